Source: an optimization exercise on an open RTL-to-GDS flow (aim: small area, a short achievable clock period and few clock cycles per item). Production flows keep margins and buffers that such runs may drop. Where RTL was checked, it was by simulation tests only, not by an equivalence proof against the original. Runs are listed by start time; runs that overlapped did not see each other's results, and the first one shown may already differ from the original design. The series may have gaps, and a smaller design here may also do less where the tests do not look. Only the layout flow was run in runs 3, 4, 9, 12, 13 and 15 to 18; the RTL was not checked for function there. Power is estimated from default activity; no workload was simulated.

===== constraint.sdc =====
create_clock -name core_clock -period 7.5 [get_ports {clk}]
set_input_delay 1.5000 -clock core_clock [delete_from_list [all_inputs] [get_ports {clk}]]
set_output_delay 1.5000 -clock core_clock [all_outputs]
set_load 0.01 [all_outputs]

===== design.v =====
`timescale 1 ns / 1 ps
`default_nettype none
`timescale 1ns/1ns
module ShiftReg
  #(parameter SHIFT = 8, DATA=32)
   (input         clk,reset,
    input [DATA-1:0]  data_in,
    output [DATA-1:0] data_out);
   reg [DATA-1:0]     shift_array [SHIFT-1:0];
   always @(posedge clk or posedge reset) begin
      if(reset)
        shift_array[0] <= 0;
      else
        shift_array[0] <= data_in;
   end
   genvar shft;
   generate
      for(shft=0; shft < SHIFT-1; shft=shft+1) begin: DELAY_BLOCK
         always @(posedge clk or posedge reset) begin
            if(reset)
              shift_array[shft+1] <= 0;
            else
              shift_array[shft+1] <= shift_array[shft];
         end
      end
   endgenerate
   assign data_out = shift_array[SHIFT-1];
endmodule
`default_nettype wire
`timescale 1ns / 1ps
module BRAM #(parameter DLEN = 32, HLEN=9)
           (input                 clk,
            input                 wen,
            input      [HLEN-1:0] waddr,
            input      [DLEN-1:0] din,
            input      [HLEN-1:0] raddr,
            output reg [DLEN-1:0] dout);
(* ram_style="block" *) reg [DLEN-1:0] blockram [(1<<HLEN)-1:0];
always @(posedge clk) begin
    if(wen)
        blockram[waddr] <= din;
end
always @(posedge clk) begin
    dout <= blockram[raddr];
end
endmodule
`timescale 1 ns / 1 ps
module FA(input  x,y,z,
          output c,s);
assign {c,s} = x+y+z;
endmodule
`timescale 1 ns / 1 ps
module CSA(input      [(2*(1 << ($clog2(14))))-1:0] x,y,z,
           output reg [(2*(1 << ($clog2(14))))-1:0] c,s);
wire [(2*(1 << ($clog2(14))))-1:0] c_t,s_t;
generate
	genvar csa_idx;
	for(csa_idx=0; csa_idx<(2*(1 << ($clog2(14)))); csa_idx=csa_idx+1) begin: FA_LOOP
		FA fau(x[csa_idx],y[csa_idx],z[csa_idx],c_t[csa_idx],s_t[csa_idx]);
	end
endgenerate
always @(*) begin: SHIFT_LOOP
	integer i;
	for(i=0; i<((2*(1 << ($clog2(14))))-1); i=i+1) begin
		c[i+1] = c_t[i];
		s[i]   = s_t[i];
	end
	c[0]                = 1'b0;
	s[(2*(1 << ($clog2(14))))-1] = s_t[(2*(1 << ($clog2(14))))-1];
end
endmodule
`timescale 1 ns / 1 ps
module intMult(input clk,reset,
			   input [14-1:0] A,B,
			   output reg[(2*14)-1:0] C);
(* use_dsp = "yes" *) reg [(2*(1 << ($clog2(14))))-1:0] output_dsp [(1 << (($clog2((1 << ($clog2(14))))) - 4))*(1 << (($clog2((1 << ($clog2(14))))) - 4))-1:0];
wire[(2*(1 << ($clog2(14))))-1:0] op_reg     [((((1 << ($clog2(14))) > 16) ? ((1 << (($clog2((1 << ($clog2(14))))) - 4))*(1 << (($clog2((1 << ($clog2(14))))) - 4))-2) : 0)*3+2)-1:0];
reg [15:0] first_index_dsp  [(1 << (($clog2((1 << ($clog2(14))))) - 4))-1:0];
reg [15:0] second_index_dsp [(1 << (($clog2((1 << ($clog2(14))))) - 4))-1:0];
wire[(2*(1 << ($clog2(14))))-1:0] csa_out_c;
wire[(2*(1 << ($clog2(14))))-1:0] csa_out_s;
reg [(2*(1 << ($clog2(14))))-1:0] C_out;
reg [(2*(1 << ($clog2(14))))-1:0] S_out;
genvar i_gen_loop,m_gen_loop;
generate
  for(i_gen_loop=0; i_gen_loop < (1 << (($clog2((1 << ($clog2(14))))) - 4)); i_gen_loop=i_gen_loop+1)
  begin
	always @(*) begin
	   first_index_dsp [i_gen_loop] = (A >> (i_gen_loop*16));
	   second_index_dsp[i_gen_loop] = (B >> (i_gen_loop*16));
	end
  end
endgenerate
integer i_loop;
integer m_loop;
always @(posedge clk or posedge reset)
begin
  if(reset) begin
    for(i_loop=0; i_loop < (1 << (($clog2((1 << ($clog2(14))))) - 4)); i_loop=i_loop+1)
      for(m_loop=0; m_loop < (1 << (($clog2((1 << ($clog2(14))))) - 4)); m_loop=m_loop+1)
        output_dsp[(i_loop*(1 << (($clog2((1 << ($clog2(14))))) - 4)))+m_loop][(2*(1 << ($clog2(14))))-1:0] <= 0;
  end
  else begin
    for(i_loop=0; i_loop < (1 << (($clog2((1 << ($clog2(14))))) - 4)); i_loop=i_loop+1)
      for(m_loop=0; m_loop < (1 << (($clog2((1 << ($clog2(14))))) - 4)); m_loop=m_loop+1)
        output_dsp[(i_loop*(1 << (($clog2((1 << ($clog2(14))))) - 4)))+m_loop][(2*(1 << ($clog2(14))))-1:0] <= (first_index_dsp[i_loop][15:0] * second_index_dsp[m_loop][15:0])<<((i_loop+m_loop)*16);
  end
end
generate
	genvar m;
	for(m=0; m<((1 << (($clog2((1 << ($clog2(14))))) - 4))*(1 << (($clog2((1 << ($clog2(14))))) - 4))); m=m+1) begin: DUMMY
        assign op_reg[m] = output_dsp[m];
    end
endgenerate
generate
	genvar k;
	for(k=0; k<((((1 << ($clog2(14))) > 16) ? ((1 << (($clog2((1 << ($clog2(14))))) - 4))*(1 << (($clog2((1 << ($clog2(14))))) - 4))-2) : 0)); k=k+1) begin: CSA_LOOP
		CSA csau(op_reg[3*k+0],op_reg[3*k+1],op_reg[3*k+2],op_reg[((1 << (($clog2((1 << ($clog2(14))))) - 4))*(1 << (($clog2((1 << ($clog2(14))))) - 4)))+2*k+0],op_reg[((1 << (($clog2((1 << ($clog2(14))))) - 4))*(1 << (($clog2((1 << ($clog2(14))))) - 4)))+2*k+1]);
	end
endgenerate
always @(posedge clk or posedge reset) begin
	if(reset) begin
		C_out <= 0;
		S_out <= 0;
	end
	else begin
		C_out <= ((1 << ($clog2(14))) > 16) ? op_reg[((((1 << ($clog2(14))) > 16) ? ((1 << (($clog2((1 << ($clog2(14))))) - 4))*(1 << (($clog2((1 << ($clog2(14))))) - 4))-2) : 0)*3+2)-1] : op_reg[0];
		S_out <= ((1 << ($clog2(14))) > 16) ? op_reg[((((1 << ($clog2(14))) > 16) ? ((1 << (($clog2((1 << ($clog2(14))))) - 4))*(1 << (($clog2((1 << ($clog2(14))))) - 4))-2) : 0)*3+2)-2] : op_reg[0];
	end
end
always @(posedge clk or posedge reset) begin
	if(reset)
		C <= 0;
	else
		C <= ((1 << ($clog2(14))) > 16) ? (C_out + S_out) : S_out;
end
endmodule
`timescale 1 ns / 1 ps
module ModRed_sub #(parameter CURR_DATA = 0, NEXT_DATA = 0)
                  (input                                     clk,reset,
				   input     [(14-((($clog2(32)))+1))-1:0]  qH,
				   input     [CURR_DATA-1:0]                 T1,
				   output reg[NEXT_DATA-1:0]                 C);
reg [(((($clog2(32)))+1))-1:0]             T2L;
reg [(((($clog2(32)))+1))-1:0]             T2;
reg [(CURR_DATA - ((($clog2(32)))+1))-1:0] T2H;
reg                             CARRY;
(* use_dsp = "yes" *) reg [14 - 1:0]      MULT;
always @(*) begin
	T2L = T1[(((($clog2(32)))+1))-1:0];
    T2  = (-T2L);
end
always @(posedge clk or posedge reset) begin
    if(reset) begin
        T2H   <= 0;
        CARRY <= 0;
        MULT  <= 0;
    end
    else begin
        T2H   <= (T1 >> (((($clog2(32)))+1)));
        CARRY <= (T2L[((($clog2(32)))+1)-1] | T2[((($clog2(32)))+1)-1]);
        MULT  <= qH * T2;
    end
end
always @(posedge clk or posedge reset) begin
    if(reset) begin
        C <= 0;
    end
    else begin
        C <= (MULT+T2H)+CARRY;
    end
end
endmodule
`timescale 1 ns / 1 ps
module ModRed (input                               clk,reset,
			   input      [14-1:0]     q,
			   input      [(2*14)-1:0] P,
			   output reg [14-1:0]     C);
wire [(2*14)-1:0] C_reg [((14 > ((($clog2(32)))+1)) ? ((14 > (((($clog2(32)))+1) * 2)) ? ((14 > (((($clog2(32)))+1) * 3)) ? ((14 > (((($clog2(32)))+1) * 4)) ? ((14 > (((($clog2(32)))+1) * 5)) ? ((14 > (((($clog2(32)))+1) * 6)) ? ((14 > (((($clog2(32)))+1) * 7)) ? 8 : 7) : 6) : 5) : 4) : 3) : 2) : 1):0];
assign C_reg[0][(2*14)-1:0] = P[(2*14)-1:0];
genvar i_gen_loop;
generate
  for(i_gen_loop=0; i_gen_loop < (((14 > ((($clog2(32)))+1)) ? ((14 > (((($clog2(32)))+1) * 2)) ? ((14 > (((($clog2(32)))+1) * 3)) ? ((14 > (((($clog2(32)))+1) * 4)) ? ((14 > (((($clog2(32)))+1) * 5)) ? ((14 > (((($clog2(32)))+1) * 6)) ? ((14 > (((($clog2(32)))+1) * 7)) ? 8 : 7) : 6) : 5) : 4) : 3) : 2) : 1)-1); i_gen_loop=i_gen_loop+1)
  begin
		ModRed_sub     #(.CURR_DATA((2*14)-(i_gen_loop  )*(((($clog2(32)))+1)-1)),
						 .NEXT_DATA((2*14)-(i_gen_loop+1)*(((($clog2(32)))+1)-1)))
		           mrs  (.clk(clk),
						 .reset(reset),
						 .qH(q[14-1:((($clog2(32)))+1)]),
						 .T1(C_reg[i_gen_loop]  [((2*14)-(i_gen_loop)  *(((($clog2(32)))+1)-1))-1:0]),
						 .C (C_reg[i_gen_loop+1][((2*14)-(i_gen_loop+1)*(((($clog2(32)))+1)-1))-1:0]));
  end
endgenerate
ModRed_sub     #(.CURR_DATA((2*14)-(((14 > ((($clog2(32)))+1)) ? ((14 > (((($clog2(32)))+1) * 2)) ? ((14 > (((($clog2(32)))+1) * 3)) ? ((14 > (((($clog2(32)))+1) * 4)) ? ((14 > (((($clog2(32)))+1) * 5)) ? ((14 > (((($clog2(32)))+1) * 6)) ? ((14 > (((($clog2(32)))+1) * 7)) ? 8 : 7) : 6) : 5) : 4) : 3) : 2) : 1)-1)*(((($clog2(32)))+1)-1)),
				 .NEXT_DATA(14+2))
		   mrsl (.clk(clk),
				 .reset(reset),
				 .qH(q[14-1:((($clog2(32)))+1)]),
				 .T1(C_reg[((14 > ((($clog2(32)))+1)) ? ((14 > (((($clog2(32)))+1) * 2)) ? ((14 > (((($clog2(32)))+1) * 3)) ? ((14 > (((($clog2(32)))+1) * 4)) ? ((14 > (((($clog2(32)))+1) * 5)) ? ((14 > (((($clog2(32)))+1) * 6)) ? ((14 > (((($clog2(32)))+1) * 7)) ? 8 : 7) : 6) : 5) : 4) : 3) : 2) : 1)-1][((2*14)-(((14 > ((($clog2(32)))+1)) ? ((14 > (((($clog2(32)))+1) * 2)) ? ((14 > (((($clog2(32)))+1) * 3)) ? ((14 > (((($clog2(32)))+1) * 4)) ? ((14 > (((($clog2(32)))+1) * 5)) ? ((14 > (((($clog2(32)))+1) * 6)) ? ((14 > (((($clog2(32)))+1) * 7)) ? 8 : 7) : 6) : 5) : 4) : 3) : 2) : 1)-1)*(((($clog2(32)))+1)-1))-1:0]),
				 .C (C_reg[((14 > ((($clog2(32)))+1)) ? ((14 > (((($clog2(32)))+1) * 2)) ? ((14 > (((($clog2(32)))+1) * 3)) ? ((14 > (((($clog2(32)))+1) * 4)) ? ((14 > (((($clog2(32)))+1) * 5)) ? ((14 > (((($clog2(32)))+1) * 6)) ? ((14 > (((($clog2(32)))+1) * 7)) ? 8 : 7) : 6) : 5) : 4) : 3) : 2) : 1)  ][(14+2)-1:0]));
wire [14+1:0] C_ext;
wire [14+1:0] C_temp;
assign C_ext  = C_reg[((14 > ((($clog2(32)))+1)) ? ((14 > (((($clog2(32)))+1) * 2)) ? ((14 > (((($clog2(32)))+1) * 3)) ? ((14 > (((($clog2(32)))+1) * 4)) ? ((14 > (((($clog2(32)))+1) * 5)) ? ((14 > (((($clog2(32)))+1) * 6)) ? ((14 > (((($clog2(32)))+1) * 7)) ? 8 : 7) : 6) : 5) : 4) : 3) : 2) : 1)][(14+2)-1:0];
assign C_temp = C_ext - q;
always @(posedge clk or posedge reset)
begin
	if(reset) begin
		C <= 0;
	end
	else begin
		if (C_temp[14+1])
			C <= C_ext;
		else
			C <= C_temp[14-1:0];
	end
end
endmodule
`timescale 1 ns / 1 ps
module ModMult(input clk,reset,
               input [14-1:0] A,B,
               input [14-1:0] q,
               output[14-1:0] C);
wire [(2*14)-1:0] P;
intMult im(clk,reset,A,B,P);
ModRed  mr(clk,reset,q,P,C);
endmodule
`timescale 1 ns / 1 ps
module NTT2(input 					        clk,reset,
			input      [14-1:0] q,
            input      [14-1:0] NTTin0,NTTin1,
			input      [14-1:0] MULin,
			output reg [14-1:0] ADDout,SUBout,
			output reg [14-1:0] NTToutEVEN,NTToutODD);
wire        [14  :0] madd;
wire signed [14+1:0] madd_q;
wire        [14-1:0] madd_res;
assign madd     = NTTin0 + NTTin1;
assign madd_q   = madd - q;
assign madd_res = (madd_q[14+1] == 1'b0) ? madd_q[14-1:0] : madd[14-1:0];
wire        [14  :0] msub;
wire signed [14+1:0] msub_q;
wire        [14-1:0] msub_res;
assign msub     = NTTin0 - NTTin1;
assign msub_q   = msub + q;
assign msub_res = (msub[14] == 1'b0) ? msub[14-1:0] : msub_q[14-1:0];
reg [14-1:0] MULin0,MULin1;
reg [14-1:0] ADDreg;
always @(posedge clk) begin
	if(reset) begin
		MULin0 <= 0;
		MULin1 <= 0;
		ADDreg <= 0;
	end
	else begin
		MULin0 <= MULin;
		MULin1 <= msub_res;
		ADDreg <= madd_res;
	end
end
wire [14-1:0] MODout;
ModMult mm(clk,reset,MULin0,MULin1,q,MODout);
wire [14-1:0] ADDreg_next;
ShiftReg #(.SHIFT(3 + ((((14 > ((($clog2(32)))+1)) ? ((14 > (((($clog2(32)))+1) * 2)) ? ((14 > (((($clog2(32)))+1) * 3)) ? ((14 > (((($clog2(32)))+1) * 4)) ? ((14 > (((($clog2(32)))+1) * 5)) ? ((14 > (((($clog2(32)))+1) * 6)) ? ((14 > (((($clog2(32)))+1) * 7)) ? 8 : 7) : 6) : 5) : 4) : 3) : 2) : 1))*2 + 1)),.DATA(14)) unit00(clk,reset,ADDreg,ADDreg_next);
always @(*) begin
    ADDout = ADDreg_next;
    SUBout = MODout;
    NTToutEVEN = ADDreg_next;
end
always @(posedge clk) begin
	if(reset) begin
		NTToutODD <= 0;
	end
	else begin
		NTToutODD <= SUBout;
	end
end
endmodule
`timescale 1 ns / 1 ps
module AddressGenerator (input                                       clk,reset,
                         input                                       start,
                         output reg [($clog2(32))-($clog2(2))+1:0]      raddr0,
                         output reg [($clog2(32))-($clog2(2))+1:0]      waddr0,waddr1,
                         output reg                                  wen0  ,wen1  ,
                         output reg                                  brsel0,brsel1,
                         output reg                                  brselen0,brselen1,
                         output reg [2*2*(($clog2(2))+1)-1:0] brscramble0,
                         output reg [($clog2(32))-($clog2(2))+2:0]      raddr_tw,
                         output reg [4:0]                            stage_count,
                         output reg                                  ntt_finished);
reg [4:0] c_stage_limit;
reg [($clog2(32))-($clog2(2)):0]   c_loop_limit;
reg [($clog2(32))-($clog2(2))+2:0] c_tw_limit;
reg [4:0] c_stage;
reg [($clog2(32))-($clog2(2)):0]   c_loop;
reg [($clog2(32))-($clog2(2))+2:0] c_tw;
reg [8:0] c_wait_limit;
reg [8:0] c_wait;
reg [($clog2(32))-($clog2(2))-1:0]     raddr;
reg [1:0]                           raddr_m;
reg [($clog2(32))-($clog2(2))-1:0]      waddre,waddro;
reg [1:0]                            waddr_m;
reg                                  wen;
reg                                  brsel;
reg                                  brselen;
reg                                  finished;
reg [2*2*(($clog2(2))+1)-1:0] brscramble;
reg [1:0] state;
always @(posedge clk or posedge reset) begin
    if(reset)
        state <= 0;
    else begin
        case(state)
        2'd0: begin
            state <= (start) ? 1 : 0;
        end
        2'd1: begin
            state <= (c_loop == c_loop_limit) ? 2 : 1;
        end
        2'd2: begin
            if((c_stage == c_stage_limit) && (c_wait == c_wait_limit))  
                state <= 0;
            else if(c_wait == c_wait_limit)                             
                state <= 1;
            else                                                        
                state <= 2;
        end
        default: state <= 0;
        endcase
    end
end
always @(posedge clk or posedge reset) begin
    if(reset) begin
        c_wait_limit <= 0;
        c_wait       <= 0;
    end
    else begin
        c_wait_limit <= (start) ? 8'd15 : c_wait_limit;
        if(state == 2'd2)
            c_wait <= (c_wait < c_wait_limit) ? (c_wait + 1) : 0;
        else
            c_wait <= 0;
    end
end
always @(posedge clk or posedge reset) begin
    if(reset) begin
        c_stage_limit <= 0;
        c_loop_limit  <= 0;
    end
    else begin
        if(start) begin
            c_stage_limit <= (($clog2(32))-1);
            c_loop_limit  <= ((32 >> (($clog2(2))+1))-1);
        end
        else begin
            c_stage_limit <= c_stage_limit;
            c_loop_limit  <= c_loop_limit;
        end
    end
end
always @(posedge clk or posedge reset) begin
    if(reset) begin
        c_stage       <= 0;
        c_loop        <= 0;
    end
    else begin
        if(start) begin
            c_stage <= 0;
            c_loop  <= 0;
        end
        else begin
            if((state == 2'd2) && (c_wait == c_wait_limit) && (c_stage == c_stage_limit))
                c_stage <= 0;
            else if((state == 2'd2) && (c_wait == c_wait_limit))
                c_stage <= c_stage + 1;
            else
                c_stage <= c_stage;
            if((state == 2'd2) && (c_wait == c_wait_limit))
                c_loop <= 0;
            else if((state == 2'd1) && (c_loop < c_loop_limit))
                c_loop <= c_loop + 1;
            else
                c_loop <= c_loop;
        end
    end
end
wire [($clog2(32))-($clog2(2))+2:0] c_tw_temp;
assign c_tw_temp = (c_loop_limit>>c_stage);
always @(posedge clk or posedge reset) begin
    if(reset) begin
        c_tw <= 0;
    end
    else begin
        if(start) begin
            c_tw <= 0;
        end
        else begin
            if((state == 2'd1) && (c_loop != c_loop_limit)) begin
                if(c_stage == 0) begin
                    if(c_loop[0] == 0)
                        c_tw <= (((c_tw + ((1 << (($clog2(32))-($clog2(2))-2))>>c_stage))) & c_loop_limit);
                    else
                        c_tw <= (((c_tw + 1 - ((1 << (($clog2(32))-($clog2(2))-2))>>c_stage))) & c_loop_limit);
                end
                else if(c_stage >= (($clog2(32))-($clog2(2))-1)) begin
                    c_tw <= c_tw;
                end
                else begin
                    if(c_loop[0] == 0) begin
                        c_tw <= c_tw + ((1 << (($clog2(32))-($clog2(2))-2))>>c_stage)
                              - (((c_loop & c_tw_temp) == c_tw_temp) ? (((c_loop & c_tw_temp)>>1)+1) : 0);
                    end
                    else begin
                        c_tw <= (c_tw + 1) - ((1 << (($clog2(32))-($clog2(2))-2))>>c_stage)
                              - (((c_loop & c_tw_temp) == c_tw_temp) ? (((c_loop & c_tw_temp)>>1)+1) : 0);
                    end
                end
            end
            else if((state == 2'd2) && (c_wait == c_wait_limit) && (c_stage == c_stage_limit))
                c_tw <= 0;
            else if((state == 2'd2) && (c_wait == c_wait_limit)) begin
                c_tw <= c_tw+1;
            end
            else begin
                c_tw <= c_tw;
            end
        end
    end
end
wire [($clog2(32))-($clog2(2))-1:0] raddr_temp;
assign raddr_temp = ((($clog2(32))-($clog2(2))-1) - (c_stage+1));
always @ (posedge clk or posedge reset) begin
    if(reset) begin
        raddr   <= 0;
        raddr_m <= 0;
    end
    else begin
        if(start) begin
            raddr   <= 0;
            raddr_m <= 0;
        end
        else begin
            if((state == 2'd2) && (c_wait == c_wait_limit))
                raddr <= 0;
            else if((state == 2'd1) && (c_loop <= c_loop_limit)) begin
                if(c_stage < (($clog2(32))-($clog2(2))-1)) begin
                    if(~c_loop[0])
                        raddr <= (c_loop >> 1) + ((c_loop >> (raddr_temp+1)) << raddr_temp);
                    else
                        raddr <= (1 << raddr_temp) + (c_loop >> 1) + ((c_loop >> (raddr_temp+1)) << raddr_temp);
                end
                else
                    raddr <= c_loop;
            end
            else
                raddr <= raddr;
            if((state == 2'd2) && (c_wait == c_wait_limit))
                raddr_m <= {raddr_m[1],~raddr_m[0]};
            else
                raddr_m <= raddr_m;
        end
    end
end
wire [($clog2(32))-($clog2(2))-1:0] waddr_temp;
assign waddr_temp = ((($clog2(32))-($clog2(2))-1) - (c_stage+1));
always @ (posedge clk or posedge reset) begin
    if(reset) begin
        waddre  <= 0;
        waddro  <= 0;
        waddr_m <= 0;
    end
    else begin
        if(start) begin
            waddre  <= 0;
            waddro  <= (1 << (($clog2(32))-($clog2(2))-1));
            waddr_m <= 1;
        end
        else begin
            if((state == 2'd2) && (c_wait == c_wait_limit)) begin
                waddre <= 0;
                waddro <= 0;
            end
            else if((state == 2'd1) && (c_loop <= c_loop_limit)) begin
                if(c_stage < (($clog2(32))-($clog2(2))-1)) begin
                    waddre <= (c_loop >> 1) + ((c_loop >> (waddr_temp+1)) << waddr_temp);
                    waddro <= (c_loop >> 1) + ((c_loop >> (waddr_temp+1)) << waddr_temp) + (1 << waddr_temp);
                end
                else begin
                    waddre <= c_loop;
                    waddro <= c_loop;
                end
            end
            else begin
                waddre <= waddre;
                waddro <= waddro;
            end
            if((state == 2'd2) && (c_wait == c_wait_limit) && (c_stage == (c_stage_limit-1)))
                waddr_m <= 2'b10;
            else if((state == 2'd2) && (c_wait == c_wait_limit))
                waddr_m <= {waddr_m[1],~waddr_m[0]};
            else
                waddr_m <= waddr_m;
        end
    end
end
always @(posedge clk or posedge reset) begin
    if(reset) begin
        wen     <= 0;
        brsel   <= 0;
        brselen <= 0;
    end
    else begin
        if(state == 2'd1) begin
            wen     <= 1;
            brsel   <= c_loop[0];
            brselen <= 1;
        end
        else begin
            wen     <= 0;
            brsel   <= 0;
            brselen <= 0;
        end
    end
end
wire [($clog2(2)):0] brscrambled_temp;
wire [($clog2(2)):0] brscrambled_temp2;
wire [($clog2(2)):0] brscrambled_temp3;
assign brscrambled_temp  = (2 >> (c_stage-(($clog2(32))-($clog2(2))-1)));
assign brscrambled_temp2 = (($clog2(2)) - (c_stage-(($clog2(32))-($clog2(2))-1)));
assign brscrambled_temp3 = ((($clog2(2))+1) - (c_stage-(($clog2(32))-($clog2(2))-1)));
always @(posedge clk or posedge reset) begin: B_BLOCK
    integer n;
    if(reset) begin
        for(n=0; n < (2*2); n=n+1) begin  
            brscramble[(($clog2(2))+1)*n+:(($clog2(2))+1)] <= 0;
        end
    end
    else begin
        for(n=0; n < (2*2); n=n+1) begin  
            if(c_stage >= (($clog2(32))-($clog2(2))-1)) begin
                brscramble[(($clog2(2))+1)*n+:(($clog2(2))+1)] <= (brscrambled_temp*n[0]) +
                                                              (((n>>1)<<1) & (brscrambled_temp-1)) +
                                                              ((n>>(brscrambled_temp2+1))<<(brscrambled_temp3)) +
                                                              ((n>>brscrambled_temp2) & 1);
            end
            else begin
                brscramble[(($clog2(2))+1)*n+:(($clog2(2))+1)] <= 0;
            end
        end
    end
end
always @(posedge clk or posedge reset) begin
    if(reset) begin
        finished <= 0;
    end
    else begin
        if((state == 2'd2) && (c_wait == c_wait_limit) && (c_stage == c_stage_limit))
            finished <= 1;
        else
            finished <= 0;
    end
end
wire [($clog2(32))-($clog2(2))+2:0] c_tw_w;
ShiftReg #(.SHIFT(1),.DATA(($clog2(32))-($clog2(2))+3)) sr00(clk,reset,c_tw,c_tw_w);
always @(posedge clk or posedge reset) begin
    if(reset) begin
        raddr0   <= 0;
        raddr_tw <= 0;
    end
    else begin
        raddr0   <= {raddr_m,raddr};
        raddr_tw <= c_tw_w;
    end
end
wire [($clog2(32))-($clog2(2))+1:0] waddre_w,waddro_w;
ShiftReg #(.SHIFT(3+((((14 > ((($clog2(32)))+1)) ? ((14 > (((($clog2(32)))+1) * 2)) ? ((14 > (((($clog2(32)))+1) * 3)) ? ((14 > (((($clog2(32)))+1) * 4)) ? ((14 > (((($clog2(32)))+1) * 5)) ? ((14 > (((($clog2(32)))+1) * 6)) ? ((14 > (((($clog2(32)))+1) * 7)) ? 8 : 7) : 6) : 5) : 4) : 3) : 2) : 1))*2 + 1)+5  ),.DATA(($clog2(32))-($clog2(2))+2)) sr01(clk,reset,{waddr_m,waddre},waddre_w);
ShiftReg #(.SHIFT(3+((((14 > ((($clog2(32)))+1)) ? ((14 > (((($clog2(32)))+1) * 2)) ? ((14 > (((($clog2(32)))+1) * 3)) ? ((14 > (((($clog2(32)))+1) * 4)) ? ((14 > (((($clog2(32)))+1) * 5)) ? ((14 > (((($clog2(32)))+1) * 6)) ? ((14 > (((($clog2(32)))+1) * 7)) ? 8 : 7) : 6) : 5) : 4) : 3) : 2) : 1))*2 + 1)+5+1),.DATA(($clog2(32))-($clog2(2))+2)) sr02(clk,reset,{waddr_m,waddro},waddro_w);
always @(*) begin
    waddr0 = waddre_w;
    waddr1 = waddro_w;
end
wire [0:0] wen0_w,wen1_w;
ShiftReg #(.SHIFT(3+((((14 > ((($clog2(32)))+1)) ? ((14 > (((($clog2(32)))+1) * 2)) ? ((14 > (((($clog2(32)))+1) * 3)) ? ((14 > (((($clog2(32)))+1) * 4)) ? ((14 > (((($clog2(32)))+1) * 5)) ? ((14 > (((($clog2(32)))+1) * 6)) ? ((14 > (((($clog2(32)))+1) * 7)) ? 8 : 7) : 6) : 5) : 4) : 3) : 2) : 1))*2 + 1)+5  ),.DATA(1)) sr03(clk,reset,wen,wen0_w);
ShiftReg #(.SHIFT(3+((((14 > ((($clog2(32)))+1)) ? ((14 > (((($clog2(32)))+1) * 2)) ? ((14 > (((($clog2(32)))+1) * 3)) ? ((14 > (((($clog2(32)))+1) * 4)) ? ((14 > (((($clog2(32)))+1) * 5)) ? ((14 > (((($clog2(32)))+1) * 6)) ? ((14 > (((($clog2(32)))+1) * 7)) ? 8 : 7) : 6) : 5) : 4) : 3) : 2) : 1))*2 + 1)+5+1),.DATA(1)) sr04(clk,reset,wen,wen1_w);
always @(*) begin
    wen0 = wen0_w;
    wen1 = wen1_w;
end
wire [0:0] brsel0_w,brsel1_w;
ShiftReg #(.SHIFT(3+((((14 > ((($clog2(32)))+1)) ? ((14 > (((($clog2(32)))+1) * 2)) ? ((14 > (((($clog2(32)))+1) * 3)) ? ((14 > (((($clog2(32)))+1) * 4)) ? ((14 > (((($clog2(32)))+1) * 5)) ? ((14 > (((($clog2(32)))+1) * 6)) ? ((14 > (((($clog2(32)))+1) * 7)) ? 8 : 7) : 6) : 5) : 4) : 3) : 2) : 1))*2 + 1)+5  ),.DATA(1)) sr05(clk,reset,brsel,brsel0_w);
ShiftReg #(.SHIFT(3+((((14 > ((($clog2(32)))+1)) ? ((14 > (((($clog2(32)))+1) * 2)) ? ((14 > (((($clog2(32)))+1) * 3)) ? ((14 > (((($clog2(32)))+1) * 4)) ? ((14 > (((($clog2(32)))+1) * 5)) ? ((14 > (((($clog2(32)))+1) * 6)) ? ((14 > (((($clog2(32)))+1) * 7)) ? 8 : 7) : 6) : 5) : 4) : 3) : 2) : 1))*2 + 1)+5+1),.DATA(1)) sr06(clk,reset,brsel,brsel1_w);
always @(*) begin
    brsel0 = brsel0_w;
    brsel1 = brsel1_w;
end
wire [0:0] brselen0_w,brselen1_w;
ShiftReg #(.SHIFT(3+((((14 > ((($clog2(32)))+1)) ? ((14 > (((($clog2(32)))+1) * 2)) ? ((14 > (((($clog2(32)))+1) * 3)) ? ((14 > (((($clog2(32)))+1) * 4)) ? ((14 > (((($clog2(32)))+1) * 5)) ? ((14 > (((($clog2(32)))+1) * 6)) ? ((14 > (((($clog2(32)))+1) * 7)) ? 8 : 7) : 6) : 5) : 4) : 3) : 2) : 1))*2 + 1)+5  ),.DATA(1)) sr07(clk,reset,brselen,brselen0_w);
ShiftReg #(.SHIFT(3+((((14 > ((($clog2(32)))+1)) ? ((14 > (((($clog2(32)))+1) * 2)) ? ((14 > (((($clog2(32)))+1) * 3)) ? ((14 > (((($clog2(32)))+1) * 4)) ? ((14 > (((($clog2(32)))+1) * 5)) ? ((14 > (((($clog2(32)))+1) * 6)) ? ((14 > (((($clog2(32)))+1) * 7)) ? 8 : 7) : 6) : 5) : 4) : 3) : 2) : 1))*2 + 1)+5+1),.DATA(1)) sr08(clk,reset,brselen,brselen1_w);
always @(*) begin
    brselen0 = brselen0_w;
    brselen1 = brselen1_w;
end
wire [4:0] c_stage_w;
ShiftReg #(.SHIFT(3+((((14 > ((($clog2(32)))+1)) ? ((14 > (((($clog2(32)))+1) * 2)) ? ((14 > (((($clog2(32)))+1) * 3)) ? ((14 > (((($clog2(32)))+1) * 4)) ? ((14 > (((($clog2(32)))+1) * 5)) ? ((14 > (((($clog2(32)))+1) * 6)) ? ((14 > (((($clog2(32)))+1) * 7)) ? 8 : 7) : 6) : 5) : 4) : 3) : 2) : 1))*2 + 1)+5+1),.DATA(5)) sr09(clk,reset,c_stage,c_stage_w);
always @(*) begin
    stage_count = c_stage_w;
end
wire [2*2*(($clog2(2))+1)-1:0] brscramble_w;
ShiftReg #(.SHIFT(3+((((14 > ((($clog2(32)))+1)) ? ((14 > (((($clog2(32)))+1) * 2)) ? ((14 > (((($clog2(32)))+1) * 3)) ? ((14 > (((($clog2(32)))+1) * 4)) ? ((14 > (((($clog2(32)))+1) * 5)) ? ((14 > (((($clog2(32)))+1) * 6)) ? ((14 > (((($clog2(32)))+1) * 7)) ? 8 : 7) : 6) : 5) : 4) : 3) : 2) : 1))*2 + 1)+5),.DATA(2*2*(($clog2(2))+1))) sr10(clk,reset,brscramble,brscramble_w);
always @(*) begin
    brscramble0 = brscramble_w;
end
wire finished_w;
ShiftReg #(.SHIFT(4),.DATA(1)) sr11(clk,reset,finished,finished_w);
always @(*) begin
    ntt_finished = finished_w;
end
endmodule
`timescale 1 ns / 1 ps
module NTTN   (input                           clk,reset,
               input                           load_w,
               input                           load_data,
               input                           start,
               input                           start_intt,
               input [14-1:0]      din,
               output reg                      done,
               output reg [14-1:0] dout
               );
reg [2:0] state;
reg [($clog2(32))+3:0] sys_cntr;
reg [14-1:0]q;
reg [14-1:0]n_inv;
reg [14-1:0]        pi [(2*2)-1:0];
wire[14-1:0]        po [(2*2)-1:0];
reg [($clog2(32))-($clog2(2))+1:0] pw [(2*2)-1:0];
reg [($clog2(32))-($clog2(2))+1:0] pr [(2*2)-1:0];
reg [0:0]                       pe [(2*2)-1:0];
reg [14-1:0]        ti [2-1:0];
wire[14-1:0]        to [2-1:0];
reg [($clog2(32))-($clog2(2))+3:0] tw [2-1:0];
reg [($clog2(32))-($clog2(2))+3:0] tr [2-1:0];
reg [0:0]                       te [2-1:0];
wire [($clog2(32))-($clog2(2))+1:0]      raddr;
wire [($clog2(32))-($clog2(2))+1:0]      waddr0,waddr1;
wire                                  wen0  ,wen1  ;
wire                                  brsel0,brsel1;
wire                                  brselen0,brselen1;
wire [2*2*(($clog2(2))+1)-1:0] brscramble;
wire [($clog2(32))-($clog2(2))+2:0]      raddr_tw;
wire [4:0]                       stage_count;
wire                             ntt_finished;
reg                              ntt_intt;  
reg [14-1:0] NTTin [(2*2)-1:0];
reg [14-1:0] MULin [2-1:0];
wire[14-1:0] ASout [(2*2)-1:0];  
wire[14-1:0] EOout [(2*2)-1:0];  
generate
	genvar k;
    for(k=0; k<2 ;k=k+1) begin: BRAM_GEN_BLOCK
        BRAM #(.DLEN(14),.HLEN(($clog2(32))-($clog2(2))+1)) bd00(clk,pe[2*k+0],{pw[2*k+0][($clog2(32))-($clog2(2))+1:($clog2(32))-($clog2(2))],pw[2*k+0][($clog2(32))-($clog2(2))-2:0]},pi[2*k+0],{pr[2*k+0][($clog2(32))-($clog2(2))+1:($clog2(32))-($clog2(2))],pr[2*k+0][($clog2(32))-($clog2(2))-2:0]},po[2*k+0]);
        BRAM #(.DLEN(14),.HLEN(($clog2(32))-($clog2(2))+1)) bd01(clk,pe[2*k+1],{pw[2*k+1][($clog2(32))-($clog2(2))+1:($clog2(32))-($clog2(2))],pw[2*k+1][($clog2(32))-($clog2(2))-2:0]},pi[2*k+1],{pr[2*k+1][($clog2(32))-($clog2(2))+1:($clog2(32))-($clog2(2))],pr[2*k+1][($clog2(32))-($clog2(2))-2:0]},po[2*k+1]);
        BRAM #(.DLEN(14),.HLEN(($clog2(32))-($clog2(2))+1)) bt00(clk,te[k],{tw[k][($clog2(32))-($clog2(2))+3],tw[k][($clog2(32))-($clog2(2))-1:0]},ti[k],{tr[k][($clog2(32))-($clog2(2))+3],tr[k][($clog2(32))-($clog2(2))-1:0]},to[k]);
    end
endgenerate
generate
	genvar m;
    for(m=0; m<2 ;m=m+1) begin: NTT2_GEN_BLOCK
        NTT2 nttu(clk,reset,
                  q,
			      NTTin[2*m+0],NTTin[2*m+1],
				  MULin[m],
				  ASout[2*m+0],ASout[2*m+1],
				  EOout[2*m+0],EOout[2*m+1]);
    end
endgenerate
AddressGenerator ag(clk,reset,
                    (start | start_intt),
                    raddr,
                    waddr0,waddr1,
                    wen0  ,wen1  ,
                    brsel0,brsel1,
                    brselen0,brselen1,
                    brscramble,
                    raddr_tw,
                    stage_count,
                    ntt_finished
                    );
always @(posedge clk or posedge reset) begin
    if(reset) begin
        ntt_intt <= 0;
    end
    else begin
        if(start)
            ntt_intt <= 0;
        else if(start_intt)
            ntt_intt <= 1;
        else
            ntt_intt <= ntt_intt;
    end
end
always @(posedge clk or posedge reset) begin
    if(reset) begin
        state <= 3'd0;
        sys_cntr <= 0;
    end
    else begin
        case(state)
        3'd0: begin
            if(load_w)
                state <= 3'd1;
            else if(load_data)
                state <= 3'd2;
            else if(start | start_intt)
                state <= 3'd3;
            else
                state <= 3'd0;
            sys_cntr <= 0;
        end
        3'd1: begin
            if(sys_cntr == ((((((1<<(($clog2(32))-($clog2(2))))-1)+($clog2(2)))<<($clog2(2)))<<1)+2-1)) begin
                state <= 3'd0;
                sys_cntr <= 0;
            end
            else begin
                state <= 3'd1;
                sys_cntr <= sys_cntr + 1;
            end
        end
        3'd2: begin
            if(sys_cntr == (32-1)) begin
                state <= 3'd0;
                sys_cntr <= 0;
            end
            else begin
                state <= 3'd2;
                sys_cntr <= sys_cntr + 1;
            end
        end
        3'd3: begin
            if(ntt_finished && (ntt_intt == 0))
                state <= 3'd4;
            else if(ntt_finished && (ntt_intt == 1))
                state <= 3'd5;
            else
                state <= 3'd3;
            sys_cntr <= 0;
        end
        3'd4: begin
            if(sys_cntr == (32+1)) begin
                state <= 3'd0;
                sys_cntr <= 0;
            end
            else begin
                state <= 3'd4;
                sys_cntr <= sys_cntr + 1;
            end
        end
        3'd5: begin
            if(sys_cntr == (((32 >> (($clog2(2))+1))<<1) + 3+((((14 > ((($clog2(32)))+1)) ? ((14 > (((($clog2(32)))+1) * 2)) ? ((14 > (((($clog2(32)))+1) * 3)) ? ((14 > (((($clog2(32)))+1) * 4)) ? ((14 > (((($clog2(32)))+1) * 5)) ? ((14 > (((($clog2(32)))+1) * 6)) ? ((14 > (((($clog2(32)))+1) * 7)) ? 8 : 7) : 6) : 5) : 4) : 3) : 2) : 1))*2 + 1)+5)) begin
                state <= 3'd4;
                sys_cntr <= 0;
            end
            else begin
                state <= 3'd5;
                sys_cntr <= sys_cntr + 1;
            end
        end
        default: begin
            state <= 3'd0;
            sys_cntr <= 0;
        end
        endcase
    end
end
always @(posedge clk or posedge reset) begin: TW_BLOCK
    integer n;
    if(reset) begin
        for(n=0; n < (2); n=n+1) begin  
            te[n] <= 0;
            tw[n] <= 0;
            ti[n] <= 0;
            tr[n] <= 0;
        end
    end
    else begin
        for(n=0; n < (2); n=n+1) begin  
            if((state == 3'd1) && (sys_cntr < ((((1<<(($clog2(32))-($clog2(2))))-1)+($clog2(2)))<<($clog2(2))))) begin
                te[n] <= (n == (sys_cntr & ((1 << ($clog2(2)))-1)));
                tw[n][($clog2(32))-($clog2(2))+3]   <= 0;
                tw[n][($clog2(32))-($clog2(2))+2:0] <= (sys_cntr >> ($clog2(2)));
                ti[n] <= din;
                tr[n] <= 0;
            end
            else if((state == 3'd1) && (sys_cntr < (((((1<<(($clog2(32))-($clog2(2))))-1)+($clog2(2)))<<($clog2(2)))<<1))) begin
                te[n] <= (n == ((sys_cntr-((((1<<(($clog2(32))-($clog2(2))))-1)+($clog2(2)))<<($clog2(2)))) & ((1 << ($clog2(2)))-1)));
                tw[n][($clog2(32))-($clog2(2))+3]   <= 1;
                tw[n][($clog2(32))-($clog2(2))+2:0] <= ((sys_cntr-((((1<<(($clog2(32))-($clog2(2))))-1)+($clog2(2)))<<($clog2(2)))) >> ($clog2(2)));
                ti[n] <= din;
                tr[n] <= 0;
            end
            else if(state == 3'd3) begin  
                te[n] <= 0;
                tw[n] <= 0;
                ti[n] <= 0;
                tr[n] <= {ntt_intt,raddr_tw};
            end
            else begin
                te[n] <= 0;
                tw[n] <= 0;
                ti[n] <= 0;
                tr[n] <= 0;
            end
        end
    end
end
always @(posedge clk or posedge reset) begin
    if(reset) begin
        q     <= 0;
        n_inv <= 0;
    end
    else begin
        q     <= ((state == 3'd1) && (sys_cntr == ((((((1<<(($clog2(32))-($clog2(2))))-1)+($clog2(2)))<<($clog2(2)))<<1)+2-2))) ? din : q;
        n_inv <= ((state == 3'd1) && (sys_cntr == ((((((1<<(($clog2(32))-($clog2(2))))-1)+($clog2(2)))<<($clog2(2)))<<1)+2-1))) ? din : n_inv;
    end
end
wire [($clog2(32))-($clog2(2))-1:0] addrout;
assign addrout = (sys_cntr >> (($clog2(2))+1));
wire [($clog2(32))-($clog2(2))-1:0] inttlast;
assign inttlast = (sys_cntr & ((32 >> (($clog2(2))+1))-1));
wire [($clog2(32))+3:0]           sys_cntr_d;
wire [($clog2(32))-($clog2(2))-1:0] inttlast_d;
always @(posedge clk or posedge reset) begin: DT_BLOCK
    integer n;
    if(reset) begin
        for(n=0; n < (2*2); n=n+1) begin  
            pe[n] <= 0;
            pw[n] <= 0;
            pi[n] <= 0;
            pr[n] <= 0;
        end
    end
    else begin
        for(n=0; n < (2*2); n=n+1) begin  
            if((state == 3'd2)) begin  
                if(sys_cntr < (32 >> 1)) begin
                    pe[n] <= (n == ((sys_cntr & ((1 << ($clog2(2)))-1)) << 1));
                    pw[n] <= (sys_cntr >> ($clog2(2)));
                    pi[n] <= din;
                    pr[n] <= 0;
                end
                else begin
                    pe[n] <= (n == (((sys_cntr & ((1 << ($clog2(2)))-1)) << 1)+1));
                    pw[n] <= ((sys_cntr-(32 >> 1)) >> ($clog2(2)));
                    pi[n] <= din;
                    pr[n] <= 0;
                end
            end
            else if(state == 3'd3) begin  
                if(stage_count < (($clog2(32)) - ($clog2(2)) - 1)) begin
                    if(brselen0) begin
                        if(brsel0 == 0) begin
                            if(n[0] == 0) begin
                                pe[n] <= wen0;
                                pw[n] <= waddr0;
                                pi[n] <= EOout[n];
                            end
                        end
                        else begin  
                            if(n[0] == 0) begin
                                pe[n] <= wen1;
                                pw[n] <= waddr1;
                                pi[n] <= EOout[n+1];
                            end
                        end
                    end
                    else begin
                        if(n[0] == 0) begin
                            pe[n] <= 0;
                            pw[n] <= pw[n];
                            pi[n] <= pi[n];
                        end
                    end
                    if(brselen1) begin
                        if(brsel1 == 0) begin
                            if(n[0] == 1) begin
                                pe[n] <= wen0;
                                pw[n] <= waddr0;
                                pi[n] <= EOout[n-1];
                            end
                        end
                        else begin  
                            if(n[0] == 1) begin
                                pe[n] <= wen1;
                                pw[n] <= waddr1;
                                pi[n] <= EOout[n];
                            end
                        end
                    end
                    else begin
                        if(n[0] == 1) begin
                            pe[n] <= 0;
                            pw[n] <= pw[n];
                            pi[n] <= pi[n];
                        end
                    end
                end
                else if(stage_count < (($clog2(32)) - 1)) begin
                    pe[n] <= wen0;
                    pw[n] <= waddr0;
                    pi[n] <= ASout[brscramble[(($clog2(2))+1)*n+:(($clog2(2))+1)]];
                end
                else begin
                    pe[n] <= wen0;
                    pw[n] <= waddr0;
                    pi[n] <= ASout[n];
                end
                pr[n] <= raddr;
            end
            else if(state == 3'd4) begin  
                pe[n] <= 0;
                pw[n] <= 0;
                pi[n] <= 0;
                pr[n] <= {2'b10,addrout};
            end
            else if(state == 3'd5) begin  
                if(sys_cntr_d < (32 >> (($clog2(2))+1))) begin
                    if(n[0] == 0) begin
                        pe[n] <= 1;
                        pw[n] <= {2'b10,inttlast_d};
                        pi[n] <= ASout[n+1];
                    end
                    else begin
                        pe[n] <= 0;
                        pw[n] <= 0;
                        pi[n] <= 0;
                    end
                end
                else if(sys_cntr_d < (32 >> (($clog2(2))))) begin
                    if(n[0] == 1) begin
                        pe[n] <= 1;
                        pw[n] <= {2'b10,inttlast_d};
                        pi[n] <= ASout[n];
                    end
                    else begin
                        pe[n] <= 0;
                        pw[n] <= 0;
                        pi[n] <= 0;
                    end
                end
                else begin
                    pe[n] <= 0;
                    pw[n] <= 0;
                    pi[n] <= 0;
                end
                pr[n] <= {2'b10,inttlast};
            end
            else begin
                pe[n] <= 0;
                pw[n] <= 0;
                pi[n] <= 0;
                pr[n] <= 0;
            end
        end
    end
end
wire [($clog2(2)):0] coefout;
assign coefout = (sys_cntr-2);
always @(posedge clk or posedge reset) begin
    if(reset) begin
        done <= 0;
        dout <= 0;
    end
    else begin
        if(state == 3'd4) begin
            done <= (sys_cntr == 1) ? 1 : 0;
            dout <= po[coefout];
        end
        else begin
            done <= 0;
            dout <= 0;
        end
    end
end
always @(posedge clk or posedge reset) begin: NT_BLOCK
    integer n;
    if(reset) begin
        for(n=0; n < (2); n=n+1) begin  
            NTTin[2*n+0] <= 0;
            NTTin[2*n+1] <= 0;
            MULin[n] <= 0;
        end
    end
    else begin
        for(n=0; n < (2); n=n+1) begin  
            if(state == 3'd5) begin
                if(sys_cntr < (2+(32 >> (($clog2(2))+1)))) begin
                    NTTin[2*n+0] <= po[2*n+0];
                    NTTin[2*n+1] <= 0;
                end
                else if(sys_cntr < (2+(32 >> (($clog2(2)))))) begin
                    NTTin[2*n+0] <= po[2*n+1];
                    NTTin[2*n+1] <= 0;
                end
                else begin
                    NTTin[2*n+0] <= po[2*n+0];
                    NTTin[2*n+1] <= po[2*n+1];
                end
                MULin[n] <= n_inv;
            end
            else begin
                NTTin[2*n+0] <= po[2*n+0];
                NTTin[2*n+1] <= po[2*n+1];
                MULin[n] <= to[n];
            end
        end
    end
end
ShiftReg #(.SHIFT(3+((((14 > ((($clog2(32)))+1)) ? ((14 > (((($clog2(32)))+1) * 2)) ? ((14 > (((($clog2(32)))+1) * 3)) ? ((14 > (((($clog2(32)))+1) * 4)) ? ((14 > (((($clog2(32)))+1) * 5)) ? ((14 > (((($clog2(32)))+1) * 6)) ? ((14 > (((($clog2(32)))+1) * 7)) ? 8 : 7) : 6) : 5) : 4) : 3) : 2) : 1))*2 + 1)+5-1),.DATA(($clog2(32))+4        )) sr00(clk,reset,sys_cntr,sys_cntr_d);
ShiftReg #(.SHIFT(3+((((14 > ((($clog2(32)))+1)) ? ((14 > (((($clog2(32)))+1) * 2)) ? ((14 > (((($clog2(32)))+1) * 3)) ? ((14 > (((($clog2(32)))+1) * 4)) ? ((14 > (((($clog2(32)))+1) * 5)) ? ((14 > (((($clog2(32)))+1) * 6)) ? ((14 > (((($clog2(32)))+1) * 7)) ? 8 : 7) : 6) : 5) : 4) : 3) : 2) : 1))*2 + 1)+5-1),.DATA(($clog2(32))-($clog2(2)))) sr01(clk,reset,inttlast,inttlast_d);
endmodule

===== run.sh =====
#!/bin/bash
# synth_recipe.tcl (not shown) runs the flow's synth.tcl, then flattens the netlist and writes it again
# the make line also repeats each setting of config.mk as NAME=value (left out here)
make -C /OpenROAD-flow-scripts/flow DESIGN_CONFIG=/design/flow/config.mk WORK_HOME=/design/flow/orfs CLKGATE_MAP_FILE= SYNTH_SCRIPT=/design/flow/synth_recipe.tcl finish

===== config.mk =====
export PLATFORM = sky130hd
export DESIGN_NAME = NTTN
export DESIGN_NICKNAME = NTTN
export VERILOG_FILES = /design/flow/design.v
export SDC_FILE = /design/flow/constraint.sdc
export NUM_CORES = 4
export LEC_CHECK = 0
export CAP_MARGIN = 20
export CORE_MARGIN = 2
export CORE_UTILIZATION = 40
export SLEW_MARGIN = 20

==> impl_metrics.toml, run 1 <==
[yosys]
synth_top_area_cell = "edfxtp_1"
synth_edf_count = 2688
netlist_area_mm2 = 0.186
synthCells = 11163
synth-seq-cells = 4421
synth_cell_types = 89
async_flop_share = 0.348
yosys_warnings = 56
synth_top_area_frac = 0.434
ys_seq_area_frac = 0.662
ys.flop_type = "edfxtp_1"
ys_top_cells_by_area = "edfxtp_1 (43%), dfrtp_1 (21%), mux4_2 (11%), fa_1 (5.0%), ha_1 (3.9%)"
synth.avg_cell_area_um2 = 16.7

[timing]
slew_viol_final = 0
final-setup-viol-count = 0
min_period_ns = 6.70
fin_crit_sh = 0.893
finalClockSkew_ns = 0.0754
holdWs_ns = 0.325
relSlewSlack = 0.186
tightest_slew_ns = 1.22
max_freq_ghz = 0.149
hold_violations = 0
rsz0062_at_grt = "no"
fin_tns_setup_ns = 0

[drt]
drtIter0Drc = 8355
wirelength_um = 439000
avgRoutedWirePerCell_um = 24.4
drt_pass1_iterations = 7
route.detailed.drc = 0
vias = 95751
viasPerCell = 5.33
antenna_left = 0

[cts]
clk_pin_slew_worst_paths_ns = 0.06
cts_made_buffers = 429
clockBufferDepth = 4
cts_hold_buf = 0
cts_sinks = 4421
cts_resized = 0
clockRootBuffer = "clkbuf_16"
cts_setup_buffers = 0
htreeDepth = 5
tritoncts = "yes"
clkLatencyLatePin_ns = 1.02

[grt]
grt_pass1_wl_um = 658000
grt_max_degree = 191
track_usage = 0.186
grt_antenna_before_repair = 31
gr-total-overflow = 0
grt_pass1_vias = 100337

[setup_path]
arrival_ns = 7.57
critPathLaunchType = "register"
crit_path_end_kind = "register"
r2r-start = "NTT2_GEN_BLOCK[1].nttu.MULin0[7]"
criticalPathCategory = "register to register"
worstPathRequired_ns = 8.37
cp_max_fo = 14
critPathLaunch = "NTT2_GEN_BLOCK[1].nttu.MULin0[7]"

[cells_and_area]
syn2layout_area_growth_pct = 12.7
final_common_cell = "edfxtp_1"
num-nets-final = 12463
final_layout_size_suffix_gt1_frac = 0.182
final_cell_mix = "edfxtp_1 (2,688), dfrtp_1 (1,482), mux4_2 (882)"
fin_area_mm2 = 0.210
utilization = 0.452

[die]
fp.dieH_um = 686
ios = 35
start_util = 0.402
die-area_mm2 = 0.470
coreArea_mm2 = 0.463
die_x_um = 686
rows = 250

[power_and_ir_drop]
p_sw_mw = 23.2
clockPowerShare = 0.303
p_comb_frac = 0.286
netSwitchingFraction = 0.314
peakVddDrop_uv = 328
leakagePower_nw = 76.9
power-per-cell-area_mw_per_mm2 = 352
internal_power_mw = 50.7
sequentialPowerShare = 0.411

[placed_design]
dpl-instance-area_mm2 = 0.195
gp_routability_congestion = 0.876
io_buffers = 34
dp_hpwl_um = 285000

[job]
max_cap_viol_count = 0

[hold_path]
min_path_type = "register to register"
min_from = "NTT2_GEN_BLOCK[0].nttu.mm.im.S_out[21]"

[run_status]
status = "no timing/DRC/antenna violations"
==> metal layers <==
| layer | global-route usage | share of wire | wire, um | vias up |
|---|---|---|---|---|
| met2 | 0.299 | 0.48 | 209000 | 2646 |
| met1 | 0.262 | 0.44 | 191000 | 50768 |
| met3 | 0.0289 | 0.056 | 24700 | 698 |
| met4 | 0.0549 | 0.031 | 13700 | 8 |
| li1 | - | - | - | 41631 |
| met5 | 0 | 0.00012 | 53 | - |
==> power by group through the flow <==
stage	combinational, mW	sequential [mW]	clock (mW)
floorplan	16.1	29.9	0
global placement	20.7	30.8	0
detailed placement	20.9	30.9	0
CTS	21.3	30.4	22.9
global route	24.0	30.6	23.8
finish	21.1	30.4	22.4
==> final timing paths <==
check / slack [ns] / cells after the start / endpoint
worst max-delay path: 0.80 / 20 / NTT2_GEN_BLOCK[1].nttu.mm.im.output_dsp[0][27]
worst min-delay path: 0.32 / 0 / NTT2_GEN_BLOCK[0].nttu.mm.im.C[21]
worst max register to register: 0.80 / 20 / NTT2_GEN_BLOCK[1].nttu.mm.im.output_dsp[0][27]
worst min register to register: 0.32 / 0 / NTT2_GEN_BLOCK[0].nttu.mm.im.C[21]
max in group asynchronous: 4.82 / 4 / pr[0][4]
min in group asynchronous: 0.92 / 2 / sr00.shift_array[13][6]
==> cells by family after synthesis <==
| group | share of synthesized area |
|---|---|
| other cells | 0.0000202 |
| fa+ha+maj | 0.0882 |
| simple gates | 0.0556 |
| xor+xnor | 0.0148 |
| buf+inv | 0.0233 |
| compound gates | 0.0332 |
| mux | 0.123 |
| flops | 0.662 |
==> stage by stage <==
step                cells  total power, mW  setup slack [ns]
CTS                 17955             74.6             0.910
detailed placement  17150             51.7             0.910
finish              17968             73.9             0.800
floorplan           11166             46.1            -19.49
global placement    17141             51.4             0.869
global route        17959             78.4             0.568
==> synthesized netlist by cell type (all sizes together), types with 102 or more instances <==
cell / count
mux2: 184
edfxtp: 2688
dfxtp: 196
ha: 575
dfrtp: 1537
fa: 460
nor2: 615
a21oi: 254
inv: 697
o21ai: 180
nor3: 102
nor2b: 108
xnor2: 232
mux4: 882
and2: 329
nand2: 649
clkbuf: 355
==> layout make-up <==
type,instances,area [um^2]
fillers,39357,254000
flip-flops and latches,4421,123000
multi-input cells,5602,58900
clock buffers,564,11900
well taps,6174,7720
clock inverters,241,2920
inverters,697,2620
repair buffers,257,2290
diodes,12,30.0
==> worst max-delay path: stages, from the launching register on <==
cell and delay, ns:
dfxtp_1 0.51, and2_1 0.26, fa_1 0.53, inv_1 0.05, fa_1 0.50, inv_1 0.07, fa_1 0.50, inv_1 0.06
fa_1 0.53, inv_1 0.05, fa_1 0.38, fa_1 0.46, ha_1 0.39, a21oi_1 0.22, a21oi_1 0.11, a211oi_1 0.48
a31oi_1 0.28, o41ai_1 0.66, o2111ai_1 0.21, a21oi_1 0.22, xnor2_1 0.15
Testbench counts, summed over its fixed seeds: cycles 13,312, transforms 64.
==> run 2: changes to the inputs <==
==> design.v (replaced) <==
module ModMult(input clk,
               input  [13:0] A, B,
               input  [13:0] q,
               output reg [13:0] C);
wire [7:0] qH = q[13:6];
reg [27:0] p0;
always @(posedge clk) p0 <= A * B;
function [22:0] rnd23;
    input [27:0] t;
    input [7:0]  qh;
    reg [5:0] m;
    begin
        m = -t[5:0];
        rnd23 = t[27:6] + (|t[5:0]) + m * qh;
    end
endfunction
reg [22:0] p1;
always @(posedge clk) p1 <= rnd23(p0, qH);
reg [16:0] p2;
always @(posedge clk) p2 <= rnd23({5'd0, p1}, qH);
wire [14:0] p3 = rnd23({11'd0, p2}, qH);
wire [15:0] p3q = {1'b0, p3} - {2'b0, q};
always @(posedge clk) C <= p3q[15] ? p3[13:0] : p3q[13:0];
endmodule
module NTT_ROM(input [6:0] cnt, output reg v, output reg pa, output reg [3:0] aa,
               output reg [3:0] ab, output reg [3:0] tw, output reg [1:0] sa,
               output reg [1:0] sb, output reg sw);
always @(*) begin
    v = 1'b0; pa = 1'b0; aa = 4'd0; ab = 4'd0; tw = 4'd0; sa = 2'd0; sb = 2'd0; sw = 1'b0;
    case (cnt)
    7'd18: begin v = 1'b1; pa = 1'b0; aa = 4'd0; ab = 4'd8; tw = 4'd0; sa = 2'd0; sb = 2'd3; sw = 1'b0; end
    7'd19: begin v = 1'b1; pa = 1'b1; aa = 4'd0; ab = 4'd8; tw = 4'd1; sa = 2'd0; sb = 2'd3; sw = 1'b0; end
    7'd20: begin v = 1'b1; pa = 1'b1; aa = 4'd1; ab = 4'd9; tw = 4'd2; sa = 2'd0; sb = 2'd3; sw = 1'b0; end
    7'd21: begin v = 1'b1; pa = 1'b0; aa = 4'd1; ab = 4'd9; tw = 4'd3; sa = 2'd0; sb = 2'd3; sw = 1'b0; end
    7'd22: begin v = 1'b1; pa = 1'b1; aa = 4'd2; ab = 4'd10; tw = 4'd4; sa = 2'd0; sb = 2'd3; sw = 1'b0; end
    7'd23: begin v = 1'b1; pa = 1'b0; aa = 4'd2; ab = 4'd10; tw = 4'd5; sa = 2'd0; sb = 2'd3; sw = 1'b0; end
    7'd24: begin v = 1'b1; pa = 1'b0; aa = 4'd3; ab = 4'd11; tw = 4'd6; sa = 2'd0; sb = 2'd3; sw = 1'b0; end
    7'd25: begin v = 1'b1; pa = 1'b1; aa = 4'd3; ab = 4'd11; tw = 4'd7; sa = 2'd0; sb = 2'd3; sw = 1'b0; end
    7'd26: begin v = 1'b1; pa = 1'b1; aa = 4'd4; ab = 4'd12; tw = 4'd8; sa = 2'd0; sb = 2'd3; sw = 1'b0; end
    7'd27: begin v = 1'b1; pa = 1'b0; aa = 4'd4; ab = 4'd12; tw = 4'd9; sa = 2'd0; sb = 2'd3; sw = 1'b0; end
    7'd28: begin v = 1'b1; pa = 1'b0; aa = 4'd5; ab = 4'd13; tw = 4'd10; sa = 2'd0; sb = 2'd3; sw = 1'b0; end
    7'd29: begin v = 1'b1; pa = 1'b1; aa = 4'd5; ab = 4'd13; tw = 4'd11; sa = 2'd0; sb = 2'd3; sw = 1'b0; end
    7'd30: begin v = 1'b1; pa = 1'b0; aa = 4'd6; ab = 4'd14; tw = 4'd12; sa = 2'd0; sb = 2'd3; sw = 1'b0; end
    7'd31: begin v = 1'b1; pa = 1'b1; aa = 4'd6; ab = 4'd14; tw = 4'd13; sa = 2'd0; sb = 2'd3; sw = 1'b0; end
    7'd32: begin v = 1'b1; pa = 1'b1; aa = 4'd7; ab = 4'd15; tw = 4'd14; sa = 2'd0; sb = 2'd3; sw = 1'b0; end
    7'd33: begin v = 1'b1; pa = 1'b0; aa = 4'd7; ab = 4'd15; tw = 4'd15; sa = 2'd0; sb = 2'd3; sw = 1'b0; end
    7'd34: begin v = 1'b1; pa = 1'b1; aa = 4'd0; ab = 4'd4; tw = 4'd2; sa = 2'd0; sb = 2'd0; sw = 1'b0; end
    7'd35: begin v = 1'b1; pa = 1'b0; aa = 4'd0; ab = 4'd4; tw = 4'd0; sa = 2'd0; sb = 2'd0; sw = 1'b0; end
    7'd36: begin v = 1'b1; pa = 1'b0; aa = 4'd1; ab = 4'd5; tw = 4'd6; sa = 2'd0; sb = 2'd0; sw = 1'b0; end
    7'd37: begin v = 1'b1; pa = 1'b1; aa = 4'd2; ab = 4'd6; tw = 4'd8; sa = 2'd0; sb = 2'd0; sw = 1'b0; end
    7'd38: begin v = 1'b1; pa = 1'b0; aa = 4'd2; ab = 4'd6; tw = 4'd10; sa = 2'd0; sb = 2'd0; sw = 1'b0; end
    7'd39: begin v = 1'b1; pa = 1'b1; aa = 4'd1; ab = 4'd5; tw = 4'd4; sa = 2'd0; sb = 2'd0; sw = 1'b0; end
    7'd40: begin v = 1'b1; pa = 1'b1; aa = 4'd3; ab = 4'd7; tw = 4'd14; sa = 2'd0; sb = 2'd0; sw = 1'b0; end
    7'd41: begin v = 1'b1; pa = 1'b0; aa = 4'd3; ab = 4'd7; tw = 4'd12; sa = 2'd0; sb = 2'd0; sw = 1'b0; end
    7'd42: begin v = 1'b1; pa = 1'b0; aa = 4'd1; ab = 4'd3; tw = 4'd12; sa = 2'd1; sb = 2'd2; sw = 1'b0; end
    7'd43: begin v = 1'b1; pa = 1'b0; aa = 4'd0; ab = 4'd2; tw = 4'd0; sa = 2'd0; sb = 2'd1; sw = 1'b0; end
    7'd44: begin v = 1'b1; pa = 1'b1; aa = 4'd0; ab = 4'd2; tw = 4'd4; sa = 2'd0; sb = 2'd1; sw = 1'b0; end
    7'd45: begin v = 1'b1; pa = 1'b0; aa = 4'd8; ab = 4'd12; tw = 4'd2; sa = 2'd0; sb = 2'd0; sw = 1'b1; end
    7'd46: begin v = 1'b1; pa = 1'b0; aa = 4'd4; ab = 4'd6; tw = 4'd4; sa = 2'd0; sb = 2'd0; sw = 1'b1; end
    7'd47: begin v = 1'b1; pa = 1'b1; aa = 4'd1; ab = 4'd3; tw = 4'd8; sa = 2'd0; sb = 2'd1; sw = 1'b0; end
    7'd48: begin v = 1'b1; pa = 1'b1; aa = 4'd10; ab = 4'd14; tw = 4'd10; sa = 2'd0; sb = 2'd0; sw = 1'b1; end
    7'd49: begin v = 1'b1; pa = 1'b0; aa = 4'd11; ab = 4'd15; tw = 4'd14; sa = 2'd0; sb = 2'd0; sw = 1'b1; end
    7'd50: begin v = 1'b1; pa = 1'b1; aa = 4'd9; ab = 4'd13; tw = 4'd6; sa = 2'd0; sb = 2'd0; sw = 1'b1; end
    7'd51: begin v = 1'b1; pa = 1'b1; aa = 4'd5; ab = 4'd7; tw = 4'd12; sa = 2'd0; sb = 2'd0; sw = 1'b1; end
    7'd52: begin v = 1'b1; pa = 1'b1; aa = 4'd0; ab = 4'd1; tw = 4'd8; sa = 2'd0; sb = 2'd0; sw = 1'b0; end
    7'd53: begin v = 1'b1; pa = 1'b0; aa = 4'd2; ab = 4'd3; tw = 4'd8; sa = 2'd0; sb = 2'd0; sw = 1'b1; end
    7'd54: begin v = 1'b1; pa = 1'b1; aa = 4'd8; ab = 4'd12; tw = 4'd0; sa = 2'd0; sb = 2'd0; sw = 1'b1; end
    7'd55: begin v = 1'b1; pa = 1'b0; aa = 4'd5; ab = 4'd7; tw = 4'd8; sa = 2'd0; sb = 2'd0; sw = 1'b1; end
    7'd56: begin v = 1'b1; pa = 1'b1; aa = 4'd4; ab = 4'd6; tw = 4'd0; sa = 2'd0; sb = 2'd0; sw = 1'b1; end
    7'd57: begin v = 1'b1; pa = 1'b0; aa = 4'd9; ab = 4'd13; tw = 4'd4; sa = 2'd0; sb = 2'd0; sw = 1'b1; end
    7'd58: begin v = 1'b1; pa = 1'b0; aa = 4'd10; ab = 4'd14; tw = 4'd8; sa = 2'd0; sb = 2'd0; sw = 1'b1; end
    7'd59: begin v = 1'b1; pa = 1'b1; aa = 4'd11; ab = 4'd15; tw = 4'd12; sa = 2'd0; sb = 2'd0; sw = 1'b1; end
    7'd60: begin v = 1'b1; pa = 1'b0; aa = 4'd4; ab = 4'd5; tw = 4'd8; sa = 2'd0; sb = 2'd0; sw = 1'b1; end
    7'd61: begin v = 1'b1; pa = 1'b0; aa = 4'd8; ab = 4'd10; tw = 4'd4; sa = 2'd0; sb = 2'd0; sw = 1'b1; end
    7'd62: begin v = 1'b1; pa = 1'b1; aa = 4'd9; ab = 4'd11; tw = 4'd12; sa = 2'd0; sb = 2'd0; sw = 1'b1; end
    7'd63: begin v = 1'b1; pa = 1'b1; aa = 4'd6; ab = 4'd7; tw = 4'd8; sa = 2'd0; sb = 2'd0; sw = 1'b1; end
    7'd64: begin v = 1'b1; pa = 1'b1; aa = 4'd8; ab = 4'd10; tw = 4'd0; sa = 2'd0; sb = 2'd1; sw = 1'b1; end
    7'd65: begin v = 1'b1; pa = 1'b1; aa = 4'd12; ab = 4'd14; tw = 4'd4; sa = 2'd0; sb = 2'd0; sw = 1'b1; end
    7'd66: begin v = 1'b1; pa = 1'b0; aa = 4'd9; ab = 4'd11; tw = 4'd8; sa = 2'd0; sb = 2'd0; sw = 1'b1; end
    7'd67: begin v = 1'b1; pa = 1'b0; aa = 4'd13; ab = 4'd15; tw = 4'd12; sa = 2'd0; sb = 2'd0; sw = 1'b1; end
    7'd68: begin v = 1'b1; pa = 1'b0; aa = 4'd8; ab = 4'd9; tw = 4'd8; sa = 2'd0; sb = 2'd1; sw = 1'b1; end
    7'd69: begin v = 1'b1; pa = 1'b1; aa = 4'd10; ab = 4'd11; tw = 4'd8; sa = 2'd0; sb = 2'd0; sw = 1'b1; end
    7'd70: begin v = 1'b1; pa = 1'b1; aa = 4'd13; ab = 4'd15; tw = 4'd8; sa = 2'd0; sb = 2'd0; sw = 1'b1; end
    7'd71: begin v = 1'b1; pa = 1'b0; aa = 4'd12; ab = 4'd14; tw = 4'd0; sa = 2'd0; sb = 2'd0; sw = 1'b1; end
    7'd73: begin v = 1'b1; pa = 1'b1; aa = 4'd12; ab = 4'd13; tw = 4'd8; sa = 2'd0; sb = 2'd1; sw = 1'b1; end
    7'd74: begin v = 1'b1; pa = 1'b0; aa = 4'd14; ab = 4'd15; tw = 4'd8; sa = 2'd0; sb = 2'd0; sw = 1'b1; end
    default: ;
    endcase
end
endmodule
module NTTN (input             clk, reset,
             input             load_w,
             input             load_data,
             input             start,
             input             start_intt,
             input      [13:0] din,
             output reg        done,
             output reg [13:0] dout);
localparam NM = 4;             
localparam LS = 2 + NM;        
localparam T0 = 62;            
localparam RUN0 = 34;          
reg        lw_r, ld_r, st_r, sti_r;
reg [13:0] din_r;
always @(posedge clk or posedge reset) begin
    if (reset) begin
        lw_r <= 1'b0; ld_r <= 1'b0; st_r <= 1'b0; sti_r <= 1'b0;
    end else begin
        lw_r <= load_w; ld_r <= load_data; st_r <= start; sti_r <= start_intt;
    end
end
always @(posedge clk) din_r <= din;
reg        wact;
reg [6:0]  wcnt;
reg        act;
reg [6:0]  cnt;
reg        dirv, intt;
wire       hold = (cnt == RUN0) && !dirv && !st_r && !sti_r;
wire       intt_now = dirv ? intt : sti_r;
always @(posedge clk or posedge reset) begin
    if (reset) begin
        wact <= 1'b0; wcnt <= 7'd0;
    end else if (lw_r) begin
        wact <= 1'b1; wcnt <= 7'd0;
    end else if (wact) begin
        wcnt <= wcnt + 7'd1;
        if (wcnt == 7'd65) wact <= 1'b0;
    end
end
always @(posedge clk or posedge reset) begin
    if (reset) begin
        act <= 1'b0; cnt <= 7'd0; dirv <= 1'b0; intt <= 1'b0;
    end else if (ld_r) begin
        act <= 1'b1; cnt <= 7'd2; dirv <= 1'b0;
    end else if (act) begin
        if ((st_r || sti_r) && !dirv) begin
            dirv <= 1'b1; intt <= sti_r;
        end
        if (!hold) cnt <= cnt + 7'd1;
        if (cnt == T0 + 31) act <= 1'b0;
    end
end
reg [13:0] T [0:15];
reg [13:0] q;
integer i;
always @(posedge clk) begin
    if (wact && wcnt < 7'd16) begin
        for (i = 0; i < 15; i = i + 1) T[i] <= T[i + 1];
        T[15] <= din_r;
    end
    if (wact && wcnt == 7'd64) q <= din_r;
end
wire       r_v, r_pa, r_sw;
wire [3:0] r_aa, r_ab, r_tw;
wire [1:0] r_sa, r_sb;
NTT_ROM rom(.cnt(cnt), .v(r_v), .pa(r_pa), .aa(r_aa), .ab(r_ab), .tw(r_tw),
            .sa(r_sa), .sb(r_sb), .sw(r_sw));
wire issue = act && r_v && !hold;
reg  [13:0] B0 [0:15];
reg  [13:0] B1 [0:15];
wire [3:0]  ra0 = r_pa ? r_ab : r_aa;
wire [3:0]  ra1 = r_pa ? r_aa : r_ab;
wire [13:0] rd0 = B0[ra0];
wire [13:0] rd1 = B1[ra1];
wire [13:0] W0, W1;
wire [3:0]  wa0, wa1;
wire        we0, we1;
reg  [13:0] S1;                   
wire [13:0] va_rf = r_pa ? rd1 : rd0;
wire [13:0] vb_rf = r_pa ? rd0 : rd1;
wire [13:0] va_w  = r_pa ? W1 : W0;
wire [13:0] vb_w  = r_pa ? W0 : W1;
wire [13:0] xsel  = (r_sa == 2'd0) ? va_rf : (r_sa == 2'd1) ? va_w : S1;
wire [13:0] ysel  = (r_sb == 2'd0) ? vb_rf : (r_sb == 2'd1) ? vb_w :
                    (r_sb == 2'd2) ? S1 : din_r;
reg [13:0] X, Y, TW, TW1, D1;
always @(posedge clk) begin
    X  <= xsel;
    Y  <= ysel;
    TW <= T[r_tw];
end
wire [14:0] s_raw = X + Y;
wire [15:0] s_q   = {1'b0, s_raw} - {2'b0, q};
wire [14:0] d_raw = {1'b0, X} - {1'b0, Y};
wire [13:0] d_q   = d_raw[13:0] + q;
always @(posedge clk) begin
    S1  <= s_q[15] ? s_raw[13:0] : s_q[13:0];
    D1  <= d_raw[14] ? d_q : d_raw[13:0];
    TW1 <= TW;
end
wire [13:0] DM;
ModMult mm(.clk(clk), .A(D1), .B(TW1), .q(q), .C(DM));
reg [13:0] SD [1:NM];
always @(posedge clk) begin
    SD[1] <= S1;
    for (i = 2; i <= NM; i = i + 1) SD[i] <= SD[i - 1];
end
reg        tv [1:LS];
reg        tpa [1:LS];
reg        tsw [1:LS];
reg [3:0]  taa [1:LS];
reg [3:0]  tab [1:LS];
always @(posedge clk or posedge reset) begin
    if (reset) begin
        for (i = 1; i <= LS; i = i + 1) tv[i] <= 1'b0;
    end else begin
        tv[1] <= issue;
        for (i = 2; i <= LS; i = i + 1) tv[i] <= tv[i - 1];
    end
end
always @(posedge clk) begin
    tpa[1] <= r_pa; tsw[1] <= r_sw & intt_now; taa[1] <= r_aa; tab[1] <= r_ab;
    for (i = 2; i <= LS; i = i + 1) begin
        tpa[i] <= tpa[i - 1]; tsw[i] <= tsw[i - 1]; taa[i] <= taa[i - 1]; tab[i] <= tab[i - 1];
    end
end
wire [13:0] val_a = tsw[LS] ? DM : SD[NM];
wire [13:0] val_b = tsw[LS] ? SD[NM] : DM;
wire [13:0] Wop0  = tpa[LS] ? val_b : val_a;
wire [13:0] Wop1  = tpa[LS] ? val_a : val_b;
assign W0 = Wop0;
assign W1 = Wop1;
wire [4:0]  lj   = cnt[4:0] - 5'd2;
wire        dinw = act && (cnt >= 7'd2) && (cnt <= 7'd17);
wire        ljp  = ^lj;
wire [13:0] B0in = dinw ? din_r : W0;
wire [13:0] B1in = dinw ? din_r : W1;
assign wa0 = dinw ? lj[4:1] : (tpa[LS] ? tab[LS] : taa[LS]);
assign wa1 = dinw ? lj[4:1] : (tpa[LS] ? taa[LS] : tab[LS]);
assign we0 = dinw ? !ljp : tv[LS];
assign we1 = dinw ?  ljp : tv[LS];
always @(posedge clk) begin
    if (we0) B0[wa0] <= B0in;
    if (we1) B1[wa1] <= B1in;
end
function [13:0] madd;
    input [13:0] a, b, qq;
    reg [14:0] s; reg [15:0] t;
    begin
        s = a + b; t = {1'b0, s} - {2'b0, qq};
        madd = t[15] ? s[13:0] : t[13:0];
    end
endfunction
function [13:0] msub;
    input [13:0] a, b, qq;
    reg [14:0] d;
    begin
        d = {1'b0, a} - {1'b0, b};
        msub = d[14] ? d[13:0] + qq : d[13:0];
    end
endfunction
function [13:0] div32;
    input [13:0] x;
    input [7:0]  qh;
    reg [4:0] m;
    reg [12:0] mq;
    begin
        m = -x[4:0];
        mq = m * qh;
        div32 = x[13:5] + (|x[4:0]) + {mq, 1'b0};
    end
endfunction
wire [6:0]  oc   = cnt - (T0 - 4);
wire        oact = act && (cnt >= T0 - 4);
wire [2:0]  oblk = oc[4:2];
wire        opar = ^oblk;
wire [3:0]  oa0  = {oblk, oc[0] ^ opar};
wire [3:0]  oa1  = {oblk, ~(oc[0] ^ opar)};
wire [13:0] o0   = B0[oa0];
wire [13:0] o1   = B1[oa1];
reg  [13:0] Ey0, Ey2, F1, F3, Z0, Z2, R1;
wire [6:0]  oc2  = oc - 7'd2;
wire [1:0]  orr  = oc2[1:0];
wire        osw4 = intt && (oblk != 3'd0);
wire        osub = orr[0] ^ (intt && !(oc2[4:2] == 3'd0 && !orr[1]));
wire [13:0] opa  = orr[1] ? Z2 : Z0;
wire [13:0] opb  = orr[1] ? F3 : F1;
wire [13:0] ysum = madd(Ey0, Ey2, q);
wire [13:0] ydif = msub(Ey0, Ey2, q);
always @(posedge clk) begin
    if (oc[1:0] == 2'd0) begin
        Ey0 <= opar ? o1 : o0;
        Ey2 <= opar ? o0 : o1;
    end
    if (oc[1:0] == 2'd1) begin
        F1 <= opar ? o0 : o1;
        F3 <= opar ? o1 : o0;
        Z0 <= osw4 ? ydif : ysum;
        Z2 <= osw4 ? ysum : ydif;
    end
    R1   <= osub ? msub(opa, opb, q) : madd(opa, opb, q);
    dout <= intt ? div32(R1, q[13:6]) : R1;
end
always @(posedge clk or posedge reset) begin
    if (reset) done <= 1'b0;
    else       done <= act && (cnt == T0 - 2);
end
endmodule
==> run 2 against run 1 <==
- still clean on timing, DRC and antenna
- clock skew down 0.036 ns
- final cell count down 55%
- clock-buffer cell count down 418
- core utilization down 0.56 points
- routed wire length down 58%
- first-iteration DRC count down 47%
- flip-flop and latch count down 3298
- worst hold slack worse by 0.014 ns
- global-route usage up 3.2 points
==> impl_metrics.toml, run 2 <==
[run_status]
status = "no timing/DRC/antenna violations"

[drt]
vias = 44933
drt_pass1_iterations = 6
antenna_left = 0
route.detailed.drc = 0
avgRoutedWirePerCell_um = 23.2
drtIter0Drc = 4391
wirelength_um = 186000
viasPerCell = 5.62

[cts]
clockBufferDepth = 3
clk_pin_slew_worst_paths_ns = 0.06
cts_made_buffers = 121
clockRootBuffer = "clkbuf_16"
cts_sinks = 1123
htreeDepth = 3
tritoncts = "yes"
cts_setup_buffers = 0
cts_hold_buf = 0
clkLatencyLatePin_ns = 0.77

[yosys]
netlist_area_mm2 = 0.0668
ys_seq_area_frac = 0.454
yosys_warnings = 10
synth-seq-cells = 1123
synth.avg_cell_area_um2 = 11.9
synth.area.mux_share = 0.120
synth_top_area_cell = "edfxtp_1"
synth_top_area_frac = 0.346
synth_edf_count = 770
ys.flop_type = "edfxtp_1"
synth_simple_gate_area_frac = 0.0879
synth_most_common_cell = "edfxtp_1"
async_flop_share = 0.0258
ys_top_cells_by_area = "edfxtp_1 (35%), dfxtp_1 (9.7%), ha_1 (8.0%), fa_1 (7.6%), mux2i_1 (5.5%)"
synth_top_family_by_area = "adder cells"
synth_compound_area_frac = 0.101
synth_xor_area_frac = 0.0386
synth_cell_types = 92
synth_common_cells = "edfxtp_1 (770), inv_1 (469), ha_1 (430)"
synthAdderAreaFrac = 0.156
synthCells = 5632

[timing]
fin_crit_sh = 0.928
tightest_slew_ns = 1.14
slew_viol_final = 0
max_freq_ghz = 0.144
rsz0062_at_grt = "no"
finalClockSkew_ns = 0.0393
min_period_ns = 6.96
hold_violations = 0
fin_tns_setup_ns = 0
final-setup-viol-count = 0
relSlewSlack = 0.241

[cells_and_area]
register_area_mm2 = 0.0303
final_common_cell = "edfxtp_1"
syn2layout_area_growth_pct = 11.3
fill_cells = 15170
multiInputGateArea_mm2 = 0.0339
num-nets-final = 6394
final_layout_size_suffix_gt1_frac = 0.113
final_cell_mix = "edfxtp_1 (770), inv_1 (469), ha_1 (427)"

[grt]
grt_pass1_vias = 45222
grt_max_degree = 113
grt_pass1_wl_um = 280000
track_usage = 0.217
gr-total-overflow = 0
grt_antenna_before_repair = 12

[die]
fp.dieH_um = 413
coreArea_mm2 = 0.166
ios = 35
die_x_um = 413
die-area_mm2 = 0.170
rows = 150
start_util = 0.401

[setup_path]
slowest_stage = "fa_1"
criticalPathCategory = "register to register"
crit_top_cell = "inv_1"
critPathLaunchType = "register"
crit_path_end_kind = "register"
crit_buf_inv = 5
crit_path_max_incr_delay_ns = 0.50
arrival_ns = 7.58
path_delay_family = "adder cells"
cp_max_fo = 14
worstPathRequired_ns = 8.12

[hold_path]
min_path_type = "register to register"

[placed_design]
io_buffers = 34
dp_hpwl_um = 130000
gp_routability_congestion = 0.932

[job]
max_cap_viol_count = 0
-- run 2: cell count changes in the layout (fill, tap and decap cells not counted), sizes merged, moves of 242 or more --
cell / change
clkbuf: -418
mux2i: +274
edfxtp: -1918
dfrtp: -1508
nor2: -297
inv: -242
nand2: -242
mux4: -742
-- run 2: final cells by class --
| type | instances | share of cell area |
|---|---|---|
| Sequential cell | 1123 | 0.408 |
| Timing Repair Buffer | 167 | 0.0191 |
| Antenna cell | 4 | 0.000135 |
| Inverter | 475 | 0.0240 |
| Clock buffer | 146 | 0.0456 |
| Multi-Input combinational cell | 3803 | 0.456 |
| Tap cell | 2204 | 0.0371 |
| Clock inverter | 79 | 0.00999 |
-- run 2: logic make-up after synthesis --
kind of cell               after synthesis
xor gates and xnor gates               294
DFF                                   1123
AOI/OAI and AO/OA                      964
muxes                                  613
buffers and inverters                  706
adders and majority gates              683
and+or+nand+nor                       1249
-- run 2: path summary, 6_finish.rpt --
check                         start  endpoint  slack, ns  depth (start not counted)
max                        mm.p2[3]   mm.C[2]       0.54                         29
min                           TW[6]    TW1[6]       0.31                          0
max reg2reg                mm.p2[3]   mm.C[2]       0.54                         29
min reg2reg                   TW[6]    TW1[6]       0.31                          0
max in group asynchronous     reset   wcnt[4]       6.08                          3
min in group asynchronous     reset     tv[5]       1.11                          3
-- run 2: worst register-to-register path: cells and delay by family (launching register included) --
kind / cells / cell delay, ns
adder cells (fa/ha/maj): 6 / 2.39
buffers and inverters: 5 / 0.52
flip-flops: 1 / 0.33
AND/OR/NAND/NOR: 6 / 0.98
AO/OA/AOI/OAI: 8 / 1.44
XOR/XNOR: 3 / 0.79
multiplexers: 1 / 0.37
-- run 2: metal layers --
layer	vias to the layer above	track usage	part of all wire
met2	1599	0.353	0.46
met4	6	0.0824	0.040
met3	337	0.0397	0.072
met1	22488	0.289	0.43
met5	-	0	0.00022
li1	20503	-	-
-- run 2: what timing repair did --
| item | CTS | global route |
|---|---|---|
| setup endpoints to repair | 0 | 13 |
| gates resized for setup | 0 | 3 |
| endpoints found under the hold margin | 0 | 0 |
-- run 2: metrics by stage --
| stage | utilization | cells | hold WS (ns) | setup WS (ns) | area, um^2 |
|---|---|---|---|---|---|
| 2_1_floorplan | - | 5632 | 0.310 | 0.526 | 66800 |
| 3_3_place_gp | 0.421 | 7770 | 0.310 | 0.425 | 70100 |
| 3_5_place_dp | 0.421 | 7771 | 0.312 | 0.349 | 70100 |
| 4_1_cts | 0.446 | 7996 | 0.312 | 0.295 | 74300 |
| 5_1_grt | 0.447 | 7997 | 0.312 | 0.117 | 74400 |
| 6_report | 0.447 | 8001 | 0.310 | 0.540 | 74400 |
Testbench counts for the RTL of run 2, summed over its fixed seeds: cycles 6,016, transforms 64.
Power of run 2 is left out: the tool's default activity adds up to more than one toggle a clock period on the data nets, which glitch-free logic cannot reach.
==> run 3: changes to the inputs <==
--- a/design.v
+++ b/design.v
@@ -1,25 +1,40 @@
-module ModMult(input clk,
+localparam NM = 4;    
+localparam T0 = 62;   
+module ModMult #(parameter NM = 4)
+              (input clk,
                input  [13:0] A, B,
                input  [13:0] q,
-               output reg [13:0] C);
+               output [13:0] C);
 wire [7:0] qH = q[13:6];
-reg [27:0] p0;
-always @(posedge clk) p0 <= A * B;
 function [22:0] rnd23;
     input [27:0] t;
     input [7:0]  qh;
     reg [5:0] m;
+    reg [13:0] mq;
     begin
         m = -t[5:0];
-        rnd23 = t[27:6] + (|t[5:0]) + m * qh;
+        mq = m * qh;
+        rnd23 = t[27:6] + (|t[5:0]) + mq;
     end
 endfunction
+reg [27:0] p0;
 reg [22:0] p1;
-always @(posedge clk) p1 <= rnd23(p0, qH);
 reg [16:0] p2;
-always @(posedge clk) p2 <= rnd23({5'd0, p1}, qH);
-wire [14:0] p3 = rnd23({11'd0, p2}, qH);
+always @(posedge clk) begin
+    p0 <= A * B;
+    p1 <= rnd23(p0, qH);
+    p2 <= rnd23({5'd0, p1}, qH);
+end
+wire [14:0] p3w = rnd23({11'd0, p2}, qH);
+reg  [14:0] p3;
+generate if (NM == 5) begin : g5
+    always @(posedge clk) p3 <= p3w;
+end else begin : g4
+    always @(*) p3 = p3w;
+end endgenerate
 wire [15:0] p3q = {1'b0, p3} - {2'b0, q};
-always @(posedge clk) C <= p3q[15] ? p3[13:0] : p3q[13:0];
+reg  [13:0] Cr;
+always @(posedge clk) Cr <= p3q[15] ? p3[13:0] : p3q[13:0];
+assign C = Cr;
 endmodule
 module NTT_ROM(input [6:0] cnt, output reg v, output reg pa, output reg [3:0] aa,
@@ -46,43 +61,43 @@
     7'd33: begin v = 1'b1; pa = 1'b0; aa = 4'd7; ab = 4'd15; tw = 4'd15; sa = 2'd0; sb = 2'd3; sw = 1'b0; end
     7'd34: begin v = 1'b1; pa = 1'b1; aa = 4'd0; ab = 4'd4; tw = 4'd2; sa = 2'd0; sb = 2'd0; sw = 1'b0; end
-    7'd35: begin v = 1'b1; pa = 1'b0; aa = 4'd0; ab = 4'd4; tw = 4'd0; sa = 2'd0; sb = 2'd0; sw = 1'b0; end
+    7'd35: begin v = 1'b1; pa = 1'b1; aa = 4'd1; ab = 4'd5; tw = 4'd4; sa = 2'd0; sb = 2'd0; sw = 1'b0; end
     7'd36: begin v = 1'b1; pa = 1'b0; aa = 4'd1; ab = 4'd5; tw = 4'd6; sa = 2'd0; sb = 2'd0; sw = 1'b0; end
-    7'd37: begin v = 1'b1; pa = 1'b1; aa = 4'd2; ab = 4'd6; tw = 4'd8; sa = 2'd0; sb = 2'd0; sw = 1'b0; end
+    7'd37: begin v = 1'b1; pa = 1'b0; aa = 4'd0; ab = 4'd4; tw = 4'd0; sa = 2'd0; sb = 2'd0; sw = 1'b0; end
     7'd38: begin v = 1'b1; pa = 1'b0; aa = 4'd2; ab = 4'd6; tw = 4'd10; sa = 2'd0; sb = 2'd0; sw = 1'b0; end
-    7'd39: begin v = 1'b1; pa = 1'b1; aa = 4'd1; ab = 4'd5; tw = 4'd4; sa = 2'd0; sb = 2'd0; sw = 1'b0; end
+    7'd39: begin v = 1'b1; pa = 1'b1; aa = 4'd2; ab = 4'd6; tw = 4'd8; sa = 2'd0; sb = 2'd0; sw = 1'b0; end
     7'd40: begin v = 1'b1; pa = 1'b1; aa = 4'd3; ab = 4'd7; tw = 4'd14; sa = 2'd0; sb = 2'd0; sw = 1'b0; end
     7'd41: begin v = 1'b1; pa = 1'b0; aa = 4'd3; ab = 4'd7; tw = 4'd12; sa = 2'd0; sb = 2'd0; sw = 1'b0; end
-    7'd42: begin v = 1'b1; pa = 1'b0; aa = 4'd1; ab = 4'd3; tw = 4'd12; sa = 2'd1; sb = 2'd2; sw = 1'b0; end
-    7'd43: begin v = 1'b1; pa = 1'b0; aa = 4'd0; ab = 4'd2; tw = 4'd0; sa = 2'd0; sb = 2'd1; sw = 1'b0; end
+    7'd42: begin v = 1'b1; pa = 1'b0; aa = 4'd11; ab = 4'd15; tw = 4'd14; sa = 2'd0; sb = 2'd0; sw = 1'b1; end
+    7'd43: begin v = 1'b1; pa = 1'b1; aa = 4'd10; ab = 4'd14; tw = 4'd10; sa = 2'd0; sb = 2'd0; sw = 1'b1; end
     7'd44: begin v = 1'b1; pa = 1'b1; aa = 4'd0; ab = 4'd2; tw = 4'd4; sa = 2'd0; sb = 2'd1; sw = 1'b0; end
-    7'd45: begin v = 1'b1; pa = 1'b0; aa = 4'd8; ab = 4'd12; tw = 4'd2; sa = 2'd0; sb = 2'd0; sw = 1'b1; end
-    7'd46: begin v = 1'b1; pa = 1'b0; aa = 4'd4; ab = 4'd6; tw = 4'd4; sa = 2'd0; sb = 2'd0; sw = 1'b1; end
+    7'd45: begin v = 1'b1; pa = 1'b0; aa = 4'd0; ab = 4'd2; tw = 4'd0; sa = 2'd0; sb = 2'd1; sw = 1'b0; end
+    7'd46: begin v = 1'b1; pa = 1'b0; aa = 4'd1; ab = 4'd3; tw = 4'd12; sa = 2'd0; sb = 2'd1; sw = 1'b0; end
     7'd47: begin v = 1'b1; pa = 1'b1; aa = 4'd1; ab = 4'd3; tw = 4'd8; sa = 2'd0; sb = 2'd1; sw = 1'b0; end
-    7'd48: begin v = 1'b1; pa = 1'b1; aa = 4'd10; ab = 4'd14; tw = 4'd10; sa = 2'd0; sb = 2'd0; sw = 1'b1; end
-    7'd49: begin v = 1'b1; pa = 1'b0; aa = 4'd11; ab = 4'd15; tw = 4'd14; sa = 2'd0; sb = 2'd0; sw = 1'b1; end
-    7'd50: begin v = 1'b1; pa = 1'b1; aa = 4'd9; ab = 4'd13; tw = 4'd6; sa = 2'd0; sb = 2'd0; sw = 1'b1; end
+    7'd48: begin v = 1'b1; pa = 1'b1; aa = 4'd9; ab = 4'd13; tw = 4'd6; sa = 2'd0; sb = 2'd0; sw = 1'b1; end
+    7'd49: begin v = 1'b1; pa = 1'b0; aa = 4'd4; ab = 4'd6; tw = 4'd4; sa = 2'd0; sb = 2'd0; sw = 1'b1; end
+    7'd50: begin v = 1'b1; pa = 1'b0; aa = 4'd8; ab = 4'd12; tw = 4'd2; sa = 2'd0; sb = 2'd0; sw = 1'b1; end
     7'd51: begin v = 1'b1; pa = 1'b1; aa = 4'd5; ab = 4'd7; tw = 4'd12; sa = 2'd0; sb = 2'd0; sw = 1'b1; end
-    7'd52: begin v = 1'b1; pa = 1'b1; aa = 4'd0; ab = 4'd1; tw = 4'd8; sa = 2'd0; sb = 2'd0; sw = 1'b0; end
+    7'd52: begin v = 1'b1; pa = 1'b1; aa = 4'd0; ab = 4'd1; tw = 4'd8; sa = 2'd0; sb = 2'd1; sw = 1'b0; end
     7'd53: begin v = 1'b1; pa = 1'b0; aa = 4'd2; ab = 4'd3; tw = 4'd8; sa = 2'd0; sb = 2'd0; sw = 1'b1; end
-    7'd54: begin v = 1'b1; pa = 1'b1; aa = 4'd8; ab = 4'd12; tw = 4'd0; sa = 2'd0; sb = 2'd0; sw = 1'b1; end
-    7'd55: begin v = 1'b1; pa = 1'b0; aa = 4'd5; ab = 4'd7; tw = 4'd8; sa = 2'd0; sb = 2'd0; sw = 1'b1; end
+    7'd54: begin v = 1'b1; pa = 1'b1; aa = 4'd11; ab = 4'd15; tw = 4'd12; sa = 2'd0; sb = 2'd0; sw = 1'b1; end
+    7'd55: begin v = 1'b1; pa = 1'b1; aa = 4'd8; ab = 4'd12; tw = 4'd0; sa = 2'd0; sb = 2'd0; sw = 1'b1; end
     7'd56: begin v = 1'b1; pa = 1'b1; aa = 4'd4; ab = 4'd6; tw = 4'd0; sa = 2'd0; sb = 2'd0; sw = 1'b1; end
-    7'd57: begin v = 1'b1; pa = 1'b0; aa = 4'd9; ab = 4'd13; tw = 4'd4; sa = 2'd0; sb = 2'd0; sw = 1'b1; end
-    7'd58: begin v = 1'b1; pa = 1'b0; aa = 4'd10; ab = 4'd14; tw = 4'd8; sa = 2'd0; sb = 2'd0; sw = 1'b1; end
-    7'd59: begin v = 1'b1; pa = 1'b1; aa = 4'd11; ab = 4'd15; tw = 4'd12; sa = 2'd0; sb = 2'd0; sw = 1'b1; end
-    7'd60: begin v = 1'b1; pa = 1'b0; aa = 4'd4; ab = 4'd5; tw = 4'd8; sa = 2'd0; sb = 2'd0; sw = 1'b1; end
-    7'd61: begin v = 1'b1; pa = 1'b0; aa = 4'd8; ab = 4'd10; tw = 4'd4; sa = 2'd0; sb = 2'd0; sw = 1'b1; end
-    7'd62: begin v = 1'b1; pa = 1'b1; aa = 4'd9; ab = 4'd11; tw = 4'd12; sa = 2'd0; sb = 2'd0; sw = 1'b1; end
+    7'd57: begin v = 1'b1; pa = 1'b0; aa = 4'd10; ab = 4'd14; tw = 4'd8; sa = 2'd0; sb = 2'd0; sw = 1'b1; end
+    7'd58: begin v = 1'b1; pa = 1'b0; aa = 4'd4; ab = 4'd5; tw = 4'd8; sa = 2'd0; sb = 2'd0; sw = 1'b1; end
+    7'd59: begin v = 1'b1; pa = 1'b0; aa = 4'd5; ab = 4'd7; tw = 4'd8; sa = 2'd0; sb = 2'd0; sw = 1'b1; end
+    7'd60: begin v = 1'b1; pa = 1'b1; aa = 4'd9; ab = 4'd11; tw = 4'd12; sa = 2'd0; sb = 2'd0; sw = 1'b1; end
+    7'd61: begin v = 1'b1; pa = 1'b0; aa = 4'd9; ab = 4'd13; tw = 4'd4; sa = 2'd0; sb = 2'd0; sw = 1'b1; end
+    7'd62: begin v = 1'b1; pa = 1'b0; aa = 4'd8; ab = 4'd10; tw = 4'd4; sa = 2'd0; sb = 2'd0; sw = 1'b1; end
     7'd63: begin v = 1'b1; pa = 1'b1; aa = 4'd6; ab = 4'd7; tw = 4'd8; sa = 2'd0; sb = 2'd0; sw = 1'b1; end
-    7'd64: begin v = 1'b1; pa = 1'b1; aa = 4'd8; ab = 4'd10; tw = 4'd0; sa = 2'd0; sb = 2'd1; sw = 1'b1; end
-    7'd65: begin v = 1'b1; pa = 1'b1; aa = 4'd12; ab = 4'd14; tw = 4'd4; sa = 2'd0; sb = 2'd0; sw = 1'b1; end
-    7'd66: begin v = 1'b1; pa = 1'b0; aa = 4'd9; ab = 4'd11; tw = 4'd8; sa = 2'd0; sb = 2'd0; sw = 1'b1; end
-    7'd67: begin v = 1'b1; pa = 1'b0; aa = 4'd13; ab = 4'd15; tw = 4'd12; sa = 2'd0; sb = 2'd0; sw = 1'b1; end
-    7'd68: begin v = 1'b1; pa = 1'b0; aa = 4'd8; ab = 4'd9; tw = 4'd8; sa = 2'd0; sb = 2'd1; sw = 1'b1; end
+    7'd64: begin v = 1'b1; pa = 1'b1; aa = 4'd8; ab = 4'd10; tw = 4'd0; sa = 2'd0; sb = 2'd0; sw = 1'b1; end
+    7'd65: begin v = 1'b1; pa = 1'b0; aa = 4'd13; ab = 4'd15; tw = 4'd12; sa = 2'd0; sb = 2'd0; sw = 1'b1; end
+    7'd66: begin v = 1'b1; pa = 1'b1; aa = 4'd12; ab = 4'd14; tw = 4'd4; sa = 2'd0; sb = 2'd0; sw = 1'b1; end
+    7'd67: begin v = 1'b1; pa = 1'b0; aa = 4'd9; ab = 4'd11; tw = 4'd8; sa = 2'd1; sb = 2'd0; sw = 1'b1; end
+    7'd68: begin v = 1'b1; pa = 1'b0; aa = 4'd8; ab = 4'd9; tw = 4'd8; sa = 2'd1; sb = 2'd0; sw = 1'b1; end
     7'd69: begin v = 1'b1; pa = 1'b1; aa = 4'd10; ab = 4'd11; tw = 4'd8; sa = 2'd0; sb = 2'd0; sw = 1'b1; end
     7'd70: begin v = 1'b1; pa = 1'b1; aa = 4'd13; ab = 4'd15; tw = 4'd8; sa = 2'd0; sb = 2'd0; sw = 1'b1; end
     7'd71: begin v = 1'b1; pa = 1'b0; aa = 4'd12; ab = 4'd14; tw = 4'd0; sa = 2'd0; sb = 2'd0; sw = 1'b1; end
-    7'd73: begin v = 1'b1; pa = 1'b1; aa = 4'd12; ab = 4'd13; tw = 4'd8; sa = 2'd0; sb = 2'd1; sw = 1'b1; end
-    7'd74: begin v = 1'b1; pa = 1'b0; aa = 4'd14; ab = 4'd15; tw = 4'd8; sa = 2'd0; sb = 2'd0; sw = 1'b1; end
+    7'd72: begin v = 1'b1; pa = 1'b1; aa = 4'd12; ab = 4'd13; tw = 4'd8; sa = 2'd1; sb = 2'd0; sw = 1'b1; end
+    7'd73: begin v = 1'b1; pa = 1'b0; aa = 4'd14; ab = 4'd15; tw = 4'd8; sa = 2'd0; sb = 2'd0; sw = 1'b1; end
     default: ;
     endcase
@@ -97,7 +112,7 @@
              output reg        done,
              output reg [13:0] dout);
-localparam NM = 4;             
+localparam NM = 4;    
+localparam T0 = 62;   
 localparam LS = 2 + NM;        
-localparam T0 = 62;            
 localparam RUN0 = 34;          
 reg        lw_r, ld_r, st_r, sti_r;
@@ -141,12 +156,12 @@
     end
 end
-reg [13:0] T [0:15];
+reg [13:0] Tr [0:15];
+reg [3:0]  tph;
 reg [13:0] q;
 integer i;
 always @(posedge clk) begin
-    if (wact && wcnt < 7'd16) begin
-        for (i = 0; i < 15; i = i + 1) T[i] <= T[i + 1];
-        T[15] <= din_r;
-    end
+    for (i = 0; i < 15; i = i + 1) Tr[i] <= Tr[i + 1];
+    Tr[15] <= (wact && wcnt < 7'd16) ? din_r : Tr[0];
+    tph <= (wact && wcnt == 7'd15) ? 4'd0 : tph + 4'd1;
     if (wact && wcnt == 7'd64) q <= din_r;
 end
@@ -166,17 +181,15 @@
 wire [3:0]  wa0, wa1;
 wire        we0, we1;
-reg  [13:0] S1;                   
 wire [13:0] va_rf = r_pa ? rd1 : rd0;
 wire [13:0] vb_rf = r_pa ? rd0 : rd1;
 wire [13:0] va_w  = r_pa ? W1 : W0;
 wire [13:0] vb_w  = r_pa ? W0 : W1;
-wire [13:0] xsel  = (r_sa == 2'd0) ? va_rf : (r_sa == 2'd1) ? va_w : S1;
-wire [13:0] ysel  = (r_sb == 2'd0) ? vb_rf : (r_sb == 2'd1) ? vb_w :
-                    (r_sb == 2'd2) ? S1 : din_r;
-reg [13:0] X, Y, TW, TW1, D1;
+wire [13:0] xsel  = r_sa[0] ? va_w : va_rf;
+wire [13:0] ysel  = r_sb[1] ? din_r : r_sb[0] ? vb_w : vb_rf;
+reg [13:0] X, Y, TW, TW1, D1, S1;
 always @(posedge clk) begin
     X  <= xsel;
     Y  <= ysel;
-    TW <= T[r_tw];
+    TW <= Tr[r_tw - tph];
 end
 wire [14:0] s_raw = X + Y;
@@ -190,5 +203,5 @@
 end
 wire [13:0] DM;
-ModMult mm(.clk(clk), .A(D1), .B(TW1), .q(q), .C(DM));
+ModMult #(.NM(NM)) mm(.clk(clk), .A(D1), .B(TW1), .q(q), .C(DM));
 reg [13:0] SD [1:NM];
 always @(posedge clk) begin
@@ -279,8 +292,6 @@
 wire [13:0] ydif = msub(Ey0, Ey2, q);
 always @(posedge clk) begin
-    if (oc[1:0] == 2'd0) begin
-        Ey0 <= opar ? o1 : o0;
-        Ey2 <= opar ? o0 : o1;
-    end
+    Ey0 <= opar ? o1 : o0;
+    Ey2 <= opar ? o0 : o1;
     if (oc[1:0] == 2'd1) begin
         F1 <= opar ? o0 : o1;
--- a/config.mk
+++ b/config.mk
@@ -6,4 +6,5 @@
 export NUM_CORES = 4
 export LEC_CHECK = 0
+export ABC_CLOCK_PERIOD_IN_PS = 3500
 export CAP_MARGIN = 20
 export CORE_MARGIN = 2
==> run 3 against run 2 <==
- register-to-register slack lost 0.02 ns
- die area shrank 2.2%
- still clean
- fmax shrank 0.34%
- routed wire length shrank 2.4%
- sequential share of layout area shrank 2.4 points
- clock-buffer cell count shrank 4
- critical path depth shrank 4
==> impl_metrics.toml, run 3 <==
[run_status]
status = "no timing/DRC/antenna violations"

[drt]
antenna_left = 0
drt_pass1_iterations = 6
viasPerCell = 5.45
drtIter0Drc = 3704
wirelength_um = 181000
avgRoutedWirePerCell_um = 22.5
vias = 43876
route.detailed.drc = 0

[cells_and_area]
multiInputGateArea_mm2 = 0.0347
num-nets-final = 6490
syn2layout_area_growth_pct = 11.1
final_cell_mix = "dfxtp_1 (580), edfxtp_1 (518), nand2_1 (500)"
final_layout_size_suffix_gt1_frac = 0.127
final_common_cell = "dfxtp_1"
register_area_mm2 = 0.0279
fill_cells = 14922

[setup_path]
r2r-start = "mm.p2[0]"
arrival_ns = 7.62
worstPathRequired_ns = 8.14
reg2regPathDepth = 25
criticalPathCategory = "register to register"
cp_max_fo = 13
reg2reg_slack_ns = 0.52
critPathLaunchType = "register"
reg2reg_to = "mm.Cr[1]"
crit_path_end_kind = "register"

[cts]
cts_sinks = 1127
clockBufferDepth = 3
clkLatencyLatePin_ns = 0.77
clk_pin_slew_worst_paths_ns = 0.06
htreeDepth = 3
clockRootBuffer = "clkbuf_16"
tritoncts = "yes"
cts_made_buffers = 117

[yosys]
synth_common_cells = "dfxtp_1 (580), edfxtp_1 (518), nand2_1 (500)"
synth_edf_count = 518
netlist_area_mm2 = 0.0654
synth.avg_cell_area_um2 = 11.4
ys_top_cells_by_area = "edfxtp_1 (24%), dfxtp_1 (18%), fa_1 (8.6%), ha_1 (8.2%), mux4_2 (7.5%)"
async_flop_share = 0.0257
ys_seq_area_frac = 0.427
yosys_warnings = 10
synth_top_area_frac = 0.238
ys.flop_type = "dfxtp_1"
synth_cell_types = 87
synth_top_area_cell = "edfxtp_1"
synth-seq-cells = 1127
synthCells = 5725
synth_most_common_cell = "dfxtp_1"

[die]
fp.dieH_um = 408
die_x_um = 408
coreArea_mm2 = 0.163
die-area_mm2 = 0.167
rows = 148
start_util = 0.402
ios = 35

[placed_design]
dp_hpwl_um = 132000
gp_routability_congestion = 0.952
io_buffers = 34

[hold_path]
min_path_type = "register to register"
holdPathStages = 0
hold_path_end = "Tr[4][12]"
min_from = "Tr[5][12]"

[job]
max_cap_viol_count = 0

[grt]
grt_pass1_wl_um = 272000
grt_antenna_before_repair = 12
grt.met1_usage = 0.294
gr-total-overflow = 0
use_met2 = 0.341
met3_usage = 0.0381
track_usage = 0.215
grt_pass1_vias = 43179
grt_max_degree = 65
top_usage_layer = "met2"

[timing]
finalClockSkew_ns = 0.0489
slew_viol_final = 0
relSlewSlack = 0.214
fin_crit_sh = 0.931
final-setup-viol-count = 0
rsz0062_at_grt = "no"
fin_tns_setup_ns = 0
max_freq_ghz = 0.143
min_period_ns = 6.98
hold_violations = 0
tightest_slew_ns = 1.18
run 3: area by class of cell:
type                       count  share of cell area
multi-input combinational   3842               0.478
sequential                  1127               0.384
clock buffer                 142              0.0430
tap                         2175              0.0375
inverter                     506              0.0262
timing repair buffer         167              0.0188
clock inverter                80              0.0119
antenna                        6            0.000207
run 3: logic make-up after synthesis:
| kind of cell | synth area share |
|---|---|
| compound gates | 0.0937 |
| xor+xnor | 0.0381 |
| fa+ha+maj | 0.168 |
| simple gates | 0.0955 |
| buf+inv | 0.0458 |
| flops | 0.427 |
| mux | 0.132 |
run 3: critical path, cell delays in order, from the launching register on:
cell       delay, ns
dfxtp_1         0.40
clkinv_1        0.26
ha_1            0.33
xnor2_1         0.14
buf_4           0.17
and2_1          0.17
fa_1            0.48
inv_1           0.05
fa_1            0.54
inv_1           0.05
fa_1            0.52
fa_1            0.43
ha_1            0.33
a21boi_0        0.16
o21a_1          0.22
or3_1           0.31
a31oi_1         0.20
xnor2_1         0.13
ha_1            0.25
or3_1           0.38
a2111oi_2       0.26
nor2_1          0.13
a41o_1          0.27
nor2b_1         0.12
buf_4           0.23
mux2_2          0.36
run 3: metal layers:
layer  part of all wire  vias up
met2               0.46     1365
li1                   -    20369
met1               0.44    21798
met5            0.00050        -
met3              0.066      332
met4              0.041       12
run 3: repair_timing:
action                     CTS  global route
setup buffers                0             0
resized for setup            0             2
hold buffers                 0             0
hold endpoints to repair     0             0
setup endpoints to repair    0            11
run 3: worst max path at each step:
stage	from	endpoint	cells after the start
after floorplan	mm.p2[0]	mm.Cr[10]	24
after global placement	mm.p2[0]	mm.Cr[6]	25
after detailed placement	mm.p2[0]	mm.Cr[1]	25
after CTS	mm.p2[0]	mm.Cr[1]	25
after global routing	mm.p2[0]	mm.Cr[8]	25
final	mm.p2[0]	mm.Cr[1]	25
run 3: stage by stage:
| stage | hold WS (ns) | util | cells | area (um^2) | setup slack (ns) |
|---|---|---|---|---|---|
| floorplan | 0.310 | - | 5725 | 65400 | 0.820 |
| global placement | 0.310 | 0.421 | 7817 | 68500 | 0.356 |
| detailed placement | 0.312 | 0.422 | 7817 | 68500 | 0.314 |
| CTS | 0.315 | 0.446 | 8039 | 72500 | 0.262 |
| global route | 0.315 | 0.447 | 8042 | 72600 | 0.0728 |
| finish | 0.308 | 0.447 | 8045 | 72600 | 0.516 |
Power of run 3 is left out for the same reason.
==> run 4: changes to the inputs <==
--- a/config.mk
+++ b/config.mk
@@ -10,3 +10,4 @@
 export CORE_MARGIN = 2
 export CORE_UTILIZATION = 40
+export SETUP_SLACK_MARGIN = 3.5
 export SLEW_MARGIN = 20
==> run 4 against run 3 <==
- clock skew up 0.023 ns
- highest routed layer unchanged
- core utilization rose by 6.3 points
- cell area grew 14%
- first-iteration DRC count rose by 25%
- synthesized area is the same
- sequential share of layout area shrank 4.6 points
- clock-buffer cell count increased by 8
- fmax rose by 12%
- final cell count is 5.7% higher
- register-to-register slack better by 0.74 ns
- flip-flop and latch count is the same
- die area did not move
==> impl_metrics.toml, run 4 <==
[run_status]
status = "no timing/DRC/antenna violations"

[grt]
grt_antenna_before_repair = 15
grt_pass1_wl_um = 293000
grt_pass1_vias = 45905
track_usage = 0.231
grt_max_degree = 60
gr-total-overflow = 0

[drt]
viasPerCell = 5.58
drt_pass1_iterations = 6
avgRoutedWirePerCell_um = 23.6
route.detailed.drc = 0
vias = 47438
wirelength_um = 200000
drtIter0Drc = 4614
antenna_left = 0

[yosys]
ys.flop_type = "dfxtp_1"
ys_seq_area_frac = 0.427
async_flop_share = 0.0257
synth_edf_count = 518
synth_top_area_frac = 0.238
synth_top_area_cell = "edfxtp_1"
synth_common_cells = "dfxtp_1 (580), edfxtp_1 (518), nand2_1 (500)"
synthCells = 5725
synth.avg_cell_area_um2 = 11.4
synth_most_common_cell = "dfxtp_1"
netlist_area_mm2 = 0.0654
ys_top_cells_by_area = "edfxtp_1 (24%), dfxtp_1 (18%), fa_1 (8.6%), ha_1 (8.2%), mux4_2 (7.5%)"
yosys_warnings = 10
synth-seq-cells = 1127
synth_cell_types = 87

[setup_path]
crit_path_max_incr_delay_ns = 0.58
crit_path_end_kind = "register"
slowest_stage = "fa_1"
criticalPathCategory = "register to register"
crit_top_cell = "fa_1"
r2r-start = "mm.p2[0]"
cp_max_fo = 5
critPathLaunch = "mm.p2[0]"
critPathLaunchType = "register"
worstPathRequired_ns = 8.14
arrival_ns = 6.88

[die]
rows = 148
ios = 35
start_util = 0.402
fp.dieH_um = 408
coreArea_mm2 = 0.163
die-area_mm2 = 0.167
die_x_um = 408

[job]
max_cap_viol_count = 0

[timing]
slew_viol_final = 0
fin_crit_sh = 0.832
tightest_slew_ns = 1.14
relSlewSlack = 0.240
fin_tns_setup_ns = 0
max_freq_ghz = 0.160
rsz0062_at_grt = "yes"
hold_violations = 0
finalClockSkew_ns = 0.0717
final-setup-viol-count = 0
min_period_ns = 6.24

[cells_and_area]
num-nets-final = 6950
final_layout_size_suffix_gt1_frac = 0.306
final_cell_mix = "dfxtp_1 (535), edfxtp_1 (518), nand2_1 (454)"
fill_cells = 13980
final_common_cell = "dfxtp_1"
syn2layout_area_growth_pct = 26.6

[placed_design]
gp_routability_congestion = 0.936
dp_hpwl_um = 131000
io_buffers = 34

[cts]
clockRootBuffer = "clkbuf_16"
clk_pin_slew_worst_paths_ns = 0.06
htreeDepth = 3
tritoncts = "yes"
cts_hold_buf = 0
clkLatencyLatePin_ns = 0.78
clockBufferDepth = 3
cts_sinks = 1127
cts_made_buffers = 117

[hold_path]
min_path_type = "register to register"
min_from = "taa[3][0]"
==> run 4: metrics by stage <==
stage / hold WS (ns) / cell area, um^2 / setup slack [ns] / util / cells
final: 0.294 / 82800 / 1.26 / 0.509 / 8500
after CTS: 0.308 / 78000 / 1.28 / 0.480 / 8286
after floorplan: 0.310 / 66600 / 1.44 / - / 5725
after global placement: 0.310 / 69100 / 0.804 / 0.425 / 7779
after global routing: 0.313 / 82800 / 1.05 / 0.509 / 8497
after detailed placement: 0.312 / 69100 / 0.743 / 0.425 / 7781
==> run 4: logic make-up (layout without fill, tap and decap cells) <==
kind of cell    after synthesis  count (layout)  synth area share
simple gates               1338            1340            0.0955
buf+inv                     756            1342            0.0458
mux                         577             585             0.132
fa+ha+maj                   709             709             0.168
compound gates              936             936            0.0937
flops                      1127            1127             0.427
xor+xnor                    282             282            0.0381
other cells                   0               4                 0
==> run 4: per-layer routing <==
layer / track usage / part of all wire
met5: 0 / 0.00034
met4: 0.0959 / 0.045
met3: 0.0450 / 0.084
met2: 0.358 / 0.45
met1: 0.317 / 0.42
==> run 4: layout make-up <==
cell class | instances | area (um^2) | area share
antenna | 4 | 10.0 | 0.000121
clock buffer | 150 | 3270 | 0.0395
clock inverter | 69 | 716 | 0.00865
inverter | 506 | 2000 | 0.0242
multi-input combinational | 3852 | 39700 | 0.480
sequential | 1127 | 28000 | 0.339
tap | 2175 | 2720 | 0.0329
timing repair buffer | 617 | 6300 | 0.0761
==> run 4: path summary, 6_finish.rpt <==
path	to	slack (ns)	depth (start not counted)
setup / recovery	mm.Cr[10]	1.26	25
hold / removal	taa[4][0]	0.29	0
setup reg to reg	mm.Cr[10]	1.26	25
hold reg to reg	taa[4][0]	0.29	0
max in group asynchronous	cnt[2]	5.89	3
min in group asynchronous	tv[4]	1.18	3
==> run 4: what timing repair did <==
| action | 4_1_cts | 5_1_grt |
|---|---|---|
| pin swaps | 181 | 316 |
| gates cloned | 28 | 8 |
| resized for setup | 506 | 666 |
| setup endpoints to repair | 981 | 410 |
| setup buffers | 258 | 202 |
==> run 4: critical path, delay by kind of cell, from the launching register on <==
family                     cells  cell delay (ns)
AOI/OAI and AO/OA              5             1.04
muxes                          1             0.33
xor gates and xnor gates       2             0.23
DFF                            1             0.38
adders and majority gates      7             2.67
buffers and inverters          5             0.38
and+or+nand+nor                5             1.10
Power of run 4 is left out for the same reason.
==> run 5: too many edits to list; what changed since run 4 <==
design.v: 309 -> 1204 lines; modules unchanged: 0
  MADD: new, 63 lines
  MSUB: new, 63 lines
  DIV32: new, 60 lines, not shown
  ModMult: edited, 37 -> 762 lines, shown in part
  NTT_ROM: edited, 66 -> 66 lines, not shown
  NTTN: edited, 204 -> 188 lines, not shown
  code outside the modules changed too, not shown
==> module MADD as of run 5 <==
module MADD (input [13:0] a, b, q, output [13:0] y);
wire ma_0 = a[0] ^ b[0];
wire ma_1 = a[0] & b[0];
wire ma_2 = a[1] ^ b[1];
wire ma_3 = a[1] & b[1];
wire ma_4 = a[2] ^ b[2];
wire ma_5 = a[2] & b[2];
wire ma_6 = a[3] ^ b[3];
wire ma_7 = a[3] & b[3];
wire ma_8 = a[4] ^ b[4];
wire ma_9 = a[4] & b[4];
wire ma_10 = a[5] ^ b[5];
wire ma_11 = a[5] & b[5];
wire ma_12 = a[6] ^ b[6];
wire ma_13 = a[6] & b[6];
wire ma_14 = a[7] ^ b[7];
wire ma_15 = a[7] & b[7];
wire ma_16 = a[8] ^ b[8];
wire ma_17 = a[8] & b[8];
wire ma_18 = a[9] ^ b[9];
wire ma_19 = a[9] & b[9];
wire ma_20 = a[10] ^ b[10];
wire ma_21 = a[10] & b[10];
wire ma_22 = a[11] ^ b[11];
wire ma_23 = a[11] & b[11];
wire ma_24 = a[12] ^ b[12];
wire ma_25 = a[12] & b[12];
wire ma_26 = a[13] ^ b[13];
wire ma_27 = a[13] & b[13];
wire ma_28 = ~q[0] ^ 1'b1;
wire ma_29 = ~q[0] & 1'b1;
wire ma_30 = ~q[1] ^ ma_1 ^ ma_2;
wire ma_31 = (~q[1] & ma_1) | (~q[1] & ma_2) | (ma_1 & ma_2);
wire ma_32 = ~q[2] ^ ma_3 ^ ma_4;
wire ma_33 = (~q[2] & ma_3) | (~q[2] & ma_4) | (ma_3 & ma_4);
wire ma_34 = ~q[3] ^ ma_5 ^ ma_6;
wire ma_35 = (~q[3] & ma_5) | (~q[3] & ma_6) | (ma_5 & ma_6);
wire ma_36 = ~q[4] ^ ma_7 ^ ma_8;
wire ma_37 = (~q[4] & ma_7) | (~q[4] & ma_8) | (ma_7 & ma_8);
wire ma_38 = ~q[5] ^ ma_9 ^ ma_10;
wire ma_39 = (~q[5] & ma_9) | (~q[5] & ma_10) | (ma_9 & ma_10);
wire ma_40 = ~q[6] ^ ma_11 ^ ma_12;
wire ma_41 = (~q[6] & ma_11) | (~q[6] & ma_12) | (ma_11 & ma_12);
wire ma_42 = ~q[7] ^ ma_13 ^ ma_14;
wire ma_43 = (~q[7] & ma_13) | (~q[7] & ma_14) | (ma_13 & ma_14);
wire ma_44 = ~q[8] ^ ma_15 ^ ma_16;
wire ma_45 = (~q[8] & ma_15) | (~q[8] & ma_16) | (ma_15 & ma_16);
wire ma_46 = ~q[9] ^ ma_17 ^ ma_18;
wire ma_47 = (~q[9] & ma_17) | (~q[9] & ma_18) | (ma_17 & ma_18);
wire ma_48 = ~q[10] ^ ma_19 ^ ma_20;
wire ma_49 = (~q[10] & ma_19) | (~q[10] & ma_20) | (ma_19 & ma_20);
wire ma_50 = ~q[11] ^ ma_21 ^ ma_22;
wire ma_51 = (~q[11] & ma_21) | (~q[11] & ma_22) | (ma_21 & ma_22);
wire ma_52 = ~q[12] ^ ma_23 ^ ma_24;
wire ma_53 = (~q[12] & ma_23) | (~q[12] & ma_24) | (ma_23 & ma_24);
wire ma_54 = ~q[13] ^ ma_25 ^ ma_26;
wire ma_55 = (~q[13] & ma_25) | (~q[13] & ma_26) | (ma_25 & ma_26);
wire ma_56 = 1'b1 ^ ma_27;
wire ma_57 = 1'b1 & ma_27;
wire [14:0] s = a + b;
wire [15:0] t = {1'b1, ma_55, ma_53, ma_51, ma_49, ma_47, ma_45, ma_43, ma_41, ma_39, ma_37, ma_35, ma_33, ma_31, ma_29, ma_0} + {ma_57, ma_56, ma_54, ma_52, ma_50, ma_48, ma_46, ma_44, ma_42, ma_40, ma_38, ma_36, ma_34, ma_32, ma_30, ma_28};
assign y = t[15] ? s[13:0] : t[13:0];
endmodule
==> module MSUB as of run 5 <==
module MSUB (input [13:0] a, b, q, output [13:0] y);
wire [14:0] d = {1'b0, a} - {1'b0, b};
wire ms_0 = a[0] ^ ~b[0];
wire ms_1 = a[0] & ~b[0];
wire ms_2 = a[1] ^ ~b[1];
wire ms_3 = a[1] & ~b[1];
wire ms_4 = a[2] ^ ~b[2];
wire ms_5 = a[2] & ~b[2];
wire ms_6 = a[3] ^ ~b[3];
wire ms_7 = a[3] & ~b[3];
wire ms_8 = a[4] ^ ~b[4];
wire ms_9 = a[4] & ~b[4];
wire ms_10 = a[5] ^ ~b[5];
wire ms_11 = a[5] & ~b[5];
wire ms_12 = a[6] ^ ~b[6];
wire ms_13 = a[6] & ~b[6];
wire ms_14 = a[7] ^ ~b[7];
wire ms_15 = a[7] & ~b[7];
wire ms_16 = a[8] ^ ~b[8];
wire ms_17 = a[8] & ~b[8];
wire ms_18 = a[9] ^ ~b[9];
wire ms_19 = a[9] & ~b[9];
wire ms_20 = a[10] ^ ~b[10];
wire ms_21 = a[10] & ~b[10];
wire ms_22 = a[11] ^ ~b[11];
wire ms_23 = a[11] & ~b[11];
wire ms_24 = a[12] ^ ~b[12];
wire ms_25 = a[12] & ~b[12];
wire ms_26 = a[13] ^ ~b[13];
wire ms_27 = a[13] & ~b[13];
wire ms_28 = q[0] ^ 1'b1;
wire ms_29 = q[0] & 1'b1;
wire ms_30 = q[1] ^ ms_1 ^ ms_2;
wire ms_31 = (q[1] & ms_1) | (q[1] & ms_2) | (ms_1 & ms_2);
wire ms_32 = q[2] ^ ms_3 ^ ms_4;
wire ms_33 = (q[2] & ms_3) | (q[2] & ms_4) | (ms_3 & ms_4);
wire ms_34 = q[3] ^ ms_5 ^ ms_6;
wire ms_35 = (q[3] & ms_5) | (q[3] & ms_6) | (ms_5 & ms_6);
wire ms_36 = q[4] ^ ms_7 ^ ms_8;
wire ms_37 = (q[4] & ms_7) | (q[4] & ms_8) | (ms_7 & ms_8);
wire ms_38 = q[5] ^ ms_9 ^ ms_10;
wire ms_39 = (q[5] & ms_9) | (q[5] & ms_10) | (ms_9 & ms_10);
wire ms_40 = q[6] ^ ms_11 ^ ms_12;
wire ms_41 = (q[6] & ms_11) | (q[6] & ms_12) | (ms_11 & ms_12);
wire ms_42 = q[7] ^ ms_13 ^ ms_14;
wire ms_43 = (q[7] & ms_13) | (q[7] & ms_14) | (ms_13 & ms_14);
wire ms_44 = q[8] ^ ms_15 ^ ms_16;
wire ms_45 = (q[8] & ms_15) | (q[8] & ms_16) | (ms_15 & ms_16);
wire ms_46 = q[9] ^ ms_17 ^ ms_18;
wire ms_47 = (q[9] & ms_17) | (q[9] & ms_18) | (ms_17 & ms_18);
wire ms_48 = q[10] ^ ms_19 ^ ms_20;
wire ms_49 = (q[10] & ms_19) | (q[10] & ms_20) | (ms_19 & ms_20);
wire ms_50 = q[11] ^ ms_21 ^ ms_22;
wire ms_51 = (q[11] & ms_21) | (q[11] & ms_22) | (ms_21 & ms_22);
wire ms_52 = q[12] ^ ms_23 ^ ms_24;
wire ms_53 = (q[12] & ms_23) | (q[12] & ms_24) | (ms_23 & ms_24);
wire ms_54 = q[13] ^ ms_25 ^ ms_26;
wire ms_55 = (q[13] & ms_25) | (q[13] & ms_26) | (ms_25 & ms_26);
wire ms_56 = 1'b1 ^ ms_27;
wire ms_57 = 1'b1 & ms_27;
wire [14:0] e = {ms_55, ms_53, ms_51, ms_49, ms_47, ms_45, ms_43, ms_41, ms_39, ms_37, ms_35, ms_33, ms_31, ms_29, ms_0} + {ms_56, ms_54, ms_52, ms_50, ms_48, ms_46, ms_44, ms_42, ms_40, ms_38, ms_36, ms_34, ms_32, ms_30, ms_28};
assign y = d[14] ? e[13:0] : d[13:0];
endmodule
==> module ModMult, changes in run 5, first 52 of 797 lines <==
@@ -1,37 +1,762 @@
-module ModMult #(parameter NM = 4)
-              (input clk,
-               input  [13:0] A, B,
-               input  [13:0] q,
-               output [13:0] C);
+module ModMult (input clk,
+                input  [13:0] A, B,
+                input  [13:0] q,
+                output [13:0] C);
 wire [7:0] qH = q[13:6];
-function [22:0] rnd23;
-    input [27:0] t;
-    input [7:0]  qh;
-    reg [5:0] m;
-    reg [13:0] mq;
-    begin
-        m = -t[5:0];
-        mq = m * qh;
-        rnd23 = t[27:6] + (|t[5:0]) + mq;
-    end
-endfunction
-reg [27:0] p0;
-reg [22:0] p1;
-reg [16:0] p2;
-always @(posedge clk) begin
-    p0 <= A * B;
-    p1 <= rnd23(p0, qH);
-    p2 <= rnd23({5'd0, p1}, qH);
-end
-wire [14:0] p3w = rnd23({11'd0, p2}, qH);
-reg  [14:0] p3;
-generate if (NM == 5) begin : g5
-    always @(posedge clk) p3 <= p3w;
-end else begin : g4
-    always @(*) p3 = p3w;
-end endgenerate
-wire [15:0] p3q = {1'b0, p3} - {2'b0, q};
-reg  [13:0] Cr;
-always @(posedge clk) Cr <= p3q[15] ? p3[13:0] : p3q[13:0];
+wire tp_0 = (A[13] & B[0]) ^ (A[12] & B[1]);
+wire tp_1 = (A[13] & B[0]) & (A[12] & B[1]);
+wire tp_2 = (A[13] & B[1]) ^ (A[12] & B[2]);
+wire tp_3 = (A[13] & B[1]) & (A[12] & B[2]);
+wire tp_4 = (A[9] & B[0]) ^ (A[8] & B[1]);
+wire tp_5 = (A[9] & B[0]) & (A[8] & B[1]);
+wire tp_6 = (A[10] & B[0]) ^ (A[9] & B[1]) ^ (A[8] & B[2]);
+wire tp_7 = ((A[10] & B[0]) & (A[9] & B[1])) | ((A[10] & B[0]) & (A[8] & B[2])) | ((A[9] & B[1]) & (A[8] & B[2]));
+wire tp_8 = (A[7] & B[3]) ^ (A[6] & B[4]);
+wire tp_9 = (A[7] & B[3]) & (A[6] & B[4]);
+wire tp_10 = (A[11] & B[0]) ^ (A[10] & B[1]) ^ (A[9] & B[2]);
+wire tp_11 = ((A[11] & B[0]) & (A[10] & B[1])) | ((A[11] & B[0]) & (A[9] & B[2])) | ((A[10] & B[1]) & (A[9] & B[2]));
--- a/config.mk
+++ b/config.mk
@@ -6,8 +6,6 @@
 export NUM_CORES = 4
 export LEC_CHECK = 0
-export ABC_CLOCK_PERIOD_IN_PS = 3500
 export CAP_MARGIN = 20
 export CORE_MARGIN = 2
 export CORE_UTILIZATION = 40
-export SETUP_SLACK_MARGIN = 3.5
 export SLEW_MARGIN = 20
==> run 5 against run 4 <==
- still clean on timing, DRC and antenna
- synthesized cell count down 5.6%
- clock-buffer cell count up 36
- first-iteration DRC count is 29% lower
- die area increased by 2.2%
- final cell count down 8.3%
- global-route usage down 3.2 points
- critical path depth shrank 13
- fmax up 18%
- sequential share of layout area is 7.7 points higher
- clock skew is 0.0072 ns lower
- core utilization shrank 5.9 points
- critical endpoint is now OPA[6]
==> impl_metrics.toml, run 5 <==
[cts]
cts_setup_buffers = 0
cts_made_buffers = 135
clockBufferDepth = 3
tritoncts = "yes"
clk_pin_slew_worst_paths_ns = 0.06
cts_resized = 0
cts_sinks = 1286
clockRootBuffer = "clkbuf_16"
cts_hold_buf = 0
clkLatencyLatePin_ns = 0.78
htreeDepth = 4

[drt]
drtIter0Drc = 3268
viasPerCell = 5.33
route.detailed.drc = 0
antenna_left = 0
avgRoutedWirePerCell_um = 21.7
drt_pass1_iterations = 8
vias = 41526
wirelength_um = 169000

[grt]
grt_max_degree = 62
track_usage = 0.200
grt_antenna_before_repair = 8
grt_pass1_vias = 42959
grt_pass1_wl_um = 256000
gr-total-overflow = 0

[setup_path]
r2r-start = "q[6]"
crit_path_end_kind = "register"
arrival_ns = 5.82
reg2regPathDepth = 12
reg2reg_slack_ns = 2.20
reg2reg_to = "OPA[6]"
cp_max_fo = 20
worstPathRequired_ns = 8.02
critPathLaunchType = "register"
criticalPathCategory = "register to register"

[die]
fp.dieH_um = 413
die_x_um = 413
coreArea_mm2 = 0.166
start_util = 0.401
ios = 35
die-area_mm2 = 0.170
rows = 150

[hold_path]
hold_path_end = "tr1[7][1]"
min_path_type = "register to register"
holdPathStages = 0
min_from = "tr1[6][1]"

[yosys]
synth_most_common_cell = "dfxtp_1"
synth_edf_count = 518
synthCells = 5405
ys_top_cells_by_area = "edfxtp_1 (23%), dfxtp_1 (22%), fa_1 (12%), mux4_2 (9.4%), ha_1 (5.8%)"
synth_top_area_frac = 0.233
ys_seq_area_frac = 0.465
synth_top_area_cell = "edfxtp_1"
synth-seq-cells = 1286
yosys_warnings = 10
netlist_area_mm2 = 0.0668
synth_common_cells = "dfxtp_1 (738), inv_1 (596), edfxtp_1 (518)"
async_flop_share = 0.0233
ys.flop_type = "dfxtp_1"
synth_cell_types = 90
synth.avg_cell_area_um2 = 12.4

[timing]
fin_crit_sh = 0.706
relSlewSlack = 0.302
hold_violations = 0
rsz0062_at_grt = "no"
tightest_slew_ns = 1.05
min_period_ns = 5.30
fin_tns_setup_ns = 0
slew_viol_final = 0
final-setup-viol-count = 0
max_freq_ghz = 0.189
finalClockSkew_ns = 0.0645

[placed_design]
gp_routability_congestion = 0.885
dp_hpwl_um = 118000
io_buffers = 34

[cells_and_area]
final_cell_mix = "dfxtp_1 (726), inv_1 (596), edfxtp_1 (518)"
num-nets-final = 6222
syn2layout_area_growth_pct = 12.1
diodes = 0
final_common_cell = "dfxtp_1"
final_layout_size_suffix_gt1_frac = 0.138

[job]
max_cap_viol_count = 0

[run_status]
status = "no timing/DRC/antenna violations"
==> run 5: cell count changes after synthesis, sizes merged, moves of 36 or more <==
| cell | delta |
|---|---|
| mux2i | -179 |
| nand2 | -168 |
| dfxtp | +158 |
| fa | +133 |
| ha | -119 |
| a21oi | -100 |
| inv | +93 |
| and2 | +77 |
| mux4 | +63 |
| a31oi | +48 |
| o21ai | -47 |
| xnor2 | -38 |
| mux2 | -36 |
==> run 5: cell families after synthesis <==
logic type / after synthesis / share of synthesized area
flops: 1286 / 0.465
simple gates: 1193 / 0.0862
buf+inv: 814 / 0.0467
compound gates: 749 / 0.0741
fa+ha+maj: 723 / 0.182
mux: 425 / 0.118
xor+xnor: 215 / 0.0283
==> run 5: cell type report <==
cell class	count	area, um^2
tap	2204	2760
clock inverter	63	797
multi-input combinational	3305	32800
inverter	608	2290
timing repair buffer	143	1160
fill	14978	91600
sequential	1286	31100
clock buffer	186	4010
==> run 5: critical path: stages (launching register included) <==
cell and delay [ns]:
edfxtp_1 0.78, inv_1 0.61, fa_1 0.63, ha_1 0.32
o21ai_0 0.10, a21boi_0 0.35, nand3_1 0.17, o211ai_1 0.23
nor3b_1 0.42, nor4_2 0.13, nor2_1 0.79, nor3_1 0.13
o32a_1 0.38
==> run 5: stage by stage <==
step	utilization	setup slack, ns	cell area (um^2)	hold slack (ns)	instances
after detailed placement	0.421	2.22	70100	0.312	7545
after floorplan	-	3.25	66800	0.310	5405
after global routing	0.450	1.71	74900	0.327	7795
final	0.450	2.20	74900	0.323	7795
after CTS	0.450	2.22	74900	0.323	7794
after global placement	0.421	2.32	70000	0.310	7544
==> run 5: worst max-delay path by stage <==
stage,start,to,slack (ns)
global placement,q[6],OPA[5],2.32
detailed placement,q[6],OPA[5],2.22
floorplan,R1[0],R2[11],3.25
CTS,q[6],OPA[11],2.22
finish,q[6],OPA[6],2.20
global route,q[6],OPA[6],1.71
==> run 5: metal layers <==
layer	global-route usage	vias to the layer above	wire length [um]	share of wire
met5	0	-	41	0.00024
met4	0.0725	6	5800	0.034
met3	0.0435	285	12400	0.074
met2	0.321	1304	78600	0.47
met1	0.266	20937	71900	0.43
li1	-	18994	-	-
Testbench counts for the RTL of run 5, summed over its fixed seeds: cycles 6,336, transforms 64.
Power of run 5 is not shown: the default activity estimate is doubtful for this run.
==> run 6: changes to the inputs <==
--- a/design.v
+++ b/design.v
@@ -1,190 +1,4 @@
 localparam NM = 5;    
-localparam T0 = 67;   
-module MADD (input [13:0] a, b, q, output [13:0] y);
-wire ma_0 = a[0] ^ b[0];
-wire ma_1 = a[0] & b[0];
-wire ma_2 = a[1] ^ b[1];
-wire ma_3 = a[1] & b[1];
-wire ma_4 = a[2] ^ b[2];
-wire ma_5 = a[2] & b[2];
-wire ma_6 = a[3] ^ b[3];
-wire ma_7 = a[3] & b[3];
-wire ma_8 = a[4] ^ b[4];
-wire ma_9 = a[4] & b[4];
-wire ma_10 = a[5] ^ b[5];
-wire ma_11 = a[5] & b[5];
-wire ma_12 = a[6] ^ b[6];
-wire ma_13 = a[6] & b[6];
-wire ma_14 = a[7] ^ b[7];
-wire ma_15 = a[7] & b[7];
-wire ma_16 = a[8] ^ b[8];
-wire ma_17 = a[8] & b[8];
-wire ma_18 = a[9] ^ b[9];
-wire ma_19 = a[9] & b[9];
-wire ma_20 = a[10] ^ b[10];
-wire ma_21 = a[10] & b[10];
-wire ma_22 = a[11] ^ b[11];
-wire ma_23 = a[11] & b[11];
-wire ma_24 = a[12] ^ b[12];
-wire ma_25 = a[12] & b[12];
-wire ma_26 = a[13] ^ b[13];
-wire ma_27 = a[13] & b[13];
-wire ma_28 = ~q[0] ^ 1'b1;
-wire ma_29 = ~q[0] & 1'b1;
-wire ma_30 = ~q[1] ^ ma_1 ^ ma_2;
-wire ma_31 = (~q[1] & ma_1) | (~q[1] & ma_2) | (ma_1 & ma_2);
-wire ma_32 = ~q[2] ^ ma_3 ^ ma_4;
-wire ma_33 = (~q[2] & ma_3) | (~q[2] & ma_4) | (ma_3 & ma_4);
-wire ma_34 = ~q[3] ^ ma_5 ^ ma_6;
-wire ma_35 = (~q[3] & ma_5) | (~q[3] & ma_6) | (ma_5 & ma_6);
-wire ma_36 = ~q[4] ^ ma_7 ^ ma_8;
-wire ma_37 = (~q[4] & ma_7) | (~q[4] & ma_8) | (ma_7 & ma_8);
-wire ma_38 = ~q[5] ^ ma_9 ^ ma_10;
-wire ma_39 = (~q[5] & ma_9) | (~q[5] & ma_10) | (ma_9 & ma_10);
-wire ma_40 = ~q[6] ^ ma_11 ^ ma_12;
-wire ma_41 = (~q[6] & ma_11) | (~q[6] & ma_12) | (ma_11 & ma_12);
-wire ma_42 = ~q[7] ^ ma_13 ^ ma_14;
-wire ma_43 = (~q[7] & ma_13) | (~q[7] & ma_14) | (ma_13 & ma_14);
-wire ma_44 = ~q[8] ^ ma_15 ^ ma_16;
-wire ma_45 = (~q[8] & ma_15) | (~q[8] & ma_16) | (ma_15 & ma_16);
-wire ma_46 = ~q[9] ^ ma_17 ^ ma_18;
-wire ma_47 = (~q[9] & ma_17) | (~q[9] & ma_18) | (ma_17 & ma_18);
-wire ma_48 = ~q[10] ^ ma_19 ^ ma_20;
-wire ma_49 = (~q[10] & ma_19) | (~q[10] & ma_20) | (ma_19 & ma_20);
-wire ma_50 = ~q[11] ^ ma_21 ^ ma_22;
-wire ma_51 = (~q[11] & ma_21) | (~q[11] & ma_22) | (ma_21 & ma_22);
-wire ma_52 = ~q[12] ^ ma_23 ^ ma_24;
-wire ma_53 = (~q[12] & ma_23) | (~q[12] & ma_24) | (ma_23 & ma_24);
-wire ma_54 = ~q[13] ^ ma_25 ^ ma_26;
-wire ma_55 = (~q[13] & ma_25) | (~q[13] & ma_26) | (ma_25 & ma_26);
-wire ma_56 = 1'b1 ^ ma_27;
-wire ma_57 = 1'b1 & ma_27;
-wire [14:0] s = a + b;
-wire [15:0] t = {1'b1, ma_55, ma_53, ma_51, ma_49, ma_47, ma_45, ma_43, ma_41, ma_39, ma_37, ma_35, ma_33, ma_31, ma_29, ma_0} + {ma_57, ma_56, ma_54, ma_52, ma_50, ma_48, ma_46, ma_44, ma_42, ma_40, ma_38, ma_36, ma_34, ma_32, ma_30, ma_28};
-assign y = t[15] ? s[13:0] : t[13:0];
-endmodule
-module MSUB (input [13:0] a, b, q, output [13:0] y);
-wire [14:0] d = {1'b0, a} - {1'b0, b};
-wire ms_0 = a[0] ^ ~b[0];
-wire ms_1 = a[0] & ~b[0];
-wire ms_2 = a[1] ^ ~b[1];
-wire ms_3 = a[1] & ~b[1];
-wire ms_4 = a[2] ^ ~b[2];
-wire ms_5 = a[2] & ~b[2];
-wire ms_6 = a[3] ^ ~b[3];
-wire ms_7 = a[3] & ~b[3];
-wire ms_8 = a[4] ^ ~b[4];
-wire ms_9 = a[4] & ~b[4];
-wire ms_10 = a[5] ^ ~b[5];
-wire ms_11 = a[5] & ~b[5];
-wire ms_12 = a[6] ^ ~b[6];
-wire ms_13 = a[6] & ~b[6];
-wire ms_14 = a[7] ^ ~b[7];
-wire ms_15 = a[7] & ~b[7];
-wire ms_16 = a[8] ^ ~b[8];
-wire ms_17 = a[8] & ~b[8];
-wire ms_18 = a[9] ^ ~b[9];
-wire ms_19 = a[9] & ~b[9];
-wire ms_20 = a[10] ^ ~b[10];
-wire ms_21 = a[10] & ~b[10];
-wire ms_22 = a[11] ^ ~b[11];
-wire ms_23 = a[11] & ~b[11];
-wire ms_24 = a[12] ^ ~b[12];
-wire ms_25 = a[12] & ~b[12];
-wire ms_26 = a[13] ^ ~b[13];
-wire ms_27 = a[13] & ~b[13];
-wire ms_28 = q[0] ^ 1'b1;
-wire ms_29 = q[0] & 1'b1;
-wire ms_30 = q[1] ^ ms_1 ^ ms_2;
-wire ms_31 = (q[1] & ms_1) | (q[1] & ms_2) | (ms_1 & ms_2);
-wire ms_32 = q[2] ^ ms_3 ^ ms_4;
-wire ms_33 = (q[2] & ms_3) | (q[2] & ms_4) | (ms_3 & ms_4);
-wire ms_34 = q[3] ^ ms_5 ^ ms_6;
-wire ms_35 = (q[3] & ms_5) | (q[3] & ms_6) | (ms_5 & ms_6);
-wire ms_36 = q[4] ^ ms_7 ^ ms_8;
-wire ms_37 = (q[4] & ms_7) | (q[4] & ms_8) | (ms_7 & ms_8);
-wire ms_38 = q[5] ^ ms_9 ^ ms_10;
-wire ms_39 = (q[5] & ms_9) | (q[5] & ms_10) | (ms_9 & ms_10);
-wire ms_40 = q[6] ^ ms_11 ^ ms_12;
-wire ms_41 = (q[6] & ms_11) | (q[6] & ms_12) | (ms_11 & ms_12);
-wire ms_42 = q[7] ^ ms_13 ^ ms_14;
-wire ms_43 = (q[7] & ms_13) | (q[7] & ms_14) | (ms_13 & ms_14);
-wire ms_44 = q[8] ^ ms_15 ^ ms_16;
-wire ms_45 = (q[8] & ms_15) | (q[8] & ms_16) | (ms_15 & ms_16);
-wire ms_46 = q[9] ^ ms_17 ^ ms_18;
-wire ms_47 = (q[9] & ms_17) | (q[9] & ms_18) | (ms_17 & ms_18);
-wire ms_48 = q[10] ^ ms_19 ^ ms_20;
-wire ms_49 = (q[10] & ms_19) | (q[10] & ms_20) | (ms_19 & ms_20);
-wire ms_50 = q[11] ^ ms_21 ^ ms_22;
-wire ms_51 = (q[11] & ms_21) | (q[11] & ms_22) | (ms_21 & ms_22);
-wire ms_52 = q[12] ^ ms_23 ^ ms_24;
-wire ms_53 = (q[12] & ms_23) | (q[12] & ms_24) | (ms_23 & ms_24);
-wire ms_54 = q[13] ^ ms_25 ^ ms_26;
-wire ms_55 = (q[13] & ms_25) | (q[13] & ms_26) | (ms_25 & ms_26);
-wire ms_56 = 1'b1 ^ ms_27;
-wire ms_57 = 1'b1 & ms_27;
-wire [14:0] e = {ms_55, ms_53, ms_51, ms_49, ms_47, ms_45, ms_43, ms_41, ms_39, ms_37, ms_35, ms_33, ms_31, ms_29, ms_0} + {ms_56, ms_54, ms_52, ms_50, ms_48, ms_46, ms_44, ms_42, ms_40, ms_38, ms_36, ms_34, ms_32, ms_30, ms_28};
-assign y = d[14] ? e[13:0] : d[13:0];
-endmodule
-module DIV32 (input [13:0] x, input [13:0] q, output [13:0] y);
-wire [4:0] m = -x[4:0];
-wire dv_0 = x[9] ^ (m[0] & q[9]);
-wire dv_1 = x[9] & (m[0] & q[9]);
-wire dv_2 = x[10] ^ (m[0] & q[10]) ^ (m[1] & q[9]);
-wire dv_3 = (x[10] & (m[0] & q[10])) | (x[10] & (m[1] & q[9])) | ((m[0] & q[10]) & (m[1] & q[9]));
-wire dv_4 = (m[2] & q[8]) ^ (m[3] & q[7]);
-wire dv_5 = (m[2] & q[8]) & (m[3] & q[7]);
-wire dv_6 = x[11] ^ (m[0] & q[11]) ^ (m[1] & q[10]);
-wire dv_7 = (x[11] & (m[0] & q[11])) | (x[11] & (m[1] & q[10])) | ((m[0] & q[11]) & (m[1] & q[10]));
-wire dv_8 = (m[2] & q[9]) ^ (m[3] & q[8]) ^ (m[4] & q[7]);
-wire dv_9 = ((m[2] & q[9]) & (m[3] & q[8])) | ((m[2] & q[9]) & (m[4] & q[7])) | ((m[3] & q[8]) & (m[4] & q[7]));
-wire dv_10 = x[12] ^ (m[0] & q[12]) ^ (m[1] & q[11]);
-wire dv_11 = (x[12] & (m[0] & q[12])) | (x[12] & (m[1] & q[11])) | ((m[0] & q[12]) & (m[1] & q[11]));
-wire dv_12 = (m[2] & q[10]) ^ (m[3] & q[9]) ^ (m[4] & q[8]);
-wire dv_13 = ((m[2] & q[10]) & (m[3] & q[9])) | ((m[2] & q[10]) & (m[4] & q[8])) | ((m[3] & q[9]) & (m[4] & q[8]));
-wire dv_14 = x[13] ^ (m[0] & q[13]) ^ (m[1] & q[12]);
-wire dv_15 = (x[13] & (m[0] & q[13])) | (x[13] & (m[1] & q[12])) | ((m[0] & q[13]) & (m[1] & q[12]));
-wire dv_16 = (m[2] & q[11]) ^ (m[3] & q[10]) ^ (m[4] & q[9]);
-wire dv_17 = ((m[2] & q[11]) & (m[3] & q[10])) | ((m[2] & q[11]) & (m[4] & q[9])) | ((m[3] & q[10]) & (m[4] & q[9]));
-wire dv_18 = (m[1] & q[13]) ^ (m[2] & q[12]) ^ (m[3] & q[11]);
-wire dv_19 = ((m[1] & q[13]) & (m[2] & q[12])) | ((m[1] & q[13]) & (m[3] & q[11])) | ((m[2] & q[12]) & (m[3] & q[11]));
-wire dv_20 = x[8] ^ (m[0] & q[8]);
-wire dv_21 = x[8] & (m[0] & q[8]);
-wire dv_22 = (m[1] & q[8]) ^ (m[2] & q[7]) ^ (m[3] & q[6]);
-wire dv_23 = ((m[1] & q[8]) & (m[2] & q[7])) | ((m[1] & q[8]) & (m[3] & q[6])) | ((m[2] & q[7]) & (m[3] & q[6]));
-wire dv_24 = (m[4] & q[6]) ^ dv_1 ^ dv_2;
-wire dv_25 = ((m[4] & q[6]) & dv_1) | ((m[4] & q[6]) & dv_2) | (dv_1 & dv_2);
-wire dv_26 = dv_3 ^ dv_5 ^ dv_6;
-wire dv_27 = (dv_3 & dv_5) | (dv_3 & dv_6) | (dv_5 & dv_6);
-wire dv_28 = dv_7 ^ dv_9 ^ dv_10;
-wire dv_29 = (dv_7 & dv_9) | (dv_7 & dv_10) | (dv_9 & dv_10);
-wire dv_30 = dv_11 ^ dv_13 ^ dv_14;
-wire dv_31 = (dv_11 & dv_13) | (dv_11 & dv_14) | (dv_13 & dv_14);
-wire dv_32 = (m[4] & q[10]) ^ dv_15 ^ dv_17;
-wire dv_33 = ((m[4] & q[10]) & dv_15) | ((m[4] & q[10]) & dv_17) | (dv_15 & dv_17);
-wire dv_34 = (m[2] & q[13]) ^ (m[3] & q[12]) ^ (m[4] & q[11]);
-wire dv_35 = ((m[2] & q[13]) & (m[3] & q[12])) | ((m[2] & q[13]) & (m[4] & q[11])) | ((m[3] & q[12]) & (m[4] & q[11]));
-wire dv_36 = x[7] ^ (m[0] & q[7]);
-wire dv_37 = x[7] & (m[0] & q[7]);
-wire dv_38 = (m[1] & q[7]) ^ (m[2] & q[6]) ^ dv_20;
-wire dv_39 = ((m[1] & q[7]) & (m[2] & q[6])) | ((m[1] & q[7]) & dv_20) | ((m[2] & q[6]) & dv_20);
-wire dv_40 = dv_0 ^ dv_21 ^ dv_22;
-wire dv_41 = (dv_0 & dv_21) | (dv_0 & dv_22) | (dv_21 & dv_22);
-wire dv_42 = dv_4 ^ dv_23 ^ dv_24;
-wire dv_43 = (dv_4 & dv_23) | (dv_4 & dv_24) | (dv_23 & dv_24);
-wire dv_44 = dv_8 ^ dv_25 ^ dv_26;
-wire dv_45 = (dv_8 & dv_25) | (dv_8 & dv_26) | (dv_25 & dv_26);
-wire dv_46 = dv_12 ^ dv_27 ^ dv_28;
-wire dv_47 = (dv_12 & dv_27) | (dv_12 & dv_28) | (dv_27 & dv_28);
-wire dv_48 = dv_16 ^ dv_29 ^ dv_30;
-wire dv_49 = (dv_16 & dv_29) | (dv_16 & dv_30) | (dv_29 & dv_30);
-wire dv_50 = dv_18 ^ dv_31 ^ dv_32;
-wire dv_51 = (dv_18 & dv_31) | (dv_18 & dv_32) | (dv_31 & dv_32);
-wire dv_52 = dv_19 ^ dv_33 ^ dv_34;
-wire dv_53 = (dv_19 & dv_33) | (dv_19 & dv_34) | (dv_33 & dv_34);
-wire dv_54 = (m[3] & q[13]) ^ (m[4] & q[12]) ^ dv_35;
-wire dv_55 = ((m[3] & q[13]) & (m[4] & q[12])) | ((m[3] & q[13]) & dv_35) | ((m[4] & q[12]) & dv_35);
-assign y = {1'b0, (m[4] & q[13]), dv_53, dv_51, dv_49, dv_47, dv_45, dv_43, dv_41, dv_39, dv_37, (m[1] & q[6]), x[6], x[5]} + {1'b0, dv_55, dv_54, dv_52, dv_50, dv_48, dv_46, dv_44, dv_42, dv_40, dv_38, dv_36, (m[0] & q[6]), (|x[4:0])};
-endmodule
+localparam T0 = 66;   
 module ModMult (input clk,
                 input  [13:0] A, B,
@@ -1024,5 +838,5 @@
              output reg [13:0] dout);
 localparam NM = 5;    
-localparam T0 = 67;   
+localparam T0 = 66;   
 localparam LS = 2 + NM;        
 localparam RUN0 = 34;          
@@ -1088,9 +902,9 @@
             .sa(n_sa), .sb(n_sb), .sw(n_sw));
 reg        r_v, r_pa, r_sw, r_sa;
-reg [3:0]  r_ra0, r_ra1, r_tw;
+reg [3:0]  r_ra0, r_ra1, r_ti;
 reg [1:0]  r_sb;
 always @(posedge clk) begin
     r_v <= n_v; r_pa <= n_pa; r_sw <= n_sw; r_sa <= n_sa; r_sb <= n_sb;
-    r_ra0 <= n_ra0; r_ra1 <= n_ra1; r_tw <= n_tw;
+    r_ra0 <= n_ra0; r_ra1 <= n_ra1; r_ti <= n_tw - tph_n;
 end
 wire issue = act && r_v && !hold;
@@ -1114,12 +928,13 @@
     X  <= r_sa ? va_w : va_rf;
     Y  <= r_sb[1] ? din_r : r_sb[0] ? vb_w : vb_rf;
-    TW <= Tr[r_tw - tph];
+    TW <= Tr[r_ti];
 end
-wire [13:0] xy_s, xy_d;
-MADD bma(.a(X), .b(Y), .q(q), .y(xy_s));
-MSUB bms(.a(X), .b(Y), .q(q), .y(xy_d));
+wire [14:0] s_raw = X + Y;
+wire [15:0] s_q   = {2'b0, X} + {2'b0, Y} - {2'b0, q};
+wire [14:0] d_raw = {1'b0, X} - {1'b0, Y};
+wire [14:0] d_q   = {1'b0, X} - {1'b0, Y} + {1'b0, q};
 always @(posedge clk) begin
-    S1  <= xy_s;
-    D1  <= xy_d;
+    S1  <= s_q[15] ? s_raw[13:0] : s_q[13:0];
+    D1  <= d_raw[14] ? d_q[13:0] : d_raw[13:0];
     TW1 <= TW;
 end
@@ -1159,9 +974,36 @@
     if (dinw ?  ljp : tv[LS]) B1[dinw ? lj[4:1] : tr1[LS]] <= dinw ? din_r : W1;
 end
-wire [6:0] oc_n  = cnt_n - (T0 - 5);
-wire [6:0] oc2_n = cnt_n - (T0 - 3);
+function [13:0] madd;
+    input [13:0] a, b, qq;
+    reg [14:0] s; reg [15:0] t;
+    begin
+        s = a + b; t = {2'b0, a} + {2'b0, b} - {2'b0, qq};
+        madd = t[15] ? s[13:0] : t[13:0];
+    end
+endfunction
+function [13:0] msub;
+    input [13:0] a, b, qq;
+    reg [14:0] d, e;
+    begin
+        d = {1'b0, a} - {1'b0, b}; e = {1'b0, a} - {1'b0, b} + {1'b0, qq};
+        msub = d[14] ? e[13:0] : d[13:0];
+    end
+endfunction
+function [13:0] div32;
+    input [13:0] x;
+    input [7:0]  qh;
+    reg [4:0] m;
+    reg [12:0] mq;
+    begin
+        m = -x[4:0];
+        mq = m * qh;
+        div32 = x[13:5] + (|x[4:0]) + {mq, 1'b0};
+    end
+endfunction
+wire [6:0] oc_n  = cnt_n - (T0 - 4);
+wire [6:0] oc2_n = cnt_n - (T0 - 2);
 wire       opar_n = ^oc_n[4:2];
 reg  [3:0] oa0, oa1;
-reg        opar, oldf, oswp, osw4, osub;
+reg        opar, oldf, onz, orr1, osub;
 always @(posedge clk) begin
     oa0    <= {oc_n[4:2], oc_n[0] ^ opar_n};
@@ -1169,32 +1011,27 @@
     opar   <= opar_n;
     oldf   <= (oc_n[1:0] == 2'd1);
-    oswp   <= (oc_n[1:0] == 2'd3);
-    osw4   <= intt_n && (oc_n[4:2] != 3'd0);
+    onz    <= (oc_n[4:2] != 3'd0);
+    orr1   <= oc2_n[1];
     osub   <= oc2_n[0] ^ (intt_n && !((oc2_n[4:2] == 3'd0) && !oc2_n[1]));
 end
 wire [13:0] o0 = B0[oa0];
 wire [13:0] o1 = B1[oa1];
-reg  [13:0] Ey0, Ey2, OPA, OPB, ZH, FH, R1, R2;
-wire [13:0] ysum, ydif, oadd, osb, odiv;
-MADD oma1(.a(Ey0), .b(Ey2), .q(q), .y(ysum));
-MSUB oms1(.a(Ey0), .b(Ey2), .q(q), .y(ydif));
-MADD oma2(.a(OPA), .b(OPB), .q(q), .y(oadd));
-MSUB oms2(.a(OPA), .b(OPB), .q(q), .y(osb));
-DIV32 odv(.x(R1), .q(q), .y(odiv));
+reg  [13:0] Ey0, Ey2, F1, F3, Z0, Z2, R1;
+wire        osw4 = intt && onz;
+wire [13:0] opa  = orr1 ? Z2 : Z0;
+wire [13:0] opb  = orr1 ? F3 : F1;
+wire [13:0] ysum = madd(Ey0, Ey2, q);
+wire [13:0] ydif = msub(Ey0, Ey2, q);
 always @(posedge clk) begin
     Ey0 <= opar ? o1 : o0;
     Ey2 <= opar ? o0 : o1;
     if (oldf) begin
-        OPB <= opar ? o0 : o1;
-        FH  <= opar ? o1 : o0;
-        OPA <= osw4 ? ydif : ysum;
-        ZH  <= osw4 ? ysum : ydif;
-    end else if (oswp) begin
-        OPA <= ZH;
-        OPB <= FH;
+        F1 <= opar ? o0 : o1;
+        F3 <= opar ? o1 : o0;
+        Z0 <= osw4 ? ydif : ysum;
+        Z2 <= osw4 ? ysum : ydif;
     end
-    R1   <= osub ? osb : oadd;
-    R2   <= intt ? odiv : R1;
-    dout <= R2;
+    R1   <= osub ? msub(opa, opb, q) : madd(opa, opb, q);
+    dout <= intt ? div32(R1, q[13:6]) : R1;
 end
 always @(posedge clk or posedge reset) begin
==> run 6 against run 5 <==
- worst setup slack worse by 0.091 ns
- via count is 1.6% lower
- clock skew is 0.013 ns lower
- non-clock buffer count is 21 lower
- cell area is 1.9% lower
- synthesized area is 1.5% lower
- critical endpoint is now R1[2]
- sequential share of layout area is 0.43 points higher
- first-iteration DRC count is 5.9% higher
- critical path depth is 1 higher
==> impl_metrics.toml, run 6 <==
[run_status]
status = "no timing/DRC/antenna violations"

[timing]
fin_crit_sh = 0.718
rsz0062_at_grt = "no"
fin_tns_setup_ns = 0
slew_viol_final = 0
relSlewSlack = 0.273
tightest_slew_ns = 1.09
hold_violations = 0
min_period_ns = 5.39
final-setup-viol-count = 0
max_freq_ghz = 0.186
finalClockSkew_ns = 0.0513

[cells_and_area]
final_layout_size_suffix_gt1_frac = 0.138
fill_cells = 14560
final_common_cell = "dfxtp_1"
num-nets-final = 6044
syn2layout_area_growth_pct = 11.6
final_cell_mix = "dfxtp_1 (712), inv_1 (594), edfxtp_1 (518)"

[placed_design]
dp_hpwl_um = 114000
io_buffers = 34
gp_routability_congestion = 0.871

[die]
rows = 148
die-area_mm2 = 0.168
coreArea_mm2 = 0.163
die_x_um = 410
fp.dieH_um = 410
ios = 35
start_util = 0.404

[cts]
cts_made_buffers = 134
clockRootBuffer = "clkbuf_16"
cts_hold_buf = 0
clk_pin_slew_worst_paths_ns = 0.07
cts_sinks = 1272
clockBufferDepth = 3
cts_resized = 0
tritoncts = "yes"
htreeDepth = 4
cts_setup_buffers = 0
clkLatencyLatePin_ns = 0.77

[grt]
track_usage = 0.197
grt_pass1_vias = 41794
grt_antenna_before_repair = 7
grt_pass1_wl_um = 252000
gr-total-overflow = 0
grt_max_degree = 60

[job]
max_cap_viol_count = 0

[yosys]
synth_top_area_frac = 0.236
netlist_area_mm2 = 0.0658
synth_most_common_cell = "dfxtp_1"
yosys_warnings = 10
synth_cell_types = 89
synth_edf_count = 518
ys.flop_type = "dfxtp_1"
synth-seq-cells = 1272
synth_common_cells = "dfxtp_1 (724), inv_1 (594), edfxtp_1 (518)"
ys_seq_area_frac = 0.468
synth.avg_cell_area_um2 = 12.5
async_flop_share = 0.0236
synthCells = 5287
synth_top_area_cell = "edfxtp_1"
ys_top_cells_by_area = "edfxtp_1 (24%), dfxtp_1 (22%), fa_1 (11%), mux4_2 (9.6%), ha_1 (6.0%)"

[drt]
wirelength_um = 165000
viasPerCell = 5.36
drtIter0Drc = 3462
antenna_left = 0
route.detailed.drc = 0
vias = 40846
avgRoutedWirePerCell_um = 21.6
drt_pass1_iterations = 6

[setup_path]
worstPathRequired_ns = 8.12
arrival_ns = 6.01
cp_max_fo = 28
critPathLaunchType = "register"
criticalPathCategory = "register to register"
crit_path_end_kind = "register"

[hold_path]
min_path_type = "register to register"
run 6: changes by cell type after synthesis, moves of 28 or more:
cell and change:
nand2_1 -37, fa_1 -42, nor2_1 -65, and2_1 +28, o21ai_0 -29, mux2i_1 +44
run 6: cells by family (layout without fill, tap and decap cells):
logic type      Yosys count  after routing  synth area share
flops                  1272           1272             0.468
simple gates           1084           1084            0.0812
buf+inv                 812            969            0.0471
compound gates          744            744            0.0752
fa+ha+maj               689            689             0.173
mux                     473            473             0.127
xor+xnor                213            213            0.0286
other cells               0              1                 0
run 6: worst max-delay path, stage by stage, from the launching register on:
cell and delay [ns]:
dfxtp_2 0.88, mux2i_1 0.67, fa_1 0.57, inv_1 0.08, ha_1 0.24, a211o_1 0.35, a2111oi_0 0.45, nor3_1 0.19
o2111a_1 0.30, o21a_1 0.22, nor3_4 0.79, nor3_1 0.14, a211oi_1 0.28, a21oi_1 0.06
run 6: final cells by class:
class                   instances  area (um^2)  area share
diodes                          1         2.50   0.0000341
clock buffers                 186         3840      0.0523
clock inverters                59          707     0.00962
inverters                     602         2260      0.0308
multi-input cells            3203        32100       0.437
flip-flops and latches       1272        30800       0.420
well taps                    2175         2720      0.0370
repair buffers                122         1010      0.0137
run 6: worst paths after layout:
| path | startpoint | endpoint | slack [ns] | cells past startpoint |
|---|---|---|---|---|
| min in group asynchronous | reset | cnt[3] | 1.12 | 3 |
| max in group asynchronous | reset | wact | 6.09 | 3 |
| worst max-delay path | orr1 | R1[2] | 2.11 | 13 |
| worst min-delay path | SD[4][1] | SD[5][1] | 0.32 | 0 |
| worst max register to register | orr1 | R1[2] | 2.11 | 13 |
| worst min register to register | SD[4][1] | SD[5][1] | 0.32 | 0 |
run 6: metal layers:
| metal | part of all wire | track usage | vias to the layer above | wire length (um) |
|---|---|---|---|---|
| met5 | 0 | 0 | - | 0 |
| met4 | 0.024 | 0.0506 | 0 | 3920 |
| met3 | 0.066 | 0.0314 | 205 | 10900 |
| met2 | 0.47 | 0.316 | 1266 | 76900 |
| met1 | 0.44 | 0.279 | 20802 | 73100 |
| li1 | - | - | 18573 | - |
run 6: through the flow:
stage / hold slack [ns] / util / setup WS (ns) / instance area, um^2 / std cells
2_1_floorplan: 0.310 / - / 2.62 / 65800 / 5287
3_3_place_gp: 0.310 / 0.422 / 2.28 / 68800 / 7373
3_5_place_dp: 0.312 / 0.422 / 2.13 / 68900 / 7373
4_1_cts: 0.313 / 0.450 / 2.14 / 73400 / 7618
5_1_grt: 0.321 / 0.450 / 1.56 / 73500 / 7619
6_report: 0.315 / 0.450 / 2.11 / 73500 / 7620
Testbench counts for the RTL of run 6, summed over its fixed seeds: cycles 6,272, transforms 64.
Power of run 6 is left out: the tool's default activity adds up to more than one toggle a clock period on the data nets, which glitch-free logic cannot reach.
==> run 7: changes to the inputs <==
==> design.v: back to that of run 5 <==
--- a/config.mk
+++ b/config.mk
@@ -9,3 +9,4 @@
 export CORE_MARGIN = 2
 export CORE_UTILIZATION = 40
+export SETUP_SLACK_MARGIN = 3.4
 export SLEW_MARGIN = 20
==> run 7 against run 6 <==
- still clean
- first-iteration DRC count shrank 7.6%
- clock-buffer cell count fell by 1
- final cell count grew 3.3%
- critical path type unchanged
- critical endpoint is now R2[11]
- largest cell class unchanged
==> impl_metrics.toml, run 7 <==
[placed_design]
io_buffers = 34
dp_hpwl_um = 117000
place_ws_ns = 2.26
gp_routability_congestion = 0.881

[drt]
drt_pass1_iterations = 5
drtIter0Drc = 3199
vias = 42124
routed.top_layer = "met5"
antenna_left = 0
wl_met3_um = 11000
avgRoutedWirePerCell_um = 21.7
route.detailed.drc = 0
wirelength_um = 170000
viasPerCell = 5.35
wl_met2_um = 80400
drt-met1-wl_um = 73900

[setup_path]
cp_max_fo = 6
slowest_stage = "fa_1"
path_delay_family = "adder cells"
crit_path_max_incr_delay_ns = 0.58
criticalPathCategory = "register to register"
worstPathRequired_ns = 8.13
critPathLaunchType = "register"
crit_buf_inv = 2
arrival_ns = 4.71
crit_chain = "inv_1 -> ha_4 -> nor3b_4 -> ha_4 -> nand2_2 -> fa_2 -> inv_2 -> fa_1 -> fa_1 -> ha_4 -> and2_4 -> a22o_1 -> o21bai_4 -> o31ai_4 -> xnor2_1 -> mux2_4"
crit_top_cell = "ha_4"
crit_path_end_kind = "register"

[grt]
grt_pass1_vias = 43232
gr-total-overflow = 0
grt_antenna_before_repair = 8
grt_max_degree = 58
grt_pass1_wl_um = 259000
track_usage = 0.201

[cts]
clockRootBuffer = "clkbuf_16"
clk_pin_slew_worst_paths_ns = 0.06
tritoncts = "yes"
clockBufferDepth = 3
clkLatencyLatePin_ns = 0.78
cts_made_buffers = 133
cts_sinks = 1286
htreeDepth = 4

[timing]
fin_crit_sh = 0.545
min_period_ns = 4.09
slew_viol_final = 0
finalClockSkew_ns = 0.0374
setup_ws_ns = 3.41
final-setup-viol-count = 0
tightest_slew_ns = 1.02
max_freq_ghz = 0.245
hold_violations = 0
rsz0062_at_grt = "yes"
relSlewSlack = 0.317
fin_tns_setup_ns = 0

[cells_and_area]
final_common_cell = "dfxtp_1"
num-nets-final = 6298
syn2layout_area_growth_pct = 13.4
final_cell_mix = "dfxtp_1 (722), inv_1 (581), edfxtp_1 (518)"
final_layout_size_suffix_gt1_frac = 0.162

[yosys]
ys.flop_type = "dfxtp_1"
async_flop_share = 0.0233
yosys_warnings = 10
synth_common_cells = "dfxtp_1 (738), inv_1 (596), edfxtp_1 (518)"
ys_seq_area_frac = 0.465
synth-seq-cells = 1286
ys_top_cells_by_area = "edfxtp_1 (23%), dfxtp_1 (22%), fa_1 (12%), mux4_2 (9.4%), ha_1 (5.8%)"
synth_edf_count = 518
synth_cell_types = 90
synth_most_common_cell = "dfxtp_1"
synth_top_area_frac = 0.233
synth_top_area_cell = "edfxtp_1"
synth.avg_cell_area_um2 = 12.4
netlist_area_mm2 = 0.0668
synthCells = 5405

[die]
rows = 150
die-area_mm2 = 0.170
die_x_um = 413
ios = 35
start_util = 0.401
coreArea_mm2 = 0.166
fp.dieH_um = 413

[job]
max_cap_viol_count = 0

[run_status]
status = "no timing/DRC/antenna violations"

[hold_path]
min_path_type = "register to register"
==> run 7: changes by cell type after synthesis, sizes merged, moves of 21 or more <==
cell / change
a21oi: -24
and2: -28
mux2i: -44
nor2: +64
nor3: +21
nand2: +37
fa: +42
o21ai: +30
a22oi: -22
==> run 7: metrics by stage <==
stage / util / std cells / cell area (um^2) / hold slack [ns]
final: 0.455 / 7871 / 75800 / 0.321
after global routing: 0.455 / 7870 / 75800 / 0.329
after CTS: 0.451 / 7829 / 75100 / 0.321
after detailed placement: 0.421 / 7549 / 70100 / 0.312
after global placement: 0.421 / 7549 / 70100 / 0.310
after floorplan: - / 5405 / 66900 / 0.310
==> run 7: final cells by class <==
class | count | area [um^2]
Timing Repair Buffer | 219 | 1780
Clock buffer | 185 | 3680
Fill cell | 14916 | 90700
Multi-Input combinational cell | 3307 | 33400
Inverter | 608 | 2350
Antenna cell | 1 | 2.50
Clock inverter | 61 | 719
Tap cell | 2204 | 2760
Sequential cell | 1286 | 31100
==> run 7: routing by layer <==
layer  track usage  vias to the layer above
li1              -                    19170
met1         0.277                    21368
met2         0.327                     1313
met3        0.0321                      271
met4        0.0630                        2
met5             0                        -
==> run 7: path summary, 6_finish.rpt <==
check                           from         to  slack (ns)  cells past startpoint
min in group asynchronous      reset     cnt[6]        1.11                      3
min reg2reg                SD[1][12]  SD[2][12]        0.32                      0
max in group asynchronous      reset       intt        6.08                      3
min                        SD[1][12]  SD[2][12]        0.32                      0
max                            R1[1]     R2[11]        3.41                     16
max reg2reg                    R1[1]     R2[11]        3.41                     16
==> run 7: cells by family after synthesis <==
| logic type | count (synthesis) | synth area share |
|---|---|---|
| XOR/XNOR | 215 | 0.0283 |
| flip-flops | 1286 | 0.465 |
| adder cells (fa/ha/maj) | 723 | 0.182 |
| AND/OR/NAND/NOR | 1193 | 0.0862 |
| AO/OA/AOI/OAI | 749 | 0.0741 |
| multiplexers | 425 | 0.118 |
| buffers and inverters | 814 | 0.0467 |
==> run 7: worst reg2reg max path: stages, from the launching register on <==
cell,delay (ns)
dfxtp_4,0.38
inv_1,0.08
ha_4,0.19
nor3b_4,0.16
ha_4,0.32
nand2_2,0.07
fa_2,0.35
inv_2,0.06
fa_1,0.42
fa_1,0.58
ha_4,0.23
and2_4,0.15
a22o_1,0.20
o21bai_4,0.19
o31ai_4,0.25
xnor2_1,0.09
mux2_4,0.25
==> run 7: repair_timing <==
action | in CTS | in global routing
cloned | 1 | 1
endpoints found under the setup margin | 104 | 115
pin swaps | 16 | 22
hold buffers | 0 | 0
setup buffers | 33 | 40
resized for setup | 56 | 70
Testbench counts for the RTL of run 7, summed over its fixed seeds: cycles 6,336, transforms 64.
Power of run 7 is left out for the same reason.
==> run 8: changes to the inputs <==
--- a/config.mk
+++ b/config.mk
@@ -9,4 +9,4 @@
 export CORE_MARGIN = 2
 export CORE_UTILIZATION = 40
-export SETUP_SLACK_MARGIN = 3.4
+export SETUP_SLACK_MARGIN = 2.7
 export SLEW_MARGIN = 20
==> run 8 against run 7 <==
- still clean
- global-route usage shrank 0.16 points
- final cell count decreased by 0.80%
- clock-buffer cell count rose by 1
- core utilization down 0.45 points
- synthesized cell count is the same
- fmax down 9.6%
- clock skew rose by 0.028 ns
- synthesized area unchanged
- die area stayed put
- critical path depth down 2
==> impl_metrics.toml, run 8 <==
[die]
start_util = 0.401
fp.dieH_um = 413
ios = 35
coreArea_mm2 = 0.166
rows = 150
die-area_mm2 = 0.170
die_x_um = 413

[drt]
route.detailed.drc = 0
viasPerCell = 5.32
antenna_left = 0
vias = 41572
avgRoutedWirePerCell_um = 21.7
drtIter0Drc = 3227
wirelength_um = 169000
drt_pass1_iterations = 5

[grt]
grt_pass1_vias = 42979
grt_pass1_wl_um = 256000
grt_max_degree = 62
track_usage = 0.200
met3_usage = 0.0429
gr-total-overflow = 0
top_usage_layer = "met2"
grt_antenna_before_repair = 9
use_met2 = 0.321
grt.met1_usage = 0.266

[yosys]
synth_compound_area_frac = 0.0741
yosys_warnings = 10
ys.flop_type = "dfxtp_1"
synth.area.mux_share = 0.118
synth_simple_gate_area_frac = 0.0862
synth-seq-cells = 1286
synth_most_common_cell = "dfxtp_1"
synth_cell_types = 90
ys_top_cells_by_area = "edfxtp_1 (23%), dfxtp_1 (22%), fa_1 (12%), mux4_2 (9.4%), ha_1 (5.8%)"
synth_xor_area_frac = 0.0283
async_flop_share = 0.0233
synthCells = 5405
synth.avg_cell_area_um2 = 12.4
synth_common_cells = "dfxtp_1 (738), inv_1 (596), edfxtp_1 (518)"
ys_seq_area_frac = 0.465
synth_top_family_by_area = "adder cells"
synth_top_area_cell = "edfxtp_1"
synth_top_area_frac = 0.233
netlist_area_mm2 = 0.0668
synth_edf_count = 518
synthAdderAreaFrac = 0.182

[cells_and_area]
final_common_cell = "dfxtp_1"
final_cell_mix = "dfxtp_1 (725), inv_1 (594), edfxtp_1 (518)"
multiInputGateArea_mm2 = 0.0328
register_area_mm2 = 0.0311
num-nets-final = 6234
fill_cells = 14968
syn2layout_area_growth_pct = 12.3
final_layout_size_suffix_gt1_frac = 0.141

[placed_design]
gp_routability_congestion = 0.885
io_buffers = 34
dp_hpwl_um = 118000

[cts]
clkLatencyLatePin_ns = 0.78
clockBufferDepth = 3
cts_made_buffers = 135
cts_hold_buf = 0
htreeDepth = 4
cts_sinks = 1286
clockRootBuffer = "clkbuf_16"
tritoncts = "yes"
clk_pin_slew_worst_paths_ns = 0.06

[timing]
tightest_slew_ns = 1.04
max_freq_ghz = 0.221
fin_crit_sh = 0.603
final-setup-viol-count = 0
hold_violations = 0
min_period_ns = 4.52
finalClockSkew_ns = 0.0649
rsz0062_at_grt = "yes"
relSlewSlack = 0.301
slew_viol_final = 0
fin_tns_setup_ns = 0

[setup_path]
criticalPathCategory = "register to register"
crit_path_end_kind = "register"
critPathLaunchType = "register"
cp_max_fo = 8
worstPathRequired_ns = 8.15
arrival_ns = 5.17

[run_status]
status = "no timing/DRC/antenna violations"

[hold_path]
min_path_type = "register to register"

[job]
max_cap_viol_count = 0
==> run 8: final timing paths <==
path	from	end	slack (ns)	depth (start not counted)
worst max-delay path	R1[2]	R2[11]	2.98	14
worst min-delay path	R2[6]	dout[6]	0.32	0
worst max register to register	R1[2]	R2[11]	2.98	14
worst min register to register	R2[6]	dout[6]	0.32	0
max in group asynchronous	reset	intt	6.07	3
min in group asynchronous	reset	wcnt[4]	1.11	3
==> run 8: kinds of logic after synthesis <==
kind of cell | Yosys count
AO/OA/AOI/OAI | 749
XOR/XNOR | 215
adder cells (fa/ha/maj) | 723
buffers and inverters | 814
flip-flops | 1286
multiplexers | 425
AND/OR/NAND/NOR | 1193
==> run 8: what timing repair did <==
action | CTS | global route
resized for setup | 5 | 4
cloned | 0 | 0
setup endpoints to repair | 26 | 37
setup buffers | 3 | 9
==> run 8: layout make-up <==
class                   count  area share
clock inverters            63      0.0106
inverters                 608      0.0307
diodes                      1   0.0000334
flip-flops and latches   1286       0.415
repair buffers            155      0.0167
clock buffers             186      0.0535
well taps                2204      0.0368
multi-input cells        3305       0.437
==> run 8: per-layer routing <==
layer	vias to the layer above	wire length, um
met5	-	41
met4	6	5940
met3	290	11800
met2	1207	79000
met1	21054	72300
li1	19015	-
==> run 8: through the flow <==
stage	utilization	instances	cell area, um^2	setup WS [ns]	hold WS (ns)
after floorplan	-	5405	66800	3.25	0.310
after global placement	0.421	7544	70000	2.32	0.310
after detailed placement	0.421	7545	70100	2.22	0.312
after CTS	0.450	7797	74900	2.69	0.323
after global routing	0.451	7807	75000	2.69	0.327
final	0.451	7808	75000	2.98	0.324
==> run 8: critical path, cell delays in order (launching register included) <==
cell and delay (ns):
dfxtp_1 0.46, nor3_1 0.11, xnor2_1 0.68, nand2_1 0.17, fa_1 0.42, inv_1 0.08, fa_1 0.43, fa_1 0.46
ha_1 0.33, and2_1 0.21, a22o_1 0.23, o21bai_1 0.19, o31ai_2 0.26, xnor2_1 0.09, mux2_2 0.26
Power of run 8 is not shown: the default activity estimate is doubtful for this run.
==> run 9: changes to the inputs <==
--- a/design.v
+++ b/design.v
@@ -1,4 +1,4 @@
 localparam NM = 5;    
-localparam T0 = 67;   
+localparam T0 = 65;   
 module MADD (input [13:0] a, b, q, output [13:0] y);
 wire ma_0 = a[0] ^ b[0];
@@ -950,65 +950,65 @@
 endmodule
 module NTT_ROM(input [6:0] cnt, output reg v, output reg pa, output reg [3:0] ra0,
-               output reg [3:0] ra1, output reg [3:0] tw, output reg sa,
+               output reg [3:0] ra1, output reg [3:0] tw, output reg [1:0] sa,
                output reg [1:0] sb, output reg sw);
 always @(*) begin
-    v = 1'b0; pa = 1'b0; ra0 = 4'd0; ra1 = 4'd0; tw = 4'd0; sa = 1'b0; sb = 2'd0; sw = 1'b0;
+    v = 1'b0; pa = 1'b0; ra0 = 4'd0; ra1 = 4'd0; tw = 4'd0; sa = 2'd0; sb = 2'd0; sw = 1'b0;
     case (cnt)
-    7'd18: begin v = 1'b1; pa = 1'b0; ra0 = 4'd0; ra1 = 4'd8; tw = 4'd0; sa = 1'b0; sb = 2'd3; sw = 1'b0; end
-    7'd19: begin v = 1'b1; pa = 1'b1; ra0 = 4'd8; ra1 = 4'd0; tw = 4'd1; sa = 1'b0; sb = 2'd3; sw = 1'b0; end
-    7'd20: begin v = 1'b1; pa = 1'b1; ra0 = 4'd9; ra1 = 4'd1; tw = 4'd2; sa = 1'b0; sb = 2'd3; sw = 1'b0; end
-    7'd21: begin v = 1'b1; pa = 1'b0; ra0 = 4'd1; ra1 = 4'd9; tw = 4'd3; sa = 1'b0; sb = 2'd3; sw = 1'b0; end
-    7'd22: begin v = 1'b1; pa = 1'b1; ra0 = 4'd10; ra1 = 4'd2; tw = 4'd4; sa = 1'b0; sb = 2'd3; sw = 1'b0; end
-    7'd23: begin v = 1'b1; pa = 1'b0; ra0 = 4'd2; ra1 = 4'd10; tw = 4'd5; sa = 1'b0; sb = 2'd3; sw = 1'b0; end
-    7'd24: begin v = 1'b1; pa = 1'b0; ra0 = 4'd3; ra1 = 4'd11; tw = 4'd6; sa = 1'b0; sb = 2'd3; sw = 1'b0; end
-    7'd25: begin v = 1'b1; pa = 1'b1; ra0 = 4'd11; ra1 = 4'd3; tw = 4'd7; sa = 1'b0; sb = 2'd3; sw = 1'b0; end
-    7'd26: begin v = 1'b1; pa = 1'b1; ra0 = 4'd12; ra1 = 4'd4; tw = 4'd8; sa = 1'b0; sb = 2'd3; sw = 1'b0; end
-    7'd27: begin v = 1'b1; pa = 1'b0; ra0 = 4'd4; ra1 = 4'd12; tw = 4'd9; sa = 1'b0; sb = 2'd3; sw = 1'b0; end
-    7'd28: begin v = 1'b1; pa = 1'b0; ra0 = 4'd5; ra1 = 4'd13; tw = 4'd10; sa = 1'b0; sb = 2'd3; sw = 1'b0; end
-    7'd29: begin v = 1'b1; pa = 1'b1; ra0 = 4'd13; ra1 = 4'd5; tw = 4'd11; sa = 1'b0; sb = 2'd3; sw = 1'b0; end
-    7'd30: begin v = 1'b1; pa = 1'b0; ra0 = 4'd6; ra1 = 4'd14; tw = 4'd12; sa = 1'b0; sb = 2'd3; sw = 1'b0; end
-    7'd31: begin v = 1'b1; pa = 1'b1; ra0 = 4'd14; ra1 = 4'd6; tw = 4'd13; sa = 1'b0; sb = 2'd3; sw = 1'b0; end
-    7'd32: begin v = 1'b1; pa = 1'b1; ra0 = 4'd15; ra1 = 4'd7; tw = 4'd14; sa = 1'b0; sb = 2'd3; sw = 1'b0; end
-    7'd33: begin v = 1'b1; pa = 1'b0; ra0 = 4'd7; ra1 = 4'd15; tw = 4'd15; sa = 1'b0; sb = 2'd3; sw = 1'b0; end
-    7'd34: begin v = 1'b1; pa = 1'b0; ra0 = 4'd0; ra1 = 4'd4; tw = 4'd0; sa = 1'b0; sb = 2'd0; sw = 1'b0; end
-    7'd35: begin v = 1'b1; pa = 1'b1; ra0 = 4'd4; ra1 = 4'd0; tw = 4'd2; sa = 1'b0; sb = 2'd0; sw = 1'b0; end
-    7'd36: begin v = 1'b1; pa = 1'b1; ra0 = 4'd5; ra1 = 4'd1; tw = 4'd4; sa = 1'b0; sb = 2'd0; sw = 1'b0; end
-    7'd37: begin v = 1'b1; pa = 1'b0; ra0 = 4'd1; ra1 = 4'd5; tw = 4'd6; sa = 1'b0; sb = 2'd0; sw = 1'b0; end
-    7'd38: begin v = 1'b1; pa = 1'b1; ra0 = 4'd6; ra1 = 4'd2; tw = 4'd8; sa = 1'b0; sb = 2'd0; sw = 1'b0; end
-    7'd39: begin v = 1'b1; pa = 1'b0; ra0 = 4'd2; ra1 = 4'd6; tw = 4'd10; sa = 1'b0; sb = 2'd0; sw = 1'b0; end
-    7'd40: begin v = 1'b1; pa = 1'b0; ra0 = 4'd3; ra1 = 4'd7; tw = 4'd12; sa = 1'b0; sb = 2'd0; sw = 1'b0; end
-    7'd41: begin v = 1'b1; pa = 1'b1; ra0 = 4'd7; ra1 = 4'd3; tw = 4'd14; sa = 1'b0; sb = 2'd0; sw = 1'b0; end
-    7'd42: begin v = 1'b1; pa = 1'b0; ra0 = 4'd8; ra1 = 4'd12; tw = 4'd2; sa = 1'b0; sb = 2'd0; sw = 1'b1; end
-    7'd43: begin v = 1'b1; pa = 1'b1; ra0 = 4'd13; ra1 = 4'd9; tw = 4'd6; sa = 1'b0; sb = 2'd0; sw = 1'b1; end
-    7'd44: begin v = 1'b1; pa = 1'b1; ra0 = 4'd14; ra1 = 4'd10; tw = 4'd10; sa = 1'b0; sb = 2'd0; sw = 1'b1; end
-    7'd45: begin v = 1'b1; pa = 1'b0; ra0 = 4'd11; ra1 = 4'd15; tw = 4'd14; sa = 1'b0; sb = 2'd0; sw = 1'b1; end
-    7'd46: begin v = 1'b1; pa = 1'b1; ra0 = 4'd2; ra1 = 4'd0; tw = 4'd4; sa = 1'b0; sb = 2'd1; sw = 1'b0; end
-    7'd47: begin v = 1'b1; pa = 1'b0; ra0 = 4'd0; ra1 = 4'd2; tw = 4'd0; sa = 1'b0; sb = 2'd0; sw = 1'b0; end
-    7'd48: begin v = 1'b1; pa = 1'b0; ra0 = 4'd1; ra1 = 4'd3; tw = 4'd12; sa = 1'b0; sb = 2'd1; sw = 1'b0; end
-    7'd49: begin v = 1'b1; pa = 1'b1; ra0 = 4'd3; ra1 = 4'd1; tw = 4'd8; sa = 1'b0; sb = 2'd0; sw = 1'b0; end
-    7'd50: begin v = 1'b1; pa = 1'b0; ra0 = 4'd4; ra1 = 4'd6; tw = 4'd4; sa = 1'b0; sb = 2'd0; sw = 1'b1; end
-    7'd51: begin v = 1'b1; pa = 1'b1; ra0 = 4'd7; ra1 = 4'd5; tw = 4'd12; sa = 1'b0; sb = 2'd0; sw = 1'b1; end
-    7'd52: begin v = 1'b1; pa = 1'b1; ra0 = 4'd12; ra1 = 4'd8; tw = 4'd0; sa = 1'b0; sb = 2'd0; sw = 1'b1; end
-    7'd53: begin v = 1'b1; pa = 1'b0; ra0 = 4'd9; ra1 = 4'd13; tw = 4'd4; sa = 1'b0; sb = 2'd0; sw = 1'b1; end
-    7'd54: begin v = 1'b1; pa = 1'b0; ra0 = 4'd10; ra1 = 4'd14; tw = 4'd8; sa = 1'b0; sb = 2'd0; sw = 1'b1; end
-    7'd55: begin v = 1'b1; pa = 1'b1; ra0 = 4'd1; ra1 = 4'd0; tw = 4'd8; sa = 1'b0; sb = 2'd1; sw = 1'b0; end
-    7'd56: begin v = 1'b1; pa = 1'b0; ra0 = 4'd2; ra1 = 4'd3; tw = 4'd8; sa = 1'b0; sb = 2'd0; sw = 1'b1; end
-    7'd57: begin v = 1'b1; pa = 1'b1; ra0 = 4'd15; ra1 = 4'd11; tw = 4'd12; sa = 1'b0; sb = 2'd0; sw = 1'b1; end
-    7'd58: begin v = 1'b1; pa = 1'b1; ra0 = 4'd6; ra1 = 4'd4; tw = 4'd0; sa = 1'b0; sb = 2'd0; sw = 1'b1; end
-    7'd59: begin v = 1'b1; pa = 1'b0; ra0 = 4'd5; ra1 = 4'd7; tw = 4'd8; sa = 1'b0; sb = 2'd0; sw = 1'b1; end
-    7'd60: begin v = 1'b1; pa = 1'b0; ra0 = 4'd8; ra1 = 4'd10; tw = 4'd4; sa = 1'b0; sb = 2'd0; sw = 1'b1; end
-    7'd61: begin v = 1'b1; pa = 1'b1; ra0 = 4'd11; ra1 = 4'd9; tw = 4'd12; sa = 1'b0; sb = 2'd0; sw = 1'b1; end
-    7'd62: begin v = 1'b1; pa = 1'b0; ra0 = 4'd4; ra1 = 4'd5; tw = 4'd8; sa = 1'b0; sb = 2'd0; sw = 1'b1; end
-    7'd63: begin v = 1'b1; pa = 1'b1; ra0 = 4'd7; ra1 = 4'd6; tw = 4'd8; sa = 1'b0; sb = 2'd0; sw = 1'b1; end
-    7'd64: begin v = 1'b1; pa = 1'b1; ra0 = 4'd10; ra1 = 4'd8; tw = 4'd0; sa = 1'b0; sb = 2'd0; sw = 1'b1; end
-    7'd65: begin v = 1'b1; pa = 1'b0; ra0 = 4'd9; ra1 = 4'd11; tw = 4'd8; sa = 1'b0; sb = 2'd0; sw = 1'b1; end
-    7'd66: begin v = 1'b1; pa = 1'b1; ra0 = 4'd14; ra1 = 4'd12; tw = 4'd4; sa = 1'b0; sb = 2'd0; sw = 1'b1; end
-    7'd67: begin v = 1'b1; pa = 1'b0; ra0 = 4'd13; ra1 = 4'd15; tw = 4'd12; sa = 1'b0; sb = 2'd0; sw = 1'b1; end
-    7'd68: begin v = 1'b1; pa = 1'b0; ra0 = 4'd8; ra1 = 4'd9; tw = 4'd8; sa = 1'b0; sb = 2'd1; sw = 1'b1; end
-    7'd69: begin v = 1'b1; pa = 1'b1; ra0 = 4'd11; ra1 = 4'd10; tw = 4'd8; sa = 1'b0; sb = 2'd0; sw = 1'b1; end
-    7'd70: begin v = 1'b1; pa = 1'b0; ra0 = 4'd12; ra1 = 4'd14; tw = 4'd0; sa = 1'b0; sb = 2'd0; sw = 1'b1; end
-    7'd71: begin v = 1'b1; pa = 1'b1; ra0 = 4'd15; ra1 = 4'd13; tw = 4'd8; sa = 1'b0; sb = 2'd0; sw = 1'b1; end
-    7'd74: begin v = 1'b1; pa = 1'b1; ra0 = 4'd13; ra1 = 4'd12; tw = 4'd8; sa = 1'b0; sb = 2'd1; sw = 1'b1; end
-    7'd75: begin v = 1'b1; pa = 1'b0; ra0 = 4'd14; ra1 = 4'd15; tw = 4'd8; sa = 1'b0; sb = 2'd0; sw = 1'b1; end
+    7'd18: begin v = 1'b1; pa = 1'b0; ra0 = 4'd0; ra1 = 4'd8; tw = 4'd0; sa = 2'd0; sb = 2'd3; sw = 1'b0; end
+    7'd19: begin v = 1'b1; pa = 1'b1; ra0 = 4'd8; ra1 = 4'd0; tw = 4'd1; sa = 2'd0; sb = 2'd3; sw = 1'b0; end
+    7'd20: begin v = 1'b1; pa = 1'b1; ra0 = 4'd9; ra1 = 4'd1; tw = 4'd2; sa = 2'd0; sb = 2'd3; sw = 1'b0; end
+    7'd21: begin v = 1'b1; pa = 1'b0; ra0 = 4'd1; ra1 = 4'd9; tw = 4'd3; sa = 2'd0; sb = 2'd3; sw = 1'b0; end
+    7'd22: begin v = 1'b1; pa = 1'b1; ra0 = 4'd10; ra1 = 4'd2; tw = 4'd4; sa = 2'd0; sb = 2'd3; sw = 1'b0; end
+    7'd23: begin v = 1'b1; pa = 1'b0; ra0 = 4'd2; ra1 = 4'd10; tw = 4'd5; sa = 2'd0; sb = 2'd3; sw = 1'b0; end
+    7'd24: begin v = 1'b1; pa = 1'b0; ra0 = 4'd3; ra1 = 4'd11; tw = 4'd6; sa = 2'd0; sb = 2'd3; sw = 1'b0; end
+    7'd25: begin v = 1'b1; pa = 1'b1; ra0 = 4'd11; ra1 = 4'd3; tw = 4'd7; sa = 2'd0; sb = 2'd3; sw = 1'b0; end
+    7'd26: begin v = 1'b1; pa = 1'b1; ra0 = 4'd12; ra1 = 4'd4; tw = 4'd8; sa = 2'd0; sb = 2'd3; sw = 1'b0; end
+    7'd27: begin v = 1'b1; pa = 1'b0; ra0 = 4'd4; ra1 = 4'd12; tw = 4'd9; sa = 2'd0; sb = 2'd3; sw = 1'b0; end
+    7'd28: begin v = 1'b1; pa = 1'b0; ra0 = 4'd5; ra1 = 4'd13; tw = 4'd10; sa = 2'd0; sb = 2'd3; sw = 1'b0; end
+    7'd29: begin v = 1'b1; pa = 1'b1; ra0 = 4'd13; ra1 = 4'd5; tw = 4'd11; sa = 2'd0; sb = 2'd3; sw = 1'b0; end
+    7'd30: begin v = 1'b1; pa = 1'b0; ra0 = 4'd6; ra1 = 4'd14; tw = 4'd12; sa = 2'd0; sb = 2'd3; sw = 1'b0; end
+    7'd31: begin v = 1'b1; pa = 1'b1; ra0 = 4'd14; ra1 = 4'd6; tw = 4'd13; sa = 2'd0; sb = 2'd3; sw = 1'b0; end
+    7'd32: begin v = 1'b1; pa = 1'b1; ra0 = 4'd15; ra1 = 4'd7; tw = 4'd14; sa = 2'd0; sb = 2'd3; sw = 1'b0; end
+    7'd33: begin v = 1'b1; pa = 1'b0; ra0 = 4'd7; ra1 = 4'd15; tw = 4'd15; sa = 2'd0; sb = 2'd3; sw = 1'b0; end
+    7'd34: begin v = 1'b1; pa = 1'b1; ra0 = 4'd12; ra1 = 4'd8; tw = 4'd0; sa = 2'd0; sb = 2'd0; sw = 1'b1; end
+    7'd35: begin v = 1'b1; pa = 1'b1; ra0 = 4'd4; ra1 = 4'd0; tw = 4'd2; sa = 2'd0; sb = 2'd0; sw = 1'b0; end
+    7'd36: begin v = 1'b1; pa = 1'b1; ra0 = 4'd5; ra1 = 4'd1; tw = 4'd4; sa = 2'd0; sb = 2'd0; sw = 1'b0; end
+    7'd37: begin v = 1'b1; pa = 1'b0; ra0 = 4'd1; ra1 = 4'd5; tw = 4'd6; sa = 2'd0; sb = 2'd0; sw = 1'b0; end
+    7'd38: begin v = 1'b1; pa = 1'b1; ra0 = 4'd6; ra1 = 4'd2; tw = 4'd8; sa = 2'd0; sb = 2'd0; sw = 1'b0; end
+    7'd39: begin v = 1'b1; pa = 1'b0; ra0 = 4'd2; ra1 = 4'd6; tw = 4'd10; sa = 2'd0; sb = 2'd0; sw = 1'b0; end
+    7'd40: begin v = 1'b1; pa = 1'b0; ra0 = 4'd3; ra1 = 4'd7; tw = 4'd12; sa = 2'd0; sb = 2'd0; sw = 1'b0; end
+    7'd41: begin v = 1'b1; pa = 1'b1; ra0 = 4'd15; ra1 = 4'd11; tw = 4'd12; sa = 2'd0; sb = 2'd0; sw = 1'b1; end
+    7'd42: begin v = 1'b1; pa = 1'b1; ra0 = 4'd7; ra1 = 4'd3; tw = 4'd14; sa = 2'd0; sb = 2'd0; sw = 1'b0; end
+    7'd43: begin v = 1'b1; pa = 1'b1; ra0 = 4'd14; ra1 = 4'd10; tw = 4'd10; sa = 2'd0; sb = 2'd0; sw = 1'b1; end
+    7'd44: begin v = 1'b1; pa = 1'b0; ra0 = 4'd1; ra1 = 4'd3; tw = 4'd12; sa = 2'd1; sb = 2'd2; sw = 1'b0; end
+    7'd45: begin v = 1'b1; pa = 1'b0; ra0 = 4'd0; ra1 = 4'd4; tw = 4'd0; sa = 2'd0; sb = 2'd0; sw = 1'b0; end
+    7'd46: begin v = 1'b1; pa = 1'b1; ra0 = 4'd2; ra1 = 4'd0; tw = 4'd4; sa = 2'd0; sb = 2'd1; sw = 1'b0; end
+    7'd47: begin v = 1'b1; pa = 1'b1; ra0 = 4'd13; ra1 = 4'd9; tw = 4'd6; sa = 2'd0; sb = 2'd0; sw = 1'b1; end
+    7'd48: begin v = 1'b1; pa = 1'b0; ra0 = 4'd4; ra1 = 4'd6; tw = 4'd4; sa = 2'd0; sb = 2'd0; sw = 1'b1; end
+    7'd49: begin v = 1'b1; pa = 1'b1; ra0 = 4'd3; ra1 = 4'd1; tw = 4'd8; sa = 2'd0; sb = 2'd0; sw = 1'b0; end
+    7'd50: begin v = 1'b1; pa = 1'b0; ra0 = 4'd5; ra1 = 4'd7; tw = 4'd8; sa = 2'd0; sb = 2'd0; sw = 1'b1; end
+    7'd51: begin v = 1'b1; pa = 1'b0; ra0 = 4'd11; ra1 = 4'd15; tw = 4'd14; sa = 2'd0; sb = 2'd0; sw = 1'b1; end
+    7'd52: begin v = 1'b1; pa = 1'b0; ra0 = 4'd0; ra1 = 4'd2; tw = 4'd0; sa = 2'd1; sb = 2'd0; sw = 1'b0; end
+    7'd53: begin v = 1'b1; pa = 1'b1; ra0 = 4'd1; ra1 = 4'd0; tw = 4'd8; sa = 2'd1; sb = 2'd0; sw = 1'b0; end
+    7'd54: begin v = 1'b1; pa = 1'b1; ra0 = 4'd7; ra1 = 4'd5; tw = 4'd12; sa = 2'd0; sb = 2'd0; sw = 1'b1; end
+    7'd55: begin v = 1'b1; pa = 1'b0; ra0 = 4'd8; ra1 = 4'd12; tw = 4'd2; sa = 2'd0; sb = 2'd0; sw = 1'b1; end
+    7'd56: begin v = 1'b1; pa = 1'b0; ra0 = 4'd2; ra1 = 4'd3; tw = 4'd8; sa = 2'd0; sb = 2'd0; sw = 1'b1; end
+    7'd57: begin v = 1'b1; pa = 1'b1; ra0 = 4'd6; ra1 = 4'd4; tw = 4'd0; sa = 2'd0; sb = 2'd0; sw = 1'b1; end
+    7'd58: begin v = 1'b1; pa = 1'b1; ra0 = 4'd11; ra1 = 4'd9; tw = 4'd12; sa = 2'd0; sb = 2'd1; sw = 1'b1; end
+    7'd59: begin v = 1'b1; pa = 1'b0; ra0 = 4'd10; ra1 = 4'd14; tw = 4'd8; sa = 2'd0; sb = 2'd0; sw = 1'b1; end
+    7'd60: begin v = 1'b1; pa = 1'b0; ra0 = 4'd9; ra1 = 4'd13; tw = 4'd4; sa = 2'd0; sb = 2'd0; sw = 1'b1; end
+    7'd61: begin v = 1'b1; pa = 1'b0; ra0 = 4'd4; ra1 = 4'd5; tw = 4'd8; sa = 2'd0; sb = 2'd1; sw = 1'b1; end
+    7'd62: begin v = 1'b1; pa = 1'b0; ra0 = 4'd8; ra1 = 4'd10; tw = 4'd4; sa = 2'd1; sb = 2'd0; sw = 1'b1; end
+    7'd63: begin v = 1'b1; pa = 1'b1; ra0 = 4'd14; ra1 = 4'd12; tw = 4'd4; sa = 2'd0; sb = 2'd0; sw = 1'b1; end
+    7'd64: begin v = 1'b1; pa = 1'b1; ra0 = 4'd7; ra1 = 4'd6; tw = 4'd8; sa = 2'd0; sb = 2'd0; sw = 1'b1; end
+    7'd65: begin v = 1'b1; pa = 1'b0; ra0 = 4'd13; ra1 = 4'd15; tw = 4'd12; sa = 2'd0; sb = 2'd0; sw = 1'b1; end
+    7'd66: begin v = 1'b1; pa = 1'b1; ra0 = 4'd10; ra1 = 4'd8; tw = 4'd0; sa = 2'd0; sb = 2'd1; sw = 1'b1; end
+    7'd67: begin v = 1'b1; pa = 1'b0; ra0 = 4'd9; ra1 = 4'd11; tw = 4'd8; sa = 2'd1; sb = 2'd0; sw = 1'b1; end
+    7'd68: begin v = 1'b1; pa = 1'b1; ra0 = 4'd15; ra1 = 4'd13; tw = 4'd8; sa = 2'd0; sb = 2'd0; sw = 1'b1; end
+    7'd69: begin v = 1'b1; pa = 1'b0; ra0 = 4'd8; ra1 = 4'd9; tw = 4'd8; sa = 2'd1; sb = 2'd0; sw = 1'b1; end
+    7'd70: begin v = 1'b1; pa = 1'b1; ra0 = 4'd11; ra1 = 4'd10; tw = 4'd8; sa = 2'd0; sb = 2'd0; sw = 1'b1; end
+    7'd71: begin v = 1'b1; pa = 1'b0; ra0 = 4'd12; ra1 = 4'd14; tw = 4'd0; sa = 2'd0; sb = 2'd0; sw = 1'b1; end
+    7'd72: begin v = 1'b1; pa = 1'b1; ra0 = 4'd13; ra1 = 4'd12; tw = 4'd8; sa = 2'd0; sb = 2'd1; sw = 1'b1; end
+    7'd73: begin v = 1'b1; pa = 1'b0; ra0 = 4'd14; ra1 = 4'd15; tw = 4'd8; sa = 2'd0; sb = 2'd0; sw = 1'b1; end
     default: ;
     endcase
@@ -1024,5 +1024,5 @@
              output reg [13:0] dout);
 localparam NM = 5;    
-localparam T0 = 67;   
+localparam T0 = 65;   
 localparam LS = 2 + NM;        
 localparam RUN0 = 34;          
@@ -1082,10 +1082,12 @@
     end
 end
-wire       n_v, n_pa, n_sw, n_sa;
+wire       n_v, n_pa, n_sw;
+wire [1:0] n_sa;
 wire [3:0] n_ra0, n_ra1, n_tw;
 wire [1:0] n_sb;
 NTT_ROM rom(.cnt(cnt_n), .v(n_v), .pa(n_pa), .ra0(n_ra0), .ra1(n_ra1), .tw(n_tw),
             .sa(n_sa), .sb(n_sb), .sw(n_sw));
-reg        r_v, r_pa, r_sw, r_sa;
+reg        r_v, r_pa, r_sw;
+reg  [1:0] r_sa;
 reg [3:0]  r_ra0, r_ra1, r_tw;
 reg [1:0]  r_sb;
@@ -1112,6 +1114,6 @@
 reg  [13:0] X, Y, TW, TW1, S1, D1;
 always @(posedge clk) begin
-    X  <= r_sa ? va_w : va_rf;
-    Y  <= r_sb[1] ? din_r : r_sb[0] ? vb_w : vb_rf;
+    X  <= r_sa[1] ? S1 : r_sa[0] ? va_w : va_rf;
+    Y  <= (r_sb == 2'd3) ? din_r : (r_sb == 2'd2) ? S1 : r_sb[0] ? vb_w : vb_rf;
     TW <= Tr[r_tw - tph];
 end
--- a/config.mk
+++ b/config.mk
@@ -8,5 +8,5 @@
 export CAP_MARGIN = 20
 export CORE_MARGIN = 2
-export CORE_UTILIZATION = 40
-export SETUP_SLACK_MARGIN = 2.7
+export CORE_UTILIZATION = 60
+export SETUP_SLACK_MARGIN = 3.2
 export SLEW_MARGIN = 20
==> run 9 against run 8 <==
- via count grew 1.1%
- routed wire length increased by 3.5%
- still clean on timing, DRC and antenna
- core utilization up 22 points
- synthesized cell count fell by 1.4%
- fmax grew 8.5%
- register-to-register slack improved by 0.36 ns
- first-iteration DRC count increased by 8.8%
- non-clock buffer count up 4
- cell area shrank 0.44%
==> impl_metrics.toml, run 9 <==
[placed_design]
gp_routability_congestion = 0.908
dp_hpwl_um = 124000
dp_cells = 6762
place_ws_ns = 2.34
io_buffers = 34

[setup_path]
cp_max_fo = 20
criticalPathCategory = "register to register"
critPathLaunch = "q[6]"
arrival_ns = 4.79
worstPathRequired_ns = 8.12
r2r-start = "q[6]"
critPathLaunchType = "register"
crit_path_end_kind = "register"

[yosys]
ys.flop_type = "dfxtp_1"
synth_common_cells = "dfxtp_1 (739), inv_1 (604), edfxtp_1 (518)"
synthCells = 5330
synth_cell_types = 88
yosys_warnings = 10
netlist_area_mm2 = 0.0673
synth_edf_count = 518
async_flop_share = 0.0233
ys_top_cells_by_area = "edfxtp_1 (23%), dfxtp_1 (22%), fa_1 (12%), mux4_2 (10%), ha_1 (5.8%)"
synth_most_common_cell = "dfxtp_1"
synth-seq-cells = 1287
synth.avg_cell_area_um2 = 12.6
synth_top_area_cell = "edfxtp_1"
ys_seq_area_frac = 0.462
synth_top_area_frac = 0.231

[timing]
fin_crit_sh = 0.555
relSlewSlack = 0.235
tightest_slew_ns = 1.14
final-setup-viol-count = 0
max_freq_ghz = 0.240
fin_tns_setup_ns = 0
finalClockSkew_ns = 0.0393
rsz0062_at_grt = "no"
slew_viol_final = 0
min_period_ns = 4.17
hold_violations = 0
setup_ws_ns = 3.33

[hold_path]
min_from = "SD[4][10]"
min_path_type = "register to register"

[cts]
clkLatencyLatePin_ns = 0.76
tritoncts = "yes"
cts_sinks = 1287
cts_hold_buf = 0
cts_made_buffers = 134
clockRootBuffer = "clkbuf_16"
htreeDepth = 4
clockBufferDepth = 3
clk_pin_slew_worst_paths_ns = 0.07

[cells_and_area]
num-nets-final = 6176
syn2layout_area_growth_pct = 10.9
final_common_cell = "dfxtp_1"
fin_cells = 7047
final_cell_mix = "dfxtp_1 (725), inv_1 (600), edfxtp_1 (518)"
final_layout_size_suffix_gt1_frac = 0.155
fill_cells = 8249

[drt]
routed.top_layer = "met5"
vias = 42033
drt_pass1_iterations = 6
wl_met3_um = 11000
drtIter0Drc = 3510
wl_met2_um = 84700
avgRoutedWirePerCell_um = 24.8
viasPerCell = 5.96
antenna_left = 0
wirelength_um = 175000
route.detailed.drc = 0
drt-met1-wl_um = 72200

[job]
max_cap_viol_count = 0

[die]
ios = 35
die_x_um = 339
rows = 122
coreArea_mm2 = 0.111
start_util = 0.607
fp.dieH_um = 339
die-area_mm2 = 0.115

[grt]
grt_pass1_wl_um = 265000
grt_antenna_before_repair = 15
grt_max_degree = 63
track_usage = 0.309
grt_pass1_vias = 43015
gr-total-overflow = 0

[run_status]
status = "no timing/DRC/antenna violations"
-- run 9: changes by cell type in the layout (fill, tap and decap cells not counted), sizes merged, moves of 23 or more --
cell	before	now
mux4	280	309
nand2	332	245
a21oi	176	206
nor2	322	291
mux2i	59	82
o21ai	153	106
a31oi	72	33
-- run 9: path summary, 6_finish.rpt --
| path | endpoint | slack (ns) | depth (start not counted) |
|---|---|---|---|
| worst max-delay path | S1[0] | 3.33 | 13 |
| worst min-delay path | SD[5][10] | 0.32 | 0 |
| worst max register to register | S1[0] | 3.33 | 13 |
| worst min register to register | SD[5][10] | 0.32 | 0 |
| max in group asynchronous | intt | 5.98 | 3 |
| min in group asynchronous | ld_r | 1.13 | 3 |
-- run 9: kinds of logic (layout without fill, tap and decap cells) --
group	after synthesis	after routing	synth area share
AO/OA/AOI/OAI	686	687	0.0675
other	0	20	0
XOR/XNOR	223	224	0.0291
buffers and inverters	818	1025	0.0474
adder cells (fa/ha/maj)	725	725	0.181
AND/OR/NAND/NOR	1098	1098	0.0804
multiplexers	493	493	0.133
flip-flops	1287	1287	0.462
-- run 9: metrics by stage --
| step | instance area, um^2 | utilization | hold slack [ns] |
|---|---|---|---|
| floorplan | 67300 | - | 0.310 |
| global placement | 69600 | 0.627 | 0.310 |
| detailed placement | 69600 | 0.627 | 0.312 |
| CTS | 74300 | 0.670 | 0.310 |
| global route | 74700 | 0.673 | 0.321 |
| finish | 74700 | 0.673 | 0.319 |
-- run 9: worst max-delay path, cell delays in order (launching register included) --
cell,delay (ns)
edfxtp_1,0.32
buf_4,0.27
clkinvlp_4,0.30
fa_1,0.54
ha_1,0.37
a211o_1,0.31
or3_1,0.37
nand2_1,0.12
o2111ai_1,0.19
a31o_1,0.26
a21oi_1,0.22
xnor2_2,0.14
buf_6,0.22
mux2_2,0.39
-- run 9: what timing repair did --
| item | CTS | global route |
|---|---|---|
| gates resized for setup | 13 | 31 |
| pin swaps | 1 | 8 |
| setup buffers | 8 | 8 |
| setup endpoints to repair | 73 | 97 |
| cloned | 1 | 1 |
-- run 9: area by class of cell --
| class | count | area [um^2] | share of cell area |
|---|---|---|---|
| diodes | 20 | 50.0 | 0.000670 |
| clock buffers | 186 | 3840 | 0.0514 |
| clock inverters | 58 | 701 | 0.00938 |
| inverters | 622 | 2350 | 0.0315 |
| multi-input cells | 3227 | 33500 | 0.448 |
| flip-flops and latches | 1287 | 31100 | 0.417 |
| well taps | 1488 | 1860 | 0.0249 |
| repair buffers | 159 | 1310 | 0.0175 |
-- run 9: routing by layer --
metal / GRT usage / vias up
met5: 0 / -
met4: 0.129 / 2
met3: 0.0490 / 278
met2: 0.504 / 1358
met1: 0.416 / 21486
li1: - / 18909
Power of run 9 is not shown: the default activity estimate is doubtful for this run.
==> run 10: changes to the inputs <==
--- a/design.v
+++ b/design.v
@@ -60,10 +60,13 @@
 wire ma_56 = 1'b1 ^ ma_27;
 wire ma_57 = 1'b1 & ma_27;
-wire [14:0] s = a + b;
-wire [15:0] t = {1'b1, ma_55, ma_53, ma_51, ma_49, ma_47, ma_45, ma_43, ma_41, ma_39, ma_37, ma_35, ma_33, ma_31, ma_29, ma_0} + {ma_57, ma_56, ma_54, ma_52, ma_50, ma_48, ma_46, ma_44, ma_42, ma_40, ma_38, ma_36, ma_34, ma_32, ma_30, ma_28};
+wire [14:0] maa_s = {1'b0, a[13], a[12], a[11], a[10], a[9], a[8], a[7], a[6], a[5], a[4], a[3], a[2], a[1], a[0]} + {1'b0, b[13], b[12], b[11], b[10], b[9], b[8], b[7], b[6], b[5], b[4], b[3], b[2], b[1], b[0]};
+wire [16:0] mab_s = {1'b0, 1'b1, ma_55, ma_53, ma_51, ma_49, ma_47, ma_45, ma_43, ma_41, ma_39, ma_37, ma_35, ma_33, ma_31, ma_29, ma_0} + {1'b0, ma_57, ma_56, ma_54, ma_52, ma_50, ma_48, ma_46, ma_44, ma_42, ma_40, ma_38, ma_36, ma_34, ma_32, ma_30, ma_28};
+wire [14:0] s = {maa_s[14], maa_s[13], maa_s[12], maa_s[11], maa_s[10], maa_s[9], maa_s[8], maa_s[7], maa_s[6], maa_s[5], maa_s[4], maa_s[3], maa_s[2], maa_s[1], maa_s[0]};
+wire [15:0] t = {mab_s[15], mab_s[14], mab_s[13], mab_s[12], mab_s[11], mab_s[10], mab_s[9], mab_s[8], mab_s[7], mab_s[6], mab_s[5], mab_s[4], mab_s[3], mab_s[2], mab_s[1], mab_s[0]};
 assign y = t[15] ? s[13:0] : t[13:0];
 endmodule
 module MSUB (input [13:0] a, b, q, output [13:0] y);
-wire [14:0] d = {1'b0, a} - {1'b0, b};
+wire [15:0] msa_s = {1'b0, 1'b0, a[13], a[12], a[11], a[10], a[9], a[8], a[7], a[6], a[5], a[4], a[3], a[2], a[1], a[0]} + {1'b0, 1'b1, ~b[13], ~b[12], ~b[11], ~b[10], ~b[9], ~b[8], ~b[7], ~b[6], ~b[5], ~b[4], ~b[3], ~b[2], ~b[1], ~b[0]} + 1'b1;
+wire [14:0] d = {msa_s[14], msa_s[13], msa_s[12], msa_s[11], msa_s[10], msa_s[9], msa_s[8], msa_s[7], msa_s[6], msa_s[5], msa_s[4], msa_s[3], msa_s[2], msa_s[1], msa_s[0]};
 wire ms_0 = a[0] ^ ~b[0];
 wire ms_1 = a[0] & ~b[0];
@@ -124,8 +127,9 @@
 wire ms_56 = 1'b1 ^ ms_27;
 wire ms_57 = 1'b1 & ms_27;
-wire [14:0] e = {ms_55, ms_53, ms_51, ms_49, ms_47, ms_45, ms_43, ms_41, ms_39, ms_37, ms_35, ms_33, ms_31, ms_29, ms_0} + {ms_56, ms_54, ms_52, ms_50, ms_48, ms_46, ms_44, ms_42, ms_40, ms_38, ms_36, ms_34, ms_32, ms_30, ms_28};
+wire [15:0] msb_s = {1'b0, ms_55, ms_53, ms_51, ms_49, ms_47, ms_45, ms_43, ms_41, ms_39, ms_37, ms_35, ms_33, ms_31, ms_29, ms_0} + {1'b0, ms_56, ms_54, ms_52, ms_50, ms_48, ms_46, ms_44, ms_42, ms_40, ms_38, ms_36, ms_34, ms_32, ms_30, ms_28};
+wire [14:0] e = {msb_s[14], msb_s[13], msb_s[12], msb_s[11], msb_s[10], msb_s[9], msb_s[8], msb_s[7], msb_s[6], msb_s[5], msb_s[4], msb_s[3], msb_s[2], msb_s[1], msb_s[0]};
 assign y = d[14] ? e[13:0] : d[13:0];
 endmodule
-module DIV32 (input [13:0] x, input [13:0] q, output [13:0] y);
+module DIV32 (input [13:0] x, input [13:0] q, output [13:0] ya, yb);
 wire [4:0] m = -x[4:0];
 wire dv_0 = x[9] ^ (m[0] & q[9]);
@@ -185,5 +189,6 @@
 wire dv_54 = (m[3] & q[13]) ^ (m[4] & q[12]) ^ dv_35;
 wire dv_55 = ((m[3] & q[13]) & (m[4] & q[12])) | ((m[3] & q[13]) & dv_35) | ((m[4] & q[12]) & dv_35);
-assign y = {1'b0, (m[4] & q[13]), dv_53, dv_51, dv_49, dv_47, dv_45, dv_43, dv_41, dv_39, dv_37, (m[1] & q[6]), x[6], x[5]} + {1'b0, dv_55, dv_54, dv_52, dv_50, dv_48, dv_46, dv_44, dv_42, dv_40, dv_38, dv_36, (m[0] & q[6]), (|x[4:0])};
+assign ya = {1'b0, (m[4] & q[13]), dv_53, dv_51, dv_49, dv_47, dv_45, dv_43, dv_41, dv_39, dv_37, (m[1] & q[6]), x[6], x[5]};
+assign yb = {1'b0, dv_55, dv_54, dv_52, dv_50, dv_48, dv_46, dv_44, dv_42, dv_40, dv_38, dv_36, (m[0] & q[6]), (|x[4:0])};
 endmodule
 module ModMult (input clk,
@@ -943,6 +948,8 @@
 wire fq_62 = 1'b1 ^ fq_29 ^ fq_30;
 wire fq_63 = (1'b1 & fq_29) | (1'b1 & fq_30) | (fq_29 & fq_30);
-wire [15:0] r3  = p3a + p3b;
-wire [15:0] r3q = {fq_61, fq_59, fq_57, fq_55, fq_53, fq_51, fq_49, fq_47, fq_45, fq_43, fq_41, fq_39, fq_37, fq_35, fq_33, fq_0} + {fq_62, fq_60, fq_58, fq_56, fq_54, fq_52, fq_50, fq_48, fq_46, fq_44, fq_42, fq_40, fq_38, fq_36, fq_34, fq_32};
+wire [16:0] fa_s = {1'b0, p3a[15], p3a[14], p3a[13], p3a[12], p3a[11], p3a[10], p3a[9], p3a[8], p3a[7], p3a[6], p3a[5], p3a[4], p3a[3], p3a[2], p3a[1], p3a[0]} + {1'b0, p3b[15], p3b[14], p3b[13], p3b[12], p3b[11], p3b[10], p3b[9], p3b[8], p3b[7], p3b[6], p3b[5], p3b[4], p3b[3], p3b[2], p3b[1], p3b[0]};
+wire [16:0] fb_s = {1'b0, fq_61, fq_59, fq_57, fq_55, fq_53, fq_51, fq_49, fq_47, fq_45, fq_43, fq_41, fq_39, fq_37, fq_35, fq_33, fq_0} + {1'b0, fq_62, fq_60, fq_58, fq_56, fq_54, fq_52, fq_50, fq_48, fq_46, fq_44, fq_42, fq_40, fq_38, fq_36, fq_34, fq_32};
+wire [15:0] r3  = {fa_s[15], fa_s[14], fa_s[13], fa_s[12], fa_s[11], fa_s[10], fa_s[9], fa_s[8], fa_s[7], fa_s[6], fa_s[5], fa_s[4], fa_s[3], fa_s[2], fa_s[1], fa_s[0]};
+wire [15:0] r3q = {fb_s[15], fb_s[14], fb_s[13], fb_s[12], fb_s[11], fb_s[10], fb_s[9], fb_s[8], fb_s[7], fb_s[6], fb_s[5], fb_s[4], fb_s[3], fb_s[2], fb_s[1], fb_s[0]};
 reg [13:0] Cr;
 always @(posedge clk) Cr <= r3q[15] ? r3[13:0] : r3q[13:0];
@@ -1177,11 +1184,11 @@
 wire [13:0] o0 = B0[oa0];
 wire [13:0] o1 = B1[oa1];
-reg  [13:0] Ey0, Ey2, OPA, OPB, ZH, FH, R1, R2;
-wire [13:0] ysum, ydif, oadd, osb, odiv;
+reg  [13:0] Ey0, Ey2, OPA, OPB, ZH, FH, R1, R2, R2a, R2b;
+wire [13:0] ysum, ydif, oadd, osb, dva, dvb;
 MADD oma1(.a(Ey0), .b(Ey2), .q(q), .y(ysum));
 MSUB oms1(.a(Ey0), .b(Ey2), .q(q), .y(ydif));
 MADD oma2(.a(OPA), .b(OPB), .q(q), .y(oadd));
 MSUB oms2(.a(OPA), .b(OPB), .q(q), .y(osb));
-DIV32 odv(.x(R1), .q(q), .y(odiv));
+DIV32 odv(.x(R1), .q(q), .ya(dva), .yb(dvb));
 always @(posedge clk) begin
     Ey0 <= opar ? o1 : o0;
@@ -1197,6 +1204,8 @@
     end
     R1   <= osub ? osb : oadd;
-    R2   <= intt ? odiv : R1;
-    dout <= R2;
+    R2   <= R1;
+    R2a  <= dva;
+    R2b  <= dvb;
+    dout <= intt ? R2a + R2b : R2;
 end
 always @(posedge clk or posedge reset) begin
--- a/config.mk
+++ b/config.mk
@@ -8,5 +8,5 @@
 export CAP_MARGIN = 20
 export CORE_MARGIN = 2
-export CORE_UTILIZATION = 60
-export SETUP_SLACK_MARGIN = 3.2
+export CORE_UTILIZATION = 55
+export SETUP_SLACK_MARGIN = 4.3
 export SLEW_MARGIN = 20
==> run 10 against run 9 <==
- non-clock buffer count grew 213
- critical path depth is 4 higher
- core utilization down 2.3 points
- clock-buffer cell count rose by 19
- fmax grew 9.7%
- first-iteration DRC count is 3.6% lower
- flip-flop and latch count grew 24
- via count is 3.4% higher
- global-route usage fell by 2.4 points
- critical endpoint is now OPA[5]
- highest routed layer is now met4
==> impl_metrics.toml, run 10 <==
[setup_path]
reg2reg_slack_ns = 3.70
worstPathRequired_ns = 8.03
cp_max_fo = 5
reg2regPathDepth = 17
reg2reg_to = "OPA[5]"
r2r-start = "q[9]"
arrival_ns = 4.33
criticalPathCategory = "register to register"
critPathLaunchType = "register"
crit_path_end_kind = "register"

[timing]
fin_tns_setup_ns = 0
finalClockSkew_ns = 0.0293
rsz0062_at_grt = "yes"
min_period_ns = 3.80
tightest_slew_ns = 1.07
fin_crit_sh = 0.506
hold_violations = 0
slew_viol_final = 0
max_freq_ghz = 0.263
relSlewSlack = 0.284
final-setup-viol-count = 0

[placed_design]
dp_hpwl_um = 119000
io_buffers = 34
gp_routability_congestion = 0.879

[cells_and_area]
final_cell_mix = "dfxtp_1 (708), inv_1 (538), edfxtp_1 (518)"
fill_cells = 9305
num-nets-final = 6489
register_area_mm2 = 0.0317
syn2layout_area_growth_pct = 17.6
final_common_cell = "dfxtp_1"
multiInputGateArea_mm2 = 0.0358
final_layout_size_suffix_gt1_frac = 0.264

[cts]
cts_made_buffers = 138
htreeDepth = 4
clockBufferDepth = 3
cts_sinks = 1311
tritoncts = "yes"
clk_pin_slew_worst_paths_ns = 0.06
cts_hold_buf = 0
clockRootBuffer = "clkbuf_16"
clkLatencyLatePin_ns = 0.79

[drt]
route.detailed.drc = 0
viasPerCell = 5.80
routed.top_layer = "met4"
wirelength_um = 180000
antenna_left = 0
drt_pass1_iterations = 6
wl_met2_um = 85800
drtIter0Drc = 3382
vias = 43473
drt-met1-wl_um = 78300
wl_met3_um = 9720
avgRoutedWirePerCell_um = 24.0

[yosys]
ys_top_cells_by_area = "edfxtp_1 (23%), dfxtp_1 (22%), fa_1 (12%), mux4_2 (10%), ha_1 (5.7%)"
ys_seq_area_frac = 0.463
netlist_area_mm2 = 0.0682
synth_common_cells = "dfxtp_1 (763), inv_1 (621), edfxtp_1 (518)"
yosys_warnings = 10
async_flop_share = 0.0229
synth_top_area_frac = 0.228
synth_cell_types = 93
synth_edf_count = 518
synth.avg_cell_area_um2 = 12.5
synth_most_common_cell = "dfxtp_1"
ys.flop_type = "dfxtp_1"
synthCells = 5449
synth_top_area_cell = "edfxtp_1"
synth-seq-cells = 1311

[die]
die-area_mm2 = 0.127
coreArea_mm2 = 0.123
start_util = 0.553
ios = 35
fp.dieH_um = 356
die_x_um = 356
rows = 129

[grt]
gr-total-overflow = 0
track_usage = 0.285
grt_pass1_wl_um = 270000
grt_max_degree = 64
grt_antenna_before_repair = 9
grt_pass1_vias = 44535

[hold_path]
hold_path_end = "tr1[5][0]"
holdPathStages = 0
min_path_type = "register to register"
min_from = "tr1[4][0]"

[run_status]
status = "no timing/DRC/antenna violations"

[job]
max_cap_viol_count = 0
[run 10: cell types whose count changed in the layout (fill, tap and decap cells not counted), sizes merged, moves of 17 or more]
| cell | before | now |
|---|---|---|
| a21oi | 206 | 226 |
| a31oi | 33 | 16 |
| and2 | 245 | 223 |
| buf | 125 | 337 |
| clkbuf | 186 | 206 |
| dfxtp | 739 | 763 |
| diode | 20 | 3 |
| nand2 | 245 | 296 |
| nor3 | 93 | 72 |
| o21ai | 106 | 128 |
| xnor2 | 170 | 145 |
[run 10: metrics by stage]
| stage | instances | worst slack (ns) | utilization | area [um^2] | hold WS (ns) |
|---|---|---|---|---|---|
| floorplan | 5449 | 3.84 | - | 68900 | 0.310 |
| global placement | 6993 | 2.67 | 0.576 | 71000 | 0.310 |
| detailed placement | 6993 | 2.64 | 0.576 | 71000 | 0.312 |
| global route | 7493 | 3.60 | 0.650 | 80200 | 0.323 |
| CTS | 7416 | 3.68 | 0.638 | 78700 | 0.312 |
| finish | 7496 | 3.70 | 0.650 | 80200 | 0.311 |
[run 10: worst max path at each step]
| stage | cells past startpoint | start | to | slack [ns] |
|---|---|---|---|---|
| finish | 17 | q[9] | OPA[5] | 3.70 |
| global route | 17 | q[9] | OPA[5] | 3.60 |
| CTS | 14 | q[9] | OPA[1] | 3.68 |
| detailed placement | 13 | q[9] | OPA[4] | 2.64 |
| global placement | 12 | q[9] | OPA[6] | 2.67 |
| floorplan | 16 | Ey2[9] | OPA[6] | 3.84 |
[run 10: cells by family after synthesis]
| logic type | Yosys count | synth area share |
|---|---|---|
| DFF | 1311 | 0.463 |
| and+or+nand+nor | 1122 | 0.0792 |
| buffers and inverters | 853 | 0.0490 |
| AOI/OAI and AO/OA | 738 | 0.0723 |
| adders and majority gates | 725 | 0.179 |
| muxes | 491 | 0.131 |
| xor gates and xnor gates | 209 | 0.0270 |
[run 10: layout make-up]
class	count	area share
Sequential cell	1311	0.396
Clock buffer	205	0.0511
Multi-Input combinational cell	3288	0.446
Inverter	633	0.0308
Antenna cell	3	0.0000936
Clock inverter	47	0.00750
Tap cell	1637	0.0255
Timing Repair Buffer	372	0.0434
[run 10: routing by layer]
layer	vias up	GRT usage
met3	273	0.0367
met1	22275	0.403
li1	19655	-
met5	-	0
met4	0	0.0927
met2	1270	0.460
[run 10: worst max-delay path, cell delays in order, from the launching register on]
cell and delay, ns:
edfxtp_1 0.48, clkinvlp_4 0.16, buf_12 0.16, fa_1 0.55
ha_4 0.23, a21oi_4 0.18, nand3_4 0.10, a2111oi_4 0.33
buf_4 0.19, a21oi_4 0.07, buf_12 0.14, o311ai_4 0.29
buf_12 0.17, buf_4 0.12, nand2_1 0.06, o21ai_2 0.08
nand2_1 0.07, a22o_1 0.18
[run 10: repair_timing]
action | in CTS | in global routing
cloned | 6 | 2
setup endpoints to repair | 274 | 186
buffers inserted | 165 | 74
pin swaps | 135 | 161
gates resized for setup | 382 | 274
Testbench counts for the RTL of run 10, summed over its fixed seeds: cycles 6,208, transforms 64.
Power of run 10 is not shown: the default activity estimate is doubtful for this run.
==> run 11: changes to the inputs <==
--- a/config.mk
+++ b/config.mk
@@ -8,5 +8,5 @@
 export CAP_MARGIN = 20
 export CORE_MARGIN = 2
-export CORE_UTILIZATION = 55
-export SETUP_SLACK_MARGIN = 4.3
+export CORE_UTILIZATION = 40
+export SETUP_SLACK_MARGIN = 3.9
 export SLEW_MARGIN = 20
==> run 11 against run 10 <==
- fmax up 1.1%
- flip-flop and latch count stayed put
- final cell count increased by 6.7%
- critical path type unchanged
- global-route usage decreased by 8.4 points
- worst setup slack gained 0.041 ns
==> impl_metrics.toml, run 11 <==
[run_status]
status = "no timing/DRC/antenna violations"

[timing]
hold_violations = 0
max_freq_ghz = 0.266
holdWs_ns = 0.313
relSlewSlack = 0.200
fin_tns_setup_ns = 0
min_period_ns = 3.76
rsz0062_at_grt = "yes"
finalClockSkew_ns = 0.0570
tightest_slew_ns = 1.20
fin_crit_sh = 0.501
slew_viol_final = 0
final-setup-viol-count = 0

[hold_path]
min_from = "SD[2][4]"
holdPathStages = 0
min_path_type = "register to register"
hold_path_end = "SD[3][4]"

[setup_path]
criticalPathCategory = "register to register"
worstPathRequired_ns = 8.20
crit_path_end_kind = "register"
r2r-start = "mm.p1b[0]"
reg2regPathDepth = 16
cp_max_fo = 6
reg2reg_slack_ns = 3.74
critPathLaunchType = "register"
arrival_ns = 4.46
reg2reg_to = "mm.p2b[11]"

[cells_and_area]
final_common_cell = "dfxtp_1"
final_cell_mix = "dfxtp_1 (714), inv_1 (575), edfxtp_1 (518)"
multiInputGateArea_mm2 = 0.0353
num-nets-final = 6409
final_layout_size_suffix_gt1_frac = 0.227
register_area_mm2 = 0.0317
syn2layout_area_growth_pct = 17.0
fill_cells = 14918

[drt]
wirelength_um = 176000
vias = 43133
route.detailed.drc = 0
drtIter0Drc = 3586
viasPerCell = 5.39
antenna_left = 0
drt_pass1_iterations = 6
avgRoutedWirePerCell_um = 22.0

[yosys]
synth_most_common_cell = "dfxtp_1"
synth_cell_types = 93
async_flop_share = 0.0229
yosys_warnings = 10
synth_top_area_frac = 0.228
ys_top_cells_by_area = "edfxtp_1 (23%), dfxtp_1 (22%), fa_1 (12%), mux4_2 (10%), ha_1 (5.7%)"
synthCells = 5449
netlist_area_mm2 = 0.0682
synth_edf_count = 518
synth_common_cells = "dfxtp_1 (763), inv_1 (621), edfxtp_1 (518)"
synth_top_area_cell = "edfxtp_1"
synth.avg_cell_area_um2 = 12.5
ys.flop_type = "dfxtp_1"
ys_seq_area_frac = 0.463
synth-seq-cells = 1311

[placed_design]
gp_routability_congestion = 0.877
dp_hpwl_um = 119000
io_buffers = 34

[grt]
track_usage = 0.201
grt_antenna_before_repair = 7
grt_pass1_vias = 44311
grt_pass1_wl_um = 266000
grt_max_degree = 62
gr-total-overflow = 0

[cts]
cts_sinks = 1311
tritoncts = "yes"
clockBufferDepth = 3
clk_pin_slew_worst_paths_ns = 0.06
clkLatencyLatePin_ns = 0.80
cts_hold_buf = 0
cts_made_buffers = 142
htreeDepth = 4
clockRootBuffer = "clkbuf_16"

[die]
coreArea_mm2 = 0.169
fp.dieH_um = 417
die_x_um = 417
ios = 35
start_util = 0.403
die-area_mm2 = 0.174
rows = 151

[job]
max_cap_viol_count = 0
==> run 11: logic make-up (layout without fill, tap and decap cells) <==
kind of cell / count (synthesis) / in the layout / share of synthesized area
other: 0 / 1 / 0
AO/OA/AOI/OAI: 738 / 738 / 0.0723
buffers and inverters: 853 / 1182 / 0.0490
multiplexers: 491 / 491 / 0.131
adder cells (fa/ha/maj): 725 / 725 / 0.179
AND/OR/NAND/NOR: 1122 / 1123 / 0.0792
flip-flops: 1311 / 1311 / 0.463
XOR/XNOR: 209 / 212 / 0.0270
==> run 11: layout make-up <==
cell class              count  area share
inverters                 633      0.0311
diodes                      1   0.0000314
multi-input cells        3289       0.443
flip-flops and latches   1311       0.397
well taps                2218      0.0348
repair buffers            287      0.0331
clock buffers             180      0.0489
clock inverters            82      0.0123
==> run 11: worst max-delay path by stage <==
stage,from,endpoint,slack (ns)
global route,mm.p1b[0],mm.p2b[11],3.63
CTS,q[9],OPA[6],3.75
detailed placement,q[9],OPA[6],2.70
floorplan,Ey2[9],OPA[6],3.84
finish,mm.p1b[0],mm.p2b[11],3.74
global placement,q[9],OPA[6],2.85
==> run 11: through the flow <==
step | utilization | cells | setup WS, ns | area [um^2]
2_1_floorplan | - | 5449 | 3.84 | 68300
3_3_place_gp | 0.421 | 7568 | 2.85 | 71200
3_5_place_dp | 0.421 | 7569 | 2.70 | 71200
4_1_cts | 0.461 | 7925 | 3.75 | 78000
5_1_grt | 0.471 | 8000 | 3.63 | 79800
6_report | 0.471 | 8001 | 3.74 | 79800
==> run 11: what timing repair did <==
item                       4_1_cts  5_1_grt
cloned                           5        6
pin swaps                       98      135
gates resized for setup        278      232
setup buffers                   89       69
setup endpoints to repair      157      160
==> run 11: metal layers <==
metal  global-route usage  wire (um)
met1                0.275      76500
met4               0.0626       5230
met3               0.0312      11000
met5                    0         23
met2                0.328      83500
==> run 11: worst max-delay path: stages, from the launching register on <==
cell and delay, ns:
dfxtp_2 0.33, ha_4 0.13, inv_2 0.04, fa_2 0.43, xnor2_4 0.18, nor3b_4 0.22, buf_4 0.14, nor3b_4 0.28
xnor2_4 0.17, buf_12 0.15, buf_4 0.11, buf_6 0.10, nand2_1 0.07, fa_2 0.35, inv_2 0.06, fa_2 0.43
fa_2 0.52
Power of run 11 is not shown: the default activity estimate is doubtful for this run.
--- run 12: outline of the changes from run 11 ---
design.v: 1215 -> 1279 lines; modules unchanged: 5
  ModMult: edited, 764 -> 828 lines, shown in part
==> module ModMult as of run 12, first 30 of 828 lines <==
module ModMult (input clk,
                input  [13:0] A, B,
                input  [13:0] q,
                output [13:0] C);
wire [7:0] qH = q[13:6];
reg  [8:0] qh1;    
always @(posedge clk) qh1 <= qH + 9'd1;
wire tp_0 = (A[13] & B[0]) ^ (A[12] & B[1]);
wire tp_1 = (A[13] & B[0]) & (A[12] & B[1]);
wire tp_2 = (A[13] & B[1]) ^ (A[12] & B[2]);
wire tp_3 = (A[13] & B[1]) & (A[12] & B[2]);
wire tp_4 = (A[9] & B[0]) ^ (A[8] & B[1]);
wire tp_5 = (A[9] & B[0]) & (A[8] & B[1]);
wire tp_6 = (A[10] & B[0]) ^ (A[9] & B[1]) ^ (A[8] & B[2]);
wire tp_7 = ((A[10] & B[0]) & (A[9] & B[1])) | ((A[10] & B[0]) & (A[8] & B[2])) | ((A[9] & B[1]) & (A[8] & B[2]));
wire tp_8 = (A[7] & B[3]) ^ (A[6] & B[4]);
wire tp_9 = (A[7] & B[3]) & (A[6] & B[4]);
wire tp_10 = (A[11] & B[0]) ^ (A[10] & B[1]) ^ (A[9] & B[2]);
wire tp_11 = ((A[11] & B[0]) & (A[10] & B[1])) | ((A[11] & B[0]) & (A[9] & B[2])) | ((A[10] & B[1]) & (A[9] & B[2]));
wire tp_12 = (A[8] & B[3]) ^ (A[7] & B[4]) ^ (A[6] & B[5]);
wire tp_13 = ((A[8] & B[3]) & (A[7] & B[4])) | ((A[8] & B[3]) & (A[6] & B[5])) | ((A[7] & B[4]) & (A[6] & B[5]));
wire tp_14 = (A[5] & B[6]) ^ (A[4] & B[7]);
wire tp_15 = (A[5] & B[6]) & (A[4] & B[7]);
wire tp_16 = (A[12] & B[0]) ^ (A[11] & B[1]) ^ (A[10] & B[2]);
wire tp_17 = ((A[12] & B[0]) & (A[11] & B[1])) | ((A[12] & B[0]) & (A[10] & B[2])) | ((A[11] & B[1]) & (A[10] & B[2]));
wire tp_18 = (A[9] & B[3]) ^ (A[8] & B[4]) ^ (A[7] & B[5]);
wire tp_19 = ((A[9] & B[3]) & (A[8] & B[4])) | ((A[9] & B[3]) & (A[7] & B[5])) | ((A[8] & B[4]) & (A[7] & B[5]));
wire tp_20 = (A[6] & B[6]) ^ (A[5] & B[7]) ^ (A[4] & B[8]);
wire tp_21 = ((A[6] & B[6]) & (A[5] & B[7])) | ((A[6] & B[6]) & (A[4] & B[8])) | ((A[5] & B[7]) & (A[4] & B[8]));
wire tp_22 = (A[3] & B[9]) ^ (A[2] & B[10]);
--- a/config.mk
+++ b/config.mk
@@ -9,4 +9,4 @@
 export CORE_MARGIN = 2
 export CORE_UTILIZATION = 40
-export SETUP_SLACK_MARGIN = 3.9
+export SETUP_SLACK_MARGIN = 4.2
 export SLEW_MARGIN = 20
==> run 12 against run 11 <==
- clock-buffer cell count rose by 16
- global-route usage increased by 0.67 points
- core utilization increased by 0.81 points
- first-iteration DRC count increased by 6.4%
- die area increased by 0.48%
- clock skew fell by 0.015 ns
- routed wire length is 3.1% higher
- fmax is 2.1% lower
- still clean
==> impl_metrics.toml, run 12 <==
[cells_and_area]
fill_cells = 14722
final_cell_mix = "dfxtp_1 (705), inv_1 (569), edfxtp_1 (518)"
num-nets-final = 6454
final_common_cell = "dfxtp_1"
final_layout_size_suffix_gt1_frac = 0.260
syn2layout_area_growth_pct = 18.7

[setup_path]
critPathLaunchType = "register"
crit_path_end_kind = "register"
reg2regPathDepth = 17
criticalPathCategory = "register to register"
reg2reg_to = "OPA[13]"
cp_max_fo = 6
arrival_ns = 4.33
r2r-start = "q[6]"
reg2reg_slack_ns = 3.66
worstPathRequired_ns = 7.99

[drt]
drt_pass1_iterations = 6
route.detailed.drc = 0
wirelength_um = 182000
viasPerCell = 5.42
antenna_left = 0
vias = 43465
avgRoutedWirePerCell_um = 22.7
drtIter0Drc = 3817

[hold_path]
min_path_type = "register to register"
min_from = "tr0[4][0]"
holdPathStages = 0
hold_path_end = "tr0[5][0]"

[placed_design]
gp_routability_congestion = 0.877
dp_hpwl_um = 123000
io_buffers = 34

[cts]
cts_made_buffers = 143
clockRootBuffer = "clkbuf_16"
cts_sinks = 1320
htreeDepth = 4
clk_pin_slew_worst_paths_ns = 0.06
cts_hold_buf = 0
clkLatencyLatePin_ns = 0.80
tritoncts = "yes"
clockBufferDepth = 3

[die]
fp.dieH_um = 418
rows = 151
ios = 35
start_util = 0.404
coreArea_mm2 = 0.170
die-area_mm2 = 0.175
die_x_um = 418

[yosys]
synth_top_area_frac = 0.227
yosys_warnings = 10
ys.flop_type = "dfxtp_1"
netlist_area_mm2 = 0.0685
ys_top_cells_by_area = "edfxtp_1 (23%), dfxtp_1 (23%), fa_1 (13%), mux4_2 (10%), ha_1 (5.8%)"
synth.avg_cell_area_um2 = 12.7
synth_most_common_cell = "dfxtp_1"
synth-seq-cells = 1320
synth_edf_count = 518
synth_common_cells = "dfxtp_1 (772), inv_1 (659), edfxtp_1 (518)"
synthCells = 5391
synth_cell_types = 90
synth_top_area_cell = "edfxtp_1"
async_flop_share = 0.0227
ys_seq_area_frac = 0.464

[job]
max_cap_viol_count = 0

[timing]
final-setup-viol-count = 0
min_period_ns = 3.84
hold_violations = 0
tightest_slew_ns = 1.11
relSlewSlack = 0.240
finalClockSkew_ns = 0.0423
max_freq_ghz = 0.261
fin_tns_setup_ns = 0
fin_crit_sh = 0.512
rsz0062_at_grt = "yes"
slew_viol_final = 0

[run_status]
status = "no timing/DRC/antenna violations"

[grt]
grt_pass1_wl_um = 274000
gr-total-overflow = 0
grt_antenna_before_repair = 6
grt_max_degree = 58
grt_pass1_vias = 44582
track_usage = 0.207
## run 12: layer usage
metal	global-route usage	routed length (um)
met5	0	13
met1	0.288	78100
met3	0.0313	12400
met4	0.0601	4900
met2	0.337	86200
## run 12: worst max-delay path, cell delays in order, from the launching register on
cell and delay, ns:
edfxtp_1 0.44, buf_12 0.18, fa_1 0.49, inv_2 0.05
ha_4 0.21, a211o_1 0.33, o221a_1 0.25, o31ai_2 0.06
buf_4 0.17, o21ai_4 0.07, a311oi_4 0.37, buf_4 0.19
buf_12 0.10, a311oi_4 0.04, buf_6 0.17, o41a_1 0.13
o21bai_1 0.15, o221ai_1 0.12
## run 12: cell families after synthesis
logic type | after synthesis | synth area share
muxes | 501 | 0.132
DFF | 1320 | 0.464
AOI/OAI and AO/OA | 705 | 0.0694
and+or+nand+nor | 1019 | 0.0720
adders and majority gates | 757 | 0.186
buffers and inverters | 878 | 0.0499
xor gates and xnor gates | 211 | 0.0271
## run 12: per-stage QoR
step / area, um^2 / hold WS [ns] / setup slack (ns) / instances / util
3_5_place_dp: 72000 / 0.312 / 2.61 / 7540 / 0.424
6_report: 81300 / 0.301 / 3.66 / 8019 / 0.479
4_1_cts: 79700 / 0.297 / 3.73 / 7926 / 0.470
2_1_floorplan: 68900 / 0.310 / 3.95 / 5391 / -
5_1_grt: 81300 / 0.293 / 3.57 / 8014 / 0.479
3_3_place_gp: 72000 / 0.310 / 2.75 / 7540 / 0.424
## run 12: final cells by class
cell class	count	area [um^2]	share of cell area
tap	2218	2780	0.0341
multi-input combinational	3194	35800	0.440
antenna	5	12.5	0.000154
inverter	672	2630	0.0323
clock inverter	68	856	0.0105
clock buffer	196	4110	0.0505
timing repair buffer	345	3210	0.0395
timing repair inverter	1	5.00	0.0000616
sequential	1320	31900	0.393
## run 12: worst max path at each step
stage / slack [ns] / to / startpoint
5_1_grt: 3.57 / OPA[13] / Ey2[6]
4_1_cts: 3.73 / OPA[10] / q[8]
6_report: 3.66 / OPA[13] / q[6]
3_3_place_gp: 2.75 / OPA[10] / q[10]
3_5_place_dp: 2.61 / OPA[10] / q[10]
2_1_floorplan: 3.95 / OPA[10] / Ey2[1]
## run 12: what timing repair did
item                                    4_1_cts  5_1_grt
gates resized for setup                     405      229
cloned                                        3        1
pin swaps                                   156      138
endpoints found under the setup margin      210      173
hold endpoints to repair                      0        0
buffers inserted                            119       87
Power of run 12 is not shown: the default activity estimate is doubtful for this run.
==> run 13: changes to the inputs <==
--- a/config.mk
+++ b/config.mk
@@ -9,4 +9,4 @@
 export CORE_MARGIN = 2
 export CORE_UTILIZATION = 40
-export SETUP_SLACK_MARGIN = 4.2
+export SETUP_SLACK_MARGIN = 3.9
 export SLEW_MARGIN = 20
==> run 13 against run 12 <==
- die area is the same
- still clean on timing, DRC and antenna
- sequential share of layout area grew 0.83 points
- highest routed layer unchanged
- final cell count shrank 1.2%
- register-to-register slack gained 0.14 ns
- non-clock buffer count shrank 80
- worst hold slack lost 0.010 ns
- cell area shrank 2.3%
- clock skew grew 0.034 ns
- fmax grew 3.8%
- clock-buffer cell count shrank 1
- first-iteration DRC count shrank 2.6%
==> impl_metrics.toml, run 13 <==
[die]
fp.dieH_um = 418
coreArea_mm2 = 0.170
ios = 35
start_util = 0.404
die-area_mm2 = 0.175
die_x_um = 418
rows = 151

[yosys]
synthCells = 5391
synth_common_cells = "dfxtp_1 (772), inv_1 (659), edfxtp_1 (518)"
ys_seq_area_frac = 0.464
netlist_area_mm2 = 0.0685
yosys_warnings = 10
async_flop_share = 0.0227
synth_top_area_cell = "edfxtp_1"
ys.flop_type = "dfxtp_1"
synth_edf_count = 518
ys_top_cells_by_area = "edfxtp_1 (23%), dfxtp_1 (23%), fa_1 (13%), mux4_2 (10%), ha_1 (5.8%)"
synth-seq-cells = 1320
synth_cell_types = 90
synth.avg_cell_area_um2 = 12.7
synth_top_area_frac = 0.227
synth_most_common_cell = "dfxtp_1"

[grt]
grt_pass1_vias = 44051
grt_pass1_wl_um = 268000
track_usage = 0.203
gr-total-overflow = 0
grt_max_degree = 68
grt_antenna_before_repair = 9

[drt]
drtIter0Drc = 3718
drt_pass1_iterations = 6
wirelength_um = 177000
antenna_left = 0
viasPerCell = 5.39
route.detailed.drc = 0
vias = 42694
avgRoutedWirePerCell_um = 22.3

[timing]
tightest_slew_ns = 1.03
final-setup-viol-count = 0
min_period_ns = 3.70
finalClockSkew_ns = 0.0761
slew_viol_final = 0
setup_ws_ns = 3.80
hold_violations = 0
fin_crit_sh = 0.493
fin_tns_setup_ns = 0
relSlewSlack = 0.314
max_freq_ghz = 0.270
rsz0062_at_grt = "yes"

[cells_and_area]
register_area_mm2 = 0.0319
final_common_cell = "dfxtp_1"
syn2layout_area_growth_pct = 16.0
multiInputGateArea_mm2 = 0.0350
final_cell_mix = "dfxtp_1 (714), inv_1 (608), edfxtp_1 (518)"
final_layout_size_suffix_gt1_frac = 0.218
diodes = 0
fill_cells = 14947
num-nets-final = 6372

[cts]
cts_made_buffers = 141
cts_hold_buf = 0
clkLatencyLatePin_ns = 0.80
htreeDepth = 4
tritoncts = "yes"
clockRootBuffer = "clkbuf_16"
clockBufferDepth = 3
cts_sinks = 1320
clk_pin_slew_worst_paths_ns = 0.06

[setup_path]
critPathLaunchType = "register"
crit_path_end_kind = "register"
cp_max_fo = 4
criticalPathCategory = "register to register"
arrival_ns = 4.22
worstPathRequired_ns = 8.03

[placed_design]
io_buffers = 34
dp_hpwl_um = 121000
place_ws_ns = 2.35
gp_routability_congestion = 0.886

[job]
max_cap_viol_count = 0

[run_status]
status = "no timing/DRC/antenna violations"

[hold_path]
min_path_type = "register to register"
-- run 13: cell types whose count changed in the layout (fill, tap and decap cells not counted), sizes merged, moves of 4 or more --
| cell | change |
|---|---|
| diode | -5 |
| clkinv | -10 |
| buf | -81 |
| clkinvlp | -4 |
| bufinv | +4 |
-- run 13: stage by stage --
| stage | cells | cell area (um^2) | util | hold WS, ns |
|---|---|---|---|---|
| after detailed placement | 7536 | 71700 | 0.422 | 0.312 |
| after floorplan | 5391 | 68600 | - | 0.310 |
| after global placement | 7533 | 71600 | 0.422 | 0.310 |
| after CTS | 7874 | 78300 | 0.462 | 0.300 |
| after global routing | 7923 | 79400 | 0.468 | 0.311 |
| final | 7923 | 79400 | 0.468 | 0.291 |
-- run 13: cell type report --
cell class | count | area share
multi-input cells | 3195 | 0.440
flip-flops and latches | 1320 | 0.401
clock buffers | 195 | 0.0499
well taps | 2218 | 0.0349
inverters | 672 | 0.0326
repair buffers | 265 | 0.0299
clock inverters | 58 | 0.0116
-- run 13: path summary, 6_finish.rpt --
kind	start	end	slack, ns	depth (start not counted)
setup / recovery	q[6]	OPA[10]	3.80	13
hold / removal	tr0[5][3]	tr0[6][3]	0.29	0
setup reg to reg	q[6]	OPA[10]	3.80	13
hold reg to reg	tr0[5][3]	tr0[6][3]	0.29	0
max in group asynchronous	reset	tv[1]	5.98	3
min in group asynchronous	reset	done	1.03	2
-- run 13: layer usage --
layer  vias to the layer above  GRT usage  share of wire
met5                         -          0        0.00031
met4                         8     0.0756          0.037
met3                       305     0.0284          0.062
met2                      1393      0.325           0.47
met1                     21800      0.281           0.43
li1                      19188          -              -
-- run 13: cells by family after synthesis --
logic type	count (synthesis)	synth area share
buf+inv	878	0.0499
mux	501	0.132
simple gates	1019	0.0720
fa+ha+maj	757	0.186
flops	1320	0.464
xor+xnor	211	0.0271
compound gates	705	0.0694
-- run 13: critical path, cell delays in order (launching register included) --
cell	delay (ns)
edfxtp_1	0.43
buf_12	0.18
fa_1	0.53
inv_2	0.05
ha_4	0.27
a211o_1	0.20
o221a_1	0.25
o31ai_4	0.10
o21ai_4	0.21
a311oi_4	0.17
a311oi_4	0.39
mux2i_1	0.29
mux2i_1	0.11
mux2_4	0.26
-- run 13: what timing repair did --
item | 4_1_cts | 5_1_grt
cloned | 3 | 2
pin swaps | 81 | 82
setup buffers | 82 | 46
setup endpoints to repair | 157 | 119
gates resized for setup | 233 | 200
Power of run 13 is not shown: the default activity estimate is doubtful for this run.
==> run 14: changes to the inputs <==
--- a/design.v
+++ b/design.v
@@ -1,4 +1,4 @@
 localparam NM = 5;    
-localparam T0 = 65;   
+localparam T0 = 81;   
 module MADD (input [13:0] a, b, q, output [13:0] y);
 wire ma_0 = a[0] ^ b[0];
@@ -1026,60 +1026,60 @@
     v = 1'b0; pa = 1'b0; ra0 = 4'd0; ra1 = 4'd0; tw = 4'd0; sa = 2'd0; sb = 2'd0; sw = 1'b0;
     case (cnt)
-    7'd18: begin v = 1'b1; pa = 1'b0; ra0 = 4'd0; ra1 = 4'd8; tw = 4'd0; sa = 2'd0; sb = 2'd3; sw = 1'b0; end
-    7'd19: begin v = 1'b1; pa = 1'b1; ra0 = 4'd8; ra1 = 4'd0; tw = 4'd1; sa = 2'd0; sb = 2'd3; sw = 1'b0; end
-    7'd20: begin v = 1'b1; pa = 1'b1; ra0 = 4'd9; ra1 = 4'd1; tw = 4'd2; sa = 2'd0; sb = 2'd3; sw = 1'b0; end
-    7'd21: begin v = 1'b1; pa = 1'b0; ra0 = 4'd1; ra1 = 4'd9; tw = 4'd3; sa = 2'd0; sb = 2'd3; sw = 1'b0; end
-    7'd22: begin v = 1'b1; pa = 1'b1; ra0 = 4'd10; ra1 = 4'd2; tw = 4'd4; sa = 2'd0; sb = 2'd3; sw = 1'b0; end
-    7'd23: begin v = 1'b1; pa = 1'b0; ra0 = 4'd2; ra1 = 4'd10; tw = 4'd5; sa = 2'd0; sb = 2'd3; sw = 1'b0; end
-    7'd24: begin v = 1'b1; pa = 1'b0; ra0 = 4'd3; ra1 = 4'd11; tw = 4'd6; sa = 2'd0; sb = 2'd3; sw = 1'b0; end
-    7'd25: begin v = 1'b1; pa = 1'b1; ra0 = 4'd11; ra1 = 4'd3; tw = 4'd7; sa = 2'd0; sb = 2'd3; sw = 1'b0; end
-    7'd26: begin v = 1'b1; pa = 1'b1; ra0 = 4'd12; ra1 = 4'd4; tw = 4'd8; sa = 2'd0; sb = 2'd3; sw = 1'b0; end
-    7'd27: begin v = 1'b1; pa = 1'b0; ra0 = 4'd4; ra1 = 4'd12; tw = 4'd9; sa = 2'd0; sb = 2'd3; sw = 1'b0; end
-    7'd28: begin v = 1'b1; pa = 1'b0; ra0 = 4'd5; ra1 = 4'd13; tw = 4'd10; sa = 2'd0; sb = 2'd3; sw = 1'b0; end
-    7'd29: begin v = 1'b1; pa = 1'b1; ra0 = 4'd13; ra1 = 4'd5; tw = 4'd11; sa = 2'd0; sb = 2'd3; sw = 1'b0; end
-    7'd30: begin v = 1'b1; pa = 1'b0; ra0 = 4'd6; ra1 = 4'd14; tw = 4'd12; sa = 2'd0; sb = 2'd3; sw = 1'b0; end
-    7'd31: begin v = 1'b1; pa = 1'b1; ra0 = 4'd14; ra1 = 4'd6; tw = 4'd13; sa = 2'd0; sb = 2'd3; sw = 1'b0; end
-    7'd32: begin v = 1'b1; pa = 1'b1; ra0 = 4'd15; ra1 = 4'd7; tw = 4'd14; sa = 2'd0; sb = 2'd3; sw = 1'b0; end
-    7'd33: begin v = 1'b1; pa = 1'b0; ra0 = 4'd7; ra1 = 4'd15; tw = 4'd15; sa = 2'd0; sb = 2'd3; sw = 1'b0; end
-    7'd34: begin v = 1'b1; pa = 1'b1; ra0 = 4'd12; ra1 = 4'd8; tw = 4'd0; sa = 2'd0; sb = 2'd0; sw = 1'b1; end
-    7'd35: begin v = 1'b1; pa = 1'b1; ra0 = 4'd4; ra1 = 4'd0; tw = 4'd2; sa = 2'd0; sb = 2'd0; sw = 1'b0; end
-    7'd36: begin v = 1'b1; pa = 1'b1; ra0 = 4'd5; ra1 = 4'd1; tw = 4'd4; sa = 2'd0; sb = 2'd0; sw = 1'b0; end
-    7'd37: begin v = 1'b1; pa = 1'b0; ra0 = 4'd1; ra1 = 4'd5; tw = 4'd6; sa = 2'd0; sb = 2'd0; sw = 1'b0; end
-    7'd38: begin v = 1'b1; pa = 1'b1; ra0 = 4'd6; ra1 = 4'd2; tw = 4'd8; sa = 2'd0; sb = 2'd0; sw = 1'b0; end
-    7'd39: begin v = 1'b1; pa = 1'b0; ra0 = 4'd2; ra1 = 4'd6; tw = 4'd10; sa = 2'd0; sb = 2'd0; sw = 1'b0; end
-    7'd40: begin v = 1'b1; pa = 1'b0; ra0 = 4'd3; ra1 = 4'd7; tw = 4'd12; sa = 2'd0; sb = 2'd0; sw = 1'b0; end
-    7'd41: begin v = 1'b1; pa = 1'b1; ra0 = 4'd15; ra1 = 4'd11; tw = 4'd12; sa = 2'd0; sb = 2'd0; sw = 1'b1; end
-    7'd42: begin v = 1'b1; pa = 1'b1; ra0 = 4'd7; ra1 = 4'd3; tw = 4'd14; sa = 2'd0; sb = 2'd0; sw = 1'b0; end
-    7'd43: begin v = 1'b1; pa = 1'b1; ra0 = 4'd14; ra1 = 4'd10; tw = 4'd10; sa = 2'd0; sb = 2'd0; sw = 1'b1; end
-    7'd44: begin v = 1'b1; pa = 1'b0; ra0 = 4'd1; ra1 = 4'd3; tw = 4'd12; sa = 2'd1; sb = 2'd2; sw = 1'b0; end
-    7'd45: begin v = 1'b1; pa = 1'b0; ra0 = 4'd0; ra1 = 4'd4; tw = 4'd0; sa = 2'd0; sb = 2'd0; sw = 1'b0; end
-    7'd46: begin v = 1'b1; pa = 1'b1; ra0 = 4'd2; ra1 = 4'd0; tw = 4'd4; sa = 2'd0; sb = 2'd1; sw = 1'b0; end
-    7'd47: begin v = 1'b1; pa = 1'b1; ra0 = 4'd13; ra1 = 4'd9; tw = 4'd6; sa = 2'd0; sb = 2'd0; sw = 1'b1; end
-    7'd48: begin v = 1'b1; pa = 1'b0; ra0 = 4'd4; ra1 = 4'd6; tw = 4'd4; sa = 2'd0; sb = 2'd0; sw = 1'b1; end
-    7'd49: begin v = 1'b1; pa = 1'b1; ra0 = 4'd3; ra1 = 4'd1; tw = 4'd8; sa = 2'd0; sb = 2'd0; sw = 1'b0; end
-    7'd50: begin v = 1'b1; pa = 1'b0; ra0 = 4'd5; ra1 = 4'd7; tw = 4'd8; sa = 2'd0; sb = 2'd0; sw = 1'b1; end
-    7'd51: begin v = 1'b1; pa = 1'b0; ra0 = 4'd11; ra1 = 4'd15; tw = 4'd14; sa = 2'd0; sb = 2'd0; sw = 1'b1; end
-    7'd52: begin v = 1'b1; pa = 1'b0; ra0 = 4'd0; ra1 = 4'd2; tw = 4'd0; sa = 2'd1; sb = 2'd0; sw = 1'b0; end
-    7'd53: begin v = 1'b1; pa = 1'b1; ra0 = 4'd1; ra1 = 4'd0; tw = 4'd8; sa = 2'd1; sb = 2'd0; sw = 1'b0; end
-    7'd54: begin v = 1'b1; pa = 1'b1; ra0 = 4'd7; ra1 = 4'd5; tw = 4'd12; sa = 2'd0; sb = 2'd0; sw = 1'b1; end
-    7'd55: begin v = 1'b1; pa = 1'b0; ra0 = 4'd8; ra1 = 4'd12; tw = 4'd2; sa = 2'd0; sb = 2'd0; sw = 1'b1; end
-    7'd56: begin v = 1'b1; pa = 1'b0; ra0 = 4'd2; ra1 = 4'd3; tw = 4'd8; sa = 2'd0; sb = 2'd0; sw = 1'b1; end
-    7'd57: begin v = 1'b1; pa = 1'b1; ra0 = 4'd6; ra1 = 4'd4; tw = 4'd0; sa = 2'd0; sb = 2'd0; sw = 1'b1; end
-    7'd58: begin v = 1'b1; pa = 1'b1; ra0 = 4'd11; ra1 = 4'd9; tw = 4'd12; sa = 2'd0; sb = 2'd1; sw = 1'b1; end
-    7'd59: begin v = 1'b1; pa = 1'b0; ra0 = 4'd10; ra1 = 4'd14; tw = 4'd8; sa = 2'd0; sb = 2'd0; sw = 1'b1; end
-    7'd60: begin v = 1'b1; pa = 1'b0; ra0 = 4'd9; ra1 = 4'd13; tw = 4'd4; sa = 2'd0; sb = 2'd0; sw = 1'b1; end
-    7'd61: begin v = 1'b1; pa = 1'b0; ra0 = 4'd4; ra1 = 4'd5; tw = 4'd8; sa = 2'd0; sb = 2'd1; sw = 1'b1; end
-    7'd62: begin v = 1'b1; pa = 1'b0; ra0 = 4'd8; ra1 = 4'd10; tw = 4'd4; sa = 2'd1; sb = 2'd0; sw = 1'b1; end
-    7'd63: begin v = 1'b1; pa = 1'b1; ra0 = 4'd14; ra1 = 4'd12; tw = 4'd4; sa = 2'd0; sb = 2'd0; sw = 1'b1; end
-    7'd64: begin v = 1'b1; pa = 1'b1; ra0 = 4'd7; ra1 = 4'd6; tw = 4'd8; sa = 2'd0; sb = 2'd0; sw = 1'b1; end
-    7'd65: begin v = 1'b1; pa = 1'b0; ra0 = 4'd13; ra1 = 4'd15; tw = 4'd12; sa = 2'd0; sb = 2'd0; sw = 1'b1; end
-    7'd66: begin v = 1'b1; pa = 1'b1; ra0 = 4'd10; ra1 = 4'd8; tw = 4'd0; sa = 2'd0; sb = 2'd1; sw = 1'b1; end
-    7'd67: begin v = 1'b1; pa = 1'b0; ra0 = 4'd9; ra1 = 4'd11; tw = 4'd8; sa = 2'd1; sb = 2'd0; sw = 1'b1; end
-    7'd68: begin v = 1'b1; pa = 1'b1; ra0 = 4'd15; ra1 = 4'd13; tw = 4'd8; sa = 2'd0; sb = 2'd0; sw = 1'b1; end
-    7'd69: begin v = 1'b1; pa = 1'b0; ra0 = 4'd8; ra1 = 4'd9; tw = 4'd8; sa = 2'd1; sb = 2'd0; sw = 1'b1; end
-    7'd70: begin v = 1'b1; pa = 1'b1; ra0 = 4'd11; ra1 = 4'd10; tw = 4'd8; sa = 2'd0; sb = 2'd0; sw = 1'b1; end
-    7'd71: begin v = 1'b1; pa = 1'b0; ra0 = 4'd12; ra1 = 4'd14; tw = 4'd0; sa = 2'd0; sb = 2'd0; sw = 1'b1; end
-    7'd72: begin v = 1'b1; pa = 1'b1; ra0 = 4'd13; ra1 = 4'd12; tw = 4'd8; sa = 2'd0; sb = 2'd1; sw = 1'b1; end
-    7'd73: begin v = 1'b1; pa = 1'b0; ra0 = 4'd14; ra1 = 4'd15; tw = 4'd8; sa = 2'd0; sb = 2'd0; sw = 1'b1; end
+    7'd34: begin v = 1'b1; pa = 1'b1; ra0 = 4'd14; ra1 = 4'd6; tw = 4'd13; sa = 2'd0; sb = 2'd0; sw = 1'b0; end
+    7'd35: begin v = 1'b1; pa = 1'b0; ra0 = 4'd4; ra1 = 4'd12; tw = 4'd9; sa = 2'd0; sb = 2'd0; sw = 1'b0; end
+    7'd36: begin v = 1'b1; pa = 1'b0; ra0 = 4'd7; ra1 = 4'd15; tw = 4'd15; sa = 2'd0; sb = 2'd0; sw = 1'b0; end
+    7'd37: begin v = 1'b1; pa = 1'b1; ra0 = 4'd10; ra1 = 4'd2; tw = 4'd4; sa = 2'd0; sb = 2'd0; sw = 1'b0; end
+    7'd38: begin v = 1'b1; pa = 1'b1; ra0 = 4'd9; ra1 = 4'd1; tw = 4'd2; sa = 2'd0; sb = 2'd0; sw = 1'b0; end
+    7'd39: begin v = 1'b1; pa = 1'b0; ra0 = 4'd1; ra1 = 4'd9; tw = 4'd3; sa = 2'd0; sb = 2'd0; sw = 1'b0; end
+    7'd40: begin v = 1'b1; pa = 1'b0; ra0 = 4'd5; ra1 = 4'd13; tw = 4'd10; sa = 2'd0; sb = 2'd0; sw = 1'b0; end
+    7'd41: begin v = 1'b1; pa = 1'b1; ra0 = 4'd8; ra1 = 4'd0; tw = 4'd1; sa = 2'd0; sb = 2'd0; sw = 1'b0; end
+    7'd42: begin v = 1'b1; pa = 1'b1; ra0 = 4'd12; ra1 = 4'd4; tw = 4'd8; sa = 2'd0; sb = 2'd0; sw = 1'b0; end
+    7'd43: begin v = 1'b1; pa = 1'b1; ra0 = 4'd15; ra1 = 4'd7; tw = 4'd14; sa = 2'd0; sb = 2'd0; sw = 1'b0; end
+    7'd44: begin v = 1'b1; pa = 1'b0; ra0 = 4'd2; ra1 = 4'd10; tw = 4'd5; sa = 2'd0; sb = 2'd0; sw = 1'b0; end
+    7'd45: begin v = 1'b1; pa = 1'b0; ra0 = 4'd3; ra1 = 4'd11; tw = 4'd6; sa = 2'd0; sb = 2'd0; sw = 1'b0; end
+    7'd46: begin v = 1'b1; pa = 1'b1; ra0 = 4'd11; ra1 = 4'd3; tw = 4'd7; sa = 2'd0; sb = 2'd0; sw = 1'b0; end
+    7'd47: begin v = 1'b1; pa = 1'b1; ra0 = 4'd5; ra1 = 4'd1; tw = 4'd4; sa = 2'd0; sb = 2'd1; sw = 1'b0; end
+    7'd48: begin v = 1'b1; pa = 1'b0; ra0 = 4'd8; ra1 = 4'd12; tw = 4'd2; sa = 2'd1; sb = 2'd0; sw = 1'b1; end
+    7'd49: begin v = 1'b1; pa = 1'b1; ra0 = 4'd4; ra1 = 4'd0; tw = 4'd2; sa = 2'd0; sb = 2'd0; sw = 1'b0; end
+    7'd50: begin v = 1'b1; pa = 1'b0; ra0 = 4'd0; ra1 = 4'd8; tw = 4'd0; sa = 2'd0; sb = 2'd0; sw = 1'b0; end
+    7'd51: begin v = 1'b1; pa = 1'b1; ra0 = 4'd13; ra1 = 4'd5; tw = 4'd11; sa = 2'd0; sb = 2'd0; sw = 1'b0; end
+    7'd52: begin v = 1'b1; pa = 1'b0; ra0 = 4'd3; ra1 = 4'd7; tw = 4'd12; sa = 2'd1; sb = 2'd0; sw = 1'b0; end
+    7'd53: begin v = 1'b1; pa = 1'b1; ra0 = 4'd7; ra1 = 4'd3; tw = 4'd14; sa = 2'd1; sb = 2'd0; sw = 1'b0; end
+    7'd54: begin v = 1'b1; pa = 1'b1; ra0 = 4'd14; ra1 = 4'd10; tw = 4'd10; sa = 2'd0; sb = 2'd0; sw = 1'b1; end
+    7'd55: begin v = 1'b1; pa = 1'b0; ra0 = 4'd6; ra1 = 4'd14; tw = 4'd12; sa = 2'd0; sb = 2'd0; sw = 1'b0; end
+    7'd56: begin v = 1'b1; pa = 1'b0; ra0 = 4'd11; ra1 = 4'd15; tw = 4'd14; sa = 2'd0; sb = 2'd0; sw = 1'b1; end
+    7'd57: begin v = 1'b1; pa = 1'b1; ra0 = 4'd6; ra1 = 4'd2; tw = 4'd8; sa = 2'd0; sb = 2'd2; sw = 1'b0; end
+    7'd58: begin v = 1'b1; pa = 1'b0; ra0 = 4'd1; ra1 = 4'd5; tw = 4'd6; sa = 2'd0; sb = 2'd1; sw = 1'b0; end
+    7'd59: begin v = 1'b1; pa = 1'b0; ra0 = 4'd0; ra1 = 4'd4; tw = 4'd0; sa = 2'd0; sb = 2'd0; sw = 1'b0; end
+    7'd60: begin v = 1'b1; pa = 1'b0; ra0 = 4'd1; ra1 = 4'd3; tw = 4'd12; sa = 2'd2; sb = 2'd1; sw = 1'b0; end
+    7'd61: begin v = 1'b1; pa = 1'b1; ra0 = 4'd13; ra1 = 4'd9; tw = 4'd6; sa = 2'd0; sb = 2'd0; sw = 1'b1; end
+    7'd62: begin v = 1'b1; pa = 1'b1; ra0 = 4'd12; ra1 = 4'd8; tw = 4'd0; sa = 2'd0; sb = 2'd0; sw = 1'b1; end
+    7'd63: begin v = 1'b1; pa = 1'b0; ra0 = 4'd2; ra1 = 4'd6; tw = 4'd10; sa = 2'd0; sb = 2'd0; sw = 1'b0; end
+    7'd64: begin v = 1'b1; pa = 1'b1; ra0 = 4'd3; ra1 = 4'd1; tw = 4'd8; sa = 2'd0; sb = 2'd0; sw = 1'b0; end
+    7'd65: begin v = 1'b1; pa = 1'b1; ra0 = 4'd2; ra1 = 4'd0; tw = 4'd4; sa = 2'd0; sb = 2'd2; sw = 1'b0; end
+    7'd66: begin v = 1'b1; pa = 1'b0; ra0 = 4'd0; ra1 = 4'd2; tw = 4'd0; sa = 2'd1; sb = 2'd0; sw = 1'b0; end
+    7'd67: begin v = 1'b1; pa = 1'b1; ra0 = 4'd1; ra1 = 4'd0; tw = 4'd8; sa = 2'd2; sb = 2'd1; sw = 1'b0; end
+    7'd68: begin v = 1'b1; pa = 1'b1; ra0 = 4'd7; ra1 = 4'd5; tw = 4'd12; sa = 2'd0; sb = 2'd0; sw = 1'b1; end
+    7'd69: begin v = 1'b1; pa = 1'b1; ra0 = 4'd6; ra1 = 4'd4; tw = 4'd0; sa = 2'd0; sb = 2'd0; sw = 1'b1; end
+    7'd70: begin v = 1'b1; pa = 1'b0; ra0 = 4'd4; ra1 = 4'd6; tw = 4'd4; sa = 2'd0; sb = 2'd1; sw = 1'b1; end
+    7'd71: begin v = 1'b1; pa = 1'b0; ra0 = 4'd5; ra1 = 4'd7; tw = 4'd8; sa = 2'd0; sb = 2'd0; sw = 1'b1; end
+    7'd72: begin v = 1'b1; pa = 1'b0; ra0 = 4'd9; ra1 = 4'd13; tw = 4'd4; sa = 2'd0; sb = 2'd0; sw = 1'b1; end
+    7'd73: begin v = 1'b1; pa = 1'b0; ra0 = 4'd2; ra1 = 4'd3; tw = 4'd8; sa = 2'd0; sb = 2'd0; sw = 1'b1; end
+    7'd74: begin v = 1'b1; pa = 1'b0; ra0 = 4'd8; ra1 = 4'd10; tw = 4'd4; sa = 2'd0; sb = 2'd0; sw = 1'b1; end
+    7'd75: begin v = 1'b1; pa = 1'b0; ra0 = 4'd10; ra1 = 4'd14; tw = 4'd8; sa = 2'd0; sb = 2'd0; sw = 1'b1; end
+    7'd76: begin v = 1'b1; pa = 1'b1; ra0 = 4'd15; ra1 = 4'd11; tw = 4'd12; sa = 2'd0; sb = 2'd0; sw = 1'b1; end
+    7'd77: begin v = 1'b1; pa = 1'b0; ra0 = 4'd4; ra1 = 4'd5; tw = 4'd8; sa = 2'd1; sb = 2'd0; sw = 1'b1; end
+    7'd78: begin v = 1'b1; pa = 1'b1; ra0 = 4'd11; ra1 = 4'd9; tw = 4'd12; sa = 2'd0; sb = 2'd0; sw = 1'b1; end
+    7'd79: begin v = 1'b1; pa = 1'b0; ra0 = 4'd13; ra1 = 4'd15; tw = 4'd12; sa = 2'd0; sb = 2'd0; sw = 1'b1; end
+    7'd80: begin v = 1'b1; pa = 1'b1; ra0 = 4'd14; ra1 = 4'd12; tw = 4'd4; sa = 2'd0; sb = 2'd0; sw = 1'b1; end
+    7'd81: begin v = 1'b1; pa = 1'b1; ra0 = 4'd7; ra1 = 4'd6; tw = 4'd8; sa = 2'd0; sb = 2'd0; sw = 1'b1; end
+    7'd82: begin v = 1'b1; pa = 1'b1; ra0 = 4'd10; ra1 = 4'd8; tw = 4'd0; sa = 2'd0; sb = 2'd1; sw = 1'b1; end
+    7'd83: begin v = 1'b1; pa = 1'b1; ra0 = 4'd15; ra1 = 4'd13; tw = 4'd8; sa = 2'd0; sb = 2'd1; sw = 1'b1; end
+    7'd84: begin v = 1'b1; pa = 1'b0; ra0 = 4'd9; ra1 = 4'd11; tw = 4'd8; sa = 2'd0; sb = 2'd0; sw = 1'b1; end
+    7'd85: begin v = 1'b1; pa = 1'b0; ra0 = 4'd8; ra1 = 4'd9; tw = 4'd8; sa = 2'd0; sb = 2'd1; sw = 1'b1; end
+    7'd86: begin v = 1'b1; pa = 1'b1; ra0 = 4'd11; ra1 = 4'd10; tw = 4'd8; sa = 2'd0; sb = 2'd0; sw = 1'b1; end
+    7'd87: begin v = 1'b1; pa = 1'b1; ra0 = 4'd13; ra1 = 4'd12; tw = 4'd8; sa = 2'd1; sb = 2'd0; sw = 1'b1; end
+    7'd88: begin v = 1'b1; pa = 1'b0; ra0 = 4'd14; ra1 = 4'd15; tw = 4'd8; sa = 2'd0; sb = 2'd0; sw = 1'b1; end
+    7'd89: begin v = 1'b1; pa = 1'b0; ra0 = 4'd12; ra1 = 4'd14; tw = 4'd0; sa = 2'd0; sb = 2'd0; sw = 1'b1; end
     default: ;
     endcase
@@ -1095,5 +1095,5 @@
              output reg [13:0] dout);
 localparam NM = 5;    
-localparam T0 = 65;   
+localparam T0 = 81;   
 localparam LS = 2 + NM;        
 localparam RUN0 = 34;          
@@ -1171,5 +1171,5 @@
 reg [4:0]  lj;
 always @(posedge clk) begin
-    dinw <= act_n && (cnt_n >= 7'd2) && (cnt_n <= 7'd17);
+    dinw <= act_n && (cnt_n >= 7'd2) && (cnt_n <= 7'd33);
     lj   <= cnt_n[4:0] - 5'd2;
 end
==> run 14 against run 13 <==
- worst hold slack better by 0.0046 ns
- sequential share of layout area down 0.24 points
- clock-buffer cell count down 7
- critical endpoint is now S1[8]
==> impl_metrics.toml, run 14 <==
[drt]
avgRoutedWirePerCell_um = 22.1
drtIter0Drc = 3919
viasPerCell = 5.34
route.detailed.drc = 0
antenna_left = 0
drt_pass1_iterations = 7
wirelength_um = 180000
vias = 43472

[grt]
grt_pass1_vias = 44123
use_met2 = 0.323
grt_antenna_before_repair = 9
grt_pass1_wl_um = 272000
top_usage_layer = "met2"
track_usage = 0.205
grt_max_degree = 62
grt.met1_usage = 0.290
gr-total-overflow = 0
met3_usage = 0.0302

[setup_path]
crit_chain = "inv_4 -> ha_4 -> inv_4 -> fa_1 -> ha_1 -> a21o_1 -> a21o_1 -> a21o_1 -> o31a_1 -> a221oi_4 -> o311ai_2 -> o211ai_2 -> xnor2_4 -> buf_12 -> mux2_4"
crit_path_end_kind = "register"
worstPathRequired_ns = 8.13
slowest_stage = "fa_1"
cp_max_fo = 8
cp.depth = 15
crit_top_cell = "a21o_1"
path_delay_family = "compound AO/OA/AOI/OAI gates"
reg2regPathDepth = 15
criticalPathCategory = "register to register"
arrival_ns = 4.36
critPathLaunchType = "register"
crit_path_max_incr_delay_ns = 0.46
crit_buf_inv = 3

[cells_and_area]
diodes = 0
register_area_mm2 = 0.0319
final_cell_mix = "dfxtp_1 (725), inv_1 (597), edfxtp_1 (518)"
final_layout_size_suffix_gt1_frac = 0.212
num-nets-final = 6506
fill_cells = 15063
final_common_cell = "dfxtp_1"
syn2layout_area_growth_pct = 16.1
multiInputGateArea_mm2 = 0.0353

[yosys]
synthCells = 5524
synth_cell_types = 91
synth-seq-cells = 1321
synth_top_area_cell = "edfxtp_1"
synth.avg_cell_area_um2 = 12.5
ys_seq_area_frac = 0.461
ys.flop_type = "dfxtp_1"
synth_edf_count = 518
synth_top_area_frac = 0.226
async_flop_share = 0.0227
synth_common_cells = "dfxtp_1 (773), inv_1 (639), edfxtp_1 (518)"
yosys_warnings = 10
netlist_area_mm2 = 0.0689
ys_top_cells_by_area = "edfxtp_1 (23%), dfxtp_1 (22%), fa_1 (13%), mux4_2 (9.6%), ha_1 (5.8%)"
synth_most_common_cell = "dfxtp_1"

[job]
max_cap_viol_count = 0

[die]
die_x_um = 419
fp.dieH_um = 419
ios = 35
die-area_mm2 = 0.176
start_util = 0.402
coreArea_mm2 = 0.171
rows = 152

[cts]
clk_pin_slew_worst_paths_ns = 0.06
clockRootBuffer = "clkbuf_16"
clkLatencyLatePin_ns = 0.80
tritoncts = "yes"
htreeDepth = 4
cts_made_buffers = 139
cts_hold_buf = 0
clockBufferDepth = 3
cts_sinks = 1321

[timing]
hold_violations = 0
tightest_slew_ns = 0.998
max_freq_ghz = 0.268
fin_tns_setup_ns = 0
slew_viol_final = 0
min_period_ns = 3.73
fin_crit_sh = 0.498
relSlewSlack = 0.332
rsz0062_at_grt = "yes"
finalClockSkew_ns = 0.0581
final-setup-viol-count = 0

[placed_design]
io_buffers = 34
gp_routability_congestion = 0.878
dp_hpwl_um = 124000

[hold_path]
holdPathStages = 0
min_path_type = "register to register"

[run_status]
status = "no timing/DRC/antenna violations"
## run 14: cell count changes after synthesis, sizes merged, moves of 15 or more
cell,delta
nand3,+18
mux2i,-15
o221ai,-15
nand2,+65
a22oi,+17
inv,-20
mux2,+15
mux4,-15
o21ai,+23
a31oi,+33
## run 14: area by class of cell
| class | instances | area share |
|---|---|---|
| Clock inverter | 66 | 0.0120 |
| Tap cell | 2310 | 0.0362 |
| Inverter | 656 | 0.0315 |
| Multi-Input combinational cell | 3336 | 0.441 |
| Sequential cell | 1321 | 0.399 |
| Timing Repair Buffer | 271 | 0.0306 |
| Clock buffer | 188 | 0.0501 |
## run 14: logic make-up (layout without fill, tap and decap cells)
| group | Yosys count | in the layout | share of synthesized area |
|---|---|---|---|
| flops | 1321 | 1321 | 0.461 |
| simple gates | 1109 | 1109 | 0.0766 |
| buf+inv | 870 | 1181 | 0.0491 |
| compound gates | 762 | 763 | 0.0732 |
| fa+ha+maj | 761 | 761 | 0.186 |
| mux | 486 | 486 | 0.126 |
| xor+xnor | 215 | 217 | 0.0274 |
## run 14: worst paths after layout
path	startpoint	endpoint	slack, ns
hold / removal	SD[1][9]	SD[2][9]	0.30
hold reg to reg	SD[1][9]	SD[2][9]	0.30
max in group asynchronous	reset	wcnt[6]	6.10
setup / recovery	Y[1]	S1[8]	3.77
setup reg to reg	Y[1]	S1[8]	3.77
min in group asynchronous	reset	ld_r	1.09
## run 14: repair_timing
| action | CTS | global route |
|---|---|---|
| pin swaps | 65 | 84 |
| endpoints found under the setup margin | 148 | 125 |
| gates resized for setup | 178 | 207 |
| cloned | 3 | 1 |
| buffers inserted | 63 | 72 |
## run 14: per-stage QoR
stage	std cells	worst slack, ns	area (um^2)	util	hold WS, ns
floorplan	5524	3.89	68900	-	0.310
global placement	7755	2.86	72200	0.421	0.310
detailed placement	7755	2.76	72200	0.421	0.312
CTS	8075	3.80	78600	0.459	0.299
global route	8148	3.69	79900	0.467	0.309
finish	8148	3.77	79900	0.467	0.296
## run 14: metal layers
metal,vias up,share of wire
li1,19671,-
met1,22056,0.44
met2,1462,0.46
met3,281,0.062
met4,2,0.031
met5,-,0.000072
Testbench counts for the RTL of run 14, summed over its fixed seeds: cycles 7,232, transforms 64.
Power of run 14 is not shown: the default activity estimate is doubtful for this run.
==> run 15: changes to the inputs <==
--- a/design.v
+++ b/design.v
@@ -1021,65 +1021,65 @@
 endmodule
 module NTT_ROM(input [6:0] cnt, output reg v, output reg pa, output reg [3:0] ra0,
-               output reg [3:0] ra1, output reg [3:0] tw, output reg [1:0] sa,
-               output reg [1:0] sb, output reg sw);
+               output reg [3:0] ra1, output reg [3:0] tw, output reg sa,
+               output reg sb, output reg sw);
 always @(*) begin
-    v = 1'b0; pa = 1'b0; ra0 = 4'd0; ra1 = 4'd0; tw = 4'd0; sa = 2'd0; sb = 2'd0; sw = 1'b0;
+    v = 1'b0; pa = 1'b0; ra0 = 4'd0; ra1 = 4'd0; tw = 4'd0; sa = 1'b0; sb = 1'b0; sw = 1'b0;
     case (cnt)
-    7'd34: begin v = 1'b1; pa = 1'b1; ra0 = 4'd14; ra1 = 4'd6; tw = 4'd13; sa = 2'd0; sb = 2'd0; sw = 1'b0; end
-    7'd35: begin v = 1'b1; pa = 1'b0; ra0 = 4'd4; ra1 = 4'd12; tw = 4'd9; sa = 2'd0; sb = 2'd0; sw = 1'b0; end
-    7'd36: begin v = 1'b1; pa = 1'b0; ra0 = 4'd7; ra1 = 4'd15; tw = 4'd15; sa = 2'd0; sb = 2'd0; sw = 1'b0; end
-    7'd37: begin v = 1'b1; pa = 1'b1; ra0 = 4'd10; ra1 = 4'd2; tw = 4'd4; sa = 2'd0; sb = 2'd0; sw = 1'b0; end
-    7'd38: begin v = 1'b1; pa = 1'b1; ra0 = 4'd9; ra1 = 4'd1; tw = 4'd2; sa = 2'd0; sb = 2'd0; sw = 1'b0; end
-    7'd39: begin v = 1'b1; pa = 1'b0; ra0 = 4'd1; ra1 = 4'd9; tw = 4'd3; sa = 2'd0; sb = 2'd0; sw = 1'b0; end
-    7'd40: begin v = 1'b1; pa = 1'b0; ra0 = 4'd5; ra1 = 4'd13; tw = 4'd10; sa = 2'd0; sb = 2'd0; sw = 1'b0; end
-    7'd41: begin v = 1'b1; pa = 1'b1; ra0 = 4'd8; ra1 = 4'd0; tw = 4'd1; sa = 2'd0; sb = 2'd0; sw = 1'b0; end
-    7'd42: begin v = 1'b1; pa = 1'b1; ra0 = 4'd12; ra1 = 4'd4; tw = 4'd8; sa = 2'd0; sb = 2'd0; sw = 1'b0; end
-    7'd43: begin v = 1'b1; pa = 1'b1; ra0 = 4'd15; ra1 = 4'd7; tw = 4'd14; sa = 2'd0; sb = 2'd0; sw = 1'b0; end
-    7'd44: begin v = 1'b1; pa = 1'b0; ra0 = 4'd2; ra1 = 4'd10; tw = 4'd5; sa = 2'd0; sb = 2'd0; sw = 1'b0; end
-    7'd45: begin v = 1'b1; pa = 1'b0; ra0 = 4'd3; ra1 = 4'd11; tw = 4'd6; sa = 2'd0; sb = 2'd0; sw = 1'b0; end
-    7'd46: begin v = 1'b1; pa = 1'b1; ra0 = 4'd11; ra1 = 4'd3; tw = 4'd7; sa = 2'd0; sb = 2'd0; sw = 1'b0; end
-    7'd47: begin v = 1'b1; pa = 1'b1; ra0 = 4'd5; ra1 = 4'd1; tw = 4'd4; sa = 2'd0; sb = 2'd1; sw = 1'b0; end
-    7'd48: begin v = 1'b1; pa = 1'b0; ra0 = 4'd8; ra1 = 4'd12; tw = 4'd2; sa = 2'd1; sb = 2'd0; sw = 1'b1; end
-    7'd49: begin v = 1'b1; pa = 1'b1; ra0 = 4'd4; ra1 = 4'd0; tw = 4'd2; sa = 2'd0; sb = 2'd0; sw = 1'b0; end
-    7'd50: begin v = 1'b1; pa = 1'b0; ra0 = 4'd0; ra1 = 4'd8; tw = 4'd0; sa = 2'd0; sb = 2'd0; sw = 1'b0; end
-    7'd51: begin v = 1'b1; pa = 1'b1; ra0 = 4'd13; ra1 = 4'd5; tw = 4'd11; sa = 2'd0; sb = 2'd0; sw = 1'b0; end
-    7'd52: begin v = 1'b1; pa = 1'b0; ra0 = 4'd3; ra1 = 4'd7; tw = 4'd12; sa = 2'd1; sb = 2'd0; sw = 1'b0; end
-    7'd53: begin v = 1'b1; pa = 1'b1; ra0 = 4'd7; ra1 = 4'd3; tw = 4'd14; sa = 2'd1; sb = 2'd0; sw = 1'b0; end
-    7'd54: begin v = 1'b1; pa = 1'b1; ra0 = 4'd14; ra1 = 4'd10; tw = 4'd10; sa = 2'd0; sb = 2'd0; sw = 1'b1; end
-    7'd55: begin v = 1'b1; pa = 1'b0; ra0 = 4'd6; ra1 = 4'd14; tw = 4'd12; sa = 2'd0; sb = 2'd0; sw = 1'b0; end
-    7'd56: begin v = 1'b1; pa = 1'b0; ra0 = 4'd11; ra1 = 4'd15; tw = 4'd14; sa = 2'd0; sb = 2'd0; sw = 1'b1; end
-    7'd57: begin v = 1'b1; pa = 1'b1; ra0 = 4'd6; ra1 = 4'd2; tw = 4'd8; sa = 2'd0; sb = 2'd2; sw = 1'b0; end
-    7'd58: begin v = 1'b1; pa = 1'b0; ra0 = 4'd1; ra1 = 4'd5; tw = 4'd6; sa = 2'd0; sb = 2'd1; sw = 1'b0; end
-    7'd59: begin v = 1'b1; pa = 1'b0; ra0 = 4'd0; ra1 = 4'd4; tw = 4'd0; sa = 2'd0; sb = 2'd0; sw = 1'b0; end
-    7'd60: begin v = 1'b1; pa = 1'b0; ra0 = 4'd1; ra1 = 4'd3; tw = 4'd12; sa = 2'd2; sb = 2'd1; sw = 1'b0; end
-    7'd61: begin v = 1'b1; pa = 1'b1; ra0 = 4'd13; ra1 = 4'd9; tw = 4'd6; sa = 2'd0; sb = 2'd0; sw = 1'b1; end
-    7'd62: begin v = 1'b1; pa = 1'b1; ra0 = 4'd12; ra1 = 4'd8; tw = 4'd0; sa = 2'd0; sb = 2'd0; sw = 1'b1; end
-    7'd63: begin v = 1'b1; pa = 1'b0; ra0 = 4'd2; ra1 = 4'd6; tw = 4'd10; sa = 2'd0; sb = 2'd0; sw = 1'b0; end
-    7'd64: begin v = 1'b1; pa = 1'b1; ra0 = 4'd3; ra1 = 4'd1; tw = 4'd8; sa = 2'd0; sb = 2'd0; sw = 1'b0; end
-    7'd65: begin v = 1'b1; pa = 1'b1; ra0 = 4'd2; ra1 = 4'd0; tw = 4'd4; sa = 2'd0; sb = 2'd2; sw = 1'b0; end
-    7'd66: begin v = 1'b1; pa = 1'b0; ra0 = 4'd0; ra1 = 4'd2; tw = 4'd0; sa = 2'd1; sb = 2'd0; sw = 1'b0; end
-    7'd67: begin v = 1'b1; pa = 1'b1; ra0 = 4'd1; ra1 = 4'd0; tw = 4'd8; sa = 2'd2; sb = 2'd1; sw = 1'b0; end
-    7'd68: begin v = 1'b1; pa = 1'b1; ra0 = 4'd7; ra1 = 4'd5; tw = 4'd12; sa = 2'd0; sb = 2'd0; sw = 1'b1; end
-    7'd69: begin v = 1'b1; pa = 1'b1; ra0 = 4'd6; ra1 = 4'd4; tw = 4'd0; sa = 2'd0; sb = 2'd0; sw = 1'b1; end
-    7'd70: begin v = 1'b1; pa = 1'b0; ra0 = 4'd4; ra1 = 4'd6; tw = 4'd4; sa = 2'd0; sb = 2'd1; sw = 1'b1; end
-    7'd71: begin v = 1'b1; pa = 1'b0; ra0 = 4'd5; ra1 = 4'd7; tw = 4'd8; sa = 2'd0; sb = 2'd0; sw = 1'b1; end
-    7'd72: begin v = 1'b1; pa = 1'b0; ra0 = 4'd9; ra1 = 4'd13; tw = 4'd4; sa = 2'd0; sb = 2'd0; sw = 1'b1; end
-    7'd73: begin v = 1'b1; pa = 1'b0; ra0 = 4'd2; ra1 = 4'd3; tw = 4'd8; sa = 2'd0; sb = 2'd0; sw = 1'b1; end
-    7'd74: begin v = 1'b1; pa = 1'b0; ra0 = 4'd8; ra1 = 4'd10; tw = 4'd4; sa = 2'd0; sb = 2'd0; sw = 1'b1; end
-    7'd75: begin v = 1'b1; pa = 1'b0; ra0 = 4'd10; ra1 = 4'd14; tw = 4'd8; sa = 2'd0; sb = 2'd0; sw = 1'b1; end
-    7'd76: begin v = 1'b1; pa = 1'b1; ra0 = 4'd15; ra1 = 4'd11; tw = 4'd12; sa = 2'd0; sb = 2'd0; sw = 1'b1; end
-    7'd77: begin v = 1'b1; pa = 1'b0; ra0 = 4'd4; ra1 = 4'd5; tw = 4'd8; sa = 2'd1; sb = 2'd0; sw = 1'b1; end
-    7'd78: begin v = 1'b1; pa = 1'b1; ra0 = 4'd11; ra1 = 4'd9; tw = 4'd12; sa = 2'd0; sb = 2'd0; sw = 1'b1; end
-    7'd79: begin v = 1'b1; pa = 1'b0; ra0 = 4'd13; ra1 = 4'd15; tw = 4'd12; sa = 2'd0; sb = 2'd0; sw = 1'b1; end
-    7'd80: begin v = 1'b1; pa = 1'b1; ra0 = 4'd14; ra1 = 4'd12; tw = 4'd4; sa = 2'd0; sb = 2'd0; sw = 1'b1; end
-    7'd81: begin v = 1'b1; pa = 1'b1; ra0 = 4'd7; ra1 = 4'd6; tw = 4'd8; sa = 2'd0; sb = 2'd0; sw = 1'b1; end
-    7'd82: begin v = 1'b1; pa = 1'b1; ra0 = 4'd10; ra1 = 4'd8; tw = 4'd0; sa = 2'd0; sb = 2'd1; sw = 1'b1; end
-    7'd83: begin v = 1'b1; pa = 1'b1; ra0 = 4'd15; ra1 = 4'd13; tw = 4'd8; sa = 2'd0; sb = 2'd1; sw = 1'b1; end
-    7'd84: begin v = 1'b1; pa = 1'b0; ra0 = 4'd9; ra1 = 4'd11; tw = 4'd8; sa = 2'd0; sb = 2'd0; sw = 1'b1; end
-    7'd85: begin v = 1'b1; pa = 1'b0; ra0 = 4'd8; ra1 = 4'd9; tw = 4'd8; sa = 2'd0; sb = 2'd1; sw = 1'b1; end
-    7'd86: begin v = 1'b1; pa = 1'b1; ra0 = 4'd11; ra1 = 4'd10; tw = 4'd8; sa = 2'd0; sb = 2'd0; sw = 1'b1; end
-    7'd87: begin v = 1'b1; pa = 1'b1; ra0 = 4'd13; ra1 = 4'd12; tw = 4'd8; sa = 2'd1; sb = 2'd0; sw = 1'b1; end
-    7'd88: begin v = 1'b1; pa = 1'b0; ra0 = 4'd14; ra1 = 4'd15; tw = 4'd8; sa = 2'd0; sb = 2'd0; sw = 1'b1; end
-    7'd89: begin v = 1'b1; pa = 1'b0; ra0 = 4'd12; ra1 = 4'd14; tw = 4'd0; sa = 2'd0; sb = 2'd0; sw = 1'b1; end
+    7'd34: begin v = 1'b1; pa = 1'b0; ra0 = 4'd7; ra1 = 4'd15; tw = 4'd15; sa = 1'b0; sb = 1'b0; sw = 1'b0; end
+    7'd35: begin v = 1'b1; pa = 1'b1; ra0 = 4'd13; ra1 = 4'd5; tw = 4'd11; sa = 1'b0; sb = 1'b0; sw = 1'b0; end
+    7'd36: begin v = 1'b1; pa = 1'b1; ra0 = 4'd8; ra1 = 4'd0; tw = 4'd1; sa = 1'b0; sb = 1'b0; sw = 1'b0; end
+    7'd37: begin v = 1'b1; pa = 1'b1; ra0 = 4'd12; ra1 = 4'd4; tw = 4'd8; sa = 1'b0; sb = 1'b0; sw = 1'b0; end
+    7'd38: begin v = 1'b1; pa = 1'b0; ra0 = 4'd4; ra1 = 4'd12; tw = 4'd9; sa = 1'b0; sb = 1'b0; sw = 1'b0; end
+    7'd39: begin v = 1'b1; pa = 1'b1; ra0 = 4'd15; ra1 = 4'd7; tw = 4'd14; sa = 1'b0; sb = 1'b0; sw = 1'b0; end
+    7'd40: begin v = 1'b1; pa = 1'b0; ra0 = 4'd2; ra1 = 4'd10; tw = 4'd5; sa = 1'b0; sb = 1'b0; sw = 1'b0; end
+    7'd41: begin v = 1'b1; pa = 1'b1; ra0 = 4'd9; ra1 = 4'd1; tw = 4'd2; sa = 1'b0; sb = 1'b0; sw = 1'b0; end
+    7'd42: begin v = 1'b1; pa = 1'b0; ra0 = 4'd5; ra1 = 4'd13; tw = 4'd10; sa = 1'b0; sb = 1'b0; sw = 1'b0; end
+    7'd43: begin v = 1'b1; pa = 1'b1; ra0 = 4'd10; ra1 = 4'd2; tw = 4'd4; sa = 1'b0; sb = 1'b0; sw = 1'b0; end
+    7'd44: begin v = 1'b1; pa = 1'b0; ra0 = 4'd1; ra1 = 4'd9; tw = 4'd3; sa = 1'b0; sb = 1'b0; sw = 1'b0; end
+    7'd45: begin v = 1'b1; pa = 1'b1; ra0 = 4'd4; ra1 = 4'd0; tw = 4'd2; sa = 1'b0; sb = 1'b1; sw = 1'b0; end
+    7'd46: begin v = 1'b1; pa = 1'b1; ra0 = 4'd11; ra1 = 4'd3; tw = 4'd7; sa = 1'b0; sb = 1'b0; sw = 1'b0; end
+    7'd47: begin v = 1'b1; pa = 1'b0; ra0 = 4'd0; ra1 = 4'd8; tw = 4'd0; sa = 1'b0; sb = 1'b0; sw = 1'b0; end
+    7'd48: begin v = 1'b1; pa = 1'b1; ra0 = 4'd14; ra1 = 4'd6; tw = 4'd13; sa = 1'b0; sb = 1'b0; sw = 1'b0; end
+    7'd49: begin v = 1'b1; pa = 1'b0; ra0 = 4'd3; ra1 = 4'd11; tw = 4'd6; sa = 1'b0; sb = 1'b0; sw = 1'b0; end
+    7'd50: begin v = 1'b1; pa = 1'b1; ra0 = 4'd5; ra1 = 4'd1; tw = 4'd4; sa = 1'b0; sb = 1'b0; sw = 1'b0; end
+    7'd51: begin v = 1'b1; pa = 1'b0; ra0 = 4'd1; ra1 = 4'd5; tw = 4'd6; sa = 1'b1; sb = 1'b0; sw = 1'b0; end
+    7'd52: begin v = 1'b1; pa = 1'b0; ra0 = 4'd6; ra1 = 4'd14; tw = 4'd12; sa = 1'b0; sb = 1'b0; sw = 1'b0; end
+    7'd53: begin v = 1'b1; pa = 1'b1; ra0 = 4'd7; ra1 = 4'd3; tw = 4'd14; sa = 1'b1; sb = 1'b0; sw = 1'b0; end
+    7'd54: begin v = 1'b1; pa = 1'b0; ra0 = 4'd0; ra1 = 4'd4; tw = 4'd0; sa = 1'b1; sb = 1'b0; sw = 1'b0; end
+    7'd55: begin v = 1'b1; pa = 1'b0; ra0 = 4'd2; ra1 = 4'd6; tw = 4'd10; sa = 1'b0; sb = 1'b1; sw = 1'b0; end
+    7'd56: begin v = 1'b1; pa = 1'b0; ra0 = 4'd3; ra1 = 4'd7; tw = 4'd12; sa = 1'b1; sb = 1'b0; sw = 1'b0; end
+    7'd57: begin v = 1'b1; pa = 1'b1; ra0 = 4'd13; ra1 = 4'd9; tw = 4'd6; sa = 1'b0; sb = 1'b0; sw = 1'b1; end
+    7'd58: begin v = 1'b1; pa = 1'b1; ra0 = 4'd14; ra1 = 4'd10; tw = 4'd10; sa = 1'b0; sb = 1'b0; sw = 1'b1; end
+    7'd59: begin v = 1'b1; pa = 1'b1; ra0 = 4'd6; ra1 = 4'd2; tw = 4'd8; sa = 1'b0; sb = 1'b1; sw = 1'b0; end
+    7'd60: begin v = 1'b1; pa = 1'b0; ra0 = 4'd1; ra1 = 4'd3; tw = 4'd12; sa = 1'b0; sb = 1'b1; sw = 1'b0; end
+    7'd61: begin v = 1'b1; pa = 1'b1; ra0 = 4'd7; ra1 = 4'd5; tw = 4'd12; sa = 1'b0; sb = 1'b0; sw = 1'b1; end
+    7'd62: begin v = 1'b1; pa = 1'b1; ra0 = 4'd2; ra1 = 4'd0; tw = 4'd4; sa = 1'b0; sb = 1'b1; sw = 1'b0; end
+    7'd63: begin v = 1'b1; pa = 1'b0; ra0 = 4'd4; ra1 = 4'd6; tw = 4'd4; sa = 1'b0; sb = 1'b0; sw = 1'b1; end
+    7'd64: begin v = 1'b1; pa = 1'b1; ra0 = 4'd15; ra1 = 4'd11; tw = 4'd12; sa = 1'b0; sb = 1'b0; sw = 1'b1; end
+    7'd65: begin v = 1'b1; pa = 1'b1; ra0 = 4'd3; ra1 = 4'd1; tw = 4'd8; sa = 1'b0; sb = 1'b0; sw = 1'b0; end
+    7'd66: begin v = 1'b1; pa = 1'b0; ra0 = 4'd8; ra1 = 4'd12; tw = 4'd2; sa = 1'b0; sb = 1'b0; sw = 1'b1; end
+    7'd67: begin v = 1'b1; pa = 1'b0; ra0 = 4'd5; ra1 = 4'd7; tw = 4'd8; sa = 1'b0; sb = 1'b0; sw = 1'b1; end
+    7'd68: begin v = 1'b1; pa = 1'b0; ra0 = 4'd0; ra1 = 4'd2; tw = 4'd0; sa = 1'b0; sb = 1'b0; sw = 1'b0; end
+    7'd69: begin v = 1'b1; pa = 1'b1; ra0 = 4'd1; ra1 = 4'd0; tw = 4'd8; sa = 1'b1; sb = 1'b0; sw = 1'b0; end
+    7'd70: begin v = 1'b1; pa = 1'b0; ra0 = 4'd2; ra1 = 4'd3; tw = 4'd8; sa = 1'b0; sb = 1'b0; sw = 1'b1; end
+    7'd71: begin v = 1'b1; pa = 1'b0; ra0 = 4'd11; ra1 = 4'd15; tw = 4'd14; sa = 1'b0; sb = 1'b0; sw = 1'b1; end
+    7'd72: begin v = 1'b1; pa = 1'b0; ra0 = 4'd9; ra1 = 4'd13; tw = 4'd4; sa = 1'b0; sb = 1'b0; sw = 1'b1; end
+    7'd73: begin v = 1'b1; pa = 1'b1; ra0 = 4'd6; ra1 = 4'd4; tw = 4'd0; sa = 1'b0; sb = 1'b0; sw = 1'b1; end
+    7'd74: begin v = 1'b1; pa = 1'b1; ra0 = 4'd12; ra1 = 4'd8; tw = 4'd0; sa = 1'b0; sb = 1'b0; sw = 1'b1; end
+    7'd75: begin v = 1'b1; pa = 1'b0; ra0 = 4'd4; ra1 = 4'd5; tw = 4'd8; sa = 1'b0; sb = 1'b0; sw = 1'b1; end
+    7'd76: begin v = 1'b1; pa = 1'b0; ra0 = 4'd10; ra1 = 4'd14; tw = 4'd8; sa = 1'b0; sb = 1'b0; sw = 1'b1; end
+    7'd77: begin v = 1'b1; pa = 1'b0; ra0 = 4'd8; ra1 = 4'd10; tw = 4'd4; sa = 1'b0; sb = 1'b0; sw = 1'b1; end
+    7'd78: begin v = 1'b1; pa = 1'b1; ra0 = 4'd11; ra1 = 4'd9; tw = 4'd12; sa = 1'b0; sb = 1'b1; sw = 1'b1; end
+    7'd79: begin v = 1'b1; pa = 1'b0; ra0 = 4'd13; ra1 = 4'd15; tw = 4'd12; sa = 1'b0; sb = 1'b0; sw = 1'b1; end
+    7'd80: begin v = 1'b1; pa = 1'b1; ra0 = 4'd7; ra1 = 4'd6; tw = 4'd8; sa = 1'b0; sb = 1'b0; sw = 1'b1; end
+    7'd81: begin v = 1'b1; pa = 1'b1; ra0 = 4'd14; ra1 = 4'd12; tw = 4'd4; sa = 1'b0; sb = 1'b0; sw = 1'b1; end
+    7'd82: begin v = 1'b1; pa = 1'b0; ra0 = 4'd9; ra1 = 4'd11; tw = 4'd8; sa = 1'b0; sb = 1'b0; sw = 1'b1; end
+    7'd83: begin v = 1'b1; pa = 1'b0; ra0 = 4'd12; ra1 = 4'd14; tw = 4'd0; sa = 1'b0; sb = 1'b1; sw = 1'b1; end
+    7'd84: begin v = 1'b1; pa = 1'b1; ra0 = 4'd10; ra1 = 4'd8; tw = 4'd0; sa = 1'b0; sb = 1'b0; sw = 1'b1; end
+    7'd85: begin v = 1'b1; pa = 1'b0; ra0 = 4'd8; ra1 = 4'd9; tw = 4'd8; sa = 1'b0; sb = 1'b1; sw = 1'b1; end
+    7'd86: begin v = 1'b1; pa = 1'b1; ra0 = 4'd11; ra1 = 4'd10; tw = 4'd8; sa = 1'b0; sb = 1'b0; sw = 1'b1; end
+    7'd87: begin v = 1'b1; pa = 1'b1; ra0 = 4'd15; ra1 = 4'd13; tw = 4'd8; sa = 1'b0; sb = 1'b0; sw = 1'b1; end
+    7'd88: begin v = 1'b1; pa = 1'b0; ra0 = 4'd14; ra1 = 4'd15; tw = 4'd8; sa = 1'b1; sb = 1'b0; sw = 1'b1; end
+    7'd89: begin v = 1'b1; pa = 1'b1; ra0 = 4'd13; ra1 = 4'd12; tw = 4'd8; sa = 1'b0; sb = 1'b0; sw = 1'b1; end
     default: ;
     endcase
@@ -1153,14 +1153,10 @@
     end
 end
-wire       n_v, n_pa, n_sw;
-wire [1:0] n_sa;
+wire       n_v, n_pa, n_sw, n_sa, n_sb;
 wire [3:0] n_ra0, n_ra1, n_tw;
-wire [1:0] n_sb;
 NTT_ROM rom(.cnt(cnt_n), .v(n_v), .pa(n_pa), .ra0(n_ra0), .ra1(n_ra1), .tw(n_tw),
             .sa(n_sa), .sb(n_sb), .sw(n_sw));
-reg        r_v, r_pa, r_sw;
-reg  [1:0] r_sa;
+reg        r_v, r_pa, r_sw, r_sa, r_sb;
 reg [3:0]  r_ra0, r_ra1, r_tw;
-reg [1:0]  r_sb;
 always @(posedge clk) begin
     r_v <= n_v; r_pa <= n_pa; r_sw <= n_sw; r_sa <= n_sa; r_sb <= n_sb;
@@ -1185,6 +1181,6 @@
 reg  [13:0] X, Y, TW, TW1, S1, D1;
 always @(posedge clk) begin
-    X  <= r_sa[1] ? S1 : r_sa[0] ? va_w : va_rf;
-    Y  <= (r_sb == 2'd3) ? din_r : (r_sb == 2'd2) ? S1 : r_sb[0] ? vb_w : vb_rf;
+    X  <= r_sa ? va_w : va_rf;
+    Y  <= r_sb ? vb_w : vb_rf;
     TW <= Tr[r_tw - tph];
 end
==> run 15 against run 14 <==
- clock skew down 0.021 ns
- worst hold slack better by 0.023 ns
- first-iteration DRC count down 6.0%
- sequential share of layout area up 0.19 points
- critical endpoint is now OPA[5]
- clock-buffer cell count up 7
- critical path depth unchanged
- still clean
- synthesized area down 0.57%
- global-route usage about the same
- via count down 0.22%
==> impl_metrics.toml, run 15 <==
[drt]
viasPerCell = 5.42
antenna_left = 0
wirelength_um = 180000
drt_pass1_iterations = 5
vias = 43378
route.detailed.drc = 0
drtIter0Drc = 3684
avgRoutedWirePerCell_um = 22.5

[setup_path]
cp_max_fo = 5
arrival_ns = 4.25
reg2regPathDepth = 15
critPathLaunchType = "register"
reg2reg_slack_ns = 3.78
slowest_stage = "fa_1"
crit_path_end_kind = "register"
criticalPathCategory = "register to register"
crit_chain = "inv_4 -> ha_4 -> fa_1 -> inv_2 -> ha_4 -> a211oi_4 -> o21ai_2 -> a31oi_2 -> o21a_1 -> o21ai_4 -> xnor2_4 -> buf_12 -> mux2i_2 -> mux2i_1 -> mux2_4"
crit_path_max_incr_delay_ns = 0.59
crit_top_cell = "ha_4"
worstPathRequired_ns = 8.03

[yosys]
yosys_warnings = 10
synth.avg_cell_area_um2 = 12.5
ys.flop_type = "dfxtp_1"
synthCells = 5465
async_flop_share = 0.0227
synth_top_area_frac = 0.227
netlist_area_mm2 = 0.0685
synth_edf_count = 518
synth-seq-cells = 1319
ys_seq_area_frac = 0.463
synth_cell_types = 97
ys_top_cells_by_area = "edfxtp_1 (23%), dfxtp_1 (23%), fa_1 (13%), mux4_2 (10%), ha_1 (5.8%)"
synth_common_cells = "dfxtp_1 (771), inv_1 (632), edfxtp_1 (518)"
synth_top_area_cell = "edfxtp_1"
synth_most_common_cell = "dfxtp_1"

[grt]
track_usage = 0.205
grt_pass1_vias = 44273
grt_pass1_wl_um = 270000
grt_max_degree = 59
grt_antenna_before_repair = 8
gr-total-overflow = 0

[cells_and_area]
num-nets-final = 6455
final_common_cell = "dfxtp_1"
final_layout_size_suffix_gt1_frac = 0.209
register_area_mm2 = 0.0318
multiInputGateArea_mm2 = 0.0351
final_cell_mix = "dfxtp_1 (727), inv_1 (585), edfxtp_1 (518)"
fill_cells = 14909
syn2layout_area_growth_pct = 16.0

[die]
start_util = 0.404
die_x_um = 418
coreArea_mm2 = 0.170
die-area_mm2 = 0.175
rows = 151
fp.dieH_um = 418
ios = 35

[timing]
max_freq_ghz = 0.269
fin_crit_sh = 0.497
rsz0062_at_grt = "yes"
hold_violations = 0
holdWs_ns = 0.319
relSlewSlack = 0.332
min_period_ns = 3.72
final-setup-viol-count = 0
setup_ws_ns = 3.78
slew_viol_final = 0
tightest_slew_ns = 1.00
finalClockSkew_ns = 0.0370
fin_tns_setup_ns = 0

[cts]
clockBufferDepth = 3
cts_sinks = 1319
htreeDepth = 4
clk_pin_slew_worst_paths_ns = 0.07
clkLatencyLatePin_ns = 0.79
tritoncts = "yes"
cts_made_buffers = 138
clockRootBuffer = "clkbuf_16"

[job]
max_cap_viol_count = 0

[hold_path]
holdPathStages = 0
min_path_type = "register to register"

[placed_design]
place_ws_ns = 2.63
dp_hpwl_um = 123000
io_buffers = 34
gp_routability_congestion = 0.878

[run_status]
status = "no timing/DRC/antenna violations"
-- run 15: logic make-up after synthesis --
kind of cell,after synthesis,share of synthesized area
adder cells (fa/ha/maj),758,0.187
AND/OR/NAND/NOR,1148,0.0803
buffers and inverters,858,0.0483
flip-flops,1319,0.463
multiplexers,439,0.122
XOR/XNOR,204,0.0266
AO/OA/AOI/OAI,739,0.0730
-- run 15: through the flow --
stage / instance area [um^2] / instances / util
detailed placement: 71700 / 7609 / 0.423
CTS: 77800 / 7920 / 0.459
floorplan: 68500 / 5465 / -
finish: 79400 / 8006 / 0.468
global placement: 71700 / 7609 / 0.423
global route: 79400 / 8004 / 0.468
-- run 15: layer usage --
metal	GRT usage	up-vias	share of wire	wire, um
met5	0	-	0	0
met4	0.0681	0	0.032	5680
met3	0.0331	274	0.065	11700
met2	0.330	1428	0.47	84500
met1	0.282	22152	0.44	78600
li1	-	19524	-	-
-- run 15: final timing paths --
check | startpoint | to
max reg2reg | Ey2[1] | OPA[5]
min | tpa[5] | tpa[6]
min reg2reg | tpa[5] | tpa[6]
max | Ey2[1] | OPA[5]
min in group asynchronous | reset | lw_r
max in group asynchronous | reset | act
-- run 15: critical path: cells and delay by family (launching register included) --
| kind | cells | cell delay (ns) |
|---|---|---|
| xor gates and xnor gates | 1 | 0.25 |
| muxes | 3 | 0.60 |
| AOI/OAI and AO/OA | 5 | 0.92 |
| buffers and inverters | 3 | 0.28 |
| DFF | 1 | 0.36 |
| adders and majority gates | 3 | 1.07 |
-- run 15: timing repair --
action,4_1_cts,5_1_grt
hold buffers,0,0
gates resized for setup,197,264
hold endpoints to repair,0,0
gates cloned,3,2
buffers inserted,59,82
setup endpoints to repair,157,154
pin swaps,63,115
-- run 15: area by class of cell --
cell class	count	area share
multi-input combinational	3289	0.442
sequential	1319	0.401
clock buffer	195	0.0510
tap	2218	0.0349
inverter	652	0.0321
timing repair buffer	277	0.0314
clock inverter	54	0.00770
antenna	2	0.0000630
Power of run 15 is not shown: the default activity estimate is doubtful for this run.
==> run 16: changes to the inputs <==
--- a/design.v
+++ b/design.v
@@ -1086,4 +1086,69 @@
 end
 endmodule
+module NTT_WROM(input [6:0] cnt, output reg v, output reg pa, output reg [3:0] ra0,
+                output reg [3:0] ra1, output reg sw);
+always @(*) begin
+    v = 1'b0; pa = 1'b0; ra0 = 4'd0; ra1 = 4'd0; sw = 1'b0;
+    case (cnt)
+    7'd41: begin v = 1'b1; pa = 1'b0; ra0 = 4'd7; ra1 = 4'd15; sw = 1'b0; end
+    7'd42: begin v = 1'b1; pa = 1'b1; ra0 = 4'd13; ra1 = 4'd5; sw = 1'b0; end
+    7'd43: begin v = 1'b1; pa = 1'b1; ra0 = 4'd8; ra1 = 4'd0; sw = 1'b0; end
+    7'd44: begin v = 1'b1; pa = 1'b1; ra0 = 4'd12; ra1 = 4'd4; sw = 1'b0; end
+    7'd45: begin v = 1'b1; pa = 1'b0; ra0 = 4'd4; ra1 = 4'd12; sw = 1'b0; end
+    7'd46: begin v = 1'b1; pa = 1'b1; ra0 = 4'd15; ra1 = 4'd7; sw = 1'b0; end
+    7'd47: begin v = 1'b1; pa = 1'b0; ra0 = 4'd2; ra1 = 4'd10; sw = 1'b0; end
+    7'd48: begin v = 1'b1; pa = 1'b1; ra0 = 4'd9; ra1 = 4'd1; sw = 1'b0; end
+    7'd49: begin v = 1'b1; pa = 1'b0; ra0 = 4'd5; ra1 = 4'd13; sw = 1'b0; end
+    7'd50: begin v = 1'b1; pa = 1'b1; ra0 = 4'd10; ra1 = 4'd2; sw = 1'b0; end
+    7'd51: begin v = 1'b1; pa = 1'b0; ra0 = 4'd1; ra1 = 4'd9; sw = 1'b0; end
+    7'd52: begin v = 1'b1; pa = 1'b1; ra0 = 4'd4; ra1 = 4'd0; sw = 1'b0; end
+    7'd53: begin v = 1'b1; pa = 1'b1; ra0 = 4'd11; ra1 = 4'd3; sw = 1'b0; end
+    7'd54: begin v = 1'b1; pa = 1'b0; ra0 = 4'd0; ra1 = 4'd8; sw = 1'b0; end
+    7'd55: begin v = 1'b1; pa = 1'b1; ra0 = 4'd14; ra1 = 4'd6; sw = 1'b0; end
+    7'd56: begin v = 1'b1; pa = 1'b0; ra0 = 4'd3; ra1 = 4'd11; sw = 1'b0; end
+    7'd57: begin v = 1'b1; pa = 1'b1; ra0 = 4'd5; ra1 = 4'd1; sw = 1'b0; end
+    7'd58: begin v = 1'b1; pa = 1'b0; ra0 = 4'd1; ra1 = 4'd5; sw = 1'b0; end
+    7'd59: begin v = 1'b1; pa = 1'b0; ra0 = 4'd6; ra1 = 4'd14; sw = 1'b0; end
+    7'd60: begin v = 1'b1; pa = 1'b1; ra0 = 4'd7; ra1 = 4'd3; sw = 1'b0; end
+    7'd61: begin v = 1'b1; pa = 1'b0; ra0 = 4'd0; ra1 = 4'd4; sw = 1'b0; end
+    7'd62: begin v = 1'b1; pa = 1'b0; ra0 = 4'd2; ra1 = 4'd6; sw = 1'b0; end
+    7'd63: begin v = 1'b1; pa = 1'b0; ra0 = 4'd3; ra1 = 4'd7; sw = 1'b0; end
+    7'd64: begin v = 1'b1; pa = 1'b1; ra0 = 4'd13; ra1 = 4'd9; sw = 1'b1; end
+    7'd65: begin v = 1'b1; pa = 1'b1; ra0 = 4'd14; ra1 = 4'd10; sw = 1'b1; end
+    7'd66: begin v = 1'b1; pa = 1'b1; ra0 = 4'd6; ra1 = 4'd2; sw = 1'b0; end
+    7'd67: begin v = 1'b1; pa = 1'b0; ra0 = 4'd1; ra1 = 4'd3; sw = 1'b0; end
+    7'd68: begin v = 1'b1; pa = 1'b1; ra0 = 4'd7; ra1 = 4'd5; sw = 1'b1; end
+    7'd69: begin v = 1'b1; pa = 1'b1; ra0 = 4'd2; ra1 = 4'd0; sw = 1'b0; end
+    7'd70: begin v = 1'b1; pa = 1'b0; ra0 = 4'd4; ra1 = 4'd6; sw = 1'b1; end
+    7'd71: begin v = 1'b1; pa = 1'b1; ra0 = 4'd15; ra1 = 4'd11; sw = 1'b1; end
+    7'd72: begin v = 1'b1; pa = 1'b1; ra0 = 4'd3; ra1 = 4'd1; sw = 1'b0; end
+    7'd73: begin v = 1'b1; pa = 1'b0; ra0 = 4'd8; ra1 = 4'd12; sw = 1'b1; end
+    7'd74: begin v = 1'b1; pa = 1'b0; ra0 = 4'd5; ra1 = 4'd7; sw = 1'b1; end
+    7'd75: begin v = 1'b1; pa = 1'b0; ra0 = 4'd0; ra1 = 4'd2; sw = 1'b0; end
+    7'd76: begin v = 1'b1; pa = 1'b1; ra0 = 4'd1; ra1 = 4'd0; sw = 1'b0; end
+    7'd77: begin v = 1'b1; pa = 1'b0; ra0 = 4'd2; ra1 = 4'd3; sw = 1'b1; end
+    7'd78: begin v = 1'b1; pa = 1'b0; ra0 = 4'd11; ra1 = 4'd15; sw = 1'b1; end
+    7'd79: begin v = 1'b1; pa = 1'b0; ra0 = 4'd9; ra1 = 4'd13; sw = 1'b1; end
+    7'd80: begin v = 1'b1; pa = 1'b1; ra0 = 4'd6; ra1 = 4'd4; sw = 1'b1; end
+    7'd81: begin v = 1'b1; pa = 1'b1; ra0 = 4'd12; ra1 = 4'd8; sw = 1'b1; end
+    7'd82: begin v = 1'b1; pa = 1'b0; ra0 = 4'd4; ra1 = 4'd5; sw = 1'b1; end
+    7'd83: begin v = 1'b1; pa = 1'b0; ra0 = 4'd10; ra1 = 4'd14; sw = 1'b1; end
+    7'd84: begin v = 1'b1; pa = 1'b0; ra0 = 4'd8; ra1 = 4'd10; sw = 1'b1; end
+    7'd85: begin v = 1'b1; pa = 1'b1; ra0 = 4'd11; ra1 = 4'd9; sw = 1'b1; end
+    7'd86: begin v = 1'b1; pa = 1'b0; ra0 = 4'd13; ra1 = 4'd15; sw = 1'b1; end
+    7'd87: begin v = 1'b1; pa = 1'b1; ra0 = 4'd7; ra1 = 4'd6; sw = 1'b1; end
+    7'd88: begin v = 1'b1; pa = 1'b1; ra0 = 4'd14; ra1 = 4'd12; sw = 1'b1; end
+    7'd89: begin v = 1'b1; pa = 1'b0; ra0 = 4'd9; ra1 = 4'd11; sw = 1'b1; end
+    7'd90: begin v = 1'b1; pa = 1'b0; ra0 = 4'd12; ra1 = 4'd14; sw = 1'b1; end
+    7'd91: begin v = 1'b1; pa = 1'b1; ra0 = 4'd10; ra1 = 4'd8; sw = 1'b1; end
+    7'd92: begin v = 1'b1; pa = 1'b0; ra0 = 4'd8; ra1 = 4'd9; sw = 1'b1; end
+    7'd93: begin v = 1'b1; pa = 1'b1; ra0 = 4'd11; ra1 = 4'd10; sw = 1'b1; end
+    7'd94: begin v = 1'b1; pa = 1'b1; ra0 = 4'd15; ra1 = 4'd13; sw = 1'b1; end
+    7'd95: begin v = 1'b1; pa = 1'b0; ra0 = 4'd14; ra1 = 4'd15; sw = 1'b1; end
+    7'd96: begin v = 1'b1; pa = 1'b1; ra0 = 4'd13; ra1 = 4'd12; sw = 1'b1; end
+    default: ;
+    endcase
+end
+endmodule
 module NTTN (input             clk, reset,
              input             load_w,
@@ -1137,5 +1202,4 @@
 wire       strt  = st_r || sti_r;
 wire       hold  = (cnt == RUN0) && !dirv && !strt;
-wire       intt_now = dirv ? intt : sti_r;
 wire       intt_n = (act && strt && !dirv) ? sti_r : intt;
 wire [6:0] cnt_n = ld_r ? 7'd2 : (act && !hold) ? cnt + 7'd1 : cnt;
@@ -1153,15 +1217,14 @@
     end
 end
-wire       n_v, n_pa, n_sw, n_sa, n_sb;
+wire       n_v, n_pa, n_sw, n_sa, n_sb;    
 wire [3:0] n_ra0, n_ra1, n_tw;
 NTT_ROM rom(.cnt(cnt_n), .v(n_v), .pa(n_pa), .ra0(n_ra0), .ra1(n_ra1), .tw(n_tw),
             .sa(n_sa), .sb(n_sb), .sw(n_sw));
-reg        r_v, r_pa, r_sw, r_sa, r_sb;
+reg        r_pa, r_sa, r_sb;
 reg [3:0]  r_ra0, r_ra1, r_tw;
 always @(posedge clk) begin
-    r_v <= n_v; r_pa <= n_pa; r_sw <= n_sw; r_sa <= n_sa; r_sb <= n_sb;
+    r_pa <= n_pa; r_sa <= n_sa; r_sb <= n_sb;
     r_ra0 <= n_ra0; r_ra1 <= n_ra1; r_tw <= n_tw;
 end
-wire issue = act && r_v && !hold;
 reg        dinw;
 reg [4:0]  lj;
@@ -1200,31 +1263,24 @@
     for (i = 2; i <= NM; i = i + 1) SD[i] <= SD[i - 1];
 end
-reg        tv  [1:LS];
-reg        tpa [1:LS];
-reg        tsw [1:LS];
-reg [3:0]  tr0 [1:LS];
-reg [3:0]  tr1 [1:LS];
+wire       m_v, m_pa, m_sw;
+wire [3:0] m_ra0, m_ra1;
+NTT_WROM wrom(.cnt(cnt_n), .v(m_v), .pa(m_pa), .ra0(m_ra0), .ra1(m_ra1), .sw(m_sw));
+reg        w_v, w_pa, w_sw;
+reg [3:0]  w_ra0, w_ra1;
 always @(posedge clk or posedge reset) begin
-    if (reset) begin
-        for (i = 1; i <= LS; i = i + 1) tv[i] <= 1'b0;
-    end else begin
-        tv[1] <= issue;
-        for (i = 2; i <= LS; i = i + 1) tv[i] <= tv[i - 1];
-    end
+    if (reset) w_v <= 1'b0;
+    else       w_v <= act_n && m_v;
 end
 always @(posedge clk) begin
-    tpa[1] <= r_pa; tsw[1] <= r_sw & intt_now; tr0[1] <= r_ra0; tr1[1] <= r_ra1;
-    for (i = 2; i <= LS; i = i + 1) begin
-        tpa[i] <= tpa[i - 1]; tsw[i] <= tsw[i - 1]; tr0[i] <= tr0[i - 1]; tr1[i] <= tr1[i - 1];
-    end
+    w_pa <= m_pa; w_sw <= m_sw & intt_n; w_ra0 <= m_ra0; w_ra1 <= m_ra1;
 end
-wire [13:0] val_a = tsw[LS] ? DM : SD[NM];
-wire [13:0] val_b = tsw[LS] ? SD[NM] : DM;
-assign W0 = tpa[LS] ? val_b : val_a;
-assign W1 = tpa[LS] ? val_a : val_b;
+wire [13:0] val_a = w_sw ? DM : SD[NM];
+wire [13:0] val_b = w_sw ? SD[NM] : DM;
+assign W0 = w_pa ? val_b : val_a;
+assign W1 = w_pa ? val_a : val_b;
 wire        ljp = ^lj;
 always @(posedge clk) begin
-    if (dinw ? !ljp : tv[LS]) B0[dinw ? lj[4:1] : tr0[LS]] <= dinw ? din_r : W0;
-    if (dinw ?  ljp : tv[LS]) B1[dinw ? lj[4:1] : tr1[LS]] <= dinw ? din_r : W1;
+    if (dinw ? !ljp : w_v) B0[dinw ? lj[4:1] : w_ra0] <= dinw ? din_r : W0;
+    if (dinw ?  ljp : w_v) B1[dinw ? lj[4:1] : w_ra1] <= dinw ? din_r : W1;
 end
 wire [6:0] oc_n  = cnt_n - (T0 - 5);
==> run 16 against run 15 <==
- sequential share of layout area decreased by 1.6 points
- routed wire length increased by 4.8%
- still clean
- clock skew grew 0.023 ns
- worst hold slack got worse by 0.0035 ns
- fmax decreased by 5.8%
- synthesized area shrank 0.20%
- critical path type unchanged
- first-iteration DRC count rose by 9.7%
- flip-flop and latch count is 68 lower
- largest cell class unchanged
- via count is 3.6% higher
- worst setup slack got worse by 0.23 ns
- register-to-register slack got worse by 0.23 ns
==> impl_metrics.toml, run 16 <==
[run_status]
status = "no timing/DRC/antenna violations"

[yosys]
synth_top_area_cell = "edfxtp_1"
synth-seq-cells = 1251
synth.avg_cell_area_um2 = 12.1
synth_top_area_frac = 0.228
synthCells = 5636
netlist_area_mm2 = 0.0683
synth_xor_area_frac = 0.0261
synth_edf_count = 518
synth_cell_types = 87
yosys_warnings = 6
synth_most_common_cell = "dfxtp_1"
ys_seq_area_frac = 0.444
async_flop_share = 0.0192
ys.flop_type = "dfxtp_1"
synthAdderAreaFrac = 0.187
synth.area.mux_share = 0.123
synth_common_cells = "dfxtp_1 (709), inv_1 (649), edfxtp_1 (518)"
synth_top_family_by_area = "adder cells"
synth_simple_gate_area_frac = 0.0904
synth_compound_area_frac = 0.0790
ys_top_cells_by_area = "edfxtp_1 (23%), dfxtp_1 (21%), fa_1 (13%), mux4_2 (10%), ha_1 (5.8%)"

[hold_path]
min_path_type = "register to register"
holdPathStages = 0
min_from = "SD[1][6]"
hold_path_end = "SD[2][6]"

[setup_path]
reg2reg_to = "OPA[4]"
crit_chain = "inv_4 -> ha_4 -> fa_1 -> inv_2 -> ha_4 -> a211o_1 -> a21oi_2 -> a2bb2oi_2 -> a221o_1 -> a311o_1 -> buf_6 -> o311ai_4 -> buf_12 -> mux2i_4 -> o221ai_1"
critPathLaunchType = "register"
crit_path_end_kind = "register"
reg2reg_slack_ns = 3.55
crit_top_cell = "ha_4"
arrival_ns = 4.47
crit_path_max_incr_delay_ns = 0.58
cp_max_fo = 5
worstPathRequired_ns = 8.02
criticalPathCategory = "register to register"
reg2regPathDepth = 15
slowest_stage = "fa_1"
r2r-start = "Ey2[1]"

[drt]
viasPerCell = 5.51
avgRoutedWirePerCell_um = 23.2
wirelength_um = 189000
vias = 44938
antenna_left = 0
drtIter0Drc = 4040
drt_pass1_iterations = 6
route.detailed.drc = 0

[timing]
max_freq_ghz = 0.253
final-setup-viol-count = 0
hold_violations = 0
fin_tns_setup_ns = 0
slew_viol_final = 0
relSlewSlack = 0.221
fin_crit_sh = 0.527
rsz0062_at_grt = "yes"
finalClockSkew_ns = 0.0601
tightest_slew_ns = 1.17
min_period_ns = 3.95

[placed_design]
dp_hpwl_um = 130000
io_buffers = 34
gp_routability_congestion = 0.899

[cells_and_area]
multiInputGateArea_mm2 = 0.0364
num-nets-final = 6608
register_area_mm2 = 0.0304
final_cell_mix = "dfxtp_1 (659), inv_1 (601), edfxtp_1 (518)"
final_common_cell = "dfxtp_1"
final_layout_size_suffix_gt1_frac = 0.204
fill_cells = 15029
syn2layout_area_growth_pct = 15.9

[cts]
clk_pin_slew_worst_paths_ns = 0.06
cts_made_buffers = 136
clockBufferDepth = 3
cts_sinks = 1251
cts_hold_buf = 0
htreeDepth = 4
clkLatencyLatePin_ns = 0.81
tritoncts = "yes"
clockRootBuffer = "clkbuf_16"

[die]
start_util = 0.403
die-area_mm2 = 0.174
fp.dieH_um = 417
rows = 151
coreArea_mm2 = 0.169
die_x_um = 417
ios = 35

[grt]
grt_pass1_vias = 45889
track_usage = 0.216
grt_max_degree = 64
grt_pass1_wl_um = 284000
grt_antenna_before_repair = 12
gr-total-overflow = 0

[job]
max_cap_viol_count = 0
## run 16: changes by cell type after synthesis, moves of 19 or more
cell,previous run,this run
a21oi_1,173,192
clkbuf_1,142,170
dfxtp_1,771,709
mux2i_1,57,79
nor2_1,276,351
nor3_1,64,84
## run 16: stage by stage
step	cell area (um^2)	utilization	worst slack, ns	std cells	hold slack, ns
after floorplan	68500	-	3.72	5636	0.310
after global placement	71500	0.422	2.72	7756	0.310
after detailed placement	71500	0.422	2.65	7758	0.312
after CTS	77900	0.460	3.52	8092	0.321
after global routing	79200	0.468	3.40	8151	0.322
final	79200	0.468	3.55	8155	0.315
## run 16: cell type report
type | count | area share
Antenna cell | 4 | 0.000126
Clock buffer | 191 | 0.0492
Clock inverter | 50 | 0.00747
Inverter | 665 | 0.0331
Multi-Input combinational cell | 3492 | 0.459
Sequential cell | 1251 | 0.384
Tap cell | 2218 | 0.0350
Timing Repair Buffer | 284 | 0.0318
## run 16: how the worst max path moves through the flow
stage,start,end,slack [ns],cells past startpoint
floorplan,Ey2[1],ZH[1],3.72,15
global placement,q[10],OPA[2],2.72,10
detailed placement,q[10],OPA[13],2.65,10
CTS,Ey2[1],OPA[4],3.52,15
global route,Ey2[1],OPA[10],3.40,16
finish,Ey2[1],OPA[4],3.55,15
## run 16: worst max-delay path, delay by kind of cell (launching register included)
| kind | cells | cell delay (ns) |
|---|---|---|
| AO/OA/AOI/OAI | 7 | 1.62 |
| adder cells (fa/ha/maj) | 3 | 1.01 |
| buffers and inverters | 4 | 0.45 |
| flip-flops | 1 | 0.36 |
| multiplexers | 1 | 0.22 |
## run 16: cells by family after synthesis
family | after synthesis
AOI/OAI and AO/OA | 788
xor gates and xnor gates | 202
adders and majority gates | 758
buffers and inverters | 895
DFF | 1251
muxes | 447
and+or+nand+nor | 1295
## run 16: timing repair
item                                    in CTS  in global routing
endpoints found under the hold margin        0                  0
resized for setup                          237                204
pin swaps                                   86                113
cloned                                       6                  0
endpoints found under the setup margin     153                157
buffers inserted                            87                 59
## run 16: per-layer routing
| metal | GRT usage | up-vias | share of wire |
|---|---|---|---|
| li1 | - | 20155 | - |
| met4 | 0.0710 | 0 | 0.031 |
| met2 | 0.345 | 1584 | 0.47 |
| met5 | 0 | - | 0 |
| met3 | 0.0358 | 314 | 0.068 |
| met1 | 0.299 | 22885 | 0.43 |
Power of run 16 is not shown: the default activity estimate is doubtful for this run.
==> run 17: changes to the inputs <==
--- a/design.v
+++ b/design.v
@@ -1,4 +1,4 @@
 localparam NM = 5;    
-localparam T0 = 81;   
+localparam T0 = 82;   
 module MADD (input [13:0] a, b, q, output [13:0] y);
 wire ma_0 = a[0] ^ b[0];
@@ -1026,59 +1026,59 @@
     v = 1'b0; pa = 1'b0; ra0 = 4'd0; ra1 = 4'd0; tw = 4'd0; sa = 1'b0; sb = 1'b0; sw = 1'b0;
     case (cnt)
-    7'd34: begin v = 1'b1; pa = 1'b0; ra0 = 4'd7; ra1 = 4'd15; tw = 4'd15; sa = 1'b0; sb = 1'b0; sw = 1'b0; end
-    7'd35: begin v = 1'b1; pa = 1'b1; ra0 = 4'd13; ra1 = 4'd5; tw = 4'd11; sa = 1'b0; sb = 1'b0; sw = 1'b0; end
-    7'd36: begin v = 1'b1; pa = 1'b1; ra0 = 4'd8; ra1 = 4'd0; tw = 4'd1; sa = 1'b0; sb = 1'b0; sw = 1'b0; end
-    7'd37: begin v = 1'b1; pa = 1'b1; ra0 = 4'd12; ra1 = 4'd4; tw = 4'd8; sa = 1'b0; sb = 1'b0; sw = 1'b0; end
-    7'd38: begin v = 1'b1; pa = 1'b0; ra0 = 4'd4; ra1 = 4'd12; tw = 4'd9; sa = 1'b0; sb = 1'b0; sw = 1'b0; end
-    7'd39: begin v = 1'b1; pa = 1'b1; ra0 = 4'd15; ra1 = 4'd7; tw = 4'd14; sa = 1'b0; sb = 1'b0; sw = 1'b0; end
-    7'd40: begin v = 1'b1; pa = 1'b0; ra0 = 4'd2; ra1 = 4'd10; tw = 4'd5; sa = 1'b0; sb = 1'b0; sw = 1'b0; end
-    7'd41: begin v = 1'b1; pa = 1'b1; ra0 = 4'd9; ra1 = 4'd1; tw = 4'd2; sa = 1'b0; sb = 1'b0; sw = 1'b0; end
-    7'd42: begin v = 1'b1; pa = 1'b0; ra0 = 4'd5; ra1 = 4'd13; tw = 4'd10; sa = 1'b0; sb = 1'b0; sw = 1'b0; end
-    7'd43: begin v = 1'b1; pa = 1'b1; ra0 = 4'd10; ra1 = 4'd2; tw = 4'd4; sa = 1'b0; sb = 1'b0; sw = 1'b0; end
-    7'd44: begin v = 1'b1; pa = 1'b0; ra0 = 4'd1; ra1 = 4'd9; tw = 4'd3; sa = 1'b0; sb = 1'b0; sw = 1'b0; end
-    7'd45: begin v = 1'b1; pa = 1'b1; ra0 = 4'd4; ra1 = 4'd0; tw = 4'd2; sa = 1'b0; sb = 1'b1; sw = 1'b0; end
-    7'd46: begin v = 1'b1; pa = 1'b1; ra0 = 4'd11; ra1 = 4'd3; tw = 4'd7; sa = 1'b0; sb = 1'b0; sw = 1'b0; end
-    7'd47: begin v = 1'b1; pa = 1'b0; ra0 = 4'd0; ra1 = 4'd8; tw = 4'd0; sa = 1'b0; sb = 1'b0; sw = 1'b0; end
-    7'd48: begin v = 1'b1; pa = 1'b1; ra0 = 4'd14; ra1 = 4'd6; tw = 4'd13; sa = 1'b0; sb = 1'b0; sw = 1'b0; end
-    7'd49: begin v = 1'b1; pa = 1'b0; ra0 = 4'd3; ra1 = 4'd11; tw = 4'd6; sa = 1'b0; sb = 1'b0; sw = 1'b0; end
-    7'd50: begin v = 1'b1; pa = 1'b1; ra0 = 4'd5; ra1 = 4'd1; tw = 4'd4; sa = 1'b0; sb = 1'b0; sw = 1'b0; end
-    7'd51: begin v = 1'b1; pa = 1'b0; ra0 = 4'd1; ra1 = 4'd5; tw = 4'd6; sa = 1'b1; sb = 1'b0; sw = 1'b0; end
-    7'd52: begin v = 1'b1; pa = 1'b0; ra0 = 4'd6; ra1 = 4'd14; tw = 4'd12; sa = 1'b0; sb = 1'b0; sw = 1'b0; end
-    7'd53: begin v = 1'b1; pa = 1'b1; ra0 = 4'd7; ra1 = 4'd3; tw = 4'd14; sa = 1'b1; sb = 1'b0; sw = 1'b0; end
-    7'd54: begin v = 1'b1; pa = 1'b0; ra0 = 4'd0; ra1 = 4'd4; tw = 4'd0; sa = 1'b1; sb = 1'b0; sw = 1'b0; end
-    7'd55: begin v = 1'b1; pa = 1'b0; ra0 = 4'd2; ra1 = 4'd6; tw = 4'd10; sa = 1'b0; sb = 1'b1; sw = 1'b0; end
-    7'd56: begin v = 1'b1; pa = 1'b0; ra0 = 4'd3; ra1 = 4'd7; tw = 4'd12; sa = 1'b1; sb = 1'b0; sw = 1'b0; end
-    7'd57: begin v = 1'b1; pa = 1'b1; ra0 = 4'd13; ra1 = 4'd9; tw = 4'd6; sa = 1'b0; sb = 1'b0; sw = 1'b1; end
-    7'd58: begin v = 1'b1; pa = 1'b1; ra0 = 4'd14; ra1 = 4'd10; tw = 4'd10; sa = 1'b0; sb = 1'b0; sw = 1'b1; end
-    7'd59: begin v = 1'b1; pa = 1'b1; ra0 = 4'd6; ra1 = 4'd2; tw = 4'd8; sa = 1'b0; sb = 1'b1; sw = 1'b0; end
-    7'd60: begin v = 1'b1; pa = 1'b0; ra0 = 4'd1; ra1 = 4'd3; tw = 4'd12; sa = 1'b0; sb = 1'b1; sw = 1'b0; end
-    7'd61: begin v = 1'b1; pa = 1'b1; ra0 = 4'd7; ra1 = 4'd5; tw = 4'd12; sa = 1'b0; sb = 1'b0; sw = 1'b1; end
-    7'd62: begin v = 1'b1; pa = 1'b1; ra0 = 4'd2; ra1 = 4'd0; tw = 4'd4; sa = 1'b0; sb = 1'b1; sw = 1'b0; end
-    7'd63: begin v = 1'b1; pa = 1'b0; ra0 = 4'd4; ra1 = 4'd6; tw = 4'd4; sa = 1'b0; sb = 1'b0; sw = 1'b1; end
-    7'd64: begin v = 1'b1; pa = 1'b1; ra0 = 4'd15; ra1 = 4'd11; tw = 4'd12; sa = 1'b0; sb = 1'b0; sw = 1'b1; end
-    7'd65: begin v = 1'b1; pa = 1'b1; ra0 = 4'd3; ra1 = 4'd1; tw = 4'd8; sa = 1'b0; sb = 1'b0; sw = 1'b0; end
-    7'd66: begin v = 1'b1; pa = 1'b0; ra0 = 4'd8; ra1 = 4'd12; tw = 4'd2; sa = 1'b0; sb = 1'b0; sw = 1'b1; end
-    7'd67: begin v = 1'b1; pa = 1'b0; ra0 = 4'd5; ra1 = 4'd7; tw = 4'd8; sa = 1'b0; sb = 1'b0; sw = 1'b1; end
-    7'd68: begin v = 1'b1; pa = 1'b0; ra0 = 4'd0; ra1 = 4'd2; tw = 4'd0; sa = 1'b0; sb = 1'b0; sw = 1'b0; end
-    7'd69: begin v = 1'b1; pa = 1'b1; ra0 = 4'd1; ra1 = 4'd0; tw = 4'd8; sa = 1'b1; sb = 1'b0; sw = 1'b0; end
-    7'd70: begin v = 1'b1; pa = 1'b0; ra0 = 4'd2; ra1 = 4'd3; tw = 4'd8; sa = 1'b0; sb = 1'b0; sw = 1'b1; end
-    7'd71: begin v = 1'b1; pa = 1'b0; ra0 = 4'd11; ra1 = 4'd15; tw = 4'd14; sa = 1'b0; sb = 1'b0; sw = 1'b1; end
-    7'd72: begin v = 1'b1; pa = 1'b0; ra0 = 4'd9; ra1 = 4'd13; tw = 4'd4; sa = 1'b0; sb = 1'b0; sw = 1'b1; end
+    7'd34: begin v = 1'b1; pa = 1'b1; ra0 = 4'd8; ra1 = 4'd0; tw = 4'd1; sa = 1'b0; sb = 1'b0; sw = 1'b0; end
+    7'd35: begin v = 1'b1; pa = 1'b0; ra0 = 4'd1; ra1 = 4'd9; tw = 4'd3; sa = 1'b0; sb = 1'b0; sw = 1'b0; end
+    7'd36: begin v = 1'b1; pa = 1'b0; ra0 = 4'd4; ra1 = 4'd12; tw = 4'd9; sa = 1'b0; sb = 1'b0; sw = 1'b0; end
+    7'd37: begin v = 1'b1; pa = 1'b0; ra0 = 4'd5; ra1 = 4'd13; tw = 4'd10; sa = 1'b0; sb = 1'b0; sw = 1'b0; end
+    7'd38: begin v = 1'b1; pa = 1'b1; ra0 = 4'd15; ra1 = 4'd7; tw = 4'd14; sa = 1'b0; sb = 1'b0; sw = 1'b0; end
+    7'd39: begin v = 1'b1; pa = 1'b0; ra0 = 4'd0; ra1 = 4'd8; tw = 4'd0; sa = 1'b0; sb = 1'b0; sw = 1'b0; end
+    7'd40: begin v = 1'b1; pa = 1'b1; ra0 = 4'd11; ra1 = 4'd3; tw = 4'd7; sa = 1'b0; sb = 1'b0; sw = 1'b0; end
+    7'd41: begin v = 1'b1; pa = 1'b0; ra0 = 4'd2; ra1 = 4'd10; tw = 4'd5; sa = 1'b0; sb = 1'b0; sw = 1'b0; end
+    7'd42: begin v = 1'b1; pa = 1'b1; ra0 = 4'd14; ra1 = 4'd6; tw = 4'd13; sa = 1'b0; sb = 1'b0; sw = 1'b0; end
+    7'd43: begin v = 1'b1; pa = 1'b1; ra0 = 4'd4; ra1 = 4'd0; tw = 4'd2; sa = 1'b0; sb = 1'b1; sw = 1'b0; end
+    7'd44: begin v = 1'b1; pa = 1'b1; ra0 = 4'd9; ra1 = 4'd1; tw = 4'd2; sa = 1'b0; sb = 1'b0; sw = 1'b0; end
+    7'd45: begin v = 1'b1; pa = 1'b0; ra0 = 4'd6; ra1 = 4'd14; tw = 4'd12; sa = 1'b0; sb = 1'b0; sw = 1'b0; end
+    7'd46: begin v = 1'b1; pa = 1'b1; ra0 = 4'd10; ra1 = 4'd2; tw = 4'd4; sa = 1'b0; sb = 1'b0; sw = 1'b0; end
+    7'd47: begin v = 1'b1; pa = 1'b0; ra0 = 4'd7; ra1 = 4'd15; tw = 4'd15; sa = 1'b0; sb = 1'b0; sw = 1'b0; end
+    7'd48: begin v = 1'b1; pa = 1'b1; ra0 = 4'd13; ra1 = 4'd5; tw = 4'd11; sa = 1'b0; sb = 1'b0; sw = 1'b0; end
+    7'd49: begin v = 1'b1; pa = 1'b0; ra0 = 4'd2; ra1 = 4'd6; tw = 4'd10; sa = 1'b0; sb = 1'b1; sw = 1'b0; end
+    7'd50: begin v = 1'b1; pa = 1'b0; ra0 = 4'd3; ra1 = 4'd11; tw = 4'd6; sa = 1'b0; sb = 1'b0; sw = 1'b0; end
+    7'd51: begin v = 1'b1; pa = 1'b1; ra0 = 4'd5; ra1 = 4'd1; tw = 4'd4; sa = 1'b1; sb = 1'b0; sw = 1'b0; end
+    7'd52: begin v = 1'b1; pa = 1'b1; ra0 = 4'd12; ra1 = 4'd4; tw = 4'd8; sa = 1'b0; sb = 1'b0; sw = 1'b0; end
+    7'd53: begin v = 1'b1; pa = 1'b1; ra0 = 4'd6; ra1 = 4'd2; tw = 4'd8; sa = 1'b1; sb = 1'b0; sw = 1'b0; end
+    7'd54: begin v = 1'b1; pa = 1'b1; ra0 = 4'd7; ra1 = 4'd3; tw = 4'd14; sa = 1'b0; sb = 1'b1; sw = 1'b0; end
+    7'd55: begin v = 1'b1; pa = 1'b0; ra0 = 4'd1; ra1 = 4'd5; tw = 4'd6; sa = 1'b0; sb = 1'b1; sw = 1'b0; end
+    7'd56: begin v = 1'b1; pa = 1'b1; ra0 = 4'd2; ra1 = 4'd0; tw = 4'd4; sa = 1'b0; sb = 1'b1; sw = 1'b0; end
+    7'd57: begin v = 1'b1; pa = 1'b0; ra0 = 4'd3; ra1 = 4'd7; tw = 4'd12; sa = 1'b1; sb = 1'b0; sw = 1'b0; end
+    7'd58: begin v = 1'b1; pa = 1'b0; ra0 = 4'd4; ra1 = 4'd6; tw = 4'd4; sa = 1'b0; sb = 1'b0; sw = 1'b1; end
+    7'd59: begin v = 1'b1; pa = 1'b0; ra0 = 4'd0; ra1 = 4'd4; tw = 4'd0; sa = 1'b0; sb = 1'b1; sw = 1'b0; end
+    7'd60: begin v = 1'b1; pa = 1'b1; ra0 = 4'd13; ra1 = 4'd9; tw = 4'd6; sa = 1'b0; sb = 1'b0; sw = 1'b1; end
+    7'd61: begin v = 1'b1; pa = 1'b0; ra0 = 4'd11; ra1 = 4'd15; tw = 4'd14; sa = 1'b0; sb = 1'b0; sw = 1'b1; end
+    7'd62: begin v = 1'b1; pa = 1'b0; ra0 = 4'd1; ra1 = 4'd3; tw = 4'd12; sa = 1'b1; sb = 1'b0; sw = 1'b0; end
+    7'd63: begin v = 1'b1; pa = 1'b0; ra0 = 4'd8; ra1 = 4'd12; tw = 4'd2; sa = 1'b0; sb = 1'b0; sw = 1'b1; end
+    7'd64: begin v = 1'b1; pa = 1'b0; ra0 = 4'd5; ra1 = 4'd7; tw = 4'd8; sa = 1'b0; sb = 1'b1; sw = 1'b1; end
+    7'd65: begin v = 1'b1; pa = 1'b1; ra0 = 4'd15; ra1 = 4'd11; tw = 4'd12; sa = 1'b0; sb = 1'b0; sw = 1'b1; end
+    7'd66: begin v = 1'b1; pa = 1'b0; ra0 = 4'd0; ra1 = 4'd2; tw = 4'd0; sa = 1'b1; sb = 1'b0; sw = 1'b0; end
+    7'd67: begin v = 1'b1; pa = 1'b1; ra0 = 4'd3; ra1 = 4'd1; tw = 4'd8; sa = 1'b0; sb = 1'b0; sw = 1'b0; end
+    7'd68: begin v = 1'b1; pa = 1'b1; ra0 = 4'd11; ra1 = 4'd9; tw = 4'd12; sa = 1'b0; sb = 1'b1; sw = 1'b1; end
+    7'd69: begin v = 1'b1; pa = 1'b1; ra0 = 4'd1; ra1 = 4'd0; tw = 4'd8; sa = 1'b0; sb = 1'b1; sw = 1'b0; end
+    7'd70: begin v = 1'b1; pa = 1'b1; ra0 = 4'd14; ra1 = 4'd10; tw = 4'd10; sa = 1'b0; sb = 1'b0; sw = 1'b1; end
+    7'd71: begin v = 1'b1; pa = 1'b1; ra0 = 4'd7; ra1 = 4'd5; tw = 4'd12; sa = 1'b0; sb = 1'b0; sw = 1'b1; end
+    7'd72: begin v = 1'b1; pa = 1'b1; ra0 = 4'd12; ra1 = 4'd8; tw = 4'd0; sa = 1'b0; sb = 1'b0; sw = 1'b1; end
     7'd73: begin v = 1'b1; pa = 1'b1; ra0 = 4'd6; ra1 = 4'd4; tw = 4'd0; sa = 1'b0; sb = 1'b0; sw = 1'b1; end
-    7'd74: begin v = 1'b1; pa = 1'b1; ra0 = 4'd12; ra1 = 4'd8; tw = 4'd0; sa = 1'b0; sb = 1'b0; sw = 1'b1; end
-    7'd75: begin v = 1'b1; pa = 1'b0; ra0 = 4'd4; ra1 = 4'd5; tw = 4'd8; sa = 1'b0; sb = 1'b0; sw = 1'b1; end
-    7'd76: begin v = 1'b1; pa = 1'b0; ra0 = 4'd10; ra1 = 4'd14; tw = 4'd8; sa = 1'b0; sb = 1'b0; sw = 1'b1; end
-    7'd77: begin v = 1'b1; pa = 1'b0; ra0 = 4'd8; ra1 = 4'd10; tw = 4'd4; sa = 1'b0; sb = 1'b0; sw = 1'b1; end
-    7'd78: begin v = 1'b1; pa = 1'b1; ra0 = 4'd11; ra1 = 4'd9; tw = 4'd12; sa = 1'b0; sb = 1'b1; sw = 1'b1; end
-    7'd79: begin v = 1'b1; pa = 1'b0; ra0 = 4'd13; ra1 = 4'd15; tw = 4'd12; sa = 1'b0; sb = 1'b0; sw = 1'b1; end
-    7'd80: begin v = 1'b1; pa = 1'b1; ra0 = 4'd7; ra1 = 4'd6; tw = 4'd8; sa = 1'b0; sb = 1'b0; sw = 1'b1; end
-    7'd81: begin v = 1'b1; pa = 1'b1; ra0 = 4'd14; ra1 = 4'd12; tw = 4'd4; sa = 1'b0; sb = 1'b0; sw = 1'b1; end
-    7'd82: begin v = 1'b1; pa = 1'b0; ra0 = 4'd9; ra1 = 4'd11; tw = 4'd8; sa = 1'b0; sb = 1'b0; sw = 1'b1; end
-    7'd83: begin v = 1'b1; pa = 1'b0; ra0 = 4'd12; ra1 = 4'd14; tw = 4'd0; sa = 1'b0; sb = 1'b1; sw = 1'b1; end
-    7'd84: begin v = 1'b1; pa = 1'b1; ra0 = 4'd10; ra1 = 4'd8; tw = 4'd0; sa = 1'b0; sb = 1'b0; sw = 1'b1; end
-    7'd85: begin v = 1'b1; pa = 1'b0; ra0 = 4'd8; ra1 = 4'd9; tw = 4'd8; sa = 1'b0; sb = 1'b1; sw = 1'b1; end
-    7'd86: begin v = 1'b1; pa = 1'b1; ra0 = 4'd11; ra1 = 4'd10; tw = 4'd8; sa = 1'b0; sb = 1'b0; sw = 1'b1; end
-    7'd87: begin v = 1'b1; pa = 1'b1; ra0 = 4'd15; ra1 = 4'd13; tw = 4'd8; sa = 1'b0; sb = 1'b0; sw = 1'b1; end
-    7'd88: begin v = 1'b1; pa = 1'b0; ra0 = 4'd14; ra1 = 4'd15; tw = 4'd8; sa = 1'b1; sb = 1'b0; sw = 1'b1; end
+    7'd74: begin v = 1'b1; pa = 1'b0; ra0 = 4'd2; ra1 = 4'd3; tw = 4'd8; sa = 1'b0; sb = 1'b0; sw = 1'b1; end
+    7'd75: begin v = 1'b1; pa = 1'b0; ra0 = 4'd10; ra1 = 4'd14; tw = 4'd8; sa = 1'b0; sb = 1'b0; sw = 1'b1; end
+    7'd76: begin v = 1'b1; pa = 1'b0; ra0 = 4'd9; ra1 = 4'd13; tw = 4'd4; sa = 1'b0; sb = 1'b0; sw = 1'b1; end
+    7'd77: begin v = 1'b1; pa = 1'b0; ra0 = 4'd8; ra1 = 4'd10; tw = 4'd4; sa = 1'b0; sb = 1'b1; sw = 1'b1; end
+    7'd78: begin v = 1'b1; pa = 1'b0; ra0 = 4'd4; ra1 = 4'd5; tw = 4'd8; sa = 1'b0; sb = 1'b1; sw = 1'b1; end
+    7'd79: begin v = 1'b1; pa = 1'b1; ra0 = 4'd14; ra1 = 4'd12; tw = 4'd4; sa = 1'b0; sb = 1'b0; sw = 1'b1; end
+    7'd80: begin v = 1'b1; pa = 1'b0; ra0 = 4'd13; ra1 = 4'd15; tw = 4'd12; sa = 1'b0; sb = 1'b0; sw = 1'b1; end
+    7'd81: begin v = 1'b1; pa = 1'b1; ra0 = 4'd7; ra1 = 4'd6; tw = 4'd8; sa = 1'b0; sb = 1'b0; sw = 1'b1; end
+    7'd82: begin v = 1'b1; pa = 1'b1; ra0 = 4'd10; ra1 = 4'd8; tw = 4'd0; sa = 1'b0; sb = 1'b1; sw = 1'b1; end
+    7'd83: begin v = 1'b1; pa = 1'b0; ra0 = 4'd9; ra1 = 4'd11; tw = 4'd8; sa = 1'b1; sb = 1'b0; sw = 1'b1; end
+    7'd84: begin v = 1'b1; pa = 1'b0; ra0 = 4'd8; ra1 = 4'd9; tw = 4'd8; sa = 1'b1; sb = 1'b0; sw = 1'b1; end
+    7'd85: begin v = 1'b1; pa = 1'b1; ra0 = 4'd15; ra1 = 4'd13; tw = 4'd8; sa = 1'b0; sb = 1'b0; sw = 1'b1; end
+    7'd86: begin v = 1'b1; pa = 1'b0; ra0 = 4'd12; ra1 = 4'd14; tw = 4'd0; sa = 1'b0; sb = 1'b0; sw = 1'b1; end
+    7'd87: begin v = 1'b1; pa = 1'b1; ra0 = 4'd11; ra1 = 4'd10; tw = 4'd8; sa = 1'b0; sb = 1'b0; sw = 1'b1; end
+    7'd88: begin v = 1'b1; pa = 1'b0; ra0 = 4'd14; ra1 = 4'd15; tw = 4'd8; sa = 1'b0; sb = 1'b0; sw = 1'b1; end
     7'd89: begin v = 1'b1; pa = 1'b1; ra0 = 4'd13; ra1 = 4'd12; tw = 4'd8; sa = 1'b0; sb = 1'b0; sw = 1'b1; end
     default: ;
@@ -1091,58 +1091,58 @@
     v = 1'b0; pa = 1'b0; ra0 = 4'd0; ra1 = 4'd0; sw = 1'b0;
     case (cnt)
-    7'd41: begin v = 1'b1; pa = 1'b0; ra0 = 4'd7; ra1 = 4'd15; sw = 1'b0; end
-    7'd42: begin v = 1'b1; pa = 1'b1; ra0 = 4'd13; ra1 = 4'd5; sw = 1'b0; end
-    7'd43: begin v = 1'b1; pa = 1'b1; ra0 = 4'd8; ra1 = 4'd0; sw = 1'b0; end
-    7'd44: begin v = 1'b1; pa = 1'b1; ra0 = 4'd12; ra1 = 4'd4; sw = 1'b0; end
-    7'd45: begin v = 1'b1; pa = 1'b0; ra0 = 4'd4; ra1 = 4'd12; sw = 1'b0; end
-    7'd46: begin v = 1'b1; pa = 1'b1; ra0 = 4'd15; ra1 = 4'd7; sw = 1'b0; end
-    7'd47: begin v = 1'b1; pa = 1'b0; ra0 = 4'd2; ra1 = 4'd10; sw = 1'b0; end
-    7'd48: begin v = 1'b1; pa = 1'b1; ra0 = 4'd9; ra1 = 4'd1; sw = 1'b0; end
-    7'd49: begin v = 1'b1; pa = 1'b0; ra0 = 4'd5; ra1 = 4'd13; sw = 1'b0; end
-    7'd50: begin v = 1'b1; pa = 1'b1; ra0 = 4'd10; ra1 = 4'd2; sw = 1'b0; end
-    7'd51: begin v = 1'b1; pa = 1'b0; ra0 = 4'd1; ra1 = 4'd9; sw = 1'b0; end
-    7'd52: begin v = 1'b1; pa = 1'b1; ra0 = 4'd4; ra1 = 4'd0; sw = 1'b0; end
-    7'd53: begin v = 1'b1; pa = 1'b1; ra0 = 4'd11; ra1 = 4'd3; sw = 1'b0; end
-    7'd54: begin v = 1'b1; pa = 1'b0; ra0 = 4'd0; ra1 = 4'd8; sw = 1'b0; end
-    7'd55: begin v = 1'b1; pa = 1'b1; ra0 = 4'd14; ra1 = 4'd6; sw = 1'b0; end
-    7'd56: begin v = 1'b1; pa = 1'b0; ra0 = 4'd3; ra1 = 4'd11; sw = 1'b0; end
-    7'd57: begin v = 1'b1; pa = 1'b1; ra0 = 4'd5; ra1 = 4'd1; sw = 1'b0; end
-    7'd58: begin v = 1'b1; pa = 1'b0; ra0 = 4'd1; ra1 = 4'd5; sw = 1'b0; end
-    7'd59: begin v = 1'b1; pa = 1'b0; ra0 = 4'd6; ra1 = 4'd14; sw = 1'b0; end
-    7'd60: begin v = 1'b1; pa = 1'b1; ra0 = 4'd7; ra1 = 4'd3; sw = 1'b0; end
-    7'd61: begin v = 1'b1; pa = 1'b0; ra0 = 4'd0; ra1 = 4'd4; sw = 1'b0; end
-    7'd62: begin v = 1'b1; pa = 1'b0; ra0 = 4'd2; ra1 = 4'd6; sw = 1'b0; end
-    7'd63: begin v = 1'b1; pa = 1'b0; ra0 = 4'd3; ra1 = 4'd7; sw = 1'b0; end
-    7'd64: begin v = 1'b1; pa = 1'b1; ra0 = 4'd13; ra1 = 4'd9; sw = 1'b1; end
-    7'd65: begin v = 1'b1; pa = 1'b1; ra0 = 4'd14; ra1 = 4'd10; sw = 1'b1; end
-    7'd66: begin v = 1'b1; pa = 1'b1; ra0 = 4'd6; ra1 = 4'd2; sw = 1'b0; end
-    7'd67: begin v = 1'b1; pa = 1'b0; ra0 = 4'd1; ra1 = 4'd3; sw = 1'b0; end
-    7'd68: begin v = 1'b1; pa = 1'b1; ra0 = 4'd7; ra1 = 4'd5; sw = 1'b1; end
-    7'd69: begin v = 1'b1; pa = 1'b1; ra0 = 4'd2; ra1 = 4'd0; sw = 1'b0; end
-    7'd70: begin v = 1'b1; pa = 1'b0; ra0 = 4'd4; ra1 = 4'd6; sw = 1'b1; end
-    7'd71: begin v = 1'b1; pa = 1'b1; ra0 = 4'd15; ra1 = 4'd11; sw = 1'b1; end
-    7'd72: begin v = 1'b1; pa = 1'b1; ra0 = 4'd3; ra1 = 4'd1; sw = 1'b0; end
-    7'd73: begin v = 1'b1; pa = 1'b0; ra0 = 4'd8; ra1 = 4'd12; sw = 1'b1; end
-    7'd74: begin v = 1'b1; pa = 1'b0; ra0 = 4'd5; ra1 = 4'd7; sw = 1'b1; end
-    7'd75: begin v = 1'b1; pa = 1'b0; ra0 = 4'd0; ra1 = 4'd2; sw = 1'b0; end
+    7'd41: begin v = 1'b1; pa = 1'b1; ra0 = 4'd8; ra1 = 4'd0; sw = 1'b0; end
+    7'd42: begin v = 1'b1; pa = 1'b0; ra0 = 4'd1; ra1 = 4'd9; sw = 1'b0; end
+    7'd43: begin v = 1'b1; pa = 1'b0; ra0 = 4'd4; ra1 = 4'd12; sw = 1'b0; end
+    7'd44: begin v = 1'b1; pa = 1'b0; ra0 = 4'd5; ra1 = 4'd13; sw = 1'b0; end
+    7'd45: begin v = 1'b1; pa = 1'b1; ra0 = 4'd15; ra1 = 4'd7; sw = 1'b0; end
+    7'd46: begin v = 1'b1; pa = 1'b0; ra0 = 4'd0; ra1 = 4'd8; sw = 1'b0; end
+    7'd47: begin v = 1'b1; pa = 1'b1; ra0 = 4'd11; ra1 = 4'd3; sw = 1'b0; end
+    7'd48: begin v = 1'b1; pa = 1'b0; ra0 = 4'd2; ra1 = 4'd10; sw = 1'b0; end
+    7'd49: begin v = 1'b1; pa = 1'b1; ra0 = 4'd14; ra1 = 4'd6; sw = 1'b0; end
+    7'd50: begin v = 1'b1; pa = 1'b1; ra0 = 4'd4; ra1 = 4'd0; sw = 1'b0; end
+    7'd51: begin v = 1'b1; pa = 1'b1; ra0 = 4'd9; ra1 = 4'd1; sw = 1'b0; end
+    7'd52: begin v = 1'b1; pa = 1'b0; ra0 = 4'd6; ra1 = 4'd14; sw = 1'b0; end
+    7'd53: begin v = 1'b1; pa = 1'b1; ra0 = 4'd10; ra1 = 4'd2; sw = 1'b0; end
+    7'd54: begin v = 1'b1; pa = 1'b0; ra0 = 4'd7; ra1 = 4'd15; sw = 1'b0; end
+    7'd55: begin v = 1'b1; pa = 1'b1; ra0 = 4'd13; ra1 = 4'd5; sw = 1'b0; end
+    7'd56: begin v = 1'b1; pa = 1'b0; ra0 = 4'd2; ra1 = 4'd6; sw = 1'b0; end
+    7'd57: begin v = 1'b1; pa = 1'b0; ra0 = 4'd3; ra1 = 4'd11; sw = 1'b0; end
+    7'd58: begin v = 1'b1; pa = 1'b1; ra0 = 4'd5; ra1 = 4'd1; sw = 1'b0; end
+    7'd59: begin v = 1'b1; pa = 1'b1; ra0 = 4'd12; ra1 = 4'd4; sw = 1'b0; end
+    7'd60: begin v = 1'b1; pa = 1'b1; ra0 = 4'd6; ra1 = 4'd2; sw = 1'b0; end
+    7'd61: begin v = 1'b1; pa = 1'b1; ra0 = 4'd7; ra1 = 4'd3; sw = 1'b0; end
+    7'd62: begin v = 1'b1; pa = 1'b0; ra0 = 4'd1; ra1 = 4'd5; sw = 1'b0; end
+    7'd63: begin v = 1'b1; pa = 1'b1; ra0 = 4'd2; ra1 = 4'd0; sw = 1'b0; end
+    7'd64: begin v = 1'b1; pa = 1'b0; ra0 = 4'd3; ra1 = 4'd7; sw = 1'b0; end
+    7'd65: begin v = 1'b1; pa = 1'b0; ra0 = 4'd4; ra1 = 4'd6; sw = 1'b1; end
+    7'd66: begin v = 1'b1; pa = 1'b0; ra0 = 4'd0; ra1 = 4'd4; sw = 1'b0; end
+    7'd67: begin v = 1'b1; pa = 1'b1; ra0 = 4'd13; ra1 = 4'd9; sw = 1'b1; end
+    7'd68: begin v = 1'b1; pa = 1'b0; ra0 = 4'd11; ra1 = 4'd15; sw = 1'b1; end
+    7'd69: begin v = 1'b1; pa = 1'b0; ra0 = 4'd1; ra1 = 4'd3; sw = 1'b0; end
+    7'd70: begin v = 1'b1; pa = 1'b0; ra0 = 4'd8; ra1 = 4'd12; sw = 1'b1; end
+    7'd71: begin v = 1'b1; pa = 1'b0; ra0 = 4'd5; ra1 = 4'd7; sw = 1'b1; end
+    7'd72: begin v = 1'b1; pa = 1'b1; ra0 = 4'd15; ra1 = 4'd11; sw = 1'b1; end
+    7'd73: begin v = 1'b1; pa = 1'b0; ra0 = 4'd0; ra1 = 4'd2; sw = 1'b0; end
+    7'd74: begin v = 1'b1; pa = 1'b1; ra0 = 4'd3; ra1 = 4'd1; sw = 1'b0; end
+    7'd75: begin v = 1'b1; pa = 1'b1; ra0 = 4'd11; ra1 = 4'd9; sw = 1'b1; end
     7'd76: begin v = 1'b1; pa = 1'b1; ra0 = 4'd1; ra1 = 4'd0; sw = 1'b0; end
-    7'd77: begin v = 1'b1; pa = 1'b0; ra0 = 4'd2; ra1 = 4'd3; sw = 1'b1; end
-    7'd78: begin v = 1'b1; pa = 1'b0; ra0 = 4'd11; ra1 = 4'd15; sw = 1'b1; end
-    7'd79: begin v = 1'b1; pa = 1'b0; ra0 = 4'd9; ra1 = 4'd13; sw = 1'b1; end
+    7'd77: begin v = 1'b1; pa = 1'b1; ra0 = 4'd14; ra1 = 4'd10; sw = 1'b1; end
+    7'd78: begin v = 1'b1; pa = 1'b1; ra0 = 4'd7; ra1 = 4'd5; sw = 1'b1; end
+    7'd79: begin v = 1'b1; pa = 1'b1; ra0 = 4'd12; ra1 = 4'd8; sw = 1'b1; end
     7'd80: begin v = 1'b1; pa = 1'b1; ra0 = 4'd6; ra1 = 4'd4; sw = 1'b1; end
-    7'd81: begin v = 1'b1; pa = 1'b1; ra0 = 4'd12; ra1 = 4'd8; sw = 1'b1; end
-    7'd82: begin v = 1'b1; pa = 1'b0; ra0 = 4'd4; ra1 = 4'd5; sw = 1'b1; end
-    7'd83: begin v = 1'b1; pa = 1'b0; ra0 = 4'd10; ra1 = 4'd14; sw = 1'b1; end
+    7'd81: begin v = 1'b1; pa = 1'b0; ra0 = 4'd2; ra1 = 4'd3; sw = 1'b1; end
+    7'd82: begin v = 1'b1; pa = 1'b0; ra0 = 4'd10; ra1 = 4'd14; sw = 1'b1; end
+    7'd83: begin v = 1'b1; pa = 1'b0; ra0 = 4'd9; ra1 = 4'd13; sw = 1'b1; end
     7'd84: begin v = 1'b1; pa = 1'b0; ra0 = 4'd8; ra1 = 4'd10; sw = 1'b1; end
-    7'd85: begin v = 1'b1; pa = 1'b1; ra0 = 4'd11; ra1 = 4'd9; sw = 1'b1; end
-    7'd86: begin v = 1'b1; pa = 1'b0; ra0 = 4'd13; ra1 = 4'd15; sw = 1'b1; end
-    7'd87: begin v = 1'b1; pa = 1'b1; ra0 = 4'd7; ra1 = 4'd6; sw = 1'b1; end
-    7'd88: begin v = 1'b1; pa = 1'b1; ra0 = 4'd14; ra1 = 4'd12; sw = 1'b1; end
-    7'd89: begin v = 1'b1; pa = 1'b0; ra0 = 4'd9; ra1 = 4'd11; sw = 1'b1; end
-    7'd90: begin v = 1'b1; pa = 1'b0; ra0 = 4'd12; ra1 = 4'd14; sw = 1'b1; end
-    7'd91: begin v = 1'b1; pa = 1'b1; ra0 = 4'd10; ra1 = 4'd8; sw = 1'b1; end
-    7'd92: begin v = 1'b1; pa = 1'b0; ra0 = 4'd8; ra1 = 4'd9; sw = 1'b1; end
-    7'd93: begin v = 1'b1; pa = 1'b1; ra0 = 4'd11; ra1 = 4'd10; sw = 1'b1; end
-    7'd94: begin v = 1'b1; pa = 1'b1; ra0 = 4'd15; ra1 = 4'd13; sw = 1'b1; end
+    7'd85: begin v = 1'b1; pa = 1'b0; ra0 = 4'd4; ra1 = 4'd5; sw = 1'b1; end
+    7'd86: begin v = 1'b1; pa = 1'b1; ra0 = 4'd14; ra1 = 4'd12; sw = 1'b1; end
+    7'd87: begin v = 1'b1; pa = 1'b0; ra0 = 4'd13; ra1 = 4'd15; sw = 1'b1; end
+    7'd88: begin v = 1'b1; pa = 1'b1; ra0 = 4'd7; ra1 = 4'd6; sw = 1'b1; end
+    7'd89: begin v = 1'b1; pa = 1'b1; ra0 = 4'd10; ra1 = 4'd8; sw = 1'b1; end
+    7'd90: begin v = 1'b1; pa = 1'b0; ra0 = 4'd9; ra1 = 4'd11; sw = 1'b1; end
+    7'd91: begin v = 1'b1; pa = 1'b0; ra0 = 4'd8; ra1 = 4'd9; sw = 1'b1; end
+    7'd92: begin v = 1'b1; pa = 1'b1; ra0 = 4'd15; ra1 = 4'd13; sw = 1'b1; end
+    7'd93: begin v = 1'b1; pa = 1'b0; ra0 = 4'd12; ra1 = 4'd14; sw = 1'b1; end
+    7'd94: begin v = 1'b1; pa = 1'b1; ra0 = 4'd11; ra1 = 4'd10; sw = 1'b1; end
     7'd95: begin v = 1'b1; pa = 1'b0; ra0 = 4'd14; ra1 = 4'd15; sw = 1'b1; end
     7'd96: begin v = 1'b1; pa = 1'b1; ra0 = 4'd13; ra1 = 4'd12; sw = 1'b1; end
@@ -1160,5 +1160,5 @@
              output reg [13:0] dout);
 localparam NM = 5;    
-localparam T0 = 81;   
+localparam T0 = 82;   
 localparam LS = 2 + NM;        
 localparam RUN0 = 34;          
@@ -1286,11 +1286,19 @@
 wire [6:0] oc_n  = cnt_n - (T0 - 5);
 wire [6:0] oc2_n = cnt_n - (T0 - 3);
+wire [6:0] oce_n = cnt_n - (T0 - 6);      
 wire       opar_n = ^oc_n[4:2];
+wire       epar_n = ^oce_n[4:2];
 reg  [3:0] oa0, oa1;
-reg        opar, oldf, oswp, osw4, osub;
+reg        opar, epar, oldf, oswp, osw4, osub;
 always @(posedge clk) begin
-    oa0    <= {oc_n[4:2], oc_n[0] ^ opar_n};
-    oa1    <= {oc_n[4:2], ~(oc_n[0] ^ opar_n)};
+    if (oc_n[1:0] == 2'd3) begin
+        oa0 <= {oce_n[4:2], epar_n};
+        oa1 <= {oce_n[4:2], ~epar_n};
+    end else begin
+        oa0 <= {oc_n[4:2], ~opar_n};
+        oa1 <= {oc_n[4:2], opar_n};
+    end
     opar   <= opar_n;
+    epar   <= epar_n;
     oldf   <= (oc_n[1:0] == 2'd1);
     oswp   <= (oc_n[1:0] == 2'd3);
@@ -1300,5 +1308,5 @@
 wire [13:0] o0 = B0[oa0];
 wire [13:0] o1 = B1[oa1];
-reg  [13:0] Ey0, Ey2, OPA, OPB, ZH, FH, R1, R2, R2a, R2b;
+reg  [13:0] Ey0, Ey2, YS, YD, OPA, OPB, ZH, FH, R1, R2, R2a, R2b;
 wire [13:0] ysum, ydif, oadd, osb, dva, dvb;
 MADD oma1(.a(Ey0), .b(Ey2), .q(q), .y(ysum));
@@ -1308,11 +1316,13 @@
 DIV32 odv(.x(R1), .q(q), .ya(dva), .yb(dvb));
 always @(posedge clk) begin
-    Ey0 <= opar ? o1 : o0;
-    Ey2 <= opar ? o0 : o1;
+    Ey0 <= epar ? o1 : o0;
+    Ey2 <= epar ? o0 : o1;
+    YS  <= ysum;
+    YD  <= ydif;
     if (oldf) begin
         OPB <= opar ? o0 : o1;
         FH  <= opar ? o1 : o0;
-        OPA <= osw4 ? ydif : ysum;
-        ZH  <= osw4 ? ysum : ydif;
+        OPA <= osw4 ? YD : YS;
+        ZH  <= osw4 ? YS : YD;
     end else if (oswp) begin
         OPA <= ZH;
==> run 17 against run 16 <==
- highest routed layer is now met5
- worst hold slack lost 0.011 ns
- final cell count shrank 0.33%
- sequential share of layout area grew 0.82 points
==> impl_metrics.toml, run 17 <==
[die]
die-area_mm2 = 0.175
rows = 152
ios = 35
die_x_um = 418
coreArea_mm2 = 0.171
start_util = 0.402
fp.dieH_um = 418

[hold_path]
min_path_type = "register to register"

[yosys]
synth_top_area_frac = 0.227
ys_seq_area_frac = 0.451
ys_top_cells_by_area = "edfxtp_1 (23%), dfxtp_1 (22%), fa_1 (13%), mux4_2 (10%), ha_1 (5.9%)"
synth_top_area_cell = "edfxtp_1"
yosys_warnings = 6
synth_common_cells = "dfxtp_1 (738), inv_1 (630), edfxtp_1 (518)"
async_flop_share = 0.0188
synth.avg_cell_area_um2 = 12.3
netlist_area_mm2 = 0.0687
synth-seq-cells = 1280
synth_most_common_cell = "dfxtp_1"
synth_edf_count = 518
synth_cell_types = 92
ys.flop_type = "dfxtp_1"
synthCells = 5601

[job]
max_cap_viol_count = 0

[cts]
cts_sinks = 1280
clockBufferDepth = 3
tritoncts = "yes"
clk_pin_slew_worst_paths_ns = 0.06
cts_made_buffers = 140
cts_hold_buf = 0
htreeDepth = 4
clockRootBuffer = "clkbuf_16"
clkLatencyLatePin_ns = 0.80

[cells_and_area]
fill_cells = 15144
final_common_cell = "dfxtp_1"
final_cell_mix = "dfxtp_1 (687), inv_1 (579), edfxtp_1 (518)"
final_layout_size_suffix_gt1_frac = 0.202
utilization = 0.462
syn2layout_area_growth_pct = 15.2
num-nets-final = 6564

[timing]
setup_ws_ns = 3.68
min_period_ns = 3.82
hold_violations = 0
rsz0062_at_grt = "yes"
relSlewSlack = 0.195
final-setup-viol-count = 0
slew_viol_final = 0
finalClockSkew_ns = 0.0512
fin_tns_setup_ns = 0
tightest_slew_ns = 1.21
fin_crit_sh = 0.509
max_freq_ghz = 0.262

[setup_path]
cp_max_fo = 5
slowest_stage = "fa_2"
crit_chain = "inv_2 -> ha_4 -> inv_4 -> fa_2 -> ha_4 -> a211oi_2 -> o21bai_1 -> o311a_1 -> a311o_1 -> o31a_1 -> a41oi_2 -> mux2i_2 -> nand2_2 -> buf_6 -> mux2i_1"
critPathLaunchType = "register"
arrival_ns = 4.45
criticalPathCategory = "register to register"
crit_path_max_incr_delay_ns = 0.55
worstPathRequired_ns = 8.13
crit_path_end_kind = "register"
crit_top_cell = "ha_4"

[run_status]
status = "no timing/DRC/antenna violations"

[drt]
drt_pass1_iterations = 6
wirelength_um = 185000
viasPerCell = 5.40
drtIter0Drc = 3830
antenna_left = 0
route.detailed.drc = 0
avgRoutedWirePerCell_um = 22.7
vias = 43858

[grt]
grt_antenna_before_repair = 8
grt_pass1_wl_um = 277000
gr-total-overflow = 0
grt_max_degree = 86
grt_pass1_vias = 44542
track_usage = 0.211

[placed_design]
place_ws_ns = 2.52
dp_hpwl_um = 126000
io_buffers = 34
gp_routability_congestion = 0.881
-- run 17: cell types whose count changed after synthesis, moves of 16 or more --
cell | before | now
mux2_2 | 60 | 93
xnor2_1 | 130 | 161
dfxtp_1 | 709 | 738
nor4_1 | 28 | 7
buf_2 | 35 | 15
inv_1 | 649 | 630
buf_1 | 17 | 34
a211oi_1 | 31 | 15
-- run 17: layout make-up --
type	instances	area [um^2]	share of cell area
multi-input combinational	3457	35800	0.453
sequential	1280	31000	0.392
clock buffer	194	3930	0.0497
tap	2233	2790	0.0353
inverter	641	2490	0.0315
timing repair buffer	261	2270	0.0287
clock inverter	60	752	0.00951
antenna	2	5.00	0.0000633
-- run 17: worst max-delay path: cells and delay by family, from the launching register on --
| family | cells | cell delay (ns) |
|---|---|---|
| AO/OA/AOI/OAI | 6 | 1.38 |
| adder cells (fa/ha/maj) | 3 | 1.04 |
| buffers and inverters | 3 | 0.28 |
| flip-flops | 1 | 0.34 |
| multiplexers | 2 | 0.47 |
| AND/OR/NAND/NOR | 1 | 0.18 |
-- run 17: path summary, 6_finish.rpt --
| path | from | end | slack (ns) | cells past startpoint |
|---|---|---|---|---|
| min in group asynchronous | reset | w_v | 1.23 | 2 |
| max in group asynchronous | reset | wcnt[6] | 5.68 | 2 |
| min reg2reg | SD[3][5] | SD[4][5] | 0.30 | 0 |
| max | Y[1] | S1[3] | 3.68 | 15 |
| min | SD[3][5] | SD[4][5] | 0.30 | 0 |
| max reg2reg | Y[1] | S1[3] | 3.68 | 15 |
-- run 17: through the flow --
step / instance area [um^2] / hold slack [ns] / cells
after floorplan: 68700 / 0.310 / 5601
after global routing: 79100 / 0.318 / 8126
final: 79100 / 0.304 / 8128
after CTS: 77900 / 0.302 / 8074
after detailed placement: 71800 / 0.312 / 7735
after global placement: 71800 / 0.310 / 7734
-- run 17: logic make-up (layout without fill, tap and decap cells) --
kind of cell	after synthesis	after routing	synth area share
DFF	1280	1280	0.451
and+or+nand+nor	1254	1256	0.0857
buffers and inverters	866	1156	0.0481
adders and majority gates	763	763	0.187
AOI/OAI and AO/OA	744	744	0.0732
muxes	473	473	0.127
xor gates and xnor gates	221	221	0.0284
other	0	2	0
-- run 17: repair_timing --
item                       4_1_cts  5_1_grt
setup endpoints to repair      146      109
setup buffers                   83       49
pin swaps                       73      102
gates resized for setup        171      193
gates cloned                     2        1
-- run 17: routing by layer --
metal,up-vias,GRT usage,share of wire
li1,19858,-,-
met1,22175,0.290,0.43
met2,1476,0.337,0.47
met3,343,0.0374,0.070
met4,6,0.0696,0.032
met5,-,0,0.00021
Power of run 17 is not shown: the default activity estimate is doubtful for this run.
==> run 18: changes to the inputs <==
--- a/design.v
+++ b/design.v
@@ -193,5 +193,6 @@
 endmodule
 module ModMult (input clk,
-                input  [13:0] A, B,
+                input  [14:0] A,
+                input  [13:0] B,
                 input  [13:0] q,
                 output [13:0] C);
@@ -201,316 +202,340 @@
 wire tp_0 = (A[13] & B[0]) ^ (A[12] & B[1]);
 wire tp_1 = (A[13] & B[0]) & (A[12] & B[1]);
-wire tp_2 = (A[13] & B[1]) ^ (A[12] & B[2]);
-wire tp_3 = (A[13] & B[1]) & (A[12] & B[2]);
-wire tp_4 = (A[9] & B[0]) ^ (A[8] & B[1]);
-wire tp_5 = (A[9] & B[0]) & (A[8] & B[1]);
-wire tp_6 = (A[10] & B[0]) ^ (A[9] & B[1]) ^ (A[8] & B[2]);
-wire tp_7 = ((A[10] & B[0]) & (A[9] & B[1])) | ((A[10] & B[0]) & (A[8] & B[2])) | ((A[9] & B[1]) & (A[8] & B[2]));
-wire tp_8 = (A[7] & B[3]) ^ (A[6] & B[4]);
-wire tp_9 = (A[7] & B[3]) & (A[6] & B[4]);
-wire tp_10 = (A[11] & B[0]) ^ (A[10] & B[1]) ^ (A[9] & B[2]);
-wire tp_11 = ((A[11] & B[0]) & (A[10] & B[1])) | ((A[11] & B[0]) & (A[9] & B[2])) | ((A[10] & B[1]) & (A[9] & B[2]));
-wire tp_12 = (A[8] & B[3]) ^ (A[7] & B[4]) ^ (A[6] & B[5]);
-wire tp_13 = ((A[8] & B[3]) & (A[7] & B[4])) | ((A[8] & B[3]) & (A[6] & B[5])) | ((A[7] & B[4]) & (A[6] & B[5]));
-wire tp_14 = (A[5] & B[6]) ^ (A[4] & B[7]);
-wire tp_15 = (A[5] & B[6]) & (A[4] & B[7]);
-wire tp_16 = (A[12] & B[0]) ^ (A[11] & B[1]) ^ (A[10] & B[2]);
-wire tp_17 = ((A[12] & B[0]) & (A[11] & B[1])) | ((A[12] & B[0]) & (A[10] & B[2])) | ((A[11] & B[1]) & (A[10] & B[2]));
-wire tp_18 = (A[9] & B[3]) ^ (A[8] & B[4]) ^ (A[7] & B[5]);
-wire tp_19 = ((A[9] & B[3]) & (A[8] & B[4])) | ((A[9] & B[3]) & (A[7] & B[5])) | ((A[8] & B[4]) & (A[7] & B[5]));
-wire tp_20 = (A[6] & B[6]) ^ (A[5] & B[7]) ^ (A[4] & B[8]);
-wire tp_21 = ((A[6] & B[6]) & (A[5] & B[7])) | ((A[6] & B[6]) & (A[4] & B[8])) | ((A[5] & B[7]) & (A[4] & B[8]));
-wire tp_22 = (A[3] & B[9]) ^ (A[2] & B[10]);
-wire tp_23 = (A[3] & B[9]) & (A[2] & B[10]);
-wire tp_24 = (A[11] & B[2]) ^ (A[10] & B[3]) ^ (A[9] & B[4]);
-wire tp_25 = ((A[11] & B[2]) & (A[10] & B[3])) | ((A[11] & B[2]) & (A[9] & B[4])) | ((A[10] & B[3]) & (A[9] & B[4]));
-wire tp_26 = (A[8] & B[5]) ^ (A[7] & B[6]) ^ (A[6] & B[7]);
-wire tp_27 = ((A[8] & B[5]) & (A[7] & B[6])) | ((A[8] & B[5]) & (A[6] & B[7])) | ((A[7] & B[6]) & (A[6] & B[7]));
-wire tp_28 = (A[5] & B[8]) ^ (A[4] & B[9]) ^ (A[3] & B[10]);
-wire tp_29 = ((A[5] & B[8]) & (A[4] & B[9])) | ((A[5] & B[8]) & (A[3] & B[10])) | ((A[4] & B[9]) & (A[3] & B[10]));
-wire tp_30 = (A[2] & B[11]) ^ (A[1] & B[12]) ^ (A[0] & B[13]);
-wire tp_31 = ((A[2] & B[11]) & (A[1] & B[12])) | ((A[2] & B[11]) & (A[0] & B[13])) | ((A[1] & B[12]) & (A[0] & B[13]));
-wire tp_32 = (A[11] & B[3]) ^ (A[10] & B[4]) ^ (A[9] & B[5]);
-wire tp_33 = ((A[11] & B[3]) & (A[10] & B[4])) | ((A[11] & B[3]) & (A[9] & B[5])) | ((A[10] & B[4]) & (A[9] & B[5]));
-wire tp_34 = (A[8] & B[6]) ^ (A[7] & B[7]) ^ (A[6] & B[8]);
-wire tp_35 = ((A[8] & B[6]) & (A[7] & B[7])) | ((A[8] & B[6]) & (A[6] & B[8])) | ((A[7] & B[7]) & (A[6] & B[8]));
-wire tp_36 = (A[5] & B[9]) ^ (A[4] & B[10]) ^ (A[3] & B[11]);
-wire tp_37 = ((A[5] & B[9]) & (A[4] & B[10])) | ((A[5] & B[9]) & (A[3] & B[11])) | ((A[4] & B[10]) & (A[3] & B[11]));
-wire tp_38 = (A[2] & B[12]) ^ (A[1] & B[13]) ^ tp_1;
-wire tp_39 = ((A[2] & B[12]) & (A[1] & B[13])) | ((A[2] & B[12]) & tp_1) | ((A[1] & B[13]) & tp_1);
-wire tp_40 = (A[13] & B[2]) ^ (A[12] & B[3]) ^ (A[11] & B[4]);
-wire tp_41 = ((A[13] & B[2]) & (A[12] & B[3])) | ((A[13] & B[2]) & (A[11] & B[4])) | ((A[12] & B[3]) & (A[11] & B[4]));
-wire tp_42 = (A[10] & B[5]) ^ (A[9] & B[6]) ^ (A[8] & B[7]);
-wire tp_43 = ((A[10] & B[5]) & (A[9] & B[6])) | ((A[10] & B[5]) & (A[8] & B[7])) | ((A[9] & B[6]) & (A[8] & B[7]));
-wire tp_44 = (A[7] & B[8]) ^ (A[6] & B[9]) ^ (A[5] & B[10]);
-wire tp_45 = ((A[7] & B[8]) & (A[6] & B[9])) | ((A[7] & B[8]) & (A[5] & B[10])) | ((A[6] & B[9]) & (A[5] & B[10]));
-wire tp_46 = (A[4] & B[11]) ^ (A[3] & B[12]) ^ (A[2] & B[13]);
-wire tp_47 = ((A[4] & B[11]) & (A[3] & B[12])) | ((A[4] & B[11]) & (A[2] & B[13])) | ((A[3] & B[12]) & (A[2] & B[13]));
-wire tp_48 = (A[13] & B[3]) ^ (A[12] & B[4]) ^ (A[11] & B[5]);
-wire tp_49 = ((A[13] & B[3]) & (A[12] & B[4])) | ((A[13] & B[3]) & (A[11] & B[5])) | ((A[12] & B[4]) & (A[11] & B[5]));
-wire tp_50 = (A[10] & B[6]) ^ (A[9] & B[7]) ^ (A[8] & B[8]);
-wire tp_51 = ((A[10] & B[6]) & (A[9] & B[7])) | ((A[10] & B[6]) & (A[8] & B[8])) | ((A[9] & B[7]) & (A[8] & B[8]));
-wire tp_52 = (A[7] & B[9]) ^ (A[6] & B[10]) ^ (A[5] & B[11]);
-wire tp_53 = ((A[7] & B[9]) & (A[6] & B[10])) | ((A[7] & B[9]) & (A[5] & B[11])) | ((A[6] & B[10]) & (A[5] & B[11]));
-wire tp_54 = (A[13] & B[4]) ^ (A[12] & B[5]) ^ (A[11] & B[6]);
-wire tp_55 = ((A[13] & B[4]) & (A[12] & B[5])) | ((A[13] & B[4]) & (A[11] & B[6])) | ((A[12] & B[5]) & (A[11] & B[6]));
-wire tp_56 = (A[10] & B[7]) ^ (A[9] & B[8]) ^ (A[8] & B[9]);
-wire tp_57 = ((A[10] & B[7]) & (A[9] & B[8])) | ((A[10] & B[7]) & (A[8] & B[9])) | ((A[9] & B[8]) & (A[8] & B[9]));
-wire tp_58 = (A[13] & B[5]) ^ (A[12] & B[6]) ^ (A[11] & B[7]);
-wire tp_59 = ((A[13] & B[5]) & (A[12] & B[6])) | ((A[13] & B[5]) & (A[11] & B[7])) | ((A[12] & B[6]) & (A[11] & B[7]));
-wire tp_60 = (A[6] & B[0]) ^ (A[5] & B[1]);
-wire tp_61 = (A[6] & B[0]) & (A[5] & B[1]);
-wire tp_62 = (A[7] & B[0]) ^ (A[6] & B[1]) ^ (A[5] & B[2]);
-wire tp_63 = ((A[7] & B[0]) & (A[6] & B[1])) | ((A[7] & B[0]) & (A[5] & B[2])) | ((A[6] & B[1]) & (A[5] & B[2]));
-wire tp_64 = (A[4] & B[3]) ^ (A[3] & B[4]);
-wire tp_65 = (A[4] & B[3]) & (A[3] & B[4]);
-wire tp_66 = (A[8] & B[0]) ^ (A[7] & B[1]) ^ (A[6] & B[2]);
-wire tp_67 = ((A[8] & B[0]) & (A[7] & B[1])) | ((A[8] & B[0]) & (A[6] & B[2])) | ((A[7] & B[1]) & (A[6] & B[2]));
-wire tp_68 = (A[5] & B[3]) ^ (A[4] & B[4]) ^ (A[3] & B[5]);
-wire tp_69 = ((A[5] & B[3]) & (A[4] & B[4])) | ((A[5] & B[3]) & (A[3] & B[5])) | ((A[4] & B[4]) & (A[3] & B[5]));
-wire tp_70 = (A[2] & B[6]) ^ (A[1] & B[7]);
-wire tp_71 = (A[2] & B[6]) & (A[1] & B[7]);
-wire tp_72 = (A[7] & B[2]) ^ (A[6] & B[3]) ^ (A[5] & B[4]);
-wire tp_73 = ((A[7] & B[2]) & (A[6] & B[3])) | ((A[7] & B[2]) & (A[5] & B[4])) | ((A[6] & B[3]) & (A[5] & B[4]));
-wire tp_74 = (A[4] & B[5]) ^ (A[3] & B[6]) ^ (A[2] & B[7]);
-wire tp_75 = ((A[4] & B[5]) & (A[3] & B[6])) | ((A[4] & B[5]) & (A[2] & B[7])) | ((A[3] & B[6]) & (A[2] & B[7]));
-wire tp_76 = (A[1] & B[8]) ^ (A[0] & B[9]) ^ tp_4;
-wire tp_77 = ((A[1] & B[8]) & (A[0] & B[9])) | ((A[1] & B[8]) & tp_4) | ((A[0] & B[9]) & tp_4);
-wire tp_78 = (A[5] & B[5]) ^ (A[4] & B[6]) ^ (A[3] & B[7]);
-wire tp_79 = ((A[5] & B[5]) & (A[4] & B[6])) | ((A[5] & B[5]) & (A[3] & B[7])) | ((A[4] & B[6]) & (A[3] & B[7]));
-wire tp_80 = (A[2] & B[8]) ^ (A[1] & B[9]) ^ (A[0] & B[10]);
-wire tp_81 = ((A[2] & B[8]) & (A[1] & B[9])) | ((A[2] & B[8]) & (A[0] & B[10])) | ((A[1] & B[9]) & (A[0] & B[10]));
-wire tp_82 = tp_5 ^ tp_6 ^ tp_8;
-wire tp_83 = (tp_5 & tp_6) | (tp_5 & tp_8) | (tp_6 & tp_8);
-wire tp_84 = (A[3] & B[8]) ^ (A[2] & B[9]) ^ (A[1] & B[10]);
-wire tp_85 = ((A[3] & B[8]) & (A[2] & B[9])) | ((A[3] & B[8]) & (A[1] & B[10])) | ((A[2] & B[9]) & (A[1] & B[10]));
-wire tp_86 = (A[0] & B[11]) ^ tp_7 ^ tp_9;
-wire tp_87 = ((A[0] & B[11]) & tp_7) | ((A[0] & B[11]) & tp_9) | (tp_7 & tp_9);
-wire tp_88 = tp_10 ^ tp_12 ^ tp_14;
-wire tp_89 = (tp_10 & tp_12) | (tp_10 & tp_14) | (tp_12 & tp_14);
-wire tp_90 = (A[1] & B[11]) ^ (A[0] & B[12]) ^ tp_11;
-wire tp_91 = ((A[1] & B[11]) & (A[0] & B[12])) | ((A[1] & B[11]) & tp_11) | ((A[0] & B[12]) & tp_11);
-wire tp_92 = tp_13 ^ tp_15 ^ tp_16;
-wire tp_93 = (tp_13 & tp_15) | (tp_13 & tp_16) | (tp_15 & tp_16);
-wire tp_94 = tp_18 ^ tp_20 ^ tp_22;
-wire tp_95 = (tp_18 & tp_20) | (tp_18 & tp_22) | (tp_20 & tp_22);
-wire tp_96 = tp_0 ^ tp_17 ^ tp_19;
-wire tp_97 = (tp_0 & tp_17) | (tp_0 & tp_19) | (tp_17 & tp_19);
-wire tp_98 = tp_21 ^ tp_23 ^ tp_24;
-wire tp_99 = (tp_21 & tp_23) | (tp_21 & tp_24) | (tp_23 & tp_24);
-wire tp_100 = tp_26 ^ tp_28 ^ tp_30;
-wire tp_101 = (tp_26 & tp_28) | (tp_26 & tp_30) | (tp_28 & tp_30);
-wire tp_102 = tp_2 ^ tp_25 ^ tp_27;
-wire tp_103 = (tp_2 & tp_25) | (tp_2 & tp_27) | (tp_25 & tp_27);
-wire tp_104 = tp_29 ^ tp_31 ^ tp_32;
-wire tp_105 = (tp_29 & tp_31) | (tp_29 & tp_32) | (tp_31 & tp_32);
-wire tp_106 = tp_34 ^ tp_36 ^ tp_38;
-wire tp_107 = (tp_34 & tp_36) | (tp_34 & tp_38) | (tp_36 & tp_38);
-wire tp_108 = tp_3 ^ tp_33 ^ tp_35;
-wire tp_109 = (tp_3 & tp_33) | (tp_3 & tp_35) | (tp_33 & tp_35);
-wire tp_110 = tp_37 ^ tp_39 ^ tp_40;
-wire tp_111 = (tp_37 & tp_39) | (tp_37 & tp_40) | (tp_39 & tp_40);
-wire tp_112 = tp_42 ^ tp_44 ^ tp_46;
-wire tp_113 = (tp_42 & tp_44) | (tp_42 & tp_46) | (tp_44 & tp_46);
-wire tp_114 = (A[4] & B[12]) ^ (A[3] & B[13]) ^ tp_41;
-wire tp_115 = ((A[4] & B[12]) & (A[3] & B[13])) | ((A[4] & B[12]) & tp_41) | ((A[3] & B[13]) & tp_41);
-wire tp_116 = tp_43 ^ tp_45 ^ tp_47;
-wire tp_117 = (tp_43 & tp_45) | (tp_43 & tp_47) | (tp_45 & tp_47);
-wire tp_118 = tp_48 ^ tp_50 ^ tp_52;
-wire tp_119 = (tp_48 & tp_50) | (tp_48 & tp_52) | (tp_50 & tp_52);
-wire tp_120 = (A[7] & B[10]) ^ (A[6] & B[11]) ^ (A[5] & B[12]);
-wire tp_121 = ((A[7] & B[10]) & (A[6] & B[11])) | ((A[7] & B[10]) & (A[5] & B[12])) | ((A[6] & B[11]) & (A[5] & B[12]));
-wire tp_122 = (A[4] & B[13]) ^ tp_49 ^ tp_51;
-wire tp_123 = ((A[4] & B[13]) & tp_49) | ((A[4] & B[13]) & tp_51) | (tp_49 & tp_51);
-wire tp_124 = tp_53 ^ tp_54 ^ tp_56;
-wire tp_125 = (tp_53 & tp_54) | (tp_53 & tp_56) | (tp_54 & tp_56);
-wire tp_126 = (A[10] & B[8]) ^ (A[9] & B[9]) ^ (A[8] & B[10]);
-wire tp_127 = ((A[10] & B[8]) & (A[9] & B[9])) | ((A[10] & B[8]) & (A[8] & B[10])) | ((A[9] & B[9]) & (A[8] & B[10]));
-wire tp_128 = (A[7] & B[11]) ^ (A[6] & B[12]) ^ (A[5] & B[13]);
-wire tp_129 = ((A[7] & B[11]) & (A[6] & B[12])) | ((A[7] & B[11]) & (A[5] & B[13])) | ((A[6] & B[12]) & (A[5] & B[13]));
-wire tp_130 = tp_55 ^ tp_57 ^ tp_58;
-wire tp_131 = (tp_55 & tp_57) | (tp_55 & tp_58) | (tp_57 & tp_58);
-wire tp_132 = (A[13] & B[6]) ^ (A[12] & B[7]) ^ (A[11] & B[8]);
-wire tp_133 = ((A[13] & B[6]) & (A[12] & B[7])) | ((A[13] & B[6]) & (A[11] & B[8])) | ((A[12] & B[7]) & (A[11] & B[8]));
-wire tp_134 = (A[10] & B[9]) ^ (A[9] & B[10]) ^ (A[8] & B[11]);
-wire tp_135 = ((A[10] & B[9]) & (A[9] & B[10])) | ((A[10] & B[9]) & (A[8] & B[11])) | ((A[9] & B[10]) & (A[8] & B[11]));
-wire tp_136 = (A[7] & B[12]) ^ (A[6] & B[13]) ^ tp_59;
-wire tp_137 = ((A[7] & B[12]) & (A[6] & B[13])) | ((A[7] & B[12]) & tp_59) | ((A[6] & B[13]) & tp_59);
-wire tp_138 = (A[13] & B[7]) ^ (A[12] & B[8]) ^ (A[11] & B[9]);
-wire tp_139 = ((A[13] & B[7]) & (A[12] & B[8])) | ((A[13] & B[7]) & (A[11] & B[9])) | ((A[12] & B[8]) & (A[11] & B[9]));
-wire tp_140 = (A[10] & B[10]) ^ (A[9] & B[11]) ^ (A[8] & B[12]);
-wire tp_141 = ((A[10] & B[10]) & (A[9] & B[11])) | ((A[10] & B[10]) & (A[8] & B[12])) | ((A[9] & B[11]) & (A[8] & B[12]));
-wire tp_142 = (A[13] & B[8]) ^ (A[12] & B[9]) ^ (A[11] & B[10]);
-wire tp_143 = ((A[13] & B[8]) & (A[12] & B[9])) | ((A[13] & B[8]) & (A[11] & B[10])) | ((A[12] & B[9]) & (A[11] & B[10]));
-wire tp_144 = (A[4] & B[0]) ^ (A[3] & B[1]);
-wire tp_145 = (A[4] & B[0]) & (A[3] & B[1]);
-wire tp_146 = (A[5] & B[0]) ^ (A[4] & B[1]) ^ (A[3] & B[2]);
-wire tp_147 = ((A[5] & B[0]) & (A[4] & B[1])) | ((A[5] & B[0]) & (A[3] & B[2])) | ((A[4] & B[1]) & (A[3] & B[2]));
-wire tp_148 = (A[2] & B[3]) ^ (A[1] & B[4]);
-wire tp_149 = (A[2] & B[3]) & (A[1] & B[4]);
-wire tp_150 = (A[4] & B[2]) ^ (A[3] & B[3]) ^ (A[2] & B[4]);
-wire tp_151 = ((A[4] & B[2]) & (A[3] & B[3])) | ((A[4] & B[2]) & (A[2] & B[4])) | ((A[3] & B[3]) & (A[2] & B[4]));
-wire tp_152 = (A[1] & B[5]) ^ (A[0] & B[6]) ^ tp_60;
-wire tp_153 = ((A[1] & B[5]) & (A[0] & B[6])) | ((A[1] & B[5]) & tp_60) | ((A[0] & B[6]) & tp_60);
-wire tp_154 = (A[2] & B[5]) ^ (A[1] & B[6]) ^ (A[0] & B[7]);
-wire tp_155 = ((A[2] & B[5]) & (A[1] & B[6])) | ((A[2] & B[5]) & (A[0] & B[7])) | ((A[1] & B[6]) & (A[0] & B[7]));
-wire tp_156 = tp_61 ^ tp_62 ^ tp_64;
-wire tp_157 = (tp_61 & tp_62) | (tp_61 & tp_64) | (tp_62 & tp_64);
-wire tp_158 = (A[0] & B[8]) ^ tp_63 ^ tp_65;
-wire tp_159 = ((A[0] & B[8]) & tp_63) | ((A[0] & B[8]) & tp_65) | (tp_63 & tp_65);
-wire tp_160 = tp_66 ^ tp_68 ^ tp_70;
-wire tp_161 = (tp_66 & tp_68) | (tp_66 & tp_70) | (tp_68 & tp_70);
-wire tp_162 = tp_67 ^ tp_69 ^ tp_71;
-wire tp_163 = (tp_67 & tp_69) | (tp_67 & tp_71) | (tp_69 & tp_71);
-wire tp_164 = tp_72 ^ tp_74 ^ tp_76;
-wire tp_165 = (tp_72 & tp_74) | (tp_72 & tp_76) | (tp_74 & tp_76);
-wire tp_166 = tp_73 ^ tp_75 ^ tp_77;
-wire tp_167 = (tp_73 & tp_75) | (tp_73 & tp_77) | (tp_75 & tp_77);
-wire tp_168 = tp_78 ^ tp_80 ^ tp_82;
-wire tp_169 = (tp_78 & tp_80) | (tp_78 & tp_82) | (tp_80 & tp_82);
-wire tp_170 = tp_79 ^ tp_81 ^ tp_83;
-wire tp_171 = (tp_79 & tp_81) | (tp_79 & tp_83) | (tp_81 & tp_83);
-wire tp_172 = tp_84 ^ tp_86 ^ tp_88;
-wire tp_173 = (tp_84 & tp_86) | (tp_84 & tp_88) | (tp_86 & tp_88);
-wire tp_174 = tp_85 ^ tp_87 ^ tp_89;
-wire tp_175 = (tp_85 & tp_87) | (tp_85 & tp_89) | (tp_87 & tp_89);
-wire tp_176 = tp_90 ^ tp_92 ^ tp_94;
-wire tp_177 = (tp_90 & tp_92) | (tp_90 & tp_94) | (tp_92 & tp_94);
-wire tp_178 = tp_91 ^ tp_93 ^ tp_95;
-wire tp_179 = (tp_91 & tp_93) | (tp_91 & tp_95) | (tp_93 & tp_95);
-wire tp_180 = tp_96 ^ tp_98 ^ tp_100;
-wire tp_181 = (tp_96 & tp_98) | (tp_96 & tp_100) | (tp_98 & tp_100);
-wire tp_182 = tp_97 ^ tp_99 ^ tp_101;
-wire tp_183 = (tp_97 & tp_99) | (tp_97 & tp_101) | (tp_99 & tp_101);
-wire tp_184 = tp_102 ^ tp_104 ^ tp_106;
-wire tp_185 = (tp_102 & tp_104) | (tp_102 & tp_106) | (tp_104 & tp_106);
-wire tp_186 = tp_103 ^ tp_105 ^ tp_107;
-wire tp_187 = (tp_103 & tp_105) | (tp_103 & tp_107) | (tp_105 & tp_107);
-wire tp_188 = tp_108 ^ tp_110 ^ tp_112;
-wire tp_189 = (tp_108 & tp_110) | (tp_108 & tp_112) | (tp_110 & tp_112);
-wire tp_190 = tp_109 ^ tp_111 ^ tp_113;
-wire tp_191 = (tp_109 & tp_111) | (tp_109 & tp_113) | (tp_111 & tp_113);
-wire tp_192 = tp_114 ^ tp_116 ^ tp_118;
-wire tp_193 = (tp_114 & tp_116) | (tp_114 & tp_118) | (tp_116 & tp_118);
-wire tp_194 = tp_115 ^ tp_117 ^ tp_119;
-wire tp_195 = (tp_115 & tp_117) | (tp_115 & tp_119) | (tp_117 & tp_119);
-wire tp_196 = tp_120 ^ tp_122 ^ tp_124;
-wire tp_197 = (tp_120 & tp_122) | (tp_120 & tp_124) | (tp_122 & tp_124);
-wire tp_198 = tp_121 ^ tp_123 ^ tp_125;
-wire tp_199 = (tp_121 & tp_123) | (tp_121 & tp_125) | (tp_123 & tp_125);
-wire tp_200 = tp_126 ^ tp_128 ^ tp_130;
-wire tp_201 = (tp_126 & tp_128) | (tp_126 & tp_130) | (tp_128 & tp_130);
-wire tp_202 = tp_127 ^ tp_129 ^ tp_131;
-wire tp_203 = (tp_127 & tp_129) | (tp_127 & tp_131) | (tp_129 & tp_131);
-wire tp_204 = tp_132 ^ tp_134 ^ tp_136;
-wire tp_205 = (tp_132 & tp_134) | (tp_132 & tp_136) | (tp_134 & tp_136);
-wire tp_206 = (A[7] & B[13]) ^ tp_133 ^ tp_135;
-wire tp_207 = ((A[7] & B[13]) & tp_133) | ((A[7] & B[13]) & tp_135) | (tp_133 & tp_135);
-wire tp_208 = tp_137 ^ tp_138 ^ tp_140;
-wire tp_209 = (tp_137 & tp_138) | (tp_137 & tp_140) | (tp_138 & tp_140);
-wire tp_210 = (A[10] & B[11]) ^ (A[9] & B[12]) ^ (A[8] & B[13]);
-wire tp_211 = ((A[10] & B[11]) & (A[9] & B[12])) | ((A[10] & B[11]) & (A[8] & B[13])) | ((A[9] & B[12]) & (A[8] & B[13]));
-wire tp_212 = tp_139 ^ tp_141 ^ tp_142;
-wire tp_213 = (tp_139 & tp_141) | (tp_139 & tp_142) | (tp_141 & tp_142);
-wire tp_214 = (A[13] & B[9]) ^ (A[12] & B[10]) ^ (A[11] & B[11]);
-wire tp_215 = ((A[13] & B[9]) & (A[12] & B[10])) | ((A[13] & B[9]) & (A[11] & B[11])) | ((A[12] & B[10]) & (A[11] & B[11]));
-wire tp_216 = (A[10] & B[12]) ^ (A[9] & B[13]) ^ tp_143;
-wire tp_217 = ((A[10] & B[12]) & (A[9] & B[13])) | ((A[10] & B[12]) & tp_143) | ((A[9] & B[13]) & tp_143);
-wire tp_218 = (A[13] & B[10]) ^ (A[12] & B[11]) ^ (A[11] & B[12]);
-wire tp_219 = ((A[13] & B[10]) & (A[12] & B[11])) | ((A[13] & B[10]) & (A[11] & B[12])) | ((A[12] & B[11]) & (A[11] & B[12]));
-wire tp_220 = (A[3] & B[0]) ^ (A[2] & B[1]);
-wire tp_221 = (A[3] & B[0]) & (A[2] & B[1]);
-wire tp_222 = (A[2] & B[2]) ^ (A[1] & B[3]) ^ (A[0] & B[4]);
-wire tp_223 = ((A[2] & B[2]) & (A[1] & B[3])) | ((A[2] & B[2]) & (A[0] & B[4])) | ((A[1] & B[3]) & (A[0] & B[4]));
-wire tp_224 = (A[0] & B[5]) ^ tp_145 ^ tp_146;
-wire tp_225 = ((A[0] & B[5]) & tp_145) | ((A[0] & B[5]) & tp_146) | (tp_145 & tp_146);
-wire tp_226 = tp_147 ^ tp_149 ^ tp_150;
-wire tp_227 = (tp_147 & tp_149) | (tp_147 & tp_150) | (tp_149 & tp_150);
-wire tp_228 = tp_151 ^ tp_153 ^ tp_154;
-wire tp_229 = (tp_151 & tp_153) | (tp_151 & tp_154) | (tp_153 & tp_154);
-wire tp_230 = tp_155 ^ tp_157 ^ tp_158;
-wire tp_231 = (tp_155 & tp_157) | (tp_155 & tp_158) | (tp_157 & tp_158);
-wire tp_232 = tp_159 ^ tp_161 ^ tp_162;
-wire tp_233 = (tp_159 & tp_161) | (tp_159 & tp_162) | (tp_161 & tp_162);
-wire tp_234 = tp_163 ^ tp_165 ^ tp_166;
-wire tp_235 = (tp_163 & tp_165) | (tp_163 & tp_166) | (tp_165 & tp_166);
-wire tp_236 = tp_167 ^ tp_169 ^ tp_170;
-wire tp_237 = (tp_167 & tp_169) | (tp_167 & tp_170) | (tp_169 & tp_170);
-wire tp_238 = tp_171 ^ tp_173 ^ tp_174;
-wire tp_239 = (tp_171 & tp_173) | (tp_171 & tp_174) | (tp_173 & tp_174);
-wire tp_240 = tp_175 ^ tp_177 ^ tp_178;
-wire tp_241 = (tp_175 & tp_177) | (tp_175 & tp_178) | (tp_177 & tp_178);
-wire tp_242 = tp_179 ^ tp_181 ^ tp_182;
-wire tp_243 = (tp_179 & tp_181) | (tp_179 & tp_182) | (tp_181 & tp_182);
-wire tp_244 = tp_183 ^ tp_185 ^ tp_186;
-wire tp_245 = (tp_183 & tp_185) | (tp_183 & tp_186) | (tp_185 & tp_186);
-wire tp_246 = tp_187 ^ tp_189 ^ tp_190;
-wire tp_247 = (tp_187 & tp_189) | (tp_187 & tp_190) | (tp_189 & tp_190);
-wire tp_248 = tp_191 ^ tp_193 ^ tp_194;
-wire tp_249 = (tp_191 & tp_193) | (tp_191 & tp_194) | (tp_193 & tp_194);
-wire tp_250 = tp_195 ^ tp_197 ^ tp_198;
-wire tp_251 = (tp_195 & tp_197) | (tp_195 & tp_198) | (tp_197 & tp_198);
-wire tp_252 = tp_199 ^ tp_201 ^ tp_202;
-wire tp_253 = (tp_199 & tp_201) | (tp_199 & tp_202) | (tp_201 & tp_202);
-wire tp_254 = tp_203 ^ tp_205 ^ tp_206;
-wire tp_255 = (tp_203 & tp_205) | (tp_203 & tp_206) | (tp_205 & tp_206);
-wire tp_256 = tp_207 ^ tp_209 ^ tp_210;
-wire tp_257 = (tp_207 & tp_209) | (tp_207 & tp_210) | (tp_209 & tp_210);
-wire tp_258 = tp_211 ^ tp_213 ^ tp_214;
-wire tp_259 = (tp_211 & tp_213) | (tp_211 & tp_214) | (tp_213 & tp_214);
-wire tp_260 = (A[10] & B[13]) ^ tp_215 ^ tp_217;
-wire tp_261 = ((A[10] & B[13]) & tp_215) | ((A[10] & B[13]) & tp_217) | (tp_215 & tp_217);
-wire tp_262 = (A[13] & B[11]) ^ (A[12] & B[12]) ^ (A[11] & B[13]);
-wire tp_263 = ((A[13] & B[11]) & (A[12] & B[12])) | ((A[13] & B[11]) & (A[11] & B[13])) | ((A[12] & B[12]) & (A[11] & B[13]));
-wire tp_264 = (A[2] & B[0]) ^ (A[1] & B[1]);
-wire tp_265 = (A[2] & B[0]) & (A[1] & B[1]);
-wire tp_266 = (A[1] & B[2]) ^ (A[0] & B[3]) ^ tp_220;
-wire tp_267 = ((A[1] & B[2]) & (A[0] & B[3])) | ((A[1] & B[2]) & tp_220) | ((A[0] & B[3]) & tp_220);
-wire tp_268 = tp_144 ^ tp_221 ^ tp_222;
-wire tp_269 = (tp_144 & tp_221) | (tp_144 & tp_222) | (tp_221 & tp_222);
-wire tp_270 = tp_148 ^ tp_223 ^ tp_224;
-wire tp_271 = (tp_148 & tp_223) | (tp_148 & tp_224) | (tp_223 & tp_224);
-wire tp_272 = tp_152 ^ tp_225 ^ tp_226;
-wire tp_273 = (tp_152 & tp_225) | (tp_152 & tp_226) | (tp_225 & tp_226);
-wire tp_274 = tp_156 ^ tp_227 ^ tp_228;
-wire tp_275 = (tp_156 & tp_227) | (tp_156 & tp_228) | (tp_227 & tp_228);
-wire tp_276 = tp_160 ^ tp_229 ^ tp_230;
-wire tp_277 = (tp_160 & tp_229) | (tp_160 & tp_230) | (tp_229 & tp_230);
-wire tp_278 = tp_164 ^ tp_231 ^ tp_232;
-wire tp_279 = (tp_164 & tp_231) | (tp_164 & tp_232) | (tp_231 & tp_232);
-wire tp_280 = tp_168 ^ tp_233 ^ tp_234;
-wire tp_281 = (tp_168 & tp_233) | (tp_168 & tp_234) | (tp_233 & tp_234);
-wire tp_282 = tp_172 ^ tp_235 ^ tp_236;
-wire tp_283 = (tp_172 & tp_235) | (tp_172 & tp_236) | (tp_235 & tp_236);
-wire tp_284 = tp_176 ^ tp_237 ^ tp_238;
-wire tp_285 = (tp_176 & tp_237) | (tp_176 & tp_238) | (tp_237 & tp_238);
-wire tp_286 = tp_180 ^ tp_239 ^ tp_240;
-wire tp_287 = (tp_180 & tp_239) | (tp_180 & tp_240) | (tp_239 & tp_240);
-wire tp_288 = tp_184 ^ tp_241 ^ tp_242;
-wire tp_289 = (tp_184 & tp_241) | (tp_184 & tp_242) | (tp_241 & tp_242);
-wire tp_290 = tp_188 ^ tp_243 ^ tp_244;
-wire tp_291 = (tp_188 & tp_243) | (tp_188 & tp_244) | (tp_243 & tp_244);
-wire tp_292 = tp_192 ^ tp_245 ^ tp_246;
-wire tp_293 = (tp_192 & tp_245) | (tp_192 & tp_246) | (tp_245 & tp_246);
-wire tp_294 = tp_196 ^ tp_247 ^ tp_248;
-wire tp_295 = (tp_196 & tp_247) | (tp_196 & tp_248) | (tp_247 & tp_248);
-wire tp_296 = tp_200 ^ tp_249 ^ tp_250;
-wire tp_297 = (tp_200 & tp_249) | (tp_200 & tp_250) | (tp_249 & tp_250);
-wire tp_298 = tp_204 ^ tp_251 ^ tp_252;
-wire tp_299 = (tp_204 & tp_251) | (tp_204 & tp_252) | (tp_251 & tp_252);
-wire tp_300 = tp_208 ^ tp_253 ^ tp_254;
-wire tp_301 = (tp_208 & tp_253) | (tp_208 & tp_254) | (tp_253 & tp_254);
-wire tp_302 = tp_212 ^ tp_255 ^ tp_256;
-wire tp_303 = (tp_212 & tp_255) | (tp_212 & tp_256) | (tp_255 & tp_256);
-wire tp_304 = tp_216 ^ tp_257 ^ tp_258;
-wire tp_305 = (tp_216 & tp_257) | (tp_216 & tp_258) | (tp_257 & tp_258);
-wire tp_306 = tp_218 ^ tp_259 ^ tp_260;
-wire tp_307 = (tp_218 & tp_259) | (tp_218 & tp_260) | (tp_259 & tp_260);
-wire tp_308 = tp_219 ^ tp_261 ^ tp_262;
-wire tp_309 = (tp_219 & tp_261) | (tp_219 & tp_262) | (tp_261 & tp_262);
-wire tp_310 = (A[13] & B[12]) ^ (A[12] & B[13]) ^ tp_263;
-wire tp_311 = ((A[13] & B[12]) & (A[12] & B[13])) | ((A[13] & B[12]) & tp_263) | ((A[12] & B[13]) & tp_263);
-reg [27:0] p0a, p0b;
-always @(posedge clk) begin p0a <= {1'b0, (A[13] & B[13]), tp_309, tp_307, tp_305, tp_303, tp_301, tp_299, tp_297, tp_295, tp_293, tp_291, tp_289, tp_287, tp_285, tp_283, tp_281, tp_279, tp_277, tp_275, tp_273, tp_271, tp_269, tp_267, tp_265, (A[0] & B[2]), (A[1] & B[0]), (A[0] & B[0])}; p0b <= {1'b0, tp_311, tp_310, tp_308, tp_306, tp_304, tp_302, tp_300, tp_298, tp_296, tp_294, tp_292, tp_290, tp_288, tp_286, tp_284, tp_282, tp_280, tp_278, tp_276, tp_274, tp_272, tp_270, tp_268, tp_266, tp_264, (A[0] & B[1]), 1'b0}; end
+wire tp_2 = (A[14] & B[0]) ^ (A[13] & B[1]) ^ (A[12] & B[2]);
+wire tp_3 = ((A[14] & B[0]) & (A[13] & B[1])) | ((A[14] & B[0]) & (A[12] & B[2])) | ((A[13] & B[1]) & (A[12] & B[2]));
+wire tp_4 = (A[14] & B[1]) ^ (A[13] & B[2]);
+wire tp_5 = (A[14] & B[1]) & (A[13] & B[2]);
+wire tp_6 = (A[9] & B[0]) ^ (A[8] & B[1]);
+wire tp_7 = (A[9] & B[0]) & (A[8] & B[1]);
+wire tp_8 = (A[10] & B[0]) ^ (A[9] & B[1]) ^ (A[8] & B[2]);
+wire tp_9 = ((A[10] & B[0]) & (A[9] & B[1])) | ((A[10] & B[0]) & (A[8] & B[2])) | ((A[9] & B[1]) & (A[8] & B[2]));
+wire tp_10 = (A[7] & B[3]) ^ (A[6] & B[4]);
+wire tp_11 = (A[7] & B[3]) & (A[6] & B[4]);
+wire tp_12 = (A[11] & B[0]) ^ (A[10] & B[1]) ^ (A[9] & B[2]);
+wire tp_13 = ((A[11] & B[0]) & (A[10] & B[1])) | ((A[11] & B[0]) & (A[9] & B[2])) | ((A[10] & B[1]) & (A[9] & B[2]));
+wire tp_14 = (A[8] & B[3]) ^ (A[7] & B[4]) ^ (A[6] & B[5]);
+wire tp_15 = ((A[8] & B[3]) & (A[7] & B[4])) | ((A[8] & B[3]) & (A[6] & B[5])) | ((A[7] & B[4]) & (A[6] & B[5]));
+wire tp_16 = (A[5] & B[6]) ^ (A[4] & B[7]);
+wire tp_17 = (A[5] & B[6]) & (A[4] & B[7]);
+wire tp_18 = (A[12] & B[0]) ^ (A[11] & B[1]) ^ (A[10] & B[2]);
+wire tp_19 = ((A[12] & B[0]) & (A[11] & B[1])) | ((A[12] & B[0]) & (A[10] & B[2])) | ((A[11] & B[1]) & (A[10] & B[2]));
+wire tp_20 = (A[9] & B[3]) ^ (A[8] & B[4]) ^ (A[7] & B[5]);
+wire tp_21 = ((A[9] & B[3]) & (A[8] & B[4])) | ((A[9] & B[3]) & (A[7] & B[5])) | ((A[8] & B[4]) & (A[7] & B[5]));
+wire tp_22 = (A[6] & B[6]) ^ (A[5] & B[7]) ^ (A[4] & B[8]);
+wire tp_23 = ((A[6] & B[6]) & (A[5] & B[7])) | ((A[6] & B[6]) & (A[4] & B[8])) | ((A[5] & B[7]) & (A[4] & B[8]));
+wire tp_24 = (A[3] & B[9]) ^ (A[2] & B[10]);
+wire tp_25 = (A[3] & B[9]) & (A[2] & B[10]);
+wire tp_26 = (A[11] & B[2]) ^ (A[10] & B[3]) ^ (A[9] & B[4]);
+wire tp_27 = ((A[11] & B[2]) & (A[10] & B[3])) | ((A[11] & B[2]) & (A[9] & B[4])) | ((A[10] & B[3]) & (A[9] & B[4]));
+wire tp_28 = (A[8] & B[5]) ^ (A[7] & B[6]) ^ (A[6] & B[7]);
+wire tp_29 = ((A[8] & B[5]) & (A[7] & B[6])) | ((A[8] & B[5]) & (A[6] & B[7])) | ((A[7] & B[6]) & (A[6] & B[7]));
+wire tp_30 = (A[5] & B[8]) ^ (A[4] & B[9]) ^ (A[3] & B[10]);
+wire tp_31 = ((A[5] & B[8]) & (A[4] & B[9])) | ((A[5] & B[8]) & (A[3] & B[10])) | ((A[4] & B[9]) & (A[3] & B[10]));
+wire tp_32 = (A[2] & B[11]) ^ (A[1] & B[12]) ^ (A[0] & B[13]);
+wire tp_33 = ((A[2] & B[11]) & (A[1] & B[12])) | ((A[2] & B[11]) & (A[0] & B[13])) | ((A[1] & B[12]) & (A[0] & B[13]));
+wire tp_34 = (A[11] & B[3]) ^ (A[10] & B[4]) ^ (A[9] & B[5]);
+wire tp_35 = ((A[11] & B[3]) & (A[10] & B[4])) | ((A[11] & B[3]) & (A[9] & B[5])) | ((A[10] & B[4]) & (A[9] & B[5]));
+wire tp_36 = (A[8] & B[6]) ^ (A[7] & B[7]) ^ (A[6] & B[8]);
+wire tp_37 = ((A[8] & B[6]) & (A[7] & B[7])) | ((A[8] & B[6]) & (A[6] & B[8])) | ((A[7] & B[7]) & (A[6] & B[8]));
+wire tp_38 = (A[5] & B[9]) ^ (A[4] & B[10]) ^ (A[3] & B[11]);
+wire tp_39 = ((A[5] & B[9]) & (A[4] & B[10])) | ((A[5] & B[9]) & (A[3] & B[11])) | ((A[4] & B[10]) & (A[3] & B[11]));
+wire tp_40 = (A[2] & B[12]) ^ (A[1] & B[13]) ^ tp_1;
+wire tp_41 = ((A[2] & B[12]) & (A[1] & B[13])) | ((A[2] & B[12]) & tp_1) | ((A[1] & B[13]) & tp_1);
+wire tp_42 = (A[12] & B[3]) ^ (A[11] & B[4]) ^ (A[10] & B[5]);
+wire tp_43 = ((A[12] & B[3]) & (A[11] & B[4])) | ((A[12] & B[3]) & (A[10] & B[5])) | ((A[11] & B[4]) & (A[10] & B[5]));
+wire tp_44 = (A[9] & B[6]) ^ (A[8] & B[7]) ^ (A[7] & B[8]);
+wire tp_45 = ((A[9] & B[6]) & (A[8] & B[7])) | ((A[9] & B[6]) & (A[7] & B[8])) | ((A[8] & B[7]) & (A[7] & B[8]));
+wire tp_46 = (A[6] & B[9]) ^ (A[5] & B[10]) ^ (A[4] & B[11]);
+wire tp_47 = ((A[6] & B[9]) & (A[5] & B[10])) | ((A[6] & B[9]) & (A[4] & B[11])) | ((A[5] & B[10]) & (A[4] & B[11]));
+wire tp_48 = (A[3] & B[12]) ^ (A[2] & B[13]) ^ tp_3;
+wire tp_49 = ((A[3] & B[12]) & (A[2] & B[13])) | ((A[3] & B[12]) & tp_3) | ((A[2] & B[13]) & tp_3);
+wire tp_50 = (A[14] & B[2]) ^ (A[13] & B[3]) ^ (A[12] & B[4]);
+wire tp_51 = ((A[14] & B[2]) & (A[13] & B[3])) | ((A[14] & B[2]) & (A[12] & B[4])) | ((A[13] & B[3]) & (A[12] & B[4]));
+wire tp_52 = (A[11] & B[5]) ^ (A[10] & B[6]) ^ (A[9] & B[7]);
+wire tp_53 = ((A[11] & B[5]) & (A[10] & B[6])) | ((A[11] & B[5]) & (A[9] & B[7])) | ((A[10] & B[6]) & (A[9] & B[7]));
+wire tp_54 = (A[8] & B[8]) ^ (A[7] & B[9]) ^ (A[6] & B[10]);
+wire tp_55 = ((A[8] & B[8]) & (A[7] & B[9])) | ((A[8] & B[8]) & (A[6] & B[10])) | ((A[7] & B[9]) & (A[6] & B[10]));
+wire tp_56 = (A[5] & B[11]) ^ (A[4] & B[12]) ^ (A[3] & B[13]);
+wire tp_57 = ((A[5] & B[11]) & (A[4] & B[12])) | ((A[5] & B[11]) & (A[3] & B[13])) | ((A[4] & B[12]) & (A[3] & B[13]));
+wire tp_58 = (A[14] & B[3]) ^ (A[13] & B[4]) ^ (A[12] & B[5]);
+wire tp_59 = ((A[14] & B[3]) & (A[13] & B[4])) | ((A[14] & B[3]) & (A[12] & B[5])) | ((A[13] & B[4]) & (A[12] & B[5]));
+wire tp_60 = (A[11] & B[6]) ^ (A[10] & B[7]) ^ (A[9] & B[8]);
+wire tp_61 = ((A[11] & B[6]) & (A[10] & B[7])) | ((A[11] & B[6]) & (A[9] & B[8])) | ((A[10] & B[7]) & (A[9] & B[8]));
+wire tp_62 = (A[8] & B[9]) ^ (A[7] & B[10]) ^ (A[6] & B[11]);
+wire tp_63 = ((A[8] & B[9]) & (A[7] & B[10])) | ((A[8] & B[9]) & (A[6] & B[11])) | ((A[7] & B[10]) & (A[6] & B[11]));
+wire tp_64 = (A[14] & B[4]) ^ (A[13] & B[5]) ^ (A[12] & B[6]);
+wire tp_65 = ((A[14] & B[4]) & (A[13] & B[5])) | ((A[14] & B[4]) & (A[12] & B[6])) | ((A[13] & B[5]) & (A[12] & B[6]));
+wire tp_66 = (A[11] & B[7]) ^ (A[10] & B[8]) ^ (A[9] & B[9]);
+wire tp_67 = ((A[11] & B[7]) & (A[10] & B[8])) | ((A[11] & B[7]) & (A[9] & B[9])) | ((A[10] & B[8]) & (A[9] & B[9]));
+wire tp_68 = (A[14] & B[5]) ^ (A[13] & B[6]) ^ (A[12] & B[7]);
+wire tp_69 = ((A[14] & B[5]) & (A[13] & B[6])) | ((A[14] & B[5]) & (A[12] & B[7])) | ((A[13] & B[6]) & (A[12] & B[7]));
+wire tp_70 = (A[6] & B[0]) ^ (A[5] & B[1]);
+wire tp_71 = (A[6] & B[0]) & (A[5] & B[1]);
+wire tp_72 = (A[7] & B[0]) ^ (A[6] & B[1]) ^ (A[5] & B[2]);
+wire tp_73 = ((A[7] & B[0]) & (A[6] & B[1])) | ((A[7] & B[0]) & (A[5] & B[2])) | ((A[6] & B[1]) & (A[5] & B[2]));
+wire tp_74 = (A[4] & B[3]) ^ (A[3] & B[4]);
+wire tp_75 = (A[4] & B[3]) & (A[3] & B[4]);
+wire tp_76 = (A[8] & B[0]) ^ (A[7] & B[1]) ^ (A[6] & B[2]);
+wire tp_77 = ((A[8] & B[0]) & (A[7] & B[1])) | ((A[8] & B[0]) & (A[6] & B[2])) | ((A[7] & B[1]) & (A[6] & B[2]));
+wire tp_78 = (A[5] & B[3]) ^ (A[4] & B[4]) ^ (A[3] & B[5]);
+wire tp_79 = ((A[5] & B[3]) & (A[4] & B[4])) | ((A[5] & B[3]) & (A[3] & B[5])) | ((A[4] & B[4]) & (A[3] & B[5]));
+wire tp_80 = (A[2] & B[6]) ^ (A[1] & B[7]);
+wire tp_81 = (A[2] & B[6]) & (A[1] & B[7]);
+wire tp_82 = (A[7] & B[2]) ^ (A[6] & B[3]) ^ (A[5] & B[4]);
+wire tp_83 = ((A[7] & B[2]) & (A[6] & B[3])) | ((A[7] & B[2]) & (A[5] & B[4])) | ((A[6] & B[3]) & (A[5] & B[4]));
+wire tp_84 = (A[4] & B[5]) ^ (A[3] & B[6]) ^ (A[2] & B[7]);
+wire tp_85 = ((A[4] & B[5]) & (A[3] & B[6])) | ((A[4] & B[5]) & (A[2] & B[7])) | ((A[3] & B[6]) & (A[2] & B[7]));
+wire tp_86 = (A[1] & B[8]) ^ (A[0] & B[9]) ^ tp_6;
+wire tp_87 = ((A[1] & B[8]) & (A[0] & B[9])) | ((A[1] & B[8]) & tp_6) | ((A[0] & B[9]) & tp_6);
+wire tp_88 = (A[5] & B[5]) ^ (A[4] & B[6]) ^ (A[3] & B[7]);
+wire tp_89 = ((A[5] & B[5]) & (A[4] & B[6])) | ((A[5] & B[5]) & (A[3] & B[7])) | ((A[4] & B[6]) & (A[3] & B[7]));
+wire tp_90 = (A[2] & B[8]) ^ (A[1] & B[9]) ^ (A[0] & B[10]);
+wire tp_91 = ((A[2] & B[8]) & (A[1] & B[9])) | ((A[2] & B[8]) & (A[0] & B[10])) | ((A[1] & B[9]) & (A[0] & B[10]));
+wire tp_92 = tp_7 ^ tp_8 ^ tp_10;
+wire tp_93 = (tp_7 & tp_8) | (tp_7 & tp_10) | (tp_8 & tp_10);
+wire tp_94 = (A[3] & B[8]) ^ (A[2] & B[9]) ^ (A[1] & B[10]);
+wire tp_95 = ((A[3] & B[8]) & (A[2] & B[9])) | ((A[3] & B[8]) & (A[1] & B[10])) | ((A[2] & B[9]) & (A[1] & B[10]));
+wire tp_96 = (A[0] & B[11]) ^ tp_9 ^ tp_11;
+wire tp_97 = ((A[0] & B[11]) & tp_9) | ((A[0] & B[11]) & tp_11) | (tp_9 & tp_11);
+wire tp_98 = tp_12 ^ tp_14 ^ tp_16;
+wire tp_99 = (tp_12 & tp_14) | (tp_12 & tp_16) | (tp_14 & tp_16);
+wire tp_100 = (A[1] & B[11]) ^ (A[0] & B[12]) ^ tp_13;
+wire tp_101 = ((A[1] & B[11]) & (A[0] & B[12])) | ((A[1] & B[11]) & tp_13) | ((A[0] & B[12]) & tp_13);
+wire tp_102 = tp_15 ^ tp_17 ^ tp_18;
+wire tp_103 = (tp_15 & tp_17) | (tp_15 & tp_18) | (tp_17 & tp_18);
+wire tp_104 = tp_20 ^ tp_22 ^ tp_24;
+wire tp_105 = (tp_20 & tp_22) | (tp_20 & tp_24) | (tp_22 & tp_24);
+wire tp_106 = tp_0 ^ tp_19 ^ tp_21;
+wire tp_107 = (tp_0 & tp_19) | (tp_0 & tp_21) | (tp_19 & tp_21);
+wire tp_108 = tp_23 ^ tp_25 ^ tp_26;
+wire tp_109 = (tp_23 & tp_25) | (tp_23 & tp_26) | (tp_25 & tp_26);
+wire tp_110 = tp_28 ^ tp_30 ^ tp_32;
+wire tp_111 = (tp_28 & tp_30) | (tp_28 & tp_32) | (tp_30 & tp_32);
+wire tp_112 = tp_2 ^ tp_27 ^ tp_29;
+wire tp_113 = (tp_2 & tp_27) | (tp_2 & tp_29) | (tp_27 & tp_29);
+wire tp_114 = tp_31 ^ tp_33 ^ tp_34;
+wire tp_115 = (tp_31 & tp_33) | (tp_31 & tp_34) | (tp_33 & tp_34);
+wire tp_116 = tp_36 ^ tp_38 ^ tp_40;
+wire tp_117 = (tp_36 & tp_38) | (tp_36 & tp_40) | (tp_38 & tp_40);
+wire tp_118 = tp_4 ^ tp_35 ^ tp_37;
+wire tp_119 = (tp_4 & tp_35) | (tp_4 & tp_37) | (tp_35 & tp_37);
+wire tp_120 = tp_39 ^ tp_41 ^ tp_42;
+wire tp_121 = (tp_39 & tp_41) | (tp_39 & tp_42) | (tp_41 & tp_42);
+wire tp_122 = tp_44 ^ tp_46 ^ tp_48;
+wire tp_123 = (tp_44 & tp_46) | (tp_44 & tp_48) | (tp_46 & tp_48);
+wire tp_124 = tp_5 ^ tp_43 ^ tp_45;
+wire tp_125 = (tp_5 & tp_43) | (tp_5 & tp_45) | (tp_43 & tp_45);
+wire tp_126 = tp_47 ^ tp_49 ^ tp_50;
+wire tp_127 = (tp_47 & tp_49) | (tp_47 & tp_50) | (tp_49 & tp_50);
+wire tp_128 = tp_52 ^ tp_54 ^ tp_56;
+wire tp_129 = (tp_52 & tp_54) | (tp_52 & tp_56) | (tp_54 & tp_56);
+wire tp_130 = (A[5] & B[12]) ^ (A[4] & B[13]) ^ tp_51;
+wire tp_131 = ((A[5] & B[12]) & (A[4] & B[13])) | ((A[5] & B[12]) & tp_51) | ((A[4] & B[13]) & tp_51);
+wire tp_132 = tp_53 ^ tp_55 ^ tp_57;
+wire tp_133 = (tp_53 & tp_55) | (tp_53 & tp_57) | (tp_55 & tp_57);
+wire tp_134 = tp_58 ^ tp_60 ^ tp_62;
+wire tp_135 = (tp_58 & tp_60) | (tp_58 & tp_62) | (tp_60 & tp_62);
+wire tp_136 = (A[8] & B[10]) ^ (A[7] & B[11]) ^ (A[6] & B[12]);
+wire tp_137 = ((A[8] & B[10]) & (A[7] & B[11])) | ((A[8] & B[10]) & (A[6] & B[12])) | ((A[7] & B[11]) & (A[6] & B[12]));
+wire tp_138 = (A[5] & B[13]) ^ tp_59 ^ tp_61;
+wire tp_139 = ((A[5] & B[13]) & tp_59) | ((A[5] & B[13]) & tp_61) | (tp_59 & tp_61);
+wire tp_140 = tp_63 ^ tp_64 ^ tp_66;
+wire tp_141 = (tp_63 & tp_64) | (tp_63 & tp_66) | (tp_64 & tp_66);
+wire tp_142 = (A[11] & B[8]) ^ (A[10] & B[9]) ^ (A[9] & B[10]);
+wire tp_143 = ((A[11] & B[8]) & (A[10] & B[9])) | ((A[11] & B[8]) & (A[9] & B[10])) | ((A[10] & B[9]) & (A[9] & B[10]));
+wire tp_144 = (A[8] & B[11]) ^ (A[7] & B[12]) ^ (A[6] & B[13]);
+wire tp_145 = ((A[8] & B[11]) & (A[7] & B[12])) | ((A[8] & B[11]) & (A[6] & B[13])) | ((A[7] & B[12]) & (A[6] & B[13]));
+wire tp_146 = tp_65 ^ tp_67 ^ tp_68;
+wire tp_147 = (tp_65 & tp_67) | (tp_65 & tp_68) | (tp_67 & tp_68);
+wire tp_148 = (A[14] & B[6]) ^ (A[13] & B[7]) ^ (A[12] & B[8]);
+wire tp_149 = ((A[14] & B[6]) & (A[13] & B[7])) | ((A[14] & B[6]) & (A[12] & B[8])) | ((A[13] & B[7]) & (A[12] & B[8]));
+wire tp_150 = (A[11] & B[9]) ^ (A[10] & B[10]) ^ (A[9] & B[11]);
+wire tp_151 = ((A[11] & B[9]) & (A[10] & B[10])) | ((A[11] & B[9]) & (A[9] & B[11])) | ((A[10] & B[10]) & (A[9] & B[11]));
+wire tp_152 = (A[8] & B[12]) ^ (A[7] & B[13]) ^ tp_69;
+wire tp_153 = ((A[8] & B[12]) & (A[7] & B[13])) | ((A[8] & B[12]) & tp_69) | ((A[7] & B[13]) & tp_69);
+wire tp_154 = (A[14] & B[7]) ^ (A[13] & B[8]) ^ (A[12] & B[9]);
+wire tp_155 = ((A[14] & B[7]) & (A[13] & B[8])) | ((A[14] & B[7]) & (A[12] & B[9])) | ((A[13] & B[8]) & (A[12] & B[9]));
+wire tp_156 = (A[11] & B[10]) ^ (A[10] & B[11]) ^ (A[9] & B[12]);
+wire tp_157 = ((A[11] & B[10]) & (A[10] & B[11])) | ((A[11] & B[10]) & (A[9] & B[12])) | ((A[10] & B[11]) & (A[9] & B[12]));
+wire tp_158 = (A[14] & B[8]) ^ (A[13] & B[9]) ^ (A[12] & B[10]);
+wire tp_159 = ((A[14] & B[8]) & (A[13] & B[9])) | ((A[14] & B[8]) & (A[12] & B[10])) | ((A[13] & B[9]) & (A[12] & B[10]));
+wire tp_160 = (A[4] & B[0]) ^ (A[3] & B[1]);
+wire tp_161 = (A[4] & B[0]) & (A[3] & B[1]);
+wire tp_162 = (A[5] & B[0]) ^ (A[4] & B[1]) ^ (A[3] & B[2]);
+wire tp_163 = ((A[5] & B[0]) & (A[4] & B[1])) | ((A[5] & B[0]) & (A[3] & B[2])) | ((A[4] & B[1]) & (A[3] & B[2]));
+wire tp_164 = (A[2] & B[3]) ^ (A[1] & B[4]);
+wire tp_165 = (A[2] & B[3]) & (A[1] & B[4]);
+wire tp_166 = (A[4] & B[2]) ^ (A[3] & B[3]) ^ (A[2] & B[4]);
+wire tp_167 = ((A[4] & B[2]) & (A[3] & B[3])) | ((A[4] & B[2]) & (A[2] & B[4])) | ((A[3] & B[3]) & (A[2] & B[4]));
+wire tp_168 = (A[1] & B[5]) ^ (A[0] & B[6]) ^ tp_70;
+wire tp_169 = ((A[1] & B[5]) & (A[0] & B[6])) | ((A[1] & B[5]) & tp_70) | ((A[0] & B[6]) & tp_70);
+wire tp_170 = (A[2] & B[5]) ^ (A[1] & B[6]) ^ (A[0] & B[7]);
+wire tp_171 = ((A[2] & B[5]) & (A[1] & B[6])) | ((A[2] & B[5]) & (A[0] & B[7])) | ((A[1] & B[6]) & (A[0] & B[7]));
+wire tp_172 = tp_71 ^ tp_72 ^ tp_74;
+wire tp_173 = (tp_71 & tp_72) | (tp_71 & tp_74) | (tp_72 & tp_74);
+wire tp_174 = (A[0] & B[8]) ^ tp_73 ^ tp_75;
+wire tp_175 = ((A[0] & B[8]) & tp_73) | ((A[0] & B[8]) & tp_75) | (tp_73 & tp_75);
+wire tp_176 = tp_76 ^ tp_78 ^ tp_80;
+wire tp_177 = (tp_76 & tp_78) | (tp_76 & tp_80) | (tp_78 & tp_80);
+wire tp_178 = tp_77 ^ tp_79 ^ tp_81;
+wire tp_179 = (tp_77 & tp_79) | (tp_77 & tp_81) | (tp_79 & tp_81);
+wire tp_180 = tp_82 ^ tp_84 ^ tp_86;
+wire tp_181 = (tp_82 & tp_84) | (tp_82 & tp_86) | (tp_84 & tp_86);
+wire tp_182 = tp_83 ^ tp_85 ^ tp_87;
+wire tp_183 = (tp_83 & tp_85) | (tp_83 & tp_87) | (tp_85 & tp_87);
+wire tp_184 = tp_88 ^ tp_90 ^ tp_92;
+wire tp_185 = (tp_88 & tp_90) | (tp_88 & tp_92) | (tp_90 & tp_92);
+wire tp_186 = tp_89 ^ tp_91 ^ tp_93;
+wire tp_187 = (tp_89 & tp_91) | (tp_89 & tp_93) | (tp_91 & tp_93);
+wire tp_188 = tp_94 ^ tp_96 ^ tp_98;
+wire tp_189 = (tp_94 & tp_96) | (tp_94 & tp_98) | (tp_96 & tp_98);
+wire tp_190 = tp_95 ^ tp_97 ^ tp_99;
+wire tp_191 = (tp_95 & tp_97) | (tp_95 & tp_99) | (tp_97 & tp_99);
+wire tp_192 = tp_100 ^ tp_102 ^ tp_104;
+wire tp_193 = (tp_100 & tp_102) | (tp_100 & tp_104) | (tp_102 & tp_104);
+wire tp_194 = tp_101 ^ tp_103 ^ tp_105;
+wire tp_195 = (tp_101 & tp_103) | (tp_101 & tp_105) | (tp_103 & tp_105);
+wire tp_196 = tp_106 ^ tp_108 ^ tp_110;
+wire tp_197 = (tp_106 & tp_108) | (tp_106 & tp_110) | (tp_108 & tp_110);
+wire tp_198 = tp_107 ^ tp_109 ^ tp_111;
+wire tp_199 = (tp_107 & tp_109) | (tp_107 & tp_111) | (tp_109 & tp_111);
+wire tp_200 = tp_112 ^ tp_114 ^ tp_116;
+wire tp_201 = (tp_112 & tp_114) | (tp_112 & tp_116) | (tp_114 & tp_116);
+wire tp_202 = tp_113 ^ tp_115 ^ tp_117;
+wire tp_203 = (tp_113 & tp_115) | (tp_113 & tp_117) | (tp_115 & tp_117);
+wire tp_204 = tp_118 ^ tp_120 ^ tp_122;
+wire tp_205 = (tp_118 & tp_120) | (tp_118 & tp_122) | (tp_120 & tp_122);
+wire tp_206 = tp_119 ^ tp_121 ^ tp_123;
+wire tp_207 = (tp_119 & tp_121) | (tp_119 & tp_123) | (tp_121 & tp_123);
+wire tp_208 = tp_124 ^ tp_126 ^ tp_128;
+wire tp_209 = (tp_124 & tp_126) | (tp_124 & tp_128) | (tp_126 & tp_128);
+wire tp_210 = tp_125 ^ tp_127 ^ tp_129;
+wire tp_211 = (tp_125 & tp_127) | (tp_125 & tp_129) | (tp_127 & tp_129);
+wire tp_212 = tp_130 ^ tp_132 ^ tp_134;
+wire tp_213 = (tp_130 & tp_132) | (tp_130 & tp_134) | (tp_132 & tp_134);
+wire tp_214 = tp_131 ^ tp_133 ^ tp_135;
+wire tp_215 = (tp_131 & tp_133) | (tp_131 & tp_135) | (tp_133 & tp_135);
+wire tp_216 = tp_136 ^ tp_138 ^ tp_140;
+wire tp_217 = (tp_136 & tp_138) | (tp_136 & tp_140) | (tp_138 & tp_140);
+wire tp_218 = tp_137 ^ tp_139 ^ tp_141;
+wire tp_219 = (tp_137 & tp_139) | (tp_137 & tp_141) | (tp_139 & tp_141);
+wire tp_220 = tp_142 ^ tp_144 ^ tp_146;
+wire tp_221 = (tp_142 & tp_144) | (tp_142 & tp_146) | (tp_144 & tp_146);
+wire tp_222 = tp_143 ^ tp_145 ^ tp_147;
+wire tp_223 = (tp_143 & tp_145) | (tp_143 & tp_147) | (tp_145 & tp_147);
+wire tp_224 = tp_148 ^ tp_150 ^ tp_152;
+wire tp_225 = (tp_148 & tp_150) | (tp_148 & tp_152) | (tp_150 & tp_152);
+wire tp_226 = (A[8] & B[13]) ^ tp_149 ^ tp_151;
+wire tp_227 = ((A[8] & B[13]) & tp_149) | ((A[8] & B[13]) & tp_151) | (tp_149 & tp_151);
+wire tp_228 = tp_153 ^ tp_154 ^ tp_156;
+wire tp_229 = (tp_153 & tp_154) | (tp_153 & tp_156) | (tp_154 & tp_156);
+wire tp_230 = (A[11] & B[11]) ^ (A[10] & B[12]) ^ (A[9] & B[13]);
+wire tp_231 = ((A[11] & B[11]) & (A[10] & B[12])) | ((A[11] & B[11]) & (A[9] & B[13])) | ((A[10] & B[12]) & (A[9] & B[13]));
+wire tp_232 = tp_155 ^ tp_157 ^ tp_158;
+wire tp_233 = (tp_155 & tp_157) | (tp_155 & tp_158) | (tp_157 & tp_158);
+wire tp_234 = (A[14] & B[9]) ^ (A[13] & B[10]) ^ (A[12] & B[11]);
+wire tp_235 = ((A[14] & B[9]) & (A[13] & B[10])) | ((A[14] & B[9]) & (A[12] & B[11])) | ((A[13] & B[10]) & (A[12] & B[11]));
+wire tp_236 = (A[11] & B[12]) ^ (A[10] & B[13]) ^ tp_159;
+wire tp_237 = ((A[11] & B[12]) & (A[10] & B[13])) | ((A[11] & B[12]) & tp_159) | ((A[10] & B[13]) & tp_159);
+wire tp_238 = (A[14] & B[10]) ^ (A[13] & B[11]) ^ (A[12] & B[12]);
+wire tp_239 = ((A[14] & B[10]) & (A[13] & B[11])) | ((A[14] & B[10]) & (A[12] & B[12])) | ((A[13] & B[11]) & (A[12] & B[12]));
+wire tp_240 = (A[3] & B[0]) ^ (A[2] & B[1]);
+wire tp_241 = (A[3] & B[0]) & (A[2] & B[1]);
+wire tp_242 = (A[2] & B[2]) ^ (A[1] & B[3]) ^ (A[0] & B[4]);
+wire tp_243 = ((A[2] & B[2]) & (A[1] & B[3])) | ((A[2] & B[2]) & (A[0] & B[4])) | ((A[1] & B[3]) & (A[0] & B[4]));
+wire tp_244 = (A[0] & B[5]) ^ tp_161 ^ tp_162;
+wire tp_245 = ((A[0] & B[5]) & tp_161) | ((A[0] & B[5]) & tp_162) | (tp_161 & tp_162);
+wire tp_246 = tp_163 ^ tp_165 ^ tp_166;
+wire tp_247 = (tp_163 & tp_165) | (tp_163 & tp_166) | (tp_165 & tp_166);
+wire tp_248 = tp_167 ^ tp_169 ^ tp_170;
+wire tp_249 = (tp_167 & tp_169) | (tp_167 & tp_170) | (tp_169 & tp_170);
+wire tp_250 = tp_171 ^ tp_173 ^ tp_174;
+wire tp_251 = (tp_171 & tp_173) | (tp_171 & tp_174) | (tp_173 & tp_174);
+wire tp_252 = tp_175 ^ tp_177 ^ tp_178;
+wire tp_253 = (tp_175 & tp_177) | (tp_175 & tp_178) | (tp_177 & tp_178);
+wire tp_254 = tp_179 ^ tp_181 ^ tp_182;
+wire tp_255 = (tp_179 & tp_181) | (tp_179 & tp_182) | (tp_181 & tp_182);
+wire tp_256 = tp_183 ^ tp_185 ^ tp_186;
+wire tp_257 = (tp_183 & tp_185) | (tp_183 & tp_186) | (tp_185 & tp_186);
+wire tp_258 = tp_187 ^ tp_189 ^ tp_190;
+wire tp_259 = (tp_187 & tp_189) | (tp_187 & tp_190) | (tp_189 & tp_190);
+wire tp_260 = tp_191 ^ tp_193 ^ tp_194;
+wire tp_261 = (tp_191 & tp_193) | (tp_191 & tp_194) | (tp_193 & tp_194);
+wire tp_262 = tp_195 ^ tp_197 ^ tp_198;
+wire tp_263 = (tp_195 & tp_197) | (tp_195 & tp_198) | (tp_197 & tp_198);
+wire tp_264 = tp_199 ^ tp_201 ^ tp_202;
+wire tp_265 = (tp_199 & tp_201) | (tp_199 & tp_202) | (tp_201 & tp_202);
+wire tp_266 = tp_203 ^ tp_205 ^ tp_206;
+wire tp_267 = (tp_203 & tp_205) | (tp_203 & tp_206) | (tp_205 & tp_206);
+wire tp_268 = tp_207 ^ tp_209 ^ tp_210;
+wire tp_269 = (tp_207 & tp_209) | (tp_207 & tp_210) | (tp_209 & tp_210);
+wire tp_270 = tp_211 ^ tp_213 ^ tp_214;
+wire tp_271 = (tp_211 & tp_213) | (tp_211 & tp_214) | (tp_213 & tp_214);
+wire tp_272 = tp_215 ^ tp_217 ^ tp_218;
+wire tp_273 = (tp_215 & tp_217) | (tp_215 & tp_218) | (tp_217 & tp_218);
+wire tp_274 = tp_219 ^ tp_221 ^ tp_222;
+wire tp_275 = (tp_219 & tp_221) | (tp_219 & tp_222) | (tp_221 & tp_222);
+wire tp_276 = tp_223 ^ tp_225 ^ tp_226;
+wire tp_277 = (tp_223 & tp_225) | (tp_223 & tp_226) | (tp_225 & tp_226);
+wire tp_278 = tp_227 ^ tp_229 ^ tp_230;
+wire tp_279 = (tp_227 & tp_229) | (tp_227 & tp_230) | (tp_229 & tp_230);
+wire tp_280 = tp_231 ^ tp_233 ^ tp_234;
+wire tp_281 = (tp_231 & tp_233) | (tp_231 & tp_234) | (tp_233 & tp_234);
+wire tp_282 = (A[11] & B[13]) ^ tp_235 ^ tp_237;
+wire tp_283 = ((A[11] & B[13]) & tp_235) | ((A[11] & B[13]) & tp_237) | (tp_235 & tp_237);
+wire tp_284 = (A[14] & B[11]) ^ (A[13] & B[12]) ^ (A[12] & B[13]);
+wire tp_285 = ((A[14] & B[11]) & (A[13] & B[12])) | ((A[14] & B[11]) & (A[12] & B[13])) | ((A[13] & B[12]) & (A[12] & B[13]));
+wire tp_286 = (A[2] & B[0]) ^ (A[1] & B[1]);
+wire tp_287 = (A[2] & B[0]) & (A[1] & B[1]);
+wire tp_288 = (A[1] & B[2]) ^ (A[0] & B[3]) ^ tp_240;
+wire tp_289 = ((A[1] & B[2]) & (A[0] & B[3])) | ((A[1] & B[2]) & tp_240) | ((A[0] & B[3]) & tp_240);
+wire tp_290 = tp_160 ^ tp_241 ^ tp_242;
+wire tp_291 = (tp_160 & tp_241) | (tp_160 & tp_242) | (tp_241 & tp_242);
+wire tp_292 = tp_164 ^ tp_243 ^ tp_244;
+wire tp_293 = (tp_164 & tp_243) | (tp_164 & tp_244) | (tp_243 & tp_244);
+wire tp_294 = tp_168 ^ tp_245 ^ tp_246;
+wire tp_295 = (tp_168 & tp_245) | (tp_168 & tp_246) | (tp_245 & tp_246);
+wire tp_296 = tp_172 ^ tp_247 ^ tp_248;
+wire tp_297 = (tp_172 & tp_247) | (tp_172 & tp_248) | (tp_247 & tp_248);
+wire tp_298 = tp_176 ^ tp_249 ^ tp_250;
+wire tp_299 = (tp_176 & tp_249) | (tp_176 & tp_250) | (tp_249 & tp_250);
+wire tp_300 = tp_180 ^ tp_251 ^ tp_252;
+wire tp_301 = (tp_180 & tp_251) | (tp_180 & tp_252) | (tp_251 & tp_252);
+wire tp_302 = tp_184 ^ tp_253 ^ tp_254;
+wire tp_303 = (tp_184 & tp_253) | (tp_184 & tp_254) | (tp_253 & tp_254);
+wire tp_304 = tp_188 ^ tp_255 ^ tp_256;
+wire tp_305 = (tp_188 & tp_255) | (tp_188 & tp_256) | (tp_255 & tp_256);
+wire tp_306 = tp_192 ^ tp_257 ^ tp_258;
+wire tp_307 = (tp_192 & tp_257) | (tp_192 & tp_258) | (tp_257 & tp_258);
+wire tp_308 = tp_196 ^ tp_259 ^ tp_260;
+wire tp_309 = (tp_196 & tp_259) | (tp_196 & tp_260) | (tp_259 & tp_260);
+wire tp_310 = tp_200 ^ tp_261 ^ tp_262;
+wire tp_311 = (tp_200 & tp_261) | (tp_200 & tp_262) | (tp_261 & tp_262);
+wire tp_312 = tp_204 ^ tp_263 ^ tp_264;
+wire tp_313 = (tp_204 & tp_263) | (tp_204 & tp_264) | (tp_263 & tp_264);
+wire tp_314 = tp_208 ^ tp_265 ^ tp_266;
+wire tp_315 = (tp_208 & tp_265) | (tp_208 & tp_266) | (tp_265 & tp_266);
+wire tp_316 = tp_212 ^ tp_267 ^ tp_268;
+wire tp_317 = (tp_212 & tp_267) | (tp_212 & tp_268) | (tp_267 & tp_268);
+wire tp_318 = tp_216 ^ tp_269 ^ tp_270;
+wire tp_319 = (tp_216 & tp_269) | (tp_216 & tp_270) | (tp_269 & tp_270);
+wire tp_320 = tp_220 ^ tp_271 ^ tp_272;
+wire tp_321 = (tp_220 & tp_271) | (tp_220 & tp_272) | (tp_271 & tp_272);
+wire tp_322 = tp_224 ^ tp_273 ^ tp_274;
+wire tp_323 = (tp_224 & tp_273) | (tp_224 & tp_274) | (tp_273 & tp_274);
+wire tp_324 = tp_228 ^ tp_275 ^ tp_276;
+wire tp_325 = (tp_228 & tp_275) | (tp_228 & tp_276) | (tp_275 & tp_276);
+wire tp_326 = tp_232 ^ tp_277 ^ tp_278;
+wire tp_327 = (tp_232 & tp_277) | (tp_232 & tp_278) | (tp_277 & tp_278);
+wire tp_328 = tp_236 ^ tp_279 ^ tp_280;
+wire tp_329 = (tp_236 & tp_279) | (tp_236 & tp_280) | (tp_279 & tp_280);
+wire tp_330 = tp_238 ^ tp_281 ^ tp_282;
+wire tp_331 = (tp_238 & tp_281) | (tp_238 & tp_282) | (tp_281 & tp_282);
+wire tp_332 = tp_239 ^ tp_283 ^ tp_284;
+wire tp_333 = (tp_239 & tp_283) | (tp_239 & tp_284) | (tp_283 & tp_284);
+wire tp_334 = (A[14] & B[12]) ^ (A[13] & B[13]) ^ tp_285;
+wire tp_335 = ((A[14] & B[12]) & (A[13] & B[13])) | ((A[14] & B[12]) & tp_285) | ((A[13] & B[13]) & tp_285);
+reg [28:0] p0a, p0b;
+always @(posedge clk) begin p0a <= {1'b0, (A[14] & B[13]), tp_333, tp_331, tp_329, tp_327, tp_325, tp_323, tp_321, tp_319, tp_317, tp_315, tp_313, tp_311, tp_309, tp_307, tp_305, tp_303, tp_301, tp_299, tp_297, tp_295, tp_293, tp_291, tp_289, tp_287, (A[0] & B[2]), (A[1] & B[0]), (A[0] & B[0])}; p0b <= {1'b0, tp_335, tp_334, tp_332, tp_330, tp_328, tp_326, tp_324, tp_322, tp_320, tp_318, tp_316, tp_314, tp_312, tp_310, tp_308, tp_306, tp_304, tp_302, tp_300, tp_298, tp_296, tp_294, tp_292, tp_290, tp_288, tp_286, (A[0] & B[1]), 1'b0}; end
 wire [6:0] r1_lo = {1'b0, p0a[5:0]} + {1'b0, p0b[5:0]};
 wire r1_0 = p0a[9] ^ p0b[9];
@@ -668,6 +693,8 @@
 wire r1_152 = p0a[27] ^ p0b[27];
 wire r1_153 = p0a[27] & p0b[27];
-reg [22:0] p1a, p1b;
-always @(posedge clk) begin p1a <= {r1_153, r1_151, r1_149, r1_147, r1_145, r1_143, r1_141, r1_139, r1_137, r1_135, r1_133, r1_131, r1_129, r1_127, r1_125, r1_123, r1_121, r1_119, r1_117, r1_115, r1_113, r1_111, r1_82}; p1b <= {1'b0, r1_152, r1_150, r1_148, r1_146, r1_144, r1_142, r1_140, r1_138, r1_136, r1_134, r1_132, r1_130, r1_128, r1_126, r1_124, r1_122, r1_120, r1_118, r1_116, r1_114, r1_112, r1_110}; end
+wire r1_154 = p0a[28] ^ p0b[28];
+wire r1_155 = p0a[28] & p0b[28];
+reg [23:0] p1a, p1b;
+always @(posedge clk) begin p1a <= {r1_155, r1_153, r1_151, r1_149, r1_147, r1_145, r1_143, r1_141, r1_139, r1_137, r1_135, r1_133, r1_131, r1_129, r1_127, r1_125, r1_123, r1_121, r1_119, r1_117, r1_115, r1_113, r1_111, r1_82}; p1b <= {1'b0, r1_154, r1_152, r1_150, r1_148, r1_146, r1_144, r1_142, r1_140, r1_138, r1_136, r1_134, r1_132, r1_130, r1_128, r1_126, r1_124, r1_122, r1_120, r1_118, r1_116, r1_114, r1_112, r1_110}; end
 wire [6:0] r2_lo = {1'b0, p1a[5:0]} + {1'b0, p1b[5:0]};
 wire r2_0 = p1a[9] ^ p1b[9];
@@ -815,6 +842,8 @@
 wire r2_142 = p1a[22] ^ p1b[22];
 wire r2_143 = p1a[22] & p1b[22];
-reg [16:0] p2a, p2b;
-always @(posedge clk) begin p2a <= {r2_141, r2_139, r2_137, r2_135, r2_133, r2_131, r2_129, r2_127, r2_125, r2_123, r2_121, r2_119, r2_117, r2_115, r2_113, r2_111, r2_82}; p2b <= {r2_142, r2_140, r2_138, r2_136, r2_134, r2_132, r2_130, r2_128, r2_126, r2_124, r2_122, r2_120, r2_118, r2_116, r2_114, r2_112, r2_110}; end
+wire r2_144 = p1a[23] ^ p1b[23];
+wire r2_145 = p1a[23] & p1b[23];
+reg [17:0] p2a, p2b;
+always @(posedge clk) begin p2a <= {r2_143, r2_141, r2_139, r2_137, r2_135, r2_133, r2_131, r2_129, r2_127, r2_125, r2_123, r2_121, r2_119, r2_117, r2_115, r2_113, r2_111, r2_82}; p2b <= {r2_144, r2_142, r2_140, r2_138, r2_136, r2_134, r2_132, r2_130, r2_128, r2_126, r2_124, r2_122, r2_120, r2_118, r2_116, r2_114, r2_112, r2_110}; end
 wire [6:0] r3_lo = {1'b0, p2a[5:0]} + {1'b0, p2b[5:0]};
 wire r3_0 = p2a[9] ^ p2b[9];
@@ -894,58 +923,62 @@
 wire r3_74 = r3_31 ^ r3_33 ^ r3_34;
 wire r3_75 = (r3_31 & r3_33) | (r3_31 & r3_34) | (r3_33 & r3_34);
-wire r3_76 = (~r3_lo[4] & qH[7]) ^ (~r3_lo[5] & qH[6]);
-wire r3_77 = (~r3_lo[4] & qH[7]) & (~r3_lo[5] & qH[6]);
-wire r3_78 = r3_lo[6] ^ qh1[0];
-wire r3_79 = r3_lo[6] & qh1[0];
-wire r3_80 = (~r3_lo[0] & qH[1]) ^ (~r3_lo[1] & qH[0]) ^ r3_37;
-wire r3_81 = ((~r3_lo[0] & qH[1]) & (~r3_lo[1] & qH[0])) | ((~r3_lo[0] & qH[1]) & r3_37) | ((~r3_lo[1] & qH[0]) & r3_37);
-wire r3_82 = (~r3_lo[2] & qH[0]) ^ r3_39 ^ r3_40;
-wire r3_83 = ((~r3_lo[2] & qH[0]) & r3_39) | ((~r3_lo[2] & qH[0]) & r3_40) | (r3_39 & r3_40);
-wire r3_84 = r3_41 ^ r3_43 ^ r3_44;
-wire r3_85 = (r3_41 & r3_43) | (r3_41 & r3_44) | (r3_43 & r3_44);
-wire r3_86 = r3_45 ^ r3_47 ^ r3_48;
-wire r3_87 = (r3_45 & r3_47) | (r3_45 & r3_48) | (r3_47 & r3_48);
-wire r3_88 = r3_49 ^ r3_51 ^ r3_52;
-wire r3_89 = (r3_49 & r3_51) | (r3_49 & r3_52) | (r3_51 & r3_52);
-wire r3_90 = r3_53 ^ r3_55 ^ r3_56;
-wire r3_91 = (r3_53 & r3_55) | (r3_53 & r3_56) | (r3_55 & r3_56);
-wire r3_92 = r3_57 ^ r3_59 ^ r3_60;
-wire r3_93 = (r3_57 & r3_59) | (r3_57 & r3_60) | (r3_59 & r3_60);
-wire r3_94 = r3_61 ^ r3_63 ^ r3_64;
-wire r3_95 = (r3_61 & r3_63) | (r3_61 & r3_64) | (r3_63 & r3_64);
-wire r3_96 = r3_65 ^ r3_67 ^ r3_68;
-wire r3_97 = (r3_65 & r3_67) | (r3_65 & r3_68) | (r3_67 & r3_68);
-wire r3_98 = r3_69 ^ r3_71 ^ r3_72;
-wire r3_99 = (r3_69 & r3_71) | (r3_69 & r3_72) | (r3_71 & r3_72);
-wire r3_100 = r3_35 ^ r3_73 ^ r3_75;
-wire r3_101 = (r3_35 & r3_73) | (r3_35 & r3_75) | (r3_73 & r3_75);
-wire r3_102 = (~r3_lo[0] & qH[0]) ^ r3_36;
-wire r3_103 = (~r3_lo[0] & qH[0]) & r3_36;
-wire r3_104 = r3_38 ^ r3_79 ^ r3_80;
-wire r3_105 = (r3_38 & r3_79) | (r3_38 & r3_80) | (r3_79 & r3_80);
-wire r3_106 = r3_42 ^ r3_81 ^ r3_82;
-wire r3_107 = (r3_42 & r3_81) | (r3_42 & r3_82) | (r3_81 & r3_82);
-wire r3_108 = r3_46 ^ r3_83 ^ r3_84;
-wire r3_109 = (r3_46 & r3_83) | (r3_46 & r3_84) | (r3_83 & r3_84);
-wire r3_110 = r3_50 ^ r3_85 ^ r3_86;
-wire r3_111 = (r3_50 & r3_85) | (r3_50 & r3_86) | (r3_85 & r3_86);
-wire r3_112 = r3_54 ^ r3_87 ^ r3_88;
-wire r3_113 = (r3_54 & r3_87) | (r3_54 & r3_88) | (r3_87 & r3_88);
-wire r3_114 = r3_58 ^ r3_89 ^ r3_90;
-wire r3_115 = (r3_58 & r3_89) | (r3_58 & r3_90) | (r3_89 & r3_90);
-wire r3_116 = r3_62 ^ r3_91 ^ r3_92;
-wire r3_117 = (r3_62 & r3_91) | (r3_62 & r3_92) | (r3_91 & r3_92);
-wire r3_118 = r3_66 ^ r3_93 ^ r3_94;
-wire r3_119 = (r3_66 & r3_93) | (r3_66 & r3_94) | (r3_93 & r3_94);
-wire r3_120 = r3_70 ^ r3_95 ^ r3_96;
-wire r3_121 = (r3_70 & r3_95) | (r3_70 & r3_96) | (r3_95 & r3_96);
-wire r3_122 = r3_74 ^ r3_97 ^ r3_98;
-wire r3_123 = (r3_74 & r3_97) | (r3_74 & r3_98) | (r3_97 & r3_98);
-wire r3_124 = r3_76 ^ r3_99 ^ r3_100;
-wire r3_125 = (r3_76 & r3_99) | (r3_76 & r3_100) | (r3_99 & r3_100);
-wire r3_126 = (~r3_lo[5] & qH[7]) ^ r3_77 ^ r3_101;
-wire r3_127 = ((~r3_lo[5] & qH[7]) & r3_77) | ((~r3_lo[5] & qH[7]) & r3_101) | (r3_77 & r3_101);
+wire r3_76 = p2a[17] ^ p2b[17] ^ (~r3_lo[4] & qH[7]);
+wire r3_77 = (p2a[17] & p2b[17]) | (p2a[17] & (~r3_lo[4] & qH[7])) | (p2b[17] & (~r3_lo[4] & qH[7]));
+wire r3_78 = (~r3_lo[5] & qH[6]) ^ r3_35;
+wire r3_79 = (~r3_lo[5] & qH[6]) & r3_35;
+wire r3_80 = r3_lo[6] ^ qh1[0];
+wire r3_81 = r3_lo[6] & qh1[0];
+wire r3_82 = (~r3_lo[0] & qH[1]) ^ (~r3_lo[1] & qH[0]) ^ r3_37;
+wire r3_83 = ((~r3_lo[0] & qH[1]) & (~r3_lo[1] & qH[0])) | ((~r3_lo[0] & qH[1]) & r3_37) | ((~r3_lo[1] & qH[0]) & r3_37);
+wire r3_84 = (~r3_lo[2] & qH[0]) ^ r3_39 ^ r3_40;
+wire r3_85 = ((~r3_lo[2] & qH[0]) & r3_39) | ((~r3_lo[2] & qH[0]) & r3_40) | (r3_39 & r3_40);
+wire r3_86 = r3_41 ^ r3_43 ^ r3_44;
+wire r3_87 = (r3_41 & r3_43) | (r3_41 & r3_44) | (r3_43 & r3_44);
+wire r3_88 = r3_45 ^ r3_47 ^ r3_48;
+wire r3_89 = (r3_45 & r3_47) | (r3_45 & r3_48) | (r3_47 & r3_48);
+wire r3_90 = r3_49 ^ r3_51 ^ r3_52;
+wire r3_91 = (r3_49 & r3_51) | (r3_49 & r3_52) | (r3_51 & r3_52);
+wire r3_92 = r3_53 ^ r3_55 ^ r3_56;
+wire r3_93 = (r3_53 & r3_55) | (r3_53 & r3_56) | (r3_55 & r3_56);
+wire r3_94 = r3_57 ^ r3_59 ^ r3_60;
+wire r3_95 = (r3_57 & r3_59) | (r3_57 & r3_60) | (r3_59 & r3_60);
+wire r3_96 = r3_61 ^ r3_63 ^ r3_64;
+wire r3_97 = (r3_61 & r3_63) | (r3_61 & r3_64) | (r3_63 & r3_64);
+wire r3_98 = r3_65 ^ r3_67 ^ r3_68;
+wire r3_99 = (r3_65 & r3_67) | (r3_65 & r3_68) | (r3_67 & r3_68);
+wire r3_100 = r3_69 ^ r3_71 ^ r3_72;
+wire r3_101 = (r3_69 & r3_71) | (r3_69 & r3_72) | (r3_71 & r3_72);
+wire r3_102 = r3_73 ^ r3_75 ^ r3_76;
+wire r3_103 = (r3_73 & r3_75) | (r3_73 & r3_76) | (r3_75 & r3_76);
+wire r3_104 = (~r3_lo[5] & qH[7]) ^ r3_77;
+wire r3_105 = (~r3_lo[5] & qH[7]) & r3_77;
+wire r3_106 = (~r3_lo[0] & qH[0]) ^ r3_36;
+wire r3_107 = (~r3_lo[0] & qH[0]) & r3_36;
+wire r3_108 = r3_38 ^ r3_81 ^ r3_82;
+wire r3_109 = (r3_38 & r3_81) | (r3_38 & r3_82) | (r3_81 & r3_82);
+wire r3_110 = r3_42 ^ r3_83 ^ r3_84;
+wire r3_111 = (r3_42 & r3_83) | (r3_42 & r3_84) | (r3_83 & r3_84);
+wire r3_112 = r3_46 ^ r3_85 ^ r3_86;
+wire r3_113 = (r3_46 & r3_85) | (r3_46 & r3_86) | (r3_85 & r3_86);
+wire r3_114 = r3_50 ^ r3_87 ^ r3_88;
+wire r3_115 = (r3_50 & r3_87) | (r3_50 & r3_88) | (r3_87 & r3_88);
+wire r3_116 = r3_54 ^ r3_89 ^ r3_90;
+wire r3_117 = (r3_54 & r3_89) | (r3_54 & r3_90) | (r3_89 & r3_90);
+wire r3_118 = r3_58 ^ r3_91 ^ r3_92;
+wire r3_119 = (r3_58 & r3_91) | (r3_58 & r3_92) | (r3_91 & r3_92);
+wire r3_120 = r3_62 ^ r3_93 ^ r3_94;
+wire r3_121 = (r3_62 & r3_93) | (r3_62 & r3_94) | (r3_93 & r3_94);
+wire r3_122 = r3_66 ^ r3_95 ^ r3_96;
+wire r3_123 = (r3_66 & r3_95) | (r3_66 & r3_96) | (r3_95 & r3_96);
+wire r3_124 = r3_70 ^ r3_97 ^ r3_98;
+wire r3_125 = (r3_70 & r3_97) | (r3_70 & r3_98) | (r3_97 & r3_98);
+wire r3_126 = r3_74 ^ r3_99 ^ r3_100;
+wire r3_127 = (r3_74 & r3_99) | (r3_74 & r3_100) | (r3_99 & r3_100);
+wire r3_128 = r3_78 ^ r3_101 ^ r3_102;
+wire r3_129 = (r3_78 & r3_101) | (r3_78 & r3_102) | (r3_101 & r3_102);
+wire r3_130 = r3_79 ^ r3_103 ^ r3_104;
+wire r3_131 = (r3_79 & r3_103) | (r3_79 & r3_104) | (r3_103 & r3_104);
 reg [15:0] p3a, p3b;
-always @(posedge clk) begin p3a <= {1'b0, 1'b0, r3_127, r3_125, r3_123, r3_121, r3_119, r3_117, r3_115, r3_113, r3_111, r3_109, r3_107, r3_105, r3_103, r3_78}; p3b <= {1'b0, 1'b0, 1'b0, r3_126, r3_124, r3_122, r3_120, r3_118, r3_116, r3_114, r3_112, r3_110, r3_108, r3_106, r3_104, r3_102}; end
+always @(posedge clk) begin p3a <= {1'b0, 1'b0, r3_105, r3_129, r3_127, r3_125, r3_123, r3_121, r3_119, r3_117, r3_115, r3_113, r3_111, r3_109, r3_107, r3_80}; p3b <= {1'b0, 1'b0, r3_131, r3_130, r3_128, r3_126, r3_124, r3_122, r3_120, r3_118, r3_116, r3_114, r3_112, r3_110, r3_108, r3_106}; end
 wire fq_0 = p3a[0] ^ p3b[0];
 wire fq_1 = p3a[0] & p3b[0];
@@ -1242,5 +1275,6 @@
 wire [13:0] va_w  = r_pa ? W1 : W0;
 wire [13:0] vb_w  = r_pa ? W0 : W1;
-reg  [13:0] X, Y, TW, TW1, S1, D1;
+reg  [13:0] X, Y, TW, TW1;
+reg  [14:0] S1, D1;
 always @(posedge clk) begin
     X  <= r_sa ? va_w : va_rf;
@@ -1248,17 +1282,15 @@
     TW <= Tr[r_tw - tph];
 end
-wire [13:0] xy_s, xy_d;
-MADD bma(.a(X), .b(Y), .q(q), .y(xy_s));
-MSUB bms(.a(X), .b(Y), .q(q), .y(xy_d));
 always @(posedge clk) begin
-    S1  <= xy_s;
-    D1  <= xy_d;
+    S1  <= {1'b0, X} + {1'b0, Y};
+    D1  <= {1'b0, X} + ~{1'b0, Y} + 15'd1 + {1'b0, q};
     TW1 <= TW;
 end
 wire [13:0] DM;
 ModMult mm(.clk(clk), .A(D1), .B(TW1), .q(q), .C(DM));
-reg [13:0] SD [1:NM];
+reg  [13:0] SD [1:NM];
+wire [15:0] s1q = {1'b0, S1} - {2'b0, q};
 always @(posedge clk) begin
-    SD[1] <= S1;
+    SD[1] <= s1q[15] ? S1[13:0] : s1q[13:0];
     for (i = 2; i <= NM; i = i + 1) SD[i] <= SD[i - 1];
 end
==> run 18 against run 17 <==
- synthesized cell count decreased by 2.0%
- via count shrank 1.3%
- cell area down 0.55%
- sequential share of layout area grew 0.42 points
- clock-buffer cell count fell by 3
- non-clock buffer count shrank 3
- routed wire length decreased by 1.5%
- core utilization grew 0.20 points
- global-route usage fell by 0.23 points
- worst hold slack improved by 0.00089 ns
- critical path depth decreased by 2
- worst setup slack improved by 0.0020 ns
- critical endpoint is now YS[4]
==> impl_metrics.toml, run 18 <==
[placed_design]
gp_routability_congestion = 0.900
place_ws_ns = 2.75
dp_hpwl_um = 123000
io_buffers = 34

[cells_and_area]
final_cell_mix = "dfxtp_1 (709), inv_1 (592), edfxtp_1 (518)"
fill_cells = 14974
multiInputGateArea_mm2 = 0.0351
register_area_mm2 = 0.0312
final_layout_size_suffix_gt1_frac = 0.199
final_common_cell = "dfxtp_1"
num-nets-final = 6462
syn2layout_area_growth_pct = 15.3
utilization = 0.465

[timing]
rsz0062_at_grt = "yes"
finalClockSkew_ns = 0.0725
tightest_slew_ns = 1.14
final-setup-viol-count = 0
setup_ws_ns = 3.69
max_freq_ghz = 0.262
fin_tns_setup_ns = 0
fin_crit_sh = 0.509
slew_viol_final = 0
relSlewSlack = 0.237
min_period_ns = 3.81
hold_violations = 0

[setup_path]
r2r-start = "q[1]"
crit_path_end = "YS[4]"
reg2regPathDepth = 13
crit_path_end_kind = "register"
critPathLaunch = "q[1]"
reg2reg_to = "YS[4]"
worstPathRequired_ns = 8.17
arrival_ns = 4.48
criticalPathCategory = "register to register"
critPathLaunchType = "register"
reg2reg_slack_ns = 3.69
cp_max_fo = 7

[yosys]
synthCells = 5490
netlist_area_mm2 = 0.0682
synth_common_cells = "dfxtp_1 (746), inv_1 (647), edfxtp_1 (518)"
synth_edf_count = 518
synth_top_area_frac = 0.228
ys.flop_type = "dfxtp_1"
synth_most_common_cell = "dfxtp_1"
ys_top_cells_by_area = "edfxtp_1 (23%), dfxtp_1 (22%), fa_1 (13%), mux4_2 (10%), ha_1 (6.0%)"
synth.avg_cell_area_um2 = 12.4
synth_cell_types = 90
async_flop_share = 0.0186
synth_top_area_cell = "edfxtp_1"
synth-seq-cells = 1288
ys_seq_area_frac = 0.456
yosys_warnings = 6

[grt]
grt_pass1_wl_um = 274000
gr-total-overflow = 0
grt_pass1_vias = 44760
grt_antenna_before_repair = 3
grt_max_degree = 86
track_usage = 0.208

[die]
rows = 151
ios = 35
die-area_mm2 = 0.174
fp.dieH_um = 417
start_util = 0.403
die_x_um = 417
coreArea_mm2 = 0.169

[cts]
cts_made_buffers = 140
htreeDepth = 4
tritoncts = "yes"
clk_pin_slew_worst_paths_ns = 0.06
clockBufferDepth = 3
cts_hold_buf = 0
clkLatencyLatePin_ns = 0.81
clockRootBuffer = "clkbuf_16"
cts_sinks = 1288

[drt]
drt_pass1_iterations = 6
avgRoutedWirePerCell_um = 22.7
antenna_left = 0
wirelength_um = 182000
drtIter0Drc = 3867
vias = 43284
route.detailed.drc = 0
viasPerCell = 5.40

[job]
max_cap_viol_count = 0

[run_status]
status = "no timing/DRC/antenna violations"

[hold_path]
min_path_type = "register to register"
## run 18: per-layer routing
layer	global-route usage	wire length, um
met3	0.0355	11300
met4	0.0739	6480
met1	0.279	78000
met2	0.342	86200
met5	0	0
## run 18: logic make-up after synthesis
kind of cell	synth area share
flops	0.456
simple gates	0.0811
buf+inv	0.0487
fa+ha+maj	0.189
compound gates	0.0712
mux	0.128
xor+xnor	0.0262
## run 18: worst max-delay path: stages (launching register included)
cell and delay, ns:
edfxtp_1 0.40, clkinvlp_4 0.19, buf_12 0.18, fa_2 0.56
ha_4 0.21, a211oi_2 0.21, o21ai_2 0.09, o311a_1 0.33
a311o_1 0.33, o31ai_4 0.23, o21ai_2 0.08, a2111o_1 0.41
nand3_4 0.16, mux2_4 0.31
## run 18: how the worst min path moves through the flow
stage          cells after the start        end  startpoint
6_report                           0  Tr[14][4]   Tr[15][4]
5_1_grt                            0  Tr[14][4]   Tr[15][4]
4_1_cts                            0  Tr[14][4]   Tr[15][4]
3_5_place_dp                       0   SD[3][7]    SD[2][7]
3_3_place_gp                       0     TW1[1]       TW[1]
2_1_floorplan                      0      R2[5]       R1[5]
## run 18: final cells by class
class	count	area share
clock inverters	64	0.0112
multi-input cells	3331	0.447
inverters	657	0.0324
repair buffers	258	0.0283
well taps	2218	0.0353
diodes	1	0.0000318
repair inverters	1	0.0000636
clock buffers	191	0.0497
flip-flops and latches	1288	0.396
## run 18: repair_timing
action / CTS / global route
cloned: 1 / 3
hold endpoints to repair: 0 / 0
endpoints found under the setup margin: 140 / 122
gates resized for setup: 169 / 149
setup buffers: 79 / 49
pin swaps: 65 / 81
## run 18: stage by stage
stage | cells | area (um^2) | hold slack [ns]
after floorplan | 5490 | 68300 | 0.310
after global routing | 8008 | 78600 | 0.321
final | 8009 | 78600 | 0.305
after global placement | 7620 | 71500 | 0.310
after CTS | 7955 | 77500 | 0.306
after detailed placement | 7620 | 71500 | 0.312
Power of run 18 is not shown: the default activity estimate is doubtful for this run.
## Run 19: large edit since run 18, in outline
design.v: 1373 -> 1410 lines; modules unchanged: 5
  ModMult: edited, 861 -> 895 lines, shown in part
  NTTN: edited, 188 -> 191 lines
==> module ModMult as of run 19, first 30 of 895 lines <==
module ModMult (input clk,
                input  [14:0] A,
                input  [13:0] B,
                input  [13:0] q,
                output [13:0] C);
wire [7:0] qH = q[13:6];
reg  [8:0] qh1;    
always @(posedge clk) qh1 <= qH + 9'd1;
wire tp_0 = (A[13] & B[0]) ^ (A[12] & B[1]);
wire tp_1 = (A[13] & B[0]) & (A[12] & B[1]);
wire tp_2 = (A[14] & B[0]) ^ (A[13] & B[1]) ^ (A[12] & B[2]);
wire tp_3 = ((A[14] & B[0]) & (A[13] & B[1])) | ((A[14] & B[0]) & (A[12] & B[2])) | ((A[13] & B[1]) & (A[12] & B[2]));
wire tp_4 = (A[14] & B[1]) ^ (A[13] & B[2]);
wire tp_5 = (A[14] & B[1]) & (A[13] & B[2]);
wire tp_6 = (A[9] & B[0]) ^ (A[8] & B[1]);
wire tp_7 = (A[9] & B[0]) & (A[8] & B[1]);
wire tp_8 = (A[10] & B[0]) ^ (A[9] & B[1]) ^ (A[8] & B[2]);
wire tp_9 = ((A[10] & B[0]) & (A[9] & B[1])) | ((A[10] & B[0]) & (A[8] & B[2])) | ((A[9] & B[1]) & (A[8] & B[2]));
wire tp_10 = (A[7] & B[3]) ^ (A[6] & B[4]);
wire tp_11 = (A[7] & B[3]) & (A[6] & B[4]);
wire tp_12 = (A[11] & B[0]) ^ (A[10] & B[1]) ^ (A[9] & B[2]);
wire tp_13 = ((A[11] & B[0]) & (A[10] & B[1])) | ((A[11] & B[0]) & (A[9] & B[2])) | ((A[10] & B[1]) & (A[9] & B[2]));
wire tp_14 = (A[8] & B[3]) ^ (A[7] & B[4]) ^ (A[6] & B[5]);
wire tp_15 = ((A[8] & B[3]) & (A[7] & B[4])) | ((A[8] & B[3]) & (A[6] & B[5])) | ((A[7] & B[4]) & (A[6] & B[5]));
wire tp_16 = (A[5] & B[6]) ^ (A[4] & B[7]);
wire tp_17 = (A[5] & B[6]) & (A[4] & B[7]);
wire tp_18 = (A[12] & B[0]) ^ (A[11] & B[1]) ^ (A[10] & B[2]);
wire tp_19 = ((A[12] & B[0]) & (A[11] & B[1])) | ((A[12] & B[0]) & (A[10] & B[2])) | ((A[11] & B[1]) & (A[10] & B[2]));
wire tp_20 = (A[9] & B[3]) ^ (A[8] & B[4]) ^ (A[7] & B[5]);
wire tp_21 = ((A[9] & B[3]) & (A[8] & B[4])) | ((A[9] & B[3]) & (A[7] & B[5])) | ((A[8] & B[4]) & (A[7] & B[5]));
==> module NTTN, changes in run 19 <==
@@ -155,8 +155,11 @@
 wire [13:0] o0 = B0[oa0];
 wire [13:0] o1 = B1[oa1];
-reg  [13:0] Ey0, Ey2, YS, YD, OPA, OPB, ZH, FH, R1, R2, R2a, R2b;
-wire [13:0] ysum, ydif, oadd, osb, dva, dvb;
-MADD oma1(.a(Ey0), .b(Ey2), .q(q), .y(ysum));
-MSUB oms1(.a(Ey0), .b(Ey2), .q(q), .y(ydif));
+reg  [13:0] Ey0, Ey2, OPA, OPB, ZH, FH, R1, R2, R2a, R2b;
+reg  [14:0] YS, YD;                   
+wire [13:0] oadd, osb, dva, dvb;
+wire [15:0] ysq = {1'b0, YS} - {2'b0, q};
+wire [15:0] ydq = {1'b0, YD} - {2'b0, q};
+wire [13:0] ysum = ysq[15] ? YS[13:0] : ysq[13:0];
+wire [13:0] ydif = ydq[15] ? YD[13:0] : ydq[13:0];
 MADD oma2(.a(OPA), .b(OPB), .q(q), .y(oadd));
 MSUB oms2(.a(OPA), .b(OPB), .q(q), .y(osb));
@@ -165,11 +168,11 @@
     Ey0 <= epar ? o1 : o0;
     Ey2 <= epar ? o0 : o1;
-    YS  <= ysum;
-    YD  <= ydif;
+    YS  <= {1'b0, Ey0} + {1'b0, Ey2};
+    YD  <= {1'b0, Ey0} + ~{1'b0, Ey2} + 15'd1 + {1'b0, q};
     if (oldf) begin
         OPB <= opar ? o0 : o1;
         FH  <= opar ? o1 : o0;
-        OPA <= osw4 ? YD : YS;
-        ZH  <= osw4 ? YS : YD;
+        OPA <= osw4 ? ydif : ysum;
+        ZH  <= osw4 ? ysum : ydif;
     end else if (oswp) begin
         OPA <= ZH;
==> run 19 against run 18 <==
- worst hold slack improved by 0.0059 ns
- register-to-register slack improved by 0.27 ns
- worst setup slack improved by 0.27 ns
- synthesized area rose by 0.62%
- core utilization fell by 0.50 points
- sequential share of layout area rose by 0.45 points
- flip-flop and latch count rose by 6
- clock skew fell by 0.017 ns
- fmax rose by 7.5%
- die area rose by 0.62%
- clock-buffer cell count rose by 11
- final cell count rose by 0.22%
==> impl_metrics.toml, run 19 <==
[grt]
gr-total-overflow = 0
grt_antenna_before_repair = 8
use_met2 = 0.333
grt_max_degree = 57
met3_usage = 0.0329
grt.met1_usage = 0.278
grt_pass1_wl_um = 272000
top_usage_layer = "met2"
track_usage = 0.204
grt_pass1_vias = 45031

[placed_design]
gp_routability_congestion = 0.916
io_buffers = 34
place_ws_ns = 2.92
dp_hpwl_um = 122000

[timing]
finalClockSkew_ns = 0.0560
min_period_ns = 3.55
hold_violations = 0
rsz0062_at_grt = "yes"
tightest_slew_ns = 1.18
setup_ws_ns = 3.95
slew_viol_final = 0
max_freq_ghz = 0.282
final-setup-viol-count = 0
fin_crit_sh = 0.473
fin_tns_setup_ns = 0
relSlewSlack = 0.216

[yosys]
netlist_area_mm2 = 0.0686
synth-seq-cells = 1294
synthCells = 5568
synth_common_cells = "dfxtp_1 (752), inv_1 (665), edfxtp_1 (518)"
synth_edf_count = 518
synth_cell_types = 92
ys.flop_type = "dfxtp_1"
synth_top_area_frac = 0.227
synth.avg_cell_area_um2 = 12.3
synth_top_area_cell = "edfxtp_1"
ys_seq_area_frac = 0.455
yosys_warnings = 6
async_flop_share = 0.0185
ys_top_cells_by_area = "edfxtp_1 (23%), dfxtp_1 (22%), fa_1 (12%), mux4_2 (10%), ha_1 (6.2%)"
synth_most_common_cell = "dfxtp_1"

[setup_path]
criticalPathCategory = "register to register"
crit_top_cell = "o41ai_4"
worstPathRequired_ns = 8.14
path_delay_family = "compound AO/OA/AOI/OAI gates"
slowest_stage = "edfxtp_1"
cp_max_fo = 4
crit_path_end_kind = "register"
crit_buf_inv = 0
arrival_ns = 4.19
critPathLaunchType = "register"
crit_path_max_incr_delay_ns = 0.49
crit_chain = "ha_4 -> fa_2 -> ha_1 -> a211oi_2 -> nor2_2 -> o41ai_4 -> o21ai_2 -> o41ai_4 -> o21ai_1 -> xnor2_1 -> o221a_2"

[cts]
htreeDepth = 4
clk_pin_slew_worst_paths_ns = 0.06
clockRootBuffer = "clkbuf_16"
cts_hold_buf = 0
cts_made_buffers = 138
tritoncts = "yes"
cts_sinks = 1294
clkLatencyLatePin_ns = 0.80
clockBufferDepth = 3

[die]
die-area_mm2 = 0.175
rows = 151
coreArea_mm2 = 0.170
ios = 35
start_util = 0.404
die_x_um = 418
fp.dieH_um = 418

[job]
max_cap_viol_count = 0

[cells_and_area]
num-nets-final = 6479
final_common_cell = "dfxtp_1"
fill_cells = 15127
syn2layout_area_growth_pct = 13.8
final_layout_size_suffix_gt1_frac = 0.169
final_cell_mix = "dfxtp_1 (714), inv_1 (650), edfxtp_1 (518)"
utilization = 0.460

[drt]
wirelength_um = 179000
drt_pass1_iterations = 6
drtIter0Drc = 3974
route.detailed.drc = 0
vias = 43906
avgRoutedWirePerCell_um = 22.3
viasPerCell = 5.47
antenna_left = 0

[hold_path]
min_path_type = "register to register"

[run_status]
status = "no timing/DRC/antenna violations"
## run 19: cell count changes after synthesis, moves of 17 or more
cell	previous run	this run
inv_1	647	665
buf_2	12	29
a21oi_1	202	174
nand2_1	348	384
o21bai_1	32	15
## run 19: cell families after synthesis
family | share of synthesized area
AOI/OAI and AO/OA | 0.0774
xor gates and xnor gates | 0.0236
DFF | 0.455
buffers and inverters | 0.0497
muxes | 0.124
and+or+nand+nor | 0.0836
adders and majority gates | 0.187
## run 19: repair_timing
action / in CTS / in global routing
pin swaps: 9 / 24
gates cloned: 1 / 2
resized for setup: 72 / 133
buffers inserted: 29 / 26
endpoints found under the setup margin: 147 / 106
## run 19: area by class of cell
class | count | area, um^2 | share of cell area
clock buffers | 202 | 3950 | 0.0506
multi-input cells | 3387 | 35000 | 0.448
clock inverters | 54 | 758 | 0.00971
diodes | 1 | 2.50 | 0.0000321
well taps | 2218 | 2780 | 0.0356
repair buffers | 199 | 1720 | 0.0221
flip-flops and latches | 1294 | 31300 | 0.401
inverters | 672 | 2560 | 0.0328
## run 19: path summary, 6_finish.rpt
| path | slack, ns | cells past startpoint | start | endpoint |
|---|---|---|---|---|
| max in group asynchronous | 6.12 | 3 | reset | ld_r |
| worst max-delay path | 3.95 | 11 | OPA[1] | R1[13] |
| min in group asynchronous | 1.08 | 3 | reset | done |
| worst min register to register | 0.31 | 0 | SD[2][4] | SD[3][4] |
| worst max register to register | 3.95 | 11 | OPA[1] | R1[13] |
| worst min-delay path | 0.31 | 0 | SD[2][4] | SD[3][4] |
## run 19: worst register-to-register path: cells and delay by family (launching register included)
| family | cells | cell delay [ns] |
|---|---|---|
| adders and majority gates | 3 | 1.17 |
| AOI/OAI and AO/OA | 6 | 1.49 |
| DFF | 1 | 0.49 |
| and+or+nand+nor | 1 | 0.11 |
| xor gates and xnor gates | 1 | 0.15 |
## run 19: metal layers
metal  vias up  share of wire
met1     22332           0.43
met5         -        0.00015
li1      19789              -
met4         4          0.033
met2      1467           0.47
met3       314          0.066
## run 19: through the flow
stage | instances | area (um^2) | hold slack (ns)
2_1_floorplan | 5568 | 68600 | 0.310
3_3_place_gp | 7711 | 71800 | 0.310
3_5_place_dp | 7712 | 71800 | 0.312
4_1_cts | 7998 | 77200 | 0.322
5_1_grt | 8026 | 78100 | 0.327
6_report | 8027 | 78100 | 0.311
Testbench counts for the RTL of run 19, summed over its fixed seeds: cycles 7,296, transforms 64.
Power of run 19 is not shown: the default activity estimate is doubtful for this run.
==> run 20: changes to the inputs <==
--- a/config.mk
+++ b/config.mk
@@ -9,4 +9,4 @@
 export CORE_MARGIN = 2
 export CORE_UTILIZATION = 40
-export SETUP_SLACK_MARGIN = 3.9
+export SETUP_SLACK_MARGIN = 4.2
 export SLEW_MARGIN = 20
==> run 20 against run 19 <==
- still clean on timing, DRC and antenna
- sequential share of layout area down 1.1 points
- final cell count up 1.4%
- worst hold slack better by 0.0096 ns
- synthesized cell count unchanged
- critical path type unchanged
- critical endpoint is now R1[4]
- highest routed layer is now met4
==> impl_metrics.toml, run 20 <==
[setup_path]
worstPathRequired_ns = 8.14
cp_max_fo = 11
critPathLaunch = "OPA[3]"
crit_path_end_kind = "register"
arrival_ns = 4.08
r2r-start = "OPA[3]"
criticalPathCategory = "register to register"
critPathLaunchType = "register"

[cts]
clkLatencyLatePin_ns = 0.79
cts_made_buffers = 141
htreeDepth = 4
clk_pin_slew_worst_paths_ns = 0.06
cts_sinks = 1294
clockBufferDepth = 3
tritoncts = "yes"
clockRootBuffer = "clkbuf_16"
cts_hold_buf = 0

[timing]
final-setup-viol-count = 0
hold_violations = 0
max_freq_ghz = 0.291
fin_tns_setup_ns = 0
slew_viol_final = 0
rsz0062_at_grt = "yes"
min_period_ns = 3.43
relSlewSlack = 0.194
finalClockSkew_ns = 0.0365
tightest_slew_ns = 1.21
fin_crit_sh = 0.458

[drt]
antenna_left = 0
vias = 44587
route.detailed.drc = 0
viasPerCell = 5.48
avgRoutedWirePerCell_um = 22.6
drt_pass1_iterations = 7
wirelength_um = 184000
drtIter0Drc = 4262

[yosys]
synth_top_area_cell = "edfxtp_1"
synth_top_area_frac = 0.227
ys_seq_area_frac = 0.455
synth_edf_count = 518
synth_common_cells = "dfxtp_1 (752), inv_1 (665), edfxtp_1 (518)"
synth-seq-cells = 1294
netlist_area_mm2 = 0.0686
async_flop_share = 0.0185
synth_most_common_cell = "dfxtp_1"
synth.avg_cell_area_um2 = 12.3
synthCells = 5568
ys.flop_type = "dfxtp_1"
yosys_warnings = 6
ys_top_cells_by_area = "edfxtp_1 (23%), dfxtp_1 (22%), fa_1 (12%), mux4_2 (10%), ha_1 (6.2%)"
synth_cell_types = 92

[cells_and_area]
syn2layout_area_growth_pct = 17.3
final_cell_mix = "dfxtp_1 (698), inv_1 (624), edfxtp_1 (518)"
final_layout_size_suffix_gt1_frac = 0.222
num-nets-final = 6594
final_common_cell = "dfxtp_1"

[die]
rows = 151
die-area_mm2 = 0.175
coreArea_mm2 = 0.170
start_util = 0.404
fp.dieH_um = 418
die_x_um = 418
ios = 35

[hold_path]
min_from = "Tr[3][10]"
min_path_type = "register to register"

[placed_design]
dp_hpwl_um = 124000
gp_routability_congestion = 0.874
io_buffers = 34

[grt]
grt_antenna_before_repair = 7
track_usage = 0.210
grt_pass1_vias = 46137
grt_pass1_wl_um = 279000
grt_max_degree = 73
gr-total-overflow = 0

[run_status]
status = "no timing/DRC/antenna violations"

[job]
max_cap_viol_count = 0
==> run 20: metrics by stage <==
stage	std cells	setup WS (ns)	area [um^2]	util	hold slack, ns
6_report	8136	4.07	80500	0.474	0.321
3_3_place_gp	7710	3.05	71900	0.423	0.310
5_1_grt	8134	3.91	80500	0.474	0.330
3_5_place_dp	7711	2.95	71900	0.423	0.312
4_1_cts	8079	4.06	79100	0.466	0.322
2_1_floorplan	5568	4.18	68800	-	0.310
==> run 20: critical path: stages, from the launching register on <==
cell      delay, ns
edfxtp_1       0.44
ha_4           0.29
fa_1           0.51
inv_1          0.07
ha_4           0.29
o21ai_1        0.10
o21a_2         0.25
nor4_4         0.29
nor3_2         0.11
nor3_4         0.22
buf_6          0.18
xnor2_2        0.16
o311a_1        0.40
==> run 20: worst paths after layout <==
| check | slack [ns] | cells after the start | endpoint |
|---|---|---|---|
| hold / removal | 0.32 | 0 | Tr[2][10] |
| setup reg to reg | 4.07 | 12 | R1[4] |
| hold reg to reg | 0.32 | 0 | Tr[2][10] |
| max in group asynchronous | 5.96 | 2 | cnt[2] |
| setup / recovery | 4.07 | 12 | R1[4] |
| min in group asynchronous | 1.12 | 2 | ld_r |
==> run 20: area by class of cell <==
cell class	instances	area, um^2
Timing Repair inverter	1	5.00
Multi-Input combinational cell	3390	36100
Timing Repair Buffer	307	2800
Inverter	672	2610
Antenna cell	2	5.00
Clock buffer	196	4090
Sequential cell	1294	31400
Fill cell	14813	89400
Tap cell	2218	2780
Clock inverter	56	764
==> run 20: logic make-up after synthesis <==
kind of cell / after synthesis / synth area share
compound gates: 783 / 0.0774
xor+xnor: 185 / 0.0236
fa+ha+maj: 767 / 0.187
buf+inv: 888 / 0.0497
flops: 1294 / 0.455
mux: 456 / 0.124
simple gates: 1195 / 0.0836
==> run 20: metal layers <==
metal / up-vias / wire length [um] / global-route usage
met5: - / 0 / 0
met4: 0 / 4990 / 0.0615
met3: 284 / 10800 / 0.0274
met2: 1420 / 89000 / 0.351
met1: 22883 / 78900 / 0.286
li1: 20000 / - / -
==> run 20: timing repair <==
| action | 4_1_cts | 5_1_grt |
|---|---|---|
| endpoints found under the setup margin | 245 | 153 |
| pin swaps | 98 | 107 |
| resized for setup | 297 | 217 |
| gates cloned | 6 | 3 |
| setup buffers | 110 | 52 |
Power of run 20 is not shown: the default activity estimate is doubtful for this run.

[what the ideal ports hide]
How much do the figures lean on ideal ports? The routed layouts below were timed once more, with nothing changed but the port constraints.
Step 1 sets driving cells, clkbuf_16 on the clock port and buf_2 on the other inputs (assumed; they add their load-dependent delay and slew).
Step 2 moves the port delays by t, midway between the first and last clock arrival at a register: inputs arrive t later, outputs are due t later. That takes back most of the time a late clock gives input paths.
a / b / c = ideal ports / drivers / drivers and shift; a / b = the first two.
run | t, ns | setup slack, ns | worst setup path at the end | worst slew at a driven data input, ns
run 1 | 1.084 | 0.800 / 0.800 / 0.800 | register to register | 0.19
run 2 | 0.831 | 0.540 / 0.540 / 0.540 | register to register | 0.05
run 3 | 0.825 | 0.516 / 0.516 / 0.516 | register to register | 0.04
run 4 | 0.830 | 1.260 / 1.260 / 1.260 | register to register | 0.08
run 5 | 0.829 | 2.202 / 2.202 / 2.202 | register to register | 0.05
run 6 | 0.822 | 2.112 / 2.112 / 2.112 | register to register | 0.03
run 7 | 0.845 | 3.413 / 3.413 / 3.413 | register to register | 0.04
run 8 | 0.830 | 2.978 / 2.978 / 2.978 | register to register | 0.05
run 9 | 0.812 | 3.334 / 3.334 / 3.334 | register to register | 0.06
run 10 | 0.851 | 3.702 / 3.702 / 3.702 | register to register | 0.04
run 11 | 0.849 | 3.743 / 3.743 / 3.743 | register to register | 0.04
run 12 | 0.863 | 3.664 / 3.664 / 3.664 | register to register | 0.03
run 13 | 0.851 | 3.803 / 3.803 / 3.803 | register to register | 0.04
run 14 | 0.846 | 3.767 / 3.767 / 3.767 | register to register | 0.05
run 15 | 0.857 | 3.776 / 3.776 / 3.776 | register to register | 0.04
run 16 | 0.863 | 3.547 / 3.547 / 3.547 | register to register | 0.04
run 17 | 0.853 | 3.684 / 3.684 / 3.684 | register to register | 0.05
run 18 | 0.857 | 3.686 / 3.686 / 3.686 | register to register | 0.03
run 19 | 0.847 | 3.951 / 3.951 / 3.951 | register to register | 0.08
run 20 | 0.855 | 4.066 / 4.066 / 4.066 | register to register | 0.08
After both steps setup and hold are still met in every run listed.
